Background: an optimization exercise with open tools, aiming at small area. Do not read the settings as production practice. RTL that was checked went through simulation tests only; none was proved equivalent to the original. Runs are listed by start time; runs that overlapped did not see each other's results, and the first one shown may already differ from the original design. Not every run is shown, and edits may drop behaviour that the tests do not exercise. Only the layout flow was run in run 12; the RTL was not checked for function there.

$ cat design.v
`timescale 1ns / 1ps
module buck_converter(clk_i, rst_i, e_i, v_1_o, v_2i_o, v_2d_o, a_out );
	input 		clk_i;
	input 		rst_i;      
	input   [31:0]		e_i;        
	output  [31:0]		v_1_o;
	output  [15:0]		v_2i_o;
	output  [15:0]		v_2d_o;
	output    	a_out;
	reg  [31:0]	   r_e_val;
	reg  [31:0] 	v_1;
	reg  [63:0] 	v_2;      
	reg  [63:0] 	i_l;      
	reg  [63:0] 	i_c;      
	reg              a;
	wire  [31:0] 	CONST_1   =    {16'b0000_0000_0000_0000,16'b0000_0000_1000_0011};  
	wire  [31:0] 	CONST_2   =    {16'b0000_0000_0000_0000,16'b1110_1000_1000_0100};  
	wire  [31:0] 	CONST_3   =    {16'b0000_0000_0000_0010,16'b0000_0000_0000_0000};  
	wire  [31:0] 	CONST_4   =    {16'b0000_0000_0000_0000,16'b0000_0000_0011_1011};  
	always @(posedge clk_i) 
	begin 
	if (rst_i)
		begin
		r_e_val <= 32'd0;
		v_1     <= 32'd0;
		v_2     <= 64'd0;
		i_l     <= 64'd0;
		i_c     <= 64'd0;
		a       <= 1'b0;
		end
	else
		begin
		r_e_val 	<= e_i;
		if(a == 1'b0)
			begin
			i_l 	<= i_l + ((v_1 - v_2[47:16])* CONST_1);
			i_c 	<= (v_2[47:16]* CONST_3) - i_c ;
			end
		else 
			begin
			v_2 	<= ((i_l[47:16] + i_c[47:16]) * CONST_2) +(r_e_val * CONST_4);
			v_1 	<= r_e_val;
			end
		a <= a+ 1'b1;
		end
	end
	assign v_1_o = v_1 ;
	assign v_2i_o = v_2[47:32] ;
	assign v_2d_o = v_2[31:16] ;
	assign a_out = a;
endmodule
$ cat run.sh
#!/bin/bash
# synth_recipe.tcl (not shown) runs the flow's synth.tcl, then flattens the netlist and writes it again
# the make line also repeats each setting of config.mk as NAME=value (left out here)
make -C /OpenROAD-flow-scripts/flow DESIGN_CONFIG=/design/flow/config.mk WORK_HOME=/design/flow/orfs CLKGATE_MAP_FILE= SYNTH_SCRIPT=/design/flow/synth_recipe.tcl finish
$ cat config.mk
export PLATFORM = sky130hd
export DESIGN_NAME = buck_converter
export DESIGN_NICKNAME = buck_converter
export VERILOG_FILES = /design/flow/design.v
export SDC_FILE = /design/flow/constraint.sdc
export NUM_CORES = 4
export LEC_CHECK = 0
export CAP_MARGIN = 20
export CORE_MARGIN = 2
export CORE_UTILIZATION = 40
export PLACE_DENSITY = 0.6
export SLEW_MARGIN = 20
$ cat constraint.sdc
create_clock -name core_clock -period 11.0 [get_ports {clk_i}]
set_input_delay 2.2000 -clock core_clock [delete_from_list [all_inputs] [get_ports {clk_i}]]
set_output_delay 2.2000 -clock core_clock [all_outputs]
set_load 0.01 [all_outputs]
==> results.txt, run 1 <==
Core Area=71200 sq um; Synth Area per Inst=8.62 sq um; Final Core Density=0.443; Crit path top cell by count=fa_1; Cells after DPL=4332; Setup crit start kind=flop; Bufs on Longest Clock Path=2; vias=23200; CTS clk-pin slew, worst paths=0.08 ns; register area share after synthesis=0.133; total track usage=0.220; Layout Nets=4197; critical path's slowest cell=or4b_1; Remaining Overflow, GRT=0; Yosys reg bits=191; DIE AREA=73800 sq um; Final Non-Filler Cells=4369; drt initial violations=1531; number of maximum-capacitance violations=0; CTS buffer count=17; Worst Path Required=11.40 ns; CP Capture Type=flop; I/O Buffers=98; Synth Net Count=4113; CTS root buf=clkbuf_16; CP max FO=6; Starting Density=0.402; layout cells sized above 1=0.0436; routed vias/inst=5.31; fin area=31600 sq um; fmax=96.5 MHz; Post-synth ARST share=0; H-tree depth=4; final hold vios=0; critical path type=reg -> reg; I/O pins=99; Wirelength per Cell=18.0 um; total routed wirelength=78500 um; synth unique cells=85; Worst-Margin Slew=1.06 ns; critical path arrival=10.76 ns; initial antenna violation count=0; # DRC=0; # clock sinks=191; ANT nets after route=0; hold-fix buffers at CTS=0; commonest cells after routing, fill and taps aside=inv_1 (614), ha_1 (460), fa_1 (294), a21oi_1 (238), nor2_1 (232); row count=98; post-synthesis cell count=3321; dominant synthesized flop cell=dfxtp_1; Tmin final=10.37 ns; Final Max Tran Viols=0; final RePlAce weighted congestion=0.910; Hold WC Path Type=reg -> reg; Die X=272 um; Post-synth EDFFs=0; post-synth top area share=0.205; Synth area leaders=fa_1 (21%), ha_1 (20%), dfxtp_1 (13%); drt pass-1 iters=6; CTS tree=yes; HPWL after DPL=65300 um; Synth area leader=fa_1; largest net degree at the start of global routing=83; dpl cell area=30800 sq um; first-pass GRT wire length=127000 um; most common cell after layout, fill and taps aside=inv_1; Final Cycle Share=0.942; synth warn=1; Syn Std Cell Area=28600 sq um; CP peak stage delay=0.56 ns; status=finished clean; vias in the first global route=23000; height of the die=272 um; Synth-to-Final Area Change=10.3%; Final setup viols=0; normalized max-slew margin=0.287; Worst-Skew Late Latency=0.51 ns; Setup Skew=0.0167 ns
## cell usage after synthesis (all sizes together), types with 26 or more instances
cell type  number
nand2b         29
inv           616
fa            294
nor2b          58
o21bai         28
xor2           77
mux2i          61
xnor2         122
o21ai         124
nor3           41
dfxtp         191
a211oi         34
clkbuf         53
nand3          45
nor2          233
o21a           27
nand2         130
a21oi         242
ha            464
nand4          26
a21o           90
## routing by layer
layer / vias to the layer above / GRT usage / wire, um
li1: 11400 / - / -
met1: 11200 / 0.300 / 36500
met2: 550 / 0.357 / 35800
met3: 100 / 0.0351 / 4280
met4: 0 / 0.0641 / 1950
met5: - / 0 / 0
## sequential cells by signal, summed over array words and instances, names as in the netlist
signal   cells
i_c         46
v_2         32
a            1
r_e_val     32
v_1         32
i_l         48
## path summary, 6_finish.rpt
path / start / endpoint / slack (ns) / depth (start not counted)
setup reg to reg: i_l[16] / v_2[46] / 0.63 / 41
setup / recovery: i_l[16] / v_2[46] / 0.63 / 41
hold / removal: i_c[30] / i_c[30] / 0.49 / 2
hold reg to reg: i_c[30] / i_c[30] / 0.49 / 2
## cells by family (layout without fill, tap and decap cells)
group                      after synthesis  after routing  share of synthesized area
adders and majority gates              761            761                      0.409
AOI/OAI and AO/OA                      736            736                      0.166
buffers and inverters                  691            788                     0.0910
and+or+nand+nor                        676            676                      0.115
xor gates and xnor gates               199            199                     0.0609
DFF                                    191            191                      0.133
muxes                                   67             67                     0.0237
other                                    0              1                          0
## layout make-up
type                            instances  area [sq um]
Inverter                              616          2310
Timing Repair Buffer                  140          1300
Clock inverter                         15           148
Multi-Input combinational cell       2439         22400
Clock buffer                           17           425
Tap cell                              950          1190
Antenna cell                            1          2.50
Sequential cell                       191          3830
Fill cell                            7097         39700
## stage by stage
| step | TNS (ns) | hold slack (ns) | worst slack [ns] |
|---|---|---|---|
| after CTS | 0 | 0.494 | 0.0902 |
| after detailed placement | 0 | 0.478 | 0.00883 |
| final | 0 | 0.494 | 0.634 |
| after floorplan | 0 | 0.458 | 1.06 |
| after global routing | -0.0464 | 0.516 | -0.0464 |
| after global placement | 0 | 0.471 | 0.179 |
## critical path: cells and delay by family (launching register included)
family / cells / cell delay [ns]
flops: 1 / 0.40
compound gates: 12 / 2.70
fa+ha+maj: 11 / 4.30
simple gates: 10 / 2.07
xor+xnor: 2 / 0.34
buf+inv: 6 / 0.42
## repair_timing
item,CTS,global route
endpoints found under the setup margin,2,11
gates resized for setup,1,34
setup buffers,0,4
pin swaps,0,7
Power of run 1 is left out: the tool's default activity adds up to more than one toggle a clock period on the data nets, which glitch-free logic cannot reach.
==> run 2: changes to the inputs <==
==> design.v (replaced) <==
`timescale 1ns / 1ps
module buck_converter(clk_i, rst_i, e_i, v_1_o, v_2i_o, v_2d_o, a_out );
	input 		clk_i;
	input 		rst_i;      
	input   [31:0]	e_i;        
	output  [31:0]	v_1_o;
	output  [15:0]	v_2i_o;
	output  [15:0]	v_2d_o;
	output    	a_out;
	reg  [31:0] r_e_val;
	reg  [31:0] v_1;
	reg  [31:0] v_2h;
	reg  [47:0] q;
	reg  [30:0] i_c;
	reg         a;
	wire [31:0] m  = a ? r_e_val : ~v_2h;
	wire [30:0] xa = a ? q[47:17] : ~v_2h[30:0];
  wire n0 = xa[0] ^ i_c[0];
  wire n1 = xa[0] & i_c[0];
  wire n2 = xa[1] ^ i_c[1] ^ n1;
  wire n3 = (xa[1] & i_c[1]) | (n1 & (xa[1] ^ i_c[1]));
  wire n4 = xa[2] ^ i_c[2] ^ n3;
  wire n5 = (xa[2] & i_c[2]) | (n3 & (xa[2] ^ i_c[2]));
  wire n6 = xa[3] ^ i_c[3] ^ n5;
  wire n7 = (xa[3] & i_c[3]) | (n5 & (xa[3] ^ i_c[3]));
  wire n8 = xa[4] ^ i_c[4] ^ n7;
  wire n9 = (xa[4] & i_c[4]) | (n7 & (xa[4] ^ i_c[4]));
  wire n10 = xa[5] ^ i_c[5] ^ n9;
  wire n11 = (xa[5] & i_c[5]) | (n9 & (xa[5] ^ i_c[5]));
  wire n12 = xa[6] ^ i_c[6] ^ n11;
  wire n13 = (xa[6] & i_c[6]) | (n11 & (xa[6] ^ i_c[6]));
  wire n14 = xa[7] ^ i_c[7];
  wire n15 = xa[7] & i_c[7];
  wire n16 = xa[8] ^ i_c[8] ^ n15;
  wire n17 = (xa[8] & i_c[8]) | (n15 & (xa[8] ^ i_c[8]));
  wire n18 = xa[9] ^ i_c[9] ^ n17;
  wire n19 = (xa[9] & i_c[9]) | (n17 & (xa[9] ^ i_c[9]));
  wire n20 = xa[10] ^ i_c[10] ^ n19;
  wire n21 = (xa[10] & i_c[10]) | (n19 & (xa[10] ^ i_c[10]));
  wire n22 = xa[11] ^ i_c[11] ^ n21;
  wire n23 = (xa[11] & i_c[11]) | (n21 & (xa[11] ^ i_c[11]));
  wire n24 = xa[12] ^ i_c[12] ^ n23;
  wire n25 = (xa[12] & i_c[12]) | (n23 & (xa[12] ^ i_c[12]));
  wire n26 = n14 ^ n13;
  wire n27 = n16 ^ (n13 & n14);
  wire n28 = n14 & n16;
  wire n29 = n18 ^ (n13 & n28);
  wire n30 = n28 & n18;
  wire n31 = n20 ^ (n13 & n30);
  wire n32 = n30 & n20;
  wire n33 = n22 ^ (n13 & n32);
  wire n34 = n32 & n22;
  wire n35 = n24 ^ (n13 & n34);
  wire n36 = n34 & n24;
  wire n37 = n25 | (n13 & n36);
  wire n38 = xa[13] ^ i_c[13];
  wire n39 = xa[13] & i_c[13];
  wire n40 = xa[14] ^ i_c[14] ^ n39;
  wire n41 = (xa[14] & i_c[14]) | (n39 & (xa[14] ^ i_c[14]));
  wire n42 = xa[15] ^ i_c[15] ^ n41;
  wire n43 = (xa[15] & i_c[15]) | (n41 & (xa[15] ^ i_c[15]));
  wire n44 = xa[16] ^ i_c[16] ^ n43;
  wire n45 = (xa[16] & i_c[16]) | (n43 & (xa[16] ^ i_c[16]));
  wire n46 = xa[17] ^ i_c[17] ^ n45;
  wire n47 = (xa[17] & i_c[17]) | (n45 & (xa[17] ^ i_c[17]));
  wire n48 = xa[18] ^ i_c[18] ^ n47;
  wire n49 = (xa[18] & i_c[18]) | (n47 & (xa[18] ^ i_c[18]));
  wire n50 = n38 ^ n37;
  wire n51 = n40 ^ (n37 & n38);
  wire n52 = n38 & n40;
  wire n53 = n42 ^ (n37 & n52);
  wire n54 = n52 & n42;
  wire n55 = n44 ^ (n37 & n54);
  wire n56 = n54 & n44;
  wire n57 = n46 ^ (n37 & n56);
  wire n58 = n56 & n46;
  wire n59 = n48 ^ (n37 & n58);
  wire n60 = n58 & n48;
  wire n61 = n49 | (n37 & n60);
  wire n62 = xa[19] ^ i_c[19];
  wire n63 = xa[19] & i_c[19];
  wire n64 = xa[20] ^ i_c[20] ^ n63;
  wire n65 = (xa[20] & i_c[20]) | (n63 & (xa[20] ^ i_c[20]));
  wire n66 = xa[21] ^ i_c[21] ^ n65;
  wire n67 = (xa[21] & i_c[21]) | (n65 & (xa[21] ^ i_c[21]));
  wire n68 = xa[22] ^ i_c[22] ^ n67;
  wire n69 = (xa[22] & i_c[22]) | (n67 & (xa[22] ^ i_c[22]));
  wire n70 = xa[23] ^ i_c[23] ^ n69;
  wire n71 = (xa[23] & i_c[23]) | (n69 & (xa[23] ^ i_c[23]));
  wire n72 = n62 ^ n61;
  wire n73 = n64 ^ (n61 & n62);
  wire n74 = n62 & n64;
  wire n75 = n66 ^ (n61 & n74);
  wire n76 = n74 & n66;
  wire n77 = n68 ^ (n61 & n76);
  wire n78 = n76 & n68;
  wire n79 = n70 ^ (n61 & n78);
  wire n80 = n78 & n70;
  wire n81 = n71 | (n61 & n80);
  wire n82 = xa[24] ^ i_c[24];
  wire n83 = xa[24] & i_c[24];
  wire n84 = xa[25] ^ i_c[25] ^ n83;
  wire n85 = (xa[25] & i_c[25]) | (n83 & (xa[25] ^ i_c[25]));
  wire n86 = xa[26] ^ i_c[26] ^ n85;
  wire n87 = (xa[26] & i_c[26]) | (n85 & (xa[26] ^ i_c[26]));
  wire n88 = xa[27] ^ i_c[27] ^ n87;
  wire n89 = (xa[27] & i_c[27]) | (n87 & (xa[27] ^ i_c[27]));
  wire n90 = n82 ^ n81;
  wire n91 = n84 ^ (n81 & n82);
  wire n92 = n82 & n84;
  wire n93 = n86 ^ (n81 & n92);
  wire n94 = n92 & n86;
  wire n95 = n88 ^ (n81 & n94);
  wire n96 = n94 & n88;
  wire n97 = n89 | (n81 & n96);
  wire n98 = xa[28] ^ i_c[28];
  wire n99 = xa[28] & i_c[28];
  wire n100 = xa[29] ^ i_c[29] ^ n99;
  wire n101 = (xa[29] & i_c[29]) | (n99 & (xa[29] ^ i_c[29]));
  wire n102 = xa[30] ^ i_c[30] ^ n101;
  wire n103 = (xa[30] & i_c[30]) | (n101 & (xa[30] ^ i_c[30]));
  wire n104 = n98 ^ n97;
  wire n105 = n100 ^ (n97 & n98);
  wire n106 = n98 & n100;
  wire n107 = n102 ^ (n97 & n106);
  wire n108 = n106 & n102;
  wire n109 = n103 ^ (n97 & n108);
  wire n110 = n108 & n103;
  wire n111 = n97 & n110;
  wire n112 = q[0] ^ a ^ m[0];
  wire n113 = (q[0] & a) | (m[0] & (q[0] ^ a));
  wire n114 = q[1] ^ m[1] ^ m[0];
  wire n115 = (q[1] & m[1]) | (m[0] & (q[1] ^ m[1]));
  wire n116 = q[2] ^ m[2] ^ m[1];
  wire n117 = (q[2] & m[2]) | (m[1] & (q[2] ^ m[2]));
  wire n118 = q[3] ^ m[3] ^ m[2];
  wire n119 = (q[3] & m[3]) | (m[2] & (q[3] ^ m[3]));
  wire n120 = q[4] ^ m[4] ^ m[3];
  wire n121 = (q[4] & m[4]) | (m[3] & (q[4] ^ m[4]));
  wire n122 = q[5] ^ m[5] ^ m[4];
  wire n123 = (q[5] & m[5]) | (m[4] & (q[5] ^ m[5]));
  wire n124 = q[6] ^ m[6] ^ m[5];
  wire n125 = (q[6] & m[6]) | (m[5] & (q[6] ^ m[6]));
  wire n126 = n123 ^ n124;
  wire n127 = n123 | n124;
  wire n128 = q[7] ^ m[7] ^ m[6];
  wire n129 = (q[7] & m[7]) | (m[6] & (q[7] ^ m[7]));
  wire n130 = m[0] ^ n125 ^ n128;
  wire n131 = (m[0] & n125) | (n128 & (m[0] ^ n125));
  wire n132 = q[8] ^ m[8] ^ m[7];
  wire n133 = (q[8] & m[8]) | (m[7] & (q[8] ^ m[8]));
  wire n134 = m[1] ^ n129 ^ n132;
  wire n135 = (m[1] & n129) | (n132 & (m[1] ^ n129));
  wire n136 = q[9] ^ m[9] ^ m[8];
  wire n137 = (q[9] & m[9]) | (m[8] & (q[9] ^ m[9]));
  wire n138 = m[2] ^ n133 ^ n136;
  wire n139 = (m[2] & n133) | (n136 & (m[2] ^ n133));
  wire n140 = q[10] ^ m[10] ^ m[9];
  wire n141 = (q[10] & m[10]) | (m[9] & (q[10] ^ m[10]));
  wire n142 = m[3] ^ n137 ^ n140;
  wire n143 = (m[3] & n137) | (n140 & (m[3] ^ n137));
  wire n144 = q[11] ^ m[11] ^ m[10];
  wire n145 = (q[11] & m[11]) | (m[10] & (q[11] ^ m[11]));
  wire n146 = m[4] ^ n141 ^ n144;
  wire n147 = (m[4] & n141) | (n144 & (m[4] ^ n141));
  wire n148 = q[12] ^ m[12] ^ m[11];
  wire n149 = (q[12] & m[12]) | (m[11] & (q[12] ^ m[12]));
  wire n150 = m[5] ^ n145 ^ n148;
  wire n151 = (m[5] & n145) | (n148 & (m[5] ^ n145));
  wire n152 = q[13] ^ m[13] ^ m[12];
  wire n153 = (q[13] & m[13]) | (m[12] & (q[13] ^ m[13]));
  wire n154 = m[6] ^ n149 ^ n152;
  wire n155 = (m[6] & n149) | (n152 & (m[6] ^ n149));
  wire n156 = q[14] ^ m[14] ^ m[13];
  wire n157 = (q[14] & m[14]) | (m[13] & (q[14] ^ m[14]));
  wire n158 = m[7] ^ n153 ^ n156;
  wire n159 = (m[7] & n153) | (n156 & (m[7] ^ n153));
  wire n160 = q[15] ^ m[15] ^ m[14];
  wire n161 = (q[15] & m[15]) | (m[14] & (q[15] ^ m[15]));
  wire n162 = m[8] ^ n157 ^ n160;
  wire n163 = (m[8] & n157) | (n160 & (m[8] ^ n157));
  wire n164 = q[16] ^ m[16] ^ m[15];
  wire n165 = (q[16] & m[16]) | (m[15] & (q[16] ^ m[16]));
  wire n166 = m[9] ^ n161 ^ n164;
  wire n167 = (m[9] & n161) | (n164 & (m[9] ^ n161));
  wire n168 = q[17] ^ m[17] ^ m[16];
  wire n169 = (q[17] & m[17]) | (m[16] & (q[17] ^ m[17]));
  wire n170 = m[10] ^ n165 ^ n168;
  wire n171 = (m[10] & n165) | (n168 & (m[10] ^ n165));
  wire n172 = q[18] ^ m[18] ^ m[17];
  wire n173 = (q[18] & m[18]) | (m[17] & (q[18] ^ m[18]));
  wire n174 = m[11] ^ n169 ^ n172;
  wire n175 = (m[11] & n169) | (n172 & (m[11] ^ n169));
  wire n176 = q[19] ^ m[19] ^ m[18];
  wire n177 = (q[19] & m[19]) | (m[18] & (q[19] ^ m[19]));
  wire n178 = m[12] ^ n173 ^ n176;
  wire n179 = (m[12] & n173) | (n176 & (m[12] ^ n173));
  wire n180 = q[20] ^ m[20] ^ m[19];
  wire n181 = (q[20] & m[20]) | (m[19] & (q[20] ^ m[20]));
  wire n182 = m[13] ^ n177 ^ n180;
  wire n183 = (m[13] & n177) | (n180 & (m[13] ^ n177));
  wire n184 = q[21] ^ m[21] ^ m[20];
  wire n185 = (q[21] & m[21]) | (m[20] & (q[21] ^ m[21]));
  wire n186 = m[14] ^ n181 ^ n184;
  wire n187 = (m[14] & n181) | (n184 & (m[14] ^ n181));
  wire n188 = q[22] ^ m[22] ^ m[21];
  wire n189 = (q[22] & m[22]) | (m[21] & (q[22] ^ m[22]));
  wire n190 = m[15] ^ n185 ^ n188;
  wire n191 = (m[15] & n185) | (n188 & (m[15] ^ n185));
  wire n192 = q[23] ^ m[23] ^ m[22];
  wire n193 = (q[23] & m[23]) | (m[22] & (q[23] ^ m[23]));
  wire n194 = m[16] ^ n189 ^ n192;
  wire n195 = (m[16] & n189) | (n192 & (m[16] ^ n189));
  wire n196 = q[24] ^ m[24] ^ m[23];
  wire n197 = (q[24] & m[24]) | (m[23] & (q[24] ^ m[24]));
  wire n198 = m[17] ^ n193 ^ n196;
  wire n199 = (m[17] & n193) | (n196 & (m[17] ^ n193));
  wire n200 = q[25] ^ m[25] ^ m[24];
  wire n201 = (q[25] & m[25]) | (m[24] & (q[25] ^ m[25]));
  wire n202 = m[18] ^ n197 ^ n200;
  wire n203 = (m[18] & n197) | (n200 & (m[18] ^ n197));
  wire n204 = q[26] ^ m[26] ^ m[25];
  wire n205 = (q[26] & m[26]) | (m[25] & (q[26] ^ m[26]));
  wire n206 = m[19] ^ n201 ^ n204;
  wire n207 = (m[19] & n201) | (n204 & (m[19] ^ n201));
  wire n208 = q[27] ^ m[27] ^ m[26];
  wire n209 = (q[27] & m[27]) | (m[26] & (q[27] ^ m[27]));
  wire n210 = m[20] ^ n205 ^ n208;
  wire n211 = (m[20] & n205) | (n208 & (m[20] ^ n205));
  wire n212 = q[28] ^ m[28] ^ m[27];
  wire n213 = (q[28] & m[28]) | (m[27] & (q[28] ^ m[28]));
  wire n214 = m[21] ^ n209 ^ n212;
  wire n215 = (m[21] & n209) | (n212 & (m[21] ^ n209));
  wire n216 = q[29] ^ m[29] ^ m[28];
  wire n217 = (q[29] & m[29]) | (m[28] & (q[29] ^ m[29]));
  wire n218 = m[22] ^ n213 ^ n216;
  wire n219 = (m[22] & n213) | (n216 & (m[22] ^ n213));
  wire n220 = q[30] ^ m[30] ^ m[29];
  wire n221 = (q[30] & m[30]) | (m[29] & (q[30] ^ m[30]));
  wire n222 = m[23] ^ n217 ^ n220;
  wire n223 = (m[23] & n217) | (n220 & (m[23] ^ n217));
  wire n224 = q[31] ^ m[31] ^ m[30];
  wire n225 = (q[31] & m[31]) | (m[30] & (q[31] ^ m[31]));
  wire n226 = m[24] ^ n221;
  wire n227 = m[24] | n221;
  wire n228 = ~n226;
  wire n229 = n224 ^ n223 ^ n228;
  wire n230 = (n224 & n223) | (n228 & (n224 ^ n223));
  wire n231 = q[32] ^ m[31] ^ m[25];
  wire n232 = (q[32] & m[31]) | (m[25] & (q[32] ^ m[31]));
  wire n233 = n225 ^ n231 ^ n227;
  wire n234 = (n225 & n231) | (n227 & (n225 ^ n231));
  wire n235 = q[33] ^ m[26] ^ n232;
  wire n236 = (q[33] & m[26]) | (n232 & (q[33] ^ m[26]));
  wire n237 = n235 ^ n234;
  wire n238 = n235 | n234;
  wire n239 = q[34] ^ m[27] ^ n236;
  wire n240 = (q[34] & m[27]) | (n236 & (q[34] ^ m[27]));
  wire n241 = n238 ^ n239;
  wire n242 = n238 | n239;
  wire n243 = q[35] ^ m[28] ^ n240;
  wire n244 = (q[35] & m[28]) | (n240 & (q[35] ^ m[28]));
  wire n245 = n242 ^ n243;
  wire n246 = n242 | n243;
  wire n247 = q[36] ^ m[29] ^ n244;
  wire n248 = (q[36] & m[29]) | (n244 & (q[36] ^ m[29]));
  wire n249 = n246 ^ n247;
  wire n250 = n246 | n247;
  wire n251 = q[37] ^ m[30] ^ n248;
  wire n252 = (q[37] & m[30]) | (n248 & (q[37] ^ m[30]));
  wire n253 = n250 ^ n251;
  wire n254 = n250 | n251;
  wire n255 = q[38] ^ m[31] ^ n252;
  wire n256 = (q[38] & m[31]) | (n252 & (q[38] ^ m[31]));
  wire n257 = q[39] ^ n256;
  wire n258 = q[39] | n256;
  wire n259 = q[40] ^ n258;
  wire n260 = q[40] | n258;
  wire n261 = q[41] ^ n260;
  wire n262 = q[41] | n260;
  wire n263 = q[42] ^ n262;
  wire n264 = q[42] | n262;
  wire n265 = q[43] ^ n264;
  wire n266 = q[43] | n264;
  wire n267 = q[44] ^ n266;
  wire n268 = q[44] | n266;
  wire n269 = q[45] ^ n268;
  wire n270 = q[45] | n268;
  wire n271 = q[46] ^ n270;
  wire n272 = q[46] | n270;
  wire n273 = n113 ^ n114 ^ n112;
  wire n274 = (n113 & n114) | (n112 & (n113 ^ n114));
  wire n275 = n115 ^ n116 ^ n274;
  wire n276 = (n115 & n116) | (n274 & (n115 ^ n116));
  wire n277 = n117 ^ n118 ^ n276;
  wire n278 = (n117 & n118) | (n276 & (n117 ^ n118));
  wire n279 = n119 ^ n120 ^ n278;
  wire n280 = (n119 & n120) | (n278 & (n119 ^ n120));
  wire n281 = n121 ^ n122 ^ n280;
  wire n282 = (n121 & n122) | (n280 & (n121 ^ n122));
  wire n283 = n126 ^ n282;
  wire n284 = ~n126 & n282;
  wire n285 = n127 ^ n130 ^ n284;
  wire n286 = (n127 & n130) | (n284 & (n127 ^ n130));
  wire n287 = n131 ^ n134 ^ n286;
  wire n288 = (n131 & n134) | (n286 & (n131 ^ n134));
  wire n289 = n135 ^ n138 ^ n288;
  wire n290 = (n135 & n138) | (n288 & (n135 ^ n138));
  wire n291 = n139 ^ n142 ^ n290;
  wire n292 = (n139 & n142) | (n290 & (n139 ^ n142));
  wire n293 = n143 ^ n146 ^ n292;
  wire n294 = (n143 & n146) | (n292 & (n143 ^ n146));
  wire n295 = n147 ^ n150;
  wire n296 = n147 & n150;
  wire n297 = n151 ^ n154 ^ n296;
  wire n298 = (n151 & n154) | (n296 & (n151 ^ n154));
  wire n299 = n155 ^ n158 ^ n298;
  wire n300 = (n155 & n158) | (n298 & (n155 ^ n158));
  wire n301 = n159 ^ n162 ^ n300;
  wire n302 = (n159 & n162) | (n300 & (n159 ^ n162));
  wire n303 = n163 ^ n166 ^ n302;
  wire n304 = (n163 & n166) | (n302 & (n163 ^ n166));
  wire n305 = n167 ^ n170 ^ n304;
  wire n306 = (n167 & n170) | (n304 & (n167 ^ n170));
  wire n307 = n171 ^ n174 ^ n306;
  wire n308 = (n171 & n174) | (n306 & (n171 ^ n174));
  wire n309 = n175 ^ n178 ^ n308;
  wire n310 = (n175 & n178) | (n308 & (n175 ^ n178));
  wire n311 = n179 ^ n182 ^ n310;
  wire n312 = (n179 & n182) | (n310 & (n179 ^ n182));
  wire n313 = n183 ^ n186 ^ n312;
  wire n314 = (n183 & n186) | (n312 & (n183 ^ n186));
  wire n315 = n295 ^ n294;
  wire n316 = n297 ^ (n294 & n295);
  wire n317 = n295 & n297;
  wire n318 = n299 ^ (n294 & n317);
  wire n319 = n317 & n299;
  wire n320 = n301 ^ (n294 & n319);
  wire n321 = n319 & n301;
  wire n322 = n303 ^ (n294 & n321);
  wire n323 = n321 & n303;
  wire n324 = n305 ^ (n294 & n323);
  wire n325 = n323 & n305;
  wire n326 = n307 ^ (n294 & n325);
  wire n327 = n325 & n307;
  wire n328 = n309 ^ (n294 & n327);
  wire n329 = n327 & n309;
  wire n330 = n311 ^ (n294 & n329);
  wire n331 = n329 & n311;
  wire n332 = n313 ^ (n294 & n331);
  wire n333 = n331 & n313;
  wire n334 = n314 | (n294 & n333);
  wire n335 = n187 ^ n190;
  wire n336 = n187 & n190;
  wire n337 = n191 ^ n194 ^ n336;
  wire n338 = (n191 & n194) | (n336 & (n191 ^ n194));
  wire n339 = n195 ^ n198 ^ n338;
  wire n340 = (n195 & n198) | (n338 & (n195 ^ n198));
  wire n341 = n199 ^ n202 ^ n340;
  wire n342 = (n199 & n202) | (n340 & (n199 ^ n202));
  wire n343 = n203 ^ n206 ^ n342;
  wire n344 = (n203 & n206) | (n342 & (n203 ^ n206));
  wire n345 = n207 ^ n210 ^ n344;
  wire n346 = (n207 & n210) | (n344 & (n207 ^ n210));
  wire n347 = n211 ^ n214 ^ n346;
  wire n348 = (n211 & n214) | (n346 & (n211 ^ n214));
  wire n349 = n215 ^ n218 ^ n348;
  wire n350 = (n215 & n218) | (n348 & (n215 ^ n218));
  wire n351 = n219 ^ n222 ^ n350;
  wire n352 = (n219 & n222) | (n350 & (n219 ^ n222));
  wire n353 = n335 ^ n334;
  wire n354 = n337 ^ (n334 & n335);
  wire n355 = n335 & n337;
  wire n356 = n339 ^ (n334 & n355);
  wire n357 = n355 & n339;
  wire n358 = n341 ^ (n334 & n357);
  wire n359 = n357 & n341;
  wire n360 = n343 ^ (n334 & n359);
  wire n361 = n359 & n343;
  wire n362 = n345 ^ (n334 & n361);
  wire n363 = n361 & n345;
  wire n364 = n347 ^ (n334 & n363);
  wire n365 = n363 & n347;
  wire n366 = n349 ^ (n334 & n365);
  wire n367 = n365 & n349;
  wire n368 = n351 ^ (n334 & n367);
  wire n369 = n367 & n351;
  wire n370 = n352 | (n334 & n369);
  wire n371 = n230 ^ n233;
  wire n372 = n230 & n233;
  wire n373 = n237 ^ n372;
  wire n374 = ~n237 & n372;
  wire n375 = n241 ^ n374;
  wire n376 = ~n241 & n374;
  wire n377 = n245 ^ n376;
  wire n378 = ~n245 & n376;
  wire n379 = n249 ^ n378;
  wire n380 = ~n249 & n378;
  wire n381 = n253 ^ n380;
  wire n382 = ~n253 & n380;
  wire n383 = n254 ^ n255 ^ n382;
  wire n384 = (n254 & n255) | (n382 & (n254 ^ n255));
  wire n385 = n229 ^ n370;
  wire n386 = n371 ^ (n370 & n229);
  wire n387 = n229 & n371;
  wire n388 = ~n373 ^ (n370 & n387);
  wire n389 = n387 & ~n373;
  wire n390 = ~n375 ^ (n370 & n389);
  wire n391 = n389 & ~n375;
  wire n392 = ~n377 ^ (n370 & n391);
  wire n393 = n391 & ~n377;
  wire n394 = ~n379 ^ (n370 & n393);
  wire n395 = n393 & ~n379;
  wire n396 = ~n381 ^ (n370 & n395);
  wire n397 = n395 & ~n381;
  wire n398 = n383 ^ (n370 & n397);
  wire n399 = n397 & n383;
  wire n400 = n384 | (n370 & n399);
  wire n401 = q[47] ^ n272;
  wire n402 = q[47] & n272;
  wire n403 = ~n257 ^ n400;
  wire n404 = ~n259 ^ (n400 & ~n257);
  wire n405 = ~n257 & ~n259;
  wire n406 = ~n261 ^ (n400 & n405);
  wire n407 = n405 & ~n261;
  wire n408 = ~n263 ^ (n400 & n407);
  wire n409 = n407 & ~n263;
  wire n410 = ~n265 ^ (n400 & n409);
  wire n411 = n409 & ~n265;
  wire n412 = ~n267 ^ (n400 & n411);
  wire n413 = n411 & ~n267;
  wire n414 = ~n269 ^ (n400 & n413);
  wire n415 = n413 & ~n269;
  wire n416 = ~n271 ^ (n400 & n415);
  wire n417 = n415 & ~n271;
  wire n418 = n401 ^ (n400 & n417);
  wire n419 = n417 & n401;
  wire n420 = n402 | (n400 & n419);
  wire n421 = ~q[16];
  wire n422 = n421 ^ r_e_val[0] ^ r_e_val[2];
  wire n423 = (n421 & r_e_val[0]) | (r_e_val[2] & (n421 ^ r_e_val[0]));
  wire n424 = r_e_val[1] ^ r_e_val[3] ^ n423;
  wire n425 = (r_e_val[1] & r_e_val[3]) | (n423 & (r_e_val[1] ^ r_e_val[3]));
  wire n426 = r_e_val[2] ^ r_e_val[4] ^ n425;
  wire n427 = (r_e_val[2] & r_e_val[4]) | (n425 & (r_e_val[2] ^ r_e_val[4]));
  wire n428 = r_e_val[3] ^ r_e_val[5] ^ n427;
  wire n429 = (r_e_val[3] & r_e_val[5]) | (n427 & (r_e_val[3] ^ r_e_val[5]));
  wire n430 = ~r_e_val[0];
  wire n431 = n430 ^ r_e_val[4] ^ r_e_val[6];
  wire n432 = (n430 & r_e_val[4]) | (r_e_val[6] & (n430 ^ r_e_val[4]));
  wire n433 = ~n6;
  wire n434 = n431 ^ n429 ^ n433;
  wire n435 = (n431 & n429) | (n433 & (n431 ^ n429));
  wire n436 = ~r_e_val[5];
  wire n437 = q[16] ^ r_e_val[1] ^ n436;
  wire n438 = (q[16] & r_e_val[1]) | (n436 & (q[16] ^ r_e_val[1]));
  wire n439 = ~n437;
  wire n440 = r_e_val[7] ^ n432 ^ n439;
  wire n441 = (r_e_val[7] & n432) | (n439 & (r_e_val[7] ^ n432));
  wire n442 = ~n8;
  wire n443 = n440 ^ n435 ^ n442;
  wire n444 = (n440 & n435) | (n442 & (n440 ^ n435));
  wire n445 = ~r_e_val[2];
  wire n446 = n445 ^ r_e_val[6] ^ r_e_val[8];
  wire n447 = (n445 & r_e_val[6]) | (r_e_val[8] & (n445 ^ r_e_val[6]));
  wire n448 = ~n446;
  wire n449 = n438 ^ n0 ^ n448;
  wire n450 = (n438 & n0) | (n448 & (n438 ^ n0));
  wire n451 = ~n441;
  wire n452 = n451 ^ n449 ^ n10;
  wire n453 = (n451 & n449) | (n10 & (n451 ^ n449));
  wire n454 = ~r_e_val[3];
  wire n455 = n454 ^ r_e_val[7] ^ r_e_val[9];
  wire n456 = (n454 & r_e_val[7]) | (r_e_val[9] & (n454 ^ r_e_val[7]));
  wire n457 = ~n2;
  wire n458 = n447 ^ n455 ^ n457;
  wire n459 = (n447 & n455) | (n457 & (n447 ^ n455));
  wire n460 = ~n458;
  wire n461 = n450 ^ n12 ^ n460;
  wire n462 = (n450 & n12) | (n460 & (n450 ^ n12));
  wire n463 = ~r_e_val[8];
  wire n464 = n26 ^ r_e_val[4] ^ n463;
  wire n465 = (n26 & r_e_val[4]) | (n463 & (n26 ^ r_e_val[4]));
  wire n466 = ~n464;
  wire n467 = r_e_val[10] ^ n456 ^ n466;
  wire n468 = (r_e_val[10] & n456) | (n466 & (r_e_val[10] ^ n456));
  wire n469 = ~n4;
  wire n470 = n467 ^ n459 ^ n469;
  wire n471 = (n467 & n459) | (n469 & (n467 ^ n459));
  wire n472 = q[16] ^ n27 ^ r_e_val[5];
  wire n473 = (q[16] & n27) | (r_e_val[5] & (q[16] ^ n27));
  wire n474 = ~n465;
  wire n475 = r_e_val[9] ^ r_e_val[11] ^ n474;
  wire n476 = (r_e_val[9] & r_e_val[11]) | (n474 & (r_e_val[9] ^ r_e_val[11]));
  wire n477 = ~n472;
  wire n478 = n477 ^ n468 ^ n475;
  wire n479 = (n477 & n468) | (n475 & (n477 ^ n468));
  wire n480 = n478 ^ n471 ^ n433;
  wire n481 = (n478 & n471) | (n433 & (n478 ^ n471));
  wire n482 = ~r_e_val[10];
  wire n483 = n29 ^ r_e_val[6] ^ n482;
  wire n484 = (n29 & r_e_val[6]) | (n482 & (n29 ^ r_e_val[6]));
  wire n485 = ~r_e_val[12];
  wire n486 = n485 ^ n473 ^ n483;
  wire n487 = (n485 & n473) | (n483 & (n485 ^ n473));
  wire n488 = ~n476;
  wire n489 = n0 ^ n486 ^ n488;
  wire n490 = (n0 & n486) | (n488 & (n0 ^ n486));
  wire n491 = ~n479;
  wire n492 = n491 ^ n489 ^ n8;
  wire n493 = (n491 & n489) | (n8 & (n491 ^ n489));
  wire n494 = q[16] ^ r_e_val[11];
  wire n495 = q[16] & r_e_val[11];
  wire n496 = ~r_e_val[13];
  wire n497 = n31 ^ r_e_val[7] ^ n496;
  wire n498 = (n31 & r_e_val[7]) | (n496 & (n31 ^ r_e_val[7]));
  wire n499 = ~n494;
  wire n500 = n499 ^ n484 ^ n497;
  wire n501 = (n499 & n484) | (n497 & (n499 ^ n484));
  wire n502 = n487 ^ n2 ^ n500;
  wire n503 = (n487 & n2) | (n500 & (n487 ^ n2));
  wire n504 = n490 ^ n502 ^ n10;
  wire n505 = (n490 & n502) | (n10 & (n490 ^ n502));
  wire n506 = n33 ^ r_e_val[8] ^ n485;
  wire n507 = (n33 & r_e_val[8]) | (n485 & (n33 ^ r_e_val[8]));
  wire n508 = ~n498;
  wire n509 = r_e_val[14] ^ n495 ^ n508;
  wire n510 = (r_e_val[14] & n495) | (n508 & (r_e_val[14] ^ n495));
  wire n511 = ~n0;
  wire n512 = n506 ^ n501 ^ n511;
  wire n513 = (n506 & n501) | (n511 & (n506 ^ n501));
  wire n514 = ~n509;
  wire n515 = n514 ^ n4 ^ n503;
  wire n516 = (n514 & n4) | (n503 & (n514 ^ n4));
  wire n517 = n512 ^ n515 ^ n12;
  wire n518 = (n512 & n515) | (n12 & (n512 ^ n515));
  wire n519 = n26 ^ n35 ^ r_e_val[9];
  wire n520 = (n26 & n35) | (r_e_val[9] & (n26 ^ n35));
  wire n521 = ~n507;
  wire n522 = r_e_val[13] ^ r_e_val[15] ^ n521;
  wire n523 = (r_e_val[13] & r_e_val[15]) | (n521 & (r_e_val[13] ^ r_e_val[15]));
  wire n524 = ~n519;
  wire n525 = n524 ^ n510 ^ n2;
  wire n526 = (n524 & n510) | (n2 & (n524 ^ n510));
  wire n527 = ~n513;
  wire n528 = n522 ^ n525 ^ n527;
  wire n529 = (n522 & n525) | (n527 & (n522 ^ n525));
  wire n530 = ~n528;
  wire n531 = n6 ^ n516 ^ n530;
  wire n532 = (n6 & n516) | (n530 & (n6 ^ n516));
  wire n533 = q[16] ^ n27 ^ n50;
  wire n534 = (q[16] & n27) | (n50 & (q[16] ^ n27));
  wire n535 = n482 ^ r_e_val[14] ^ r_e_val[16];
  wire n536 = (n482 & r_e_val[14]) | (r_e_val[16] & (n482 ^ r_e_val[14]));
  wire n537 = ~n535;
  wire n538 = n520 ^ n533 ^ n537;
  wire n539 = (n520 & n533) | (n537 & (n520 ^ n533));
  wire n540 = ~n538;
  wire n541 = n523 ^ n4 ^ n540;
  wire n542 = (n523 & n4) | (n540 & (n523 ^ n4));
  wire n543 = n526 ^ n529 ^ n541;
  wire n544 = (n526 & n529) | (n541 & (n526 ^ n529));
  wire n545 = ~n543;
  wire n546 = n8 ^ n532 ^ n545;
  wire n547 = (n8 & n532) | (n545 & (n8 ^ n532));
  wire n548 = n29 ^ n51 ^ r_e_val[11];
  wire n549 = (n29 & n51) | (r_e_val[11] & (n29 ^ n51));
  wire n550 = ~n534;
  wire n551 = r_e_val[15] ^ r_e_val[17] ^ n550;
  wire n552 = (r_e_val[15] & r_e_val[17]) | (n550 & (r_e_val[15] ^ r_e_val[17]));
  wire n553 = ~n536;
  wire n554 = n553 ^ n548 ^ n0;
  wire n555 = (n553 & n548) | (n0 & (n553 ^ n548));
  wire n556 = ~n551;
  wire n557 = n556 ^ n539 ^ n554;
  wire n558 = (n556 & n539) | (n554 & (n556 ^ n539));
  wire n559 = ~n557;
  wire n560 = n559 ^ n6 ^ n542;
  wire n561 = (n559 & n6) | (n542 & (n559 ^ n6));
  wire n562 = ~n10;
  wire n563 = n544 ^ n560 ^ n562;
  wire n564 = (n544 & n560) | (n562 & (n544 ^ n560));
  wire n565 = n31 ^ n53 ^ r_e_val[12];
  wire n566 = (n31 & n53) | (r_e_val[12] & (n31 ^ n53));
  wire n567 = ~n549;
  wire n568 = r_e_val[16] ^ r_e_val[18] ^ n567;
  wire n569 = (r_e_val[16] & r_e_val[18]) | (n567 & (r_e_val[16] ^ r_e_val[18]));
  wire n570 = ~n565;
  wire n571 = n570 ^ n552 ^ n568;
  wire n572 = (n570 & n552) | (n568 & (n570 ^ n552));
  wire n573 = ~n571;
  wire n574 = n555 ^ n2 ^ n573;
  wire n575 = (n555 & n2) | (n573 & (n555 ^ n2));
  wire n576 = n558 ^ n574 ^ n442;
  wire n577 = (n558 & n574) | (n442 & (n558 ^ n574));
  wire n578 = ~n561;
  wire n579 = n578 ^ n576 ^ n12;
  wire n580 = (n578 & n576) | (n12 & (n578 ^ n576));
  wire n581 = n26 ^ n33 ^ n55;
  wire n582 = (n26 & n33) | (n55 & (n26 ^ n33));
  wire n583 = n496 ^ r_e_val[17] ^ r_e_val[19];
  wire n584 = (n496 & r_e_val[17]) | (r_e_val[19] & (n496 ^ r_e_val[17]));
  wire n585 = ~n583;
  wire n586 = n566 ^ n581 ^ n585;
  wire n587 = (n566 & n581) | (n585 & (n566 ^ n581));
  wire n588 = ~n586;
  wire n589 = n569 ^ n572 ^ n588;
  wire n590 = (n569 & n572) | (n588 & (n569 ^ n572));
  wire n591 = ~n589;
  wire n592 = n4 ^ n575 ^ n591;
  wire n593 = (n4 & n575) | (n591 & (n4 ^ n575));
  wire n594 = n592 ^ n577 ^ n562;
  wire n595 = (n592 & n577) | (n562 & (n592 ^ n577));
  wire n596 = n27 ^ n35 ^ n57;
  wire n597 = (n27 & n35) | (n57 & (n27 ^ n35));
  wire n598 = ~r_e_val[14];
  wire n599 = n598 ^ r_e_val[18] ^ r_e_val[20];
  wire n600 = (n598 & r_e_val[18]) | (r_e_val[20] & (n598 ^ r_e_val[18]));
  wire n601 = ~n584;
  wire n602 = n582 ^ n596 ^ n601;
  wire n603 = (n582 & n596) | (n601 & (n582 ^ n596));
  wire n604 = ~n599;
  wire n605 = n604 ^ n587 ^ n602;
  wire n606 = (n604 & n587) | (n602 & (n604 ^ n587));
  wire n607 = ~n590;
  wire n608 = n605 ^ n6 ^ n607;
  wire n609 = (n605 & n6) | (n607 & (n605 ^ n6));
  wire n610 = ~n12;
  wire n611 = n593 ^ n608 ^ n610;
  wire n612 = (n593 & n608) | (n610 & (n593 ^ n608));
  wire n613 = n26 ^ r_e_val[19] ^ r_e_val[21];
  wire n614 = (n26 & r_e_val[19]) | (r_e_val[21] & (n26 ^ r_e_val[19]));
  wire n615 = n29 ^ n50 ^ n59;
  wire n616 = (n29 & n50) | (n59 & (n29 ^ n50));
  wire n617 = ~n600;
  wire n618 = r_e_val[15] ^ n597 ^ n617;
  wire n619 = (r_e_val[15] & n597) | (n617 & (r_e_val[15] ^ n597));
  wire n620 = ~n613;
  wire n621 = n620 ^ n615 ^ n603;
  wire n622 = (n620 & n615) | (n603 & (n620 ^ n615));
  wire n623 = n618 ^ n606 ^ n621;
  wire n624 = (n618 & n606) | (n621 & (n618 ^ n606));
  wire n625 = n623 ^ n8 ^ n609;
  wire n626 = (n623 & n8) | (n609 & (n623 ^ n8));
  wire n627 = n27 ^ r_e_val[20] ^ r_e_val[22];
  wire n628 = (n27 & r_e_val[20]) | (r_e_val[22] & (n27 ^ r_e_val[20]));
  wire n629 = n31 ^ n51 ^ n72;
  wire n630 = (n31 & n51) | (n72 & (n31 ^ n51));
  wire n631 = ~n614;
  wire n632 = r_e_val[16] ^ n616 ^ n631;
  wire n633 = (r_e_val[16] & n616) | (n631 & (r_e_val[16] ^ n616));
  wire n634 = ~n627;
  wire n635 = n634 ^ n629 ^ n619;
  wire n636 = (n634 & n629) | (n619 & (n634 ^ n629));
  wire n637 = n632 ^ n622 ^ n635;
  wire n638 = (n632 & n622) | (n635 & (n632 ^ n622));
  wire n639 = n624 ^ n637 ^ n10;
  wire n640 = (n624 & n637) | (n10 & (n624 ^ n637));
  wire n641 = n29 ^ r_e_val[21] ^ r_e_val[23];
  wire n642 = (n29 & r_e_val[21]) | (r_e_val[23] & (n29 ^ r_e_val[21]));
  wire n643 = n33 ^ n53 ^ n73;
  wire n644 = (n33 & n53) | (n73 & (n33 ^ n53));
  wire n645 = ~n628;
  wire n646 = r_e_val[17] ^ n630 ^ n645;
  wire n647 = (r_e_val[17] & n630) | (n645 & (r_e_val[17] ^ n630));
  wire n648 = ~n641;
  wire n649 = n648 ^ n643 ^ n633;
  wire n650 = (n648 & n643) | (n633 & (n648 ^ n643));
  wire n651 = n646 ^ n636 ^ n649;
  wire n652 = (n646 & n636) | (n649 & (n646 ^ n636));
  wire n653 = n638 ^ n651 ^ n12;
  wire n654 = (n638 & n651) | (n12 & (n638 ^ n651));
  wire n655 = n26 ^ n35 ^ n55;
  wire n656 = (n26 & n35) | (n55 & (n26 ^ n35));
  wire n657 = n31 ^ r_e_val[22] ^ r_e_val[24];
  wire n658 = (n31 & r_e_val[22]) | (r_e_val[24] & (n31 ^ r_e_val[22]));
  wire n659 = ~n642;
  wire n660 = n75 ^ r_e_val[18] ^ n659;
  wire n661 = (n75 & r_e_val[18]) | (n659 & (n75 ^ r_e_val[18]));
  wire n662 = ~n657;
  wire n663 = n644 ^ n655 ^ n662;
  wire n664 = (n644 & n655) | (n662 & (n644 ^ n655));
  wire n665 = n647 ^ n660 ^ n663;
  wire n666 = (n647 & n660) | (n663 & (n647 ^ n660));
  wire n667 = n650 ^ n665 ^ n652;
  wire n668 = (n650 & n665) | (n652 & (n650 ^ n665));
  wire n669 = n27 ^ n50 ^ n57;
  wire n670 = (n27 & n50) | (n57 & (n27 ^ n50));
  wire n671 = n33 ^ r_e_val[23] ^ r_e_val[25];
  wire n672 = (n33 & r_e_val[23]) | (r_e_val[25] & (n33 ^ r_e_val[23]));
  wire n673 = n77 ^ r_e_val[19] ^ n656;
  wire n674 = (n77 & r_e_val[19]) | (n656 & (n77 ^ r_e_val[19]));
  wire n675 = ~n669;
  wire n676 = n658 ^ n671 ^ n675;
  wire n677 = (n658 & n671) | (n675 & (n658 ^ n671));
  wire n678 = n661 ^ n673 ^ n664;
  wire n679 = (n661 & n673) | (n664 & (n661 ^ n673));
  wire n680 = ~n676;
  wire n681 = n680 ^ n666 ^ n678;
  wire n682 = (n680 & n666) | (n678 & (n680 ^ n666));
  wire n683 = n29 ^ n51 ^ n59;
  wire n684 = (n29 & n51) | (n59 & (n29 ^ n51));
  wire n685 = n35 ^ r_e_val[24] ^ r_e_val[26];
  wire n686 = (n35 & r_e_val[24]) | (r_e_val[26] & (n35 ^ r_e_val[24]));
  wire n687 = n79 ^ r_e_val[20] ^ n670;
  wire n688 = (n79 & r_e_val[20]) | (n670 & (n79 ^ r_e_val[20]));
  wire n689 = ~n683;
  wire n690 = n672 ^ n685 ^ n689;
  wire n691 = (n672 & n685) | (n689 & (n672 ^ n685));
  wire n692 = ~n677;
  wire n693 = n674 ^ n687 ^ n692;
  wire n694 = (n674 & n687) | (n692 & (n674 ^ n687));
  wire n695 = ~n690;
  wire n696 = n695 ^ n679 ^ n693;
  wire n697 = (n695 & n679) | (n693 & (n695 ^ n679));
  wire n698 = n31 ^ n53 ^ n72;
  wire n699 = (n31 & n53) | (n72 & (n31 ^ n53));
  wire n700 = n50 ^ r_e_val[25] ^ r_e_val[27];
  wire n701 = (n50 & r_e_val[25]) | (r_e_val[27] & (n50 ^ r_e_val[25]));
  wire n702 = n90 ^ r_e_val[21] ^ n684;
  wire n703 = (n90 & r_e_val[21]) | (n684 & (n90 ^ r_e_val[21]));
  wire n704 = ~n698;
  wire n705 = n686 ^ n700 ^ n704;
  wire n706 = (n686 & n700) | (n704 & (n686 ^ n700));
  wire n707 = ~n691;
  wire n708 = n688 ^ n702 ^ n707;
  wire n709 = (n688 & n702) | (n707 & (n688 ^ n702));
  wire n710 = ~n705;
  wire n711 = n710 ^ n694 ^ n708;
  wire n712 = (n710 & n694) | (n708 & (n710 ^ n694));
  wire n713 = n33 ^ n55 ^ n73;
  wire n714 = (n33 & n55) | (n73 & (n33 ^ n55));
  wire n715 = n51 ^ r_e_val[26] ^ r_e_val[28];
  wire n716 = (n51 & r_e_val[26]) | (r_e_val[28] & (n51 ^ r_e_val[26]));
  wire n717 = n91 ^ r_e_val[22] ^ n699;
  wire n718 = (n91 & r_e_val[22]) | (n699 & (n91 ^ r_e_val[22]));
  wire n719 = ~n713;
  wire n720 = n701 ^ n715 ^ n719;
  wire n721 = (n701 & n715) | (n719 & (n701 ^ n715));
  wire n722 = ~n706;
  wire n723 = n703 ^ n717 ^ n722;
  wire n724 = (n703 & n717) | (n722 & (n703 ^ n717));
  wire n725 = ~n720;
  wire n726 = n725 ^ n709 ^ n723;
  wire n727 = (n725 & n709) | (n723 & (n725 ^ n709));
  wire n728 = n35 ^ n57 ^ n75;
  wire n729 = (n35 & n57) | (n75 & (n35 ^ n57));
  wire n730 = n53 ^ r_e_val[27] ^ r_e_val[29];
  wire n731 = (n53 & r_e_val[27]) | (r_e_val[29] & (n53 ^ r_e_val[27]));
  wire n732 = n93 ^ r_e_val[23] ^ n714;
  wire n733 = (n93 & r_e_val[23]) | (n714 & (n93 ^ r_e_val[23]));
  wire n734 = ~n728;
  wire n735 = n716 ^ n730 ^ n734;
  wire n736 = (n716 & n730) | (n734 & (n716 ^ n730));
  wire n737 = ~n721;
  wire n738 = n718 ^ n732 ^ n737;
  wire n739 = (n718 & n732) | (n737 & (n718 ^ n732));
  wire n740 = ~n735;
  wire n741 = n740 ^ n724 ^ n738;
  wire n742 = (n740 & n724) | (n738 & (n740 ^ n724));
  wire n743 = n50 ^ n59 ^ n77;
  wire n744 = (n50 & n59) | (n77 & (n50 ^ n59));
  wire n745 = n55 ^ r_e_val[28] ^ r_e_val[30];
  wire n746 = (n55 & r_e_val[28]) | (r_e_val[30] & (n55 ^ r_e_val[28]));
  wire n747 = n95 ^ r_e_val[24] ^ n729;
  wire n748 = (n95 & r_e_val[24]) | (n729 & (n95 ^ r_e_val[24]));
  wire n749 = ~n743;
  wire n750 = n731 ^ n745 ^ n749;
  wire n751 = (n731 & n745) | (n749 & (n731 ^ n745));
  wire n752 = ~n736;
  wire n753 = n733 ^ n747 ^ n752;
  wire n754 = (n733 & n747) | (n752 & (n733 ^ n747));
  wire n755 = ~n750;
  wire n756 = n755 ^ n739 ^ n753;
  wire n757 = (n755 & n739) | (n753 & (n755 ^ n739));
  wire n758 = n51 ^ n72 ^ n79;
  wire n759 = (n51 & n72) | (n79 & (n51 ^ n72));
  wire n760 = n57 ^ r_e_val[29] ^ r_e_val[31];
  wire n761 = (n57 & r_e_val[29]) | (r_e_val[31] & (n57 ^ r_e_val[29]));
  wire n762 = n104 ^ r_e_val[25] ^ n744;
  wire n763 = (n104 & r_e_val[25]) | (n744 & (n104 ^ r_e_val[25]));
  wire n764 = ~n758;
  wire n765 = n746 ^ n760 ^ n764;
  wire n766 = (n746 & n760) | (n764 & (n746 ^ n760));
  wire n767 = ~n751;
  wire n768 = n748 ^ n762 ^ n767;
  wire n769 = (n748 & n762) | (n767 & (n748 ^ n762));
  wire n770 = ~n765;
  wire n771 = n770 ^ n754 ^ n768;
  wire n772 = (n770 & n754) | (n768 & (n770 ^ n754));
  wire n773 = n53 ^ n73 ^ n90;
  wire n774 = (n53 & n73) | (n90 & (n53 ^ n73));
  wire n775 = n59 ^ r_e_val[30];
  wire n776 = n59 & r_e_val[30];
  wire n777 = ~n775;
  wire n778 = n105 ^ r_e_val[26] ^ n777;
  wire n779 = (n105 & r_e_val[26]) | (n777 & (n105 ^ r_e_val[26]));
  wire n780 = ~n761;
  wire n781 = n759 ^ n773 ^ n780;
  wire n782 = (n759 & n773) | (n780 & (n759 ^ n773));
  wire n783 = ~n766;
  wire n784 = n763 ^ n778 ^ n783;
  wire n785 = (n763 & n778) | (n783 & (n763 ^ n778));
  wire n786 = n781 ^ n769 ^ n784;
  wire n787 = (n781 & n769) | (n784 & (n781 ^ n769));
  wire n788 = n55 ^ n75 ^ n91;
  wire n789 = (n55 & n75) | (n91 & (n55 ^ n75));
  wire n790 = n72 ^ r_e_val[31];
  wire n791 = n72 & r_e_val[31];
  wire n792 = ~n776;
  wire n793 = n107 ^ r_e_val[27] ^ n792;
  wire n794 = (n107 & r_e_val[27]) | (n792 & (n107 ^ r_e_val[27]));
  wire n795 = ~n790;
  wire n796 = n795 ^ n774 ^ n788;
  wire n797 = (n795 & n774) | (n788 & (n795 ^ n774));
  wire n798 = n779 ^ n793 ^ n782;
  wire n799 = (n779 & n793) | (n782 & (n779 ^ n793));
  wire n800 = n796 ^ n798 ^ n785;
  wire n801 = (n796 & n798) | (n785 & (n796 ^ n798));
  wire n802 = n57 ^ n77 ^ n93;
  wire n803 = (n57 & n77) | (n93 & (n57 ^ n77));
  wire n804 = ~n73;
  wire n805 = n804 ^ n109 ^ r_e_val[28];
  wire n806 = (n804 & n109) | (r_e_val[28] & (n804 ^ n109));
  wire n807 = ~n791;
  wire n808 = n807 ^ n789 ^ n802;
  wire n809 = (n807 & n789) | (n802 & (n807 ^ n789));
  wire n810 = n805 ^ n794 ^ n797;
  wire n811 = (n805 & n794) | (n797 & (n805 ^ n794));
  wire n812 = n808 ^ n799 ^ n810;
  wire n813 = (n808 & n799) | (n810 & (n808 ^ n799));
  wire n814 = n59 ^ n79 ^ n95;
  wire n815 = (n59 & n79) | (n95 & (n59 ^ n79));
  wire n816 = ~n75;
  wire n817 = n816 ^ r_e_val[29] ^ n803;
  wire n818 = (n816 & r_e_val[29]) | (n803 & (n816 ^ r_e_val[29]));
  wire n819 = n806 ^ n814;
  wire n820 = n806 | n814;
  wire n821 = ~n819;
  wire n822 = n821 ^ n809 ^ n817;
  wire n823 = (n821 & n809) | (n817 & (n821 ^ n809));
  wire n824 = n811 ^ n822 ^ n813;
  wire n825 = (n811 & n822) | (n813 & (n811 ^ n822));
  wire n826 = n72 ^ n90 ^ n104;
  wire n827 = (n72 & n90) | (n104 & (n72 ^ n90));
  wire n828 = ~n77;
  wire n829 = n828 ^ r_e_val[30] ^ n815;
  wire n830 = (n828 & r_e_val[30]) | (n815 & (n828 ^ r_e_val[30]));
  wire n831 = n826 ^ n820;
  wire n832 = n826 | n820;
  wire n833 = ~n831;
  wire n834 = n818 ^ n829 ^ n833;
  wire n835 = (n818 & n829) | (n833 & (n818 ^ n829));
  wire n836 = n823 ^ n834 ^ n825;
  wire n837 = (n823 & n834) | (n825 & (n823 ^ n834));
  wire n838 = n73 ^ n91 ^ n105;
  wire n839 = (n73 & n91) | (n105 & (n73 ^ n91));
  wire n840 = ~n79;
  wire n841 = n840 ^ r_e_val[31] ^ n827;
  wire n842 = (n840 & r_e_val[31]) | (n827 & (n840 ^ r_e_val[31]));
  wire n843 = n838 ^ n830;
  wire n844 = n838 | n830;
  wire n845 = ~n843;
  wire n846 = n841 ^ n832 ^ n845;
  wire n847 = (n841 & n832) | (n845 & (n841 ^ n832));
  wire n848 = n835 ^ n846 ^ n837;
  wire n849 = (n835 & n846) | (n837 & (n835 ^ n846));
  wire n850 = n75 ^ n93 ^ n107;
  wire n851 = (n75 & n93) | (n107 & (n75 ^ n93));
  wire n852 = ~n90;
  wire n853 = n852 ^ n839 ^ n850;
  wire n854 = (n852 & n839) | (n850 & (n852 ^ n839));
  wire n855 = n842 ^ n853;
  wire n856 = n842 | n853;
  wire n857 = ~n855;
  wire n858 = n844 ^ n847 ^ n857;
  wire n859 = (n844 & n847) | (n857 & (n844 ^ n847));
  wire n860 = n77 ^ n95 ^ n109;
  wire n861 = (n77 & n95) | (n109 & (n77 ^ n95));
  wire n862 = ~n91;
  wire n863 = n862 ^ n851 ^ n860;
  wire n864 = (n862 & n851) | (n860 & (n862 ^ n851));
  wire n865 = n854 ^ n863;
  wire n866 = n854 | n863;
  wire n867 = ~n865;
  wire n868 = n856 ^ n859 ^ n867;
  wire n869 = (n856 & n859) | (n867 & (n856 ^ n859));
  wire n870 = ~n93;
  wire n871 = n79 ^ n104 ^ n870;
  wire n872 = (n79 & n104) | (n870 & (n79 ^ n104));
  wire n873 = n861 ^ n871;
  wire n874 = n861 | n871;
  wire n875 = ~n873;
  wire n876 = n875 ^ n864 ^ n866;
  wire n877 = (n875 & n864) | (n866 & (n875 ^ n864));
  wire n878 = ~n95;
  wire n879 = n90 ^ n105 ^ n878;
  wire n880 = (n90 & n105) | (n878 & (n90 ^ n105));
  wire n881 = n872 ^ n879;
  wire n882 = n872 | n879;
  wire n883 = ~n881;
  wire n884 = n874 ^ n877 ^ n883;
  wire n885 = (n874 & n877) | (n883 & (n874 ^ n877));
  wire n886 = ~n104;
  wire n887 = n91 ^ n107 ^ n886;
  wire n888 = (n91 & n107) | (n886 & (n91 ^ n107));
  wire n889 = n880 ^ n887;
  wire n890 = n880 | n887;
  wire n891 = ~n889;
  wire n892 = n882 ^ n885 ^ n891;
  wire n893 = (n882 & n885) | (n891 & (n882 ^ n885));
  wire n894 = ~n105;
  wire n895 = n93 ^ n109 ^ n894;
  wire n896 = (n93 & n109) | (n894 & (n93 ^ n109));
  wire n897 = n888 ^ n895;
  wire n898 = n888 | n895;
  wire n899 = ~n897;
  wire n900 = n890 ^ n893 ^ n899;
  wire n901 = (n890 & n893) | (n899 & (n890 ^ n893));
  wire n902 = ~n107;
  wire n903 = n95 ^ n902 ^ n896;
  wire n904 = (n95 & n902) | (n896 & (n95 ^ n902));
  wire n905 = n898 ^ n903;
  wire n906 = n898 | n903;
  wire n907 = ~n109;
  wire n908 = n104 ^ n907 ^ n904;
  wire n909 = (n104 & n907) | (n904 & (n104 ^ n907));
  wire n910 = n906 ^ n908;
  wire n911 = n906 | n908;
  wire n912 = n105 ^ n909 ^ n911;
  wire n913 = (n105 & n909) | (n911 & (n105 ^ n909));
  wire n914 = n107 ^ n913;
  wire n915 = n107 | n913;
  wire n916 = r_e_val[1] ^ r_e_val[0];
  wire n917 = ~r_e_val[1] & ~r_e_val[0];
  wire n918 = n422 ^ n917;
  wire n919 = ~n422 | n917;
  wire n920 = ~n424;
  wire n921 = n0 ^ n920 ^ n919;
  wire n922 = (n0 & n920) | (n919 & (n0 ^ n920));
  wire n923 = ~n426;
  wire n924 = n2 ^ n923 ^ n922;
  wire n925 = (n2 & n923) | (n922 & (n2 ^ n923));
  wire n926 = ~n428;
  wire n927 = n4 ^ n926 ^ n925;
  wire n928 = (n4 & n926) | (n925 & (n4 ^ n926));
  wire n929 = n434 ^ n928;
  wire n930 = ~n434 & n928;
  wire n931 = n443 ^ n930;
  wire n932 = ~n443 & n930;
  wire n933 = ~n444;
  wire n934 = n933 ^ n452 ^ n932;
  wire n935 = (n933 & n452) | (n932 & (n933 ^ n452));
  wire n936 = n453 ^ n461 ^ n935;
  wire n937 = (n453 & n461) | (n935 & (n453 ^ n461));
  wire n938 = ~n470;
  wire n939 = n462 ^ n938 ^ n937;
  wire n940 = (n462 & n938) | (n937 & (n462 ^ n938));
  wire n941 = n480 ^ n940;
  wire n942 = ~n480 & n940;
  wire n943 = ~n481;
  wire n944 = n943 ^ n492 ^ n942;
  wire n945 = (n943 & n492) | (n942 & (n943 ^ n492));
  wire n946 = n493 ^ n504 ^ n945;
  wire n947 = (n493 & n504) | (n945 & (n493 ^ n504));
  wire n948 = n505 ^ n517 ^ n947;
  wire n949 = (n505 & n517) | (n947 & (n505 ^ n517));
  wire n950 = n518 ^ n531 ^ n949;
  wire n951 = (n518 & n531) | (n949 & (n518 ^ n531));
  wire n952 = n546 ^ n951;
  wire n953 = n546 & n951;
  wire n954 = ~n563;
  wire n955 = n547 ^ n954 ^ n953;
  wire n956 = (n547 & n954) | (n953 & (n547 ^ n954));
  wire n957 = ~n564;
  wire n958 = n957 ^ n579 ^ n956;
  wire n959 = (n957 & n579) | (n956 & (n957 ^ n579));
  wire n960 = n580 ^ n594 ^ n959;
  wire n961 = (n580 & n594) | (n959 & (n580 ^ n594));
  wire n962 = n595 ^ n611 ^ n961;
  wire n963 = (n595 & n611) | (n961 & (n595 ^ n611));
  wire n964 = n612 ^ n625 ^ n963;
  wire n965 = (n612 & n625) | (n963 & (n612 ^ n625));
  wire n966 = n626 ^ n639;
  wire n967 = n626 & n639;
  wire n968 = n640 ^ n653 ^ n967;
  wire n969 = (n640 & n653) | (n967 & (n640 ^ n653));
  wire n970 = n654 ^ n667 ^ n969;
  wire n971 = (n654 & n667) | (n969 & (n654 ^ n667));
  wire n972 = n668 ^ n681 ^ n971;
  wire n973 = (n668 & n681) | (n971 & (n668 ^ n681));
  wire n974 = n682 ^ n696 ^ n973;
  wire n975 = (n682 & n696) | (n973 & (n682 ^ n696));
  wire n976 = n697 ^ n711 ^ n975;
  wire n977 = (n697 & n711) | (n975 & (n697 ^ n711));
  wire n978 = n966 ^ n965;
  wire n979 = n968 ^ (n965 & n966);
  wire n980 = n966 & n968;
  wire n981 = n970 ^ (n965 & n980);
  wire n982 = n980 & n970;
  wire n983 = n972 ^ (n965 & n982);
  wire n984 = n982 & n972;
  wire n985 = n974 ^ (n965 & n984);
  wire n986 = n984 & n974;
  wire n987 = n976 ^ (n965 & n986);
  wire n988 = n986 & n976;
  wire n989 = n977 | (n965 & n988);
  wire n990 = n712 ^ n726;
  wire n991 = n712 & n726;
  wire n992 = n727 ^ n741 ^ n991;
  wire n993 = (n727 & n741) | (n991 & (n727 ^ n741));
  wire n994 = n742 ^ n756 ^ n993;
  wire n995 = (n742 & n756) | (n993 & (n742 ^ n756));
  wire n996 = n757 ^ n771 ^ n995;
  wire n997 = (n757 & n771) | (n995 & (n757 ^ n771));
  wire n998 = n772 ^ n786 ^ n997;
  wire n999 = (n772 & n786) | (n997 & (n772 ^ n786));
  wire n1000 = n787 ^ n800 ^ n999;
  wire n1001 = (n787 & n800) | (n999 & (n787 ^ n800));
  wire n1002 = n990 ^ n989;
  wire n1003 = n992 ^ (n989 & n990);
  wire n1004 = n990 & n992;
  wire n1005 = n994 ^ (n989 & n1004);
  wire n1006 = n1004 & n994;
  wire n1007 = n996 ^ (n989 & n1006);
  wire n1008 = n1006 & n996;
  wire n1009 = n998 ^ (n989 & n1008);
  wire n1010 = n1008 & n998;
  wire n1011 = n1000 ^ (n989 & n1010);
  wire n1012 = n1010 & n1000;
  wire n1013 = n1001 | (n989 & n1012);
  wire n1014 = n801 ^ n812;
  wire n1015 = n801 & n812;
  wire n1016 = n824 ^ n1015;
  wire n1017 = n824 & n1015;
  wire n1018 = n836 ^ n1017;
  wire n1019 = n836 & n1017;
  wire n1020 = n848 ^ n1019;
  wire n1021 = n848 & n1019;
  wire n1022 = n849 ^ n858 ^ n1021;
  wire n1023 = (n849 & n858) | (n1021 & (n849 ^ n858));
  wire n1024 = n1014 ^ n1013;
  wire n1025 = n1016 ^ (n1013 & n1014);
  wire n1026 = n1014 & n1016;
  wire n1027 = n1018 ^ (n1013 & n1026);
  wire n1028 = n1026 & n1018;
  wire n1029 = n1020 ^ (n1013 & n1028);
  wire n1030 = n1028 & n1020;
  wire n1031 = n1022 ^ (n1013 & n1030);
  wire n1032 = n1030 & n1022;
  wire n1033 = n1023 | (n1013 & n1032);
  wire n1034 = n869 ^ n876;
  wire n1035 = n869 & n876;
  wire n1036 = n884 ^ n1035;
  wire n1037 = n884 & n1035;
  wire n1038 = n892 ^ n1037;
  wire n1039 = n892 & n1037;
  wire n1040 = n868 ^ n1033;
  wire n1041 = n1034 ^ (n1033 & n868);
  wire n1042 = n868 & n1034;
  wire n1043 = n1036 ^ (n1033 & n1042);
  wire n1044 = n1042 & n1036;
  wire n1045 = n1038 ^ (n1033 & n1044);
  wire n1046 = n1044 & n1038;
  wire n1047 = n1039 | (n1033 & n1046);
  wire n1048 = n901 ^ n905;
  wire n1049 = n901 & ~n905;
  wire n1050 = n910 ^ n1049;
  wire n1051 = ~n910 & n1049;
  wire n1052 = n912 ^ n1051;
  wire n1053 = n912 & n1051;
  wire n1054 = n914 ^ n1053;
  wire n1055 = ~n914 & n1053;
  wire n1056 = n900 ^ n1047;
  wire n1057 = ~n1048 ^ (n1047 & n900);
  wire n1058 = n900 & ~n1048;
  wire n1059 = ~n1050 ^ (n1047 & n1058);
  wire n1060 = n1058 & ~n1050;
  wire n1061 = n1052 ^ (n1047 & n1060);
  wire n1062 = n1060 & n1052;
  wire n1063 = ~n1054 ^ (n1047 & n1062);
  wire n1064 = n1062 & ~n1054;
  wire n1065 = n1055 | (n1047 & n1064);
	wire [47:0] q_n  = {n418, n416, n414, n412, n410, n408, n406, n404, n403, n398, n396, n394, n392, n390, n388, n386, n385, n368, n366, n364, n362, n360, n358, n356, n354, n353, n332, n330, n328, n326, n324, n322, n320, n318, n316, n315, n293, n291, n289, n287, n285, ~n283, n281, n279, n277, n275, n273, ~n112};
	wire [31:0] v2_n = {n1063, n1061, n1059, n1057, n1056, n1045, n1043, n1041, n1040, n1031, n1029, n1027, n1025, n1024, n1011, n1009, n1007, n1005, n1003, n1002, n987, n985, n983, n981, n979, n978, n964, n962, n960, n958, n955, n952};
	wire [30:0] ic_n = ~{n107, n105, n104, n95, n93, n91, n90, n79, n77, n75, n73, n72, n59, n57, n55, n53, n51, n50, n35, n33, n31, n29, n27, n26, n12, n10, n8, n6, n4, n2, n0};
	always @(posedge clk_i) begin
		r_e_val <= e_i;
		if (rst_i) begin
			v_1  <= 32'd0;
			v_2h <= 32'd0;
			q    <= 48'h7FBE80000042;
			i_c  <= 31'd0;
			a    <= 1'b0;
		end else begin
			a <= ~a;
			q <= q_n;
			if (!a) begin
				i_c <= ic_n;
			end else begin
				v_2h <= v2_n;
				v_1  <= r_e_val;
			end
		end
	end
	assign v_1_o  = v_1;
	assign v_2i_o = v_2h[31:16];
	assign v_2d_o = v_2h[15:0];
	assign a_out  = a;
endmodule
--- a/config.mk
+++ b/config.mk
@@ -5,6 +5,7 @@
 export SDC_FILE = /design/flow/constraint.sdc
 export NUM_CORES = 4
 export LEC_CHECK = 0
+export ABC_AREA = 1
 export CAP_MARGIN = 20
 export CORE_MARGIN = 2
 export CORE_UTILIZATION = 40
==> results.txt, run 2 <==
status=finished clean; Post-synth top cells=inv_1 (525), fa_1 (314), dfxtp_1 (176), nand2_1 (167), o21ai_0 (123); synth warn=1 (unchanged); post-synth top area share=0.398 (+0.192); Worst-Skew Late Latency=0.47 ns (-0.04 ns); critical path's slowest cell=fa_1; initial antenna violation count=0 (unchanged); Post-synth ARST share=0 (unchanged); routed vias/inst=4.70 (-11%); I/O pins=99 (unchanged); Synth Net Count=2152 (-48%); DIE AREA=41100 sq um (-44%); register area share after synthesis=0.223 (+0.0896); Crit path top cell by count=inv_1; max reg flops=48 (unchanged); Starting Density=0.407 (+0.00479); fmax=96.6 MHz (about the same); dpl cell area=17400 sq um (-43%); critical path arrival=10.68 ns (-0.08 ns); Worst-Margin Slew=0.986 ns (-0.0751 ns); CP max FO=13 (+7); Core Area=38800 sq um (-45%); drt initial violations=593 (-61%); CP peak stage delay=0.49 ns (-0.07 ns); CTS clk-pin slew, worst paths=0.08 ns (about the same); Final setup viols=0 (unchanged); HPWL after DPL=33000 um (-49%); dominant synthesized flop cell=dfxtp_1; met3 WL=1630 um (-62%); Syn Std Cell Area=15800 sq um (-45%); Final Max Tran Viols=0 (unchanged); Remaining Overflow, GRT=0 (unchanged); height of the die=203 um (-25%); # clock sinks=176 (-7.9%); # DRC=0 (unchanged); largest net degree at the start of global routing=139 (+67%); final hold vios=0 (unchanged); number of maximum-capacitance violations=0 (unchanged); Tmin final=10.36 ns (-0.00954 ns); met1 wire length=17200 um (-53%); Synth Area per Inst=9.17 sq um (+6.3%); synth unique cells=32 (-62%); total track usage=0.208 (-0.0117); first-pass GRT wire length=64000 um (-49%); I/O Buffers=98 (unchanged); ANT nets after route=0 (unchanged); CP Capture Type=flop; Worst Path Required=11.32 ns (-0.08 ns); CTS tree=yes; total routed wirelength=40500 um (-48%); CTS root buf=clkbuf_16; commonest cells after routing, fill and taps aside=inv_1 (524), fa_1 (308), dfxtp_1 (175), nand2_1 (163), o21ai_0 (123); hold-fix buffers at CTS=0 (unchanged); H-tree depth=4 (unchanged); Bufs on Longest Clock Path=2 (unchanged); Synth area leaders=fa_1 (40%), dfxtp_1 (22%), inv_1 (12%); Top Layer Used=met4; most common cell after layout, fill and taps aside=inv_1; CTS buffer count=17 (unchanged); row count=72 (-27%); drt pass-1 iters=5 (-1); diode count=0 (-1); critical path type=reg -> reg; Yosys reg bits=176 (-7.9%); Layout Nets=2251 (-46%); Die X=203 um (-25%); fin area=18100 sq um (-43%); post-synthesis cell count=1723 (-48%); most common cell in the netlist=inv_1; layout cells sized above 1=0.0572 (+0.0136); final RePlAce weighted congestion=0.864 (-5.0%); vias=11100 (-52%); largest reg by FF count=q; Synth-to-Final Area Change=14.7%; Post-synth EDFFs=0 (unchanged); normalized max-slew margin=0.336 (+0.0482); Setup Skew=0.0155 ns (-0.00121 ns); Setup crit start kind=flop; met2 WL post-DR=20300 um (-43%); vias in the first global route=11600 (-49%); Wirelength per Cell=17.2 um (-4.4%); WHS=0.502 ns (+0.00827 ns); Synth area leader=fa_1; Final Cycle Share=0.941 (about the same); Hold WC Path Type=reg -> reg
## run 2: timing repair
action,in CTS,in global routing
buffers inserted,0,3
endpoints found under the setup margin,0,16
gates resized for setup,0,16
## run 2: worst max-delay path, delay by kind of cell, from the launching register on
| kind | cells | cell delay, ns |
|---|---|---|
| adders and majority gates | 20 | 6.73 |
| and+or+nand+nor | 21 | 1.88 |
| buffers and inverters | 13 | 0.88 |
| DFF | 1 | 0.37 |
| AOI/OAI and AO/OA | 4 | 0.33 |
## run 2: metal layers
metal	up-vias	track usage
met3	61	0.0363
met5	-	0
met2	241	0.362
met4	0	0.0733
met1	5515	0.260
li1	5250	-
## run 2: layout make-up
class / count / area (sq um)
inverter: 527 / 1990
fill: 3715 / 20700
tap: 518 / 648
sequential: 176 / 3530
clock inverter: 13 / 145
clock buffer: 19 / 454
timing repair buffer: 123 / 1200
multi-input combinational: 977 / 10200
## run 2: path summary, 6_finish.rpt
check | from | endpoint | slack, ns | cells past startpoint
setup / recovery | a | v_2h[28] | 0.64 | 58
hold / removal | v_1[15] | v_1[15] | 0.50 | 2
setup reg to reg | a | v_2h[28] | 0.64 | 58
hold reg to reg | v_1[15] | v_1[15] | 0.50 | 2
## run 2: cell families after synthesis
logic type | count (synthesis) | synth area share
buffers and inverters | 570 | 0.136
adders and majority gates | 395 | 0.462
and+or+nand+nor | 339 | 0.0947
AOI/OAI and AO/OA | 229 | 0.0761
DFF | 176 | 0.223
xor gates and xnor gates | 14 | 0.00776
## run 2: stage by stage
step	setup WS, ns	TNS (ns)	instances	utilization
floorplan	0.307	0	1723	-
global placement	0.450	0	2317	0.449
detailed placement	0.230	0	2317	0.449
CTS	0.201	0	2349	0.464
global route	-0.0322	-0.0322	2353	0.467
finish	0.644	0	2353	0.467
Power of run 2 is left out for the same reason.
==> run 3: changes to the inputs <==
--- a/config.mk
+++ b/config.mk
@@ -9,5 +9,6 @@
 export CAP_MARGIN = 20
 export CORE_MARGIN = 2
 export CORE_UTILIZATION = 40
+export CTS_BUF_LIST = sky130_fd_sc_hd__clkbuf_2 sky130_fd_sc_hd__clkbuf_4 sky130_fd_sc_hd__clkbuf_8
 export PLACE_DENSITY = 0.6
 export SLEW_MARGIN = 20
==> results.txt, run 3 <==
status=finished clean; # DRC=0 (unchanged); total routed wirelength=40200 um (-0.65%); post-synth top area share=0.398 (unchanged); commonest cells after routing, fill and taps aside=inv_1 (524), fa_1 (308), dfxtp_1 (175), nand2_1 (163), o21ai_0 (123); Yosys reg bits=176 (unchanged); dominant synthesized flop cell=dfxtp_1; Worst-Margin Slew=0.976 ns (-0.0105 ns); Layout Nets=2251 (unchanged); most common cell in the netlist=inv_1; Post-synth EDFFs=0 (unchanged); CTS root buf=clkbuf_8; WHS=0.510 ns (+0.00769 ns); register area share after synthesis=0.223 (unchanged); # clock sinks=176 (unchanged); CP max FO=13 (unchanged); Synth area leaders=fa_1 (40%), dfxtp_1 (22%), inv_1 (12%); setup ws final=0.706 ns (+0.0615 ns); Final Cycle Share=0.936 (-0.00559); Compound-Gate Fraction of Synth Area=0.0761 (unchanged); post-synthesis mux area share=0 (unchanged); largest reg by FF count=q; simple-gate share of the synthesized area=0.0947 (unchanged); Die X=203 um (unchanged); Bufs on Longest Clock Path=2 (unchanged); CTS tree=yes; height of the die=203 um (unchanged); drt pass-1 iters=5 (unchanged); DIE AREA=41100 sq um (unchanged); ANT nets after route=0 (unchanged); Worst-Skew Late Latency=0.53 ns (+0.06 ns); fin area=17900 sq um (-0.98%); layout cells sized above 1=0.0578 (+0.000545); Filler Cell Count=3739 (+0.65%); Worst Path Required=11.38 ns (+0.06 ns); Syn Std Cell Area=15800 sq um (unchanged); CTS clk-pin slew, worst paths=0.11 ns (+0.03 ns); I/O pins=99 (unchanged); synth unique cells=32 (unchanged); Wirelength per Cell=17.1 um (-0.65%); Post-synth top cells=inv_1 (525), fa_1 (314), dfxtp_1 (176), nand2_1 (167), o21ai_0 (123); first-pass GRT wire length=63800 um (-0.33%); Remaining Overflow, GRT=0 (unchanged); number of maximum-capacitance violations=0 (unchanged); Starting Density=0.407 (unchanged); critical path's slowest cell=fa_1; Final Max Tran Viols=0 (unchanged); Post-synth ARST share=0 (unchanged); drt initial violations=583 (-1.7%); final hold vios=0 (unchanged); Adder-Cell Fraction of Synth Area=0.462 (unchanged); fmax=97.1 MHz (+0.60%); largest net degree at the start of global routing=139 (unchanged); largest family of logic cells by synthesized area=adder cells; Synth area leader=fa_1; diode count=0 (unchanged); worst slack at placement=0.230 ns (unchanged); critical path arrival=10.68 ns (about the same); total track usage=0.207 (-0.00117); Synth Area in XOR/XNOR=0.00776 (unchanged); row count=72 (unchanged); Crit path top cell by count=inv_1; post-synthesis cell count=1723 (unchanged); Final setup viols=0 (unchanged); final RePlAce weighted congestion=0.864 (unchanged); CTS buffer count=17 (unchanged); Synth Net Count=2152 (unchanged); normalized max-slew margin=0.343 (+0.00706); Synth Area per Inst=9.17 sq um (unchanged); CP Capture Type=flop; I/O Buffers=98 (unchanged); vias=11000 (-0.29%); Tmin final=10.29 ns (-0.0615 ns); Hold WC Path Type=reg -> reg; Setup Skew=0.0239 ns (+0.00840 ns); synth warn=1 (unchanged); initial antenna violation count=0 (unchanged); critical path type=reg -> reg; routed vias/inst=4.69 (-0.29%); Setup crit start kind=flop; CP peak stage delay=0.49 ns (about the same); max reg flops=48 (unchanged); dpl cell area=17400 sq um (unchanged); vias in the first global route=11600 (-0.34%); Synth-to-Final Area Change=13.6%; most common cell after layout, fill and taps aside=inv_1; Core Area=38800 sq um (unchanged); HPWL after DPL=33000 um (unchanged); H-tree depth=4 (unchanged)
-- run 3: final cells by class --
type	instances	area [sq um]	area share
Sequential cell	176	3530	0.197
Clock buffer	18	241	0.0135
Timing Repair Buffer	123	1200	0.0670
Tap cell	518	648	0.0361
Multi-Input combinational cell	977	10200	0.566
Clock inverter	14	175	0.00976
Inverter	527	1990	0.111
-- run 3: worst max-delay path, delay by kind of cell (launching register included) --
| kind | cells | cell delay [ns] |
|---|---|---|
| AND/OR/NAND/NOR | 20 | 1.73 |
| AO/OA/AOI/OAI | 4 | 0.41 |
| flip-flops | 1 | 0.40 |
| adder cells (fa/ha/maj) | 20 | 6.72 |
| buffers and inverters | 13 | 0.86 |
-- run 3: metrics by stage --
stage               setup TNS (ns)   util  instances
finish                           0  0.462       2353
global route               -0.0267  0.462       2353
CTS                              0  0.459       2349
detailed placement               0  0.449       2317
global placement                 0  0.449       2317
floorplan                        0      -       1723
-- run 3: per-layer routing --
metal / GRT usage / routed length (um) / up-vias
li1: - / - / 5255
met1: 0.259 / 16900 / 5468
met2: 0.358 / 20100 / 238
met3: 0.0364 / 1760 / 74
met4: 0.0756 / 1370 / 0
met5: 0 / 0 / -
-- run 3: worst paths after layout --
kind / startpoint / end / slack [ns] / depth (start not counted)
max: a / v_2h[28] / 0.71 / 57
min: v_1[15] / v_1[15] / 0.51 / 2
max reg2reg: a / v_2h[28] / 0.71 / 57
min reg2reg: v_1[15] / v_1[15] / 0.51 / 2
-- run 3: cells by family after synthesis --
| kind of cell | Yosys count |
|---|---|
| buffers and inverters | 570 |
| adder cells (fa/ha/maj) | 395 |
| AND/OR/NAND/NOR | 339 |
| AO/OA/AOI/OAI | 229 |
| flip-flops | 176 |
| XOR/XNOR | 14 |
-- run 3: what timing repair did --
action	in CTS	in global routing
buffers inserted	0	3
resized for setup	0	17
hold buffers	0	0
endpoints found under the setup margin	0	16
Power of run 3 is left out for the same reason.
==> run 4: changes to the inputs <==
==> flow/run.sh (new file) <==
#!/bin/bash
# Own layout flow: the standard synthesis, then the same synthesis run
# again on a copy of design.v whose spelled-out full/half adders are turned
# into sky130 fa/ha cells (flow/mknet.py), so Yosys cannot re-extract them
# with inverters around them.  The adder netlist is used only if its
# registers (names and cell types) are exactly those of the standard
# synthesis; otherwise the standard netlist is laid out.  The rest is
# the standard flow (standard.sh).
set -euo pipefail
W=$(pwd)
R=$W/orfs/results/$FLOW_PLATFORM/buck_converter/base
RF=$W/orfs_fa/results/$FLOW_PLATFORM/buck_converter/base
EXTRA=()
if [[ -f flow/extra.txt ]]; then mapfile -t EXTRA < flow/extra.txt; fi

bash standard.sh synth > std_synth.log 2>&1
cp "$R/1_2_yosys.v" "$W/std_1_2_yosys.v"

use_fa=0
if python3 flow/mknet.py design.v "$W/design_fa.v" > mknet.log 2>&1; then
  sed "s#WORK_HOME=[^ ]*#WORK_HOME=$W/orfs_fa#" standard.sh > standard_fa.sh
  if bash standard_fa.sh VERILOG_FILES="$W/design_fa.v" synth > fa_synth.log 2>&1; then
    if python3 flow/netopt.py "$RF/1_2_yosys.v" "$W/fa_opt.v" > netopt.log 2>&1 \
       && python3 flow/regcmp.py "$W/std_1_2_yosys.v" "$W/fa_opt.v" > regcmp.log 2>&1; then
      use_fa=1
    fi
  fi
fi
echo "use_fa=$use_fa" | tee use_fa.log
if [[ $use_fa == 1 ]]; then
  cp "$W/fa_opt.v" "$R/1_2_yosys.v"
  rm -f "$R/1_synth.odb" "$R/1_synth.sdc"
fi
bash standard.sh "${EXTRA[@]}" finish > finish.log 2>&1
==> flow/extra.txt (new file) <==
BUFFER_PORTS_ARGS=-buffer_cell sky130_fd_sc_hd__buf_1
==> flow/mknet.py (new file) <==
#!/usr/bin/env python3
"""Turn the full and half adders that design.v spells out as
    wire s = x ^ y ^ z;  wire c = (x & y) | (z & (x ^ y));
    wire s = x ^ y;      wire c = x & y;
into sky130 fa/ha cell instances, so that synthesis keeps them as written.
usage: mknet.py design.v out.v"""
import re, sys

NAME = r'[A-Za-z_][\w$]*(?:\[\d+\])?'
W = re.compile(r'^\s*wire\s+(' + NAME + r')\s*=\s*(.*?);\s*$')
lines = open(sys.argv[1]).read().split('\n')
out = []
i = 0
nfa = nha = 0
while i < len(lines):
    m1 = W.match(lines[i])
    m2 = W.match(lines[i + 1]) if m1 and i + 1 < len(lines) else None
    if m1 and m2:
        s, e1 = m1.groups(); c, e2 = m2.groups()
        f = re.fullmatch(r'(%s) \^ (%s) \^ (%s)' % (NAME, NAME, NAME), e1)
        if f:
            x, y, z = f.groups()
            if e2 == '(%s & %s) | (%s & (%s ^ %s))' % (x, y, z, x, y):
                out.append('  wire %s, %s;' % (s, c))
                out.append('  sky130_fd_sc_hd__fa_1 fa%d (.A(%s), .B(%s), .CIN(%s), .SUM(%s), .COUT(%s));' % (nfa, x, y, z, s, c))
                nfa += 1; i += 2; continue
        h = re.fullmatch(r'(%s) \^ (%s)' % (NAME, NAME), e1)
        if h:
            x, y = h.groups()
            if e2 == '%s & %s' % (x, y):
                out.append('  wire %s, %s;' % (s, c))
                out.append('  sky130_fd_sc_hd__ha_1 ha%d (.A(%s), .B(%s), .SUM(%s), .COUT(%s));' % (nha, x, y, s, c))
                nha += 1; i += 2; continue
    out.append(lines[i]); i += 1
open(sys.argv[2], 'w').write('\n'.join(out))
sys.stderr.write('mknet: %d fa, %d ha\n' % (nfa, nha))
==> flow/netopt.py (new file) <==
#!/usr/bin/env python3
"""Remove inverters around full adders in a flat Yosys netlist.

A full adder is self-dual: FA(~a,~b,~c) = (~sum, ~cout).  Every sky130 fa
cell may therefore be "flipped" (fed complemented inputs, giving
complemented outputs).  This script drops the netlist's inverters, picks a
flip for each fa cell that needs few inverters, and puts back one inverter
per signal whose complement is still needed.  Registers, ports and all
other cells are left as they are.

usage: netopt.py IN.v OUT.v
"""
import re, sys, collections

INV = re.compile(r'sky130_fd_sc_hd__(clk)?inv_\d+$')
FA = re.compile(r'sky130_fd_sc_hd__fa_\d+$')
OUTPINS = {'X', 'Y', 'Q', 'Q_N', 'COUT', 'SUM', 'HI', 'LO'}

def main():
    src = open(sys.argv[1]).read()
    m = re.search(r'^module\s+(\S+)\s*\((.*?)\);', src, re.M | re.S)
    body_start = m.end()
    end = src.rindex('endmodule')
    body = src[body_start:end]
    # split declarations and cells
    cell_re = re.compile(r'^\s*(sky130_fd_sc_hd__\w+)\s+(\S+)\s*\((.*?)\);', re.M | re.S)
    cells = []
    for cm in cell_re.finditer(body):
        pins = [(p, n.strip()) for p, n in re.findall(r'\.(\w+)\(([^()]*)\)', cm.group(3))]
        cells.append([cm.group(1), cm.group(2), pins])
    decl = cell_re.sub('', body)
    assert 'assign' not in decl, 'assign statements are not handled'
    ports_out = set()
    ports_in = set()
    for d, rng, names in re.findall(r'^\s*(input|output)\s*(\[\d+:\d+\])?\s*([^;]+);', decl, re.M):
        for nm in names.split(','):
            nm = nm.strip()
            if rng:
                hi, lo = map(int, rng[1:-1].split(':'))
                bits = ['%s[%d]' % (nm, i) for i in range(min(hi, lo), max(hi, lo) + 1)]
            else:
                bits = [nm]
            (ports_out if d == 'output' else ports_in).update(bits)
    def norm(n): return n.replace(' ', '')
    driver = {}
    for ci, (t, nm, pins) in enumerate(cells):
        for p, n in pins:
            if p in OUTPINS: driver[norm(n)] = (ci, p)
    # inverters that may be removed: not driving a port
    removable = set()
    for ci, (t, nm, pins) in enumerate(cells):
        if INV.match(t):
            y = norm(dict(pins)['Y'])
            if y not in ports_out: removable.add(ci)
    def resolve(n):
        """(source net, parity) through removable inverters."""
        par = 0
        n = norm(n)
        seen = 0
        while n in driver and driver[n][0] in removable:
            ci = driver[n][0]
            n = norm(dict(cells[ci][2])['A']); par ^= 1
            seen += 1
            assert seen < 100
        return n, par
    fas = [ci for ci, c in enumerate(cells) if FA.match(c[0])
           and not any(p in OUTPINS and norm(n) in ports_out for p, n in c[2])]
    isfa = set(fas)
    # consumers: (cell index, pin, src, par)
    cons = []
    for ci, (t, nm, pins) in enumerate(cells):
        if ci in removable: continue
        for pi, (p, n) in enumerate(pins):
            if p in OUTPINS: continue
            if n.startswith("1'b") or n == '': continue
            s, par = resolve(n)
            cons.append((ci, pi, s, par))
    # output ports driven through removable inverters are not possible (excluded above)
    srcfa = {}   # src net -> fa cell index driving it
    for ci in fas:
        for p, n in cells[ci][2]:
            if p in OUTPINS: srcfa[norm(n)] = ci
    by_src = collections.defaultdict(list)
    by_cell = collections.defaultdict(list)
    for k, (ci, pi, s, par) in enumerate(cons):
        by_src[s].append(k); by_cell[ci].append(k)
    phi = collections.defaultdict(int)
    def need(k):
        ci, pi, s, par = cons[k]
        return par ^ phi[ci] ^ (phi[srcfa[s]] if s in srcfa else 0)
    def src_cost(s):
        return 1 if any(need(k) for k in by_src[s]) else 0
    def affected(f):
        ss = set(cons[k][2] for k in by_cell[f])
        for p, n in cells[f][2]:
            if p in OUTPINS: ss.add(norm(n))
        return ss
    total = sum(src_cost(s) for s in by_src)
    before = len(removable)
    improved = True
    it = 0
    while improved and it < 50:
        improved = False; it += 1
        for f in fas:
            ss = affected(f)
            c0 = sum(src_cost(s) for s in ss)
            phi[f] ^= 1
            c1 = sum(src_cost(s) for s in ss)
            if c1 < c0:
                total += c1 - c0; improved = True
            else:
                phi[f] ^= 1
    # rebuild
    invnet = {}
    newcells = []
    newwires = []
    for k, (ci, pi, s, par) in enumerate(cons):
        if need(k):
            if s not in invnet:
                nn = '_ninv%d_' % len(invnet)
                invnet[s] = nn
                newwires.append(nn)
                newcells.append(['sky130_fd_sc_hd__inv_1', '_ninvc%d_' % (len(invnet) - 1),
                                 [('A', s), ('Y', nn)]])
            net = invnet[s]
        else:
            net = s
        p, _ = cells[ci][2][pi]
        cells[ci][2][pi] = (p, net)
    out = []
    def fmt(n):
        if n.startswith('\\') or (not re.match(r'^[A-Za-z_][\w$]*(\[\d+\])?$', n)):
            if not n.startswith('\\'): n = '\\' + n
            return n + ' '
        return n
    def fmtnet(n):
        # bus bit of a declared vector (e.g. e_i[3]) or an escaped name
        mm = re.match(r'^(\\\S+?)(\[\d+\])?$', n)
        if n.startswith('\\'):
            # escaped identifiers were normalised without the trailing space
            mb = re.match(r'^(\\\S*?)(\[\d+\])$', n)
            if mb and mb.group(1) + mb.group(2) == n and False: pass
            return n + ' '
        return n
    lines = [src[:body_start], decl.rstrip() + '\n']
    for w in newwires: lines.append('  wire %s;\n' % w)
    for ci, (t, nm, pins) in enumerate(cells + newcells):
        if ci < len(cells) and ci in removable: continue
        lines.append('  %s %s (\n%s\n  );\n' % (t, nm, ',\n'.join('    .%s(%s)' % (p, fmtnet(n)) for p, n in pins)))
    lines.append('endmodule\n')
    open(sys.argv[2], 'w').write(''.join(lines))
    sys.stderr.write('netopt: %d inverters before, %d after; %d of %d fa cells flipped\n'
                     % (before, len(invnet), sum(phi[f] for f in fas), len(fas)))

main()
==> flow/regcmp.py (new file) <==
#!/usr/bin/env python3
"""Exit 0 only if two flat netlists have the same registers: the same
instance names, each of the same cell type (clocked cells: any cell with a
CLK pin)."""
import re, sys

def regs(path):
    txt = open(path).read()
    out = {}
    for t, n, pins in re.findall(r'(sky130_fd_sc_hd__\w+)\s+(\S+)\s*\((.*?)\);', txt, re.S):
        if re.search(r'\.CLK\(', pins):
            out[n] = t
    return out

a, b = regs(sys.argv[1]), regs(sys.argv[2])
if a != b or not a:
    print('registers differ: %d vs %d' % (len(a), len(b)))
    for k in sorted(set(a) ^ set(b))[:20]: print(' ', k, a.get(k), b.get(k))
    sys.exit(1)
print('registers match: %d' % len(a))
==> standard.sh (new file) <==
#!/bin/bash
# synth_recipe.tcl (not shown) runs the flow's synth.tcl, then flattens the netlist and writes it again
# the make line also repeats each setting of config.mk as NAME=value (left out here)
make -C /OpenROAD-flow-scripts/flow DESIGN_CONFIG=/design/flow/config.mk WORK_HOME=/design/flow/orfs CLKGATE_MAP_FILE= SYNTH_SCRIPT=/design/flow/synth_recipe.tcl "${@:-finish}"
removed: run.sh
==> results.txt, run 4 <==
vias in the first global route=10900 (-5.5%); critical path arrival=10.95 ns (+0.27 ns); CTS root buf=clkbuf_8; CTS buffer count=17 (unchanged); FF-to-FF Start=a; CP max FO=6 (-7); normalized max-slew margin=0.376 (+0.0338); status=finished clean; CP peak stage delay=0.54 ns (+0.05 ns); CTS tree=yes; CTS clk-pin slew, worst paths=0.09 ns (-0.02 ns); Reg2Reg Setup Slack=0.43 ns (-0.27 ns); Cells after DPL=2014 (-13%); Final Max Tran Viols=0 (unchanged); # clock sinks=176 (unchanged); WHS=0.467 ns (-0.0433 ns); Bufs on Longest Clock Path=2 (unchanged); Final Non-Filler Cells=2045 (-13%); diode count=0 (unchanged); number of maximum-capacitance violations=0 (unchanged); height of the die=197 um (-2.6%); I/O Buffers=98 (unchanged); crit-path leading delay family=adder cells; I/O pins=99 (unchanged); largest reg by FF count=q; total track usage=0.210 (+0.00323); CP bufs+invs=4 (-9); HPWL after DPL=31800 um (-3.6%); layout cells sized above 1=0.0755 (+0.0177); Core Area=36700 sq um (-5.5%); row count=70 (-2.8%); # DRC=0 (unchanged); drt pass-1 iters=7 (+2); total routed wirelength=38100 um (-5.1%); Setup crit start kind=flop; Starting Density=0.408 (+0.00117); largest net degree at the start of global routing=88 (-37%); Hold WC Path Type=reg -> reg; Worst-Margin Slew=0.936 ns (-0.0403 ns); post-synthesis cell count=1469 (-15%); Final setup viols=0 (unchanged); Die X=197 um (-2.6%); initial antenna violation count=0 (unchanged); Worst Path Required=11.38 ns (about the same); setup TNS=0 ns (unchanged); critical path's slowest cell=fa_1; Setup Skew=0.0159 ns (-0.00797 ns); commonest cells after routing, fill and taps aside=fa_1 (315), inv_1 (260), nand2_1 (217), dfxtp_1 (175), buf_1 (97); Worst-Skew Late Latency=0.49 ns (-0.04 ns); vias=10200 (-7.9%); routed vias/inst=4.97 (+6.0%); Hold EP=v_1[8]; Remaining Overflow, GRT=0 (unchanged); Synth Area per Inst=10.2 sq um (+11%); first-pass GRT wire length=60500 um (-5.1%); critical path type=reg -> reg; final RePlAce weighted congestion=0.896 (+3.6%); fmax=94.7 MHz (-2.6%); R2R depth=44 (-23%); Tmin final=10.57 ns (+0.271 ns); R2R Path End=v_2h[28]; Synth Net Count=1899 (-12%); Final Core Density=0.447 (-0.0149); final hold vios=0 (unchanged); Crit path top cell by count=fa_1; WHS Path Cells=2 (unchanged); H-tree depth=4 (unchanged); RSZ-0062 raised after global routing=no; drt initial violations=476 (-18%); Wirelength per Cell=18.6 um (+9.2%); Final Cycle Share=0.960 (+0.0246); ANT nets after route=0 (unchanged); hold path start=v_1[8]; Syn Std Cell Area=15000 sq um (-5.2%); Layout Nets=1996 (-11%); Synth-to-Final Area Change=9.61%; max reg flops=48 (unchanged); DIE AREA=39000 sq um (-5.1%); CP Capture Type=flop; synth warn=1 (unchanged); most common cell after layout, fill and taps aside=fa_1
## run 4: cell count changes in the layout (fill, tap and decap cells not counted), moves of 19 or more
cell and change:
o21ai_0 -50, buf_1 +97, inv_1 -264, o211ai_1 +19
a21oi_1 -21, clkdlybuf4s50_1 -97, nand2_1 +54
## run 4: worst reg2reg max path, delay by kind of cell (launching register included)
family	cells	cell delay (ns)
DFF	1	0.37
AOI/OAI and AO/OA	2	0.25
xor gates and xnor gates	1	0.16
and+or+nand+nor	14	1.11
buffers and inverters	4	0.31
adders and majority gates	23	8.24
## run 4: worst max path at each step
stage,start,endpoint,slack (ns),depth (start not counted)
after CTS,a,v_2h[28],0.02,45
final,a,v_2h[28],0.43,44
after floorplan,a,v_2h[28],0.02,47
after detailed placement,a,v_2h[28],0.05,45
after global placement,a,v_2h[28],0.15,44
after global routing,a,v_2h[28],0.001,46
## run 4: repair_timing
item	CTS	global route
resized for setup	1	10
endpoints found under the setup margin	1	8
pin swaps	0	6
hold buffers	0	0
buffers inserted	0	1
## run 4: cell type report
class | count | area [sq um]
multi-input combinational | 987 | 10300
fill | 3517 | 20300
clock buffer | 20 | 263
timing repair buffer | 120 | 534
inverter | 264 | 992
sequential | 176 | 3530
clock inverter | 10 | 164
tap | 468 | 586
## run 4: layer usage
metal	share of wire	vias to the layer above	GRT usage
met3	0.057	47	0.0439
met4	0.023	0	0.0515
li1	-	4686	-
met2	0.51	254	0.371
met5	0	-	0
met1	0.41	5178	0.263
## run 4: per-stage QoR
stage	cell area, sq um	worst slack [ns]
floorplan	15000	0.0173
global placement	15900	0.155
detailed placement	15900	0.0540
CTS	16400	0.0201
global route	16400	0.00104
finish	16400	0.435
Power of run 4 is left out for the same reason.
==> run 5: changes to the inputs <==
==> design.v (replaced) <==
`timescale 1ns / 1ps
module buck_converter(clk_i, rst_i, e_i, v_1_o, v_2i_o, v_2d_o, a_out );
	input 		clk_i;
	input 		rst_i;      
	input   [31:0]	e_i;        
	output  [31:0]	v_1_o;
	output  [15:0]	v_2i_o;
	output  [15:0]	v_2d_o;
	output    	a_out;
	reg  [31:0] r_e_val;
	reg  [31:0] v_1;
	reg  [31:0] v_2h;
	reg  [47:0] q;
	reg  [30:0] i_c;
	reg         a;
	wire [31:0] m  = a ? r_e_val : ~v_2h;
	wire [30:0] xa = a ? q[47:17] : ~v_2h[30:0];
  wire n0 = xa[0] ^ i_c[0];
  wire n1 = xa[0] & i_c[0];
  wire n2 = xa[1] ^ i_c[1] ^ n1;
  wire n3 = (xa[1] & i_c[1]) | (n1 & (xa[1] ^ i_c[1]));
  wire n4 = xa[2] ^ i_c[2] ^ n3;
  wire n5 = (xa[2] & i_c[2]) | (n3 & (xa[2] ^ i_c[2]));
  wire n6 = xa[3] ^ i_c[3] ^ n5;
  wire n7 = (xa[3] & i_c[3]) | (n5 & (xa[3] ^ i_c[3]));
  wire n8 = xa[4] ^ i_c[4] ^ n7;
  wire n9 = (xa[4] & i_c[4]) | (n7 & (xa[4] ^ i_c[4]));
  wire n10 = xa[5] ^ i_c[5] ^ n9;
  wire n11 = (xa[5] & i_c[5]) | (n9 & (xa[5] ^ i_c[5]));
  wire n12 = xa[6] ^ i_c[6] ^ n11;
  wire n13 = (xa[6] & i_c[6]) | (n11 & (xa[6] ^ i_c[6]));
  wire n14 = xa[7] ^ i_c[7];
  wire n15 = xa[7] & i_c[7];
  wire n16 = xa[8] ^ i_c[8] ^ n15;
  wire n17 = (xa[8] & i_c[8]) | (n15 & (xa[8] ^ i_c[8]));
  wire n18 = xa[9] ^ i_c[9] ^ n17;
  wire n19 = (xa[9] & i_c[9]) | (n17 & (xa[9] ^ i_c[9]));
  wire n20 = xa[10] ^ i_c[10] ^ n19;
  wire n21 = (xa[10] & i_c[10]) | (n19 & (xa[10] ^ i_c[10]));
  wire n22 = xa[11] ^ i_c[11] ^ n21;
  wire n23 = (xa[11] & i_c[11]) | (n21 & (xa[11] ^ i_c[11]));
  wire n24 = xa[12] ^ i_c[12] ^ n23;
  wire n25 = (xa[12] & i_c[12]) | (n23 & (xa[12] ^ i_c[12]));
  wire n26 = n14 ^ n13;
  wire n27 = n16 ^ (n13 & n14);
  wire n28 = n14 & n16;
  wire n29 = n18 ^ (n13 & n28);
  wire n30 = n28 & n18;
  wire n31 = n20 ^ (n13 & n30);
  wire n32 = n30 & n20;
  wire n33 = n22 ^ (n13 & n32);
  wire n34 = n32 & n22;
  wire n35 = n24 ^ (n13 & n34);
  wire n36 = n34 & n24;
  wire n37 = n25 | (n13 & n36);
  wire n38 = xa[13] ^ i_c[13];
  wire n39 = xa[13] & i_c[13];
  wire n40 = xa[14] ^ i_c[14] ^ n39;
  wire n41 = (xa[14] & i_c[14]) | (n39 & (xa[14] ^ i_c[14]));
  wire n42 = xa[15] ^ i_c[15] ^ n41;
  wire n43 = (xa[15] & i_c[15]) | (n41 & (xa[15] ^ i_c[15]));
  wire n44 = xa[16] ^ i_c[16] ^ n43;
  wire n45 = (xa[16] & i_c[16]) | (n43 & (xa[16] ^ i_c[16]));
  wire n46 = xa[17] ^ i_c[17] ^ n45;
  wire n47 = (xa[17] & i_c[17]) | (n45 & (xa[17] ^ i_c[17]));
  wire n48 = xa[18] ^ i_c[18] ^ n47;
  wire n49 = (xa[18] & i_c[18]) | (n47 & (xa[18] ^ i_c[18]));
  wire n50 = n38 ^ n37;
  wire n51 = n40 ^ (n37 & n38);
  wire n52 = n38 & n40;
  wire n53 = n42 ^ (n37 & n52);
  wire n54 = n52 & n42;
  wire n55 = n44 ^ (n37 & n54);
  wire n56 = n54 & n44;
  wire n57 = n46 ^ (n37 & n56);
  wire n58 = n56 & n46;
  wire n59 = n48 ^ (n37 & n58);
  wire n60 = n58 & n48;
  wire n61 = n49 | (n37 & n60);
  wire n62 = xa[19] ^ i_c[19];
  wire n63 = xa[19] & i_c[19];
  wire n64 = xa[20] ^ i_c[20] ^ n63;
  wire n65 = (xa[20] & i_c[20]) | (n63 & (xa[20] ^ i_c[20]));
  wire n66 = xa[21] ^ i_c[21] ^ n65;
  wire n67 = (xa[21] & i_c[21]) | (n65 & (xa[21] ^ i_c[21]));
  wire n68 = xa[22] ^ i_c[22] ^ n67;
  wire n69 = (xa[22] & i_c[22]) | (n67 & (xa[22] ^ i_c[22]));
  wire n70 = xa[23] ^ i_c[23] ^ n69;
  wire n71 = (xa[23] & i_c[23]) | (n69 & (xa[23] ^ i_c[23]));
  wire n72 = n62 ^ n61;
  wire n73 = n64 ^ (n61 & n62);
  wire n74 = n62 & n64;
  wire n75 = n66 ^ (n61 & n74);
  wire n76 = n74 & n66;
  wire n77 = n68 ^ (n61 & n76);
  wire n78 = n76 & n68;
  wire n79 = n70 ^ (n61 & n78);
  wire n80 = n78 & n70;
  wire n81 = n71 | (n61 & n80);
  wire n82 = xa[24] ^ i_c[24];
  wire n83 = xa[24] & i_c[24];
  wire n84 = xa[25] ^ i_c[25] ^ n83;
  wire n85 = (xa[25] & i_c[25]) | (n83 & (xa[25] ^ i_c[25]));
  wire n86 = xa[26] ^ i_c[26] ^ n85;
  wire n87 = (xa[26] & i_c[26]) | (n85 & (xa[26] ^ i_c[26]));
  wire n88 = xa[27] ^ i_c[27] ^ n87;
  wire n89 = (xa[27] & i_c[27]) | (n87 & (xa[27] ^ i_c[27]));
  wire n90 = n82 ^ n81;
  wire n91 = n84 ^ (n81 & n82);
  wire n92 = n82 & n84;
  wire n93 = n86 ^ (n81 & n92);
  wire n94 = n92 & n86;
  wire n95 = n88 ^ (n81 & n94);
  wire n96 = n94 & n88;
  wire n97 = n89 | (n81 & n96);
  wire n98 = xa[28] ^ i_c[28];
  wire n99 = xa[28] & i_c[28];
  wire n100 = xa[29] ^ i_c[29] ^ n99;
  wire n101 = (xa[29] & i_c[29]) | (n99 & (xa[29] ^ i_c[29]));
  wire n102 = xa[30] ^ i_c[30] ^ n101;
  wire n103 = (xa[30] & i_c[30]) | (n101 & (xa[30] ^ i_c[30]));
  wire n104 = n98 ^ n97;
  wire n105 = n100 ^ (n97 & n98);
  wire n106 = n98 & n100;
  wire n107 = n102 ^ (n97 & n106);
  wire n108 = n106 & n102;
  wire n109 = n103 ^ (n97 & n108);
  wire n110 = n108 & n103;
  wire n111 = n97 & n110;
  wire n112 = q[0] ^ a;
  wire n113 = q[0] | a;
  wire n114 = q[1] ^ n113 ^ m[1];
  wire n115 = (q[1] & n113) | (m[1] & (q[1] ^ n113));
  wire n116 = q[2] ^ m[2] ^ m[1];
  wire n117 = (q[2] & m[2]) | (m[1] & (q[2] ^ m[2]));
  wire n118 = q[3] ^ m[3] ^ m[2];
  wire n119 = (q[3] & m[3]) | (m[2] & (q[3] ^ m[3]));
  wire n120 = q[4] ^ m[4] ^ m[3];
  wire n121 = (q[4] & m[4]) | (m[3] & (q[4] ^ m[4]));
  wire n122 = q[5] ^ m[5] ^ m[4];
  wire n123 = (q[5] & m[5]) | (m[4] & (q[5] ^ m[5]));
  wire n124 = q[6] ^ m[6] ^ m[5];
  wire n125 = (q[6] & m[6]) | (m[5] & (q[6] ^ m[6]));
  wire n126 = n123 ^ n124;
  wire n127 = n123 | n124;
  wire n128 = q[7] ^ m[7] ^ m[6];
  wire n129 = (q[7] & m[7]) | (m[6] & (q[7] ^ m[7]));
  wire n130 = m[0] ^ n125 ^ n128;
  wire n131 = (m[0] & n125) | (n128 & (m[0] ^ n125));
  wire n132 = q[8] ^ m[8] ^ m[7];
  wire n133 = (q[8] & m[8]) | (m[7] & (q[8] ^ m[8]));
  wire n134 = m[1] ^ n129 ^ n132;
  wire n135 = (m[1] & n129) | (n132 & (m[1] ^ n129));
  wire n136 = q[9] ^ m[9] ^ m[8];
  wire n137 = (q[9] & m[9]) | (m[8] & (q[9] ^ m[9]));
  wire n138 = m[2] ^ n133 ^ n136;
  wire n139 = (m[2] & n133) | (n136 & (m[2] ^ n133));
  wire n140 = q[10] ^ m[10] ^ m[9];
  wire n141 = (q[10] & m[10]) | (m[9] & (q[10] ^ m[10]));
  wire n142 = m[3] ^ n137 ^ n140;
  wire n143 = (m[3] & n137) | (n140 & (m[3] ^ n137));
  wire n144 = q[11] ^ m[11] ^ m[10];
  wire n145 = (q[11] & m[11]) | (m[10] & (q[11] ^ m[11]));
  wire n146 = m[4] ^ n141 ^ n144;
  wire n147 = (m[4] & n141) | (n144 & (m[4] ^ n141));
  wire n148 = q[12] ^ m[12] ^ m[11];
  wire n149 = (q[12] & m[12]) | (m[11] & (q[12] ^ m[12]));
  wire n150 = m[5] ^ n145 ^ n148;
  wire n151 = (m[5] & n145) | (n148 & (m[5] ^ n145));
  wire n152 = q[13] ^ m[13] ^ m[12];
  wire n153 = (q[13] & m[13]) | (m[12] & (q[13] ^ m[13]));
  wire n154 = m[6] ^ n149 ^ n152;
  wire n155 = (m[6] & n149) | (n152 & (m[6] ^ n149));
  wire n156 = q[14] ^ m[14] ^ m[13];
  wire n157 = (q[14] & m[14]) | (m[13] & (q[14] ^ m[14]));
  wire n158 = m[7] ^ n153 ^ n156;
  wire n159 = (m[7] & n153) | (n156 & (m[7] ^ n153));
  wire n160 = q[15] ^ m[15] ^ m[14];
  wire n161 = (q[15] & m[15]) | (m[14] & (q[15] ^ m[15]));
  wire n162 = m[8] ^ n157 ^ n160;
  wire n163 = (m[8] & n157) | (n160 & (m[8] ^ n157));
  wire n164 = q[16] ^ m[16] ^ m[15];
  wire n165 = (q[16] & m[16]) | (m[15] & (q[16] ^ m[16]));
  wire n166 = m[9] ^ n161 ^ n164;
  wire n167 = (m[9] & n161) | (n164 & (m[9] ^ n161));
  wire n168 = q[17] ^ m[17] ^ m[16];
  wire n169 = (q[17] & m[17]) | (m[16] & (q[17] ^ m[17]));
  wire n170 = m[10] ^ n165 ^ n168;
  wire n171 = (m[10] & n165) | (n168 & (m[10] ^ n165));
  wire n172 = q[18] ^ m[18] ^ m[17];
  wire n173 = (q[18] & m[18]) | (m[17] & (q[18] ^ m[18]));
  wire n174 = m[11] ^ n169 ^ n172;
  wire n175 = (m[11] & n169) | (n172 & (m[11] ^ n169));
  wire n176 = q[19] ^ m[19] ^ m[18];
  wire n177 = (q[19] & m[19]) | (m[18] & (q[19] ^ m[19]));
  wire n178 = m[12] ^ n173 ^ n176;
  wire n179 = (m[12] & n173) | (n176 & (m[12] ^ n173));
  wire n180 = q[20] ^ m[20] ^ m[19];
  wire n181 = (q[20] & m[20]) | (m[19] & (q[20] ^ m[20]));
  wire n182 = m[13] ^ n177 ^ n180;
  wire n183 = (m[13] & n177) | (n180 & (m[13] ^ n177));
  wire n184 = q[21] ^ m[21] ^ m[20];
  wire n185 = (q[21] & m[21]) | (m[20] & (q[21] ^ m[21]));
  wire n186 = m[14] ^ n181 ^ n184;
  wire n187 = (m[14] & n181) | (n184 & (m[14] ^ n181));
  wire n188 = q[22] ^ m[22] ^ m[21];
  wire n189 = (q[22] & m[22]) | (m[21] & (q[22] ^ m[22]));
  wire n190 = m[15] ^ n185 ^ n188;
  wire n191 = (m[15] & n185) | (n188 & (m[15] ^ n185));
  wire n192 = q[23] ^ m[23] ^ m[22];
  wire n193 = (q[23] & m[23]) | (m[22] & (q[23] ^ m[23]));
  wire n194 = m[16] ^ n189 ^ n192;
  wire n195 = (m[16] & n189) | (n192 & (m[16] ^ n189));
  wire n196 = q[24] ^ m[24] ^ m[23];
  wire n197 = (q[24] & m[24]) | (m[23] & (q[24] ^ m[24]));
  wire n198 = m[17] ^ n193 ^ n196;
  wire n199 = (m[17] & n193) | (n196 & (m[17] ^ n193));
  wire n200 = q[25] ^ m[25] ^ m[24];
  wire n201 = (q[25] & m[25]) | (m[24] & (q[25] ^ m[25]));
  wire n202 = m[18] ^ n197 ^ n200;
  wire n203 = (m[18] & n197) | (n200 & (m[18] ^ n197));
  wire n204 = q[26] ^ m[26] ^ m[25];
  wire n205 = (q[26] & m[26]) | (m[25] & (q[26] ^ m[26]));
  wire n206 = m[19] ^ n201 ^ n204;
  wire n207 = (m[19] & n201) | (n204 & (m[19] ^ n201));
  wire n208 = q[27] ^ m[27] ^ m[26];
  wire n209 = (q[27] & m[27]) | (m[26] & (q[27] ^ m[27]));
  wire n210 = m[20] ^ n205 ^ n208;
  wire n211 = (m[20] & n205) | (n208 & (m[20] ^ n205));
  wire n212 = q[28] ^ m[28] ^ m[27];
  wire n213 = (q[28] & m[28]) | (m[27] & (q[28] ^ m[28]));
  wire n214 = m[21] ^ n209 ^ n212;
  wire n215 = (m[21] & n209) | (n212 & (m[21] ^ n209));
  wire n216 = q[29] ^ m[29] ^ m[28];
  wire n217 = (q[29] & m[29]) | (m[28] & (q[29] ^ m[29]));
  wire n218 = m[22] ^ n213 ^ n216;
  wire n219 = (m[22] & n213) | (n216 & (m[22] ^ n213));
  wire n220 = q[30] ^ m[30] ^ m[29];
  wire n221 = (q[30] & m[30]) | (m[29] & (q[30] ^ m[30]));
  wire n222 = m[23] ^ n217 ^ n220;
  wire n223 = (m[23] & n217) | (n220 & (m[23] ^ n217));
  wire n224 = q[31] ^ m[31] ^ m[30];
  wire n225 = (q[31] & m[31]) | (m[30] & (q[31] ^ m[31]));
  wire n226 = m[24] ^ n221;
  wire n227 = m[24] | n221;
  wire n228 = ~n226;
  wire n229 = n224 ^ n228 ^ n223;
  wire n230 = (n224 & n228) | (n223 & (n224 ^ n228));
  wire n231 = q[32] ^ m[31] ^ m[25];
  wire n232 = (q[32] & m[31]) | (m[25] & (q[32] ^ m[31]));
  wire n233 = n225 ^ n231 ^ n227;
  wire n234 = (n225 & n231) | (n227 & (n225 ^ n231));
  wire n235 = q[33] ^ m[26];
  wire n236 = q[33] | m[26];
  wire n237 = ~n235;
  wire n238 = n237 ^ n232 ^ n234;
  wire n239 = (n237 & n232) | (n234 & (n237 ^ n232));
  wire n240 = q[34] ^ m[27];
  wire n241 = q[34] | m[27];
  wire n242 = ~n240;
  wire n243 = n236 ^ n242 ^ n239;
  wire n244 = (n236 & n242) | (n239 & (n236 ^ n242));
  wire n245 = q[35] ^ m[28];
  wire n246 = q[35] | m[28];
  wire n247 = ~n245;
  wire n248 = n241 ^ n247 ^ n244;
  wire n249 = (n241 & n247) | (n244 & (n241 ^ n247));
  wire n250 = q[36] ^ m[29];
  wire n251 = q[36] | m[29];
  wire n252 = ~n250;
  wire n253 = n246 ^ n252 ^ n249;
  wire n254 = (n246 & n252) | (n249 & (n246 ^ n252));
  wire n255 = q[37] ^ m[30];
  wire n256 = q[37] | m[30];
  wire n257 = ~n255;
  wire n258 = n251 ^ n257 ^ n254;
  wire n259 = (n251 & n257) | (n254 & (n251 ^ n257));
  wire n260 = q[38] ^ m[31] ^ n256;
  wire n261 = (q[38] & m[31]) | (n256 & (q[38] ^ m[31]));
  wire n262 = q[39] ^ n261;
  wire n263 = q[39] | n261;
  wire n264 = q[40] ^ n263;
  wire n265 = q[40] | n263;
  wire n266 = q[41] ^ n265;
  wire n267 = q[41] | n265;
  wire n268 = q[42] ^ n267;
  wire n269 = q[42] | n267;
  wire n270 = q[43] ^ n269;
  wire n271 = q[43] | n269;
  wire n272 = q[44] ^ n271;
  wire n273 = q[44] | n271;
  wire n274 = q[45] ^ n273;
  wire n275 = q[45] | n273;
  wire n276 = q[46] ^ n275;
  wire n277 = q[46] | n275;
  wire n278 = m[0] ^ n112;
  wire n279 = m[0] & ~n112;
  wire n280 = m[0] ^ n114 ^ n279;
  wire n281 = (m[0] & n114) | (n279 & (m[0] ^ n114));
  wire n282 = n115 ^ n116 ^ n281;
  wire n283 = (n115 & n116) | (n281 & (n115 ^ n116));
  wire n284 = n117 ^ n118 ^ n283;
  wire n285 = (n117 & n118) | (n283 & (n117 ^ n118));
  wire n286 = n119 ^ n120 ^ n285;
  wire n287 = (n119 & n120) | (n285 & (n119 ^ n120));
  wire n288 = n121 ^ n122 ^ n287;
  wire n289 = (n121 & n122) | (n287 & (n121 ^ n122));
  wire n290 = n126 ^ n289;
  wire n291 = ~n126 & n289;
  wire n292 = n127 ^ n130 ^ n291;
  wire n293 = (n127 & n130) | (n291 & (n127 ^ n130));
  wire n294 = n131 ^ n134 ^ n293;
  wire n295 = (n131 & n134) | (n293 & (n131 ^ n134));
  wire n296 = n135 ^ n138 ^ n295;
  wire n297 = (n135 & n138) | (n295 & (n135 ^ n138));
  wire n298 = n139 ^ n142 ^ n297;
  wire n299 = (n139 & n142) | (n297 & (n139 ^ n142));
  wire n300 = n143 ^ n146 ^ n299;
  wire n301 = (n143 & n146) | (n299 & (n143 ^ n146));
  wire n302 = n147 ^ n150;
  wire n303 = n147 & n150;
  wire n304 = n151 ^ n154 ^ n303;
  wire n305 = (n151 & n154) | (n303 & (n151 ^ n154));
  wire n306 = n155 ^ n158 ^ n305;
  wire n307 = (n155 & n158) | (n305 & (n155 ^ n158));
  wire n308 = n159 ^ n162 ^ n307;
  wire n309 = (n159 & n162) | (n307 & (n159 ^ n162));
  wire n310 = n163 ^ n166 ^ n309;
  wire n311 = (n163 & n166) | (n309 & (n163 ^ n166));
  wire n312 = n167 ^ n170 ^ n311;
  wire n313 = (n167 & n170) | (n311 & (n167 ^ n170));
  wire n314 = n171 ^ n174 ^ n313;
  wire n315 = (n171 & n174) | (n313 & (n171 ^ n174));
  wire n316 = n175 ^ n178 ^ n315;
  wire n317 = (n175 & n178) | (n315 & (n175 ^ n178));
  wire n318 = n179 ^ n182 ^ n317;
  wire n319 = (n179 & n182) | (n317 & (n179 ^ n182));
  wire n320 = n183 ^ n186 ^ n319;
  wire n321 = (n183 & n186) | (n319 & (n183 ^ n186));
  wire n322 = n302 ^ n301;
  wire n323 = n304 ^ (n301 & n302);
  wire n324 = n302 & n304;
  wire n325 = n306 ^ (n301 & n324);
  wire n326 = n324 & n306;
  wire n327 = n308 ^ (n301 & n326);
  wire n328 = n326 & n308;
  wire n329 = n310 ^ (n301 & n328);
  wire n330 = n328 & n310;
  wire n331 = n312 ^ (n301 & n330);
  wire n332 = n330 & n312;
  wire n333 = n314 ^ (n301 & n332);
  wire n334 = n332 & n314;
  wire n335 = n316 ^ (n301 & n334);
  wire n336 = n334 & n316;
  wire n337 = n318 ^ (n301 & n336);
  wire n338 = n336 & n318;
  wire n339 = n320 ^ (n301 & n338);
  wire n340 = n338 & n320;
  wire n341 = n321 | (n301 & n340);
  wire n342 = n187 ^ n190;
  wire n343 = n187 & n190;
  wire n344 = n191 ^ n194 ^ n343;
  wire n345 = (n191 & n194) | (n343 & (n191 ^ n194));
  wire n346 = n195 ^ n198 ^ n345;
  wire n347 = (n195 & n198) | (n345 & (n195 ^ n198));
  wire n348 = n199 ^ n202 ^ n347;
  wire n349 = (n199 & n202) | (n347 & (n199 ^ n202));
  wire n350 = n203 ^ n206 ^ n349;
  wire n351 = (n203 & n206) | (n349 & (n203 ^ n206));
  wire n352 = n207 ^ n210 ^ n351;
  wire n353 = (n207 & n210) | (n351 & (n207 ^ n210));
  wire n354 = n211 ^ n214 ^ n353;
  wire n355 = (n211 & n214) | (n353 & (n211 ^ n214));
  wire n356 = n215 ^ n218 ^ n355;
  wire n357 = (n215 & n218) | (n355 & (n215 ^ n218));
  wire n358 = n219 ^ n222 ^ n357;
  wire n359 = (n219 & n222) | (n357 & (n219 ^ n222));
  wire n360 = n342 ^ n341;
  wire n361 = n344 ^ (n341 & n342);
  wire n362 = n342 & n344;
  wire n363 = n346 ^ (n341 & n362);
  wire n364 = n362 & n346;
  wire n365 = n348 ^ (n341 & n364);
  wire n366 = n364 & n348;
  wire n367 = n350 ^ (n341 & n366);
  wire n368 = n366 & n350;
  wire n369 = n352 ^ (n341 & n368);
  wire n370 = n368 & n352;
  wire n371 = n354 ^ (n341 & n370);
  wire n372 = n370 & n354;
  wire n373 = n356 ^ (n341 & n372);
  wire n374 = n372 & n356;
  wire n375 = n358 ^ (n341 & n374);
  wire n376 = n374 & n358;
  wire n377 = n359 | (n341 & n376);
  wire n378 = n230 ^ n233;
  wire n379 = n230 & n233;
  wire n380 = n238 ^ n379;
  wire n381 = n238 & n379;
  wire n382 = n243 ^ n381;
  wire n383 = n243 & n381;
  wire n384 = n248 ^ n383;
  wire n385 = n248 & n383;
  wire n386 = n253 ^ n385;
  wire n387 = n253 & n385;
  wire n388 = n258 ^ n387;
  wire n389 = n258 & n387;
  wire n390 = n259 ^ n260 ^ n389;
  wire n391 = (n259 & n260) | (n389 & (n259 ^ n260));
  wire n392 = n229 ^ n377;
  wire n393 = n378 ^ (n377 & n229);
  wire n394 = n229 & n378;
  wire n395 = n380 ^ (n377 & n394);
  wire n396 = n394 & n380;
  wire n397 = n382 ^ (n377 & n396);
  wire n398 = n396 & n382;
  wire n399 = n384 ^ (n377 & n398);
  wire n400 = n398 & n384;
  wire n401 = n386 ^ (n377 & n400);
  wire n402 = n400 & n386;
  wire n403 = n388 ^ (n377 & n402);
  wire n404 = n402 & n388;
  wire n405 = n390 ^ (n377 & n404);
  wire n406 = n404 & n390;
  wire n407 = n391 | (n377 & n406);
  wire n408 = q[47] ^ n277;
  wire n409 = q[47] & n277;
  wire n410 = ~n262 ^ n407;
  wire n411 = ~n264 ^ (n407 & ~n262);
  wire n412 = ~n262 & ~n264;
  wire n413 = ~n266 ^ (n407 & n412);
  wire n414 = n412 & ~n266;
  wire n415 = ~n268 ^ (n407 & n414);
  wire n416 = n414 & ~n268;
  wire n417 = ~n270 ^ (n407 & n416);
  wire n418 = n416 & ~n270;
  wire n419 = ~n272 ^ (n407 & n418);
  wire n420 = n418 & ~n272;
  wire n421 = ~n274 ^ (n407 & n420);
  wire n422 = n420 & ~n274;
  wire n423 = ~n276 ^ (n407 & n422);
  wire n424 = n422 & ~n276;
  wire n425 = n408 ^ (n407 & n424);
  wire n426 = n424 & n408;
  wire n427 = n409 | (n407 & n426);
  wire n428 = ~q[16];
  wire n429 = n428 ^ r_e_val[0] ^ r_e_val[2];
  wire n430 = (n428 & r_e_val[0]) | (r_e_val[2] & (n428 ^ r_e_val[0]));
  wire n431 = r_e_val[1] ^ r_e_val[3] ^ n430;
  wire n432 = (r_e_val[1] & r_e_val[3]) | (n430 & (r_e_val[1] ^ r_e_val[3]));
  wire n433 = r_e_val[2] ^ r_e_val[4] ^ n432;
  wire n434 = (r_e_val[2] & r_e_val[4]) | (n432 & (r_e_val[2] ^ r_e_val[4]));
  wire n435 = r_e_val[3] ^ r_e_val[5] ^ n434;
  wire n436 = (r_e_val[3] & r_e_val[5]) | (n434 & (r_e_val[3] ^ r_e_val[5]));
  wire n437 = ~r_e_val[0];
  wire n438 = n437 ^ r_e_val[4] ^ r_e_val[6];
  wire n439 = (n437 & r_e_val[4]) | (r_e_val[6] & (n437 ^ r_e_val[4]));
  wire n440 = ~n6;
  wire n441 = n438 ^ n436 ^ n440;
  wire n442 = (n438 & n436) | (n440 & (n438 ^ n436));
  wire n443 = r_e_val[5] ^ r_e_val[7] ^ n439;
  wire n444 = (r_e_val[5] & r_e_val[7]) | (n439 & (r_e_val[5] ^ r_e_val[7]));
  wire n445 = ~n443;
  wire n446 = q[16] ^ r_e_val[1] ^ n445;
  wire n447 = (q[16] & r_e_val[1]) | (n445 & (q[16] ^ r_e_val[1]));
  wire n448 = ~n442;
  wire n449 = n446 ^ n8 ^ n448;
  wire n450 = (n446 & n8) | (n448 & (n446 ^ n8));
  wire n451 = ~r_e_val[2];
  wire n452 = n451 ^ r_e_val[6] ^ r_e_val[8];
  wire n453 = (n451 & r_e_val[6]) | (r_e_val[8] & (n451 ^ r_e_val[6]));
  wire n454 = ~n0;
  wire n455 = n452 ^ n454 ^ n444;
  wire n456 = (n452 & n454) | (n444 & (n452 ^ n454));
  wire n457 = n447 ^ n10 ^ n450;
  wire n458 = (n447 & n10) | (n450 & (n447 ^ n10));
  wire n459 = r_e_val[7] ^ r_e_val[9] ^ n453;
  wire n460 = (r_e_val[7] & r_e_val[9]) | (n453 & (r_e_val[7] ^ r_e_val[9]));
  wire n461 = ~n459;
  wire n462 = r_e_val[3] ^ n461 ^ n2;
  wire n463 = (r_e_val[3] & n461) | (n2 & (r_e_val[3] ^ n461));
  wire n464 = n462 ^ n12 ^ n458;
  wire n465 = (n462 & n12) | (n458 & (n462 ^ n12));
  wire n466 = ~r_e_val[4];
  wire n467 = n466 ^ r_e_val[8] ^ r_e_val[10];
  wire n468 = (n466 & r_e_val[8]) | (r_e_val[10] & (n466 ^ r_e_val[8]));
  wire n469 = ~n4;
  wire n470 = n467 ^ n460 ^ n469;
  wire n471 = (n467 & n460) | (n469 & (n467 ^ n460));
  wire n472 = n463 ^ n26 ^ n465;
  wire n473 = (n463 & n26) | (n465 & (n463 ^ n26));
  wire n474 = r_e_val[9] ^ r_e_val[11] ^ n468;
  wire n475 = (r_e_val[9] & r_e_val[11]) | (n468 & (r_e_val[9] ^ r_e_val[11]));
  wire n476 = ~n474;
  wire n477 = q[16] ^ r_e_val[5] ^ n476;
  wire n478 = (q[16] & r_e_val[5]) | (n476 & (q[16] ^ r_e_val[5]));
  wire n479 = ~n471;
  wire n480 = n477 ^ n6 ^ n479;
  wire n481 = (n477 & n6) | (n479 & (n477 ^ n6));
  wire n482 = n480 ^ n27 ^ n473;
  wire n483 = (n480 & n27) | (n473 & (n480 ^ n27));
  wire n484 = ~r_e_val[6];
  wire n485 = n484 ^ r_e_val[10] ^ r_e_val[12];
  wire n486 = (n484 & r_e_val[10]) | (r_e_val[12] & (n484 ^ r_e_val[10]));
  wire n487 = n485 ^ n454 ^ n475;
  wire n488 = (n485 & n454) | (n475 & (n485 ^ n454));
  wire n489 = n478 ^ n8 ^ n481;
  wire n490 = (n478 & n8) | (n481 & (n478 ^ n8));
  wire n491 = ~n487;
  wire n492 = n491 ^ n489 ^ n29;
  wire n493 = (n491 & n489) | (n29 & (n491 ^ n489));
  wire n494 = q[16] ^ r_e_val[11] ^ r_e_val[13];
  wire n495 = (q[16] & r_e_val[11]) | (r_e_val[13] & (q[16] ^ r_e_val[11]));
  wire n496 = r_e_val[7] ^ n486;
  wire n497 = r_e_val[7] | ~n486;
  wire n498 = ~n494;
  wire n499 = n498 ^ n496 ^ n2;
  wire n500 = (n498 & n496) | (n2 & (n498 ^ n496));
  wire n501 = n499 ^ n10 ^ n490;
  wire n502 = (n499 & n10) | (n490 & (n499 ^ n10));
  wire n503 = n501 ^ n31 ^ n493;
  wire n504 = (n501 & n31) | (n493 & (n501 ^ n31));
  wire n505 = r_e_val[12] ^ r_e_val[14] ^ n495;
  wire n506 = (r_e_val[12] & r_e_val[14]) | (n495 & (r_e_val[12] ^ r_e_val[14]));
  wire n507 = r_e_val[8] ^ n454 ^ n497;
  wire n508 = (r_e_val[8] & n454) | (n497 & (r_e_val[8] ^ n454));
  wire n509 = n507 ^ n4 ^ n500;
  wire n510 = (n507 & n4) | (n500 & (n507 ^ n4));
  wire n511 = n509 ^ n12 ^ n502;
  wire n512 = (n509 & n12) | (n502 & (n509 ^ n12));
  wire n513 = n33 ^ n511 ^ n504;
  wire n514 = (n33 & n511) | (n504 & (n33 ^ n511));
  wire n515 = ~r_e_val[9];
  wire n516 = n515 ^ r_e_val[13] ^ r_e_val[15];
  wire n517 = (n515 & r_e_val[13]) | (r_e_val[15] & (n515 ^ r_e_val[13]));
  wire n518 = n516 ^ n506 ^ n2;
  wire n519 = (n516 & n506) | (n2 & (n516 ^ n506));
  wire n520 = n508 ^ n6 ^ n510;
  wire n521 = (n508 & n6) | (n510 & (n508 ^ n6));
  wire n522 = n520 ^ n26 ^ n35;
  wire n523 = (n520 & n26) | (n35 & (n520 ^ n26));
  wire n524 = ~n518;
  wire n525 = n524 ^ n512 ^ n522;
  wire n526 = (n524 & n512) | (n522 & (n524 ^ n512));
  wire n527 = r_e_val[14] ^ r_e_val[16] ^ n517;
  wire n528 = (r_e_val[14] & r_e_val[16]) | (n517 & (r_e_val[14] ^ r_e_val[16]));
  wire n529 = n527 ^ n4 ^ n519;
  wire n530 = (n527 & n4) | (n519 & (n527 ^ n4));
  wire n531 = q[16] ^ r_e_val[10] ^ n8;
  wire n532 = (q[16] & r_e_val[10]) | (n8 & (q[16] ^ r_e_val[10]));
  wire n533 = n521 ^ n531 ^ n27;
  wire n534 = (n521 & n531) | (n27 & (n521 ^ n531));
  wire n535 = n50 ^ n523 ^ n533;
  wire n536 = (n50 & n523) | (n533 & (n50 ^ n523));
  wire n537 = ~n529;
  wire n538 = n537 ^ n526 ^ n535;
  wire n539 = (n537 & n526) | (n535 & (n537 ^ n526));
  wire n540 = ~r_e_val[11];
  wire n541 = n540 ^ r_e_val[15] ^ r_e_val[17];
  wire n542 = (n540 & r_e_val[15]) | (r_e_val[17] & (n540 ^ r_e_val[15]));
  wire n543 = n541 ^ n454 ^ n528;
  wire n544 = (n541 & n454) | (n528 & (n541 ^ n454));
  wire n545 = n543 ^ n6 ^ n530;
  wire n546 = (n543 & n6) | (n530 & (n543 ^ n6));
  wire n547 = ~n545;
  wire n548 = n547 ^ n10 ^ n532;
  wire n549 = (n547 & n10) | (n532 & (n547 ^ n10));
  wire n550 = n548 ^ n29 ^ n51;
  wire n551 = (n548 & n29) | (n51 & (n548 ^ n29));
  wire n552 = n534 ^ n550 ^ n536;
  wire n553 = (n534 & n550) | (n536 & (n534 ^ n550));
  wire n554 = r_e_val[16] ^ r_e_val[18] ^ n542;
  wire n555 = (r_e_val[16] & r_e_val[18]) | (n542 & (r_e_val[16] ^ r_e_val[18]));
  wire n556 = ~n554;
  wire n557 = r_e_val[12] ^ n556 ^ n2;
  wire n558 = (r_e_val[12] & n556) | (n2 & (r_e_val[12] ^ n556));
  wire n559 = n544 ^ n8 ^ n546;
  wire n560 = (n544 & n8) | (n546 & (n544 ^ n8));
  wire n561 = n557 ^ n12 ^ n549;
  wire n562 = (n557 & n12) | (n549 & (n557 ^ n12));
  wire n563 = n31 ^ n561 ^ n53;
  wire n564 = (n31 & n561) | (n53 & (n31 ^ n561));
  wire n565 = n551 ^ n563 ^ n553;
  wire n566 = (n551 & n563) | (n553 & (n551 ^ n563));
  wire n567 = ~r_e_val[13];
  wire n568 = n567 ^ r_e_val[17] ^ r_e_val[19];
  wire n569 = (n567 & r_e_val[17]) | (r_e_val[19] & (n567 ^ r_e_val[17]));
  wire n570 = n568 ^ n555 ^ n469;
  wire n571 = (n568 & n555) | (n469 & (n568 ^ n555));
  wire n572 = n570 ^ n10 ^ n560;
  wire n573 = (n570 & n10) | (n560 & (n570 ^ n10));
  wire n574 = n558 ^ n26 ^ n33;
  wire n575 = (n558 & n26) | (n33 & (n558 ^ n26));
  wire n576 = n562 ^ n55 ^ n574;
  wire n577 = (n562 & n55) | (n574 & (n562 ^ n55));
  wire n578 = ~n572;
  wire n579 = n578 ^ n564 ^ n576;
  wire n580 = (n578 & n564) | (n576 & (n578 ^ n564));
  wire n581 = r_e_val[18] ^ r_e_val[20] ^ n569;
  wire n582 = (r_e_val[18] & r_e_val[20]) | (n569 & (r_e_val[18] ^ r_e_val[20]));
  wire n583 = ~n581;
  wire n584 = r_e_val[14] ^ n583 ^ n6;
  wire n585 = (r_e_val[14] & n583) | (n6 & (r_e_val[14] ^ n583));
  wire n586 = n571 ^ n12 ^ n573;
  wire n587 = (n571 & n12) | (n573 & (n571 ^ n12));
  wire n588 = n584 ^ n27 ^ n35;
  wire n589 = (n584 & n27) | (n35 & (n584 ^ n27));
  wire n590 = n57 ^ n575 ^ n588;
  wire n591 = (n57 & n575) | (n588 & (n57 ^ n575));
  wire n592 = n577 ^ n590 ^ n580;
  wire n593 = (n577 & n590) | (n580 & (n577 ^ n590));
  wire n594 = ~r_e_val[15];
  wire n595 = n594 ^ r_e_val[19] ^ r_e_val[21];
  wire n596 = (n594 & r_e_val[19]) | (r_e_val[21] & (n594 ^ r_e_val[19]));
  wire n597 = ~n8;
  wire n598 = n595 ^ n582 ^ n597;
  wire n599 = (n595 & n582) | (n597 & (n595 ^ n582));
  wire n600 = n598 ^ n26 ^ n587;
  wire n601 = (n598 & n26) | (n587 & (n598 ^ n26));
  wire n602 = n585 ^ n29 ^ n50;
  wire n603 = (n585 & n29) | (n50 & (n585 ^ n29));
  wire n604 = n59 ^ n589 ^ n602;
  wire n605 = (n59 & n589) | (n602 & (n59 ^ n589));
  wire n606 = ~n600;
  wire n607 = n606 ^ n591 ^ n604;
  wire n608 = (n606 & n591) | (n604 & (n606 ^ n591));
  wire n609 = r_e_val[20] ^ r_e_val[22] ^ n596;
  wire n610 = (r_e_val[20] & r_e_val[22]) | (n596 & (r_e_val[20] ^ r_e_val[22]));
  wire n611 = ~n609;
  wire n612 = r_e_val[16] ^ n611 ^ n10;
  wire n613 = (r_e_val[16] & n611) | (n10 & (r_e_val[16] ^ n611));
  wire n614 = n612 ^ n31 ^ n51;
  wire n615 = (n612 & n31) | (n51 & (n612 ^ n31));
  wire n616 = n599 ^ n27 ^ n601;
  wire n617 = (n599 & n27) | (n601 & (n599 ^ n27));
  wire n618 = n72 ^ n603 ^ n614;
  wire n619 = (n72 & n603) | (n614 & (n72 ^ n603));
  wire n620 = n605 ^ n618 ^ n608;
  wire n621 = (n605 & n618) | (n608 & (n605 ^ n618));
  wire n622 = ~r_e_val[17];
  wire n623 = n622 ^ r_e_val[21] ^ r_e_val[23];
  wire n624 = (n622 & r_e_val[21]) | (r_e_val[23] & (n622 ^ r_e_val[21]));
  wire n625 = n623 ^ n610 ^ n29;
  wire n626 = (n623 & n610) | (n29 & (n623 ^ n610));
  wire n627 = n12 ^ n613 ^ n33;
  wire n628 = (n12 & n613) | (n33 & (n12 ^ n613));
  wire n629 = n53 ^ n73 ^ n627;
  wire n630 = (n53 & n73) | (n627 & (n53 ^ n73));
  wire n631 = n615 ^ n629 ^ n619;
  wire n632 = (n615 & n629) | (n619 & (n615 ^ n629));
  wire n633 = ~n631;
  wire n634 = n625 ^ n617 ^ n633;
  wire n635 = (n625 & n617) | (n633 & (n625 ^ n617));
  wire n636 = r_e_val[22] ^ r_e_val[24] ^ n624;
  wire n637 = (r_e_val[22] & r_e_val[24]) | (n624 & (r_e_val[22] ^ r_e_val[24]));
  wire n638 = r_e_val[18] ^ n26 ^ n35;
  wire n639 = (r_e_val[18] & n26) | (n35 & (r_e_val[18] ^ n26));
  wire n640 = n636 ^ n31 ^ n626;
  wire n641 = (n636 & n31) | (n626 & (n636 ^ n31));
  wire n642 = n55 ^ n628 ^ n75;
  wire n643 = (n55 & n628) | (n75 & (n55 ^ n628));
  wire n644 = n638 ^ n630 ^ n642;
  wire n645 = (n638 & n630) | (n642 & (n638 ^ n630));
  wire n646 = ~n640;
  wire n647 = n646 ^ n644 ^ n632;
  wire n648 = (n646 & n644) | (n632 & (n646 ^ n644));
  wire n649 = ~r_e_val[19];
  wire n650 = n649 ^ r_e_val[23] ^ r_e_val[25];
  wire n651 = (n649 & r_e_val[23]) | (r_e_val[25] & (n649 ^ r_e_val[23]));
  wire n652 = n650 ^ n637 ^ n33;
  wire n653 = (n650 & n637) | (n33 & (n650 ^ n637));
  wire n654 = n27 ^ n50 ^ n57;
  wire n655 = (n27 & n50) | (n57 & (n27 ^ n50));
  wire n656 = n639 ^ n77 ^ n654;
  wire n657 = (n639 & n77) | (n654 & (n639 ^ n77));
  wire n658 = n643 ^ n656 ^ n645;
  wire n659 = (n643 & n656) | (n645 & (n643 ^ n656));
  wire n660 = ~n658;
  wire n661 = n652 ^ n641 ^ n660;
  wire n662 = (n652 & n641) | (n660 & (n652 ^ n641));
  wire n663 = r_e_val[24] ^ r_e_val[26] ^ n651;
  wire n664 = (r_e_val[24] & r_e_val[26]) | (n651 & (r_e_val[24] ^ r_e_val[26]));
  wire n665 = r_e_val[20] ^ n29 ^ n51;
  wire n666 = (r_e_val[20] & n29) | (n51 & (r_e_val[20] ^ n29));
  wire n667 = n663 ^ n35 ^ n653;
  wire n668 = (n663 & n35) | (n653 & (n663 ^ n35));
  wire n669 = n59 ^ n79 ^ n655;
  wire n670 = (n59 & n79) | (n655 & (n59 ^ n79));
  wire n671 = n665 ^ n657 ^ n669;
  wire n672 = (n665 & n657) | (n669 & (n665 ^ n657));
  wire n673 = ~n667;
  wire n674 = n673 ^ n671 ^ n659;
  wire n675 = (n673 & n671) | (n659 & (n673 ^ n671));
  wire n676 = ~r_e_val[21];
  wire n677 = n676 ^ r_e_val[25] ^ r_e_val[27];
  wire n678 = (n676 & r_e_val[25]) | (r_e_val[27] & (n676 ^ r_e_val[25]));
  wire n679 = n677 ^ n664 ^ n50;
  wire n680 = (n677 & n664) | (n50 & (n677 ^ n664));
  wire n681 = n31 ^ n53 ^ n72;
  wire n682 = (n31 & n53) | (n72 & (n31 ^ n53));
  wire n683 = n90 ^ n666 ^ n681;
  wire n684 = (n90 & n666) | (n681 & (n90 ^ n666));
  wire n685 = n670 ^ n683 ^ n672;
  wire n686 = (n670 & n683) | (n672 & (n670 ^ n683));
  wire n687 = ~n685;
  wire n688 = n679 ^ n668 ^ n687;
  wire n689 = (n679 & n668) | (n687 & (n679 ^ n668));
  wire n690 = r_e_val[26] ^ r_e_val[28] ^ n678;
  wire n691 = (r_e_val[26] & r_e_val[28]) | (n678 & (r_e_val[26] ^ r_e_val[28]));
  wire n692 = r_e_val[22] ^ n33 ^ n55;
  wire n693 = (r_e_val[22] & n33) | (n55 & (r_e_val[22] ^ n33));
  wire n694 = n690 ^ n51 ^ n680;
  wire n695 = (n690 & n51) | (n680 & (n690 ^ n51));
  wire n696 = n73 ^ n91 ^ n682;
  wire n697 = (n73 & n91) | (n682 & (n73 ^ n91));
  wire n698 = n692 ^ n684 ^ n696;
  wire n699 = (n692 & n684) | (n696 & (n692 ^ n684));
  wire n700 = ~n694;
  wire n701 = n700 ^ n698 ^ n686;
  wire n702 = (n700 & n698) | (n686 & (n700 ^ n698));
  wire n703 = ~r_e_val[23];
  wire n704 = n703 ^ r_e_val[27] ^ r_e_val[29];
  wire n705 = (n703 & r_e_val[27]) | (r_e_val[29] & (n703 ^ r_e_val[27]));
  wire n706 = n704 ^ n691 ^ n53;
  wire n707 = (n704 & n691) | (n53 & (n704 ^ n691));
  wire n708 = n35 ^ n57 ^ n75;
  wire n709 = (n35 & n57) | (n75 & (n35 ^ n57));
  wire n710 = n693 ^ n93 ^ n708;
  wire n711 = (n693 & n93) | (n708 & (n693 ^ n93));
  wire n712 = n697 ^ n710 ^ n699;
  wire n713 = (n697 & n710) | (n699 & (n697 ^ n710));
  wire n714 = ~n712;
  wire n715 = n706 ^ n695 ^ n714;
  wire n716 = (n706 & n695) | (n714 & (n706 ^ n695));
  wire n717 = r_e_val[28] ^ r_e_val[30] ^ n705;
  wire n718 = (r_e_val[28] & r_e_val[30]) | (n705 & (r_e_val[28] ^ r_e_val[30]));
  wire n719 = r_e_val[24] ^ n50 ^ n59;
  wire n720 = (r_e_val[24] & n50) | (n59 & (r_e_val[24] ^ n50));
  wire n721 = n717 ^ n55 ^ n707;
  wire n722 = (n717 & n55) | (n707 & (n717 ^ n55));
  wire n723 = n77 ^ n95 ^ n719;
  wire n724 = (n77 & n95) | (n719 & (n77 ^ n95));
  wire n725 = n709 ^ n723 ^ n711;
  wire n726 = (n709 & n723) | (n711 & (n709 ^ n723));
  wire n727 = ~n721;
  wire n728 = n727 ^ n725 ^ n713;
  wire n729 = (n727 & n725) | (n713 & (n727 ^ n725));
  wire n730 = ~r_e_val[25];
  wire n731 = n730 ^ r_e_val[29] ^ r_e_val[31];
  wire n732 = (n730 & r_e_val[29]) | (r_e_val[31] & (n730 ^ r_e_val[29]));
  wire n733 = n731 ^ n718 ^ n57;
  wire n734 = (n731 & n718) | (n57 & (n731 ^ n718));
  wire n735 = n51 ^ n72 ^ n79;
  wire n736 = (n51 & n72) | (n79 & (n51 ^ n72));
  wire n737 = n720 ^ n104 ^ n735;
  wire n738 = (n720 & n104) | (n735 & (n720 ^ n104));
  wire n739 = ~n724;
  wire n740 = n733 ^ n722 ^ n739;
  wire n741 = (n733 & n722) | (n739 & (n733 ^ n722));
  wire n742 = ~n740;
  wire n743 = n737 ^ n742 ^ n726;
  wire n744 = (n737 & n742) | (n726 & (n737 ^ n742));
  wire n745 = r_e_val[26] ^ r_e_val[30];
  wire n746 = r_e_val[26] | ~r_e_val[30];
  wire n747 = n745 ^ n53 ^ n73;
  wire n748 = (n745 & n53) | (n73 & (n745 ^ n53));
  wire n749 = n732 ^ n59 ^ n734;
  wire n750 = (n732 & n59) | (n734 & (n732 ^ n59));
  wire n751 = n90 ^ n736 ^ n105;
  wire n752 = (n90 & n736) | (n105 & (n90 ^ n736));
  wire n753 = n747 ^ n738 ^ n751;
  wire n754 = (n747 & n738) | (n751 & (n747 ^ n738));
  wire n755 = ~n753;
  wire n756 = n749 ^ n741 ^ n755;
  wire n757 = (n749 & n741) | (n755 & (n749 ^ n741));
  wire n758 = r_e_val[27] ^ r_e_val[31];
  wire n759 = r_e_val[27] | ~r_e_val[31];
  wire n760 = n746 ^ n758 ^ n55;
  wire n761 = (n746 & n758) | (n55 & (n746 ^ n758));
  wire n762 = n75 ^ n91 ^ n760;
  wire n763 = (n75 & n91) | (n760 & (n75 ^ n91));
  wire n764 = n748 ^ n107 ^ n762;
  wire n765 = (n748 & n107) | (n762 & (n748 ^ n107));
  wire n766 = n752 ^ n764 ^ n754;
  wire n767 = (n752 & n764) | (n754 & (n752 ^ n764));
  wire n768 = n72 ^ n750 ^ n757;
  wire n769 = (n72 & n750) | (n757 & (n72 ^ n750));
  wire n770 = r_e_val[28] ^ n759 ^ n57;
  wire n771 = (r_e_val[28] & n759) | (n57 & (r_e_val[28] ^ n759));
  wire n772 = n77 ^ n761 ^ n93;
  wire n773 = (n77 & n761) | (n93 & (n77 ^ n761));
  wire n774 = n770 ^ n109 ^ n763;
  wire n775 = (n770 & n109) | (n763 & (n770 ^ n109));
  wire n776 = n772 ^ n765 ^ n774;
  wire n777 = (n772 & n765) | (n774 & (n772 ^ n765));
  wire n778 = ~n73;
  wire n779 = n778 ^ n776 ^ n767;
  wire n780 = (n778 & n776) | (n767 & (n778 ^ n776));
  wire n781 = r_e_val[29] ^ n59;
  wire n782 = r_e_val[29] | n59;
  wire n783 = n79 ^ n771 ^ n95;
  wire n784 = (n79 & n771) | (n95 & (n79 ^ n771));
  wire n785 = n773 ^ n783 ^ n775;
  wire n786 = (n773 & n783) | (n775 & (n773 ^ n783));
  wire n787 = ~n777;
  wire n788 = n75 ^ n781 ^ n787;
  wire n789 = (n75 & n781) | (n787 & (n75 ^ n781));
  wire n790 = ~n788;
  wire n791 = n785 ^ n790 ^ n780;
  wire n792 = (n785 & n790) | (n780 & (n785 ^ n790));
  wire n793 = r_e_val[30] ^ n72;
  wire n794 = r_e_val[30] | n72;
  wire n795 = n782 ^ n90 ^ n104;
  wire n796 = (n782 & n90) | (n104 & (n782 ^ n90));
  wire n797 = ~n784;
  wire n798 = n77 ^ n793 ^ n797;
  wire n799 = (n77 & n793) | (n797 & (n77 ^ n793));
  wire n800 = ~n798;
  wire n801 = n795 ^ n800 ^ n786;
  wire n802 = (n795 & n800) | (n786 & (n795 ^ n800));
  wire n803 = ~n789;
  wire n804 = n801 ^ n803 ^ n792;
  wire n805 = (n801 & n803) | (n792 & (n801 ^ n803));
  wire n806 = r_e_val[31] ^ n73;
  wire n807 = r_e_val[31] | n73;
  wire n808 = n794 ^ n91 ^ n105;
  wire n809 = (n794 & n91) | (n105 & (n794 ^ n91));
  wire n810 = n79 ^ n806 ^ n799;
  wire n811 = (n79 & n806) | (n799 & (n79 ^ n806));
  wire n812 = n796 ^ n808 ^ n802;
  wire n813 = (n796 & n808) | (n802 & (n796 ^ n808));
  wire n814 = ~n810;
  wire n815 = n814 ^ n812 ^ n805;
  wire n816 = (n814 & n812) | (n805 & (n814 ^ n812));
  wire n817 = n75 ^ n90;
  wire n818 = n75 | ~n90;
  wire n819 = n93 ^ n807 ^ n817;
  wire n820 = (n93 & n807) | (n817 & (n93 ^ n807));
  wire n821 = n107 ^ n809 ^ n819;
  wire n822 = (n107 & n809) | (n819 & (n107 ^ n809));
  wire n823 = ~n811;
  wire n824 = n821 ^ n823 ^ n813;
  wire n825 = (n821 & n823) | (n813 & (n821 ^ n823));
  wire n826 = n77 ^ n91;
  wire n827 = n77 | ~n91;
  wire n828 = n95 ^ n818 ^ n109;
  wire n829 = (n95 & n818) | (n109 & (n95 ^ n818));
  wire n830 = n826 ^ n820 ^ n828;
  wire n831 = (n826 & n820) | (n828 & (n826 ^ n820));
  wire n832 = n822 ^ n830 ^ n825;
  wire n833 = (n822 & n830) | (n825 & (n822 ^ n830));
  wire n834 = n79 ^ n93;
  wire n835 = n79 | ~n93;
  wire n836 = n104 ^ n827 ^ n834;
  wire n837 = (n104 & n827) | (n834 & (n104 ^ n827));
  wire n838 = n829 ^ n836 ^ n831;
  wire n839 = (n829 & n836) | (n831 & (n829 ^ n836));
  wire n840 = n90 ^ n95;
  wire n841 = n90 | ~n95;
  wire n842 = n105 ^ n835 ^ n840;
  wire n843 = (n105 & n835) | (n840 & (n105 ^ n835));
  wire n844 = n837 ^ n842 ^ n839;
  wire n845 = (n837 & n842) | (n839 & (n837 ^ n842));
  wire n846 = n91 ^ n104;
  wire n847 = n91 | ~n104;
  wire n848 = n107 ^ n841 ^ n846;
  wire n849 = (n107 & n841) | (n846 & (n107 ^ n841));
  wire n850 = n843 ^ n848 ^ n845;
  wire n851 = (n843 & n848) | (n845 & (n843 ^ n848));
  wire n852 = n93 ^ n105;
  wire n853 = n93 | ~n105;
  wire n854 = n109 ^ n847 ^ n852;
  wire n855 = (n109 & n847) | (n852 & (n109 ^ n847));
  wire n856 = n849 ^ n854 ^ n851;
  wire n857 = (n849 & n854) | (n851 & (n849 ^ n854));
  wire n858 = n95 ^ n107;
  wire n859 = n95 | ~n107;
  wire n860 = n853 ^ n858 ^ n855;
  wire n861 = (n853 & n858) | (n855 & (n853 ^ n858));
  wire n862 = n104 ^ n109;
  wire n863 = n104 | ~n109;
  wire n864 = n859 ^ n862 ^ n861;
  wire n865 = (n859 & n862) | (n861 & (n859 ^ n862));
  wire n866 = n105 ^ n863 ^ n865;
  wire n867 = (n105 & n863) | (n865 & (n105 ^ n863));
  wire n868 = n107 ^ n867;
  wire n869 = n107 | n867;
  wire n870 = ~r_e_val[0] & 1'b1;
  wire n871 = ~r_e_val[1] & n870;
  wire n872 = (1'b0 & n429) | (~n871 & (1'b0 | n429));
  wire n873 = (~n0 & n431) | (n872 & (~n0 | n431));
  wire n874 = (~n2 & n433) | (n873 & (~n2 | n433));
  wire n875 = (~n4 & n435) | (n874 & (~n4 | n435));
  wire n876 = ~n441 & ~n875;
  wire n877 = n449 & n876;
  wire n878 = (~n455 & n457) | (n877 & (~n455 | n457));
  wire n879 = (~n456 & n464) | (n878 & (~n456 | n464));
  wire n880 = (~n470 & n472) | (n879 & (~n470 | n472));
  wire n881 = n482 & n880;
  wire n882 = (n483 & n492) | (n881 & (n483 | n492));
  wire n883 = (~n488 & n503) | (n882 & (~n488 | n503));
  wire n884 = (~n505 & n513) | (n883 & (~n505 | n513));
  wire n885 = (n514 & n525) | (n884 & (n514 | n525));
  wire n886 = n538 ^ n885;
  wire n887 = n538 & n885;
  wire n888 = n539 ^ n552 ^ n887;
  wire n889 = (n539 & n552) | (n887 & (n539 ^ n552));
  wire n890 = ~n559;
  wire n891 = n890 ^ n565 ^ n889;
  wire n892 = (n890 & n565) | (n889 & (n890 ^ n565));
  wire n893 = n566 ^ n579 ^ n892;
  wire n894 = (n566 & n579) | (n892 & (n566 ^ n579));
  wire n895 = ~n586;
  wire n896 = n895 ^ n592 ^ n894;
  wire n897 = (n895 & n592) | (n894 & (n895 ^ n592));
  wire n898 = n593 ^ n607 ^ n897;
  wire n899 = (n593 & n607) | (n897 & (n593 ^ n607));
  wire n900 = n616 ^ n620;
  wire n901 = ~n616 & n620;
  wire n902 = ~n634;
  wire n903 = n621 ^ n902 ^ n901;
  wire n904 = (n621 & n902) | (n901 & (n621 ^ n902));
  wire n905 = ~n635;
  wire n906 = n905 ^ n647 ^ n904;
  wire n907 = (n905 & n647) | (n904 & (n905 ^ n647));
  wire n908 = ~n661;
  wire n909 = n648 ^ n908 ^ n907;
  wire n910 = (n648 & n908) | (n907 & (n648 ^ n908));
  wire n911 = ~n662;
  wire n912 = n911 ^ n674 ^ n910;
  wire n913 = (n911 & n674) | (n910 & (n911 ^ n674));
  wire n914 = ~n688;
  wire n915 = n675 ^ n914 ^ n913;
  wire n916 = (n675 & n914) | (n913 & (n675 ^ n914));
  wire n917 = ~n900 ^ n899;
  wire n918 = n903 ^ (n899 & ~n900);
  wire n919 = ~n900 & n903;
  wire n920 = n906 ^ (n899 & n919);
  wire n921 = n919 & n906;
  wire n922 = n909 ^ (n899 & n921);
  wire n923 = n921 & n909;
  wire n924 = n912 ^ (n899 & n923);
  wire n925 = n923 & n912;
  wire n926 = n915 ^ (n899 & n925);
  wire n927 = n925 & n915;
  wire n928 = n916 | (n899 & n927);
  wire n929 = n689 ^ n701;
  wire n930 = ~n689 & n701;
  wire n931 = ~n715;
  wire n932 = n702 ^ n931 ^ n930;
  wire n933 = (n702 & n931) | (n930 & (n702 ^ n931));
  wire n934 = ~n716;
  wire n935 = n934 ^ n728 ^ n933;
  wire n936 = (n934 & n728) | (n933 & (n934 ^ n728));
  wire n937 = n729 ^ n743 ^ n936;
  wire n938 = (n729 & n743) | (n936 & (n729 ^ n743));
  wire n939 = ~n756;
  wire n940 = n744 ^ n939 ^ n938;
  wire n941 = (n744 & n939) | (n938 & (n744 ^ n939));
  wire n942 = ~n768;
  wire n943 = n766 ^ n942 ^ n941;
  wire n944 = (n766 & n942) | (n941 & (n766 ^ n942));
  wire n945 = ~n929 ^ n928;
  wire n946 = n932 ^ (n928 & ~n929);
  wire n947 = ~n929 & n932;
  wire n948 = n935 ^ (n928 & n947);
  wire n949 = n947 & n935;
  wire n950 = n937 ^ (n928 & n949);
  wire n951 = n949 & n937;
  wire n952 = n940 ^ (n928 & n951);
  wire n953 = n951 & n940;
  wire n954 = n943 ^ (n928 & n953);
  wire n955 = n953 & n943;
  wire n956 = n944 | (n928 & n955);
  wire n957 = n769 ^ n779;
  wire n958 = ~n769 & n779;
  wire n959 = n791 ^ n958;
  wire n960 = n791 & n958;
  wire n961 = n804 ^ n960;
  wire n962 = n804 & n960;
  wire n963 = n815 ^ n962;
  wire n964 = n815 & n962;
  wire n965 = n816 ^ n824 ^ n964;
  wire n966 = (n816 & n824) | (n964 & (n816 ^ n824));
  wire n967 = ~n957 ^ n956;
  wire n968 = n959 ^ (n956 & ~n957);
  wire n969 = ~n957 & n959;
  wire n970 = n961 ^ (n956 & n969);
  wire n971 = n969 & n961;
  wire n972 = n963 ^ (n956 & n971);
  wire n973 = n971 & n963;
  wire n974 = n965 ^ (n956 & n973);
  wire n975 = n973 & n965;
  wire n976 = n966 | (n956 & n975);
  wire n977 = n833 ^ n838;
  wire n978 = n833 & n838;
  wire n979 = n844 ^ n978;
  wire n980 = n844 & n978;
  wire n981 = n850 ^ n980;
  wire n982 = n850 & n980;
  wire n983 = n832 ^ n976;
  wire n984 = n977 ^ (n976 & n832);
  wire n985 = n832 & n977;
  wire n986 = n979 ^ (n976 & n985);
  wire n987 = n985 & n979;
  wire n988 = n981 ^ (n976 & n987);
  wire n989 = n987 & n981;
  wire n990 = n982 | (n976 & n989);
  wire n991 = n857 ^ n860;
  wire n992 = n857 & n860;
  wire n993 = n864 ^ n992;
  wire n994 = n864 & n992;
  wire n995 = n866 ^ n994;
  wire n996 = n866 & n994;
  wire n997 = n868 ^ n996;
  wire n998 = ~n868 & n996;
  wire n999 = n856 ^ n990;
  wire n1000 = n991 ^ (n990 & n856);
  wire n1001 = n856 & n991;
  wire n1002 = n993 ^ (n990 & n1001);
  wire n1003 = n1001 & n993;
  wire n1004 = n995 ^ (n990 & n1003);
  wire n1005 = n1003 & n995;
  wire n1006 = ~n997 ^ (n990 & n1005);
  wire n1007 = n1005 & ~n997;
  wire n1008 = n998 | (n990 & n1007);
	wire [47:0] q_n  = {n425, n423, n421, n419, n417, n415, n413, n411, n410, n405, n403, n401, n399, n397, n395, n393, n392, n375, n373, n371, n369, n367, n365, n363, n361, n360, n339, n337, n335, n333, n331, n329, n327, n325, n323, n322, n300, n298, n296, n294, n292, ~n290, n288, n286, n284, n282, n280, ~n278};
	wire [31:0] v2_n = {n1006, n1004, n1002, n1000, n999, n988, n986, n984, n983, n974, n972, n970, n968, n967, n954, n952, n950, n948, n946, n945, n926, n924, n922, n920, n918, n917, n898, n896, n893, n891, n888, n886};
	wire [30:0] ic_n = ~{n107, n105, n104, n95, n93, n91, n90, n79, n77, n75, n73, n72, n59, n57, n55, n53, n51, n50, n35, n33, n31, n29, n27, n26, n12, n10, n8, n6, n4, n2, n0};
	always @(posedge clk_i) begin
		r_e_val <= e_i;
		if (rst_i) begin
			v_1  <= 32'd0;
			v_2h <= 32'd0;
			q    <= 48'h7FBE80000042;
			i_c  <= 31'd0;
			a    <= 1'b0;
		end else begin
			a <= ~a;
			q <= q_n;
			if (!a) begin
				i_c <= ic_n;
			end else begin
				v_2h <= v2_n;
				v_1  <= r_e_val;
			end
		end
	end
	assign v_1_o  = v_1;
	assign v_2i_o = v_2h[31:16];
	assign v_2d_o = v_2h[15:0];
	assign a_out  = a;
endmodule
==> results.txt, run 5 <==
status=finished clean; Tmin final=10.30 ns (-0.261 ns); critical path type=reg -> reg; synth warn=1 (unchanged); Syn Std Cell Area=15000 sq um (about the same); total routed wirelength=37400 um (-1.9%); Final setup viols=0 (unchanged); initial antenna violation count=0 (unchanged); hold-fix buffers at CTS=0 (unchanged); height of the die=197 um (about the same); Worst Path Required=11.42 ns (+0.04 ns); Hold EP=v_1[18]; total track usage=0.208 (-0.00152); R2R depth=43 (-2.3%); Final Max Tran Viols=0 (unchanged); Final Cycle Share=0.937 (-0.0238); worst slack at placement=0.734 ns (+0.680 ns); post-synthesis cell count=1500 (+2.1%); final RePlAce weighted congestion=0.879 (-1.9%); post-CTS sizing=0 (-1); final hold vios=0 (unchanged); Synth Net Count=1921 (+1.2%); Starting Density=0.408 (about the same); WHS Path Cells=2 (unchanged); Core Area=36700 sq um (unchanged); critical path arrival=10.72 ns (-0.23 ns); Layout Nets=2005 (+0.45%); fmax=97.1 MHz (+2.5%); number of maximum-capacitance violations=0 (unchanged); Crit path top cell by count=fa_1; Setup Skew=0.0141 ns (-0.00182 ns); setup ws final=0.696 ns (+0.261 ns); CTS clk-pin slew, worst paths=0.10 ns (about the same); Wirelength per Cell=18.1 um (-2.8%); Remaining Overflow, GRT=0 (unchanged); R2R Path End=v_2h[28]; CTS buffer count=17 (unchanged); Die X=197 um (about the same); layout cells sized above 1=0.0570 (-0.0185); max reg flops=48 (unchanged); vias in the first global route=11200 (+2.1%); HPWL after DPL=31300 um (-1.6%); ANT nets after route=0 (unchanged); setup TNS=0 ns (unchanged); drt pass-1 iters=5 (-2); critical path's slowest cell=dfxtp_4; # DRC=0 (unchanged); largest reg by FF count=q; hold path start=v_1[18]; Reg2Reg Setup Slack=0.70 ns (+0.26 ns); first-pass GRT wire length=60700 um (+0.26%); diode count=0 (unchanged); CP peak stage delay=0.66 ns (+0.12 ns); RSZ-0062 raised after global routing=no; CTS tree=yes; largest net degree at the start of global routing=86 (-2.3%); row count=70 (unchanged); commonest cells after routing, fill and taps aside=fa_1 (313), inv_1 (277), nand2_1 (234), dfxtp_1 (175), buf_1 (97); Hold WC Path Type=reg -> reg; normalized max-slew margin=0.371 (-0.00485); H-tree depth=4 (unchanged); Bufs on Longest Clock Path=2 (unchanged); CP Capture Type=flop; Setup crit start kind=flop; Worst-Skew Late Latency=0.52 ns (+0.03 ns); routed vias/inst=4.96 (-0.28%); # clock sinks=176 (unchanged); Worst-Margin Slew=0.933 ns (-0.00259 ns); vias=10200 (+0.70%); CTS root buf=clkbuf_8; FF-to-FF Start=a; I/O pins=99 (unchanged); post-CTS setup buffers=0 (unchanged); I/O Buffers=98 (unchanged); DIE AREA=39000 sq um (about the same); most common cell after layout, fill and taps aside=fa_1; Synth-to-Final Area Change=8.43%; Synth Area per Inst=9.98 sq um (-2.1%); drt initial violations=390 (-18%); CP max FO=54 (+48)
run 5: cell count changes in the layout (fill, tap and decap cells not counted), sizes merged, moves of 4 or more:
cell	before	now
buf	119	107
fa	324	313
inv	263	288
nand2	232	243
nand3	28	34
nor2	82	88
o21ai	73	78
xor2	13	17
run 5: final cells by class:
type,count,area (sq um)
clock buffers,17,234
clock inverters,15,164
inverters,279,1050
repair buffers,108,444
fillers,3589,20500
flip-flops and latches,176,3530
well taps,468,586
multi-input cells,1002,10200
run 5: routing by layer:
metal / global-route usage / part of all wire / wire (um)
met1: 0.258 / 0.41 / 15400
met2: 0.372 / 0.52 / 19400
met3: 0.0323 / 0.044 / 1660
met5: 0 / 0 / 0
met4: 0.0693 / 0.026 / 961
run 5: worst max-delay path by stage:
stage	end	from
after floorplan	v_2h[28]	a
after global placement	v_2h[28]	a
after detailed placement	v_2h[28]	a
after CTS	v_2h[28]	a
after global routing	v_2h[28]	a
final	v_2h[28]	a
run 5: stage by stage:
stage	std cells	instance area (sq um)	util	hold WS [ns]
detailed placement	2033	15800	0.431	0.453
CTS	2065	16200	0.442	0.468
floorplan	1500	15000	-	0.483
finish	2065	16200	0.442	0.467
global placement	2033	15800	0.431	0.450
global route	2065	16200	0.442	0.489
run 5: worst max-delay path, delay by kind of cell, from the launching register on:
| family | cells | cell delay [ns] |
|---|---|---|
| AO/OA/AOI/OAI | 3 | 0.45 |
| XOR/XNOR | 1 | 0.16 |
| buffers and inverters | 6 | 0.52 |
| adder cells (fa/ha/maj) | 19 | 7.14 |
| AND/OR/NAND/NOR | 14 | 1.24 |
| flip-flops | 1 | 0.66 |
Power of run 5 is left out for the same reason.
==> run 6: changes to the inputs <==
==> flow/extra.txt (replaced) <==
BUFFER_PORTS_ARGS=-buffer_cell sky130_fd_sc_hd__buf_1
CTS_ARGS=-sink_clustering_enable -repair_clock_nets -dont_use_dummy_load -sink_clustering_size 30 -buf_list {sky130_fd_sc_hd__clkbuf_4 sky130_fd_sc_hd__clkbuf_8}
==> results.txt, run 6 <==
I/O pins=99 (unchanged); R2R Path End=v_2h[28]; HPWL after DPL=31300 um (unchanged); FF-to-FF Start=a; synth warn=1 (unchanged); Worst-Skew Late Latency=0.50 ns (-0.02 ns); drt initial violations=410 (+5.1%); critical path arrival=10.71 ns (about the same); Crit path top cell by count=fa_1; crit-path leading delay family=adder cells; Synth Net Count=1921 (unchanged); largest net degree at the start of global routing=86 (unchanged); CP Capture Type=flop; CP max FO=58 (+7.4%); critical path type=reg -> reg; max reg flops=48 (unchanged); Wirelength per Cell=18.2 um (+0.38%); hold path start=v_1[18]; layout cells sized above 1=0.0480 (-0.00894); number of maximum-capacitance violations=0 (unchanged); most common cell after layout, fill and taps aside=fa_1; initial antenna violation count=0 (unchanged); R2R depth=38 (-12%); Setup Skew=0.0316 ns (+0.0175 ns); CP bufs+invs=5 (-1); Remaining Overflow, GRT=0 (unchanged); vias=10200 (-0.23%); first-pass GRT wire length=60500 um (-0.34%); Final Max Tran Viols=0 (unchanged); post-synthesis cell count=1500 (unchanged); Starting Density=0.408 (unchanged); Bufs on Longest Clock Path=2 (unchanged); RSZ-0062 raised after global routing=no; fmax=96.8 MHz (-0.23%); largest reg by FF count=q; Cells after DPL=2033 (unchanged); CTS clk-pin slew, worst paths=0.09 ns (about the same); I/O Buffers=98 (unchanged); WHS Path Cells=2 (unchanged); total routed wirelength=37300 um (-0.34%); # clock sinks=176 (unchanged); Reg2Reg Setup Slack=0.67 ns (-0.02 ns); ANT nets after route=0 (unchanged); Worst Path Required=11.39 ns (-0.03 ns); CTS root buf=clkbuf_8; Final Non-Filler Cells=2050 (-0.73%); post-CTS setup buffers=0 (unchanged); DIE AREA=39000 sq um (unchanged); fin area=16100 sq um (-1.0%); vias in the first global route=11100 (-0.36%); # DRC=0 (unchanged); final RePlAce weighted congestion=0.879 (unchanged); Synth Area per Inst=9.98 sq um (unchanged); Synth-to-Final Area Change=7.33%; routed vias/inst=4.98 (+0.50%); Final Cycle Share=0.939 (+0.00221); Syn Std Cell Area=15000 sq um (unchanged); Worst-Margin Slew=0.930 ns (-0.00257 ns); CP peak stage delay=0.64 ns (-0.02 ns); height of the die=197 um (unchanged); total track usage=0.207 (-0.000975); Die X=197 um (unchanged); row count=70 (unchanged); commonest cells after routing, fill and taps aside=fa_1 (313), inv_1 (277), nand2_1 (234), dfxtp_1 (175), buf_1 (97); normalized max-slew margin=0.373 (+0.00173); post-CTS sizing=0 (unchanged); Setup crit start kind=flop; setup TNS=0 ns (unchanged); Hold EP=v_1[18]; final hold vios=0 (unchanged); status=finished clean; diode count=0 (unchanged); dpl cell area=15800 sq um (unchanged); critical path's slowest cell=dfxtp_4; hold-fix buffers at CTS=0 (unchanged); drt pass-1 iters=4 (-1); Hold WC Path Type=reg -> reg; Layout Nets=2005 (unchanged); CTS tree=yes; Tmin final=10.33 ns (+0.0243 ns); Final setup viols=0 (unchanged); CTS buffer count=17 (unchanged); H-tree depth=4 (unchanged); Core Area=36700 sq um (unchanged)
run 6: cell type report:
| class | count | area, sq um |
|---|---|---|
| flip-flops and latches | 176 | 3530 |
| fillers | 3613 | 20600 |
| repair buffers | 108 | 444 |
| well taps | 468 | 586 |
| multi-input cells | 1002 | 10200 |
| clock buffers | 17 | 234 |
| inverters | 279 | 1050 |
run 6: stage by stage:
| step | setup slack, ns | util | hold WS (ns) |
|---|---|---|---|
| final | 0.672 | 0.438 | 0.465 |
| after global routing | 0.104 | 0.438 | 0.489 |
| after CTS | 0.710 | 0.438 | 0.466 |
| after detailed placement | 0.734 | 0.431 | 0.453 |
| after global placement | 0.891 | 0.431 | 0.450 |
| after floorplan | 1.04 | - | 0.483 |
run 6: how the worst max path moves through the flow:
stage,from,to,slack (ns),depth (start not counted)
after CTS,a,v_2h[28],0.71,43
after global placement,a,v_2h[28],0.89,43
after global routing,a,v_2h[28],0.10,38
final,a,v_2h[28],0.67,38
after detailed placement,a,v_2h[28],0.73,43
after floorplan,a,v_2h[28],1.04,45
run 6: worst reg2reg max path, delay by kind of cell (launching register included):
family                     cells  cell delay, ns
buffers and inverters          5            0.98
xor gates and xnor gates       2            0.37
AOI/OAI and AO/OA              2            0.26
adders and majority gates     16            6.28
and+or+nand+nor               13            1.67
DFF                            1            0.64
run 6: layer usage:
layer	wire [um]	up-vias	GRT usage	share of wire
li1	-	4721	-	-
met1	15400	5223	0.257	0.41
met2	19300	220	0.372	0.52
met3	1700	48	0.0321	0.046
met4	895	0	0.0629	0.024
met5	0	-	0	0
Power of run 6 is left out for the same reason.
==> run 7: changes to the inputs <==
==> design.v (replaced) <==
`timescale 1ns / 1ps
module buck_converter(clk_i, rst_i, e_i, v_1_o, v_2i_o, v_2d_o, a_out );
	input 		clk_i;
	input 		rst_i;      
	input   [31:0]	e_i;        
	output  [31:0]	v_1_o;
	output  [15:0]	v_2i_o;
	output  [15:0]	v_2d_o;
	output    	a_out;
	reg  [31:0] r_e_val;
	reg  [31:0] v_1;
	reg  [31:0] v_2h;
	reg  [47:0] q;
	reg  [30:0] i_c;
	reg         a;
	wire [31:0] m  = a ? r_e_val : ~v_2h;
	wire [30:0] xa = a ? q[47:17] : ~v_2h[30:0];
  wire n0 = xa[0] ^ i_c[0];
  wire n1 = xa[0] & i_c[0];
  wire n2 = xa[1] ^ i_c[1] ^ n1;
  wire n3 = (xa[1] & i_c[1]) | (n1 & (xa[1] ^ i_c[1]));
  wire n4 = xa[2] ^ i_c[2] ^ n3;
  wire n5 = (xa[2] & i_c[2]) | (n3 & (xa[2] ^ i_c[2]));
  wire n6 = xa[3] ^ i_c[3] ^ n5;
  wire n7 = (xa[3] & i_c[3]) | (n5 & (xa[3] ^ i_c[3]));
  wire n8 = xa[4] ^ i_c[4] ^ n7;
  wire n9 = (xa[4] & i_c[4]) | (n7 & (xa[4] ^ i_c[4]));
  wire n10 = xa[5] ^ i_c[5] ^ n9;
  wire n11 = (xa[5] & i_c[5]) | (n9 & (xa[5] ^ i_c[5]));
  wire n12 = xa[6] ^ i_c[6];
  wire n13 = xa[6] & i_c[6];
  wire n14 = xa[7] ^ i_c[7] ^ n13;
  wire n15 = (xa[7] & i_c[7]) | (n13 & (xa[7] ^ i_c[7]));
  wire n16 = xa[8] ^ i_c[8] ^ n15;
  wire n17 = (xa[8] & i_c[8]) | (n15 & (xa[8] ^ i_c[8]));
  wire n18 = xa[9] ^ i_c[9] ^ n17;
  wire n19 = (xa[9] & i_c[9]) | (n17 & (xa[9] ^ i_c[9]));
  wire n20 = xa[10] ^ i_c[10] ^ n19;
  wire n21 = (xa[10] & i_c[10]) | (n19 & (xa[10] ^ i_c[10]));
  wire n22 = xa[11] ^ i_c[11] ^ n21;
  wire n23 = (xa[11] & i_c[11]) | (n21 & (xa[11] ^ i_c[11]));
  wire n24 = n12 ^ n11;
  wire n25 = n14 ^ (n11 & n12);
  wire n26 = n12 & n14;
  wire n27 = n16 ^ (n11 & n26);
  wire n28 = n26 & n16;
  wire n29 = n18 ^ (n11 & n28);
  wire n30 = n28 & n18;
  wire n31 = n20 ^ (n11 & n30);
  wire n32 = n30 & n20;
  wire n33 = n22 ^ (n11 & n32);
  wire n34 = n32 & n22;
  wire n35 = n23 | (n11 & n34);
  wire n36 = xa[12] ^ i_c[12];
  wire n37 = xa[12] & i_c[12];
  wire n38 = xa[13] ^ i_c[13] ^ n37;
  wire n39 = (xa[13] & i_c[13]) | (n37 & (xa[13] ^ i_c[13]));
  wire n40 = xa[14] ^ i_c[14] ^ n39;
  wire n41 = (xa[14] & i_c[14]) | (n39 & (xa[14] ^ i_c[14]));
  wire n42 = xa[15] ^ i_c[15] ^ n41;
  wire n43 = (xa[15] & i_c[15]) | (n41 & (xa[15] ^ i_c[15]));
  wire n44 = xa[16] ^ i_c[16] ^ n43;
  wire n45 = (xa[16] & i_c[16]) | (n43 & (xa[16] ^ i_c[16]));
  wire n46 = xa[17] ^ i_c[17] ^ n45;
  wire n47 = (xa[17] & i_c[17]) | (n45 & (xa[17] ^ i_c[17]));
  wire n48 = n36 ^ n35;
  wire n49 = n38 ^ (n35 & n36);
  wire n50 = n36 & n38;
  wire n51 = n40 ^ (n35 & n50);
  wire n52 = n50 & n40;
  wire n53 = n42 ^ (n35 & n52);
  wire n54 = n52 & n42;
  wire n55 = n44 ^ (n35 & n54);
  wire n56 = n54 & n44;
  wire n57 = n46 ^ (n35 & n56);
  wire n58 = n56 & n46;
  wire n59 = n47 | (n35 & n58);
  wire n60 = xa[18] ^ i_c[18];
  wire n61 = xa[18] & i_c[18];
  wire n62 = xa[19] ^ i_c[19] ^ n61;
  wire n63 = (xa[19] & i_c[19]) | (n61 & (xa[19] ^ i_c[19]));
  wire n64 = xa[20] ^ i_c[20] ^ n63;
  wire n65 = (xa[20] & i_c[20]) | (n63 & (xa[20] ^ i_c[20]));
  wire n66 = xa[21] ^ i_c[21] ^ n65;
  wire n67 = (xa[21] & i_c[21]) | (n65 & (xa[21] ^ i_c[21]));
  wire n68 = xa[22] ^ i_c[22] ^ n67;
  wire n69 = (xa[22] & i_c[22]) | (n67 & (xa[22] ^ i_c[22]));
  wire n70 = n60 ^ n59;
  wire n71 = n62 ^ (n59 & n60);
  wire n72 = n60 & n62;
  wire n73 = n64 ^ (n59 & n72);
  wire n74 = n72 & n64;
  wire n75 = n66 ^ (n59 & n74);
  wire n76 = n74 & n66;
  wire n77 = n68 ^ (n59 & n76);
  wire n78 = n76 & n68;
  wire n79 = n69 | (n59 & n78);
  wire n80 = xa[23] ^ i_c[23];
  wire n81 = xa[23] & i_c[23];
  wire n82 = xa[24] ^ i_c[24] ^ n81;
  wire n83 = (xa[24] & i_c[24]) | (n81 & (xa[24] ^ i_c[24]));
  wire n84 = xa[25] ^ i_c[25] ^ n83;
  wire n85 = (xa[25] & i_c[25]) | (n83 & (xa[25] ^ i_c[25]));
  wire n86 = xa[26] ^ i_c[26] ^ n85;
  wire n87 = (xa[26] & i_c[26]) | (n85 & (xa[26] ^ i_c[26]));
  wire n88 = n80 ^ n79;
  wire n89 = n82 ^ (n79 & n80);
  wire n90 = n80 & n82;
  wire n91 = n84 ^ (n79 & n90);
  wire n92 = n90 & n84;
  wire n93 = n86 ^ (n79 & n92);
  wire n94 = n92 & n86;
  wire n95 = n87 | (n79 & n94);
  wire n96 = xa[27] ^ i_c[27];
  wire n97 = xa[27] & i_c[27];
  wire n98 = xa[28] ^ i_c[28] ^ n97;
  wire n99 = (xa[28] & i_c[28]) | (n97 & (xa[28] ^ i_c[28]));
  wire n100 = xa[29] ^ i_c[29] ^ n99;
  wire n101 = (xa[29] & i_c[29]) | (n99 & (xa[29] ^ i_c[29]));
  wire n102 = xa[30] ^ i_c[30] ^ n101;
  wire n103 = (xa[30] & i_c[30]) | (n101 & (xa[30] ^ i_c[30]));
  wire n104 = n96 ^ n95;
  wire n105 = n98 ^ (n95 & n96);
  wire n106 = n96 & n98;
  wire n107 = n100 ^ (n95 & n106);
  wire n108 = n106 & n100;
  wire n109 = n102 ^ (n95 & n108);
  wire n110 = n108 & n102;
  wire n111 = n103 ^ (n95 & n110);
  wire n112 = n110 & n103;
  wire n113 = n95 & n112;
  wire n114 = q[0] ^ a;
  wire n115 = q[0] | a;
  wire n116 = q[1] ^ n115 ^ m[1];
  wire n117 = (q[1] & n115) | (m[1] & (q[1] ^ n115));
  wire n118 = q[2] ^ m[2] ^ m[1];
  wire n119 = (q[2] & m[2]) | (m[1] & (q[2] ^ m[2]));
  wire n120 = q[3] ^ m[3] ^ m[2];
  wire n121 = (q[3] & m[3]) | (m[2] & (q[3] ^ m[3]));
  wire n122 = q[4] ^ m[4] ^ m[3];
  wire n123 = (q[4] & m[4]) | (m[3] & (q[4] ^ m[4]));
  wire n124 = q[5] ^ m[5] ^ m[4];
  wire n125 = (q[5] & m[5]) | (m[4] & (q[5] ^ m[5]));
  wire n126 = q[6] ^ m[6] ^ m[5];
  wire n127 = (q[6] & m[6]) | (m[5] & (q[6] ^ m[6]));
  wire n128 = n125 ^ n126;
  wire n129 = n125 | n126;
  wire n130 = q[7] ^ m[7] ^ m[6];
  wire n131 = (q[7] & m[7]) | (m[6] & (q[7] ^ m[7]));
  wire n132 = m[0] ^ n127 ^ n130;
  wire n133 = (m[0] & n127) | (n130 & (m[0] ^ n127));
  wire n134 = q[8] ^ m[8] ^ m[7];
  wire n135 = (q[8] & m[8]) | (m[7] & (q[8] ^ m[8]));
  wire n136 = m[1] ^ n131 ^ n134;
  wire n137 = (m[1] & n131) | (n134 & (m[1] ^ n131));
  wire n138 = q[9] ^ m[9] ^ m[8];
  wire n139 = (q[9] & m[9]) | (m[8] & (q[9] ^ m[9]));
  wire n140 = m[2] ^ n135 ^ n138;
  wire n141 = (m[2] & n135) | (n138 & (m[2] ^ n135));
  wire n142 = q[10] ^ m[10] ^ m[9];
  wire n143 = (q[10] & m[10]) | (m[9] & (q[10] ^ m[10]));
  wire n144 = m[3] ^ n139 ^ n142;
  wire n145 = (m[3] & n139) | (n142 & (m[3] ^ n139));
  wire n146 = q[11] ^ m[11] ^ m[10];
  wire n147 = (q[11] & m[11]) | (m[10] & (q[11] ^ m[11]));
  wire n148 = m[4] ^ n143 ^ n146;
  wire n149 = (m[4] & n143) | (n146 & (m[4] ^ n143));
  wire n150 = q[12] ^ m[12] ^ m[11];
  wire n151 = (q[12] & m[12]) | (m[11] & (q[12] ^ m[12]));
  wire n152 = m[5] ^ n147 ^ n150;
  wire n153 = (m[5] & n147) | (n150 & (m[5] ^ n147));
  wire n154 = q[13] ^ m[13] ^ m[12];
  wire n155 = (q[13] & m[13]) | (m[12] & (q[13] ^ m[13]));
  wire n156 = m[6] ^ n151 ^ n154;
  wire n157 = (m[6] & n151) | (n154 & (m[6] ^ n151));
  wire n158 = q[14] ^ m[14] ^ m[13];
  wire n159 = (q[14] & m[14]) | (m[13] & (q[14] ^ m[14]));
  wire n160 = m[7] ^ n155 ^ n158;
  wire n161 = (m[7] & n155) | (n158 & (m[7] ^ n155));
  wire n162 = q[15] ^ m[15] ^ m[14];
  wire n163 = (q[15] & m[15]) | (m[14] & (q[15] ^ m[15]));
  wire n164 = m[8] ^ n159 ^ n162;
  wire n165 = (m[8] & n159) | (n162 & (m[8] ^ n159));
  wire n166 = q[16] ^ m[16] ^ m[15];
  wire n167 = (q[16] & m[16]) | (m[15] & (q[16] ^ m[16]));
  wire n168 = m[9] ^ n163 ^ n166;
  wire n169 = (m[9] & n163) | (n166 & (m[9] ^ n163));
  wire n170 = q[17] ^ m[17] ^ m[16];
  wire n171 = (q[17] & m[17]) | (m[16] & (q[17] ^ m[17]));
  wire n172 = m[10] ^ n167 ^ n170;
  wire n173 = (m[10] & n167) | (n170 & (m[10] ^ n167));
  wire n174 = q[18] ^ m[18] ^ m[17];
  wire n175 = (q[18] & m[18]) | (m[17] & (q[18] ^ m[18]));
  wire n176 = m[11] ^ n171 ^ n174;
  wire n177 = (m[11] & n171) | (n174 & (m[11] ^ n171));
  wire n178 = q[19] ^ m[19] ^ m[18];
  wire n179 = (q[19] & m[19]) | (m[18] & (q[19] ^ m[19]));
  wire n180 = m[12] ^ n175 ^ n178;
  wire n181 = (m[12] & n175) | (n178 & (m[12] ^ n175));
  wire n182 = q[20] ^ m[20] ^ m[19];
  wire n183 = (q[20] & m[20]) | (m[19] & (q[20] ^ m[20]));
  wire n184 = m[13] ^ n179 ^ n182;
  wire n185 = (m[13] & n179) | (n182 & (m[13] ^ n179));
  wire n186 = q[21] ^ m[21] ^ m[20];
  wire n187 = (q[21] & m[21]) | (m[20] & (q[21] ^ m[21]));
  wire n188 = m[14] ^ n183 ^ n186;
  wire n189 = (m[14] & n183) | (n186 & (m[14] ^ n183));
  wire n190 = q[22] ^ m[22] ^ m[21];
  wire n191 = (q[22] & m[22]) | (m[21] & (q[22] ^ m[22]));
  wire n192 = m[15] ^ n187 ^ n190;
  wire n193 = (m[15] & n187) | (n190 & (m[15] ^ n187));
  wire n194 = q[23] ^ m[23] ^ m[22];
  wire n195 = (q[23] & m[23]) | (m[22] & (q[23] ^ m[23]));
  wire n196 = m[16] ^ n191 ^ n194;
  wire n197 = (m[16] & n191) | (n194 & (m[16] ^ n191));
  wire n198 = q[24] ^ m[24] ^ m[23];
  wire n199 = (q[24] & m[24]) | (m[23] & (q[24] ^ m[24]));
  wire n200 = m[17] ^ n195 ^ n198;
  wire n201 = (m[17] & n195) | (n198 & (m[17] ^ n195));
  wire n202 = q[25] ^ m[25] ^ m[24];
  wire n203 = (q[25] & m[25]) | (m[24] & (q[25] ^ m[25]));
  wire n204 = m[18] ^ n199 ^ n202;
  wire n205 = (m[18] & n199) | (n202 & (m[18] ^ n199));
  wire n206 = q[26] ^ m[26] ^ m[25];
  wire n207 = (q[26] & m[26]) | (m[25] & (q[26] ^ m[26]));
  wire n208 = m[19] ^ n203 ^ n206;
  wire n209 = (m[19] & n203) | (n206 & (m[19] ^ n203));
  wire n210 = q[27] ^ m[27] ^ m[26];
  wire n211 = (q[27] & m[27]) | (m[26] & (q[27] ^ m[27]));
  wire n212 = m[20] ^ n207 ^ n210;
  wire n213 = (m[20] & n207) | (n210 & (m[20] ^ n207));
  wire n214 = q[28] ^ m[28] ^ m[27];
  wire n215 = (q[28] & m[28]) | (m[27] & (q[28] ^ m[28]));
  wire n216 = m[21] ^ n211 ^ n214;
  wire n217 = (m[21] & n211) | (n214 & (m[21] ^ n211));
  wire n218 = q[29] ^ m[29] ^ m[28];
  wire n219 = (q[29] & m[29]) | (m[28] & (q[29] ^ m[29]));
  wire n220 = m[22] ^ n215 ^ n218;
  wire n221 = (m[22] & n215) | (n218 & (m[22] ^ n215));
  wire n222 = q[30] ^ m[30] ^ m[29];
  wire n223 = (q[30] & m[30]) | (m[29] & (q[30] ^ m[30]));
  wire n224 = m[23] ^ n219 ^ n222;
  wire n225 = (m[23] & n219) | (n222 & (m[23] ^ n219));
  wire n226 = q[31] ^ m[31] ^ m[30];
  wire n227 = (q[31] & m[31]) | (m[30] & (q[31] ^ m[31]));
  wire n228 = m[24] ^ n223;
  wire n229 = m[24] | n223;
  wire n230 = ~n228;
  wire n231 = n226 ^ n230 ^ n225;
  wire n232 = (n226 & n230) | (n225 & (n226 ^ n230));
  wire n233 = q[32] ^ m[31] ^ m[25];
  wire n234 = (q[32] & m[31]) | (m[25] & (q[32] ^ m[31]));
  wire n235 = n227 ^ n233 ^ n229;
  wire n236 = (n227 & n233) | (n229 & (n227 ^ n233));
  wire n237 = q[33] ^ m[26];
  wire n238 = q[33] | m[26];
  wire n239 = ~n237;
  wire n240 = n239 ^ n234 ^ n236;
  wire n241 = (n239 & n234) | (n236 & (n239 ^ n234));
  wire n242 = q[34] ^ m[27];
  wire n243 = q[34] | m[27];
  wire n244 = ~n242;
  wire n245 = n238 ^ n244 ^ n241;
  wire n246 = (n238 & n244) | (n241 & (n238 ^ n244));
  wire n247 = q[35] ^ m[28];
  wire n248 = q[35] | m[28];
  wire n249 = ~n247;
  wire n250 = n243 ^ n249 ^ n246;
  wire n251 = (n243 & n249) | (n246 & (n243 ^ n249));
  wire n252 = q[36] ^ m[29];
  wire n253 = q[36] | m[29];
  wire n254 = ~n252;
  wire n255 = n248 ^ n254 ^ n251;
  wire n256 = (n248 & n254) | (n251 & (n248 ^ n254));
  wire n257 = q[37] ^ m[30];
  wire n258 = q[37] | m[30];
  wire n259 = ~n257;
  wire n260 = n253 ^ n259 ^ n256;
  wire n261 = (n253 & n259) | (n256 & (n253 ^ n259));
  wire n262 = q[38] ^ m[31] ^ n258;
  wire n263 = (q[38] & m[31]) | (n258 & (q[38] ^ m[31]));
  wire n264 = q[39] ^ n263;
  wire n265 = q[39] | n263;
  wire n266 = q[40] ^ n265;
  wire n267 = q[40] | n265;
  wire n268 = q[41] ^ n267;
  wire n269 = q[41] | n267;
  wire n270 = q[42] ^ n269;
  wire n271 = q[42] | n269;
  wire n272 = q[43] ^ n271;
  wire n273 = q[43] | n271;
  wire n274 = q[44] ^ n273;
  wire n275 = q[44] | n273;
  wire n276 = q[45] ^ n275;
  wire n277 = q[45] | n275;
  wire n278 = q[46] ^ n277;
  wire n279 = q[46] | n277;
  wire n280 = m[0] ^ n114;
  wire n281 = m[0] & ~n114;
  wire n282 = m[0] ^ n116 ^ n281;
  wire n283 = (m[0] & n116) | (n281 & (m[0] ^ n116));
  wire n284 = n117 ^ n118 ^ n283;
  wire n285 = (n117 & n118) | (n283 & (n117 ^ n118));
  wire n286 = n119 ^ n120 ^ n285;
  wire n287 = (n119 & n120) | (n285 & (n119 ^ n120));
  wire n288 = n121 ^ n122 ^ n287;
  wire n289 = (n121 & n122) | (n287 & (n121 ^ n122));
  wire n290 = n123 ^ n124 ^ n289;
  wire n291 = (n123 & n124) | (n289 & (n123 ^ n124));
  wire n292 = n128 ^ n291;
  wire n293 = ~n128 & n291;
  wire n294 = n129 ^ n132 ^ n293;
  wire n295 = (n129 & n132) | (n293 & (n129 ^ n132));
  wire n296 = n133 ^ n136 ^ n295;
  wire n297 = (n133 & n136) | (n295 & (n133 ^ n136));
  wire n298 = n137 ^ n140 ^ n297;
  wire n299 = (n137 & n140) | (n297 & (n137 ^ n140));
  wire n300 = n141 ^ n144 ^ n299;
  wire n301 = (n141 & n144) | (n299 & (n141 ^ n144));
  wire n302 = n145 ^ n148 ^ n301;
  wire n303 = (n145 & n148) | (n301 & (n145 ^ n148));
  wire n304 = n149 ^ n152 ^ n303;
  wire n305 = (n149 & n152) | (n303 & (n149 ^ n152));
  wire n306 = n153 ^ n156 ^ n305;
  wire n307 = (n153 & n156) | (n305 & (n153 ^ n156));
  wire n308 = n157 ^ n160 ^ n307;
  wire n309 = (n157 & n160) | (n307 & (n157 ^ n160));
  wire n310 = n161 ^ n164 ^ n309;
  wire n311 = (n161 & n164) | (n309 & (n161 ^ n164));
  wire n312 = n165 ^ n168 ^ n311;
  wire n313 = (n165 & n168) | (n311 & (n165 ^ n168));
  wire n314 = n169 ^ n172 ^ n313;
  wire n315 = (n169 & n172) | (n313 & (n169 ^ n172));
  wire n316 = n173 ^ n176;
  wire n317 = n173 & n176;
  wire n318 = n177 ^ n180 ^ n317;
  wire n319 = (n177 & n180) | (n317 & (n177 ^ n180));
  wire n320 = n181 ^ n184 ^ n319;
  wire n321 = (n181 & n184) | (n319 & (n181 ^ n184));
  wire n322 = n185 ^ n188 ^ n321;
  wire n323 = (n185 & n188) | (n321 & (n185 ^ n188));
  wire n324 = n189 ^ n192 ^ n323;
  wire n325 = (n189 & n192) | (n323 & (n189 ^ n192));
  wire n326 = n193 ^ n196 ^ n325;
  wire n327 = (n193 & n196) | (n325 & (n193 ^ n196));
  wire n328 = n197 ^ n200 ^ n327;
  wire n329 = (n197 & n200) | (n327 & (n197 ^ n200));
  wire n330 = n201 ^ n204 ^ n329;
  wire n331 = (n201 & n204) | (n329 & (n201 ^ n204));
  wire n332 = n205 ^ n208 ^ n331;
  wire n333 = (n205 & n208) | (n331 & (n205 ^ n208));
  wire n334 = n209 ^ n212 ^ n333;
  wire n335 = (n209 & n212) | (n333 & (n209 ^ n212));
  wire n336 = n213 ^ n216 ^ n335;
  wire n337 = (n213 & n216) | (n335 & (n213 ^ n216));
  wire n338 = n217 ^ n220 ^ n337;
  wire n339 = (n217 & n220) | (n337 & (n217 ^ n220));
  wire n340 = n221 ^ n224 ^ n339;
  wire n341 = (n221 & n224) | (n339 & (n221 ^ n224));
  wire n342 = n316 ^ n315;
  wire n343 = n318 ^ (n315 & n316);
  wire n344 = n316 & n318;
  wire n345 = n320 ^ (n315 & n344);
  wire n346 = n344 & n320;
  wire n347 = n322 ^ (n315 & n346);
  wire n348 = n346 & n322;
  wire n349 = n324 ^ (n315 & n348);
  wire n350 = n348 & n324;
  wire n351 = n326 ^ (n315 & n350);
  wire n352 = n350 & n326;
  wire n353 = n328 ^ (n315 & n352);
  wire n354 = n352 & n328;
  wire n355 = n330 ^ (n315 & n354);
  wire n356 = n354 & n330;
  wire n357 = n332 ^ (n315 & n356);
  wire n358 = n356 & n332;
  wire n359 = n334 ^ (n315 & n358);
  wire n360 = n358 & n334;
  wire n361 = n336 ^ (n315 & n360);
  wire n362 = n360 & n336;
  wire n363 = n338 ^ (n315 & n362);
  wire n364 = n362 & n338;
  wire n365 = n340 ^ (n315 & n364);
  wire n366 = n364 & n340;
  wire n367 = n341 | (n315 & n366);
  wire n368 = n232 ^ n235;
  wire n369 = n232 & n235;
  wire n370 = n240 ^ n369;
  wire n371 = n240 & n369;
  wire n372 = n245 ^ n371;
  wire n373 = n245 & n371;
  wire n374 = n250 ^ n373;
  wire n375 = n250 & n373;
  wire n376 = n255 ^ n375;
  wire n377 = n255 & n375;
  wire n378 = n260 ^ n377;
  wire n379 = n260 & n377;
  wire n380 = n261 ^ n262 ^ n379;
  wire n381 = (n261 & n262) | (n379 & (n261 ^ n262));
  wire n382 = n264 ^ n381;
  wire n383 = ~n264 & n381;
  wire n384 = n266 ^ n383;
  wire n385 = ~n266 & n383;
  wire n386 = n231 ^ n367;
  wire n387 = n368 ^ (n367 & n231);
  wire n388 = n231 & n368;
  wire n389 = n370 ^ (n367 & n388);
  wire n390 = n388 & n370;
  wire n391 = n372 ^ (n367 & n390);
  wire n392 = n390 & n372;
  wire n393 = n374 ^ (n367 & n392);
  wire n394 = n392 & n374;
  wire n395 = n376 ^ (n367 & n394);
  wire n396 = n394 & n376;
  wire n397 = n378 ^ (n367 & n396);
  wire n398 = n396 & n378;
  wire n399 = n380 ^ (n367 & n398);
  wire n400 = n398 & n380;
  wire n401 = ~n382 ^ (n367 & n400);
  wire n402 = n400 & ~n382;
  wire n403 = ~n384 ^ (n367 & n402);
  wire n404 = n402 & ~n384;
  wire n405 = n385 | (n367 & n404);
  wire n406 = q[47] ^ n279;
  wire n407 = q[47] & n279;
  wire n408 = ~n268 ^ n405;
  wire n409 = ~n270 ^ (n405 & ~n268);
  wire n410 = ~n268 & ~n270;
  wire n411 = ~n272 ^ (n405 & n410);
  wire n412 = n410 & ~n272;
  wire n413 = ~n274 ^ (n405 & n412);
  wire n414 = n412 & ~n274;
  wire n415 = ~n276 ^ (n405 & n414);
  wire n416 = n414 & ~n276;
  wire n417 = ~n278 ^ (n405 & n416);
  wire n418 = n416 & ~n278;
  wire n419 = n406 ^ (n405 & n418);
  wire n420 = n418 & n406;
  wire n421 = n407 | (n405 & n420);
  wire n422 = ~q[16];
  wire n423 = n422 ^ r_e_val[0] ^ r_e_val[2];
  wire n424 = (n422 & r_e_val[0]) | (r_e_val[2] & (n422 ^ r_e_val[0]));
  wire n425 = r_e_val[1] ^ r_e_val[3] ^ n424;
  wire n426 = (r_e_val[1] & r_e_val[3]) | (n424 & (r_e_val[1] ^ r_e_val[3]));
  wire n427 = r_e_val[2] ^ r_e_val[4] ^ n426;
  wire n428 = (r_e_val[2] & r_e_val[4]) | (n426 & (r_e_val[2] ^ r_e_val[4]));
  wire n429 = r_e_val[3] ^ r_e_val[5] ^ n428;
  wire n430 = (r_e_val[3] & r_e_val[5]) | (n428 & (r_e_val[3] ^ r_e_val[5]));
  wire n431 = ~r_e_val[0];
  wire n432 = n431 ^ r_e_val[4] ^ r_e_val[6];
  wire n433 = (n431 & r_e_val[4]) | (r_e_val[6] & (n431 ^ r_e_val[4]));
  wire n434 = ~n6;
  wire n435 = n432 ^ n430 ^ n434;
  wire n436 = (n432 & n430) | (n434 & (n432 ^ n430));
  wire n437 = r_e_val[5] ^ r_e_val[7] ^ n433;
  wire n438 = (r_e_val[5] & r_e_val[7]) | (n433 & (r_e_val[5] ^ r_e_val[7]));
  wire n439 = ~n437;
  wire n440 = q[16] ^ r_e_val[1] ^ n439;
  wire n441 = (q[16] & r_e_val[1]) | (n439 & (q[16] ^ r_e_val[1]));
  wire n442 = ~n436;
  wire n443 = n440 ^ n8 ^ n442;
  wire n444 = (n440 & n8) | (n442 & (n440 ^ n8));
  wire n445 = ~r_e_val[2];
  wire n446 = n445 ^ r_e_val[6] ^ r_e_val[8];
  wire n447 = (n445 & r_e_val[6]) | (r_e_val[8] & (n445 ^ r_e_val[6]));
  wire n448 = ~n0;
  wire n449 = n446 ^ n448 ^ n438;
  wire n450 = (n446 & n448) | (n438 & (n446 ^ n448));
  wire n451 = n441 ^ n10 ^ n444;
  wire n452 = (n441 & n10) | (n444 & (n441 ^ n10));
  wire n453 = r_e_val[7] ^ r_e_val[9] ^ n447;
  wire n454 = (r_e_val[7] & r_e_val[9]) | (n447 & (r_e_val[7] ^ r_e_val[9]));
  wire n455 = ~n453;
  wire n456 = r_e_val[3] ^ n455 ^ n2;
  wire n457 = (r_e_val[3] & n455) | (n2 & (r_e_val[3] ^ n455));
  wire n458 = n456 ^ n24 ^ n452;
  wire n459 = (n456 & n24) | (n452 & (n456 ^ n24));
  wire n460 = ~r_e_val[4];
  wire n461 = n460 ^ r_e_val[8] ^ r_e_val[10];
  wire n462 = (n460 & r_e_val[8]) | (r_e_val[10] & (n460 ^ r_e_val[8]));
  wire n463 = ~n4;
  wire n464 = n461 ^ n454 ^ n463;
  wire n465 = (n461 & n454) | (n463 & (n461 ^ n454));
  wire n466 = ~n464;
  wire n467 = n457 ^ n466 ^ n25;
  wire n468 = (n457 & n466) | (n25 & (n457 ^ n466));
  wire n469 = r_e_val[9] ^ r_e_val[11] ^ n462;
  wire n470 = (r_e_val[9] & r_e_val[11]) | (n462 & (r_e_val[9] ^ r_e_val[11]));
  wire n471 = ~n469;
  wire n472 = q[16] ^ r_e_val[5] ^ n471;
  wire n473 = (q[16] & r_e_val[5]) | (n471 & (q[16] ^ r_e_val[5]));
  wire n474 = ~n465;
  wire n475 = n472 ^ n6 ^ n474;
  wire n476 = (n472 & n6) | (n474 & (n472 ^ n6));
  wire n477 = n475 ^ n27 ^ n468;
  wire n478 = (n475 & n27) | (n468 & (n475 ^ n27));
  wire n479 = ~r_e_val[6];
  wire n480 = n479 ^ r_e_val[10] ^ r_e_val[12];
  wire n481 = (n479 & r_e_val[10]) | (r_e_val[12] & (n479 ^ r_e_val[10]));
  wire n482 = n480 ^ n448 ^ n470;
  wire n483 = (n480 & n448) | (n470 & (n480 ^ n448));
  wire n484 = n473 ^ n8 ^ n476;
  wire n485 = (n473 & n8) | (n476 & (n473 ^ n8));
  wire n486 = ~n482;
  wire n487 = n486 ^ n484 ^ n29;
  wire n488 = (n486 & n484) | (n29 & (n486 ^ n484));
  wire n489 = q[16] ^ r_e_val[11] ^ r_e_val[13];
  wire n490 = (q[16] & r_e_val[11]) | (r_e_val[13] & (q[16] ^ r_e_val[11]));
  wire n491 = r_e_val[7] ^ n481;
  wire n492 = r_e_val[7] | ~n481;
  wire n493 = ~n489;
  wire n494 = n493 ^ n491 ^ n2;
  wire n495 = (n493 & n491) | (n2 & (n493 ^ n491));
  wire n496 = n494 ^ n10 ^ n485;
  wire n497 = (n494 & n10) | (n485 & (n494 ^ n10));
  wire n498 = n31 ^ n496 ^ n488;
  wire n499 = (n31 & n496) | (n488 & (n31 ^ n496));
  wire n500 = r_e_val[12] ^ r_e_val[14] ^ n490;
  wire n501 = (r_e_val[12] & r_e_val[14]) | (n490 & (r_e_val[12] ^ r_e_val[14]));
  wire n502 = r_e_val[8] ^ n448 ^ n492;
  wire n503 = (r_e_val[8] & n448) | (n492 & (r_e_val[8] ^ n448));
  wire n504 = n502 ^ n4 ^ n495;
  wire n505 = (n502 & n4) | (n495 & (n502 ^ n4));
  wire n506 = n504 ^ n24 ^ n33;
  wire n507 = (n504 & n24) | (n33 & (n504 ^ n24));
  wire n508 = n497 ^ n506 ^ n499;
  wire n509 = (n497 & n506) | (n499 & (n497 ^ n506));
  wire n510 = ~r_e_val[9];
  wire n511 = n510 ^ r_e_val[13] ^ r_e_val[15];
  wire n512 = (n510 & r_e_val[13]) | (r_e_val[15] & (n510 ^ r_e_val[13]));
  wire n513 = n511 ^ n501 ^ n2;
  wire n514 = (n511 & n501) | (n2 & (n511 ^ n501));
  wire n515 = n503 ^ n6 ^ n505;
  wire n516 = (n503 & n6) | (n505 & (n503 ^ n6));
  wire n517 = n515 ^ n25 ^ n48;
  wire n518 = (n515 & n25) | (n48 & (n515 ^ n25));
  wire n519 = n507 ^ n517 ^ n509;
  wire n520 = (n507 & n517) | (n509 & (n507 ^ n517));
  wire n521 = r_e_val[14] ^ r_e_val[16] ^ n512;
  wire n522 = (r_e_val[14] & r_e_val[16]) | (n512 & (r_e_val[14] ^ r_e_val[16]));
  wire n523 = n521 ^ n4 ^ n514;
  wire n524 = (n521 & n4) | (n514 & (n521 ^ n4));
  wire n525 = q[16] ^ r_e_val[10] ^ n8;
  wire n526 = (q[16] & r_e_val[10]) | (n8 & (q[16] ^ r_e_val[10]));
  wire n527 = n516 ^ n525 ^ n27;
  wire n528 = (n516 & n525) | (n27 & (n516 ^ n525));
  wire n529 = n49 ^ n527 ^ n518;
  wire n530 = (n49 & n527) | (n518 & (n49 ^ n527));
  wire n531 = ~n523;
  wire n532 = n531 ^ n529 ^ n520;
  wire n533 = (n531 & n529) | (n520 & (n531 ^ n529));
  wire n534 = ~r_e_val[11];
  wire n535 = n534 ^ r_e_val[15] ^ r_e_val[17];
  wire n536 = (n534 & r_e_val[15]) | (r_e_val[17] & (n534 ^ r_e_val[15]));
  wire n537 = n535 ^ n448 ^ n522;
  wire n538 = (n535 & n448) | (n522 & (n535 ^ n448));
  wire n539 = n537 ^ n6 ^ n524;
  wire n540 = (n537 & n6) | (n524 & (n537 ^ n6));
  wire n541 = n10 ^ n526 ^ n29;
  wire n542 = (n10 & n526) | (n29 & (n10 ^ n526));
  wire n543 = n528 ^ n51 ^ n541;
  wire n544 = (n528 & n51) | (n541 & (n528 ^ n51));
  wire n545 = ~n539;
  wire n546 = n545 ^ n543 ^ n530;
  wire n547 = (n545 & n543) | (n530 & (n545 ^ n543));
  wire n548 = r_e_val[16] ^ r_e_val[18] ^ n536;
  wire n549 = (r_e_val[16] & r_e_val[18]) | (n536 & (r_e_val[16] ^ r_e_val[18]));
  wire n550 = ~n548;
  wire n551 = r_e_val[12] ^ n550 ^ n2;
  wire n552 = (r_e_val[12] & n550) | (n2 & (r_e_val[12] ^ n550));
  wire n553 = n538 ^ n8 ^ n540;
  wire n554 = (n538 & n8) | (n540 & (n538 ^ n8));
  wire n555 = n551 ^ n24 ^ n31;
  wire n556 = (n551 & n24) | (n31 & (n551 ^ n24));
  wire n557 = n542 ^ n53 ^ n555;
  wire n558 = (n542 & n53) | (n555 & (n542 ^ n53));
  wire n559 = n544 ^ n557 ^ n547;
  wire n560 = (n544 & n557) | (n547 & (n544 ^ n557));
  wire n561 = ~r_e_val[13];
  wire n562 = n561 ^ r_e_val[17] ^ r_e_val[19];
  wire n563 = (n561 & r_e_val[17]) | (r_e_val[19] & (n561 ^ r_e_val[17]));
  wire n564 = n562 ^ n549 ^ n463;
  wire n565 = (n562 & n549) | (n463 & (n562 ^ n549));
  wire n566 = n564 ^ n10 ^ n554;
  wire n567 = (n564 & n10) | (n554 & (n564 ^ n10));
  wire n568 = n552 ^ n25 ^ n33;
  wire n569 = (n552 & n25) | (n33 & (n552 ^ n25));
  wire n570 = n556 ^ n55 ^ n568;
  wire n571 = (n556 & n55) | (n568 & (n556 ^ n55));
  wire n572 = ~n566;
  wire n573 = n572 ^ n558 ^ n570;
  wire n574 = (n572 & n558) | (n570 & (n572 ^ n558));
  wire n575 = r_e_val[18] ^ r_e_val[20] ^ n563;
  wire n576 = (r_e_val[18] & r_e_val[20]) | (n563 & (r_e_val[18] ^ r_e_val[20]));
  wire n577 = ~n575;
  wire n578 = r_e_val[14] ^ n577 ^ n6;
  wire n579 = (r_e_val[14] & n577) | (n6 & (r_e_val[14] ^ n577));
  wire n580 = n565 ^ n24 ^ n567;
  wire n581 = (n565 & n24) | (n567 & (n565 ^ n24));
  wire n582 = n578 ^ n27 ^ n48;
  wire n583 = (n578 & n27) | (n48 & (n578 ^ n27));
  wire n584 = n569 ^ n57 ^ n582;
  wire n585 = (n569 & n57) | (n582 & (n569 ^ n57));
  wire n586 = n571 ^ n584 ^ n574;
  wire n587 = (n571 & n584) | (n574 & (n571 ^ n584));
  wire n588 = ~r_e_val[15];
  wire n589 = n588 ^ r_e_val[19] ^ r_e_val[21];
  wire n590 = (n588 & r_e_val[19]) | (r_e_val[21] & (n588 ^ r_e_val[19]));
  wire n591 = ~n8;
  wire n592 = n589 ^ n576 ^ n591;
  wire n593 = (n589 & n576) | (n591 & (n589 ^ n576));
  wire n594 = n592 ^ n25 ^ n581;
  wire n595 = (n592 & n25) | (n581 & (n592 ^ n25));
  wire n596 = n579 ^ n29 ^ n49;
  wire n597 = (n579 & n29) | (n49 & (n579 ^ n29));
  wire n598 = n70 ^ n583 ^ n596;
  wire n599 = (n70 & n583) | (n596 & (n70 ^ n583));
  wire n600 = n585 ^ n598 ^ n587;
  wire n601 = (n585 & n598) | (n587 & (n585 ^ n598));
  wire n602 = r_e_val[20] ^ r_e_val[22] ^ n590;
  wire n603 = (r_e_val[20] & r_e_val[22]) | (n590 & (r_e_val[20] ^ r_e_val[22]));
  wire n604 = n602 ^ n593 ^ n27;
  wire n605 = (n602 & n593) | (n27 & (n602 ^ n593));
  wire n606 = r_e_val[16] ^ n10 ^ n31;
  wire n607 = (r_e_val[16] & n10) | (n31 & (r_e_val[16] ^ n10));
  wire n608 = n51 ^ n606 ^ n71;
  wire n609 = (n51 & n606) | (n71 & (n51 ^ n606));
  wire n610 = n597 ^ n608 ^ n599;
  wire n611 = (n597 & n608) | (n599 & (n597 ^ n608));
  wire n612 = ~n610;
  wire n613 = n604 ^ n595 ^ n612;
  wire n614 = (n604 & n595) | (n612 & (n604 ^ n595));
  wire n615 = ~r_e_val[17];
  wire n616 = n615 ^ r_e_val[21] ^ r_e_val[23];
  wire n617 = (n615 & r_e_val[21]) | (r_e_val[23] & (n615 ^ r_e_val[21]));
  wire n618 = n616 ^ n603 ^ n29;
  wire n619 = (n616 & n603) | (n29 & (n616 ^ n603));
  wire n620 = n24 ^ n33 ^ n607;
  wire n621 = (n24 & n33) | (n607 & (n24 ^ n33));
  wire n622 = n53 ^ n73 ^ n620;
  wire n623 = (n53 & n73) | (n620 & (n53 ^ n73));
  wire n624 = ~n609;
  wire n625 = n605 ^ n618 ^ n624;
  wire n626 = (n605 & n618) | (n624 & (n605 ^ n618));
  wire n627 = ~n625;
  wire n628 = n622 ^ n627 ^ n611;
  wire n629 = (n622 & n627) | (n611 & (n622 ^ n627));
  wire n630 = r_e_val[22] ^ r_e_val[24] ^ n617;
  wire n631 = (r_e_val[22] & r_e_val[24]) | (n617 & (r_e_val[22] ^ r_e_val[24]));
  wire n632 = r_e_val[18] ^ n25 ^ n48;
  wire n633 = (r_e_val[18] & n25) | (n48 & (r_e_val[18] ^ n25));
  wire n634 = n630 ^ n31 ^ n619;
  wire n635 = (n630 & n31) | (n619 & (n630 ^ n31));
  wire n636 = n55 ^ n75 ^ n621;
  wire n637 = (n55 & n75) | (n621 & (n55 ^ n75));
  wire n638 = n632 ^ n623 ^ n636;
  wire n639 = (n632 & n623) | (n636 & (n632 ^ n623));
  wire n640 = ~n638;
  wire n641 = n634 ^ n626 ^ n640;
  wire n642 = (n634 & n626) | (n640 & (n634 ^ n626));
  wire n643 = ~r_e_val[19];
  wire n644 = n643 ^ r_e_val[23] ^ r_e_val[25];
  wire n645 = (n643 & r_e_val[23]) | (r_e_val[25] & (n643 ^ r_e_val[23]));
  wire n646 = n644 ^ n631 ^ n33;
  wire n647 = (n644 & n631) | (n33 & (n644 ^ n631));
  wire n648 = n27 ^ n49 ^ n57;
  wire n649 = (n27 & n49) | (n57 & (n27 ^ n49));
  wire n650 = n77 ^ n633 ^ n648;
  wire n651 = (n77 & n633) | (n648 & (n77 ^ n633));
  wire n652 = n637 ^ n650 ^ n639;
  wire n653 = (n637 & n650) | (n639 & (n637 ^ n650));
  wire n654 = n646 ^ n635 ^ n642;
  wire n655 = (n646 & n635) | (n642 & (n646 ^ n635));
  wire n656 = r_e_val[24] ^ r_e_val[26] ^ n645;
  wire n657 = (r_e_val[24] & r_e_val[26]) | (n645 & (r_e_val[24] ^ r_e_val[26]));
  wire n658 = n656 ^ n48 ^ n647;
  wire n659 = (n656 & n48) | (n647 & (n656 ^ n48));
  wire n660 = r_e_val[20] ^ n29 ^ n51;
  wire n661 = (r_e_val[20] & n29) | (n51 & (r_e_val[20] ^ n29));
  wire n662 = n70 ^ n88 ^ n649;
  wire n663 = (n70 & n88) | (n649 & (n70 ^ n88));
  wire n664 = n660 ^ n651 ^ n662;
  wire n665 = (n660 & n651) | (n662 & (n660 ^ n651));
  wire n666 = ~n658;
  wire n667 = n666 ^ n664 ^ n653;
  wire n668 = (n666 & n664) | (n653 & (n666 ^ n664));
  wire n669 = ~r_e_val[21];
  wire n670 = n669 ^ r_e_val[25] ^ r_e_val[27];
  wire n671 = (n669 & r_e_val[25]) | (r_e_val[27] & (n669 ^ r_e_val[25]));
  wire n672 = n670 ^ n657 ^ n49;
  wire n673 = (n670 & n657) | (n49 & (n670 ^ n657));
  wire n674 = n31 ^ n53 ^ n71;
  wire n675 = (n31 & n53) | (n71 & (n31 ^ n53));
  wire n676 = n661 ^ n89 ^ n674;
  wire n677 = (n661 & n89) | (n674 & (n661 ^ n89));
  wire n678 = n663 ^ n676 ^ n665;
  wire n679 = (n663 & n676) | (n665 & (n663 ^ n676));
  wire n680 = ~n678;
  wire n681 = n659 ^ n672 ^ n680;
  wire n682 = (n659 & n672) | (n680 & (n659 ^ n672));
  wire n683 = r_e_val[26] ^ r_e_val[28] ^ n671;
  wire n684 = (r_e_val[26] & r_e_val[28]) | (n671 & (r_e_val[26] ^ r_e_val[28]));
  wire n685 = r_e_val[22] ^ n33 ^ n55;
  wire n686 = (r_e_val[22] & n33) | (n55 & (r_e_val[22] ^ n33));
  wire n687 = n683 ^ n51 ^ n673;
  wire n688 = (n683 & n51) | (n673 & (n683 ^ n51));
  wire n689 = n73 ^ n91 ^ n685;
  wire n690 = (n73 & n91) | (n685 & (n73 ^ n91));
  wire n691 = n675 ^ n689 ^ n677;
  wire n692 = (n675 & n689) | (n677 & (n675 ^ n689));
  wire n693 = ~n687;
  wire n694 = n693 ^ n691 ^ n679;
  wire n695 = (n693 & n691) | (n679 & (n693 ^ n691));
  wire n696 = ~r_e_val[23];
  wire n697 = n696 ^ r_e_val[27] ^ r_e_val[29];
  wire n698 = (n696 & r_e_val[27]) | (r_e_val[29] & (n696 ^ r_e_val[27]));
  wire n699 = n697 ^ n684 ^ n53;
  wire n700 = (n697 & n684) | (n53 & (n697 ^ n684));
  wire n701 = n48 ^ n57 ^ n75;
  wire n702 = (n48 & n57) | (n75 & (n48 ^ n57));
  wire n703 = n686 ^ n93 ^ n701;
  wire n704 = (n686 & n93) | (n701 & (n686 ^ n93));
  wire n705 = ~n690;
  wire n706 = n699 ^ n688 ^ n705;
  wire n707 = (n699 & n688) | (n705 & (n699 ^ n688));
  wire n708 = n703 ^ n692 ^ n695;
  wire n709 = (n703 & n692) | (n695 & (n703 ^ n692));
  wire n710 = r_e_val[28] ^ r_e_val[30] ^ n698;
  wire n711 = (r_e_val[28] & r_e_val[30]) | (n698 & (r_e_val[28] ^ r_e_val[30]));
  wire n712 = r_e_val[24] ^ n49 ^ n70;
  wire n713 = (r_e_val[24] & n49) | (n70 & (r_e_val[24] ^ n49));
  wire n714 = n710 ^ n55 ^ n700;
  wire n715 = (n710 & n55) | (n700 & (n710 ^ n55));
  wire n716 = n77 ^ n104 ^ n712;
  wire n717 = (n77 & n104) | (n712 & (n77 ^ n104));
  wire n718 = n702 ^ n716 ^ n704;
  wire n719 = (n702 & n716) | (n704 & (n702 ^ n716));
  wire n720 = ~n718;
  wire n721 = n714 ^ n707 ^ n720;
  wire n722 = (n714 & n707) | (n720 & (n714 ^ n707));
  wire n723 = ~r_e_val[25];
  wire n724 = n723 ^ r_e_val[29] ^ r_e_val[31];
  wire n725 = (n723 & r_e_val[29]) | (r_e_val[31] & (n723 ^ r_e_val[29]));
  wire n726 = n724 ^ n711 ^ n57;
  wire n727 = (n724 & n711) | (n57 & (n724 ^ n711));
  wire n728 = n51 ^ n71 ^ n88;
  wire n729 = (n51 & n71) | (n88 & (n51 ^ n71));
  wire n730 = n713 ^ n105 ^ n728;
  wire n731 = (n713 & n105) | (n728 & (n713 ^ n105));
  wire n732 = n717 ^ n730 ^ n719;
  wire n733 = (n717 & n730) | (n719 & (n717 ^ n730));
  wire n734 = n726 ^ n715 ^ n722;
  wire n735 = (n726 & n715) | (n722 & (n726 ^ n715));
  wire n736 = r_e_val[26] ^ r_e_val[30];
  wire n737 = r_e_val[26] | ~r_e_val[30];
  wire n738 = n736 ^ n53 ^ n73;
  wire n739 = (n736 & n53) | (n73 & (n736 ^ n53));
  wire n740 = n725 ^ n70 ^ n727;
  wire n741 = (n725 & n70) | (n727 & (n725 ^ n70));
  wire n742 = n89 ^ n107 ^ n738;
  wire n743 = (n89 & n107) | (n738 & (n89 ^ n107));
  wire n744 = n729 ^ n742 ^ n731;
  wire n745 = (n729 & n742) | (n731 & (n729 ^ n742));
  wire n746 = ~n740;
  wire n747 = n746 ^ n744 ^ n733;
  wire n748 = (n746 & n744) | (n733 & (n746 ^ n744));
  wire n749 = r_e_val[27] ^ r_e_val[31];
  wire n750 = r_e_val[27] | ~r_e_val[31];
  wire n751 = n737 ^ n749 ^ n55;
  wire n752 = (n737 & n749) | (n55 & (n737 ^ n749));
  wire n753 = n75 ^ n91 ^ n751;
  wire n754 = (n75 & n91) | (n751 & (n75 ^ n91));
  wire n755 = n739 ^ n109 ^ n753;
  wire n756 = (n739 & n109) | (n753 & (n739 ^ n109));
  wire n757 = n743 ^ n755 ^ n745;
  wire n758 = (n743 & n755) | (n745 & (n743 ^ n755));
  wire n759 = ~n757;
  wire n760 = n71 ^ n741 ^ n759;
  wire n761 = (n71 & n741) | (n759 & (n71 ^ n741));
  wire n762 = r_e_val[28] ^ n750 ^ n57;
  wire n763 = (r_e_val[28] & n750) | (n57 & (r_e_val[28] ^ n750));
  wire n764 = n77 ^ n752 ^ n93;
  wire n765 = (n77 & n752) | (n93 & (n77 ^ n752));
  wire n766 = n762 ^ n111 ^ n754;
  wire n767 = (n762 & n111) | (n754 & (n762 ^ n111));
  wire n768 = n764 ^ n756 ^ n766;
  wire n769 = (n764 & n756) | (n766 & (n764 ^ n756));
  wire n770 = ~n73;
  wire n771 = n770 ^ n768 ^ n758;
  wire n772 = (n770 & n768) | (n758 & (n770 ^ n768));
  wire n773 = r_e_val[29] ^ n70;
  wire n774 = r_e_val[29] | n70;
  wire n775 = n88 ^ n763 ^ n104;
  wire n776 = (n88 & n763) | (n104 & (n88 ^ n763));
  wire n777 = n765 ^ n775 ^ n767;
  wire n778 = (n765 & n775) | (n767 & (n765 ^ n775));
  wire n779 = ~n769;
  wire n780 = n75 ^ n773 ^ n779;
  wire n781 = (n75 & n773) | (n779 & (n75 ^ n773));
  wire n782 = ~n780;
  wire n783 = n777 ^ n782 ^ n772;
  wire n784 = (n777 & n782) | (n772 & (n777 ^ n782));
  wire n785 = r_e_val[30] ^ n71;
  wire n786 = r_e_val[30] | n71;
  wire n787 = n774 ^ n89 ^ n105;
  wire n788 = (n774 & n89) | (n105 & (n774 ^ n89));
  wire n789 = ~n776;
  wire n790 = n77 ^ n785 ^ n789;
  wire n791 = (n77 & n785) | (n789 & (n77 ^ n785));
  wire n792 = ~n790;
  wire n793 = n787 ^ n792 ^ n778;
  wire n794 = (n787 & n792) | (n778 & (n787 ^ n792));
  wire n795 = ~n781;
  wire n796 = n793 ^ n795 ^ n784;
  wire n797 = (n793 & n795) | (n784 & (n793 ^ n795));
  wire n798 = r_e_val[31] ^ n73;
  wire n799 = r_e_val[31] | n73;
  wire n800 = n91 ^ n786 ^ n107;
  wire n801 = (n91 & n786) | (n107 & (n91 ^ n786));
  wire n802 = n88 ^ n798 ^ n791;
  wire n803 = (n88 & n798) | (n791 & (n88 ^ n798));
  wire n804 = n788 ^ n800 ^ n794;
  wire n805 = (n788 & n800) | (n794 & (n788 ^ n800));
  wire n806 = ~n802;
  wire n807 = n806 ^ n804 ^ n797;
  wire n808 = (n806 & n804) | (n797 & (n806 ^ n804));
  wire n809 = n75 ^ n89;
  wire n810 = n75 | ~n89;
  wire n811 = n93 ^ n799 ^ n109;
  wire n812 = (n93 & n799) | (n109 & (n93 ^ n799));
  wire n813 = n809 ^ n801 ^ n811;
  wire n814 = (n809 & n801) | (n811 & (n809 ^ n801));
  wire n815 = ~n803;
  wire n816 = n813 ^ n815 ^ n805;
  wire n817 = (n813 & n815) | (n805 & (n813 ^ n815));
  wire n818 = n77 ^ n91;
  wire n819 = n77 | ~n91;
  wire n820 = n104 ^ n111 ^ n810;
  wire n821 = (n104 & n111) | (n810 & (n104 ^ n111));
  wire n822 = n818 ^ n812 ^ n820;
  wire n823 = (n818 & n812) | (n820 & (n818 ^ n812));
  wire n824 = n814 ^ n822 ^ n817;
  wire n825 = (n814 & n822) | (n817 & (n814 ^ n822));
  wire n826 = n88 ^ n93;
  wire n827 = n88 | ~n93;
  wire n828 = n105 ^ n819 ^ n826;
  wire n829 = (n105 & n819) | (n826 & (n105 ^ n819));
  wire n830 = n821 ^ n828 ^ n823;
  wire n831 = (n821 & n828) | (n823 & (n821 ^ n828));
  wire n832 = n89 ^ n104;
  wire n833 = n89 | ~n104;
  wire n834 = n107 ^ n827 ^ n832;
  wire n835 = (n107 & n827) | (n832 & (n107 ^ n827));
  wire n836 = n829 ^ n834 ^ n831;
  wire n837 = (n829 & n834) | (n831 & (n829 ^ n834));
  wire n838 = n91 ^ n105;
  wire n839 = n91 | ~n105;
  wire n840 = n109 ^ n833 ^ n838;
  wire n841 = (n109 & n833) | (n838 & (n109 ^ n833));
  wire n842 = n835 ^ n840 ^ n837;
  wire n843 = (n835 & n840) | (n837 & (n835 ^ n840));
  wire n844 = n93 ^ n107;
  wire n845 = n93 | ~n107;
  wire n846 = n111 ^ n839 ^ n844;
  wire n847 = (n111 & n839) | (n844 & (n111 ^ n839));
  wire n848 = n841 ^ n846 ^ n843;
  wire n849 = (n841 & n846) | (n843 & (n841 ^ n846));
  wire n850 = n104 ^ n109;
  wire n851 = n104 | ~n109;
  wire n852 = n845 ^ n850 ^ n847;
  wire n853 = (n845 & n850) | (n847 & (n845 ^ n850));
  wire n854 = n105 ^ n111;
  wire n855 = n105 | ~n111;
  wire n856 = n851 ^ n854 ^ n853;
  wire n857 = (n851 & n854) | (n853 & (n851 ^ n854));
  wire n858 = n107 ^ n855 ^ n857;
  wire n859 = (n107 & n855) | (n857 & (n107 ^ n855));
  wire n860 = n109 ^ n859;
  wire n861 = n109 | n859;
  wire n862 = ~r_e_val[0] & 1'b1;
  wire n863 = ~r_e_val[1] & n862;
  wire n864 = (1'b0 & n423) | (~n863 & (1'b0 | n423));
  wire n865 = (~n0 & n425) | (n864 & (~n0 | n425));
  wire n866 = (~n2 & n427) | (n865 & (~n2 | n427));
  wire n867 = (~n4 & n429) | (n866 & (~n4 | n429));
  wire n868 = ~n435 & ~n867;
  wire n869 = n443 & n868;
  wire n870 = (~n449 & n451) | (n869 & (~n449 | n451));
  wire n871 = (~n450 & n458) | (n870 & (~n450 | n458));
  wire n872 = (n459 & n467) | (n871 & (n459 | n467));
  wire n873 = n477 & n872;
  wire n874 = (n478 & n487) | (n873 & (n478 | n487));
  wire n875 = (~n483 & n498) | (n874 & (~n483 | n498));
  wire n876 = (~n500 & n508) | (n875 & (~n500 | n508));
  wire n877 = (~n513 & n519) | (n876 & (~n513 | n519));
  wire n878 = n532 ^ n877;
  wire n879 = n532 & n877;
  wire n880 = n533 ^ n546 ^ n879;
  wire n881 = (n533 & n546) | (n879 & (n533 ^ n546));
  wire n882 = ~n553;
  wire n883 = n882 ^ n559 ^ n881;
  wire n884 = (n882 & n559) | (n881 & (n882 ^ n559));
  wire n885 = n560 ^ n573 ^ n884;
  wire n886 = (n560 & n573) | (n884 & (n560 ^ n573));
  wire n887 = ~n580;
  wire n888 = n887 ^ n586 ^ n886;
  wire n889 = (n887 & n586) | (n886 & (n887 ^ n586));
  wire n890 = n594 ^ n600;
  wire n891 = ~n594 & n600;
  wire n892 = ~n613;
  wire n893 = n601 ^ n892 ^ n891;
  wire n894 = (n601 & n892) | (n891 & (n601 ^ n892));
  wire n895 = ~n614;
  wire n896 = n895 ^ n628 ^ n894;
  wire n897 = (n895 & n628) | (n894 & (n895 ^ n628));
  wire n898 = ~n641;
  wire n899 = n629 ^ n898 ^ n897;
  wire n900 = (n629 & n898) | (n897 & (n629 ^ n898));
  wire n901 = ~n654;
  wire n902 = n652 ^ n901 ^ n900;
  wire n903 = (n652 & n901) | (n900 & (n652 ^ n901));
  wire n904 = ~n655;
  wire n905 = n904 ^ n667 ^ n903;
  wire n906 = (n904 & n667) | (n903 & (n904 ^ n667));
  wire n907 = ~n890 ^ n889;
  wire n908 = n893 ^ (n889 & ~n890);
  wire n909 = ~n890 & n893;
  wire n910 = n896 ^ (n889 & n909);
  wire n911 = n909 & n896;
  wire n912 = n899 ^ (n889 & n911);
  wire n913 = n911 & n899;
  wire n914 = n902 ^ (n889 & n913);
  wire n915 = n913 & n902;
  wire n916 = n905 ^ (n889 & n915);
  wire n917 = n915 & n905;
  wire n918 = n906 | (n889 & n917);
  wire n919 = n668 ^ n681;
  wire n920 = n668 & ~n681;
  wire n921 = ~n682;
  wire n922 = n921 ^ n694 ^ n920;
  wire n923 = (n921 & n694) | (n920 & (n921 ^ n694));
  wire n924 = ~n706;
  wire n925 = n924 ^ n708 ^ n923;
  wire n926 = (n924 & n708) | (n923 & (n924 ^ n708));
  wire n927 = ~n721;
  wire n928 = n709 ^ n927 ^ n926;
  wire n929 = (n709 & n927) | (n926 & (n709 ^ n927));
  wire n930 = ~n734;
  wire n931 = n732 ^ n930 ^ n929;
  wire n932 = (n732 & n930) | (n929 & (n732 ^ n930));
  wire n933 = ~n735;
  wire n934 = n933 ^ n747 ^ n932;
  wire n935 = (n933 & n747) | (n932 & (n933 ^ n747));
  wire n936 = ~n919 ^ n918;
  wire n937 = n922 ^ (n918 & ~n919);
  wire n938 = ~n919 & n922;
  wire n939 = n925 ^ (n918 & n938);
  wire n940 = n938 & n925;
  wire n941 = n928 ^ (n918 & n940);
  wire n942 = n940 & n928;
  wire n943 = n931 ^ (n918 & n942);
  wire n944 = n942 & n931;
  wire n945 = n934 ^ (n918 & n944);
  wire n946 = n944 & n934;
  wire n947 = n935 | (n918 & n946);
  wire n948 = n748 ^ n760;
  wire n949 = n748 & ~n760;
  wire n950 = ~n761;
  wire n951 = n950 ^ n771 ^ n949;
  wire n952 = (n950 & n771) | (n949 & (n950 ^ n771));
  wire n953 = n783 ^ n952;
  wire n954 = n783 & n952;
  wire n955 = n796 ^ n954;
  wire n956 = n796 & n954;
  wire n957 = n807 ^ n956;
  wire n958 = n807 & n956;
  wire n959 = ~n948 ^ n947;
  wire n960 = n951 ^ (n947 & ~n948);
  wire n961 = ~n948 & n951;
  wire n962 = n953 ^ (n947 & n961);
  wire n963 = n961 & n953;
  wire n964 = n955 ^ (n947 & n963);
  wire n965 = n963 & n955;
  wire n966 = n957 ^ (n947 & n965);
  wire n967 = n965 & n957;
  wire n968 = n958 | (n947 & n967);
  wire n969 = n808 ^ n816;
  wire n970 = n808 & n816;
  wire n971 = n824 ^ n970;
  wire n972 = n824 & n970;
  wire n973 = n825 ^ n830 ^ n972;
  wire n974 = (n825 & n830) | (n972 & (n825 ^ n830));
  wire n975 = n836 ^ n974;
  wire n976 = n836 & n974;
  wire n977 = n969 ^ n968;
  wire n978 = n971 ^ (n968 & n969);
  wire n979 = n969 & n971;
  wire n980 = n973 ^ (n968 & n979);
  wire n981 = n979 & n973;
  wire n982 = n975 ^ (n968 & n981);
  wire n983 = n981 & n975;
  wire n984 = n976 | (n968 & n983);
  wire n985 = n849 ^ n852;
  wire n986 = n849 & n852;
  wire n987 = n856 ^ n986;
  wire n988 = n856 & n986;
  wire n989 = n858 ^ n988;
  wire n990 = n858 & n988;
  wire n991 = n860 ^ n990;
  wire n992 = ~n860 & n990;
  wire n993 = n842 ^ n984;
  wire n994 = n848 ^ (n984 & n842);
  wire n995 = n842 & n848;
  wire n996 = n985 ^ (n984 & n995);
  wire n997 = n995 & n985;
  wire n998 = n987 ^ (n984 & n997);
  wire n999 = n997 & n987;
  wire n1000 = n989 ^ (n984 & n999);
  wire n1001 = n999 & n989;
  wire n1002 = ~n991 ^ (n984 & n1001);
  wire n1003 = n1001 & ~n991;
  wire n1004 = n992 | (n984 & n1003);
	wire [47:0] q_n  = {n419, n417, n415, n413, n411, n409, n408, n403, n401, n399, n397, n395, n393, n391, n389, n387, n386, n365, n363, n361, n359, n357, n355, n353, n351, n349, n347, n345, n343, n342, n314, n312, n310, n308, n306, n304, n302, n300, n298, n296, n294, ~n292, n290, n288, n286, n284, n282, ~n280};
	wire [31:0] v2_n = {n1002, n1000, n998, n996, n994, n993, n982, n980, n978, n977, n966, n964, n962, n960, n959, n945, n943, n941, n939, n937, n936, n916, n914, n912, n910, n908, n907, n888, n885, n883, n880, n878};
	wire [30:0] ic_n = ~{n109, n107, n105, n104, n93, n91, n89, n88, n77, n75, n73, n71, n70, n57, n55, n53, n51, n49, n48, n33, n31, n29, n27, n25, n24, n10, n8, n6, n4, n2, n0};
	always @(posedge clk_i) begin
		r_e_val <= e_i;
		if (rst_i) begin
			v_1  <= 32'd0;
			v_2h <= 32'd0;
			q    <= 48'h7FBE80000042;
			i_c  <= 31'd0;
			a    <= 1'b0;
		end else begin
			a <= ~a;
			q <= q_n;
			if (!a) begin
				i_c <= ic_n;
			end else begin
				v_2h <= v2_n;
				v_1  <= r_e_val;
			end
		end
	end
	assign v_1_o  = v_1;
	assign v_2i_o = v_2h[31:16];
	assign v_2d_o = v_2h[15:0];
	assign a_out  = a;
endmodule
--- a/flow/run.sh
+++ b/flow/run.sh
@@ -1,8 +1,10 @@
 #!/bin/bash
 # Own layout flow: the standard synthesis, then the same synthesis run
 # again on a copy of design.v whose spelled-out full/half adders are turned
-# into sky130 fa/ha cells (flow/mknet.py), so Yosys cannot re-extract them
-# with inverters around them.  The adder netlist is used only if its
+# into sky130 fa/ha cells (flow/mknet.py), synthesized without Yosys's
+# adder extraction (ADDER_MAP_FILE empty), so the adders stay as written
+# instead of being re-extracted with inverters around them; flow/netopt.py
+# then flips full adders to drop more inverters.  The adder netlist is used only if its
 # registers (names and cell types) are exactly those of the standard
 # synthesis; otherwise the standard netlist is laid out.  The rest is
 # the standard flow (standard.sh).
@@ -19,7 +21,7 @@
 use_fa=0
 if python3 flow/mknet.py design.v "$W/design_fa.v" > mknet.log 2>&1; then
   sed "s#WORK_HOME=[^ ]*#WORK_HOME=$W/orfs_fa#" standard.sh > standard_fa.sh
-  if bash standard_fa.sh VERILOG_FILES="$W/design_fa.v" synth > fa_synth.log 2>&1; then
+  if bash standard_fa.sh VERILOG_FILES="$W/design_fa.v" ADDER_MAP_FILE= synth > fa_synth.log 2>&1; then
     if python3 flow/netopt.py "$RF/1_2_yosys.v" "$W/fa_opt.v" > netopt.log 2>&1 \
        && python3 flow/regcmp.py "$W/std_1_2_yosys.v" "$W/fa_opt.v" > regcmp.log 2>&1; then
       use_fa=1
--- a/config.mk
+++ b/config.mk
@@ -5,7 +5,7 @@
 export SDC_FILE = /design/flow/constraint.sdc
 export NUM_CORES = 4
 export LEC_CHECK = 0
-export ABC_AREA = 1
+export ABC_AREA = 0
 export CAP_MARGIN = 20
 export CORE_MARGIN = 2
 export CORE_UTILIZATION = 40
==> results.txt, run 7 <==
status=finished clean; initial antenna violation count=0 (unchanged); setup ws final=0.465 ns (-0.207 ns); ANT nets after route=0 (unchanged); critical path's slowest cell=fa_1; routed vias/inst=5.10 (+2.3%); Bufs on Longest Clock Path=2 (unchanged); Filler Cell Count=3386 (-6.3%); Crit path top cell by count=fa_1; Reg2Reg Setup Slack=0.47 ns (-0.21 ns); RSZ-0062 raised after global routing=no; hold-fix buffers at CTS=0 (unchanged); row count=69 (-1.4%); commonest cells after routing, fill and taps aside=fa_1 (314), dfxtp_1 (175), nor2_1 (131), buf_1 (97), inv_1 (91); most common cell after layout, fill and taps aside=fa_1; CTS root buf=clkbuf_8; largest reg by FF count=q; CP Capture Type=flop; Hold WC Path Type=reg -> reg; diode count=0 (unchanged); post-synthesis cell count=1314 (-12%); I/O pins=99 (unchanged); first-pass GRT wire length=58500 um (-3.3%); Starting Density=0.408 (about the same); Worst-Margin Slew=0.998 ns (+0.0676 ns); drt initial violations=410 (unchanged); Final Non-Filler Cells=1882 (-8.2%); DIE AREA=37900 sq um (-2.8%); Layout Nets=1795 (-10%); synth warn=1 (unchanged); HPWL after DPL=30400 um (-2.9%); critical path type=reg -> reg; vias=9594 (-6.1%); height of the die=195 um (-1.4%); R2R Path End=v_2h[30]; I/O Buffers=98 (unchanged); Wirelength per Cell=19.4 um (+6.6%); Worst-Skew Late Latency=0.48 ns (-0.02 ns); number of maximum-capacitance violations=0 (unchanged); worst slack at placement=0.247 ns (-0.487 ns); Setup crit start kind=flop; drt pass-1 iters=4 (unchanged); H-tree depth=4 (unchanged); final hold vios=0 (unchanged); Tmin final=10.53 ns (+0.207 ns); Final setup viols=0 (unchanged); Synth Net Count=1686 (-12%); critical path arrival=10.90 ns (+0.19 ns); Final Core Density=0.445 (+0.00753); Final Max Tran Viols=0 (unchanged); CTS tree=yes; largest net degree at the start of global routing=86 (unchanged); CP max FO=13 (-78%); vias in the first global route=10500 (-5.7%); CP Capture Point=v_2h[30]; setup TNS=0 ns (unchanged); # clock sinks=176 (unchanged); Die X=195 um (-1.4%); R2R depth=33 (-13%); max reg flops=48 (unchanged); normalized max-slew margin=0.328 (-0.0455); layout cells sized above 1=0.0598 (+0.0118); Final Cycle Share=0.958 (+0.0188); FF-to-FF Start=a; CTS clk-pin slew, worst paths=0.10 ns (about the same); Setup Skew=0.0343 ns (+0.00264 ns); fmax=94.9 MHz (-2.0%); CP peak stage delay=0.59 ns (-0.05 ns); Synth Area per Inst=11.1 sq um (+11%); final RePlAce weighted congestion=0.852 (-3.1%); CTS buffer count=17 (unchanged); Core Area=35700 sq um (-2.8%); Synth-to-Final Area Change=9.24%; Syn Std Cell Area=14500 sq um (-2.9%); total routed wirelength=36500 um (-2.2%); total track usage=0.206 (-0.00122); Remaining Overflow, GRT=0 (unchanged); Worst Path Required=11.37 ns (-0.02 ns); Cells after DPL=1862 (-8.4%); crit path from=a; # DRC=0 (unchanged)
==> run 7: routing by layer <==
metal  routed length [um]  global-route usage  part of all wire
met5                    0                   0                 0
met4                  894              0.0578             0.025
met3                 1390              0.0318             0.038
met2                19300               0.376              0.53
met1                14900               0.253              0.41
==> run 7: area by class of cell <==
cell class	count	area, sq um	area share
clock buffer	17	234	0.0147
inverter	92	345	0.0217
multi-input combinational	1001	10500	0.664
sequential	176	3530	0.222
tap	461	577	0.0363
timing repair buffer	135	649	0.0409
==> run 7: worst min-delay path by stage <==
stage	from	end	slack, ns	cells past startpoint
after floorplan	i_c[0]	i_c[0]	0.46	2
after global placement	v_1[12]	v_1[12]	0.46	2
after detailed placement	v_1[29]	v_1[29]	0.46	2
after CTS	v_1[6]	v_1[6]	0.48	2
after global routing	v_1[6]	v_1[6]	0.49	2
final	v_1[6]	v_1[6]	0.48	2
==> run 7: stage by stage <==
step                hold WS, ns  area (sq um)
global placement          0.460         15600
global route              0.491         15900
finish                    0.481         15900
CTS                       0.481         15800
detailed placement        0.463         15600
floorplan                 0.463         14600
==> run 7: timing repair <==
item / 4_1_cts / 5_1_grt
resized for setup: 0 / 5
buffers inserted: 0 / 3
endpoints found under the setup margin: 0 / 9
==> run 7: critical path, delay by kind of cell (launching register included) <==
family | cells | cell delay [ns]
AOI/OAI and AO/OA | 6 | 1.58
DFF | 1 | 0.45
and+or+nand+nor | 8 | 1.33
adders and majority gates | 16 | 6.65
xor gates and xnor gates | 2 | 0.37
buffers and inverters | 1 | 0.05
Power of run 7 is left out for the same reason.
==> run 8: changes to the inputs <==
--- a/config.mk
+++ b/config.mk
@@ -8,7 +8,7 @@
 export ABC_AREA = 0
 export CAP_MARGIN = 20
 export CORE_MARGIN = 2
-export CORE_UTILIZATION = 40
+export CORE_UTILIZATION = 60
 export CTS_BUF_LIST = sky130_fd_sc_hd__clkbuf_2 sky130_fd_sc_hd__clkbuf_4 sky130_fd_sc_hd__clkbuf_8
-export PLACE_DENSITY = 0.6
+export PLACE_DENSITY = 0.8
 export SLEW_MARGIN = 20
==> results.txt, run 8 <==
status=finished clean; CTS tree=yes; Remaining Overflow, GRT=0 (unchanged); Final setup viols=0 (unchanged); Hold WC Path Type=reg -> reg; CP peak stage delay=0.56 ns (-0.03 ns); critical path type=reg -> reg; largest reg by FF count=q; height of the die=160 um (-18%); DIE AREA=25500 sq um (-33%); Core Area=23600 sq um (-34%); Synth-to-Final Area Change=7.99%; Worst-Skew Late Latency=0.47 ns (about the same); I/O Buffers=98 (unchanged); critical path arrival=10.90 ns (about the same); hold path start=v_1[21]; Worst Path Required=11.35 ns (-0.02 ns); diode count=0 (unchanged); H-tree depth=4 (unchanged); layout cells sized above 1=0.0585 (-0.00128); fmax=94.8 MHz (-0.13%); R2R depth=33 (unchanged); ANT nets after route=0 (unchanged); critical path's slowest cell=fa_1; Final Cycle Share=0.959 (+0.00120); Bufs on Longest Clock Path=2 (unchanged); routed vias/inst=5.73 (+12%); post-synthesis cell count=1314 (unchanged); CP Capture Type=flop; total routed wirelength=35100 um (-3.8%); largest net degree at the start of global routing=112 (+30%); Syn Std Cell Area=14500 sq um (unchanged); Reg2Reg Setup Slack=0.45 ns (about the same); total track usage=0.288 (+0.0813); vias=9952 (+3.7%); Worst-Margin Slew=1.03 ns (+0.0356 ns); Synth Area per Inst=11.1 sq um (unchanged); Hold EP=v_1[21]; Starting Density=0.616 (+0.208); FF-to-FF Start=a; # clock sinks=176 (unchanged); Wirelength per Cell=20.2 um (+4.2%); Tmin final=10.55 ns (+0.0132 ns); I/O pins=99 (unchanged); RSZ-0062 raised after global routing=no; Crit path top cell by count=fa_1; commonest cells after routing, fill and taps aside=fa_1 (314), dfxtp_1 (175), nor2_1 (131), buf_1 (97), inv_1 (91); number of maximum-capacitance violations=0 (unchanged); most common cell after layout, fill and taps aside=fa_1; Setup crit start kind=flop; Die X=160 um (-18%); Final Max Tran Viols=0 (unchanged); WHS Path Cells=2 (unchanged); Cells after DPL=1716 (-7.8%); vias in the first global route=10700 (+2.5%); final hold vios=0 (unchanged); Filler Cell Count=1835 (-46%); WHS=0.472 ns (-0.00862 ns); setup TNS=0 ns (unchanged); synth warn=1 (unchanged); max reg flops=48 (unchanged); Synth Net Count=1686 (unchanged); CP max FO=22 (+9); drt pass-1 iters=7 (+3); HPWL after DPL=28900 um (-5.1%); row count=56 (-19%); CTS root buf=clkbuf_8; drt initial violations=848 (+110%); Final Non-Filler Cells=1737 (-7.7%); WP depth=33 (unchanged); CTS buffer count=17 (unchanged); Setup Skew=0.0424 ns (+0.00809 ns); CP bufs+invs=2 (+1); R2R Path End=v_2h[30]; # DRC=0 (unchanged); final RePlAce weighted congestion=0.899 (+5.6%); Layout Nets=1792 (-0.17%); CTS clk-pin slew, worst paths=0.09 ns (about the same); crit-path leading delay family=adder cells; initial antenna violation count=0 (unchanged); normalized max-slew margin=0.304 (-0.0240); first-pass GRT wire length=55900 um (-4.4%)
## run 8: final cells by class
type / count / area, sq um / area share
Multi-Input combinational cell: 1001 / 10500 / 0.672
Sequential cell: 176 / 3530 / 0.225
Timing Repair Buffer: 132 / 647 / 0.0412
Tap cell: 319 / 399 / 0.0254
Inverter: 92 / 345 / 0.0220
Clock buffer: 17 / 234 / 0.0149
## run 8: worst reg2reg max path: cells and delay by family, from the launching register on
family	cells	cell delay, ns
buf+inv	2	0.28
simple gates	7	1.16
compound gates	6	1.62
xor+xnor	2	0.34
flops	1	0.44
fa+ha+maj	16	6.62
## run 8: worst max path at each step
stage          start       end
5_1_grt            a  v_2h[30]
2_1_floorplan      a  v_2h[30]
6_report           a  v_2h[30]
4_1_cts            a  v_2h[30]
3_5_place_dp       a  v_2h[31]
3_3_place_gp       a  v_2h[31]
## run 8: metrics by stage
| stage | util | area, sq um | setup WS, ns |
|---|---|---|---|
| CTS | 0.662 | 15600 | 0.183 |
| global route | 0.665 | 15700 | 0.00381 |
| finish | 0.665 | 15700 | 0.452 |
| detailed placement | 0.652 | 15400 | 0.214 |
| global placement | 0.652 | 15400 | 0.432 |
| floorplan | - | 14600 | 0.0466 |
## run 8: routing by layer
| layer | share of wire | GRT usage | vias up |
|---|---|---|---|
| li1 | - | - | 4407 |
| met1 | 0.36 | 0.345 | 5042 |
| met2 | 0.52 | 0.506 | 386 |
| met3 | 0.057 | 0.0405 | 117 |
| met4 | 0.059 | 0.150 | 0 |
| met5 | 0 | 0 | - |
## run 8: what timing repair did
action | in CTS | in global routing
resized for setup | 0 | 6
endpoints found under the hold margin | 0 | 0
hold buffers | 0 | 0
setup buffers | 0 | 4
endpoints found under the setup margin | 0 | 9
Power of run 8 is left out for the same reason.
==> run 9: changes to the inputs <==
==> flow/extra.txt (replaced) <==
BUFFER_PORTS_ARGS=-buffer_cell sky130_fd_sc_hd__buf_1
CTS_ARGS=-sink_clustering_enable -repair_clock_nets -dont_use_dummy_load -sink_clustering_size 40 -sink_clustering_max_diameter 150 -buf_list {sky130_fd_sc_hd__clkbuf_4 sky130_fd_sc_hd__clkbuf_8 sky130_fd_sc_hd__clkbuf_16}
--- a/config.mk
+++ b/config.mk
@@ -8,7 +8,7 @@
 export ABC_AREA = 0
 export CAP_MARGIN = 20
 export CORE_MARGIN = 2
-export CORE_UTILIZATION = 60
+export CORE_UTILIZATION = 40
 export CTS_BUF_LIST = sky130_fd_sc_hd__clkbuf_2 sky130_fd_sc_hd__clkbuf_4 sky130_fd_sc_hd__clkbuf_8
-export PLACE_DENSITY = 0.8
+export PLACE_DENSITY = 0.6
 export SLEW_MARGIN = 20
==> results.txt, run 9 <==
status=finished clean; total track usage=0.207 (-0.0805); Final setup viols=0 (unchanged); Die X=195 um (+22%); vias=9619 (-3.3%); diode count=0 (unchanged); Reg2Reg Setup Slack=0.41 ns (-0.05 ns); Worst Path Required=11.33 ns (-0.02 ns); CP Capture Point=v_2h[30]; initial antenna violation count=0 (unchanged); Starting Density=0.408 (-0.208); Synth Area per Inst=11.1 sq um (unchanged); final RePlAce weighted congestion=0.852 (-5.3%); hold-fix buffers at CTS=0 (unchanged); ANT nets after route=0 (unchanged); Synth-to-Final Area Change=10.4%; R2R Path End=v_2h[30]; Worst-Skew Late Latency=0.44 ns (-0.03 ns); # DRC=0 (unchanged); first-pass GRT wire length=58800 um (+5.1%); synth warn=1 (unchanged); fmax=94.4 MHz (-0.44%); FF-to-FF Start=a; commonest cells after routing, fill and taps aside=fa_1 (314), dfxtp_1 (175), nor2_1 (131), buf_1 (97), inv_1 (91); Tmin final=10.59 ns (+0.0467 ns); DIE AREA=37900 sq um (+49%); Cells after DPL=1862 (+8.5%); setup TNS=0 ns (unchanged); Worst-Margin Slew=0.984 ns (-0.0498 ns); Setup Skew=0.0235 ns (-0.0189 ns); CTS root buf=clkbuf_16; Wirelength per Cell=19.5 um (-3.3%); critical path type=reg -> reg; height of the die=195 um (+22%); drt initial violations=475 (-44%); Layout Nets=1793 (+0.056%); CTS clk-pin slew, worst paths=0.07 ns (-0.02 ns); # clock sinks=176 (unchanged); Setup crit start kind=flop; normalized max-slew margin=0.337 (+0.0336); Core Area=35700 sq um (+51%); number of maximum-capacitance violations=0 (unchanged); CP max FO=13 (-41%); CTS buffer count=17 (unchanged); HPWL after DPL=30400 um (+5.4%); I/O Buffers=98 (unchanged); WHS Path Cells=2 (unchanged); row count=69 (+23%); critical path arrival=10.93 ns (+0.03 ns); Bufs on Longest Clock Path=2 (unchanged); RSZ-0062 raised after global routing=no; R2R depth=33 (unchanged); crit-path leading delay family=adder cells; total routed wirelength=36700 um (+4.6%); Final Non-Filler Cells=1880 (+8.2%); max reg flops=48 (unchanged); Hold WC Path Type=reg -> reg; vias in the first global route=10600 (-1.5%); Synth Net Count=1686 (unchanged); Crit path top cell by count=fa_1; Remaining Overflow, GRT=0 (unchanged); CP peak stage delay=0.56 ns (about the same); H-tree depth=4 (unchanged); Syn Std Cell Area=14500 sq um (unchanged); Final Cycle Share=0.963 (+0.00425); Final Core Density=0.450 (-0.215); CP bufs+invs=1 (-1); largest reg by FF count=q; CTS tree=yes; routed vias/inst=5.12 (-11%); drt pass-1 iters=5 (-2); post-synthesis cell count=1314 (unchanged); most common cell after layout, fill and taps aside=fa_1; CP Capture Type=flop; Final Max Tran Viols=0 (unchanged); I/O pins=99 (unchanged); largest net degree at the start of global routing=86 (-23%); crit path from=a; final hold vios=0 (unchanged); critical path's slowest cell=fa_1; layout cells sized above 1=0.0578 (-0.000746); WP depth=33 (unchanged)
-- run 9: cell type report --
class | count | area, sq um
fillers | 3382 | 19600
multi-input cells | 1001 | 10500
flip-flops and latches | 176 | 3530
repair buffers | 133 | 634
well taps | 461 | 577
clock buffers | 17 | 425
inverters | 92 | 345
-- run 9: routing by layer --
metal	GRT usage	wire length, um
met2	0.379	19500
met3	0.0309	1320
met5	0	0
met1	0.252	15000
met4	0.0604	923
-- run 9: worst min path at each step --
stage,startpoint,to,slack (ns)
floorplan,i_c[0],i_c[0],0.46
global placement,v_1[12],v_1[12],0.46
detailed placement,v_1[29],v_1[29],0.46
CTS,v_1[6],v_1[6],0.48
global route,v_1[6],v_1[6],0.49
finish,v_1[6],v_1[6],0.48
-- run 9: through the flow --
step / hold WS [ns] / cell area [sq um] / setup slack, ns
final: 0.477 / 16000 / 0.405
after global routing: 0.487 / 16000 / 0.00279
after CTS: 0.479 / 16000 / 0.186
after detailed placement: 0.463 / 15600 / 0.247
after global placement: 0.460 / 15600 / 0.474
after floorplan: 0.463 / 14600 / 0.0466
-- run 9: repair_timing --
item,4_1_cts,5_1_grt
resized for setup,0,4
endpoints found under the hold margin,0,0
endpoints found under the setup margin,0,10
setup buffers,0,1
-- run 9: worst register-to-register path, delay by kind of cell, from the launching register on --
| kind | cells | cell delay, ns |
|---|---|---|
| buf+inv | 1 | 0.05 |
| xor+xnor | 2 | 0.38 |
| flops | 1 | 0.44 |
| compound gates | 6 | 1.68 |
| simple gates | 8 | 1.32 |
| fa+ha+maj | 16 | 6.62 |
Power of run 9 is left out for the same reason.
==> run 10: changes to the inputs <==
==> flow/extra.txt (replaced) <==
BUFFER_PORTS_ARGS=-buffer_cell sky130_fd_sc_hd__buf_1
CTS_ARGS=-sink_clustering_enable -repair_clock_nets -dont_use_dummy_load -sink_clustering_size 30 -buf_list {sky130_fd_sc_hd__clkbuf_4 sky130_fd_sc_hd__clkbuf_8}
--- a/config.mk
+++ b/config.mk
@@ -10,5 +10,7 @@
 export CORE_MARGIN = 2
 export CORE_UTILIZATION = 40
 export CTS_BUF_LIST = sky130_fd_sc_hd__clkbuf_2 sky130_fd_sc_hd__clkbuf_4 sky130_fd_sc_hd__clkbuf_8
+export GPL_ROUTABILITY_DRIVEN = 0
+export GPL_TIMING_DRIVEN = 0
 export PLACE_DENSITY = 0.6
 export SLEW_MARGIN = 20
==> results.txt, run 10 <==
Reg2Reg Setup Slack=0.34 ns (-0.06 ns); Hold WC Path Type=reg -> reg; CP max FO=19 (+6); Remaining Overflow, GRT=0 (unchanged); layout cells sized above 1=0.0800 (+0.0222); hold-fix buffers at CTS=0 (unchanged); row count=69 (unchanged); Final Core Density=0.458 (+0.00762); most common cell after layout, fill and taps aside=fa_1; Filler Cell Count=3413 (+0.92%); Synth Area per Inst=11.1 sq um (unchanged); CTS root buf=clkbuf_8; Cells after DPL=1872 (+0.54%); Final Non-Filler Cells=1911 (+1.6%); setup TNS=0 ns (unchanged); FF-to-FF Start=a; number of maximum-capacitance violations=0 (unchanged); largest net degree at the start of global routing=20 (-77%); Wirelength per Cell=20.9 um (+7.2%); Die X=195 um (unchanged); Worst-Skew Late Latency=0.48 ns (+0.04 ns); Synth-to-Final Area Change=12.3%; Crit path top cell by count=fa_1; Final Cycle Share=0.969 (+0.00549); post-synthesis cell count=1314 (unchanged); setup ws final=0.345 ns (-0.0604 ns); vias in the first global route=10800 (+2.0%); R2R depth=38 (+15%); total routed wirelength=40000 um (+8.9%); Worst-Margin Slew=1.04 ns (+0.0602 ns); Final setup viols=0 (unchanged); commonest cells after routing, fill and taps aside=fa_1 (305), dfxtp_1 (175), nor2_1 (128), buf_1 (102); CTS buffer count=17 (unchanged); total track usage=0.221 (+0.0144); # clock sinks=176 (unchanged); R2R Path End=v_2h[31]; Tmin final=10.66 ns (+0.0604 ns); fmax=93.9 MHz (-0.57%); crit path from=a; DIE AREA=37900 sq um (unchanged); CTS tree=yes; CP peak stage delay=0.56 ns (about the same); max reg flops=48 (unchanged); critical path type=reg -> reg; critical path arrival=11.05 ns (+0.12 ns); H-tree depth=4 (unchanged); HPWL after DPL=33000 um (+8.6%); synth warn=1 (unchanged); height of the die=195 um (unchanged); final hold vios=0 (unchanged); CP Capture Point=v_2h[31]; WHS Path Cells=2 (unchanged); vias=10100 (+5.0%); Bufs on Longest Clock Path=2 (unchanged); Setup Skew=0.0347 ns (+0.0112 ns); first-pass GRT wire length=62200 um (+5.9%); status=finished clean; I/O Buffers=97 (-1.0%); Core Area=35700 sq um (unchanged); diode count=0 (unchanged); ANT nets after route=0 (unchanged); # DRC=0 (unchanged); Synth Net Count=1686 (unchanged); drt pass-1 iters=5 (unchanged); Final Max Tran Viols=0 (unchanged); drt initial violations=647 (+36%); CP Capture Type=flop; FF+latch area=3530 sq um (unchanged); Setup crit start kind=flop; critical path's slowest cell=fa_1; Multi-input gate area=10900 sq um (+3.0%); I/O pins=99 (unchanged); Worst Path Required=11.39 ns (+0.06 ns); routed vias/inst=5.28 (+3.3%); Layout Nets=1824 (+1.7%); Syn Std Cell Area=14500 sq um (unchanged); largest reg by FF count=q; initial antenna violation count=0 (unchanged); normalized max-slew margin=0.302 (-0.0355); Starting Density=0.408 (unchanged); worst slack at placement=-1.64 ns (-1.88 ns); CTS clk-pin slew, worst paths=0.10 ns (+0.03 ns)
run 10: cell type report:
cell class	instances	area share
multi-input cells	1001	0.665
inverters	92	0.0215
flip-flops and latches	176	0.216
repair buffers	123	0.0350
clock buffers	17	0.0143
well taps	461	0.0353
plain buffers	41	0.0126
run 10: through the flow:
step                cell area, sq um  hold WS [ns]
floorplan                      14600         0.463
global placement               15500         0.460
detailed placement             15600         0.461
CTS                            16000         0.478
global route                   16300         0.494
finish                         16300         0.476
run 10: repair_timing:
action                                  4_1_cts  5_1_grt
gates resized for setup                      31       48
buffers inserted                              9       17
endpoints found under the setup margin       35       16
pin swaps                                     6       13
run 10: worst min path at each step:
stage / slack, ns / from / end
after floorplan: 0.46 / i_c[0] / i_c[0]
after global placement: 0.46 / v_1[30] / v_1[30]
after detailed placement: 0.46 / v_1[21] / v_1[21]
after CTS: 0.48 / v_1[21] / v_1[21]
after global routing: 0.49 / v_1[30] / v_1[30]
final: 0.48 / v_1[21] / v_1[21]
run 10: metal layers:
layer	GRT usage	up-vias	share of wire
met3	0.0408	57	0.062
met4	0.0687	0	0.026
met5	0	-	0
met1	0.290	5243	0.41
li1	-	4462	-
met2	0.375	337	0.50
run 10: worst max-delay path: cells and delay by family (launching register included):
kind                       cells  cell delay [ns]
DFF                            1             0.39
buffers and inverters          7             0.98
and+or+nand+nor                7             1.00
xor gates and xnor gates       2             0.33
adders and majority gates     15             6.19
AOI/OAI and AO/OA              7             1.67
Power of run 10 is left out for the same reason.
==> run 11: changes to the inputs <==
==> flow/extra.txt (replaced) <==
BUFFER_PORTS_ARGS=-buffer_cell sky130_fd_sc_hd__buf_1
CTS_ARGS=-sink_clustering_enable -repair_clock_nets -dont_use_dummy_load -sink_clustering_size 30 -root_buf sky130_fd_sc_hd__clkbuf_8 -sink_clustering_buffer sky130_fd_sc_hd__clkbuf_4 -buf_list {sky130_fd_sc_hd__clkbuf_4 sky130_fd_sc_hd__clkbuf_8}
--- a/config.mk
+++ b/config.mk
@@ -10,7 +10,5 @@
 export CORE_MARGIN = 2
 export CORE_UTILIZATION = 40
 export CTS_BUF_LIST = sky130_fd_sc_hd__clkbuf_2 sky130_fd_sc_hd__clkbuf_4 sky130_fd_sc_hd__clkbuf_8
-export GPL_ROUTABILITY_DRIVEN = 0
-export GPL_TIMING_DRIVEN = 0
 export PLACE_DENSITY = 0.6
 export SLEW_MARGIN = 20
==> results.txt, run 11 <==
post-synthesis cell count=1314 (unchanged); final RePlAce weighted congestion=0.852; Synth Net Count=1686 (unchanged); largest net degree at the start of global routing=86 (+330%); Worst Path Required=11.37 ns (-0.02 ns); I/O Buffers=98 (+1.0%); synth warn=1 (unchanged); crit-path leading delay family=adder cells; # DRC=0 (unchanged); Setup crit start kind=flop; most common cell after layout, fill and taps aside=fa_1; normalized max-slew margin=0.328 (+0.0259); first-pass GRT wire length=58500 um (-6.0%); fmax=94.9 MHz (+1.1%); Setup Skew=0.0343 ns (-0.000369 ns); CP peak stage delay=0.59 ns (+0.03 ns); RSZ-0062 raised after global routing=no; CTS buffer count=17 (unchanged); hold-fix buffers at CTS=0 (unchanged); FF+latch area=3530 sq um (unchanged); max reg flops=48 (unchanged); CP bufs+invs=1 (-6); Final Cycle Share=0.958 (-0.0109); Core Area=35700 sq um (unchanged); Starting Density=0.408 (unchanged); Wirelength per Cell=19.4 um (-7.4%); Remaining Overflow, GRT=0 (unchanged); vias in the first global route=10500 (-2.9%); ANT nets after route=0 (unchanged); CP max FO=13 (-6); height of the die=195 um (unchanged); DIE AREA=37900 sq um (unchanged); Multi-input gate area=10500 sq um (-2.8%); final hold vios=0 (unchanged); setup TNS=0 ns (unchanged); Worst-Skew Late Latency=0.48 ns (about the same); Die X=195 um (unchanged); drt initial violations=410 (-37%); row count=69 (unchanged); Bufs on Longest Clock Path=2 (unchanged); Worst-Margin Slew=0.998 ns (-0.0459 ns); I/O pins=99 (unchanged); Crit path top cell by count=fa_1; Final Max Tran Viols=0 (unchanged); status=finished clean; Tmin final=10.53 ns (-0.120 ns); diode count=0 (unchanged); Final setup viols=0 (unchanged); Syn Std Cell Area=14500 sq um (unchanged); drt pass-1 iters=4 (-1); total track usage=0.206 (-0.0152); critical path's slowest cell=fa_1; Filler Cell Count=3386 (-0.79%); number of maximum-capacitance violations=0 (unchanged); Hold WC Path Type=reg -> reg; Synth Area per Inst=11.1 sq um (unchanged); # clock sinks=176 (unchanged); H-tree depth=4 (unchanged); critical path type=reg -> reg; vias=9594 (-5.0%); Layout Nets=1795 (-1.6%); CTS root buf=clkbuf_8; layout cells sized above 1=0.0598 (-0.0202); total routed wirelength=36500 um (-8.8%); HPWL after DPL=30400 um (-7.9%); CP Capture Type=flop; initial antenna violation count=0 (unchanged); commonest cells after routing, fill and taps aside=fa_1 (314), dfxtp_1 (175), nor2_1 (131), buf_1 (97), inv_1 (91); critical path arrival=10.90 ns (-0.15 ns); CTS tree=yes; routed vias/inst=5.10 (-3.5%); Synth-to-Final Area Change=9.24%; largest reg by FF count=q; CTS clk-pin slew, worst paths=0.10 ns (about the same)
[run 11: what timing repair did]
item                       in CTS  in global routing
setup endpoints to repair       0                  9
setup buffers                   0                  3
gates resized for setup         0                  5
[run 11: area by class of cell]
cell class / count / area share
flip-flops and latches: 176 / 0.222
repair buffers: 135 / 0.0409
inverters: 92 / 0.0217
multi-input cells: 1001 / 0.664
well taps: 461 / 0.0363
clock buffers: 17 / 0.0147
[run 11: final timing paths]
path	depth (start not counted)	startpoint	endpoint	slack, ns
min	2	v_1[6]	v_1[6]	0.48
max reg2reg	33	a	v_2h[30]	0.47
min reg2reg	2	v_1[6]	v_1[6]	0.48
max	33	a	v_2h[30]	0.47
[run 11: routing by layer]
layer,share of wire,global-route usage,up-vias
li1,-,-,4402
met1,0.41,0.253,4927
met2,0.53,0.376,220
met3,0.038,0.0318,45
met4,0.025,0.0578,0
met5,0,0,-
[run 11: worst reg2reg max path, delay by kind of cell, from the launching register on]
kind,cells,cell delay [ns]
fa+ha+maj,16,6.65
simple gates,8,1.34
compound gates,6,1.58
buf+inv,1,0.05
xor+xnor,2,0.37
flops,1,0.45
[run 11: stage by stage]
| stage | area (sq um) | setup slack (ns) | util | hold WS [ns] | instances |
|---|---|---|---|---|---|
| final | 15900 | 0.465 | 0.445 | 0.481 | 1882 |
| after global placement | 15600 | 0.474 | 0.437 | 0.460 | 1862 |
| after detailed placement | 15600 | 0.247 | 0.437 | 0.463 | 1862 |
| after global routing | 15900 | 0.0616 | 0.445 | 0.491 | 1882 |
| after CTS | 15800 | 0.189 | 0.444 | 0.481 | 1879 |
| after floorplan | 14600 | 0.0466 | - | 0.463 | 1314 |
Power of run 11 is left out for the same reason.
==> run 12: changes to the inputs <==
==> design.v (replaced) <==
`timescale 1ns / 1ps
module buck_converter(clk_i, rst_i, e_i, v_1_o, v_2i_o, v_2d_o, a_out );
	input 		clk_i;
	input 		rst_i;      
	input   [31:0]	e_i;        
	output  [31:0]	v_1_o;
	output  [15:0]	v_2i_o;
	output  [15:0]	v_2d_o;
	output    	a_out;
	reg  [31:0] r_e_val;
	reg  [31:0] v_1;
	reg  [31:0] v_2h;
	reg  [47:0] q;
	reg  [30:0] i_c;
	reg         a;
	wire [31:0] m  = a ? r_e_val : ~v_2h;
	wire [30:0] xa = a ? q[47:17] : ~v_2h[30:0];
  wire n0 = xa[0] ^ i_c[0];
  wire n1 = xa[0] & i_c[0];
  wire n2 = xa[1] ^ i_c[1] ^ n1;
  wire n3 = (xa[1] & i_c[1]) | (n1 & (xa[1] ^ i_c[1]));
  wire n4 = xa[2] ^ i_c[2] ^ n3;
  wire n5 = (xa[2] & i_c[2]) | (n3 & (xa[2] ^ i_c[2]));
  wire n6 = xa[3] ^ i_c[3] ^ n5;
  wire n7 = (xa[3] & i_c[3]) | (n5 & (xa[3] ^ i_c[3]));
  wire n8 = xa[4] ^ i_c[4] ^ n7;
  wire n9 = (xa[4] & i_c[4]) | (n7 & (xa[4] ^ i_c[4]));
  wire n10 = xa[5] ^ i_c[5] ^ n9;
  wire n11 = (xa[5] & i_c[5]) | (n9 & (xa[5] ^ i_c[5]));
  wire n12 = xa[6] ^ i_c[6] ^ n11;
  wire n13 = (xa[6] & i_c[6]) | (n11 & (xa[6] ^ i_c[6]));
  wire n14 = xa[7] ^ i_c[7];
  wire n15 = xa[7] & i_c[7];
  wire n16 = xa[8] ^ i_c[8] ^ n15;
  wire n17 = (xa[8] & i_c[8]) | (n15 & (xa[8] ^ i_c[8]));
  wire n18 = xa[9] ^ i_c[9] ^ n17;
  wire n19 = (xa[9] & i_c[9]) | (n17 & (xa[9] ^ i_c[9]));
  wire n20 = xa[10] ^ i_c[10] ^ n19;
  wire n21 = (xa[10] & i_c[10]) | (n19 & (xa[10] ^ i_c[10]));
  wire n22 = xa[11] ^ i_c[11] ^ n21;
  wire n23 = (xa[11] & i_c[11]) | (n21 & (xa[11] ^ i_c[11]));
  wire n24 = xa[12] ^ i_c[12] ^ n23;
  wire n25 = (xa[12] & i_c[12]) | (n23 & (xa[12] ^ i_c[12]));
  wire n26 = xa[13] ^ i_c[13] ^ n25;
  wire n27 = (xa[13] & i_c[13]) | (n25 & (xa[13] ^ i_c[13]));
  wire n28 = n14 ^ n13;
  wire n29 = n16 ^ (n13 & n14);
  wire n30 = n14 & n16;
  wire n31 = n18 ^ (n13 & n30);
  wire n32 = n30 & n18;
  wire n33 = n20 ^ (n13 & n32);
  wire n34 = n32 & n20;
  wire n35 = n22 ^ (n13 & n34);
  wire n36 = n34 & n22;
  wire n37 = n24 ^ (n13 & n36);
  wire n38 = n36 & n24;
  wire n39 = n26 ^ (n13 & n38);
  wire n40 = n38 & n26;
  wire n41 = n27 | (n13 & n40);
  wire n42 = xa[14] ^ i_c[14];
  wire n43 = xa[14] & i_c[14];
  wire n44 = xa[15] ^ i_c[15] ^ n43;
  wire n45 = (xa[15] & i_c[15]) | (n43 & (xa[15] ^ i_c[15]));
  wire n46 = xa[16] ^ i_c[16] ^ n45;
  wire n47 = (xa[16] & i_c[16]) | (n45 & (xa[16] ^ i_c[16]));
  wire n48 = xa[17] ^ i_c[17] ^ n47;
  wire n49 = (xa[17] & i_c[17]) | (n47 & (xa[17] ^ i_c[17]));
  wire n50 = xa[18] ^ i_c[18] ^ n49;
  wire n51 = (xa[18] & i_c[18]) | (n49 & (xa[18] ^ i_c[18]));
  wire n52 = xa[19] ^ i_c[19] ^ n51;
  wire n53 = (xa[19] & i_c[19]) | (n51 & (xa[19] ^ i_c[19]));
  wire n54 = n42 ^ n41;
  wire n55 = n44 ^ (n41 & n42);
  wire n56 = n42 & n44;
  wire n57 = n46 ^ (n41 & n56);
  wire n58 = n56 & n46;
  wire n59 = n48 ^ (n41 & n58);
  wire n60 = n58 & n48;
  wire n61 = n50 ^ (n41 & n60);
  wire n62 = n60 & n50;
  wire n63 = n52 ^ (n41 & n62);
  wire n64 = n62 & n52;
  wire n65 = n53 | (n41 & n64);
  wire n66 = xa[20] ^ i_c[20];
  wire n67 = xa[20] & i_c[20];
  wire n68 = xa[21] ^ i_c[21] ^ n67;
  wire n69 = (xa[21] & i_c[21]) | (n67 & (xa[21] ^ i_c[21]));
  wire n70 = xa[22] ^ i_c[22] ^ n69;
  wire n71 = (xa[22] & i_c[22]) | (n69 & (xa[22] ^ i_c[22]));
  wire n72 = xa[23] ^ i_c[23] ^ n71;
  wire n73 = (xa[23] & i_c[23]) | (n71 & (xa[23] ^ i_c[23]));
  wire n74 = xa[24] ^ i_c[24] ^ n73;
  wire n75 = (xa[24] & i_c[24]) | (n73 & (xa[24] ^ i_c[24]));
  wire n76 = n66 ^ n65;
  wire n77 = n68 ^ (n65 & n66);
  wire n78 = n66 & n68;
  wire n79 = n70 ^ (n65 & n78);
  wire n80 = n78 & n70;
  wire n81 = n72 ^ (n65 & n80);
  wire n82 = n80 & n72;
  wire n83 = n74 ^ (n65 & n82);
  wire n84 = n82 & n74;
  wire n85 = n75 | (n65 & n84);
  wire n86 = xa[25] ^ i_c[25];
  wire n87 = xa[25] & i_c[25];
  wire n88 = xa[26] ^ i_c[26] ^ n87;
  wire n89 = (xa[26] & i_c[26]) | (n87 & (xa[26] ^ i_c[26]));
  wire n90 = xa[27] ^ i_c[27] ^ n89;
  wire n91 = (xa[27] & i_c[27]) | (n89 & (xa[27] ^ i_c[27]));
  wire n92 = xa[28] ^ i_c[28] ^ n91;
  wire n93 = (xa[28] & i_c[28]) | (n91 & (xa[28] ^ i_c[28]));
  wire n94 = n86 ^ n85;
  wire n95 = n88 ^ (n85 & n86);
  wire n96 = n86 & n88;
  wire n97 = n90 ^ (n85 & n96);
  wire n98 = n96 & n90;
  wire n99 = n92 ^ (n85 & n98);
  wire n100 = n98 & n92;
  wire n101 = n93 | (n85 & n100);
  wire n102 = xa[29] ^ i_c[29];
  wire n103 = xa[29] & i_c[29];
  wire n104 = xa[30] ^ i_c[30] ^ n103;
  wire n105 = (xa[30] & i_c[30]) | (n103 & (xa[30] ^ i_c[30]));
  wire n106 = n102 ^ n101;
  wire n107 = n104 ^ (n101 & n102);
  wire n108 = n102 & n104;
  wire n109 = n105 ^ (n101 & n108);
  wire n110 = n108 & n105;
  wire n111 = n101 & n110;
  wire n112 = q[0] ^ a;
  wire n113 = q[0] | a;
  wire n114 = q[1] ^ n113 ^ m[1];
  wire n115 = (q[1] & n113) | (m[1] & (q[1] ^ n113));
  wire n116 = q[2] ^ m[2] ^ m[1];
  wire n117 = (q[2] & m[2]) | (m[1] & (q[2] ^ m[2]));
  wire n118 = q[3] ^ m[3] ^ m[2];
  wire n119 = (q[3] & m[3]) | (m[2] & (q[3] ^ m[3]));
  wire n120 = q[4] ^ m[4] ^ m[3];
  wire n121 = (q[4] & m[4]) | (m[3] & (q[4] ^ m[4]));
  wire n122 = q[5] ^ m[5] ^ m[4];
  wire n123 = (q[5] & m[5]) | (m[4] & (q[5] ^ m[5]));
  wire n124 = q[6] ^ m[6] ^ m[5];
  wire n125 = (q[6] & m[6]) | (m[5] & (q[6] ^ m[6]));
  wire n126 = n123 ^ n124;
  wire n127 = n123 | n124;
  wire n128 = q[7] ^ m[7] ^ m[6];
  wire n129 = (q[7] & m[7]) | (m[6] & (q[7] ^ m[7]));
  wire n130 = m[0] ^ n125 ^ n128;
  wire n131 = (m[0] & n125) | (n128 & (m[0] ^ n125));
  wire n132 = q[8] ^ m[8] ^ m[7];
  wire n133 = (q[8] & m[8]) | (m[7] & (q[8] ^ m[8]));
  wire n134 = m[1] ^ n129 ^ n132;
  wire n135 = (m[1] & n129) | (n132 & (m[1] ^ n129));
  wire n136 = q[9] ^ m[9] ^ m[8];
  wire n137 = (q[9] & m[9]) | (m[8] & (q[9] ^ m[9]));
  wire n138 = m[2] ^ n133 ^ n136;
  wire n139 = (m[2] & n133) | (n136 & (m[2] ^ n133));
  wire n140 = q[10] ^ m[10] ^ m[9];
  wire n141 = (q[10] & m[10]) | (m[9] & (q[10] ^ m[10]));
  wire n142 = m[3] ^ n137 ^ n140;
  wire n143 = (m[3] & n137) | (n140 & (m[3] ^ n137));
  wire n144 = q[11] ^ m[11] ^ m[10];
  wire n145 = (q[11] & m[11]) | (m[10] & (q[11] ^ m[11]));
  wire n146 = m[4] ^ n141 ^ n144;
  wire n147 = (m[4] & n141) | (n144 & (m[4] ^ n141));
  wire n148 = q[12] ^ m[12] ^ m[11];
  wire n149 = (q[12] & m[12]) | (m[11] & (q[12] ^ m[12]));
  wire n150 = m[5] ^ n145 ^ n148;
  wire n151 = (m[5] & n145) | (n148 & (m[5] ^ n145));
  wire n152 = q[13] ^ m[13] ^ m[12];
  wire n153 = (q[13] & m[13]) | (m[12] & (q[13] ^ m[13]));
  wire n154 = m[6] ^ n149 ^ n152;
  wire n155 = (m[6] & n149) | (n152 & (m[6] ^ n149));
  wire n156 = q[14] ^ m[14] ^ m[13];
  wire n157 = (q[14] & m[14]) | (m[13] & (q[14] ^ m[14]));
  wire n158 = m[7] ^ n153 ^ n156;
  wire n159 = (m[7] & n153) | (n156 & (m[7] ^ n153));
  wire n160 = q[15] ^ m[15] ^ m[14];
  wire n161 = (q[15] & m[15]) | (m[14] & (q[15] ^ m[15]));
  wire n162 = m[8] ^ n157 ^ n160;
  wire n163 = (m[8] & n157) | (n160 & (m[8] ^ n157));
  wire n164 = q[16] ^ m[16] ^ m[15];
  wire n165 = (q[16] & m[16]) | (m[15] & (q[16] ^ m[16]));
  wire n166 = m[9] ^ n161 ^ n164;
  wire n167 = (m[9] & n161) | (n164 & (m[9] ^ n161));
  wire n168 = q[17] ^ m[17] ^ m[16];
  wire n169 = (q[17] & m[17]) | (m[16] & (q[17] ^ m[17]));
  wire n170 = m[10] ^ n165 ^ n168;
  wire n171 = (m[10] & n165) | (n168 & (m[10] ^ n165));
  wire n172 = q[18] ^ m[18] ^ m[17];
  wire n173 = (q[18] & m[18]) | (m[17] & (q[18] ^ m[18]));
  wire n174 = m[11] ^ n169 ^ n172;
  wire n175 = (m[11] & n169) | (n172 & (m[11] ^ n169));
  wire n176 = q[19] ^ m[19] ^ m[18];
  wire n177 = (q[19] & m[19]) | (m[18] & (q[19] ^ m[19]));
  wire n178 = m[12] ^ n173 ^ n176;
  wire n179 = (m[12] & n173) | (n176 & (m[12] ^ n173));
  wire n180 = q[20] ^ m[20] ^ m[19];
  wire n181 = (q[20] & m[20]) | (m[19] & (q[20] ^ m[20]));
  wire n182 = m[13] ^ n177 ^ n180;
  wire n183 = (m[13] & n177) | (n180 & (m[13] ^ n177));
  wire n184 = q[21] ^ m[21] ^ m[20];
  wire n185 = (q[21] & m[21]) | (m[20] & (q[21] ^ m[21]));
  wire n186 = m[14] ^ n181 ^ n184;
  wire n187 = (m[14] & n181) | (n184 & (m[14] ^ n181));
  wire n188 = q[22] ^ m[22] ^ m[21];
  wire n189 = (q[22] & m[22]) | (m[21] & (q[22] ^ m[22]));
  wire n190 = m[15] ^ n185 ^ n188;
  wire n191 = (m[15] & n185) | (n188 & (m[15] ^ n185));
  wire n192 = q[23] ^ m[23] ^ m[22];
  wire n193 = (q[23] & m[23]) | (m[22] & (q[23] ^ m[23]));
  wire n194 = m[16] ^ n189 ^ n192;
  wire n195 = (m[16] & n189) | (n192 & (m[16] ^ n189));
  wire n196 = q[24] ^ m[24] ^ m[23];
  wire n197 = (q[24] & m[24]) | (m[23] & (q[24] ^ m[24]));
  wire n198 = m[17] ^ n193 ^ n196;
  wire n199 = (m[17] & n193) | (n196 & (m[17] ^ n193));
  wire n200 = q[25] ^ m[25] ^ m[24];
  wire n201 = (q[25] & m[25]) | (m[24] & (q[25] ^ m[25]));
  wire n202 = m[18] ^ n197 ^ n200;
  wire n203 = (m[18] & n197) | (n200 & (m[18] ^ n197));
  wire n204 = q[26] ^ m[26] ^ m[25];
  wire n205 = (q[26] & m[26]) | (m[25] & (q[26] ^ m[26]));
  wire n206 = m[19] ^ n201 ^ n204;
  wire n207 = (m[19] & n201) | (n204 & (m[19] ^ n201));
  wire n208 = q[27] ^ m[27] ^ m[26];
  wire n209 = (q[27] & m[27]) | (m[26] & (q[27] ^ m[27]));
  wire n210 = m[20] ^ n205 ^ n208;
  wire n211 = (m[20] & n205) | (n208 & (m[20] ^ n205));
  wire n212 = q[28] ^ m[28] ^ m[27];
  wire n213 = (q[28] & m[28]) | (m[27] & (q[28] ^ m[28]));
  wire n214 = m[21] ^ n209 ^ n212;
  wire n215 = (m[21] & n209) | (n212 & (m[21] ^ n209));
  wire n216 = q[29] ^ m[29] ^ m[28];
  wire n217 = (q[29] & m[29]) | (m[28] & (q[29] ^ m[29]));
  wire n218 = m[22] ^ n213 ^ n216;
  wire n219 = (m[22] & n213) | (n216 & (m[22] ^ n213));
  wire n220 = q[30] ^ m[30] ^ m[29];
  wire n221 = (q[30] & m[30]) | (m[29] & (q[30] ^ m[30]));
  wire n222 = m[23] ^ n217 ^ n220;
  wire n223 = (m[23] & n217) | (n220 & (m[23] ^ n217));
  wire n224 = q[31] ^ m[31] ^ m[30];
  wire n225 = (q[31] & m[31]) | (m[30] & (q[31] ^ m[31]));
  wire n226 = m[24] ^ n221;
  wire n227 = m[24] | n221;
  wire n228 = ~n226;
  wire n229 = n224 ^ n228 ^ n223;
  wire n230 = (n224 & n228) | (n223 & (n224 ^ n228));
  wire n231 = q[32] ^ m[31] ^ m[25];
  wire n232 = (q[32] & m[31]) | (m[25] & (q[32] ^ m[31]));
  wire n233 = n225 ^ n231 ^ n227;
  wire n234 = (n225 & n231) | (n227 & (n225 ^ n231));
  wire n235 = q[33] ^ m[26];
  wire n236 = q[33] | m[26];
  wire n237 = ~n235;
  wire n238 = n237 ^ n232 ^ n234;
  wire n239 = (n237 & n232) | (n234 & (n237 ^ n232));
  wire n240 = q[34] ^ m[27];
  wire n241 = q[34] | m[27];
  wire n242 = ~n240;
  wire n243 = n236 ^ n242 ^ n239;
  wire n244 = (n236 & n242) | (n239 & (n236 ^ n242));
  wire n245 = q[35] ^ m[28];
  wire n246 = q[35] | m[28];
  wire n247 = ~n245;
  wire n248 = n241 ^ n247 ^ n244;
  wire n249 = (n241 & n247) | (n244 & (n241 ^ n247));
  wire n250 = q[36] ^ m[29];
  wire n251 = q[36] | m[29];
  wire n252 = ~n250;
  wire n253 = n246 ^ n252 ^ n249;
  wire n254 = (n246 & n252) | (n249 & (n246 ^ n252));
  wire n255 = q[37] ^ m[30];
  wire n256 = q[37] | m[30];
  wire n257 = ~n255;
  wire n258 = n251 ^ n257 ^ n254;
  wire n259 = (n251 & n257) | (n254 & (n251 ^ n257));
  wire n260 = q[38] ^ m[31] ^ n256;
  wire n261 = (q[38] & m[31]) | (n256 & (q[38] ^ m[31]));
  wire n262 = q[39] ^ n261;
  wire n263 = q[39] | n261;
  wire n264 = q[40] ^ n263;
  wire n265 = q[40] | n263;
  wire n266 = q[41] ^ n265;
  wire n267 = q[41] | n265;
  wire n268 = q[42] ^ n267;
  wire n269 = q[42] | n267;
  wire n270 = q[43] ^ n269;
  wire n271 = q[43] | n269;
  wire n272 = q[44] ^ n271;
  wire n273 = q[44] | n271;
  wire n274 = q[45] ^ n273;
  wire n275 = q[45] | n273;
  wire n276 = q[46] ^ n275;
  wire n277 = q[46] | n275;
  wire n278 = m[0] ^ n112;
  wire n279 = m[0] & ~n112;
  wire n280 = m[0] ^ n114 ^ n279;
  wire n281 = (m[0] & n114) | (n279 & (m[0] ^ n114));
  wire n282 = n115 ^ n116 ^ n281;
  wire n283 = (n115 & n116) | (n281 & (n115 ^ n116));
  wire n284 = n117 ^ n118 ^ n283;
  wire n285 = (n117 & n118) | (n283 & (n117 ^ n118));
  wire n286 = n119 ^ n120 ^ n285;
  wire n287 = (n119 & n120) | (n285 & (n119 ^ n120));
  wire n288 = n121 ^ n122 ^ n287;
  wire n289 = (n121 & n122) | (n287 & (n121 ^ n122));
  wire n290 = n126 ^ n289;
  wire n291 = ~n126 & n289;
  wire n292 = n127 ^ n130 ^ n291;
  wire n293 = (n127 & n130) | (n291 & (n127 ^ n130));
  wire n294 = n131 ^ n134 ^ n293;
  wire n295 = (n131 & n134) | (n293 & (n131 ^ n134));
  wire n296 = n135 ^ n138 ^ n295;
  wire n297 = (n135 & n138) | (n295 & (n135 ^ n138));
  wire n298 = n139 ^ n142 ^ n297;
  wire n299 = (n139 & n142) | (n297 & (n139 ^ n142));
  wire n300 = n143 ^ n146 ^ n299;
  wire n301 = (n143 & n146) | (n299 & (n143 ^ n146));
  wire n302 = n147 ^ n150 ^ n301;
  wire n303 = (n147 & n150) | (n301 & (n147 ^ n150));
  wire n304 = n151 ^ n154 ^ n303;
  wire n305 = (n151 & n154) | (n303 & (n151 ^ n154));
  wire n306 = n155 ^ n158 ^ n305;
  wire n307 = (n155 & n158) | (n305 & (n155 ^ n158));
  wire n308 = n159 ^ n162 ^ n307;
  wire n309 = (n159 & n162) | (n307 & (n159 ^ n162));
  wire n310 = n163 ^ n166 ^ n309;
  wire n311 = (n163 & n166) | (n309 & (n163 ^ n166));
  wire n312 = n167 ^ n170 ^ n311;
  wire n313 = (n167 & n170) | (n311 & (n167 ^ n170));
  wire n314 = n171 ^ n174 ^ n313;
  wire n315 = (n171 & n174) | (n313 & (n171 ^ n174));
  wire n316 = n175 ^ n178 ^ n315;
  wire n317 = (n175 & n178) | (n315 & (n175 ^ n178));
  wire n318 = n179 ^ n182;
  wire n319 = n179 & n182;
  wire n320 = n183 ^ n186 ^ n319;
  wire n321 = (n183 & n186) | (n319 & (n183 ^ n186));
  wire n322 = n187 ^ n190 ^ n321;
  wire n323 = (n187 & n190) | (n321 & (n187 ^ n190));
  wire n324 = n191 ^ n194 ^ n323;
  wire n325 = (n191 & n194) | (n323 & (n191 ^ n194));
  wire n326 = n195 ^ n198 ^ n325;
  wire n327 = (n195 & n198) | (n325 & (n195 ^ n198));
  wire n328 = n199 ^ n202 ^ n327;
  wire n329 = (n199 & n202) | (n327 & (n199 ^ n202));
  wire n330 = n203 ^ n206 ^ n329;
  wire n331 = (n203 & n206) | (n329 & (n203 ^ n206));
  wire n332 = n207 ^ n210 ^ n331;
  wire n333 = (n207 & n210) | (n331 & (n207 ^ n210));
  wire n334 = n211 ^ n214 ^ n333;
  wire n335 = (n211 & n214) | (n333 & (n211 ^ n214));
  wire n336 = n215 ^ n218 ^ n335;
  wire n337 = (n215 & n218) | (n335 & (n215 ^ n218));
  wire n338 = n219 ^ n222 ^ n337;
  wire n339 = (n219 & n222) | (n337 & (n219 ^ n222));
  wire n340 = n229 ^ n339;
  wire n341 = n229 & n339;
  wire n342 = n230 ^ n233 ^ n341;
  wire n343 = (n230 & n233) | (n341 & (n230 ^ n233));
  wire n344 = n318 ^ n317;
  wire n345 = n320 ^ (n317 & n318);
  wire n346 = n318 & n320;
  wire n347 = n322 ^ (n317 & n346);
  wire n348 = n346 & n322;
  wire n349 = n324 ^ (n317 & n348);
  wire n350 = n348 & n324;
  wire n351 = n326 ^ (n317 & n350);
  wire n352 = n350 & n326;
  wire n353 = n328 ^ (n317 & n352);
  wire n354 = n352 & n328;
  wire n355 = n330 ^ (n317 & n354);
  wire n356 = n354 & n330;
  wire n357 = n332 ^ (n317 & n356);
  wire n358 = n356 & n332;
  wire n359 = n334 ^ (n317 & n358);
  wire n360 = n358 & n334;
  wire n361 = n336 ^ (n317 & n360);
  wire n362 = n360 & n336;
  wire n363 = n338 ^ (n317 & n362);
  wire n364 = n362 & n338;
  wire n365 = n340 ^ (n317 & n364);
  wire n366 = n364 & n340;
  wire n367 = n342 ^ (n317 & n366);
  wire n368 = n366 & n342;
  wire n369 = n343 | (n317 & n368);
  wire n370 = n259 ^ n260;
  wire n371 = n259 & n260;
  wire n372 = n262 ^ n371;
  wire n373 = ~n262 & n371;
  wire n374 = n264 ^ n373;
  wire n375 = ~n264 & n373;
  wire n376 = n266 ^ n375;
  wire n377 = ~n266 & n375;
  wire n378 = n238 ^ n369;
  wire n379 = n243 ^ (n369 & n238);
  wire n380 = n238 & n243;
  wire n381 = n248 ^ (n369 & n380);
  wire n382 = n380 & n248;
  wire n383 = n253 ^ (n369 & n382);
  wire n384 = n382 & n253;
  wire n385 = n258 ^ (n369 & n384);
  wire n386 = n384 & n258;
  wire n387 = n370 ^ (n369 & n386);
  wire n388 = n386 & n370;
  wire n389 = ~n372 ^ (n369 & n388);
  wire n390 = n388 & ~n372;
  wire n391 = ~n374 ^ (n369 & n390);
  wire n392 = n390 & ~n374;
  wire n393 = ~n376 ^ (n369 & n392);
  wire n394 = n392 & ~n376;
  wire n395 = n377 | (n369 & n394);
  wire n396 = q[47] ^ n277;
  wire n397 = q[47] & n277;
  wire n398 = ~n268 ^ n395;
  wire n399 = ~n270 ^ (n395 & ~n268);
  wire n400 = ~n268 & ~n270;
  wire n401 = ~n272 ^ (n395 & n400);
  wire n402 = n400 & ~n272;
  wire n403 = ~n274 ^ (n395 & n402);
  wire n404 = n402 & ~n274;
  wire n405 = ~n276 ^ (n395 & n404);
  wire n406 = n404 & ~n276;
  wire n407 = n396 ^ (n395 & n406);
  wire n408 = n406 & n396;
  wire n409 = n397 | (n395 & n408);
  wire n410 = ~q[16];
  wire n411 = n410 ^ r_e_val[0] ^ r_e_val[2];
  wire n412 = (n410 & r_e_val[0]) | (r_e_val[2] & (n410 ^ r_e_val[0]));
  wire n413 = r_e_val[1] ^ r_e_val[3] ^ n412;
  wire n414 = (r_e_val[1] & r_e_val[3]) | (n412 & (r_e_val[1] ^ r_e_val[3]));
  wire n415 = r_e_val[2] ^ r_e_val[4] ^ n414;
  wire n416 = (r_e_val[2] & r_e_val[4]) | (n414 & (r_e_val[2] ^ r_e_val[4]));
  wire n417 = r_e_val[3] ^ r_e_val[5] ^ n416;
  wire n418 = (r_e_val[3] & r_e_val[5]) | (n416 & (r_e_val[3] ^ r_e_val[5]));
  wire n419 = ~r_e_val[0];
  wire n420 = n419 ^ r_e_val[4] ^ r_e_val[6];
  wire n421 = (n419 & r_e_val[4]) | (r_e_val[6] & (n419 ^ r_e_val[4]));
  wire n422 = ~n6;
  wire n423 = n420 ^ n418 ^ n422;
  wire n424 = (n420 & n418) | (n422 & (n420 ^ n418));
  wire n425 = r_e_val[5] ^ r_e_val[7] ^ n421;
  wire n426 = (r_e_val[5] & r_e_val[7]) | (n421 & (r_e_val[5] ^ r_e_val[7]));
  wire n427 = ~n425;
  wire n428 = q[16] ^ r_e_val[1] ^ n427;
  wire n429 = (q[16] & r_e_val[1]) | (n427 & (q[16] ^ r_e_val[1]));
  wire n430 = ~n424;
  wire n431 = n428 ^ n8 ^ n430;
  wire n432 = (n428 & n8) | (n430 & (n428 ^ n8));
  wire n433 = ~r_e_val[2];
  wire n434 = n433 ^ r_e_val[6] ^ r_e_val[8];
  wire n435 = (n433 & r_e_val[6]) | (r_e_val[8] & (n433 ^ r_e_val[6]));
  wire n436 = ~n0;
  wire n437 = n434 ^ n436 ^ n426;
  wire n438 = (n434 & n436) | (n426 & (n434 ^ n436));
  wire n439 = n429 ^ n10 ^ n432;
  wire n440 = (n429 & n10) | (n432 & (n429 ^ n10));
  wire n441 = r_e_val[7] ^ r_e_val[9] ^ n435;
  wire n442 = (r_e_val[7] & r_e_val[9]) | (n435 & (r_e_val[7] ^ r_e_val[9]));
  wire n443 = ~n441;
  wire n444 = r_e_val[3] ^ n443 ^ n2;
  wire n445 = (r_e_val[3] & n443) | (n2 & (r_e_val[3] ^ n443));
  wire n446 = n444 ^ n12 ^ n440;
  wire n447 = (n444 & n12) | (n440 & (n444 ^ n12));
  wire n448 = ~r_e_val[4];
  wire n449 = n448 ^ r_e_val[8] ^ r_e_val[10];
  wire n450 = (n448 & r_e_val[8]) | (r_e_val[10] & (n448 ^ r_e_val[8]));
  wire n451 = ~n4;
  wire n452 = n449 ^ n442 ^ n451;
  wire n453 = (n449 & n442) | (n451 & (n449 ^ n442));
  wire n454 = n445 ^ n28 ^ n447;
  wire n455 = (n445 & n28) | (n447 & (n445 ^ n28));
  wire n456 = r_e_val[9] ^ r_e_val[11] ^ n450;
  wire n457 = (r_e_val[9] & r_e_val[11]) | (n450 & (r_e_val[9] ^ r_e_val[11]));
  wire n458 = ~n456;
  wire n459 = q[16] ^ r_e_val[5] ^ n458;
  wire n460 = (q[16] & r_e_val[5]) | (n458 & (q[16] ^ r_e_val[5]));
  wire n461 = ~n453;
  wire n462 = n459 ^ n6 ^ n461;
  wire n463 = (n459 & n6) | (n461 & (n459 ^ n6));
  wire n464 = n462 ^ n29 ^ n455;
  wire n465 = (n462 & n29) | (n455 & (n462 ^ n29));
  wire n466 = ~r_e_val[6];
  wire n467 = n466 ^ r_e_val[10] ^ r_e_val[12];
  wire n468 = (n466 & r_e_val[10]) | (r_e_val[12] & (n466 ^ r_e_val[10]));
  wire n469 = n467 ^ n436 ^ n457;
  wire n470 = (n467 & n436) | (n457 & (n467 ^ n436));
  wire n471 = n460 ^ n8 ^ n463;
  wire n472 = (n460 & n8) | (n463 & (n460 ^ n8));
  wire n473 = ~n469;
  wire n474 = n473 ^ n471 ^ n31;
  wire n475 = (n473 & n471) | (n31 & (n473 ^ n471));
  wire n476 = q[16] ^ r_e_val[11] ^ r_e_val[13];
  wire n477 = (q[16] & r_e_val[11]) | (r_e_val[13] & (q[16] ^ r_e_val[11]));
  wire n478 = r_e_val[7] ^ n468;
  wire n479 = r_e_val[7] | ~n468;
  wire n480 = ~n476;
  wire n481 = n480 ^ n478 ^ n2;
  wire n482 = (n480 & n478) | (n2 & (n480 ^ n478));
  wire n483 = n481 ^ n10 ^ n472;
  wire n484 = (n481 & n10) | (n472 & (n481 ^ n10));
  wire n485 = n483 ^ n33 ^ n475;
  wire n486 = (n483 & n33) | (n475 & (n483 ^ n33));
  wire n487 = r_e_val[12] ^ r_e_val[14] ^ n477;
  wire n488 = (r_e_val[12] & r_e_val[14]) | (n477 & (r_e_val[12] ^ r_e_val[14]));
  wire n489 = r_e_val[8] ^ n436 ^ n479;
  wire n490 = (r_e_val[8] & n436) | (n479 & (r_e_val[8] ^ n436));
  wire n491 = n489 ^ n4 ^ n482;
  wire n492 = (n489 & n4) | (n482 & (n489 ^ n4));
  wire n493 = n491 ^ n12 ^ n484;
  wire n494 = (n491 & n12) | (n484 & (n491 ^ n12));
  wire n495 = n35 ^ n493 ^ n486;
  wire n496 = (n35 & n493) | (n486 & (n35 ^ n493));
  wire n497 = ~r_e_val[9];
  wire n498 = n497 ^ r_e_val[13] ^ r_e_val[15];
  wire n499 = (n497 & r_e_val[13]) | (r_e_val[15] & (n497 ^ r_e_val[13]));
  wire n500 = n498 ^ n488 ^ n2;
  wire n501 = (n498 & n488) | (n2 & (n498 ^ n488));
  wire n502 = n490 ^ n6 ^ n492;
  wire n503 = (n490 & n6) | (n492 & (n490 ^ n6));
  wire n504 = n502 ^ n28 ^ n37;
  wire n505 = (n502 & n28) | (n37 & (n502 ^ n28));
  wire n506 = ~n500;
  wire n507 = n506 ^ n494 ^ n504;
  wire n508 = (n506 & n494) | (n504 & (n506 ^ n494));
  wire n509 = r_e_val[14] ^ r_e_val[16] ^ n499;
  wire n510 = (r_e_val[14] & r_e_val[16]) | (n499 & (r_e_val[14] ^ r_e_val[16]));
  wire n511 = n509 ^ n4 ^ n501;
  wire n512 = (n509 & n4) | (n501 & (n509 ^ n4));
  wire n513 = q[16] ^ r_e_val[10] ^ n8;
  wire n514 = (q[16] & r_e_val[10]) | (n8 & (q[16] ^ r_e_val[10]));
  wire n515 = n503 ^ n513 ^ n29;
  wire n516 = (n503 & n513) | (n29 & (n503 ^ n513));
  wire n517 = n39 ^ n505 ^ n515;
  wire n518 = (n39 & n505) | (n515 & (n39 ^ n505));
  wire n519 = ~n511;
  wire n520 = n519 ^ n508 ^ n517;
  wire n521 = (n519 & n508) | (n517 & (n519 ^ n508));
  wire n522 = ~r_e_val[11];
  wire n523 = n522 ^ r_e_val[15] ^ r_e_val[17];
  wire n524 = (n522 & r_e_val[15]) | (r_e_val[17] & (n522 ^ r_e_val[15]));
  wire n525 = n523 ^ n436 ^ n510;
  wire n526 = (n523 & n436) | (n510 & (n523 ^ n436));
  wire n527 = n525 ^ n6 ^ n512;
  wire n528 = (n525 & n6) | (n512 & (n525 ^ n6));
  wire n529 = ~n527;
  wire n530 = n529 ^ n10 ^ n514;
  wire n531 = (n529 & n10) | (n514 & (n529 ^ n10));
  wire n532 = n530 ^ n31 ^ n54;
  wire n533 = (n530 & n31) | (n54 & (n530 ^ n31));
  wire n534 = n516 ^ n532 ^ n518;
  wire n535 = (n516 & n532) | (n518 & (n516 ^ n532));
  wire n536 = r_e_val[16] ^ r_e_val[18] ^ n524;
  wire n537 = (r_e_val[16] & r_e_val[18]) | (n524 & (r_e_val[16] ^ r_e_val[18]));
  wire n538 = ~n536;
  wire n539 = r_e_val[12] ^ n538 ^ n2;
  wire n540 = (r_e_val[12] & n538) | (n2 & (r_e_val[12] ^ n538));
  wire n541 = n526 ^ n8 ^ n528;
  wire n542 = (n526 & n8) | (n528 & (n526 ^ n8));
  wire n543 = n539 ^ n12 ^ n531;
  wire n544 = (n539 & n12) | (n531 & (n539 ^ n12));
  wire n545 = n33 ^ n543 ^ n55;
  wire n546 = (n33 & n543) | (n55 & (n33 ^ n543));
  wire n547 = n533 ^ n545 ^ n535;
  wire n548 = (n533 & n545) | (n535 & (n533 ^ n545));
  wire n549 = ~r_e_val[13];
  wire n550 = n549 ^ r_e_val[17] ^ r_e_val[19];
  wire n551 = (n549 & r_e_val[17]) | (r_e_val[19] & (n549 ^ r_e_val[17]));
  wire n552 = n550 ^ n537 ^ n451;
  wire n553 = (n550 & n537) | (n451 & (n550 ^ n537));
  wire n554 = n552 ^ n10 ^ n542;
  wire n555 = (n552 & n10) | (n542 & (n552 ^ n10));
  wire n556 = n540 ^ n28 ^ n35;
  wire n557 = (n540 & n28) | (n35 & (n540 ^ n28));
  wire n558 = n544 ^ n57 ^ n556;
  wire n559 = (n544 & n57) | (n556 & (n544 ^ n57));
  wire n560 = ~n554;
  wire n561 = n560 ^ n546 ^ n558;
  wire n562 = (n560 & n546) | (n558 & (n560 ^ n546));
  wire n563 = r_e_val[18] ^ r_e_val[20] ^ n551;
  wire n564 = (r_e_val[18] & r_e_val[20]) | (n551 & (r_e_val[18] ^ r_e_val[20]));
  wire n565 = ~n563;
  wire n566 = r_e_val[14] ^ n565 ^ n6;
  wire n567 = (r_e_val[14] & n565) | (n6 & (r_e_val[14] ^ n565));
  wire n568 = n553 ^ n12 ^ n555;
  wire n569 = (n553 & n12) | (n555 & (n553 ^ n12));
  wire n570 = n566 ^ n29 ^ n37;
  wire n571 = (n566 & n29) | (n37 & (n566 ^ n29));
  wire n572 = n557 ^ n59 ^ n570;
  wire n573 = (n557 & n59) | (n570 & (n557 ^ n59));
  wire n574 = n559 ^ n572 ^ n562;
  wire n575 = (n559 & n572) | (n562 & (n559 ^ n572));
  wire n576 = ~r_e_val[15];
  wire n577 = n576 ^ r_e_val[19] ^ r_e_val[21];
  wire n578 = (n576 & r_e_val[19]) | (r_e_val[21] & (n576 ^ r_e_val[19]));
  wire n579 = ~n8;
  wire n580 = n577 ^ n564 ^ n579;
  wire n581 = (n577 & n564) | (n579 & (n577 ^ n564));
  wire n582 = n567 ^ n31 ^ n39;
  wire n583 = (n567 & n31) | (n39 & (n567 ^ n31));
  wire n584 = n580 ^ n28 ^ n569;
  wire n585 = (n580 & n28) | (n569 & (n580 ^ n28));
  wire n586 = n571 ^ n61 ^ n582;
  wire n587 = (n571 & n61) | (n582 & (n571 ^ n61));
  wire n588 = ~n584;
  wire n589 = n588 ^ n573 ^ n586;
  wire n590 = (n588 & n573) | (n586 & (n588 ^ n573));
  wire n591 = r_e_val[20] ^ r_e_val[22] ^ n578;
  wire n592 = (r_e_val[20] & r_e_val[22]) | (n578 & (r_e_val[20] ^ r_e_val[22]));
  wire n593 = ~n591;
  wire n594 = r_e_val[16] ^ n593 ^ n10;
  wire n595 = (r_e_val[16] & n593) | (n10 & (r_e_val[16] ^ n593));
  wire n596 = n594 ^ n33 ^ n54;
  wire n597 = (n594 & n33) | (n54 & (n594 ^ n33));
  wire n598 = n581 ^ n29 ^ n585;
  wire n599 = (n581 & n29) | (n585 & (n581 ^ n29));
  wire n600 = n583 ^ n63 ^ n596;
  wire n601 = (n583 & n63) | (n596 & (n583 ^ n63));
  wire n602 = n587 ^ n600 ^ n590;
  wire n603 = (n587 & n600) | (n590 & (n587 ^ n600));
  wire n604 = ~r_e_val[17];
  wire n605 = n604 ^ r_e_val[21] ^ r_e_val[23];
  wire n606 = (n604 & r_e_val[21]) | (r_e_val[23] & (n604 ^ r_e_val[21]));
  wire n607 = n605 ^ n592 ^ n31;
  wire n608 = (n605 & n592) | (n31 & (n605 ^ n592));
  wire n609 = n12 ^ n595 ^ n35;
  wire n610 = (n12 & n595) | (n35 & (n12 ^ n595));
  wire n611 = n55 ^ n609 ^ n76;
  wire n612 = (n55 & n609) | (n76 & (n55 ^ n609));
  wire n613 = n597 ^ n611 ^ n601;
  wire n614 = (n597 & n611) | (n601 & (n597 ^ n611));
  wire n615 = ~n613;
  wire n616 = n607 ^ n599 ^ n615;
  wire n617 = (n607 & n599) | (n615 & (n607 ^ n599));
  wire n618 = r_e_val[22] ^ r_e_val[24] ^ n606;
  wire n619 = (r_e_val[22] & r_e_val[24]) | (n606 & (r_e_val[22] ^ r_e_val[24]));
  wire n620 = r_e_val[18] ^ n28 ^ n37;
  wire n621 = (r_e_val[18] & n28) | (n37 & (r_e_val[18] ^ n28));
  wire n622 = n618 ^ n33 ^ n608;
  wire n623 = (n618 & n33) | (n608 & (n618 ^ n33));
  wire n624 = n610 ^ n57 ^ n620;
  wire n625 = (n610 & n57) | (n620 & (n610 ^ n57));
  wire n626 = n77 ^ n612 ^ n624;
  wire n627 = (n77 & n612) | (n624 & (n77 ^ n612));
  wire n628 = ~n622;
  wire n629 = n628 ^ n626 ^ n614;
  wire n630 = (n628 & n626) | (n614 & (n628 ^ n626));
  wire n631 = ~r_e_val[19];
  wire n632 = n631 ^ r_e_val[23] ^ r_e_val[25];
  wire n633 = (n631 & r_e_val[23]) | (r_e_val[25] & (n631 ^ r_e_val[23]));
  wire n634 = n632 ^ n619 ^ n35;
  wire n635 = (n632 & n619) | (n35 & (n632 ^ n619));
  wire n636 = n29 ^ n39 ^ n621;
  wire n637 = (n29 & n39) | (n621 & (n29 ^ n39));
  wire n638 = n59 ^ n79 ^ n625;
  wire n639 = (n59 & n79) | (n625 & (n59 ^ n79));
  wire n640 = n636 ^ n627 ^ n638;
  wire n641 = (n636 & n627) | (n638 & (n636 ^ n627));
  wire n642 = ~n640;
  wire n643 = n634 ^ n623 ^ n642;
  wire n644 = (n634 & n623) | (n642 & (n634 ^ n623));
  wire n645 = r_e_val[24] ^ r_e_val[26] ^ n633;
  wire n646 = (r_e_val[24] & r_e_val[26]) | (n633 & (r_e_val[24] ^ r_e_val[26]));
  wire n647 = r_e_val[20] ^ n31 ^ n54;
  wire n648 = (r_e_val[20] & n31) | (n54 & (r_e_val[20] ^ n31));
  wire n649 = n645 ^ n37 ^ n635;
  wire n650 = (n645 & n37) | (n635 & (n645 ^ n37));
  wire n651 = n61 ^ n81 ^ n637;
  wire n652 = (n61 & n81) | (n637 & (n61 ^ n81));
  wire n653 = n647 ^ n651 ^ n639;
  wire n654 = (n647 & n651) | (n639 & (n647 ^ n651));
  wire n655 = ~n649;
  wire n656 = n655 ^ n641 ^ n653;
  wire n657 = (n655 & n641) | (n653 & (n655 ^ n641));
  wire n658 = ~r_e_val[21];
  wire n659 = n658 ^ r_e_val[25] ^ r_e_val[27];
  wire n660 = (n658 & r_e_val[25]) | (r_e_val[27] & (n658 ^ r_e_val[25]));
  wire n661 = n659 ^ n646 ^ n39;
  wire n662 = (n659 & n646) | (n39 & (n659 ^ n646));
  wire n663 = n33 ^ n55 ^ n63;
  wire n664 = (n33 & n55) | (n63 & (n33 ^ n55));
  wire n665 = n83 ^ n648 ^ n663;
  wire n666 = (n83 & n648) | (n663 & (n83 ^ n648));
  wire n667 = n652 ^ n665 ^ n654;
  wire n668 = (n652 & n665) | (n654 & (n652 ^ n665));
  wire n669 = ~n657;
  wire n670 = n661 ^ n650 ^ n669;
  wire n671 = (n661 & n650) | (n669 & (n661 ^ n650));
  wire n672 = r_e_val[26] ^ r_e_val[28] ^ n660;
  wire n673 = (r_e_val[26] & r_e_val[28]) | (n660 & (r_e_val[26] ^ r_e_val[28]));
  wire n674 = n672 ^ n54 ^ n662;
  wire n675 = (n672 & n54) | (n662 & (n672 ^ n54));
  wire n676 = r_e_val[22] ^ n35 ^ n57;
  wire n677 = (r_e_val[22] & n35) | (n57 & (r_e_val[22] ^ n35));
  wire n678 = n76 ^ n94 ^ n664;
  wire n679 = (n76 & n94) | (n664 & (n76 ^ n94));
  wire n680 = n676 ^ n666 ^ n678;
  wire n681 = (n676 & n666) | (n678 & (n676 ^ n666));
  wire n682 = ~n674;
  wire n683 = n682 ^ n680 ^ n668;
  wire n684 = (n682 & n680) | (n668 & (n682 ^ n680));
  wire n685 = ~r_e_val[23];
  wire n686 = n685 ^ r_e_val[27] ^ r_e_val[29];
  wire n687 = (n685 & r_e_val[27]) | (r_e_val[29] & (n685 ^ r_e_val[27]));
  wire n688 = n686 ^ n673 ^ n55;
  wire n689 = (n686 & n673) | (n55 & (n686 ^ n673));
  wire n690 = n37 ^ n59 ^ n77;
  wire n691 = (n37 & n59) | (n77 & (n37 ^ n59));
  wire n692 = n677 ^ n95 ^ n690;
  wire n693 = (n677 & n95) | (n690 & (n677 ^ n95));
  wire n694 = n679 ^ n692 ^ n681;
  wire n695 = (n679 & n692) | (n681 & (n679 ^ n692));
  wire n696 = ~n694;
  wire n697 = n675 ^ n688 ^ n696;
  wire n698 = (n675 & n688) | (n696 & (n675 ^ n688));
  wire n699 = r_e_val[28] ^ r_e_val[30] ^ n687;
  wire n700 = (r_e_val[28] & r_e_val[30]) | (n687 & (r_e_val[28] ^ r_e_val[30]));
  wire n701 = r_e_val[24] ^ n39 ^ n61;
  wire n702 = (r_e_val[24] & n39) | (n61 & (r_e_val[24] ^ n39));
  wire n703 = n699 ^ n57 ^ n689;
  wire n704 = (n699 & n57) | (n689 & (n699 ^ n57));
  wire n705 = n79 ^ n97 ^ n701;
  wire n706 = (n79 & n97) | (n701 & (n79 ^ n97));
  wire n707 = n691 ^ n705 ^ n693;
  wire n708 = (n691 & n705) | (n693 & (n691 ^ n705));
  wire n709 = ~n703;
  wire n710 = n709 ^ n707 ^ n695;
  wire n711 = (n709 & n707) | (n695 & (n709 ^ n707));
  wire n712 = ~r_e_val[25];
  wire n713 = n712 ^ r_e_val[29] ^ r_e_val[31];
  wire n714 = (n712 & r_e_val[29]) | (r_e_val[31] & (n712 ^ r_e_val[29]));
  wire n715 = n713 ^ n700 ^ n59;
  wire n716 = (n713 & n700) | (n59 & (n713 ^ n700));
  wire n717 = n54 ^ n63 ^ n81;
  wire n718 = (n54 & n63) | (n81 & (n54 ^ n63));
  wire n719 = n702 ^ n99 ^ n717;
  wire n720 = (n702 & n99) | (n717 & (n702 ^ n99));
  wire n721 = ~n706;
  wire n722 = n715 ^ n704 ^ n721;
  wire n723 = (n715 & n704) | (n721 & (n715 ^ n704));
  wire n724 = n719 ^ n708 ^ n711;
  wire n725 = (n719 & n708) | (n711 & (n719 ^ n708));
  wire n726 = r_e_val[26] ^ r_e_val[30];
  wire n727 = r_e_val[26] | ~r_e_val[30];
  wire n728 = n726 ^ n55 ^ n76;
  wire n729 = (n726 & n55) | (n76 & (n726 ^ n55));
  wire n730 = n714 ^ n61 ^ n716;
  wire n731 = (n714 & n61) | (n716 & (n714 ^ n61));
  wire n732 = n83 ^ n106 ^ n728;
  wire n733 = (n83 & n106) | (n728 & (n83 ^ n106));
  wire n734 = n718 ^ n732 ^ n720;
  wire n735 = (n718 & n732) | (n720 & (n718 ^ n732));
  wire n736 = ~n734;
  wire n737 = n730 ^ n723 ^ n736;
  wire n738 = (n730 & n723) | (n736 & (n730 ^ n723));
  wire n739 = r_e_val[27] ^ r_e_val[31];
  wire n740 = r_e_val[27] | ~r_e_val[31];
  wire n741 = n727 ^ n739 ^ n57;
  wire n742 = (n727 & n739) | (n57 & (n727 ^ n739));
  wire n743 = n77 ^ n94 ^ n729;
  wire n744 = (n77 & n94) | (n729 & (n77 ^ n94));
  wire n745 = n741 ^ n107 ^ n733;
  wire n746 = (n741 & n107) | (n733 & (n741 ^ n107));
  wire n747 = n743 ^ n745 ^ n735;
  wire n748 = (n743 & n745) | (n735 & (n743 ^ n745));
  wire n749 = n63 ^ n731 ^ n738;
  wire n750 = (n63 & n731) | (n738 & (n63 ^ n731));
  wire n751 = r_e_val[28] ^ n740 ^ n59;
  wire n752 = (r_e_val[28] & n740) | (n59 & (r_e_val[28] ^ n740));
  wire n753 = n79 ^ n742 ^ n95;
  wire n754 = (n79 & n742) | (n95 & (n79 ^ n742));
  wire n755 = n751 ^ n109 ^ n744;
  wire n756 = (n751 & n109) | (n744 & (n751 ^ n109));
  wire n757 = n753 ^ n746 ^ n755;
  wire n758 = (n753 & n746) | (n755 & (n753 ^ n746));
  wire n759 = ~n76;
  wire n760 = n759 ^ n757 ^ n748;
  wire n761 = (n759 & n757) | (n748 & (n759 ^ n757));
  wire n762 = r_e_val[29] ^ n61;
  wire n763 = r_e_val[29] | n61;
  wire n764 = n81 ^ n752 ^ n97;
  wire n765 = (n81 & n752) | (n97 & (n81 ^ n752));
  wire n766 = n754 ^ n764 ^ n756;
  wire n767 = (n754 & n764) | (n756 & (n754 ^ n764));
  wire n768 = n758 ^ n766 ^ n761;
  wire n769 = (n758 & n766) | (n761 & (n758 ^ n766));
  wire n770 = ~n768;
  wire n771 = n77 ^ n762 ^ n770;
  wire n772 = (n77 & n762) | (n770 & (n77 ^ n762));
  wire n773 = r_e_val[30] ^ n63;
  wire n774 = r_e_val[30] | n63;
  wire n775 = n83 ^ n763 ^ n99;
  wire n776 = (n83 & n763) | (n99 & (n83 ^ n763));
  wire n777 = ~n765;
  wire n778 = n79 ^ n773 ^ n777;
  wire n779 = (n79 & n773) | (n777 & (n79 ^ n773));
  wire n780 = ~n778;
  wire n781 = n775 ^ n780 ^ n767;
  wire n782 = (n775 & n780) | (n767 & (n775 ^ n780));
  wire n783 = ~n772;
  wire n784 = n781 ^ n769 ^ n783;
  wire n785 = (n781 & n769) | (n783 & (n781 ^ n769));
  wire n786 = r_e_val[31] ^ n76;
  wire n787 = r_e_val[31] | n76;
  wire n788 = n774 ^ n94 ^ n106;
  wire n789 = (n774 & n94) | (n106 & (n774 ^ n94));
  wire n790 = n81 ^ n786 ^ n779;
  wire n791 = (n81 & n786) | (n779 & (n81 ^ n786));
  wire n792 = n776 ^ n788 ^ n782;
  wire n793 = (n776 & n788) | (n782 & (n776 ^ n788));
  wire n794 = ~n790;
  wire n795 = n794 ^ n792 ^ n785;
  wire n796 = (n794 & n792) | (n785 & (n794 ^ n792));
  wire n797 = n77 ^ n83;
  wire n798 = n77 | ~n83;
  wire n799 = n787 ^ n95 ^ n797;
  wire n800 = (n787 & n95) | (n797 & (n787 ^ n95));
  wire n801 = n107 ^ n789 ^ n799;
  wire n802 = (n107 & n789) | (n799 & (n107 ^ n789));
  wire n803 = ~n791;
  wire n804 = n801 ^ n803 ^ n793;
  wire n805 = (n801 & n803) | (n793 & (n801 ^ n803));
  wire n806 = n79 ^ n94;
  wire n807 = n79 | ~n94;
  wire n808 = n97 ^ n798 ^ n806;
  wire n809 = (n97 & n798) | (n806 & (n97 ^ n798));
  wire n810 = n109 ^ n800 ^ n808;
  wire n811 = (n109 & n800) | (n808 & (n109 ^ n800));
  wire n812 = n802 ^ n810 ^ n805;
  wire n813 = (n802 & n810) | (n805 & (n802 ^ n810));
  wire n814 = n81 ^ n95;
  wire n815 = n81 | ~n95;
  wire n816 = n99 ^ n807 ^ n814;
  wire n817 = (n99 & n807) | (n814 & (n99 ^ n807));
  wire n818 = n809 ^ n816 ^ n811;
  wire n819 = (n809 & n816) | (n811 & (n809 ^ n816));
  wire n820 = n83 ^ n97;
  wire n821 = n83 | ~n97;
  wire n822 = n106 ^ n815 ^ n820;
  wire n823 = (n106 & n815) | (n820 & (n106 ^ n815));
  wire n824 = n817 ^ n822 ^ n819;
  wire n825 = (n817 & n822) | (n819 & (n817 ^ n822));
  wire n826 = n94 ^ n99;
  wire n827 = n94 | ~n99;
  wire n828 = n107 ^ n821 ^ n826;
  wire n829 = (n107 & n821) | (n826 & (n107 ^ n821));
  wire n830 = n823 ^ n828 ^ n825;
  wire n831 = (n823 & n828) | (n825 & (n823 ^ n828));
  wire n832 = n95 ^ n106;
  wire n833 = n95 | ~n106;
  wire n834 = n109 ^ n827 ^ n832;
  wire n835 = (n109 & n827) | (n832 & (n109 ^ n827));
  wire n836 = n829 ^ n834 ^ n831;
  wire n837 = (n829 & n834) | (n831 & (n829 ^ n834));
  wire n838 = n97 ^ n107;
  wire n839 = n97 | ~n107;
  wire n840 = n833 ^ n838 ^ n835;
  wire n841 = (n833 & n838) | (n835 & (n833 ^ n838));
  wire n842 = n99 ^ n109;
  wire n843 = n99 | ~n109;
  wire n844 = n839 ^ n842 ^ n841;
  wire n845 = (n839 & n842) | (n841 & (n839 ^ n842));
  wire n846 = n106 ^ n843 ^ n845;
  wire n847 = (n106 & n843) | (n845 & (n106 ^ n843));
  wire n848 = n107 ^ n847;
  wire n849 = n107 | n847;
  wire n850 = ~r_e_val[0] & 1'b1;
  wire n851 = ~r_e_val[1] & n850;
  wire n852 = (1'b0 & n411) | (~n851 & (1'b0 | n411));
  wire n853 = (~n0 & n413) | (n852 & (~n0 | n413));
  wire n854 = (~n2 & n415) | (n853 & (~n2 | n415));
  wire n855 = (~n4 & n417) | (n854 & (~n4 | n417));
  wire n856 = ~n423 & ~n855;
  wire n857 = n431 & n856;
  wire n858 = (~n437 & n439) | (n857 & (~n437 | n439));
  wire n859 = (~n438 & n446) | (n858 & (~n438 | n446));
  wire n860 = (~n452 & n454) | (n859 & (~n452 | n454));
  wire n861 = n464 & n860;
  wire n862 = (n465 & n474) | (n861 & (n465 | n474));
  wire n863 = (~n470 & n485) | (n862 & (~n470 | n485));
  wire n864 = (~n487 & n495) | (n863 & (~n487 | n495));
  wire n865 = (n496 & n507) | (n864 & (n496 | n507));
  wire n866 = n520 ^ n865;
  wire n867 = n520 & n865;
  wire n868 = n521 ^ n534 ^ n867;
  wire n869 = (n521 & n534) | (n867 & (n521 ^ n534));
  wire n870 = ~n541;
  wire n871 = n870 ^ n547 ^ n869;
  wire n872 = (n870 & n547) | (n869 & (n870 ^ n547));
  wire n873 = n548 ^ n561 ^ n872;
  wire n874 = (n548 & n561) | (n872 & (n548 ^ n561));
  wire n875 = ~n568;
  wire n876 = n875 ^ n574 ^ n874;
  wire n877 = (n875 & n574) | (n874 & (n875 ^ n574));
  wire n878 = n575 ^ n589 ^ n877;
  wire n879 = (n575 & n589) | (n877 & (n575 ^ n589));
  wire n880 = ~n598;
  wire n881 = n880 ^ n602 ^ n879;
  wire n882 = (n880 & n602) | (n879 & (n880 ^ n602));
  wire n883 = n603 ^ n616;
  wire n884 = n603 & ~n616;
  wire n885 = ~n617;
  wire n886 = n885 ^ n629 ^ n884;
  wire n887 = (n885 & n629) | (n884 & (n885 ^ n629));
  wire n888 = ~n643;
  wire n889 = n630 ^ n888 ^ n887;
  wire n890 = (n630 & n888) | (n887 & (n630 ^ n888));
  wire n891 = ~n644;
  wire n892 = n891 ^ n656 ^ n890;
  wire n893 = (n891 & n656) | (n890 & (n891 ^ n656));
  wire n894 = ~n670;
  wire n895 = n667 ^ n894 ^ n893;
  wire n896 = (n667 & n894) | (n893 & (n667 ^ n894));
  wire n897 = ~n671;
  wire n898 = n897 ^ n683 ^ n896;
  wire n899 = (n897 & n683) | (n896 & (n897 ^ n683));
  wire n900 = ~n883 ^ n882;
  wire n901 = n886 ^ (n882 & ~n883);
  wire n902 = ~n883 & n886;
  wire n903 = n889 ^ (n882 & n902);
  wire n904 = n902 & n889;
  wire n905 = n892 ^ (n882 & n904);
  wire n906 = n904 & n892;
  wire n907 = n895 ^ (n882 & n906);
  wire n908 = n906 & n895;
  wire n909 = n898 ^ (n882 & n908);
  wire n910 = n908 & n898;
  wire n911 = n899 | (n882 & n910);
  wire n912 = n684 ^ n697;
  wire n913 = n684 & ~n697;
  wire n914 = ~n698;
  wire n915 = n914 ^ n710 ^ n913;
  wire n916 = (n914 & n710) | (n913 & (n914 ^ n710));
  wire n917 = ~n722;
  wire n918 = n917 ^ n724 ^ n916;
  wire n919 = (n917 & n724) | (n916 & (n917 ^ n724));
  wire n920 = ~n737;
  wire n921 = n725 ^ n920 ^ n919;
  wire n922 = (n725 & n920) | (n919 & (n725 ^ n920));
  wire n923 = ~n749;
  wire n924 = n747 ^ n923 ^ n922;
  wire n925 = (n747 & n923) | (n922 & (n747 ^ n923));
  wire n926 = ~n750;
  wire n927 = n926 ^ n760 ^ n925;
  wire n928 = (n926 & n760) | (n925 & (n926 ^ n760));
  wire n929 = ~n912 ^ n911;
  wire n930 = n915 ^ (n911 & ~n912);
  wire n931 = ~n912 & n915;
  wire n932 = n918 ^ (n911 & n931);
  wire n933 = n931 & n918;
  wire n934 = n921 ^ (n911 & n933);
  wire n935 = n933 & n921;
  wire n936 = n924 ^ (n911 & n935);
  wire n937 = n935 & n924;
  wire n938 = n927 ^ (n911 & n937);
  wire n939 = n937 & n927;
  wire n940 = n928 | (n911 & n939);
  wire n941 = n796 ^ n804;
  wire n942 = n796 & n804;
  wire n943 = n812 ^ n942;
  wire n944 = n812 & n942;
  wire n945 = ~n771 ^ n940;
  wire n946 = n784 ^ (n940 & ~n771);
  wire n947 = ~n771 & n784;
  wire n948 = n795 ^ (n940 & n947);
  wire n949 = n947 & n795;
  wire n950 = n941 ^ (n940 & n949);
  wire n951 = n949 & n941;
  wire n952 = n943 ^ (n940 & n951);
  wire n953 = n951 & n943;
  wire n954 = n944 | (n940 & n953);
  wire n955 = n813 ^ n818;
  wire n956 = n813 & n818;
  wire n957 = n824 ^ n956;
  wire n958 = n824 & n956;
  wire n959 = n830 ^ n958;
  wire n960 = n830 & n958;
  wire n961 = n836 ^ n960;
  wire n962 = n836 & n960;
  wire n963 = n955 ^ n954;
  wire n964 = n957 ^ (n954 & n955);
  wire n965 = n955 & n957;
  wire n966 = n959 ^ (n954 & n965);
  wire n967 = n965 & n959;
  wire n968 = n961 ^ (n954 & n967);
  wire n969 = n967 & n961;
  wire n970 = n962 | (n954 & n969);
  wire n971 = n837 ^ n840;
  wire n972 = n837 & n840;
  wire n973 = n844 ^ n972;
  wire n974 = n844 & n972;
  wire n975 = n846 ^ n974;
  wire n976 = n846 & n974;
  wire n977 = n848 ^ n976;
  wire n978 = ~n848 & n976;
  wire n979 = n971 ^ n970;
  wire n980 = n973 ^ (n970 & n971);
  wire n981 = n971 & n973;
  wire n982 = n975 ^ (n970 & n981);
  wire n983 = n981 & n975;
  wire n984 = ~n977 ^ (n970 & n983);
  wire n985 = n983 & ~n977;
  wire n986 = n978 | (n970 & n985);
	wire [47:0] q_n  = {n407, n405, n403, n401, n399, n398, n393, n391, n389, n387, n385, n383, n381, n379, n378, n367, n365, n363, n361, n359, n357, n355, n353, n351, n349, n347, n345, n344, n316, n314, n312, n310, n308, n306, n304, n302, n300, n298, n296, n294, n292, ~n290, n288, n286, n284, n282, n280, ~n278};
	wire [31:0] v2_n = {n984, n982, n980, n979, n968, n966, n964, n963, n952, n950, n948, n946, n945, n938, n936, n934, n932, n930, n929, n909, n907, n905, n903, n901, n900, n881, n878, n876, n873, n871, n868, n866};
	wire [30:0] ic_n = ~{n107, n106, n99, n97, n95, n94, n83, n81, n79, n77, n76, n63, n61, n59, n57, n55, n54, n39, n37, n35, n33, n31, n29, n28, n12, n10, n8, n6, n4, n2, n0};
	always @(posedge clk_i) begin
		r_e_val <= e_i;
		if (rst_i) begin
			v_1  <= 32'd0;
			v_2h <= 32'd0;
			q    <= 48'h7FBE80000042;
			i_c  <= 31'd0;
			a    <= 1'b0;
		end else begin
			a <= ~a;
			q <= q_n;
			if (!a) begin
				i_c <= ic_n;
			end else begin
				v_2h <= v2_n;
				v_1  <= r_e_val;
			end
		end
	end
	assign v_1_o  = v_1;
	assign v_2i_o = v_2h[31:16];
	assign v_2d_o = v_2h[15:0];
	assign a_out  = a;
endmodule
==> flow/extra.txt (replaced) <==
BUFFER_PORTS_ARGS=-buffer_cell sky130_fd_sc_hd__buf_1
CTS_ARGS=-sink_clustering_enable -repair_clock_nets -dont_use_dummy_load -sink_clustering_size 30 -buf_list {sky130_fd_sc_hd__clkbuf_4 sky130_fd_sc_hd__clkbuf_8}
==> results.txt, run 12 <==
status=finished clean; hold-fix buffers at CTS=0 (unchanged); initial antenna violation count=0 (unchanged); routed vias/inst=5.04 (-1.2%); fmax=94.5 MHz (-0.42%); critical path's slowest cell=fa_2; Multi-input gate area=10600 sq um (+0.74%); hold path start=v_1[26]; Syn Std Cell Area=14700 sq um (+0.85%); H-tree depth=4 (unchanged); total routed wirelength=36800 um (+0.89%); setup TNS=0 ns (unchanged); number of maximum-capacitance violations=0 (unchanged); Filler Cell Count=3457 (+2.1%); commonest cells after routing, fill and taps aside=fa_1 (313), dfxtp_1 (175), nor2_1 (140), inv_1 (100), buf_1 (97); final RePlAce weighted congestion=0.894 (+4.9%); final hold vios=0 (unchanged); synth warn=1 (unchanged); Bufs on Longest Clock Path=2 (unchanged); CP peak stage delay=0.57 ns (-0.02 ns); drt initial violations=496 (+21%); total track usage=0.208 (+0.00170); largest reg by FF count=q; first-pass GRT wire length=58900 um (+0.74%); CP Capture Type=flop; drt pass-1 iters=5 (+1); Synth Net Count=1676 (-0.59%); CP bufs+invs=5 (+4); Synth Area per Inst=11.2 sq um (+1.3%); RSZ-0062 raised after global routing=no; height of the die=195 um (+0.42%); Worst-Margin Slew=1.01 ns (+0.00836 ns); CP Capture Point=v_2h[27]; crit path from=a; Synth-to-Final Area Change=9.91%; Final Max Tran Viols=0 (unchanged); Setup crit start kind=flop; critical path arrival=10.99 ns (+0.09 ns); Crit path top cell by count=fa_1; Tmin final=10.58 ns (+0.0439 ns); Die X=195 um (+0.42%); Remaining Overflow, GRT=0 (unchanged); crit-path leading delay family=adder cells; # clock sinks=176 (unchanged); largest net degree at the start of global routing=105 (+22%); DIE AREA=38200 sq um (+0.83%); row count=70 (+1.4%); max reg flops=48 (unchanged); Worst Path Required=11.41 ns (+0.04 ns); layout cells sized above 1=0.0680 (+0.00821); CTS buffer count=17 (unchanged); HPWL after DPL=30700 um (+1.0%); vias in the first global route=10500 (+0.53%); Worst-Skew Late Latency=0.51 ns (+0.03 ns); diode count=0 (unchanged); CTS tree=yes; post-synthesis cell count=1308 (-0.46%); I/O pins=99 (unchanged); Core Area=36300 sq um (+1.9%); WP depth=35 (+6.1%); R2R Path End=v_2h[27]; critical path type=reg -> reg; most common cell after layout, fill and taps aside=fa_1; Wirelength per Cell=19.4 um (+0.25%); FF+latch area=3530 sq um (unchanged); Final setup viols=0 (unchanged); Final Cycle Share=0.962 (+0.00399); Setup Skew=0.0469 ns (+0.0126 ns); I/O Buffers=98 (unchanged); ANT nets after route=0 (unchanged); Starting Density=0.403 (-0.00435); Layout Nets=1796 (+0.056%); FF-to-FF Start=a; CTS clk-pin slew, worst paths=0.11 ns (about the same); CTS root buf=clkbuf_8; Reg2Reg Setup Slack=0.42 ns (-0.04 ns); # DRC=0 (unchanged); CP max FO=21 (+8); normalized max-slew margin=0.322 (-0.00564); R2R depth=35 (+6.1%); Hold WC Path Type=reg -> reg; vias=9537 (-0.59%)
run 12: cell type report:
class / instances / area share
inverters: 100 / 0.0233
clock buffers: 17 / 0.0145
flip-flops and latches: 176 / 0.219
repair buffers: 148 / 0.0476
multi-input cells: 985 / 0.659
well taps: 468 / 0.0363
run 12: how the worst min path moves through the flow:
| stage | to | slack, ns | cells after the start |
|---|---|---|---|
| final | v_1[26] | 0.48 | 2 |
| after global routing | v_1[26] | 0.50 | 2 |
| after CTS | v_1[21] | 0.48 | 2 |
| after detailed placement | v_1[21] | 0.47 | 2 |
| after global placement | v_1[21] | 0.46 | 2 |
| after floorplan | i_c[0] | 0.46 | 2 |
run 12: worst reg2reg max path: cells and delay by family, from the launching register on:
| family | cells | cell delay (ns) |
|---|---|---|
| simple gates | 8 | 1.44 |
| fa+ha+maj | 15 | 6.50 |
| xor+xnor | 2 | 0.35 |
| buf+inv | 5 | 0.75 |
| flops | 1 | 0.39 |
| compound gates | 5 | 1.06 |
run 12: what timing repair did:
item	CTS	global route
setup buffers	0	7
resized for setup	0	12
endpoints found under the setup margin	0	11
run 12: metal layers:
metal  vias up  track usage  part of all wire
met3        55       0.0344             0.034
met2       179        0.372              0.52
met5         -            0                 0
met1      4901        0.249              0.41
li1       4402            -                 -
met4         0       0.0837             0.037
run 12: per-stage QoR:
stage / utilization / worst slack (ns) / instance area (sq um) / cells / hold slack, ns
6_report: 0.443 / 0.421 / 16100 / 1894 / 0.480
4_1_cts: 0.439 / 0.0889 / 16000 / 1886 / 0.481
5_1_grt: 0.443 / 0.0335 / 16100 / 1894 / 0.503
3_3_place_gp: 0.433 / 0.306 / 15700 / 1869 / 0.459
3_5_place_dp: 0.433 / 0.140 / 15700 / 1869 / 0.465
2_1_floorplan: - / 0.0246 / 14700 / 1308 / 0.463
Power of run 12 is left out for the same reason.
==> run 13: changes to the inputs <==
==> design.v: back to that of run 5 <==
==> results.txt, run 13 <==
CP max FO=18 (-14%); synth warn=1 (unchanged); Setup crit start kind=flop; critical path type=reg -> reg; Worst Path Required=11.39 ns (-0.02 ns); Setup Skew=0.0439 ns (-0.00294 ns); post-synthesis cell count=1350 (+3.2%); crit-path leading delay family=adder cells; global route hottest layer=met2; critical path arrival=10.84 ns (-0.15 ns); Synth-to-Final Area Change=8.85%; drt initial violations=572 (+15%); total track usage=0.210 (+0.00186); Syn Std Cell Area=14600 sq um (-0.17%); GR Util met3=0.0302 (-0.00415); Synth Net Count=1722 (+2.7%); ANT nets after route=0 (unchanged); Filler Cell Count=3457 (unchanged); CP Capture Type=flop; largest reg by FF count=q; Crit path top cell by count=fa_1; initial antenna violation count=0 (unchanged); CTS clk-pin slew, worst paths=0.10 ns (about the same); status=finished clean; DIE AREA=38100 sq um (-0.17%); met1 global-route usage=0.261 (+0.0120); diode count=0 (unchanged); GR Layer Usage met2=0.378 (+0.00556); CTS root buf=clkbuf_8; Tmin final=10.45 ns (-0.124 ns); Die X=195 um (about the same); drt pass-1 iters=5 (unchanged); hold-fix buffers at CTS=0 (unchanged); H-tree depth=4 (unchanged); Final setup viols=0 (unchanged); number of maximum-capacitance violations=0 (unchanged); Wirelength per Cell=19.5 um (+0.51%); Synth Area per Inst=10.8 sq um (-3.3%); CTS buffer count=17 (unchanged); final RePlAce weighted congestion=0.862 (-3.6%); Final Max Tran Viols=0 (unchanged); Remaining Overflow, GRT=0 (unchanged); commonest cells after routing, fill and taps aside=fa_1 (313), dfxtp_1 (175), nand2_1 (137), nor2_1 (132), buf_1 (97); I/O pins=99 (unchanged); Layout Nets=1824 (+1.6%); Worst-Margin Slew=1.06 ns (+0.0562 ns); routed vias/inst=5.13 (+1.8%); max reg flops=48 (unchanged); most common cell after layout, fill and taps aside=fa_1; final hold vios=0 (unchanged); largest net degree at the start of global routing=95 (-9.5%); Cells after DPL=1899 (+1.6%); WHS=0.463 ns (-0.0165 ns); HPWL after DPL=30900 um (+0.63%); FF+latch area=3530 sq um (unchanged); Final Non-Filler Cells=1918 (+1.3%); fmax=95.7 MHz (+1.2%); row count=70 (unchanged); vias=9836 (+3.1%); total routed wirelength=37500 um (+1.8%); vias in the first global route=10700 (+2.0%); setup ws final=0.546 ns (+0.124 ns); Worst-Skew Late Latency=0.48 ns (-0.03 ns); Final Cycle Share=0.950 (-0.0113); first-pass GRT wire length=60300 um (+2.4%); height of the die=195 um (about the same); CP bufs+invs=0 (-5); # DRC=0 (unchanged); I/O Buffers=98 (unchanged); CP peak stage delay=0.56 ns (about the same); normalized max-slew margin=0.292 (-0.0304); Final Core Density=0.438 (-0.00503); Hold WC Path Type=reg -> reg; Multi-input gate area=10600 sq um (about the same); Core Area=36300 sq um (unchanged); critical path's slowest cell=fa_1; CTS tree=yes; layout cells sized above 1=0.0538 (-0.0142); # clock sinks=176 (unchanged); Bufs on Longest Clock Path=2 (unchanged); Starting Density=0.403 (-0.000688); worst slack at placement=0.173 ns (+0.0327 ns)
run 13: area by class of cell:
cell class / instances / share of cell area
Clock buffer: 17 / 0.0147
Inverter: 84 / 0.0198
Multi-Input combinational cell: 1041 / 0.668
Sequential cell: 176 / 0.221
Tap cell: 468 / 0.0368
Timing Repair Buffer: 132 / 0.0398
run 13: stage by stage:
step                      TNS [ns]  area [sq um]
after CTS                        0         15900
after floorplan                  0         14600
final                            0         15900
after global routing       -0.0152         15900
after global placement           0         15700
after detailed placement         0         15700
run 13: repair_timing:
action	4_1_cts	5_1_grt
setup buffers	0	2
endpoints found under the setup margin	0	9
gates resized for setup	0	4
run 13: path summary, 6_finish.rpt:
path,start,endpoint,slack [ns],cells after the start
worst max-delay path,a,v_2h[31],0.55,30
worst min-delay path,v_1[7],v_1[7],0.46,2
worst max register to register,a,v_2h[31],0.55,30
worst min register to register,v_1[7],v_1[7],0.46,2
run 13: worst register-to-register path: cells and delay by family (launching register included):
| family | cells | cell delay (ns) |
|---|---|---|
| DFF | 1 | 0.49 |
| xor gates and xnor gates | 1 | 0.33 |
| and+or+nand+nor | 6 | 1.30 |
| adders and majority gates | 15 | 6.03 |
| AOI/OAI and AO/OA | 8 | 2.20 |
run 13: routing by layer:
| metal | vias to the layer above | wire (um) |
|---|---|---|
| met5 | - | 0 |
| met4 | 0 | 1030 |
| met2 | 246 | 19700 |
| met3 | 47 | 1460 |
| met1 | 5014 | 15300 |
| li1 | 4529 | - |
Power of run 13 is left out for the same reason.

## re-timing with driven ports
How much do the figures lean on ideal ports? The routed layouts below were timed once more, with nothing changed but the port constraints.
Step 1 assumes that a clkbuf_16 drives the clock port and a buf_2 every other input.
Step 2 also shifts input and output timing later by t, the mid clock arrival at the registers, as if the neighbouring blocks saw the same clock.
Slacks: no drivers / after step 1 / after step 2; pairs: no drivers / after step 1.
run | t (ns) | setup slack, ns | clock arrival spread, ns
run 1 | 0.565 | 0.634 / 0.634 / 0.634 | 0.017 / 0.017
run 2 | 0.516 | 0.644 / 0.644 / 0.644 | 0.016 / 0.016
run 3 | 0.568 | 0.706 / 0.706 / 0.706 | 0.024 / 0.024
run 4 | 0.531 | 0.435 / 0.435 / 0.435 | 0.017 / 0.016
run 5 | 0.560 | 0.696 / 0.696 / 0.696 | 0.015 / 0.014
run 6 | 0.537 | 0.672 / 0.672 / 0.672 | 0.032 / 0.032
run 7 | 0.510 | 0.465 / 0.465 / 0.465 | 0.036 / 0.036
run 8 | 0.489 | 0.452 / 0.452 / 0.452 | 0.046 / 0.046
run 9 | 0.480 | 0.405 / 0.405 / 0.405 | 0.025 / 0.025
run 10 | 0.508 | 0.345 / 0.345 / 0.345 | 0.034 / 0.035
run 11 | 0.510 | 0.465 / 0.465 / 0.465 | 0.036 / 0.036
run 12 | 0.536 | 0.421 / 0.421 / 0.421 | 0.047 / 0.047
run 13 | 0.504 | 0.546 / 0.546 / 0.546 | 0.044 / 0.044
After both steps every run listed still meets setup and hold.
